Context: an optimization exercise on an open-source flow, tuned for small area. The choices shown serve that exercise and are no tape-out recipe. At most, simulation tests tie the RTL to the original design; equivalence was not proved. Order is by start time. A run may have started before the one above it ended, and the first run may already hold edits. Some runs may be left out. An edit can pass the tests and still lose a function that they never use. No functional check of the RTL was part of runs 1 and 2.

### flow/config.mk
export PLATFORM = sky130hd
export DESIGN_NAME = z
export DESIGN_NICKNAME = z
export VERILOG_FILES = /design/flow/design.v
export SDC_FILE = /design/flow/constraint.sdc
export NUM_CORES = 4
export LEC_CHECK = 0
export CAP_MARGIN = 20
export CORE_MARGIN = 2
export CORE_UTILIZATION = 40
export SLEW_MARGIN = 20
### flow/constraint.sdc
create_clock -name core_clock -period 12.0 [get_ports {clk}]
set_input_delay 2.4000 -clock core_clock [delete_from_list [all_inputs] [get_ports {clk}]]
set_output_delay 2.4000 -clock core_clock [all_outputs]
set_load 0.01 [all_outputs]
### flow/design.v
module Fmultiplier #(parameter BIAS = 127)(
    input clk,
    input reset_n,
    input [31:0] A,
    input [31:0] B,
    output reg exception,
    output reg [31:0] result
);
reg A_sign, B_sign;
reg [7:0] A_exponent, B_exponent;
reg [22:0] A_fraction, B_fraction;
reg [23:0] ta_fraction, tb_fraction;
reg [7:0] temp_exponent;
reg [47:0] frac_prod, temp_fraction, normed_prod;
reg carry_exp, normed_carry, product_round, overflow, underflow;
reg result_sign;
reg [7:0] result_exp;
reg [22:0] result_frac;
always @ (posedge clk) begin
    if (!reset_n) begin
        result <= result;
    end else begin
        A_sign = A[31];
        B_sign = B[31];
        A_exponent = A[30:23];
        B_exponent = B[30:23];
        A_fraction = A[22:0];
        B_fraction = B[22:0];
        result_sign = A[31] ^ B[31];
        if (A[30:0] == 31'b0) begin  
            result <= {result_sign, 31'b0};
            exception <= 1'b0;
        end else if (B[30:0] == 31'b0) begin  
            result <= {result_sign, 31'b0};
            exception <= 1'b0;
        end else if ((A_exponent == 8'b1) & (A_fraction != 23'b0)) begin  
            result <= 32'b1;
            exception <= 1'b1;
        end else if ((B_exponent == 8'b1) & (B_fraction != 23'b0)) begin  
            result <= 32'b1;
            exception <= 1'b1;
        end else begin  
            ta_fraction = (|A_exponent) ? {1'b1, A_fraction} : {1'b0, A_fraction};
            tb_fraction = (|B_exponent) ? {1'b1, B_fraction} : {1'b0, B_fraction};
            frac_prod = ta_fraction * tb_fraction;
            normed_carry = frac_prod[47] ? 1'b1 : 1'b0;
            normed_prod = normed_carry ? frac_prod : frac_prod << 1;
            product_round = |normed_prod[22:0];  
	        result_frac = normed_prod[46:24]  + (normed_prod[23] & product_round);
            {carry_exp, result_exp} = A_exponent + B_exponent - BIAS + normed_carry;
            overflow = carry_exp;
            underflow = (!carry_exp & !result_exp[7]);
            result <= {result_sign, result_exp, result_frac};
	        exception <= 1'b0;
	    end 
    end
end
endmodule
module Fadder_Fsubtractor(
    input clk,
    input [31:0] A,
    input [31:0] B,
    input reset_n,
    input IsSub,
    output reg [31:0] result
);
reg result_sign;
reg B_sign;
reg big_sign, small_sign;
reg [7:0] big_exponent, small_exponent;
reg [22:0] big_fraction, small_fraction;
reg [7:0] exponent_diff;
reg input_diff;
reg [23:0] ts_fraction, temp_fraction;
reg [7:0] temp_exponent;
reg right_shift;
reg [4:0] left_shift;
reg operator;
always @ (posedge clk) begin
    if (!reset_n) begin
        temp_fraction = 0;
        temp_exponent = 0;
    end else begin
        B_sign = B[31];
        operator = (IsSub & B_sign) ? 1'b0 : IsSub;  
        B_sign = (IsSub & B_sign) ? 1'b0 : B_sign; 
        B_sign = (!operator) ? B_sign : 1'b1;
        input_diff = ({A[30:23], A[22:0]} >= {B[30:23], B[22:0]}) ? 1'b1 : 1'b0;
        big_sign = (input_diff) ? A[31] : B_sign;
        big_exponent = (input_diff) ? A[30:23] : B[30:23];
        big_fraction = (input_diff) ? A[22:0] : B[22:0];
        small_sign = (input_diff) ? B_sign : A[31];
        small_exponent = (input_diff) ? B[30:23] : A[30:23];
        small_fraction = (input_diff) ? B[22:0] : A[22:0];
        result_sign = big_sign;
        if (big_sign == small_sign) begin
            big_sign = 1'b0;
            small_sign = 1'b0;
        end
        exponent_diff = big_exponent - small_exponent;
        ts_fraction = {1'b1, small_fraction};
        ts_fraction = ts_fraction >> exponent_diff;
        {right_shift, temp_fraction} = (big_sign == small_sign) ? {1'b1, big_fraction} + ts_fraction : {1'b1, big_fraction} - ts_fraction;
        temp_exponent = big_exponent;
        if (right_shift) begin
            temp_fraction = temp_fraction >> 1'b1;
            temp_exponent = temp_exponent + 1'b1;
        end else begin
            left_shift = 0;
            casex (temp_fraction)
                24'b1xxx_xxxx_xxxx_xxxx_xxxx_xxxx :	    begin
                                                            temp_fraction = temp_fraction;
                                                            left_shift = 5'd0;
                                                        end
                24'b01xx_xxxx_xxxx_xxxx_xxxx_xxxx :     begin
                                                            temp_fraction = temp_fraction << 1;
                                                            left_shift = 5'd1;
                                                        end
                24'b001x_xxxx_xxxx_xxxx_xxxx_xxxx : 	begin
                                                            temp_fraction = temp_fraction << 2;
                                                            left_shift = 5'd2;
                                                        end
                24'b0001_xxxx_xxxx_xxxx_xxxx_xxxx : 	begin
                                                            temp_fraction = temp_fraction << 3;
                                                            left_shift = 5'd3;
                                                        end
                24'b0000_1xxx_xxxx_xxxx_xxxx_xxxx : 	begin
                                                            temp_fraction = temp_fraction << 4;
                                                            left_shift = 5'd4;
                                                        end
                24'b0000_01xx_xxxx_xxxx_xxxx_xxxx : 	begin
                                                            temp_fraction = temp_fraction << 5;
                                                            left_shift = 5'd5;
                                                        end
                24'b0000_001x_xxxx_xxxx_xxxx_xxxx : 	begin
                                                            temp_fraction = temp_fraction << 6;
                                                            left_shift = 5'd6;
                                                        end
                24'b0000_0001_xxxx_xxxx_xxxx_xxxx : 	begin
                                                            temp_fraction = temp_fraction << 7;
                                                            left_shift = 5'd7;
                                                        end
                24'b0000_0000_1xxx_xxxx_xxxx_xxxx : 	begin
                                                            temp_fraction = temp_fraction << 8;
                                                            left_shift = 5'd8;
                                                        end
                24'b0000_0000_01xx_xxxx_xxxx_xxxx : 	begin
                                                            temp_fraction = temp_fraction << 9;
                                                            left_shift = 5'd9;
                                                        end
                24'b0000_0000_001x_xxxx_xxxx_xxxx : 	begin
                                                            temp_fraction = temp_fraction << 10;
                                                            left_shift = 5'd10;
                                                        end
                24'b0000_0000_0001_xxxx_xxxx_xxxx : 	begin
                                                            temp_fraction = temp_fraction << 11;
                                                            left_shift = 5'd11;
                                                        end
                24'b0000_0000_0000_1xxx_xxxx_xxxx : 	begin
                                                            temp_fraction = temp_fraction << 12;
                                                            left_shift = 5'd12;
                                                        end
                24'b0000_0000_0000_01xx_xxxx_xxxx : 	begin
                                                            temp_fraction = temp_fraction << 13;
                                                            left_shift = 5'd13;
                                                        end
                24'b0000_0000_0000_001x_xxxx_xxxx : 	begin
                                                            temp_fraction = temp_fraction << 14;
                                                            left_shift = 5'd14;
                                                        end
                24'b0000_0000_0000_0001_xxxx_xxxx  : 	begin
                                                            temp_fraction = temp_fraction << 15;
                                                            left_shift = 5'd15;
                                                        end
                24'b0000_0000_0000_0000_1xxx_xxxx : 	begin
                                                            temp_fraction = temp_fraction << 16;
                                                            left_shift = 5'd16;
                                                        end
                24'b0000_0000_0000_0000_01xx_xxxx : 	begin
                                                            temp_fraction = temp_fraction << 17;
                                                            left_shift = 5'd17;
                                                        end
                24'b0000_0000_0000_0000_001x_xxxx : 	begin
                                                            temp_fraction = temp_fraction << 18;
                                                            left_shift = 5'd18;
                                                        end
                24'b0000_0000_0000_0000_0001_xxxx : 	begin
                                                            temp_fraction = temp_fraction << 19;
                                                            left_shift = 5'd19;
                                                        end
                24'b0000_0000_0000_0000_0000_1xxx :	begin
                                                            temp_fraction = temp_fraction << 20;
                                                            left_shift = 5'd20;
                                                        end
                24'b0000_0000_0000_0000_0000_01xx : 	begin
                                                            temp_fraction = temp_fraction << 21;
                                                            left_shift = 5'd21;
                                                        end
                24'b0000_0000_0000_0000_0000_001x : 	begin
                                                            temp_fraction = temp_fraction << 22;
                                                            left_shift = 5'd21;
                                                        end
                24'b0000_0000_0000_0000_0000_0001 : 	begin
                                                            temp_fraction = temp_fraction << 23;
                                                            left_shift = 5'd22;
                                                        end
                default : 	                            begin
                                                            temp_fraction = temp_fraction;
                                                            left_shift = 5'd0;
                                                        end
            endcase
	        temp_exponent = temp_exponent - left_shift;
        end
    end
    result <= (A == B) ? 32'b0 : {result_sign, temp_exponent, temp_fraction[22:0]};
end
endmodule
module sum(
    input clk,
    input [31:0] x1, x2, x3,
    input [31:0] w1, w2, w3,
    output[31:0] out
);
wire [31:0] wx1;
wire [31:0] wx2;
wire [31:0] wx3;
wire [31:0] sum_wx1, sum_wx2;
wire [31:0] final_result;
reg  [31:0] wx3_d;
always @(posedge clk) begin
    wx3_d <= wx3;
end
Fmultiplier mult1(.clk(clk), .reset_n(1'b1), .A(w1), .B(x1), .result(wx1));
Fmultiplier mult2(.clk(clk), .reset_n(1'b1), .A(w2), .B(x2), .result(wx2));
Fmultiplier mult3(.clk(clk), .reset_n(1'b1), .A(w3), .B(x3), .result(wx3));
Fadder_Fsubtractor add3(.clk(clk), .reset_n(1'b1), .IsSub(1'b0), .A(wx1), .B(wx2), .result(sum_wx1));
Fadder_Fsubtractor add4(.clk(clk), .reset_n(1'b1), .IsSub(1'b0), .A(sum_wx1), .B(wx3_d), .result(final_result));
assign out = final_result;
endmodule
module z(
    input [31:0] x1, x2, x3,
    input [31:0] w1, w2, w3,
    input clk,
    output[31:0] out
);
wire [31:0] sum;
reg [31:0] x11, x22, x33, w11, w22, w33;
assign out = sum;
sum sm(.clk(clk), .x1(x11), .x2(x22), .x3(x33), .w1(w11), .w2(w22), .w3(w33), .out(sum));
always @(posedge clk) begin
    x11 <= x1;
    x22 <= x2;
    x33 <= x3;
    w11 <= w1;
    w22 <= w2;
    w33 <= w3;
end
endmodule
### flow/run.sh
#!/bin/bash
# synth_recipe.tcl (not shown) runs the flow's synth.tcl, then flattens the netlist and writes it again
# the make line also repeats each setting of config.mk as NAME=value (left out here)
make -C /OpenROAD-flow-scripts/flow DESIGN_CONFIG=/design/flow/config.mk WORK_HOME=/design/flow/orfs CLKGATE_MAP_FILE= SYNTH_SCRIPT=/design/flow/synth_recipe.tcl finish
==> out/results.txt, run 1 <==
ANT nets after route = 0
Slew @ Worst Pin = 1.25 ns
Worst setup SP type = flop
Critical path capture point type = flop
First-pass GRT wire length = 441000 um
Asr flop ratio synth = 0
Top cell type by total area after synthesis = fa_1
Syn Inst Count = 10053
Worst rel slew slack = 0.164
P&R area growth vs syn = 9.85%
Cell family with most CP delay = adder cells
Synth top area share = 0.344
Root Buffer = clkbuf_16
Synth area leaders = fa_1 34%, ha_1 10%, dfxtp_1 9.1%
Max Clk Rate = 0.0893 GHz
Most common cell on crit path = fa_1
Grt ovf = 0
Maxcap violations = 0
Status = no timing/DRC/antenna violations
Clock Skews = 0.0487 ns
Num rows = 168
Final setup violation count = 0
Unrepaired setup endpoints after global routing = no
Bufs on Longest Clock Path = 3
Placed Cells = 12868
Largest net degree at the start of global routing = 72
Sequential cell area = 7700 um^2
Nets@finish = 12469
Commonest cells post-synth = 1642 x inv_1, 1561 x nand2_1, 1453 x fa_1
Mean area per synthesized cell = 8.42 um^2
Share of cells above drive strength 1 = 0.0622
Filler cells = 20569
Antenna violations before repair = 19
RD Place Congestion = 0.985
Most common flop cell mapped by yosys = dfxtp_1
Die height = 464 um
Die W = 464 um
Multi-input logic area = 68800 um^2
Register area share after synthesis = 0.0908
H-Tree Depth = 2
IO Pins = 225
CTS clock-pin slew for the worst setup and hold paths = 0.06 ns
Minimum clock period = 11.19 ns
Total buffers and inverters traversed by the critical path = 4
Post-route cell area = 93000 um^2
Cts hold-fix bufs = 0
Clock Sink Count = 384
Synth warnings = 4
Iteration count of the initial detailed-routing pass = 9
# DRC = 0
WP data arrival = 11.78 ns
Final hold violation count = 0
Clk latency of the worst-skew pair = 0.75 ns
GRT Overall Usage = 0.260
Critical path type = flop to flop
Cell with the most instances after synthesis = inv_1
Avg WL per Cell = 21.6 um
Initial DRC Count = 5913
Via Count = 72341
Mapped cell area = 84600 um^2
Routed Wire Length = 281000 um
Cell Area, Placed = 90800 um^2
Clock buffer count from CTS = 54
Slowest stage delay, CP = 0.63 ns
Core area = 210000 um^2
Final Cycle Share = 0.933
Distinct cells, synth = 118
Number of synthesized register bits = 384
Vias in the first global route = 75733
Post-synth EDFFs = 0
HPWL after DPL = 222000 um
Crit path max fanout = 23
Die area = 215000 um^2
Initial Utilization = 0.403
Slowest-stage cell, CP = or2_2
Port Buf Inserts = 224
Vias per cell = 5.57
Setup TNS = 0 ns
Hold Path Class = flop to flop
Pins Over Slew Limit = 0
Clock tree from TritonCTS = yes
CP Data Required Time = 12.59 ns
Final non-filler cell total = 12988
[flip-flops by register name (all words and copies together) (netlist names)]
name	count
w22	32
x11	32
w33	32
sm.wx3_d	32
x33	32
sm.add4.result	32
w11	32
sm.mult2.result	32
x22	32
sm.add3.result	32
sm.mult1.result	32
sm.mult3.result	32
[through the flow]
step | worst slack (ns) | util | hold WS [ns]
2_1_floorplan | 0.240 | - | 0.310
3_3_place_gp | 0.591 | 0.432 | 0.313
3_5_place_dp | 0.433 | 0.432 | 0.313
4_1_cts | 0.376 | 0.442 | 0.326
5_1_grt | 0.0236 | 0.443 | 0.329
6_report | 0.808 | 0.443 | 0.327
[placed cells by master, fill, tap and decap left out, types with 25 or more instances in the layout]
cell,count
a211oi_1,85
a21o_1,109
a21oi_1,351
a221oi_1,53
a22oi_1,63
a31oi_1,70
and2_1,601
and3_1,51
buf_4,336
clkbuf_16,55
clkdlybuf4s50_1,224
dfxtp_1,376
fa_1,1453
ha_1,694
inv_1,1641
mux2_2,25
mux2i_1,80
nand2_1,1559
nand2b_1,59
nand3_1,145
nand4_1,70
nor2_1,415
nor2b_1,48
nor3_1,170
nor4_1,71
o211ai_1,40
o21a_1,48
o21ai_0,303
o21bai_1,41
o221ai_1,30
o22ai_1,32
o31ai_1,36
or3_1,28
xnor2_1,192
xor2_1,116
[what timing repair did]
| item | 4_1_cts | 5_1_grt |
|---|---|---|
| setup endpoints to repair | 0 | 7 |
| buffers inserted | 0 | 5 |
| resized for setup | 0 | 17 |
[metal layers]
metal | vias to the layer above | part of all wire | global-route usage
met1 | 36463 | 0.43 | 0.350
met5 | - | 0.00054 | 0.00245
li1 | 32501 | - | -
met4 | 12 | 0.041 | 0.0956
met3 | 526 | 0.072 | 0.0364
met2 | 2839 | 0.46 | 0.425
[worst reg2reg max path: cells and delay by family (launching register included)]
kind | cells | cell delay (ns)
AND/OR/NAND/NOR | 11 | 2.88
adder cells (fa/ha/maj) | 10 | 4.42
XOR/XNOR | 1 | 0.20
buffers and inverters | 4 | 0.49
AO/OA/AOI/OAI | 11 | 2.40
multiplexers | 1 | 0.31
flip-flops | 1 | 0.32
[cells by family after synthesis]
group,synth area share
simple gates,0.187
buf+inv,0.0986
fa+ha+maj,0.447
compound gates,0.123
flops,0.0908
xor+xnor,0.0339
mux,0.0192
[layout make-up]
class                   count  area share
multi-input cells        7478       0.740
flip-flops and latches    384      0.0828
inverters                1645      0.0665
repair buffers            562      0.0516
well taps                2805      0.0378
clock buffers              68      0.0163
clock inverters            32     0.00477
diodes                     14    0.000377
[worst paths after layout]
kind,slack (ns),startpoint,end,cells past startpoint
setup / recovery,0.81,w22[27],sm.mult2.result[20],38
hold / removal,0.33,sm.mult3.result[18],sm.wx3_d[18],0
hold reg to reg,0.33,sm.mult3.result[18],sm.wx3_d[18],0
setup reg to reg,0.81,w22[27],sm.mult2.result[20],38
Power of run 1 is left out: the tool's default activity adds up to more than one toggle a clock period on the data nets, which glitch-free logic cannot reach.
--- run 2: outline of the changes from run 1 ---
flow/design.v: 258 -> 2342 lines; modules unchanged: 0
  mul24_pieces: new, 1868 lines, shown in part
  inc23: new, 70 lines
  Fmultiplier: edited, 58 -> 38 lines
  fa: new, 4 lines
  fadd_pieces: new, 268 lines
  Fadder_Fsubtractor: edited, 159 -> 62 lines
  z: edited, 19 -> 32 lines
  removed: sum
==> module mul24_pieces as of run 2, first 57 of 1868 lines <==
module mul24_pieces(
    input  [23:0] ta,
    input  [23:0] tb,
    output [25:0] P,           
    output        sticky_lo    
);
  wire m_1 = ~(ta[0] & tb[0]);
  wire m_2 = ~(ta[0] & tb[1]);
  wire m_3 = ~(ta[0] & tb[2]);
  wire m_4 = ~(ta[0] & tb[3]);
  wire m_5 = ~(ta[0] & tb[4]);
  wire m_6 = ~(ta[0] & tb[5]);
  wire m_7 = ~(ta[0] & tb[6]);
  wire m_8 = ~(ta[0] & tb[7]);
  wire m_9 = ~(ta[0] & tb[8]);
  wire m_10 = ~(ta[0] & tb[9]);
  wire m_11 = ~(ta[0] & tb[10]);
  wire m_12 = ~(ta[0] & tb[11]);
  wire m_13 = ~(ta[0] & tb[12]);
  wire m_14 = ~(ta[0] & tb[13]);
  wire m_15 = ~(ta[0] & tb[14]);
  wire m_16 = ~(ta[0] & tb[15]);
  wire m_17 = ~(ta[0] & tb[16]);
  wire m_18 = ~(ta[0] & tb[17]);
  wire m_19 = ~(ta[0] & tb[18]);
  wire m_20 = ~(ta[0] & tb[19]);
  wire m_21 = ~(ta[0] & tb[20]);
  wire m_22 = ~(ta[0] & tb[21]);
  wire m_23 = ~(ta[0] & tb[22]);
  wire m_24 = ~(ta[0] & tb[23]);
  wire m_25 = ~(ta[1] & tb[0]);
  wire m_26 = ~(ta[1] & tb[1]);
  wire m_27 = ~(ta[1] & tb[2]);
  wire m_28 = ~(ta[1] & tb[3]);
  wire m_29 = ~(ta[1] & tb[4]);
  wire m_30 = ~(ta[1] & tb[5]);
  wire m_31 = ~(ta[1] & tb[6]);
  wire m_32 = ~(ta[1] & tb[7]);
  wire m_33 = ~(ta[1] & tb[8]);
  wire m_34 = ~(ta[1] & tb[9]);
  wire m_35 = ~(ta[1] & tb[10]);
  wire m_36 = ~(ta[1] & tb[11]);
  wire m_37 = ~(ta[1] & tb[12]);
  wire m_38 = ~(ta[1] & tb[13]);
  wire m_39 = ~(ta[1] & tb[14]);
  wire m_40 = ~(ta[1] & tb[15]);
  wire m_41 = ~(ta[1] & tb[16]);
  wire m_42 = ~(ta[1] & tb[17]);
  wire m_43 = ~(ta[1] & tb[18]);
  wire m_44 = ~(ta[1] & tb[19]);
  wire m_45 = ~(ta[1] & tb[20]);
  wire m_46 = ~(ta[1] & tb[21]);
  wire m_47 = ~(ta[1] & tb[22]);
  wire m_48 = ~(ta[1] & tb[23]);
  wire m_49 = ~(ta[2] & tb[0]);
  wire m_50 = ~(ta[2] & tb[1]);
  wire m_51 = ~(ta[2] & tb[2]);
==> module inc23 as of run 2 <==
module inc23(input [22:0] f, input inc, output [22:0] r);
  wire i_1 = f[1] & f[0];
  wire i_2 = f[3] & f[2];
  wire i_3 = f[5] & f[4];
  wire i_4 = f[7] & f[6];
  wire i_5 = f[9] & f[8];
  wire i_6 = f[11] & f[10];
  wire i_7 = f[13] & f[12];
  wire i_8 = f[15] & f[14];
  wire i_9 = f[17] & f[16];
  wire i_10 = f[19] & f[18];
  wire i_11 = f[21] & f[20];
  wire i_12 = f[2] & i_1;
  wire i_13 = i_2 & i_1;
  wire i_14 = f[6] & i_3;
  wire i_15 = i_4 & i_3;
  wire i_16 = f[10] & i_5;
  wire i_17 = i_6 & i_5;
  wire i_18 = f[14] & i_7;
  wire i_19 = i_8 & i_7;
  wire i_20 = f[18] & i_9;
  wire i_21 = i_10 & i_9;
  wire i_22 = f[4] & i_13;
  wire i_23 = i_3 & i_13;
  wire i_24 = i_14 & i_13;
  wire i_25 = i_15 & i_13;
  wire i_26 = f[12] & i_17;
  wire i_27 = i_7 & i_17;
  wire i_28 = i_18 & i_17;
  wire i_29 = i_19 & i_17;
  wire i_30 = f[20] & i_21;
  wire i_31 = i_11 & i_21;
  wire i_32 = f[8] & i_25;
  wire i_33 = i_5 & i_25;
  wire i_34 = i_16 & i_25;
  wire i_35 = i_17 & i_25;
  wire i_36 = i_26 & i_25;
  wire i_37 = i_27 & i_25;
  wire i_38 = i_28 & i_25;
  wire i_39 = i_29 & i_25;
  wire i_40 = f[16] & i_39;
  wire i_41 = i_9 & i_39;
  wire i_42 = i_20 & i_39;
  wire i_43 = i_21 & i_39;
  wire i_44 = i_30 & i_39;
  wire i_45 = i_31 & i_39;
  assign r[0] = f[0] ^ inc;
  assign r[1] = f[1] ^ (inc & f[0]);
  assign r[2] = f[2] ^ (inc & i_1);
  assign r[3] = f[3] ^ (inc & i_12);
  assign r[4] = f[4] ^ (inc & i_13);
  assign r[5] = f[5] ^ (inc & i_22);
  assign r[6] = f[6] ^ (inc & i_23);
  assign r[7] = f[7] ^ (inc & i_24);
  assign r[8] = f[8] ^ (inc & i_25);
  assign r[9] = f[9] ^ (inc & i_32);
  assign r[10] = f[10] ^ (inc & i_33);
  assign r[11] = f[11] ^ (inc & i_34);
  assign r[12] = f[12] ^ (inc & i_35);
  assign r[13] = f[13] ^ (inc & i_36);
  assign r[14] = f[14] ^ (inc & i_37);
  assign r[15] = f[15] ^ (inc & i_38);
  assign r[16] = f[16] ^ (inc & i_39);
  assign r[17] = f[17] ^ (inc & i_40);
  assign r[18] = f[18] ^ (inc & i_41);
  assign r[19] = f[19] ^ (inc & i_42);
  assign r[20] = f[20] ^ (inc & i_43);
  assign r[21] = f[21] ^ (inc & i_44);
  assign r[22] = f[22] ^ (inc & i_45);
endmodule
==> module Fmultiplier as of run 2 <==
module Fmultiplier(
    input  [31:0] A,
    input  [31:0] B,
    output [31:0] result
);
    wire [7:0]  eA = A[30:23];
    wire [7:0]  eB = B[30:23];
    wire [23:0] ta = {|eA, A[22:0]};
    wire [23:0] tb = {|eB, B[22:0]};
    wire [25:0] P;
    wire        sticky_lo;
    mul24_pieces u_pp(.ta(ta), .tb(tb), .P(P), .sticky_lo(sticky_lo));
    wire        n     = P[25];                        
    wire [22:0] frac  = n ? P[24:2] : P[23:1];
    wire        guard = n ? P[1] : P[0];
    wire        st    = n ? (P[0] | sticky_lo) : sticky_lo;
    wire        inc   = guard & st;
    wire [22:0] rfrac;
    inc23 u_inc(.f(frac), .inc(inc), .r(rfrac));
    genvar i;
    wire [7:0] e0;
    wire [8:0] ec;
    assign ec[0] = 1'b1;
    generate for (i = 0; i < 8; i = i + 1) begin : g_exp
        assign e0[i]   = eA[i] ^ eB[i] ^ ec[i];
        assign ec[i+1] = (eA[i] & eB[i]) | (eA[i] & ec[i]) | (eB[i] & ec[i]);
    end endgenerate
    wire [7:0] ic;
    assign ic[0] = n;
    generate for (i = 1; i < 8; i = i + 1) begin : g_einc
        assign ic[i] = ic[i-1] & e0[i-1];
    end endgenerate
    wire [7:0] rexp = (e0 ^ ic) ^ 8'h80;
    wire sgn   = A[31] ^ B[31];
    wire zero  = ~(|A[30:0]) | ~(|B[30:0]);
    wire nan   = ((eA == 8'd1) & (|A[22:0])) | ((eB == 8'd1) & (|B[22:0]));
    assign result = zero ? {sgn, 31'b0} : nan ? 32'h00000001 : {sgn, rexp, rfrac};
endmodule
==> module fa as of run 2 <==
module fa(input a, input b, input c, output s, output co);
    assign s  = a ^ b ^ c;
    assign co = (a & b) | (a & c) | (b & c);
endmodule
==> module fadd_pieces as of run 2 <==
module fadd_pieces(
    input  [31:0] A,
    input  [31:0] B,
    input  [23:0] X,
    input  [23:0] Y,
    input         cin,
    output        ge,       
    output        eqm,      
    output [24:0] S         
);
  wire a_1 = A[0] & ~B[0];
  wire a_2 = ~(A[0] ^ B[0]);
  wire a_3 = A[1] & ~B[1];
  wire a_4 = ~(A[1] ^ B[1]);
  wire a_5 = A[2] & ~B[2];
  wire a_6 = ~(A[2] ^ B[2]);
  wire a_7 = A[3] & ~B[3];
  wire a_8 = ~(A[3] ^ B[3]);
  wire a_9 = A[4] & ~B[4];
  wire a_10 = ~(A[4] ^ B[4]);
  wire a_11 = A[5] & ~B[5];
  wire a_12 = ~(A[5] ^ B[5]);
  wire a_13 = A[6] & ~B[6];
  wire a_14 = ~(A[6] ^ B[6]);
  wire a_15 = A[7] & ~B[7];
  wire a_16 = ~(A[7] ^ B[7]);
  wire a_17 = A[8] & ~B[8];
  wire a_18 = ~(A[8] ^ B[8]);
  wire a_19 = A[9] & ~B[9];
  wire a_20 = ~(A[9] ^ B[9]);
  wire a_21 = A[10] & ~B[10];
  wire a_22 = ~(A[10] ^ B[10]);
  wire a_23 = A[11] & ~B[11];
  wire a_24 = ~(A[11] ^ B[11]);
  wire a_25 = A[12] & ~B[12];
  wire a_26 = ~(A[12] ^ B[12]);
  wire a_27 = A[13] & ~B[13];
  wire a_28 = ~(A[13] ^ B[13]);
  wire a_29 = A[14] & ~B[14];
  wire a_30 = ~(A[14] ^ B[14]);
  wire a_31 = A[15] & ~B[15];
  wire a_32 = ~(A[15] ^ B[15]);
  wire a_33 = A[16] & ~B[16];
  wire a_34 = ~(A[16] ^ B[16]);
  wire a_35 = A[17] & ~B[17];
  wire a_36 = ~(A[17] ^ B[17]);
  wire a_37 = A[18] & ~B[18];
  wire a_38 = ~(A[18] ^ B[18]);
  wire a_39 = A[19] & ~B[19];
  wire a_40 = ~(A[19] ^ B[19]);
  wire a_41 = A[20] & ~B[20];
  wire a_42 = ~(A[20] ^ B[20]);
  wire a_43 = A[21] & ~B[21];
  wire a_44 = ~(A[21] ^ B[21]);
  wire a_45 = A[22] & ~B[22];
  wire a_46 = ~(A[22] ^ B[22]);
  wire a_47 = A[23] & ~B[23];
  wire a_48 = ~(A[23] ^ B[23]);
  wire a_49 = A[24] & ~B[24];
  wire a_50 = ~(A[24] ^ B[24]);
  wire a_51 = A[25] & ~B[25];
  wire a_52 = ~(A[25] ^ B[25]);
  wire a_53 = A[26] & ~B[26];
  wire a_54 = ~(A[26] ^ B[26]);
  wire a_55 = A[27] & ~B[27];
  wire a_56 = ~(A[27] ^ B[27]);
  wire a_57 = A[28] & ~B[28];
  wire a_58 = ~(A[28] ^ B[28]);
  wire a_59 = A[29] & ~B[29];
  wire a_60 = ~(A[29] ^ B[29]);
  wire a_61 = A[30] & ~B[30];
  wire a_62 = ~(A[30] ^ B[30]);
  wire a_63 = a_3 | (a_4 & a_1);
  wire a_64 = a_4 & a_2;
  wire a_65 = a_7 | (a_8 & a_5);
  wire a_66 = a_8 & a_6;
  wire a_67 = a_11 | (a_12 & a_9);
  wire a_68 = a_12 & a_10;
  wire a_69 = a_15 | (a_16 & a_13);
  wire a_70 = a_16 & a_14;
  wire a_71 = a_19 | (a_20 & a_17);
  wire a_72 = a_20 & a_18;
  wire a_73 = a_23 | (a_24 & a_21);
  wire a_74 = a_24 & a_22;
  wire a_75 = a_27 | (a_28 & a_25);
  wire a_76 = a_28 & a_26;
  wire a_77 = a_31 | (a_32 & a_29);
  wire a_78 = a_32 & a_30;
  wire a_79 = a_35 | (a_36 & a_33);
  wire a_80 = a_36 & a_34;
  wire a_81 = a_39 | (a_40 & a_37);
  wire a_82 = a_40 & a_38;
  wire a_83 = a_43 | (a_44 & a_41);
  wire a_84 = a_44 & a_42;
  wire a_85 = a_47 | (a_48 & a_45);
  wire a_86 = a_48 & a_46;
  wire a_87 = a_51 | (a_52 & a_49);
  wire a_88 = a_52 & a_50;
  wire a_89 = a_55 | (a_56 & a_53);
  wire a_90 = a_56 & a_54;
  wire a_91 = a_59 | (a_60 & a_57);
  wire a_92 = a_60 & a_58;
  wire a_93 = a_65 | (a_66 & a_63);
  wire a_94 = a_66 & a_64;
  wire a_95 = a_69 | (a_70 & a_67);
  wire a_96 = a_70 & a_68;
  wire a_97 = a_73 | (a_74 & a_71);
  wire a_98 = a_74 & a_72;
  wire a_99 = a_77 | (a_78 & a_75);
  wire a_100 = a_78 & a_76;
  wire a_101 = a_81 | (a_82 & a_79);
  wire a_102 = a_82 & a_80;
  wire a_103 = a_85 | (a_86 & a_83);
  wire a_104 = a_86 & a_84;
  wire a_105 = a_89 | (a_90 & a_87);
  wire a_106 = a_90 & a_88;
  wire a_107 = a_61 | (a_62 & a_91);
  wire a_108 = a_62 & a_92;
  wire a_109 = a_95 | (a_96 & a_93);
  wire a_110 = a_96 & a_94;
  wire a_111 = a_99 | (a_100 & a_97);
  wire a_112 = a_100 & a_98;
  wire a_113 = a_103 | (a_104 & a_101);
  wire a_114 = a_104 & a_102;
  wire a_115 = a_107 | (a_108 & a_105);
  wire a_116 = a_108 & a_106;
  wire a_117 = a_111 | (a_112 & a_109);
  wire a_118 = a_112 & a_110;
  wire a_119 = a_115 | (a_116 & a_113);
  wire a_120 = a_116 & a_114;
  wire a_121 = a_119 | (a_120 & a_117);
  wire a_122 = a_120 & a_118;
  assign ge = a_121 | a_122;
  assign eqm = a_122;
  wire a_123 = X[0] & Y[0];
  wire a_124 = X[0] ^ Y[0];
  wire a_125 = X[1] & Y[1];
  wire a_126 = X[1] ^ Y[1];
  wire a_127 = X[2] & Y[2];
  wire a_128 = X[2] ^ Y[2];
  wire a_129 = X[3] & Y[3];
  wire a_130 = X[3] ^ Y[3];
  wire a_131 = X[4] & Y[4];
  wire a_132 = X[4] ^ Y[4];
  wire a_133 = X[5] & Y[5];
  wire a_134 = X[5] ^ Y[5];
  wire a_135 = X[6] & Y[6];
  wire a_136 = X[6] ^ Y[6];
  wire a_137 = X[7] & Y[7];
  wire a_138 = X[7] ^ Y[7];
  wire a_139 = X[8] & Y[8];
  wire a_140 = X[8] ^ Y[8];
  wire a_141 = X[9] & Y[9];
  wire a_142 = X[9] ^ Y[9];
  wire a_143 = X[10] & Y[10];
  wire a_144 = X[10] ^ Y[10];
  wire a_145 = X[11] & Y[11];
  wire a_146 = X[11] ^ Y[11];
  wire a_147 = X[12] & Y[12];
  wire a_148 = X[12] ^ Y[12];
  wire a_149 = X[13] & Y[13];
  wire a_150 = X[13] ^ Y[13];
  wire a_151 = X[14] & Y[14];
  wire a_152 = X[14] ^ Y[14];
  wire a_153 = X[15] & Y[15];
  wire a_154 = X[15] ^ Y[15];
  wire a_155 = X[16] & Y[16];
  wire a_156 = X[16] ^ Y[16];
  wire a_157 = X[17] & Y[17];
  wire a_158 = X[17] ^ Y[17];
  wire a_159 = X[18] & Y[18];
  wire a_160 = X[18] ^ Y[18];
  wire a_161 = X[19] & Y[19];
  wire a_162 = X[19] ^ Y[19];
  wire a_163 = X[20] & Y[20];
  wire a_164 = X[20] ^ Y[20];
  wire a_165 = X[21] & Y[21];
  wire a_166 = X[21] ^ Y[21];
  wire a_167 = X[22] & Y[22];
  wire a_168 = X[22] ^ Y[22];
  wire a_169 = X[23] & Y[23];
  wire a_170 = X[23] ^ Y[23];
  wire a_171 = a_123 | (a_124 & cin);
  wire a_172 = a_127 | (a_128 & a_125);
  wire a_173 = a_128 & a_126;
  wire a_174 = a_131 | (a_132 & a_129);
  wire a_175 = a_132 & a_130;
  wire a_176 = a_135 | (a_136 & a_133);
  wire a_177 = a_136 & a_134;
  wire a_178 = a_139 | (a_140 & a_137);
  wire a_179 = a_140 & a_138;
  wire a_180 = a_143 | (a_144 & a_141);
  wire a_181 = a_144 & a_142;
  wire a_182 = a_147 | (a_148 & a_145);
  wire a_183 = a_148 & a_146;
  wire a_184 = a_151 | (a_152 & a_149);
  wire a_185 = a_152 & a_150;
  wire a_186 = a_155 | (a_156 & a_153);
  wire a_187 = a_156 & a_154;
  wire a_188 = a_159 | (a_160 & a_157);
  wire a_189 = a_160 & a_158;
  wire a_190 = a_163 | (a_164 & a_161);
  wire a_191 = a_164 & a_162;
  wire a_192 = a_167 | (a_168 & a_165);
  wire a_193 = a_168 & a_166;
  wire a_194 = a_172 | (a_173 & a_171);
  wire a_195 = a_176 | (a_177 & a_174);
  wire a_196 = a_177 & a_175;
  wire a_197 = a_180 | (a_181 & a_178);
  wire a_198 = a_181 & a_179;
  wire a_199 = a_184 | (a_185 & a_182);
  wire a_200 = a_185 & a_183;
  wire a_201 = a_188 | (a_189 & a_186);
  wire a_202 = a_189 & a_187;
  wire a_203 = a_192 | (a_193 & a_190);
  wire a_204 = a_193 & a_191;
  wire a_205 = a_195 | (a_196 & a_194);
  wire a_206 = a_199 | (a_200 & a_197);
  wire a_207 = a_200 & a_198;
  wire a_208 = a_203 | (a_204 & a_201);
  wire a_209 = a_204 & a_202;
  wire a_210 = a_206 | (a_207 & a_205);
  wire a_211 = a_208 | (a_209 & a_210);
  wire a_212 = a_197 | (a_198 & a_205);
  wire a_213 = a_201 | (a_202 & a_210);
  wire a_214 = a_174 | (a_175 & a_194);
  wire a_215 = a_178 | (a_179 & a_205);
  wire a_216 = a_182 | (a_183 & a_212);
  wire a_217 = a_186 | (a_187 & a_210);
  wire a_218 = a_190 | (a_191 & a_213);
  wire a_219 = a_125 | (a_126 & a_171);
  wire a_220 = a_129 | (a_130 & a_194);
  wire a_221 = a_133 | (a_134 & a_214);
  wire a_222 = a_137 | (a_138 & a_205);
  wire a_223 = a_141 | (a_142 & a_215);
  wire a_224 = a_145 | (a_146 & a_212);
  wire a_225 = a_149 | (a_150 & a_216);
  wire a_226 = a_153 | (a_154 & a_210);
  wire a_227 = a_157 | (a_158 & a_217);
  wire a_228 = a_161 | (a_162 & a_213);
  wire a_229 = a_165 | (a_166 & a_218);
  wire a_230 = a_169 | (a_170 & a_211);
  assign S[0] = a_124 ^ cin;
  assign S[1] = a_126 ^ a_171;
  assign S[2] = a_128 ^ a_219;
  assign S[3] = a_130 ^ a_194;
  assign S[4] = a_132 ^ a_220;
  assign S[5] = a_134 ^ a_214;
  assign S[6] = a_136 ^ a_221;
  assign S[7] = a_138 ^ a_205;
  assign S[8] = a_140 ^ a_222;
  assign S[9] = a_142 ^ a_215;
  assign S[10] = a_144 ^ a_223;
  assign S[11] = a_146 ^ a_212;
  assign S[12] = a_148 ^ a_224;
  assign S[13] = a_150 ^ a_216;
  assign S[14] = a_152 ^ a_225;
  assign S[15] = a_154 ^ a_210;
  assign S[16] = a_156 ^ a_226;
  assign S[17] = a_158 ^ a_217;
  assign S[18] = a_160 ^ a_227;
  assign S[19] = a_162 ^ a_213;
  assign S[20] = a_164 ^ a_228;
  assign S[21] = a_166 ^ a_218;
  assign S[22] = a_168 ^ a_229;
  assign S[23] = a_170 ^ a_211;
  assign S[24] = a_230;
endmodule
==> module Fadder_Fsubtractor as of run 2 <==
module Fadder_Fsubtractor(
    input  [31:0] A,
    input  [31:0] B,
    output [31:0] result
);
    genvar i;
    wire ge, eqm;
    wire [24:0] S;
    wire [23:0] X, Y;
    wire sub = A[31] ^ B[31];
    fadd_pieces u_p(.A(A), .B(B), .X(X), .Y(Y), .cin(sub), .ge(ge), .eqm(eqm), .S(S));
    wire        rsign = ge ? A[31] : B[31];
    wire [7:0]  big_e = ge ? A[30:23] : B[30:23];
    wire [22:0] big_f = ge ? A[22:0] : B[22:0];
    wire [22:0] sml_f = ge ? B[22:0] : A[22:0];
    wire [7:0] dab, dba;
    wire [8:0] c1, c2;
    assign c1[0] = 1'b1;
    assign c2[0] = 1'b1;
    generate for (i = 0; i < 8; i = i + 1) begin : g_d
        assign dab[i]  = A[23+i] ^ ~B[23+i] ^ c1[i];
        assign c1[i+1] = (A[23+i] & ~B[23+i]) | (A[23+i] & c1[i]) | (~B[23+i] & c1[i]);
        assign dba[i]  = B[23+i] ^ ~A[23+i] ^ c2[i];
        assign c2[i+1] = (B[23+i] & ~A[23+i]) | (B[23+i] & c2[i]) | (~A[23+i] & c2[i]);
    end endgenerate
    wire [7:0] d = ge ? dab : dba;
    wire [23:0] s0 = {1'b1, sml_f};
    wire [23:0] s1 = d[0] ? {1'b0,  s0[23:1]}  : s0;
    wire [23:0] s2 = d[1] ? {2'b0,  s1[23:2]}  : s1;
    wire [23:0] s3 = d[2] ? {4'b0,  s2[23:4]}  : s2;
    wire [23:0] s4 = d[3] ? {8'b0,  s3[23:8]}  : s3;
    wire [23:0] s5 = d[4] ? {16'b0, s4[23:16]} : s4;
    wire        kill = |d[7:5] | (d[4] & d[3]);
    wire [23:0] ts = kill ? 24'b0 : s5;
    assign X = {1'b1, big_f};
    assign Y = sub ? ~ts : ts;
    wire rs = ~sub & S[24];
    wire [23:0] tf = S[23:0];
    wire z16 = ~(|tf[23:8]);
    wire [23:0] n1 = z16 ? {tf[7:0], 16'b0} : tf;
    wire z8  = ~(|n1[23:16]);
    wire [23:0] n2 = z8 ? {n1[15:0], 8'b0} : n1;
    wire z4  = ~(|n2[23:20]);
    wire [23:0] n3 = z4 ? {n2[19:0], 4'b0} : n2;
    wire z2  = ~(|n3[23:22]);
    wire [23:0] n4 = z2 ? {n3[21:0], 2'b0} : n3;
    wire z1  = ~n4[23];
    wire [22:0] nf = z1 ? n4[21:0] << 1 : n4[22:0];
    wire [4:0] lz = {z16, z8, z4, z2, z1};
    wire [4:0] ls = (lz == 5'd31) ? 5'd0 : (lz == 5'd22) ? 5'd21 : (lz == 5'd23) ? 5'd22 : lz;
    wire [22:0] rfrac = rs ? S[23:1] : nf;
    wire [7:0] xe = rs ? 8'd0 : ~{3'b0, ls};
    wire [7:0] rexp;
    wire [8:0] c3;
    assign c3[0] = 1'b1;
    generate for (i = 0; i < 8; i = i + 1) begin : g_e
        assign rexp[i]  = big_e[i] ^ xe[i] ^ c3[i];
        assign c3[i+1] = (big_e[i] & xe[i]) | (big_e[i] & c3[i]) | (xe[i] & c3[i]);
    end endgenerate
    wire eq = eqm & ~sub;
    assign result = eq ? 32'b0 : {rsign, rexp, rfrac};
endmodule
==> module z as of run 2 <==
module z(
    input [31:0] x1, x2, x3,
    input [31:0] w1, w2, w3,
    input clk,
    output[31:0] out
);
    wire [31:0] p1, p2, p3;
    Fmultiplier mul1(.A(w1), .B(x1), .result(p1));
    Fmultiplier mul2(.A(w2), .B(x2), .result(p2));
    Fmultiplier mul3(.A(w3), .B(x3), .result(p3));
    reg [31:0] p1_q, p2_q, p3_q;
    always @(posedge clk) begin
        p1_q <= p1;
        p2_q <= p2;
        p3_q <= p3;
    end
    wire [31:0] s12;
    Fadder_Fsubtractor add1(.A(p1_q), .B(p2_q), .result(s12));
    reg [31:0] s12_q, p3_qq;
    always @(posedge clk) begin
        s12_q <= s12;
        p3_qq <= p3_q;
    end
    wire [31:0] s;
    Fadder_Fsubtractor add2(.A(s12_q), .B(p3_qq), .result(s));
    reg [31:0] s_q, out_q;
    always @(posedge clk) begin
        s_q   <= s;
        out_q <= s_q;
    end
    assign out = out_q;
endmodule
--- a/flow/config.mk
+++ b/flow/config.mk
@@ -9,3 +9,4 @@
 export CORE_MARGIN = 2
 export CORE_UTILIZATION = 40
 export SLEW_MARGIN = 20
+export SYNTH_HIERARCHICAL = 1
==> out/results.txt, run 2 <==
Status = no timing/DRC/antenna violations
Critical path type = flop to flop
Worst rel slew slack = 0.254
Number of synthesized register bits = 224
Asr flop ratio synth = 0
Syn Inst Count = 6630
Antenna violations before repair = 9
Vias in the first global route = 56991
WP data arrival = 11.70 ns
Cell with the most instances after synthesis = nand2_1
ANT nets after route = 0
Met2 Resource Use GR = 0.427
Most common flop cell mapped by yosys = dfxtp_1
Hold EP = out_q[19]
Commonest cells post-synth = 1910 x nand2_1, 1664 x fa_1, 361 x clkbuf_1
GRT Overall Usage = 0.256
Post-synth EDFFs = 0
# DRC = 0
Final Cycle Share = 0.937
Reg2Reg Launch Point = p2_q[12]
Die W = 409 um
Final setup violation count = 0
Mux contribution to synthesized area = 0.0568
Core area = 163000 um^2
Reg2Reg Depth = 46
Avg WL per Cell = 23.6 um
Synth Area in Simple Gates = 0.169
Setup ws final = 0.756 ns
IO Pins = 225
Synth area leaders = fa_1 51%, nand2_1 11%, dfxtp_1 6.8%
Root Buffer = clkbuf_16
Mapped cell area = 65700 um^2
First-pass GRT wire length = 333000 um
Critical path capture point type = flop
Cts hold-fix bufs = 0
Slew @ Worst Pin = 1.12 ns
HPWL after DPL = 170000 um
Synth top area share = 0.507
Most common cell on crit path = fa_1
Slowest stage delay, CP = 0.60 ns
Reg2reg end = s12_q[30]
Hold Path Class = flop to flop
Clock Sink Count = 224
Clock buffer count from CTS = 25
Nets@finish = 8876
Crit path max fanout = 48
Most frequent cells in the layout = 1910 x nand2_1, 1664 x fa_1, 311 x inv_1
Initial DRC Count = 4138
Synth warnings = 7
Top cell type by total area after synthesis = fa_1
Die height = 409 um
Register area share after synthesis = 0.0683
Port Buf Inserts = 224
CTS clock-pin slew for the worst setup and hold paths = 0.07 ns
Clock tree from TritonCTS = yes
Minimum clock period = 11.24 ns
Setup WS pre-CTS = 0.580 ns
Max Clk Rate = 0.0889 GHz
Iteration count of the initial detailed-routing pass = 6
Unrepaired setup endpoints after global routing = no
Grt ovf = 0
Compound-Gate Fraction of Synth Area = 0.0626
Via Count = 51015
Clk latency of the worst-skew pair = 0.57 ns
Post-synthesis xor/xnor area fraction = 0.0303
Vias per cell = 5.70
Hold Path Origin = s_q[19]
H-Tree Depth = 1
Bufs on Longest Clock Path = 3
Slowest-stage cell, CP = or4_4
Num rows = 148
Most common cell after layout, fill and taps aside = nand2_1
Worst hold slack = 0.317 ns
Setup TNS = 0 ns
Share of cells above drive strength 1 = 0.0969
Adder-cell share of the synthesized area = 0.560
Clock Skews = 0.0183 ns
GRT busiest layer = met2
CP Data Required Time = 12.45 ns
Hold Crit Depth = 0
R2R Setup Slk = 0.76 ns
Pins Over Slew Limit = 0
Fraction of met1 tracks used by global routing = 0.333
Routed Wire Length = 211000 um
Largest family of logic cells by synthesized area = adder cells
Initial Utilization = 0.403
Maxcap violations = 0
Die area = 167000 um^2
Worst setup SP type = flop
RD Place Congestion = 0.937
Grt met3 use = 0.0501
Largest net degree at the start of global routing = 49
Mean area per synthesized cell = 9.91 um^2
P&R area growth vs syn = 9.35%
Distinct cells, synth = 93
Filler cells = 15571
Final hold violation count = 0
-- run 2: Yosys stat by module (local to each module, per instance) --
module,area (um^2),flops+latches
mul24_pieces,4660,0
fadd_pieces,1780,0
inc23,420,0
fa,20.0,0
Fmultiplier,1120,0
Fadder_Fsubtractor,4310,0
z,4480,224
-- run 2: cell families after synthesis --
logic type | count (synthesis)
other cells | 5
flops | 224
buf+inv | 806
simple gates | 2543
fa+ha+maj | 1941
xor+xnor | 227
compound gates | 585
mux | 299
-- run 2: final cells by class --
type                       instances  area (um^2)  share of cell area
antenna                            7         17.5            0.000244
clock buffer                      32          692             0.00964
clock inverter                    14          234             0.00326
inverter                         313         1170              0.0164
multi-input combinational       5666        58100               0.809
sequential                       224         4480              0.0624
tap                             2175         2720              0.0379
timing repair buffer             512         4410              0.0614
-- run 2: how the worst max path moves through the flow --
stage	from	end	slack [ns]	cells after the start
floorplan	p2_q[29]	s12_q[30]	1.43	45
global placement	p2_q[15]	s12_q[30]	0.74	45
detailed placement	p2_q[30]	s12_q[30]	0.58	43
CTS	p2_q[30]	s12_q[30]	0.55	43
global route	p3_qq[29]	s_q[30]	0.05	45
finish	p2_q[12]	s12_q[30]	0.76	46
-- run 2: worst max-delay path, delay by kind of cell (launching register included) --
kind                     cells  cell delay, ns
flip-flops                   1            0.44
XOR/XNOR                     3            0.41
multiplexers                 2            0.85
buffers and inverters        6            0.69
adder cells (fa/ha/maj)     10            3.29
AND/OR/NAND/NOR             11            2.80
AO/OA/AOI/OAI               14            2.58
-- run 2: per-layer routing --
| metal | up-vias | share of wire |
|---|---|---|
| met5 | - | 0.00079 |
| met4 | 10 | 0.038 |
| met3 | 542 | 0.088 |
| met2 | 2504 | 0.48 |
| met1 | 26464 | 0.40 |
| li1 | 21495 | - |
-- run 2: what timing repair did --
item / 4_1_cts / 5_1_grt
buffers inserted: 0 / 1
setup endpoints to repair: 0 / 1
gates resized for setup: 0 / 4
-- run 2: per-stage QoR --
step	cell area [um^2]	utilization	instances
final	71800	0.441	8943
after global routing	71800	0.441	8939
after CTS	71800	0.440	8935
after detailed placement	70800	0.435	8889
after global placement	70800	0.435	8889
after floorplan	65900	-	6696
Power of run 2 is left out for the same reason.
==> run 3: changes to the inputs <==
==> flow/design.v (replaced) <==
module mul24_pieces(
    input  [23:0] ta,
    input  [23:0] tb,
    output [25:0] P,           
    output        sticky_lo    
);
  wire m_1 = ta[0] ^ 1'b0;
  wire m_2 = (ta[1] & ~ta[0] & ~1'b0) | (~ta[1] & ta[0] & 1'b0);
  wire [24:0] m_y3;
  boothrow m_br3(.one(m_1), .two(m_2), .b(tb), .y(m_y3));
  wire m_4 = m_y3[0] ^ ta[1];
  wire m_5 = m_y3[1] ^ ta[1];
  wire m_6 = m_y3[2] ^ ta[1];
  wire m_7 = m_y3[3] ^ ta[1];
  wire m_8 = m_y3[4] ^ ta[1];
  wire m_9 = m_y3[5] ^ ta[1];
  wire m_10 = m_y3[6] ^ ta[1];
  wire m_11 = m_y3[7] ^ ta[1];
  wire m_12 = m_y3[8] ^ ta[1];
  wire m_13 = m_y3[9] ^ ta[1];
  wire m_14 = m_y3[10] ^ ta[1];
  wire m_15 = m_y3[11] ^ ta[1];
  wire m_16 = m_y3[12] ^ ta[1];
  wire m_17 = m_y3[13] ^ ta[1];
  wire m_18 = m_y3[14] ^ ta[1];
  wire m_19 = m_y3[15] ^ ta[1];
  wire m_20 = m_y3[16] ^ ta[1];
  wire m_21 = m_y3[17] ^ ta[1];
  wire m_22 = m_y3[18] ^ ta[1];
  wire m_23 = m_y3[19] ^ ta[1];
  wire m_24 = m_y3[20] ^ ta[1];
  wire m_25 = m_y3[21] ^ ta[1];
  wire m_26 = m_y3[22] ^ ta[1];
  wire m_27 = m_y3[23] ^ ta[1];
  wire m_28 = m_y3[24] ^ ta[1];
  wire m_29 = ~ta[1];
  wire m_30 = ta[2] ^ ta[1];
  wire m_31 = (ta[3] & ~ta[2] & ~ta[1]) | (~ta[3] & ta[2] & ta[1]);
  wire [24:0] m_y32;
  boothrow m_br32(.one(m_30), .two(m_31), .b(tb), .y(m_y32));
  wire m_33 = m_y32[0] ^ ta[3];
  wire m_34 = m_y32[1] ^ ta[3];
  wire m_35 = m_y32[2] ^ ta[3];
  wire m_36 = m_y32[3] ^ ta[3];
  wire m_37 = m_y32[4] ^ ta[3];
  wire m_38 = m_y32[5] ^ ta[3];
  wire m_39 = m_y32[6] ^ ta[3];
  wire m_40 = m_y32[7] ^ ta[3];
  wire m_41 = m_y32[8] ^ ta[3];
  wire m_42 = m_y32[9] ^ ta[3];
  wire m_43 = m_y32[10] ^ ta[3];
  wire m_44 = m_y32[11] ^ ta[3];
  wire m_45 = m_y32[12] ^ ta[3];
  wire m_46 = m_y32[13] ^ ta[3];
  wire m_47 = m_y32[14] ^ ta[3];
  wire m_48 = m_y32[15] ^ ta[3];
  wire m_49 = m_y32[16] ^ ta[3];
  wire m_50 = m_y32[17] ^ ta[3];
  wire m_51 = m_y32[18] ^ ta[3];
  wire m_52 = m_y32[19] ^ ta[3];
  wire m_53 = m_y32[20] ^ ta[3];
  wire m_54 = m_y32[21] ^ ta[3];
  wire m_55 = m_y32[22] ^ ta[3];
  wire m_56 = m_y32[23] ^ ta[3];
  wire m_57 = m_y32[24] ^ ta[3];
  wire m_58 = ~ta[3];
  wire m_59 = ta[4] ^ ta[3];
  wire m_60 = (ta[5] & ~ta[4] & ~ta[3]) | (~ta[5] & ta[4] & ta[3]);
  wire [24:0] m_y61;
  boothrow m_br61(.one(m_59), .two(m_60), .b(tb), .y(m_y61));
  wire m_62 = m_y61[0] ^ ta[5];
  wire m_63 = m_y61[1] ^ ta[5];
  wire m_64 = m_y61[2] ^ ta[5];
  wire m_65 = m_y61[3] ^ ta[5];
  wire m_66 = m_y61[4] ^ ta[5];
  wire m_67 = m_y61[5] ^ ta[5];
  wire m_68 = m_y61[6] ^ ta[5];
  wire m_69 = m_y61[7] ^ ta[5];
  wire m_70 = m_y61[8] ^ ta[5];
  wire m_71 = m_y61[9] ^ ta[5];
  wire m_72 = m_y61[10] ^ ta[5];
  wire m_73 = m_y61[11] ^ ta[5];
  wire m_74 = m_y61[12] ^ ta[5];
  wire m_75 = m_y61[13] ^ ta[5];
  wire m_76 = m_y61[14] ^ ta[5];
  wire m_77 = m_y61[15] ^ ta[5];
  wire m_78 = m_y61[16] ^ ta[5];
  wire m_79 = m_y61[17] ^ ta[5];
  wire m_80 = m_y61[18] ^ ta[5];
  wire m_81 = m_y61[19] ^ ta[5];
  wire m_82 = m_y61[20] ^ ta[5];
  wire m_83 = m_y61[21] ^ ta[5];
  wire m_84 = m_y61[22] ^ ta[5];
  wire m_85 = m_y61[23] ^ ta[5];
  wire m_86 = m_y61[24] ^ ta[5];
  wire m_87 = ~ta[5];
  wire m_88 = ta[6] ^ ta[5];
  wire m_89 = (ta[7] & ~ta[6] & ~ta[5]) | (~ta[7] & ta[6] & ta[5]);
  wire [24:0] m_y90;
  boothrow m_br90(.one(m_88), .two(m_89), .b(tb), .y(m_y90));
  wire m_91 = m_y90[0] ^ ta[7];
  wire m_92 = m_y90[1] ^ ta[7];
  wire m_93 = m_y90[2] ^ ta[7];
  wire m_94 = m_y90[3] ^ ta[7];
  wire m_95 = m_y90[4] ^ ta[7];
  wire m_96 = m_y90[5] ^ ta[7];
  wire m_97 = m_y90[6] ^ ta[7];
  wire m_98 = m_y90[7] ^ ta[7];
  wire m_99 = m_y90[8] ^ ta[7];
  wire m_100 = m_y90[9] ^ ta[7];
  wire m_101 = m_y90[10] ^ ta[7];
  wire m_102 = m_y90[11] ^ ta[7];
  wire m_103 = m_y90[12] ^ ta[7];
  wire m_104 = m_y90[13] ^ ta[7];
  wire m_105 = m_y90[14] ^ ta[7];
  wire m_106 = m_y90[15] ^ ta[7];
  wire m_107 = m_y90[16] ^ ta[7];
  wire m_108 = m_y90[17] ^ ta[7];
  wire m_109 = m_y90[18] ^ ta[7];
  wire m_110 = m_y90[19] ^ ta[7];
  wire m_111 = m_y90[20] ^ ta[7];
  wire m_112 = m_y90[21] ^ ta[7];
  wire m_113 = m_y90[22] ^ ta[7];
  wire m_114 = m_y90[23] ^ ta[7];
  wire m_115 = m_y90[24] ^ ta[7];
  wire m_116 = ~ta[7];
  wire m_117 = ta[8] ^ ta[7];
  wire m_118 = (ta[9] & ~ta[8] & ~ta[7]) | (~ta[9] & ta[8] & ta[7]);
  wire [24:0] m_y119;
  boothrow m_br119(.one(m_117), .two(m_118), .b(tb), .y(m_y119));
  wire m_120 = m_y119[0] ^ ta[9];
  wire m_121 = m_y119[1] ^ ta[9];
  wire m_122 = m_y119[2] ^ ta[9];
  wire m_123 = m_y119[3] ^ ta[9];
  wire m_124 = m_y119[4] ^ ta[9];
  wire m_125 = m_y119[5] ^ ta[9];
  wire m_126 = m_y119[6] ^ ta[9];
  wire m_127 = m_y119[7] ^ ta[9];
  wire m_128 = m_y119[8] ^ ta[9];
  wire m_129 = m_y119[9] ^ ta[9];
  wire m_130 = m_y119[10] ^ ta[9];
  wire m_131 = m_y119[11] ^ ta[9];
  wire m_132 = m_y119[12] ^ ta[9];
  wire m_133 = m_y119[13] ^ ta[9];
  wire m_134 = m_y119[14] ^ ta[9];
  wire m_135 = m_y119[15] ^ ta[9];
  wire m_136 = m_y119[16] ^ ta[9];
  wire m_137 = m_y119[17] ^ ta[9];
  wire m_138 = m_y119[18] ^ ta[9];
  wire m_139 = m_y119[19] ^ ta[9];
  wire m_140 = m_y119[20] ^ ta[9];
  wire m_141 = m_y119[21] ^ ta[9];
  wire m_142 = m_y119[22] ^ ta[9];
  wire m_143 = m_y119[23] ^ ta[9];
  wire m_144 = m_y119[24] ^ ta[9];
  wire m_145 = ~ta[9];
  wire m_146 = ta[10] ^ ta[9];
  wire m_147 = (ta[11] & ~ta[10] & ~ta[9]) | (~ta[11] & ta[10] & ta[9]);
  wire [24:0] m_y148;
  boothrow m_br148(.one(m_146), .two(m_147), .b(tb), .y(m_y148));
  wire m_149 = m_y148[0] ^ ta[11];
  wire m_150 = m_y148[1] ^ ta[11];
  wire m_151 = m_y148[2] ^ ta[11];
  wire m_152 = m_y148[3] ^ ta[11];
  wire m_153 = m_y148[4] ^ ta[11];
  wire m_154 = m_y148[5] ^ ta[11];
  wire m_155 = m_y148[6] ^ ta[11];
  wire m_156 = m_y148[7] ^ ta[11];
  wire m_157 = m_y148[8] ^ ta[11];
  wire m_158 = m_y148[9] ^ ta[11];
  wire m_159 = m_y148[10] ^ ta[11];
  wire m_160 = m_y148[11] ^ ta[11];
  wire m_161 = m_y148[12] ^ ta[11];
  wire m_162 = m_y148[13] ^ ta[11];
  wire m_163 = m_y148[14] ^ ta[11];
  wire m_164 = m_y148[15] ^ ta[11];
  wire m_165 = m_y148[16] ^ ta[11];
  wire m_166 = m_y148[17] ^ ta[11];
  wire m_167 = m_y148[18] ^ ta[11];
  wire m_168 = m_y148[19] ^ ta[11];
  wire m_169 = m_y148[20] ^ ta[11];
  wire m_170 = m_y148[21] ^ ta[11];
  wire m_171 = m_y148[22] ^ ta[11];
  wire m_172 = m_y148[23] ^ ta[11];
  wire m_173 = m_y148[24] ^ ta[11];
  wire m_174 = ~ta[11];
  wire m_175 = ta[12] ^ ta[11];
  wire m_176 = (ta[13] & ~ta[12] & ~ta[11]) | (~ta[13] & ta[12] & ta[11]);
  wire [24:0] m_y177;
  boothrow m_br177(.one(m_175), .two(m_176), .b(tb), .y(m_y177));
  wire m_178 = m_y177[0] ^ ta[13];
  wire m_179 = m_y177[1] ^ ta[13];
  wire m_180 = m_y177[2] ^ ta[13];
  wire m_181 = m_y177[3] ^ ta[13];
  wire m_182 = m_y177[4] ^ ta[13];
  wire m_183 = m_y177[5] ^ ta[13];
  wire m_184 = m_y177[6] ^ ta[13];
  wire m_185 = m_y177[7] ^ ta[13];
  wire m_186 = m_y177[8] ^ ta[13];
  wire m_187 = m_y177[9] ^ ta[13];
  wire m_188 = m_y177[10] ^ ta[13];
  wire m_189 = m_y177[11] ^ ta[13];
  wire m_190 = m_y177[12] ^ ta[13];
  wire m_191 = m_y177[13] ^ ta[13];
  wire m_192 = m_y177[14] ^ ta[13];
  wire m_193 = m_y177[15] ^ ta[13];
  wire m_194 = m_y177[16] ^ ta[13];
  wire m_195 = m_y177[17] ^ ta[13];
  wire m_196 = m_y177[18] ^ ta[13];
  wire m_197 = m_y177[19] ^ ta[13];
  wire m_198 = m_y177[20] ^ ta[13];
  wire m_199 = m_y177[21] ^ ta[13];
  wire m_200 = m_y177[22] ^ ta[13];
  wire m_201 = m_y177[23] ^ ta[13];
  wire m_202 = m_y177[24] ^ ta[13];
  wire m_203 = ~ta[13];
  wire m_204 = ta[14] ^ ta[13];
  wire m_205 = (ta[15] & ~ta[14] & ~ta[13]) | (~ta[15] & ta[14] & ta[13]);
  wire [24:0] m_y206;
  boothrow m_br206(.one(m_204), .two(m_205), .b(tb), .y(m_y206));
  wire m_207 = m_y206[0] ^ ta[15];
  wire m_208 = m_y206[1] ^ ta[15];
  wire m_209 = m_y206[2] ^ ta[15];
  wire m_210 = m_y206[3] ^ ta[15];
  wire m_211 = m_y206[4] ^ ta[15];
  wire m_212 = m_y206[5] ^ ta[15];
  wire m_213 = m_y206[6] ^ ta[15];
  wire m_214 = m_y206[7] ^ ta[15];
  wire m_215 = m_y206[8] ^ ta[15];
  wire m_216 = m_y206[9] ^ ta[15];
  wire m_217 = m_y206[10] ^ ta[15];
  wire m_218 = m_y206[11] ^ ta[15];
  wire m_219 = m_y206[12] ^ ta[15];
  wire m_220 = m_y206[13] ^ ta[15];
  wire m_221 = m_y206[14] ^ ta[15];
  wire m_222 = m_y206[15] ^ ta[15];
  wire m_223 = m_y206[16] ^ ta[15];
  wire m_224 = m_y206[17] ^ ta[15];
  wire m_225 = m_y206[18] ^ ta[15];
  wire m_226 = m_y206[19] ^ ta[15];
  wire m_227 = m_y206[20] ^ ta[15];
  wire m_228 = m_y206[21] ^ ta[15];
  wire m_229 = m_y206[22] ^ ta[15];
  wire m_230 = m_y206[23] ^ ta[15];
  wire m_231 = m_y206[24] ^ ta[15];
  wire m_232 = ~ta[15];
  wire m_233 = ta[16] ^ ta[15];
  wire m_234 = (ta[17] & ~ta[16] & ~ta[15]) | (~ta[17] & ta[16] & ta[15]);
  wire [24:0] m_y235;
  boothrow m_br235(.one(m_233), .two(m_234), .b(tb), .y(m_y235));
  wire m_236 = m_y235[0] ^ ta[17];
  wire m_237 = m_y235[1] ^ ta[17];
  wire m_238 = m_y235[2] ^ ta[17];
  wire m_239 = m_y235[3] ^ ta[17];
  wire m_240 = m_y235[4] ^ ta[17];
  wire m_241 = m_y235[5] ^ ta[17];
  wire m_242 = m_y235[6] ^ ta[17];
  wire m_243 = m_y235[7] ^ ta[17];
  wire m_244 = m_y235[8] ^ ta[17];
  wire m_245 = m_y235[9] ^ ta[17];
  wire m_246 = m_y235[10] ^ ta[17];
  wire m_247 = m_y235[11] ^ ta[17];
  wire m_248 = m_y235[12] ^ ta[17];
  wire m_249 = m_y235[13] ^ ta[17];
  wire m_250 = m_y235[14] ^ ta[17];
  wire m_251 = m_y235[15] ^ ta[17];
  wire m_252 = m_y235[16] ^ ta[17];
  wire m_253 = m_y235[17] ^ ta[17];
  wire m_254 = m_y235[18] ^ ta[17];
  wire m_255 = m_y235[19] ^ ta[17];
  wire m_256 = m_y235[20] ^ ta[17];
  wire m_257 = m_y235[21] ^ ta[17];
  wire m_258 = m_y235[22] ^ ta[17];
  wire m_259 = m_y235[23] ^ ta[17];
  wire m_260 = m_y235[24] ^ ta[17];
  wire m_261 = ~ta[17];
  wire m_262 = ta[18] ^ ta[17];
  wire m_263 = (ta[19] & ~ta[18] & ~ta[17]) | (~ta[19] & ta[18] & ta[17]);
  wire [24:0] m_y264;
  boothrow m_br264(.one(m_262), .two(m_263), .b(tb), .y(m_y264));
  wire m_265 = m_y264[0] ^ ta[19];
  wire m_266 = m_y264[1] ^ ta[19];
  wire m_267 = m_y264[2] ^ ta[19];
  wire m_268 = m_y264[3] ^ ta[19];
  wire m_269 = m_y264[4] ^ ta[19];
  wire m_270 = m_y264[5] ^ ta[19];
  wire m_271 = m_y264[6] ^ ta[19];
  wire m_272 = m_y264[7] ^ ta[19];
  wire m_273 = m_y264[8] ^ ta[19];
  wire m_274 = m_y264[9] ^ ta[19];
  wire m_275 = m_y264[10] ^ ta[19];
  wire m_276 = m_y264[11] ^ ta[19];
  wire m_277 = m_y264[12] ^ ta[19];
  wire m_278 = m_y264[13] ^ ta[19];
  wire m_279 = m_y264[14] ^ ta[19];
  wire m_280 = m_y264[15] ^ ta[19];
  wire m_281 = m_y264[16] ^ ta[19];
  wire m_282 = m_y264[17] ^ ta[19];
  wire m_283 = m_y264[18] ^ ta[19];
  wire m_284 = m_y264[19] ^ ta[19];
  wire m_285 = m_y264[20] ^ ta[19];
  wire m_286 = m_y264[21] ^ ta[19];
  wire m_287 = m_y264[22] ^ ta[19];
  wire m_288 = m_y264[23] ^ ta[19];
  wire m_289 = m_y264[24] ^ ta[19];
  wire m_290 = ~ta[19];
  wire m_291 = ta[20] ^ ta[19];
  wire m_292 = (ta[21] & ~ta[20] & ~ta[19]) | (~ta[21] & ta[20] & ta[19]);
  wire [24:0] m_y293;
  boothrow m_br293(.one(m_291), .two(m_292), .b(tb), .y(m_y293));
  wire m_294 = m_y293[0] ^ ta[21];
  wire m_295 = m_y293[1] ^ ta[21];
  wire m_296 = m_y293[2] ^ ta[21];
  wire m_297 = m_y293[3] ^ ta[21];
  wire m_298 = m_y293[4] ^ ta[21];
  wire m_299 = m_y293[5] ^ ta[21];
  wire m_300 = m_y293[6] ^ ta[21];
  wire m_301 = m_y293[7] ^ ta[21];
  wire m_302 = m_y293[8] ^ ta[21];
  wire m_303 = m_y293[9] ^ ta[21];
  wire m_304 = m_y293[10] ^ ta[21];
  wire m_305 = m_y293[11] ^ ta[21];
  wire m_306 = m_y293[12] ^ ta[21];
  wire m_307 = m_y293[13] ^ ta[21];
  wire m_308 = m_y293[14] ^ ta[21];
  wire m_309 = m_y293[15] ^ ta[21];
  wire m_310 = m_y293[16] ^ ta[21];
  wire m_311 = m_y293[17] ^ ta[21];
  wire m_312 = m_y293[18] ^ ta[21];
  wire m_313 = m_y293[19] ^ ta[21];
  wire m_314 = m_y293[20] ^ ta[21];
  wire m_315 = m_y293[21] ^ ta[21];
  wire m_316 = m_y293[22] ^ ta[21];
  wire m_317 = m_y293[23] ^ ta[21];
  wire m_318 = m_y293[24] ^ ta[21];
  wire m_319 = ~ta[21];
  wire m_320 = ta[22] ^ ta[21];
  wire m_321 = (ta[23] & ~ta[22] & ~ta[21]) | (~ta[23] & ta[22] & ta[21]);
  wire [24:0] m_y322;
  boothrow m_br322(.one(m_320), .two(m_321), .b(tb), .y(m_y322));
  wire m_323 = m_y322[0] ^ ta[23];
  wire m_324 = m_y322[1] ^ ta[23];
  wire m_325 = m_y322[2] ^ ta[23];
  wire m_326 = m_y322[3] ^ ta[23];
  wire m_327 = m_y322[4] ^ ta[23];
  wire m_328 = m_y322[5] ^ ta[23];
  wire m_329 = m_y322[6] ^ ta[23];
  wire m_330 = m_y322[7] ^ ta[23];
  wire m_331 = m_y322[8] ^ ta[23];
  wire m_332 = m_y322[9] ^ ta[23];
  wire m_333 = m_y322[10] ^ ta[23];
  wire m_334 = m_y322[11] ^ ta[23];
  wire m_335 = m_y322[12] ^ ta[23];
  wire m_336 = m_y322[13] ^ ta[23];
  wire m_337 = m_y322[14] ^ ta[23];
  wire m_338 = m_y322[15] ^ ta[23];
  wire m_339 = m_y322[16] ^ ta[23];
  wire m_340 = m_y322[17] ^ ta[23];
  wire m_341 = m_y322[18] ^ ta[23];
  wire m_342 = m_y322[19] ^ ta[23];
  wire m_343 = m_y322[20] ^ ta[23];
  wire m_344 = m_y322[21] ^ ta[23];
  wire m_345 = m_y322[22] ^ ta[23];
  wire m_346 = m_y322[23] ^ ta[23];
  wire m_347 = m_y322[24] ^ ta[23];
  wire m_348 = ~ta[23];
  wire m_349 = ~(ta[23] & tb[0]);
  wire m_350 = ~(ta[23] & tb[1]);
  wire m_351 = ~(ta[23] & tb[2]);
  wire m_352 = ~(ta[23] & tb[3]);
  wire m_353 = ~(ta[23] & tb[4]);
  wire m_354 = ~(ta[23] & tb[5]);
  wire m_355 = ~(ta[23] & tb[6]);
  wire m_356 = ~(ta[23] & tb[7]);
  wire m_357 = ~(ta[23] & tb[8]);
  wire m_358 = ~(ta[23] & tb[9]);
  wire m_359 = ~(ta[23] & tb[10]);
  wire m_360 = ~(ta[23] & tb[11]);
  wire m_361 = ~(ta[23] & tb[12]);
  wire m_362 = ~(ta[23] & tb[13]);
  wire m_363 = ~(ta[23] & tb[14]);
  wire m_364 = ~(ta[23] & tb[15]);
  wire m_365 = ~(ta[23] & tb[16]);
  wire m_366 = ~(ta[23] & tb[17]);
  wire m_367 = ~(ta[23] & tb[18]);
  wire m_368 = ~(ta[23] & tb[19]);
  wire m_369 = ~(ta[23] & tb[20]);
  wire m_370 = ~(ta[23] & tb[21]);
  wire m_371 = ~(ta[23] & tb[22]);
  wire m_372 = ~(ta[23] & tb[23]);
  wire m_373 = ~ta[1];
  wire m_374 = ~m_351;
  wire m_s375, m_c375;
  fa m_fa375(.a(m_261), .b(m_20), .c(1'b1), .s(m_s375), .co(m_c375));
  wire m_s376, m_c376;
  fa m_fa376(.a(m_21), .b(m_48), .c(1'b1), .s(m_s376), .co(m_c376));
  wire m_s377, m_c377;
  fa m_fa377(.a(m_290), .b(m_22), .c(m_49), .s(m_s377), .co(m_c377));
  wire m_s378, m_c378;
  fa m_fa378(.a(m_76), .b(m_103), .c(1'b1), .s(m_s378), .co(m_c378));
  wire m_s379, m_c379;
  fa m_fa379(.a(m_23), .b(m_50), .c(m_77), .s(m_s379), .co(m_c379));
  wire m_s380, m_c380;
  fa m_fa380(.a(m_104), .b(m_131), .c(1'b1), .s(m_s380), .co(m_c380));
  wire m_s381, m_c381;
  fa m_fa381(.a(m_319), .b(m_24), .c(m_51), .s(m_s381), .co(m_c381));
  wire m_s382, m_c382;
  fa m_fa382(.a(m_78), .b(m_105), .c(m_132), .s(m_s382), .co(m_c382));
  wire m_s383, m_c383;
  fa m_fa383(.a(m_159), .b(m_186), .c(1'b1), .s(m_s383), .co(m_c383));
  wire m_s384, m_c384;
  fa m_fa384(.a(m_25), .b(m_52), .c(m_79), .s(m_s384), .co(m_c384));
  wire m_s385, m_c385;
  fa m_fa385(.a(m_106), .b(m_133), .c(m_160), .s(m_s385), .co(m_c385));
  wire m_s386, m_c386;
  fa m_fa386(.a(m_187), .b(m_214), .c(1'b1), .s(m_s386), .co(m_c386));
  wire m_s387, m_c387;
  fa m_fa387(.a(m_348), .b(m_26), .c(m_53), .s(m_s387), .co(m_c387));
  wire m_s388, m_c388;
  fa m_fa388(.a(m_80), .b(m_107), .c(m_134), .s(m_s388), .co(m_c388));
  wire m_s389, m_c389;
  fa m_fa389(.a(m_161), .b(m_188), .c(m_215), .s(m_s389), .co(m_c389));
  wire m_s390, m_c390;
  fa m_fa390(.a(m_242), .b(m_269), .c(1'b1), .s(m_s390), .co(m_c390));
  wire m_s391, m_c391;
  fa m_fa391(.a(m_27), .b(m_54), .c(m_81), .s(m_s391), .co(m_c391));
  wire m_s392, m_c392;
  fa m_fa392(.a(m_108), .b(m_135), .c(m_162), .s(m_s392), .co(m_c392));
  wire m_s393, m_c393;
  fa m_fa393(.a(m_189), .b(m_216), .c(m_243), .s(m_s393), .co(m_c393));
  wire m_s394, m_c394;
  fa m_fa394(.a(m_270), .b(m_297), .c(1'b1), .s(m_s394), .co(m_c394));
  wire m_s395, m_c395;
  fa m_fa395(.a(m_349), .b(m_28), .c(m_55), .s(m_s395), .co(m_c395));
  wire m_s396, m_c396;
  fa m_fa396(.a(m_82), .b(m_109), .c(m_136), .s(m_s396), .co(m_c396));
  wire m_s397, m_c397;
  fa m_fa397(.a(m_163), .b(m_190), .c(m_217), .s(m_s397), .co(m_c397));
  wire m_s398, m_c398;
  fa m_fa398(.a(m_244), .b(m_271), .c(m_298), .s(m_s398), .co(m_c398));
  wire m_s399, m_c399;
  fa m_fa399(.a(m_350), .b(m_373), .c(m_56), .s(m_s399), .co(m_c399));
  wire m_s400, m_c400;
  fa m_fa400(.a(m_83), .b(m_110), .c(m_137), .s(m_s400), .co(m_c400));
  wire m_s401, m_c401;
  fa m_fa401(.a(m_164), .b(m_191), .c(m_218), .s(m_s401), .co(m_c401));
  wire m_s402, m_c402;
  fa m_fa402(.a(m_245), .b(m_272), .c(m_299), .s(m_s402), .co(m_c402));
  wire m_s403, m_c403;
  fa m_fa403(.a(ta[1]), .b(m_374), .c(m_57), .s(m_s403), .co(m_c403));
  wire m_s404, m_c404;
  fa m_fa404(.a(m_84), .b(m_111), .c(m_138), .s(m_s404), .co(m_c404));
  wire m_s405, m_c405;
  fa m_fa405(.a(m_165), .b(m_192), .c(m_219), .s(m_s405), .co(m_c405));
  wire m_s406, m_c406;
  fa m_fa406(.a(m_246), .b(m_273), .c(m_300), .s(m_s406), .co(m_c406));
  wire m_s407, m_c407;
  fa m_fa407(.a(ta[3]), .b(m_352), .c(m_351), .s(m_s407), .co(m_c407));
  wire m_s408, m_c408;
  fa m_fa408(.a(m_85), .b(m_112), .c(m_139), .s(m_s408), .co(m_c408));
  wire m_s409, m_c409;
  fa m_fa409(.a(m_166), .b(m_193), .c(m_220), .s(m_s409), .co(m_c409));
  wire m_s410, m_c410;
  fa m_fa410(.a(m_247), .b(m_274), .c(m_301), .s(m_s410), .co(m_c410));
  wire m_411 = m_353 ^ m_86;
  wire m_412 = m_353 & m_86;
  wire m_s413, m_c413;
  fa m_fa413(.a(m_113), .b(m_140), .c(m_167), .s(m_s413), .co(m_c413));
  wire m_s414, m_c414;
  fa m_fa414(.a(m_194), .b(m_221), .c(m_248), .s(m_s414), .co(m_c414));
  wire m_s415, m_c415;
  fa m_fa415(.a(m_275), .b(m_302), .c(1'b1), .s(m_s415), .co(m_c415));
  wire m_s416, m_c416;
  fa m_fa416(.a(ta[5]), .b(m_354), .c(m_114), .s(m_s416), .co(m_c416));
  wire m_s417, m_c417;
  fa m_fa417(.a(m_141), .b(m_168), .c(m_195), .s(m_s417), .co(m_c417));
  wire m_s418, m_c418;
  fa m_fa418(.a(m_222), .b(m_249), .c(m_276), .s(m_s418), .co(m_c418));
  wire m_419 = m_355 ^ m_115;
  wire m_420 = m_355 & m_115;
  wire m_s421, m_c421;
  fa m_fa421(.a(m_142), .b(m_169), .c(m_196), .s(m_s421), .co(m_c421));
  wire m_s422, m_c422;
  fa m_fa422(.a(m_223), .b(m_250), .c(1'b1), .s(m_s422), .co(m_c422));
  wire m_s423, m_c423;
  fa m_fa423(.a(ta[7]), .b(m_356), .c(m_143), .s(m_s423), .co(m_c423));
  wire m_s424, m_c424;
  fa m_fa424(.a(m_170), .b(m_197), .c(m_224), .s(m_s424), .co(m_c424));
  wire m_425 = m_357 ^ m_144;
  wire m_426 = m_357 & m_144;
  wire m_s427, m_c427;
  fa m_fa427(.a(m_171), .b(m_198), .c(1'b1), .s(m_s427), .co(m_c427));
  wire m_s428, m_c428;
  fa m_fa428(.a(ta[9]), .b(m_358), .c(m_172), .s(m_s428), .co(m_c428));
  wire m_429 = ~m_359;
  wire m_s430, m_c430;
  fa m_fa430(.a(m_174), .b(m_14), .c(1'b1), .s(m_s430), .co(m_c430));
  wire m_s431, m_c431;
  fa m_fa431(.a(m_15), .b(m_42), .c(1'b1), .s(m_s431), .co(m_c431));
  wire m_s432, m_c432;
  fa m_fa432(.a(m_203), .b(m_16), .c(m_43), .s(m_s432), .co(m_c432));
  wire m_s433, m_c433;
  fa m_fa433(.a(m_70), .b(m_97), .c(1'b1), .s(m_s433), .co(m_c433));
  wire m_s434, m_c434;
  fa m_fa434(.a(m_17), .b(m_44), .c(m_71), .s(m_s434), .co(m_c434));
  wire m_s435, m_c435;
  fa m_fa435(.a(m_98), .b(m_125), .c(1'b1), .s(m_s435), .co(m_c435));
  wire m_s436, m_c436;
  fa m_fa436(.a(m_232), .b(m_18), .c(m_45), .s(m_s436), .co(m_c436));
  wire m_s437, m_c437;
  fa m_fa437(.a(m_72), .b(m_99), .c(m_126), .s(m_s437), .co(m_c437));
  wire m_s438, m_c438;
  fa m_fa438(.a(m_153), .b(m_180), .c(1'b1), .s(m_s438), .co(m_c438));
  wire m_s439, m_c439;
  fa m_fa439(.a(m_19), .b(m_46), .c(m_73), .s(m_s439), .co(m_c439));
  wire m_s440, m_c440;
  fa m_fa440(.a(m_100), .b(m_127), .c(m_154), .s(m_s440), .co(m_c440));
  wire m_s441, m_c441;
  fa m_fa441(.a(m_181), .b(m_208), .c(1'b1), .s(m_s441), .co(m_c441));
  wire m_s442, m_c442;
  fa m_fa442(.a(m_47), .b(m_74), .c(m_101), .s(m_s442), .co(m_c442));
  wire m_s443, m_c443;
  fa m_fa443(.a(m_128), .b(m_155), .c(m_182), .s(m_s443), .co(m_c443));
  wire m_s444, m_c444;
  fa m_fa444(.a(m_209), .b(m_236), .c(m_s375), .s(m_s444), .co(m_c444));
  wire m_s445, m_c445;
  fa m_fa445(.a(m_75), .b(m_102), .c(m_129), .s(m_s445), .co(m_c445));
  wire m_s446, m_c446;
  fa m_fa446(.a(m_156), .b(m_183), .c(m_210), .s(m_s446), .co(m_c446));
  wire m_s447, m_c447;
  fa m_fa447(.a(m_237), .b(m_c375), .c(m_s376), .s(m_s447), .co(m_c447));
  wire m_s448, m_c448;
  fa m_fa448(.a(m_130), .b(m_157), .c(m_184), .s(m_s448), .co(m_c448));
  wire m_s449, m_c449;
  fa m_fa449(.a(m_211), .b(m_238), .c(m_265), .s(m_s449), .co(m_c449));
  wire m_s450, m_c450;
  fa m_fa450(.a(m_c376), .b(m_s378), .c(m_s377), .s(m_s450), .co(m_c450));
  wire m_s451, m_c451;
  fa m_fa451(.a(m_158), .b(m_185), .c(m_212), .s(m_s451), .co(m_c451));
  wire m_s452, m_c452;
  fa m_fa452(.a(m_239), .b(m_266), .c(m_c378), .s(m_s452), .co(m_c452));
  wire m_s453, m_c453;
  fa m_fa453(.a(m_s380), .b(m_c377), .c(m_s379), .s(m_s453), .co(m_c453));
  wire m_s454, m_c454;
  fa m_fa454(.a(m_213), .b(m_240), .c(m_267), .s(m_s454), .co(m_c454));
  wire m_s455, m_c455;
  fa m_fa455(.a(m_294), .b(m_c380), .c(m_s383), .s(m_s455), .co(m_c455));
  wire m_s456, m_c456;
  fa m_fa456(.a(m_c379), .b(m_s381), .c(m_s382), .s(m_s456), .co(m_c456));
  wire m_s457, m_c457;
  fa m_fa457(.a(m_241), .b(m_268), .c(m_295), .s(m_s457), .co(m_c457));
  wire m_s458, m_c458;
  fa m_fa458(.a(m_c383), .b(m_s386), .c(m_c381), .s(m_s458), .co(m_c458));
  wire m_s459, m_c459;
  fa m_fa459(.a(m_c382), .b(m_s384), .c(m_s385), .s(m_s459), .co(m_c459));
  wire m_s460, m_c460;
  fa m_fa460(.a(m_296), .b(m_323), .c(m_c386), .s(m_s460), .co(m_c460));
  wire m_s461, m_c461;
  fa m_fa461(.a(m_s390), .b(m_c384), .c(m_c385), .s(m_s461), .co(m_c461));
  wire m_s462, m_c462;
  fa m_fa462(.a(m_s387), .b(m_s388), .c(m_s389), .s(m_s462), .co(m_c462));
  wire m_s463, m_c463;
  fa m_fa463(.a(m_324), .b(m_c390), .c(m_s394), .s(m_s463), .co(m_c463));
  wire m_s464, m_c464;
  fa m_fa464(.a(m_c387), .b(m_c388), .c(m_c389), .s(m_s464), .co(m_c464));
  wire m_s465, m_c465;
  fa m_fa465(.a(m_s391), .b(m_s392), .c(m_s393), .s(m_s465), .co(m_c465));
  wire m_s466, m_c466;
  fa m_fa466(.a(m_325), .b(m_c394), .c(m_c391), .s(m_s466), .co(m_c466));
  wire m_s467, m_c467;
  fa m_fa467(.a(m_c392), .b(m_c393), .c(m_s395), .s(m_s467), .co(m_c467));
  wire m_s468, m_c468;
  fa m_fa468(.a(m_s396), .b(m_s397), .c(m_s398), .s(m_s468), .co(m_c468));
  wire m_s469, m_c469;
  fa m_fa469(.a(m_326), .b(m_c395), .c(m_c396), .s(m_s469), .co(m_c469));
  wire m_s470, m_c470;
  fa m_fa470(.a(m_c397), .b(m_c398), .c(m_s399), .s(m_s470), .co(m_c470));
  wire m_s471, m_c471;
  fa m_fa471(.a(m_s400), .b(m_s401), .c(m_s402), .s(m_s471), .co(m_c471));
  wire m_s472, m_c472;
  fa m_fa472(.a(m_327), .b(m_c399), .c(m_c400), .s(m_s472), .co(m_c472));
  wire m_s473, m_c473;
  fa m_fa473(.a(m_c401), .b(m_c402), .c(m_s403), .s(m_s473), .co(m_c473));
  wire m_s474, m_c474;
  fa m_fa474(.a(m_s404), .b(m_s405), .c(m_s406), .s(m_s474), .co(m_c474));
  wire m_s475, m_c475;
  fa m_fa475(.a(m_328), .b(m_c403), .c(m_c404), .s(m_s475), .co(m_c475));
  wire m_s476, m_c476;
  fa m_fa476(.a(m_c405), .b(m_c406), .c(m_s407), .s(m_s476), .co(m_c476));
  wire m_s477, m_c477;
  fa m_fa477(.a(m_s408), .b(m_s409), .c(m_s410), .s(m_s477), .co(m_c477));
  wire m_s478, m_c478;
  fa m_fa478(.a(m_329), .b(m_c407), .c(m_s415), .s(m_s478), .co(m_c478));
  wire m_s479, m_c479;
  fa m_fa479(.a(m_c408), .b(m_c409), .c(m_c410), .s(m_s479), .co(m_c479));
  wire m_s480, m_c480;
  fa m_fa480(.a(m_411), .b(m_s413), .c(m_s414), .s(m_s480), .co(m_c480));
  wire m_s481, m_c481;
  fa m_fa481(.a(m_303), .b(m_330), .c(m_c415), .s(m_s481), .co(m_c481));
  wire m_s482, m_c482;
  fa m_fa482(.a(m_412), .b(m_c413), .c(m_c414), .s(m_s482), .co(m_c482));
  wire m_s483, m_c483;
  fa m_fa483(.a(m_s416), .b(m_s417), .c(m_s418), .s(m_s483), .co(m_c483));
  wire m_s484, m_c484;
  fa m_fa484(.a(m_277), .b(m_304), .c(m_331), .s(m_s484), .co(m_c484));
  wire m_s485, m_c485;
  fa m_fa485(.a(m_s422), .b(m_c416), .c(m_c417), .s(m_s485), .co(m_c485));
  wire m_s486, m_c486;
  fa m_fa486(.a(m_c418), .b(m_419), .c(m_s421), .s(m_s486), .co(m_c486));
  wire m_s487, m_c487;
  fa m_fa487(.a(m_251), .b(m_278), .c(m_305), .s(m_s487), .co(m_c487));
  wire m_s488, m_c488;
  fa m_fa488(.a(m_332), .b(m_c422), .c(m_420), .s(m_s488), .co(m_c488));
  wire m_s489, m_c489;
  fa m_fa489(.a(m_c421), .b(m_s423), .c(m_s424), .s(m_s489), .co(m_c489));
  wire m_s490, m_c490;
  fa m_fa490(.a(m_225), .b(m_252), .c(m_279), .s(m_s490), .co(m_c490));
  wire m_s491, m_c491;
  fa m_fa491(.a(m_306), .b(m_333), .c(m_s427), .s(m_s491), .co(m_c491));
  wire m_s492, m_c492;
  fa m_fa492(.a(m_c423), .b(m_c424), .c(m_425), .s(m_s492), .co(m_c492));
  wire m_s493, m_c493;
  fa m_fa493(.a(m_199), .b(m_226), .c(m_253), .s(m_s493), .co(m_c493));
  wire m_s494, m_c494;
  fa m_fa494(.a(m_280), .b(m_307), .c(m_334), .s(m_s494), .co(m_c494));
  wire m_s495, m_c495;
  fa m_fa495(.a(m_c427), .b(m_426), .c(m_s428), .s(m_s495), .co(m_c495));
  wire m_s496, m_c496;
  fa m_fa496(.a(m_429), .b(m_173), .c(m_200), .s(m_s496), .co(m_c496));
  wire m_s497, m_c497;
  fa m_fa497(.a(m_227), .b(m_254), .c(m_281), .s(m_s497), .co(m_c497));
  wire m_s498, m_c498;
  fa m_fa498(.a(m_308), .b(m_335), .c(m_c428), .s(m_s498), .co(m_c498));
  wire m_s499, m_c499;
  fa m_fa499(.a(ta[11]), .b(m_360), .c(m_359), .s(m_s499), .co(m_c499));
  wire m_s500, m_c500;
  fa m_fa500(.a(m_201), .b(m_228), .c(m_255), .s(m_s500), .co(m_c500));
  wire m_s501, m_c501;
  fa m_fa501(.a(m_282), .b(m_309), .c(m_336), .s(m_s501), .co(m_c501));
  wire m_502 = m_361 ^ m_202;
  wire m_503 = m_361 & m_202;
  wire m_s504, m_c504;
  fa m_fa504(.a(m_229), .b(m_256), .c(m_283), .s(m_s504), .co(m_c504));
  wire m_s505, m_c505;
  fa m_fa505(.a(m_310), .b(m_337), .c(1'b1), .s(m_s505), .co(m_c505));
  wire m_s506, m_c506;
  fa m_fa506(.a(ta[13]), .b(m_362), .c(m_230), .s(m_s506), .co(m_c506));
  wire m_s507, m_c507;
  fa m_fa507(.a(m_257), .b(m_284), .c(m_311), .s(m_s507), .co(m_c507));
  wire m_508 = m_363 ^ m_231;
  wire m_509 = m_363 & m_231;
  wire m_s510, m_c510;
  fa m_fa510(.a(m_258), .b(m_285), .c(1'b1), .s(m_s510), .co(m_c510));
  wire m_s511, m_c511;
  fa m_fa511(.a(ta[15]), .b(m_364), .c(m_259), .s(m_s511), .co(m_c511));
  wire m_512 = ~m_365;
  wire m_s513, m_c513;
  fa m_fa513(.a(m_116), .b(m_10), .c(1'b1), .s(m_s513), .co(m_c513));
  wire m_s514, m_c514;
  fa m_fa514(.a(m_11), .b(m_38), .c(1'b1), .s(m_s514), .co(m_c514));
  wire m_s515, m_c515;
  fa m_fa515(.a(m_145), .b(m_12), .c(m_39), .s(m_s515), .co(m_c515));
  wire m_s516, m_c516;
  fa m_fa516(.a(m_66), .b(m_93), .c(1'b1), .s(m_s516), .co(m_c516));
  wire m_s517, m_c517;
  fa m_fa517(.a(m_13), .b(m_40), .c(m_67), .s(m_s517), .co(m_c517));
  wire m_s518, m_c518;
  fa m_fa518(.a(m_94), .b(m_121), .c(1'b1), .s(m_s518), .co(m_c518));
  wire m_s519, m_c519;
  fa m_fa519(.a(m_41), .b(m_68), .c(m_95), .s(m_s519), .co(m_c519));
  wire m_s520, m_c520;
  fa m_fa520(.a(m_122), .b(m_149), .c(m_s430), .s(m_s520), .co(m_c520));
  wire m_s521, m_c521;
  fa m_fa521(.a(m_69), .b(m_96), .c(m_123), .s(m_s521), .co(m_c521));
  wire m_s522, m_c522;
  fa m_fa522(.a(m_150), .b(m_c430), .c(m_s431), .s(m_s522), .co(m_c522));
  wire m_s523, m_c523;
  fa m_fa523(.a(m_124), .b(m_151), .c(m_178), .s(m_s523), .co(m_c523));
  wire m_s524, m_c524;
  fa m_fa524(.a(m_c431), .b(m_s433), .c(m_s432), .s(m_s524), .co(m_c524));
  wire m_s525, m_c525;
  fa m_fa525(.a(m_152), .b(m_179), .c(m_c433), .s(m_s525), .co(m_c525));
  wire m_s526, m_c526;
  fa m_fa526(.a(m_s435), .b(m_c432), .c(m_s434), .s(m_s526), .co(m_c526));
  wire m_s527, m_c527;
  fa m_fa527(.a(m_207), .b(m_c435), .c(m_s438), .s(m_s527), .co(m_c527));
  wire m_s528, m_c528;
  fa m_fa528(.a(m_c434), .b(m_s436), .c(m_s437), .s(m_s528), .co(m_c528));
  wire m_s529, m_c529;
  fa m_fa529(.a(m_c438), .b(m_s441), .c(m_c436), .s(m_s529), .co(m_c529));
  wire m_s530, m_c530;
  fa m_fa530(.a(m_c437), .b(m_s439), .c(m_s440), .s(m_s530), .co(m_c530));
  wire m_s531, m_c531;
  fa m_fa531(.a(m_c441), .b(m_c439), .c(m_c440), .s(m_s531), .co(m_c531));
  wire m_s532, m_c532;
  fa m_fa532(.a(m_s442), .b(m_s443), .c(m_s444), .s(m_s532), .co(m_c532));
  wire m_s533, m_c533;
  fa m_fa533(.a(m_c442), .b(m_c443), .c(m_s445), .s(m_s533), .co(m_c533));
  wire m_s534, m_c534;
  fa m_fa534(.a(m_s446), .b(m_c444), .c(m_s447), .s(m_s534), .co(m_c534));
  wire m_s535, m_c535;
  fa m_fa535(.a(m_c445), .b(m_c446), .c(m_s448), .s(m_s535), .co(m_c535));
  wire m_s536, m_c536;
  fa m_fa536(.a(m_s449), .b(m_c447), .c(m_s450), .s(m_s536), .co(m_c536));
  wire m_s537, m_c537;
  fa m_fa537(.a(m_c448), .b(m_c449), .c(m_s451), .s(m_s537), .co(m_c537));
  wire m_s538, m_c538;
  fa m_fa538(.a(m_s452), .b(m_c450), .c(m_s453), .s(m_s538), .co(m_c538));
  wire m_s539, m_c539;
  fa m_fa539(.a(m_c451), .b(m_s454), .c(m_c452), .s(m_s539), .co(m_c539));
  wire m_s540, m_c540;
  fa m_fa540(.a(m_s455), .b(m_c453), .c(m_s456), .s(m_s540), .co(m_c540));
  wire m_s541, m_c541;
  fa m_fa541(.a(m_c454), .b(m_s457), .c(m_c455), .s(m_s541), .co(m_c541));
  wire m_s542, m_c542;
  fa m_fa542(.a(m_c456), .b(m_s458), .c(m_s459), .s(m_s542), .co(m_c542));
  wire m_s543, m_c543;
  fa m_fa543(.a(m_c457), .b(m_s460), .c(m_c458), .s(m_s543), .co(m_c543));
  wire m_s544, m_c544;
  fa m_fa544(.a(m_c459), .b(m_s461), .c(m_s462), .s(m_s544), .co(m_c544));
  wire m_s545, m_c545;
  fa m_fa545(.a(m_c460), .b(m_c461), .c(m_s463), .s(m_s545), .co(m_c545));
  wire m_s546, m_c546;
  fa m_fa546(.a(m_c462), .b(m_s464), .c(m_s465), .s(m_s546), .co(m_c546));
  wire m_s547, m_c547;
  fa m_fa547(.a(m_c463), .b(m_c464), .c(m_c465), .s(m_s547), .co(m_c547));
  wire m_s548, m_c548;
  fa m_fa548(.a(m_s466), .b(m_s467), .c(m_s468), .s(m_s548), .co(m_c548));
  wire m_s549, m_c549;
  fa m_fa549(.a(m_c466), .b(m_c467), .c(m_c468), .s(m_s549), .co(m_c549));
  wire m_s550, m_c550;
  fa m_fa550(.a(m_s469), .b(m_s470), .c(m_s471), .s(m_s550), .co(m_c550));
  wire m_s551, m_c551;
  fa m_fa551(.a(m_c469), .b(m_c470), .c(m_c471), .s(m_s551), .co(m_c551));
  wire m_s552, m_c552;
  fa m_fa552(.a(m_s472), .b(m_s473), .c(m_s474), .s(m_s552), .co(m_c552));
  wire m_s553, m_c553;
  fa m_fa553(.a(m_c472), .b(m_c473), .c(m_c474), .s(m_s553), .co(m_c553));
  wire m_s554, m_c554;
  fa m_fa554(.a(m_s475), .b(m_s476), .c(m_s477), .s(m_s554), .co(m_c554));
  wire m_s555, m_c555;
  fa m_fa555(.a(m_c475), .b(m_c476), .c(m_s478), .s(m_s555), .co(m_c555));
  wire m_s556, m_c556;
  fa m_fa556(.a(m_c477), .b(m_s479), .c(m_s480), .s(m_s556), .co(m_c556));
  wire m_s557, m_c557;
  fa m_fa557(.a(m_c478), .b(m_s481), .c(m_c479), .s(m_s557), .co(m_c557));
  wire m_s558, m_c558;
  fa m_fa558(.a(m_c480), .b(m_s482), .c(m_s483), .s(m_s558), .co(m_c558));
  wire m_s559, m_c559;
  fa m_fa559(.a(m_s484), .b(m_c481), .c(m_c482), .s(m_s559), .co(m_c559));
  wire m_s560, m_c560;
  fa m_fa560(.a(m_c483), .b(m_s485), .c(m_s486), .s(m_s560), .co(m_c560));
  wire m_s561, m_c561;
  fa m_fa561(.a(m_c484), .b(m_s487), .c(m_c485), .s(m_s561), .co(m_c561));
  wire m_s562, m_c562;
  fa m_fa562(.a(m_c486), .b(m_s488), .c(m_s489), .s(m_s562), .co(m_c562));
  wire m_s563, m_c563;
  fa m_fa563(.a(m_c487), .b(m_s490), .c(m_c488), .s(m_s563), .co(m_c563));
  wire m_s564, m_c564;
  fa m_fa564(.a(m_s491), .b(m_c489), .c(m_s492), .s(m_s564), .co(m_c564));
  wire m_s565, m_c565;
  fa m_fa565(.a(m_c490), .b(m_s493), .c(m_s494), .s(m_s565), .co(m_c565));
  wire m_s566, m_c566;
  fa m_fa566(.a(m_c491), .b(m_c492), .c(m_s495), .s(m_s566), .co(m_c566));
  wire m_s567, m_c567;
  fa m_fa567(.a(m_c493), .b(m_c494), .c(m_s496), .s(m_s567), .co(m_c567));
  wire m_s568, m_c568;
  fa m_fa568(.a(m_s497), .b(m_c495), .c(m_s498), .s(m_s568), .co(m_c568));
  wire m_s569, m_c569;
  fa m_fa569(.a(m_c496), .b(m_c497), .c(m_s499), .s(m_s569), .co(m_c569));
  wire m_s570, m_c570;
  fa m_fa570(.a(m_s500), .b(m_s501), .c(m_c498), .s(m_s570), .co(m_c570));
  wire m_s571, m_c571;
  fa m_fa571(.a(m_c499), .b(m_s505), .c(m_c500), .s(m_s571), .co(m_c571));
  wire m_s572, m_c572;
  fa m_fa572(.a(m_c501), .b(m_502), .c(m_s504), .s(m_s572), .co(m_c572));
  wire m_s573, m_c573;
  fa m_fa573(.a(m_338), .b(m_c505), .c(m_503), .s(m_s573), .co(m_c573));
  wire m_s574, m_c574;
  fa m_fa574(.a(m_c504), .b(m_s506), .c(m_s507), .s(m_s574), .co(m_c574));
  wire m_s575, m_c575;
  fa m_fa575(.a(m_312), .b(m_339), .c(m_s510), .s(m_s575), .co(m_c575));
  wire m_s576, m_c576;
  fa m_fa576(.a(m_c506), .b(m_c507), .c(m_508), .s(m_s576), .co(m_c576));
  wire m_s577, m_c577;
  fa m_fa577(.a(m_286), .b(m_313), .c(m_340), .s(m_s577), .co(m_c577));
  wire m_s578, m_c578;
  fa m_fa578(.a(m_c510), .b(m_509), .c(m_s511), .s(m_s578), .co(m_c578));
  wire m_s579, m_c579;
  fa m_fa579(.a(m_512), .b(m_260), .c(m_287), .s(m_s579), .co(m_c579));
  wire m_s580, m_c580;
  fa m_fa580(.a(m_314), .b(m_341), .c(m_c511), .s(m_s580), .co(m_c580));
  wire m_s581, m_c581;
  fa m_fa581(.a(ta[17]), .b(m_366), .c(m_365), .s(m_s581), .co(m_c581));
  wire m_s582, m_c582;
  fa m_fa582(.a(m_288), .b(m_315), .c(m_342), .s(m_s582), .co(m_c582));
  wire m_583 = m_367 ^ m_289;
  wire m_584 = m_367 & m_289;
  wire m_s585, m_c585;
  fa m_fa585(.a(m_316), .b(m_343), .c(1'b1), .s(m_s585), .co(m_c585));
  wire m_s586, m_c586;
  fa m_fa586(.a(ta[19]), .b(m_368), .c(m_317), .s(m_s586), .co(m_c586));
  wire m_587 = ~m_369;
  wire m_s588, m_c588;
  fa m_fa588(.a(m_87), .b(m_8), .c(1'b1), .s(m_s588), .co(m_c588));
  wire m_s589, m_c589;
  fa m_fa589(.a(m_9), .b(m_36), .c(1'b1), .s(m_s589), .co(m_c589));
  wire m_s590, m_c590;
  fa m_fa590(.a(m_37), .b(m_64), .c(m_91), .s(m_s590), .co(m_c590));
  wire m_s591, m_c591;
  fa m_fa591(.a(m_65), .b(m_92), .c(m_c513), .s(m_s591), .co(m_c591));
  wire m_s592, m_c592;
  fa m_fa592(.a(m_120), .b(m_c514), .c(m_s516), .s(m_s592), .co(m_c592));
  wire m_s593, m_c593;
  fa m_fa593(.a(m_c516), .b(m_s518), .c(m_c515), .s(m_s593), .co(m_c593));
  wire m_s594, m_c594;
  fa m_fa594(.a(m_c518), .b(m_c517), .c(m_s519), .s(m_s594), .co(m_c594));
  wire m_s595, m_c595;
  fa m_fa595(.a(m_c519), .b(m_s521), .c(m_c520), .s(m_s595), .co(m_c595));
  wire m_s596, m_c596;
  fa m_fa596(.a(m_c521), .b(m_s523), .c(m_c522), .s(m_s596), .co(m_c596));
  wire m_s597, m_c597;
  fa m_fa597(.a(m_c523), .b(m_s525), .c(m_c524), .s(m_s597), .co(m_c597));
  wire m_s598, m_c598;
  fa m_fa598(.a(m_c525), .b(m_s527), .c(m_c526), .s(m_s598), .co(m_c598));
  wire m_s599, m_c599;
  fa m_fa599(.a(m_c527), .b(m_c528), .c(m_s529), .s(m_s599), .co(m_c599));
  wire m_s600, m_c600;
  fa m_fa600(.a(m_c529), .b(m_c530), .c(m_s531), .s(m_s600), .co(m_c600));
  wire m_s601, m_c601;
  fa m_fa601(.a(m_c531), .b(m_s533), .c(m_c532), .s(m_s601), .co(m_c601));
  wire m_s602, m_c602;
  fa m_fa602(.a(m_c533), .b(m_s535), .c(m_c534), .s(m_s602), .co(m_c602));
  wire m_s603, m_c603;
  fa m_fa603(.a(m_c535), .b(m_s537), .c(m_c536), .s(m_s603), .co(m_c603));
  wire m_s604, m_c604;
  fa m_fa604(.a(m_c537), .b(m_s539), .c(m_c538), .s(m_s604), .co(m_c604));
  wire m_s605, m_c605;
  fa m_fa605(.a(m_c539), .b(m_s541), .c(m_c540), .s(m_s605), .co(m_c605));
  wire m_s606, m_c606;
  fa m_fa606(.a(m_c541), .b(m_s543), .c(m_c542), .s(m_s606), .co(m_c606));
  wire m_s607, m_c607;
  fa m_fa607(.a(m_c543), .b(m_s545), .c(m_c544), .s(m_s607), .co(m_c607));
  wire m_s608, m_c608;
  fa m_fa608(.a(m_c545), .b(m_s547), .c(m_c546), .s(m_s608), .co(m_c608));
  wire m_s609, m_c609;
  fa m_fa609(.a(m_c547), .b(m_s549), .c(m_c548), .s(m_s609), .co(m_c609));
  wire m_s610, m_c610;
  fa m_fa610(.a(m_c549), .b(m_s551), .c(m_c550), .s(m_s610), .co(m_c610));
  wire m_s611, m_c611;
  fa m_fa611(.a(m_c551), .b(m_s553), .c(m_c552), .s(m_s611), .co(m_c611));
  wire m_s612, m_c612;
  fa m_fa612(.a(m_c553), .b(m_s555), .c(m_c554), .s(m_s612), .co(m_c612));
  wire m_s613, m_c613;
  fa m_fa613(.a(m_c555), .b(m_s557), .c(m_c556), .s(m_s613), .co(m_c613));
  wire m_s614, m_c614;
  fa m_fa614(.a(m_c557), .b(m_s559), .c(m_c558), .s(m_s614), .co(m_c614));
  wire m_s615, m_c615;
  fa m_fa615(.a(m_c559), .b(m_s561), .c(m_c560), .s(m_s615), .co(m_c615));
  wire m_s616, m_c616;
  fa m_fa616(.a(m_c561), .b(m_s563), .c(m_c562), .s(m_s616), .co(m_c616));
  wire m_s617, m_c617;
  fa m_fa617(.a(m_s565), .b(m_c563), .c(m_c564), .s(m_s617), .co(m_c617));
  wire m_s618, m_c618;
  fa m_fa618(.a(m_c565), .b(m_s567), .c(m_s568), .s(m_s618), .co(m_c618));
  wire m_s619, m_c619;
  fa m_fa619(.a(m_c567), .b(m_s569), .c(m_s570), .s(m_s619), .co(m_c619));
  wire m_s620, m_c620;
  fa m_fa620(.a(m_c569), .b(m_s571), .c(m_s572), .s(m_s620), .co(m_c620));
  wire m_s621, m_c621;
  fa m_fa621(.a(m_c571), .b(m_c572), .c(m_s573), .s(m_s621), .co(m_c621));
  wire m_s622, m_c622;
  fa m_fa622(.a(m_c573), .b(m_s575), .c(m_c574), .s(m_s622), .co(m_c622));
  wire m_s623, m_c623;
  fa m_fa623(.a(m_s577), .b(m_c575), .c(m_c576), .s(m_s623), .co(m_c623));
  wire m_s624, m_c624;
  fa m_fa624(.a(m_c577), .b(m_s579), .c(m_c578), .s(m_s624), .co(m_c624));
  wire m_s625, m_c625;
  fa m_fa625(.a(m_c579), .b(m_s581), .c(m_s582), .s(m_s625), .co(m_c625));
  wire m_s626, m_c626;
  fa m_fa626(.a(m_c581), .b(m_s585), .c(m_c582), .s(m_s626), .co(m_c626));
  wire m_s627, m_c627;
  fa m_fa627(.a(m_344), .b(m_c585), .c(m_584), .s(m_s627), .co(m_c627));
  wire m_s628, m_c628;
  fa m_fa628(.a(m_587), .b(m_318), .c(m_345), .s(m_s628), .co(m_c628));
  wire m_s629, m_c629;
  fa m_fa629(.a(ta[21]), .b(m_370), .c(m_369), .s(m_s629), .co(m_c629));
  wire m_630 = ~m_371;
  wire m_s631, m_c631;
  fa m_fa631(.a(m_58), .b(m_6), .c(1'b1), .s(m_s631), .co(m_c631));
  wire m_s632, m_c632;
  fa m_fa632(.a(m_7), .b(m_34), .c(1'b1), .s(m_s632), .co(m_c632));
  wire m_s633, m_c633;
  fa m_fa633(.a(m_35), .b(m_62), .c(m_s588), .s(m_s633), .co(m_c633));
  wire m_s634, m_c634;
  fa m_fa634(.a(m_63), .b(m_c588), .c(m_s589), .s(m_s634), .co(m_c634));
  wire m_s635, m_c635;
  fa m_fa635(.a(m_c589), .b(m_s513), .c(m_s590), .s(m_s635), .co(m_c635));
  wire m_s636, m_c636;
  fa m_fa636(.a(m_s514), .b(m_c590), .c(m_s591), .s(m_s636), .co(m_c636));
  wire m_s637, m_c637;
  fa m_fa637(.a(m_s515), .b(m_c591), .c(m_s592), .s(m_s637), .co(m_c637));
  wire m_s638, m_c638;
  fa m_fa638(.a(m_s517), .b(m_c592), .c(m_s593), .s(m_s638), .co(m_c638));
  wire m_s639, m_c639;
  fa m_fa639(.a(m_c593), .b(m_s520), .c(m_s594), .s(m_s639), .co(m_c639));
  wire m_s640, m_c640;
  fa m_fa640(.a(m_s522), .b(m_c594), .c(m_s595), .s(m_s640), .co(m_c640));
  wire m_s641, m_c641;
  fa m_fa641(.a(m_s524), .b(m_c595), .c(m_s596), .s(m_s641), .co(m_c641));
  wire m_s642, m_c642;
  fa m_fa642(.a(m_s526), .b(m_c596), .c(m_s597), .s(m_s642), .co(m_c642));
  wire m_s643, m_c643;
  fa m_fa643(.a(m_s528), .b(m_c597), .c(m_s598), .s(m_s643), .co(m_c643));
  wire m_s644, m_c644;
  fa m_fa644(.a(m_s530), .b(m_c598), .c(m_s599), .s(m_s644), .co(m_c644));
  wire m_s645, m_c645;
  fa m_fa645(.a(m_c599), .b(m_s532), .c(m_s600), .s(m_s645), .co(m_c645));
  wire m_s646, m_c646;
  fa m_fa646(.a(m_c600), .b(m_s534), .c(m_s601), .s(m_s646), .co(m_c646));
  wire m_s647, m_c647;
  fa m_fa647(.a(m_s536), .b(m_c601), .c(m_s602), .s(m_s647), .co(m_c647));
  wire m_s648, m_c648;
  fa m_fa648(.a(m_s538), .b(m_c602), .c(m_s603), .s(m_s648), .co(m_c648));
  wire m_s649, m_c649;
  fa m_fa649(.a(m_s540), .b(m_c603), .c(m_s604), .s(m_s649), .co(m_c649));
  wire m_s650, m_c650;
  fa m_fa650(.a(m_s542), .b(m_c604), .c(m_s605), .s(m_s650), .co(m_c650));
  wire m_s651, m_c651;
  fa m_fa651(.a(m_s544), .b(m_c605), .c(m_s606), .s(m_s651), .co(m_c651));
  wire m_s652, m_c652;
  fa m_fa652(.a(m_s546), .b(m_c606), .c(m_s607), .s(m_s652), .co(m_c652));
  wire m_s653, m_c653;
  fa m_fa653(.a(m_s548), .b(m_c607), .c(m_s608), .s(m_s653), .co(m_c653));
  wire m_s654, m_c654;
  fa m_fa654(.a(m_s550), .b(m_c608), .c(m_s609), .s(m_s654), .co(m_c654));
  wire m_s655, m_c655;
  fa m_fa655(.a(m_s552), .b(m_c609), .c(m_s610), .s(m_s655), .co(m_c655));
  wire m_s656, m_c656;
  fa m_fa656(.a(m_s554), .b(m_c610), .c(m_s611), .s(m_s656), .co(m_c656));
  wire m_s657, m_c657;
  fa m_fa657(.a(m_s556), .b(m_c611), .c(m_s612), .s(m_s657), .co(m_c657));
  wire m_s658, m_c658;
  fa m_fa658(.a(m_s558), .b(m_c612), .c(m_s613), .s(m_s658), .co(m_c658));
  wire m_s659, m_c659;
  fa m_fa659(.a(m_s560), .b(m_c613), .c(m_s614), .s(m_s659), .co(m_c659));
  wire m_s660, m_c660;
  fa m_fa660(.a(m_s562), .b(m_c614), .c(m_s615), .s(m_s660), .co(m_c660));
  wire m_s661, m_c661;
  fa m_fa661(.a(m_s564), .b(m_c615), .c(m_s616), .s(m_s661), .co(m_c661));
  wire m_s662, m_c662;
  fa m_fa662(.a(m_s566), .b(m_c616), .c(m_s617), .s(m_s662), .co(m_c662));
  wire m_s663, m_c663;
  fa m_fa663(.a(m_c566), .b(m_c617), .c(m_s618), .s(m_s663), .co(m_c663));
  wire m_s664, m_c664;
  fa m_fa664(.a(m_c568), .b(m_c618), .c(m_s619), .s(m_s664), .co(m_c664));
  wire m_s665, m_c665;
  fa m_fa665(.a(m_c570), .b(m_s620), .c(m_c619), .s(m_s665), .co(m_c665));
  wire m_s666, m_c666;
  fa m_fa666(.a(m_s574), .b(m_s621), .c(m_c620), .s(m_s666), .co(m_c666));
  wire m_s667, m_c667;
  fa m_fa667(.a(m_s576), .b(m_c621), .c(m_s622), .s(m_s667), .co(m_c667));
  wire m_s668, m_c668;
  fa m_fa668(.a(m_s578), .b(m_c622), .c(m_s623), .s(m_s668), .co(m_c668));
  wire m_s669, m_c669;
  fa m_fa669(.a(m_s580), .b(m_c623), .c(m_s624), .s(m_s669), .co(m_c669));
  wire m_s670, m_c670;
  fa m_fa670(.a(m_c580), .b(m_s625), .c(m_c624), .s(m_s670), .co(m_c670));
  wire m_s671, m_c671;
  fa m_fa671(.a(m_583), .b(m_c625), .c(m_s626), .s(m_s671), .co(m_c671));
  wire m_s672, m_c672;
  fa m_fa672(.a(m_s586), .b(m_c626), .c(m_s627), .s(m_s672), .co(m_c672));
  wire m_s673, m_c673;
  fa m_fa673(.a(m_c586), .b(m_s628), .c(m_c627), .s(m_s673), .co(m_c673));
  wire m_s674, m_c674;
  fa m_fa674(.a(m_346), .b(m_c628), .c(m_s629), .s(m_s674), .co(m_c674));
  wire m_s675, m_c675;
  fa m_fa675(.a(m_630), .b(m_347), .c(m_c629), .s(m_s675), .co(m_c675));
  wire m_s676, m_c676;
  fa m_fa676(.a(ta[23]), .b(m_372), .c(m_371), .s(m_s676), .co(m_c676));
  wire m_677 = m_29 ^ m_4;
  wire m_678 = m_29 & m_4;
  wire m_679 = ~m_5;
  wire m_680 = m_s631 ^ m_33;
  wire m_681 = m_s631 & m_33;
  wire m_682 = m_c631 ^ m_s632;
  wire m_683 = m_c631 & m_s632;
  wire m_684 = m_c632 ^ m_s633;
  wire m_685 = m_c632 & m_s633;
  wire m_686 = m_c633 ^ m_s634;
  wire m_687 = m_c633 & m_s634;
  wire m_688 = m_c634 ^ m_s635;
  wire m_689 = m_c634 & m_s635;
  wire m_690 = m_c635 ^ m_s636;
  wire m_691 = m_c635 & m_s636;
  wire m_692 = m_c636 ^ m_s637;
  wire m_693 = m_c636 & m_s637;
  wire m_694 = m_c637 ^ m_s638;
  wire m_695 = m_c637 & m_s638;
  wire m_696 = m_c638 ^ m_s639;
  wire m_697 = m_c638 & m_s639;
  wire m_698 = m_c639 ^ m_s640;
  wire m_699 = m_c639 & m_s640;
  wire m_700 = m_c640 ^ m_s641;
  wire m_701 = m_c640 & m_s641;
  wire m_702 = m_c641 ^ m_s642;
  wire m_703 = m_c641 & m_s642;
  wire m_704 = m_c642 ^ m_s643;
  wire m_705 = m_c642 & m_s643;
  wire m_706 = m_c643 ^ m_s644;
  wire m_707 = m_c643 & m_s644;
  wire m_708 = m_c644 ^ m_s645;
  wire m_709 = m_c644 & m_s645;
  wire m_710 = m_c645 ^ m_s646;
  wire m_711 = m_c645 & m_s646;
  wire m_712 = m_c646 ^ m_s647;
  wire m_713 = m_c646 & m_s647;
  wire m_714 = m_c647 ^ m_s648;
  wire m_715 = m_c647 & m_s648;
  wire m_716 = m_c648 ^ m_s649;
  wire m_717 = m_c648 & m_s649;
  wire m_718 = m_c649 ^ m_s650;
  wire m_719 = m_c649 & m_s650;
  wire m_720 = m_c650 ^ m_s651;
  wire m_721 = m_c650 & m_s651;
  wire m_722 = m_c651 ^ m_s652;
  wire m_723 = m_c651 & m_s652;
  wire m_724 = m_c652 ^ m_s653;
  wire m_725 = m_c652 & m_s653;
  wire m_726 = m_c653 ^ m_s654;
  wire m_727 = m_c653 & m_s654;
  wire m_728 = m_c654 ^ m_s655;
  wire m_729 = m_c654 & m_s655;
  wire m_730 = m_c655 ^ m_s656;
  wire m_731 = m_c655 & m_s656;
  wire m_732 = m_c656 ^ m_s657;
  wire m_733 = m_c656 & m_s657;
  wire m_734 = m_c657 ^ m_s658;
  wire m_735 = m_c657 & m_s658;
  wire m_736 = m_c658 ^ m_s659;
  wire m_737 = m_c658 & m_s659;
  wire m_738 = m_c659 ^ m_s660;
  wire m_739 = m_c659 & m_s660;
  wire m_740 = m_c660 ^ m_s661;
  wire m_741 = m_c660 & m_s661;
  wire m_742 = m_c661 ^ m_s662;
  wire m_743 = m_c661 & m_s662;
  wire m_744 = m_c662 ^ m_s663;
  wire m_745 = m_c662 & m_s663;
  wire m_746 = m_c663 ^ m_s664;
  wire m_747 = m_c663 & m_s664;
  wire m_748 = m_c664 ^ m_s665;
  wire m_749 = m_c664 & m_s665;
  wire m_750 = m_c665 ^ m_s666;
  wire m_751 = m_c665 & m_s666;
  wire m_752 = m_c666 ^ m_s667;
  wire m_753 = m_c666 & m_s667;
  wire m_754 = m_c667 ^ m_s668;
  wire m_755 = m_c667 & m_s668;
  wire m_756 = m_c668 ^ m_s669;
  wire m_757 = m_c668 & m_s669;
  wire m_758 = m_c669 ^ m_s670;
  wire m_759 = m_c669 & m_s670;
  wire m_760 = m_c670 ^ m_s671;
  wire m_761 = m_c670 & m_s671;
  wire m_762 = m_c671 ^ m_s672;
  wire m_763 = m_c671 & m_s672;
  wire m_764 = m_c672 ^ m_s673;
  wire m_765 = m_c672 & m_s673;
  wire m_766 = m_c673 ^ m_s674;
  wire m_767 = m_c673 & m_s674;
  wire m_768 = m_c674 ^ m_s675;
  wire m_769 = m_c674 & m_s675;
  wire m_770 = m_c675 ^ m_s676;
  wire m_771 = m_c675 & m_s676;
  wire m_772 = m_679 ^ m_678;
  wire m_773 = m_680 ^ m_5;
  wire m_774 = m_682 ^ m_681;
  wire m_775 = m_684 ^ m_683;
  wire m_776 = m_686 ^ m_685;
  wire m_777 = m_688 ^ m_687;
  wire m_778 = m_690 ^ m_689;
  wire m_779 = m_692 ^ m_691;
  wire m_780 = m_694 ^ m_693;
  wire m_781 = m_696 ^ m_695;
  wire m_782 = m_698 ^ m_697;
  wire m_783 = m_700 ^ m_699;
  wire m_784 = m_702 ^ m_701;
  wire m_785 = m_704 ^ m_703;
  wire m_786 = m_706 ^ m_705;
  wire m_787 = m_708 ^ m_707;
  wire m_788 = m_710 ^ m_709;
  wire m_789 = m_712 ^ m_711;
  wire m_790 = m_714 ^ m_713;
  wire m_791 = m_716 ^ m_715;
  wire m_792 = m_718 ^ m_717;
  wire m_793 = ~(~m_677 & m_772 & m_773 & m_774 & m_775 & m_776 & m_777 & m_778 & m_779 & m_780 & m_781 & m_782 & m_783 & m_784 & m_785 & m_786 & m_787 & m_788 & m_789 & m_790 & m_791 & m_792);
  wire m_794 = m_678 | (m_677 & 1'b1);
  wire m_795 = m_681 | (m_680 & m_5);
  wire m_796 = m_680 & m_679;
  wire m_797 = m_685 | (m_684 & m_683);
  wire m_798 = m_684 & m_682;
  wire m_799 = m_689 | (m_688 & m_687);
  wire m_800 = m_688 & m_686;
  wire m_801 = m_693 | (m_692 & m_691);
  wire m_802 = m_692 & m_690;
  wire m_803 = m_697 | (m_696 & m_695);
  wire m_804 = m_696 & m_694;
  wire m_805 = m_701 | (m_700 & m_699);
  wire m_806 = m_700 & m_698;
  wire m_807 = m_705 | (m_704 & m_703);
  wire m_808 = m_704 & m_702;
  wire m_809 = m_709 | (m_708 & m_707);
  wire m_810 = m_708 & m_706;
  wire m_811 = m_713 | (m_712 & m_711);
  wire m_812 = m_712 & m_710;
  wire m_813 = m_717 | (m_716 & m_715);
  wire m_814 = m_716 & m_714;
  wire m_815 = m_721 | (m_720 & m_719);
  wire m_816 = m_720 & m_718;
  wire m_817 = m_725 | (m_724 & m_723);
  wire m_818 = m_724 & m_722;
  wire m_819 = m_729 | (m_728 & m_727);
  wire m_820 = m_728 & m_726;
  wire m_821 = m_733 | (m_732 & m_731);
  wire m_822 = m_732 & m_730;
  wire m_823 = m_737 | (m_736 & m_735);
  wire m_824 = m_736 & m_734;
  wire m_825 = m_741 | (m_740 & m_739);
  wire m_826 = m_740 & m_738;
  wire m_827 = m_745 | (m_744 & m_743);
  wire m_828 = m_744 & m_742;
  wire m_829 = m_749 | (m_748 & m_747);
  wire m_830 = m_748 & m_746;
  wire m_831 = m_753 | (m_752 & m_751);
  wire m_832 = m_752 & m_750;
  wire m_833 = m_757 | (m_756 & m_755);
  wire m_834 = m_756 & m_754;
  wire m_835 = m_761 | (m_760 & m_759);
  wire m_836 = m_760 & m_758;
  wire m_837 = m_765 | (m_764 & m_763);
  wire m_838 = m_764 & m_762;
  wire m_839 = m_769 | (m_768 & m_767);
  wire m_840 = m_768 & m_766;
  wire m_841 = m_795 | (m_796 & m_794);
  wire m_842 = m_799 | (m_800 & m_797);
  wire m_843 = m_800 & m_798;
  wire m_844 = m_803 | (m_804 & m_801);
  wire m_845 = m_804 & m_802;
  wire m_846 = m_807 | (m_808 & m_805);
  wire m_847 = m_808 & m_806;
  wire m_848 = m_811 | (m_812 & m_809);
  wire m_849 = m_812 & m_810;
  wire m_850 = m_815 | (m_816 & m_813);
  wire m_851 = m_816 & m_814;
  wire m_852 = m_819 | (m_820 & m_817);
  wire m_853 = m_820 & m_818;
  wire m_854 = m_823 | (m_824 & m_821);
  wire m_855 = m_824 & m_822;
  wire m_856 = m_827 | (m_828 & m_825);
  wire m_857 = m_828 & m_826;
  wire m_858 = m_831 | (m_832 & m_829);
  wire m_859 = m_832 & m_830;
  wire m_860 = m_835 | (m_836 & m_833);
  wire m_861 = m_836 & m_834;
  wire m_862 = m_839 | (m_840 & m_837);
  wire m_863 = m_840 & m_838;
  wire m_864 = m_842 | (m_843 & m_841);
  wire m_865 = m_846 | (m_847 & m_844);
  wire m_866 = m_847 & m_845;
  wire m_867 = m_850 | (m_851 & m_848);
  wire m_868 = m_851 & m_849;
  wire m_869 = m_854 | (m_855 & m_852);
  wire m_870 = m_855 & m_853;
  wire m_871 = m_858 | (m_859 & m_856);
  wire m_872 = m_859 & m_857;
  wire m_873 = m_862 | (m_863 & m_860);
  wire m_874 = m_863 & m_861;
  wire m_875 = m_865 | (m_866 & m_864);
  wire m_876 = m_869 | (m_870 & m_867);
  wire m_877 = m_870 & m_868;
  wire m_878 = m_873 | (m_874 & m_871);
  wire m_879 = m_874 & m_872;
  wire m_880 = m_876 | (m_877 & m_875);
  wire m_881 = m_878 | (m_879 & m_880);
  wire m_882 = m_867 | (m_868 & m_875);
  wire m_883 = m_871 | (m_872 & m_880);
  wire m_884 = m_844 | (m_845 & m_864);
  wire m_885 = m_848 | (m_849 & m_875);
  wire m_886 = m_852 | (m_853 & m_882);
  wire m_887 = m_856 | (m_857 & m_880);
  wire m_888 = m_860 | (m_861 & m_883);
  wire m_889 = m_797 | (m_798 & m_841);
  wire m_890 = m_801 | (m_802 & m_864);
  wire m_891 = m_805 | (m_806 & m_884);
  wire m_892 = m_809 | (m_810 & m_875);
  wire m_893 = m_813 | (m_814 & m_885);
  wire m_894 = m_817 | (m_818 & m_882);
  wire m_895 = m_821 | (m_822 & m_886);
  wire m_896 = m_825 | (m_826 & m_880);
  wire m_897 = m_829 | (m_830 & m_887);
  wire m_898 = m_833 | (m_834 & m_883);
  wire m_899 = m_837 | (m_838 & m_888);
  wire m_900 = m_5 | (m_679 & m_794);
  wire m_901 = m_683 | (m_682 & m_841);
  wire m_902 = m_687 | (m_686 & m_889);
  wire m_903 = m_691 | (m_690 & m_864);
  wire m_904 = m_695 | (m_694 & m_890);
  wire m_905 = m_699 | (m_698 & m_884);
  wire m_906 = m_703 | (m_702 & m_891);
  wire m_907 = m_707 | (m_706 & m_875);
  wire m_908 = m_711 | (m_710 & m_892);
  wire m_909 = m_715 | (m_714 & m_885);
  wire m_910 = m_719 | (m_718 & m_893);
  wire m_911 = m_723 | (m_722 & m_882);
  wire m_912 = m_727 | (m_726 & m_894);
  wire m_913 = m_731 | (m_730 & m_886);
  wire m_914 = m_735 | (m_734 & m_895);
  wire m_915 = m_739 | (m_738 & m_880);
  wire m_916 = m_743 | (m_742 & m_896);
  wire m_917 = m_747 | (m_746 & m_887);
  wire m_918 = m_751 | (m_750 & m_897);
  wire m_919 = m_755 | (m_754 & m_883);
  wire m_920 = m_759 | (m_758 & m_898);
  wire m_921 = m_763 | (m_762 & m_888);
  wire m_922 = m_767 | (m_766 & m_899);
  wire m_923 = m_771 | (m_770 & m_881);
  wire m_924 = ~(m_720 ^ m_910);
  wire m_925 = ~(m_722 ^ m_882);
  wire m_926 = ~(m_724 ^ m_911);
  wire m_927 = ~(m_726 ^ m_894);
  wire m_928 = ~(m_728 ^ m_912);
  wire m_929 = ~(m_730 ^ m_886);
  wire m_930 = ~(m_732 ^ m_913);
  wire m_931 = ~(m_734 ^ m_895);
  wire m_932 = ~(m_736 ^ m_914);
  wire m_933 = ~(m_738 ^ m_880);
  wire m_934 = ~(m_740 ^ m_915);
  wire m_935 = ~(m_742 ^ m_896);
  wire m_936 = ~(m_744 ^ m_916);
  wire m_937 = ~(m_746 ^ m_887);
  wire m_938 = ~(m_748 ^ m_917);
  wire m_939 = ~(m_750 ^ m_897);
  wire m_940 = ~(m_752 ^ m_918);
  wire m_941 = ~(m_754 ^ m_883);
  wire m_942 = ~(m_756 ^ m_919);
  wire m_943 = ~(m_758 ^ m_898);
  wire m_944 = ~(m_760 ^ m_920);
  wire m_945 = ~(m_762 ^ m_888);
  wire m_946 = ~(m_764 ^ m_921);
  wire m_947 = ~(m_766 ^ m_899);
  wire m_948 = ~(m_768 ^ m_922);
  wire m_949 = ~(m_770 ^ m_881);
  assign P = {m_949, m_948, m_947, m_946, m_945, m_944, m_943, m_942, m_941, m_940, m_939, m_938, m_937, m_936, m_935, m_934, m_933, m_932, m_931, m_930, m_929, m_928, m_927, m_926, m_925, m_924};
  assign sticky_lo = m_793;
endmodule
module inc23(input [22:0] f, input inc, output [22:0] r);
  wire i_1 = f[1] & f[0];
  wire i_2 = f[3] & f[2];
  wire i_3 = f[5] & f[4];
  wire i_4 = f[7] & f[6];
  wire i_5 = f[9] & f[8];
  wire i_6 = f[11] & f[10];
  wire i_7 = f[13] & f[12];
  wire i_8 = f[15] & f[14];
  wire i_9 = f[17] & f[16];
  wire i_10 = f[19] & f[18];
  wire i_11 = f[21] & f[20];
  wire i_12 = f[2] & i_1;
  wire i_13 = i_2 & i_1;
  wire i_14 = f[6] & i_3;
  wire i_15 = i_4 & i_3;
  wire i_16 = f[10] & i_5;
  wire i_17 = i_6 & i_5;
  wire i_18 = f[14] & i_7;
  wire i_19 = i_8 & i_7;
  wire i_20 = f[18] & i_9;
  wire i_21 = i_10 & i_9;
  wire i_22 = f[4] & i_13;
  wire i_23 = i_3 & i_13;
  wire i_24 = i_14 & i_13;
  wire i_25 = i_15 & i_13;
  wire i_26 = f[12] & i_17;
  wire i_27 = i_7 & i_17;
  wire i_28 = i_18 & i_17;
  wire i_29 = i_19 & i_17;
  wire i_30 = f[20] & i_21;
  wire i_31 = i_11 & i_21;
  wire i_32 = f[8] & i_25;
  wire i_33 = i_5 & i_25;
  wire i_34 = i_16 & i_25;
  wire i_35 = i_17 & i_25;
  wire i_36 = i_26 & i_25;
  wire i_37 = i_27 & i_25;
  wire i_38 = i_28 & i_25;
  wire i_39 = i_29 & i_25;
  wire i_40 = f[16] & i_39;
  wire i_41 = i_9 & i_39;
  wire i_42 = i_20 & i_39;
  wire i_43 = i_21 & i_39;
  wire i_44 = i_30 & i_39;
  wire i_45 = i_31 & i_39;
  assign r[0] = f[0] ^ inc;
  assign r[1] = f[1] ^ (inc & f[0]);
  assign r[2] = f[2] ^ (inc & i_1);
  assign r[3] = f[3] ^ (inc & i_12);
  assign r[4] = f[4] ^ (inc & i_13);
  assign r[5] = f[5] ^ (inc & i_22);
  assign r[6] = f[6] ^ (inc & i_23);
  assign r[7] = f[7] ^ (inc & i_24);
  assign r[8] = f[8] ^ (inc & i_25);
  assign r[9] = f[9] ^ (inc & i_32);
  assign r[10] = f[10] ^ (inc & i_33);
  assign r[11] = f[11] ^ (inc & i_34);
  assign r[12] = f[12] ^ (inc & i_35);
  assign r[13] = f[13] ^ (inc & i_36);
  assign r[14] = f[14] ^ (inc & i_37);
  assign r[15] = f[15] ^ (inc & i_38);
  assign r[16] = f[16] ^ (inc & i_39);
  assign r[17] = f[17] ^ (inc & i_40);
  assign r[18] = f[18] ^ (inc & i_41);
  assign r[19] = f[19] ^ (inc & i_42);
  assign r[20] = f[20] ^ (inc & i_43);
  assign r[21] = f[21] ^ (inc & i_44);
  assign r[22] = f[22] ^ (inc & i_45);
endmodule
module Fmultiplier(
    input  [31:0] A,
    input  [31:0] B,
    output [31:0] result
);
    wire [7:0]  eA = A[30:23];
    wire [7:0]  eB = B[30:23];
    wire [23:0] ta = {|eA, A[22:0]};
    wire [23:0] tb = {|eB, B[22:0]};
    wire [25:0] P;
    wire        sticky_lo;
    mul24_pieces u_pp(.ta(ta), .tb(tb), .P(P), .sticky_lo(sticky_lo));
    wire        n     = P[25];                        
    wire [22:0] frac  = n ? P[24:2] : P[23:1];
    wire        guard = n ? P[1] : P[0];
    wire        st    = n ? (P[0] | sticky_lo) : sticky_lo;
    wire        inc   = guard & st;
    wire [22:0] rfrac;
    inc23 u_inc(.f(frac), .inc(inc), .r(rfrac));
    genvar i;
    wire [7:0] e0;
    wire [8:0] ec;
    assign ec[0] = 1'b1;
    generate for (i = 0; i < 8; i = i + 1) begin : g_exp
        assign e0[i]   = eA[i] ^ eB[i] ^ ec[i];
        assign ec[i+1] = (eA[i] & eB[i]) | (eA[i] & ec[i]) | (eB[i] & ec[i]);
    end endgenerate
    wire [7:0] ic;
    assign ic[0] = n;
    generate for (i = 1; i < 8; i = i + 1) begin : g_einc
        assign ic[i] = ic[i-1] & e0[i-1];
    end endgenerate
    wire [7:0] rexp = (e0 ^ ic) ^ 8'h80;
    wire sgn   = A[31] ^ B[31];
    wire zero  = ~(|A[30:0]) | ~(|B[30:0]);
    wire nan   = ((eA == 8'd1) & (|A[22:0])) | ((eB == 8'd1) & (|B[22:0]));
    assign result = zero ? {sgn, 31'b0} : nan ? 32'h00000001 : {sgn, rexp, rfrac};
endmodule
module fa(input a, input b, input c, output s, output co);
    assign s  = a ^ b ^ c;
    assign co = (a & b) | (a & c) | (b & c);
endmodule
module boothrow(input one, input two, input [23:0] b, output [24:0] y);
    assign y = ~(({25{one}} & {1'b0, b}) | ({25{two}} & {b, 1'b0}));
endmodule
module fadd_pieces(
    input  [31:0] A,
    input  [31:0] B,
    input  [23:0] X,
    input  [23:0] Y,
    input         cin,
    output        ge,       
    output        eqm,      
    output [24:0] S         
);
  wire a_1 = A[0] & ~B[0];
  wire a_2 = ~(A[0] ^ B[0]);
  wire a_3 = A[1] & ~B[1];
  wire a_4 = ~(A[1] ^ B[1]);
  wire a_5 = A[2] & ~B[2];
  wire a_6 = ~(A[2] ^ B[2]);
  wire a_7 = A[3] & ~B[3];
  wire a_8 = ~(A[3] ^ B[3]);
  wire a_9 = A[4] & ~B[4];
  wire a_10 = ~(A[4] ^ B[4]);
  wire a_11 = A[5] & ~B[5];
  wire a_12 = ~(A[5] ^ B[5]);
  wire a_13 = A[6] & ~B[6];
  wire a_14 = ~(A[6] ^ B[6]);
  wire a_15 = A[7] & ~B[7];
  wire a_16 = ~(A[7] ^ B[7]);
  wire a_17 = A[8] & ~B[8];
  wire a_18 = ~(A[8] ^ B[8]);
  wire a_19 = A[9] & ~B[9];
  wire a_20 = ~(A[9] ^ B[9]);
  wire a_21 = A[10] & ~B[10];
  wire a_22 = ~(A[10] ^ B[10]);
  wire a_23 = A[11] & ~B[11];
  wire a_24 = ~(A[11] ^ B[11]);
  wire a_25 = A[12] & ~B[12];
  wire a_26 = ~(A[12] ^ B[12]);
  wire a_27 = A[13] & ~B[13];
  wire a_28 = ~(A[13] ^ B[13]);
  wire a_29 = A[14] & ~B[14];
  wire a_30 = ~(A[14] ^ B[14]);
  wire a_31 = A[15] & ~B[15];
  wire a_32 = ~(A[15] ^ B[15]);
  wire a_33 = A[16] & ~B[16];
  wire a_34 = ~(A[16] ^ B[16]);
  wire a_35 = A[17] & ~B[17];
  wire a_36 = ~(A[17] ^ B[17]);
  wire a_37 = A[18] & ~B[18];
  wire a_38 = ~(A[18] ^ B[18]);
  wire a_39 = A[19] & ~B[19];
  wire a_40 = ~(A[19] ^ B[19]);
  wire a_41 = A[20] & ~B[20];
  wire a_42 = ~(A[20] ^ B[20]);
  wire a_43 = A[21] & ~B[21];
  wire a_44 = ~(A[21] ^ B[21]);
  wire a_45 = A[22] & ~B[22];
  wire a_46 = ~(A[22] ^ B[22]);
  wire a_47 = A[23] & ~B[23];
  wire a_48 = ~(A[23] ^ B[23]);
  wire a_49 = A[24] & ~B[24];
  wire a_50 = ~(A[24] ^ B[24]);
  wire a_51 = A[25] & ~B[25];
  wire a_52 = ~(A[25] ^ B[25]);
  wire a_53 = A[26] & ~B[26];
  wire a_54 = ~(A[26] ^ B[26]);
  wire a_55 = A[27] & ~B[27];
  wire a_56 = ~(A[27] ^ B[27]);
  wire a_57 = A[28] & ~B[28];
  wire a_58 = ~(A[28] ^ B[28]);
  wire a_59 = A[29] & ~B[29];
  wire a_60 = ~(A[29] ^ B[29]);
  wire a_61 = A[30] & ~B[30];
  wire a_62 = ~(A[30] ^ B[30]);
  wire a_63 = a_3 | (a_4 & a_1);
  wire a_64 = a_4 & a_2;
  wire a_65 = a_7 | (a_8 & a_5);
  wire a_66 = a_8 & a_6;
  wire a_67 = a_11 | (a_12 & a_9);
  wire a_68 = a_12 & a_10;
  wire a_69 = a_15 | (a_16 & a_13);
  wire a_70 = a_16 & a_14;
  wire a_71 = a_19 | (a_20 & a_17);
  wire a_72 = a_20 & a_18;
  wire a_73 = a_23 | (a_24 & a_21);
  wire a_74 = a_24 & a_22;
  wire a_75 = a_27 | (a_28 & a_25);
  wire a_76 = a_28 & a_26;
  wire a_77 = a_31 | (a_32 & a_29);
  wire a_78 = a_32 & a_30;
  wire a_79 = a_35 | (a_36 & a_33);
  wire a_80 = a_36 & a_34;
  wire a_81 = a_39 | (a_40 & a_37);
  wire a_82 = a_40 & a_38;
  wire a_83 = a_43 | (a_44 & a_41);
  wire a_84 = a_44 & a_42;
  wire a_85 = a_47 | (a_48 & a_45);
  wire a_86 = a_48 & a_46;
  wire a_87 = a_51 | (a_52 & a_49);
  wire a_88 = a_52 & a_50;
  wire a_89 = a_55 | (a_56 & a_53);
  wire a_90 = a_56 & a_54;
  wire a_91 = a_59 | (a_60 & a_57);
  wire a_92 = a_60 & a_58;
  wire a_93 = a_65 | (a_66 & a_63);
  wire a_94 = a_66 & a_64;
  wire a_95 = a_69 | (a_70 & a_67);
  wire a_96 = a_70 & a_68;
  wire a_97 = a_73 | (a_74 & a_71);
  wire a_98 = a_74 & a_72;
  wire a_99 = a_77 | (a_78 & a_75);
  wire a_100 = a_78 & a_76;
  wire a_101 = a_81 | (a_82 & a_79);
  wire a_102 = a_82 & a_80;
  wire a_103 = a_85 | (a_86 & a_83);
  wire a_104 = a_86 & a_84;
  wire a_105 = a_89 | (a_90 & a_87);
  wire a_106 = a_90 & a_88;
  wire a_107 = a_61 | (a_62 & a_91);
  wire a_108 = a_62 & a_92;
  wire a_109 = a_95 | (a_96 & a_93);
  wire a_110 = a_96 & a_94;
  wire a_111 = a_99 | (a_100 & a_97);
  wire a_112 = a_100 & a_98;
  wire a_113 = a_103 | (a_104 & a_101);
  wire a_114 = a_104 & a_102;
  wire a_115 = a_107 | (a_108 & a_105);
  wire a_116 = a_108 & a_106;
  wire a_117 = a_111 | (a_112 & a_109);
  wire a_118 = a_112 & a_110;
  wire a_119 = a_115 | (a_116 & a_113);
  wire a_120 = a_116 & a_114;
  wire a_121 = a_119 | (a_120 & a_117);
  wire a_122 = a_120 & a_118;
  assign ge = a_121 | a_122;
  assign eqm = a_122;
  wire a_123 = X[0] & Y[0];
  wire a_124 = X[0] ^ Y[0];
  wire a_125 = X[1] & Y[1];
  wire a_126 = X[1] ^ Y[1];
  wire a_127 = X[2] & Y[2];
  wire a_128 = X[2] ^ Y[2];
  wire a_129 = X[3] & Y[3];
  wire a_130 = X[3] ^ Y[3];
  wire a_131 = X[4] & Y[4];
  wire a_132 = X[4] ^ Y[4];
  wire a_133 = X[5] & Y[5];
  wire a_134 = X[5] ^ Y[5];
  wire a_135 = X[6] & Y[6];
  wire a_136 = X[6] ^ Y[6];
  wire a_137 = X[7] & Y[7];
  wire a_138 = X[7] ^ Y[7];
  wire a_139 = X[8] & Y[8];
  wire a_140 = X[8] ^ Y[8];
  wire a_141 = X[9] & Y[9];
  wire a_142 = X[9] ^ Y[9];
  wire a_143 = X[10] & Y[10];
  wire a_144 = X[10] ^ Y[10];
  wire a_145 = X[11] & Y[11];
  wire a_146 = X[11] ^ Y[11];
  wire a_147 = X[12] & Y[12];
  wire a_148 = X[12] ^ Y[12];
  wire a_149 = X[13] & Y[13];
  wire a_150 = X[13] ^ Y[13];
  wire a_151 = X[14] & Y[14];
  wire a_152 = X[14] ^ Y[14];
  wire a_153 = X[15] & Y[15];
  wire a_154 = X[15] ^ Y[15];
  wire a_155 = X[16] & Y[16];
  wire a_156 = X[16] ^ Y[16];
  wire a_157 = X[17] & Y[17];
  wire a_158 = X[17] ^ Y[17];
  wire a_159 = X[18] & Y[18];
  wire a_160 = X[18] ^ Y[18];
  wire a_161 = X[19] & Y[19];
  wire a_162 = X[19] ^ Y[19];
  wire a_163 = X[20] & Y[20];
  wire a_164 = X[20] ^ Y[20];
  wire a_165 = X[21] & Y[21];
  wire a_166 = X[21] ^ Y[21];
  wire a_167 = X[22] & Y[22];
  wire a_168 = X[22] ^ Y[22];
  wire a_169 = X[23] & Y[23];
  wire a_170 = X[23] ^ Y[23];
  wire a_171 = a_123 | (a_124 & cin);
  wire a_172 = a_127 | (a_128 & a_125);
  wire a_173 = a_128 & a_126;
  wire a_174 = a_131 | (a_132 & a_129);
  wire a_175 = a_132 & a_130;
  wire a_176 = a_135 | (a_136 & a_133);
  wire a_177 = a_136 & a_134;
  wire a_178 = a_139 | (a_140 & a_137);
  wire a_179 = a_140 & a_138;
  wire a_180 = a_143 | (a_144 & a_141);
  wire a_181 = a_144 & a_142;
  wire a_182 = a_147 | (a_148 & a_145);
  wire a_183 = a_148 & a_146;
  wire a_184 = a_151 | (a_152 & a_149);
  wire a_185 = a_152 & a_150;
  wire a_186 = a_155 | (a_156 & a_153);
  wire a_187 = a_156 & a_154;
  wire a_188 = a_159 | (a_160 & a_157);
  wire a_189 = a_160 & a_158;
  wire a_190 = a_163 | (a_164 & a_161);
  wire a_191 = a_164 & a_162;
  wire a_192 = a_167 | (a_168 & a_165);
  wire a_193 = a_168 & a_166;
  wire a_194 = a_172 | (a_173 & a_171);
  wire a_195 = a_176 | (a_177 & a_174);
  wire a_196 = a_177 & a_175;
  wire a_197 = a_180 | (a_181 & a_178);
  wire a_198 = a_181 & a_179;
  wire a_199 = a_184 | (a_185 & a_182);
  wire a_200 = a_185 & a_183;
  wire a_201 = a_188 | (a_189 & a_186);
  wire a_202 = a_189 & a_187;
  wire a_203 = a_192 | (a_193 & a_190);
  wire a_204 = a_193 & a_191;
  wire a_205 = a_195 | (a_196 & a_194);
  wire a_206 = a_199 | (a_200 & a_197);
  wire a_207 = a_200 & a_198;
  wire a_208 = a_203 | (a_204 & a_201);
  wire a_209 = a_204 & a_202;
  wire a_210 = a_206 | (a_207 & a_205);
  wire a_211 = a_208 | (a_209 & a_210);
  wire a_212 = a_197 | (a_198 & a_205);
  wire a_213 = a_201 | (a_202 & a_210);
  wire a_214 = a_174 | (a_175 & a_194);
  wire a_215 = a_178 | (a_179 & a_205);
  wire a_216 = a_182 | (a_183 & a_212);
  wire a_217 = a_186 | (a_187 & a_210);
  wire a_218 = a_190 | (a_191 & a_213);
  wire a_219 = a_125 | (a_126 & a_171);
  wire a_220 = a_129 | (a_130 & a_194);
  wire a_221 = a_133 | (a_134 & a_214);
  wire a_222 = a_137 | (a_138 & a_205);
  wire a_223 = a_141 | (a_142 & a_215);
  wire a_224 = a_145 | (a_146 & a_212);
  wire a_225 = a_149 | (a_150 & a_216);
  wire a_226 = a_153 | (a_154 & a_210);
  wire a_227 = a_157 | (a_158 & a_217);
  wire a_228 = a_161 | (a_162 & a_213);
  wire a_229 = a_165 | (a_166 & a_218);
  wire a_230 = a_169 | (a_170 & a_211);
  assign S[0] = a_124 ^ cin;
  assign S[1] = a_126 ^ a_171;
  assign S[2] = a_128 ^ a_219;
  assign S[3] = a_130 ^ a_194;
  assign S[4] = a_132 ^ a_220;
  assign S[5] = a_134 ^ a_214;
  assign S[6] = a_136 ^ a_221;
  assign S[7] = a_138 ^ a_205;
  assign S[8] = a_140 ^ a_222;
  assign S[9] = a_142 ^ a_215;
  assign S[10] = a_144 ^ a_223;
  assign S[11] = a_146 ^ a_212;
  assign S[12] = a_148 ^ a_224;
  assign S[13] = a_150 ^ a_216;
  assign S[14] = a_152 ^ a_225;
  assign S[15] = a_154 ^ a_210;
  assign S[16] = a_156 ^ a_226;
  assign S[17] = a_158 ^ a_217;
  assign S[18] = a_160 ^ a_227;
  assign S[19] = a_162 ^ a_213;
  assign S[20] = a_164 ^ a_228;
  assign S[21] = a_166 ^ a_218;
  assign S[22] = a_168 ^ a_229;
  assign S[23] = a_170 ^ a_211;
  assign S[24] = a_230;
endmodule
module Fadder_Fsubtractor(
    input  [31:0] A,
    input  [31:0] B,
    output [31:0] result
);
    genvar i;
    wire ge, eqm;
    wire [24:0] S;
    wire [23:0] X, Y;
    wire sub = A[31] ^ B[31];
    fadd_pieces u_p(.A(A), .B(B), .X(X), .Y(Y), .cin(sub), .ge(ge), .eqm(eqm), .S(S));
    wire        rsign = ge ? A[31] : B[31];
    wire [7:0]  big_e = ge ? A[30:23] : B[30:23];
    wire [22:0] big_f = ge ? A[22:0] : B[22:0];
    wire [22:0] sml_f = ge ? B[22:0] : A[22:0];
    wire [7:0] dab, dba;
    wire [8:0] c1, c2;
    assign c1[0] = 1'b1;
    assign c2[0] = 1'b1;
    generate for (i = 0; i < 8; i = i + 1) begin : g_d
        assign dab[i]  = A[23+i] ^ ~B[23+i] ^ c1[i];
        assign c1[i+1] = (A[23+i] & ~B[23+i]) | (A[23+i] & c1[i]) | (~B[23+i] & c1[i]);
        assign dba[i]  = B[23+i] ^ ~A[23+i] ^ c2[i];
        assign c2[i+1] = (B[23+i] & ~A[23+i]) | (B[23+i] & c2[i]) | (~A[23+i] & c2[i]);
    end endgenerate
    wire [7:0] d = ge ? dab : dba;
    wire [23:0] s0 = {1'b1, sml_f};
    wire [23:0] s1 = d[0] ? {1'b0,  s0[23:1]}  : s0;
    wire [23:0] s2 = d[1] ? {2'b0,  s1[23:2]}  : s1;
    wire [23:0] s3 = d[2] ? {4'b0,  s2[23:4]}  : s2;
    wire [23:0] s4 = d[3] ? {8'b0,  s3[23:8]}  : s3;
    wire [23:0] s5 = d[4] ? {16'b0, s4[23:16]} : s4;
    wire        kill = |d[7:5] | (d[4] & d[3]);
    wire [23:0] ts = kill ? 24'b0 : s5;
    assign X = {1'b1, big_f};
    assign Y = sub ? ~ts : ts;
    wire rs = ~sub & S[24];
    wire [23:0] tf = S[23:0];
    wire z16 = ~(|tf[23:8]);
    wire [23:0] n1 = z16 ? {tf[7:0], 16'b0} : tf;
    wire z8  = ~(|n1[23:16]);
    wire [23:0] n2 = z8 ? {n1[15:0], 8'b0} : n1;
    wire z4  = ~(|n2[23:20]);
    wire [23:0] n3 = z4 ? {n2[19:0], 4'b0} : n2;
    wire z2  = ~(|n3[23:22]);
    wire [23:0] n4 = z2 ? {n3[21:0], 2'b0} : n3;
    wire z1  = ~n4[23];
    wire [22:0] nf = z1 ? n4[21:0] << 1 : n4[22:0];
    wire [4:0] lz = {z16, z8, z4, z2, z1};
    wire [4:0] ls = (lz == 5'd31) ? 5'd0 : (lz == 5'd22) ? 5'd21 : (lz == 5'd23) ? 5'd22 : lz;
    wire [22:0] rfrac = rs ? S[23:1] : nf;
    wire [7:0] xe = rs ? 8'd0 : ~{3'b0, ls};
    wire [7:0] rexp;
    wire [8:0] c3;
    assign c3[0] = 1'b1;
    generate for (i = 0; i < 8; i = i + 1) begin : g_e
        assign rexp[i]  = big_e[i] ^ xe[i] ^ c3[i];
        assign c3[i+1] = (big_e[i] & xe[i]) | (big_e[i] & c3[i]) | (xe[i] & c3[i]);
    end endgenerate
    wire eq = eqm & ~sub;
    assign result = eq ? 32'b0 : {rsign, rexp, rfrac};
endmodule
module z(
    input [31:0] x1, x2, x3,
    input [31:0] w1, w2, w3,
    input clk,
    output[31:0] out
);
    wire [31:0] p1, p2, p3;
    Fmultiplier mul1(.A(w1), .B(x1), .result(p1));
    Fmultiplier mul2(.A(w2), .B(x2), .result(p2));
    Fmultiplier mul3(.A(w3), .B(x3), .result(p3));
    reg [31:0] p1_q, p2_q, p3_q;
    always @(posedge clk) begin
        p1_q <= p1;
        p2_q <= p2;
        p3_q <= p3;
    end
    wire [31:0] s12;
    Fadder_Fsubtractor add1(.A(p1_q), .B(p2_q), .result(s12));
    reg [31:0] s12_q, p3_qq;
    always @(posedge clk) begin
        s12_q <= s12;
        p3_qq <= p3_q;
    end
    wire [31:0] s;
    Fadder_Fsubtractor add2(.A(s12_q), .B(p3_qq), .result(s));
    reg [31:0] s_q, out_q;
    always @(posedge clk) begin
        s_q   <= s;
        out_q <= s_q;
    end
    assign out = out_q;
endmodule
--- a/flow/config.mk
+++ b/flow/config.mk
@@ -7,6 +7,6 @@
 export LEC_CHECK = 0
 export CAP_MARGIN = 20
 export CORE_MARGIN = 2
-export CORE_UTILIZATION = 40
+export CORE_UTILIZATION = 60
 export SLEW_MARGIN = 20
 export SYNTH_HIERARCHICAL = 1
==> out/results.txt, run 3 <==
Status = no timing/DRC/antenna violations
H-Tree Depth = 1
Die height = 327 um
Final non-filler cell total = 7813
Number of synthesized register bits = 224
Clk latency of the worst-skew pair = 0.55 ns
Die area = 107000 um^2
Final setup violation count = 0
Reg2Reg Depth = 45
Most frequent cells in the layout = 1004 x fa_1, 947 x xor2_1, 836 x a22oi_1
Syn Inst Count = 6284
Final hold violation count = 0
Top cell type by total area after synthesis = fa_1
Maxcap violations = 0
Synth warnings = 7
Sequential cell area = 4480 um^2
Antenna violations before repair = 4
Vias per cell = 6.52
Cts hold-fix bufs = 0
Most common flop cell mapped by yosys = dfxtp_1
Hold Crit Depth = 0
Mapped cell area = 62400 um^2
Max Clk Rate = 0.0888 GHz
Num rows = 118
Port Buf Inserts = 224
Clock buffer count from CTS = 25
Most common cell on crit path = fa_1
# DRC = 0
Initial Utilization = 0.604
Grt ovf = 0
Register area share after synthesis = 0.0718
Commonest cells post-synth = 1004 x fa_1, 972 x xor2_1, 836 x a22oi_1
Synth area leaders = fa_1 32%, xor2_1 14%, a22oi_1 10%
Unrepaired setup endpoints after global routing = yes
Pins Over Slew Limit = 0
Core area = 103000 um^2
Setup WS pre-CTS = 0.633 ns
Crit path max fanout = 60
Slowest-stage cell, CP = mux4_2
GRT Overall Usage = 0.382
CP Data Required Time = 12.41 ns
Critical path capture point type = flop
Iteration count of the initial detailed-routing pass = 7
Slew @ Worst Pin = 1.12 ns
Setup ws final = 0.739 ns
Fraction of met1 tracks used by global routing = 0.498
Final Cycle Share = 0.938
Post-synth EDFFs = 0
Avg WL per Cell = 25.9 um
CTS clock-pin slew for the worst setup and hold paths = 0.06 ns
Share of cells above drive strength 1 = 0.105
End-of-flow core utilization = 0.646
First-pass GRT wire length = 318000 um
P&R area growth vs syn = 6.92%
Synth top area share = 0.322
Post-CTS sizing = 0
Filler cells = 8793
Bufs on Longest Clock Path = 3
IO Pins = 225
Met2 Resource Use GR = 0.618
WP data arrival = 11.67 ns
RD Place Congestion = 0.961
Worst rel slew slack = 0.251
HPWL after DPL = 157000 um
Post-CTS Setup Inserts = 0
Root Buffer = clkbuf_16
Placed Cells = 7769
Most common cell after layout, fill and taps aside = fa_1
Critical path type = flop to flop
Hold Path Class = flop to flop
Mean area per synthesized cell = 9.93 um^2
Routed Wire Length = 202000 um
Clock Sink Count = 224
ANT nets after route = 0
Nets@finish = 7914
Worst setup SP type = flop
Initial DRC Count = 5544
Via Count = 50924
Largest net degree at the start of global routing = 67
Slowest stage delay, CP = 0.61 ns
Grt met3 use = 0.0726
Asr flop ratio synth = 0
Multi-input logic area = 54200 um^2
Vias in the first global route = 53777
GRT busiest layer = met2
Die W = 327 um
Cell with the most instances after synthesis = fa_1
Clock tree from TritonCTS = yes
Clock Skews = 0.0228 ns
Minimum clock period = 11.26 ns
Distinct cells, synth = 91
==> run 3: through the flow <==
step | setup TNS, ns | instance area, um^2 | hold slack [ns]
global placement | 0 | 65900 | 0.310
floorplan | 0 | 62700 | 0.310
finish | 0 | 66700 | 0.322
CTS | 0 | 66700 | 0.325
global route | -0.0534 | 66700 | 0.329
detailed placement | 0 | 65900 | 0.312
==> run 3: final timing paths <==
| path | start | to | slack [ns] |
|---|---|---|---|
| worst max-delay path | p3_qq[15] | s_q[30] | 0.74 |
| worst min-delay path | s_q[0] | out_q[0] | 0.32 |
| worst max register to register | p3_qq[15] | s_q[30] | 0.74 |
| worst min register to register | s_q[0] | out_q[0] | 0.32 |
==> run 3: cells by family (layout without fill, tap and decap cells) <==
family / count (synthesis) / after routing / synth area share
compound gates: 1430 / 1430 / 0.165
other cells: 5 / 87 / 0.000301
fa+ha+maj: 1305 / 1305 / 0.382
simple gates: 1000 / 1000 / 0.0850
flops: 224 / 224 / 0.0718
buf+inv: 846 / 913 / 0.0707
xor+xnor: 1169 / 1169 / 0.164
mux: 305 / 305 / 0.0612
==> run 3: worst max-delay path, delay by kind of cell, from the launching register on <==
family,cells,cell delay [ns]
AO/OA/AOI/OAI,15,3.48
XOR/XNOR,3,0.46
adder cells (fa/ha/maj),10,3.33
buffers and inverters,6,0.76
flip-flops,1,0.36
multiplexers,1,0.61
AND/OR/NAND/NOR,10,2.13
==> run 3: cell type report <==
| class | count | area share |
|---|---|---|
| antenna | 1 | 0.0000375 |
| clock buffer | 30 | 0.0103 |
| clock inverter | 13 | 0.00199 |
| inverter | 378 | 0.0213 |
| multi-input combinational | 5295 | 0.812 |
| sequential | 224 | 0.0672 |
| tap | 1380 | 0.0259 |
| timing repair buffer | 492 | 0.0618 |
==> run 3: layer usage <==
layer / vias up / wire length, um
met4: 6 / 10600
met2: 2848 / 94500
met3: 662 / 19000
met1: 25312 / 78300
met5: - / 37
li1: 22096 / -
==> run 3: Yosys stat by module, one instance, submodules excluded <==
| module | cells | area (um^2) | times used | flip-flops and latches |
|---|---|---|---|---|
| z | 224 | 4480 | 1 | 224 |
| inc23 | 52 | 420 | 3 | 0 |
| fadd_pieces | 223 | 1780 | 2 | 0 |
| Fmultiplier | 142 | 1120 | 3 | 0 |
| Fadder_Fsubtractor | 548 | 4240 | 2 | 0 |
| boothrow | 29 | 218 | 36 | 0 |
| mul24_pieces | 678 | 5420 | 3 | 0 |
| fa | 1 | 20.0 | 858 | 0 |
Power of run 3 is left out for the same reason.
==> run 4: changes to the inputs <==
==> flow/flow/run.sh (new file) <==
#!/bin/bash
# The standard layout, with the smallest buffer on the input and output ports.
set -euo pipefail
export BUFFER_PORTS_ARGS="-buffer_cell sky130_fd_sc_hd__buf_1"
bash standard.sh > standard_flow.log 2>&1
==> flow/standard.sh (new file) <==
#!/bin/bash
# synth_recipe.tcl (not shown) runs the flow's synth.tcl, then flattens the netlist and writes it again
# the make line also repeats each setting of config.mk as NAME=value (left out here)
make -C /OpenROAD-flow-scripts/flow DESIGN_CONFIG=/design/flow/config.mk WORK_HOME=/design/flow/orfs CLKGATE_MAP_FILE= SYNTH_SCRIPT=/design/flow/synth_recipe.tcl "${@:-finish}"
removed: flow/run.sh
==> out/results.txt, run 4 <==
Final non-filler cell total = 7823
Cts hold-fix bufs = 0
Iteration count of the initial detailed-routing pass = 8
Worst rel slew slack = 0.193
Mapped cell area = 62400 um^2
Crit path depth = 41
Cell family with most CP delay = adder cells
Initial DRC Count = 5522
Filler cells = 8862
Largest net degree at the start of global routing = 52
Avg WL per Cell = 25.9 um
Commonest cells post-synth = 1004 x fa_1, 972 x xor2_1, 836 x a22oi_1
RD Place Congestion = 0.985
Post-synth EDFFs = 0
Worst setup SP type = flop
Most common cell after layout, fill and taps aside = fa_1
CP endpoint = s12_q[30]
CP Data Required Time = 12.44 ns
Adder-cell share of the synthesized area = 0.382
Compound-Gate Fraction of Synth Area = 0.165
Unrepaired setup endpoints after global routing = no
Die height = 327 um
Slowest stage delay, CP = 0.57 ns
Largest family of logic cells by synthesized area = adder cells
Pins Over Slew Limit = 0
Slew @ Worst Pin = 1.21 ns
Most common flop cell mapped by yosys = dfxtp_1
First-pass GRT wire length = 316000 um
Synth warnings = 7
Distinct cells, synth = 91
Crit path max fanout = 20
Share of cells above drive strength 1 = 0.108
CP startpoint = p2_q[26]
Max Clk Rate = 0.0886 GHz
Bufs on Longest Clock Path = 3
Setup TNS = 0 ns
Critical path capture point type = flop
Port Buf Inserts = 224
Num rows = 118
Die W = 327 um
Root Buffer = clkbuf_16
Reg2reg end = s12_q[30]
Clock Skews = 0.0327 ns
Status = no timing/DRC/antenna violations
Minimum clock period = 11.29 ns
Sequential cell area = 4480 um^2
Syn Inst Count = 6284
P&R area growth vs syn = 5.19%
Synth Area in Simple Gates = 0.0850
Synth top area share = 0.322
Synth area leaders = fa_1 32%, xor2_1 14%, a22oi_1 10%
Slowest-stage cell, CP = mux4_2
ANT nets after route = 0
Asr flop ratio synth = 0
# DRC = 0
Most frequent cells in the layout = 1004 x fa_1, 945 x xor2_1, 836 x a22oi_1
Via Count = 51164
Post-CTS Setup Inserts = 0
GRT Overall Usage = 0.380
Number of synthesized register bits = 224
Multi-input logic area = 54200 um^2
CTS clock-pin slew for the worst setup and hold paths = 0.06 ns
Cell with the most instances after synthesis = fa_1
Final hold violation count = 0
Final Cycle Share = 0.941
Mux contribution to synthesized area = 0.0612
Register area share after synthesis = 0.0718
Clock tree from TritonCTS = yes
Top cell type by total area after synthesis = fa_1
Clock buffer count from CTS = 25
WP data arrival = 11.72 ns
Final setup violation count = 0
Critical path type = flop to flop
Reg2Reg Launch Point = p2_q[26]
Routed Wire Length = 203000 um
Clk latency of the worst-skew pair = 0.57 ns
Die area = 107000 um^2
Clock Sink Count = 224
Vias per cell = 6.54
Reg2Reg Depth = 41
IO Pins = 225
Vias in the first global route = 53426
Most common cell on crit path = fa_1
Maxcap violations = 0
Mean area per synthesized cell = 9.93 um^2
R2R Setup Slk = 0.71 ns
Hold Path Class = flop to flop
Nets@finish = 7922
Antenna violations before repair = 4
Placed Cells = 7777
HPWL after DPL = 157000 um
Total buffers and inverters traversed by the critical path = 7
Grt ovf = 0
Initial Utilization = 0.604
H-Tree Depth = 1
Core area = 103000 um^2
Post-CTS sizing = 0
Post-synthesis xor/xnor area fraction = 0.164
[run 4: cell types whose count changed in the layout (fill, tap and decap cells not counted), sizes merged]
cell | previous run | this run
buf | 301 | 462
bufinv | 1 | 4
clkbuf | 30 | 67
clkdlybuf4s50 | 191 | 0
clkinv | 3 | 6
diode | 1 | 2
inv | 384 | 380
[run 4: final cells by class]
class,count,area share
tap,1380,0.0263
inverter,378,0.0216
clock inverter,15,0.00305
clock buffer,29,0.00991
sequential,224,0.0683
multi-input combinational,5295,0.826
timing repair buffer,500,0.0451
antenna,2,0.0000762
[run 4: logic make-up (layout without fill, tap and decap cells)]
| group | after synthesis | in the layout |
|---|---|---|
| other | 5 | 88 |
| DFF | 224 | 224 |
| adders and majority gates | 1305 | 1305 |
| buffers and inverters | 846 | 922 |
| muxes | 305 | 305 |
| and+or+nand+nor | 1000 | 1000 |
| AOI/OAI and AO/OA | 1430 | 1430 |
| xor gates and xnor gates | 1169 | 1169 |
[run 4: metal layers]
layer	share of wire	track usage
met5	0.00011	0
met4	0.050	0.163
met3	0.098	0.0788
met2	0.47	0.615
met1	0.39	0.495
[run 4: per-module statistics from Yosys, one instance, submodules excluded]
module	cells	times used
Fadder_Fsubtractor	548	2
mul24_pieces	678	3
fa	1	858
boothrow	29	36
inc23	52	3
fadd_pieces	223	2
z	224	1
Fmultiplier	142	3
[run 4: worst register-to-register path: cells and delay by family (launching register included)]
| kind | cells | cell delay (ns) |
|---|---|---|
| simple gates | 8 | 2.09 |
| compound gates | 11 | 2.91 |
| mux | 3 | 1.05 |
| xor+xnor | 3 | 0.44 |
| flops | 1 | 0.42 |
| fa+ha+maj | 9 | 3.17 |
| buf+inv | 7 | 1.10 |
[run 4: per-stage QoR]
stage / util / worst slack, ns / hold slack [ns] / instance area (um^2)
final: 0.635 / 0.711 / 0.324 / 65700
after global routing: 0.635 / 0.00269 / 0.329 / 65700
after CTS: 0.635 / 0.509 / 0.325 / 65600
after detailed placement: 0.627 / 0.532 / 0.312 / 64800
after global placement: 0.627 / 0.629 / 0.309 / 64800
after floorplan: - / 1.41 / 0.310 / 62700
[run 4: worst min path at each step]
stage | start | to | slack (ns) | cells past startpoint
final | s_q[2] | out_q[2] | 0.32 | 0
after floorplan | s_q[0] | out_q[0] | 0.31 | 0
after CTS | s_q[29] | out_q[29] | 0.32 | 0
after global placement | p3_q[31] | p3_qq[31] | 0.31 | 0
after global routing | p3_q[10] | p3_qq[10] | 0.33 | 0
after detailed placement | s_q[21] | out_q[21] | 0.31 | 0
Power of run 4 is left out for the same reason.
==> run 5: changes to the inputs <==
--- a/flow/design.v
+++ b/flow/design.v
@@ -1254,7 +1254,8 @@
   assign P = {m_949, m_948, m_947, m_946, m_945, m_944, m_943, m_942, m_941, m_940, m_939, m_938, m_937, m_936, m_935, m_934, m_933, m_932, m_931, m_930, m_929, m_928, m_927, m_926, m_925, m_924};
   assign sticky_lo = m_793;
 endmodule
-module inc23(input [22:0] f, input inc, output [22:0] r);
+module inc23(input [22:0] f, input inc, input z, input nan, output [22:0] r);
+  wire en = ~z & ~nan;
   wire i_1 = f[1] & f[0];
   wire i_2 = f[3] & f[2];
   wire i_3 = f[5] & f[4];
@@ -1300,29 +1301,29 @@
   wire i_43 = i_21 & i_39;
   wire i_44 = i_30 & i_39;
   wire i_45 = i_31 & i_39;
-  assign r[0] = f[0] ^ inc;
-  assign r[1] = f[1] ^ (inc & f[0]);
-  assign r[2] = f[2] ^ (inc & i_1);
-  assign r[3] = f[3] ^ (inc & i_12);
-  assign r[4] = f[4] ^ (inc & i_13);
-  assign r[5] = f[5] ^ (inc & i_22);
-  assign r[6] = f[6] ^ (inc & i_23);
-  assign r[7] = f[7] ^ (inc & i_24);
-  assign r[8] = f[8] ^ (inc & i_25);
-  assign r[9] = f[9] ^ (inc & i_32);
-  assign r[10] = f[10] ^ (inc & i_33);
-  assign r[11] = f[11] ^ (inc & i_34);
-  assign r[12] = f[12] ^ (inc & i_35);
-  assign r[13] = f[13] ^ (inc & i_36);
-  assign r[14] = f[14] ^ (inc & i_37);
-  assign r[15] = f[15] ^ (inc & i_38);
-  assign r[16] = f[16] ^ (inc & i_39);
-  assign r[17] = f[17] ^ (inc & i_40);
-  assign r[18] = f[18] ^ (inc & i_41);
-  assign r[19] = f[19] ^ (inc & i_42);
-  assign r[20] = f[20] ^ (inc & i_43);
-  assign r[21] = f[21] ^ (inc & i_44);
-  assign r[22] = f[22] ^ (inc & i_45);
+  assign r[0] = ~z & (nan | (f[0] ^ inc));
+  assign r[1] = en & (f[1] ^ (inc & f[0]));
+  assign r[2] = en & (f[2] ^ (inc & i_1));
+  assign r[3] = en & (f[3] ^ (inc & i_12));
+  assign r[4] = en & (f[4] ^ (inc & i_13));
+  assign r[5] = en & (f[5] ^ (inc & i_22));
+  assign r[6] = en & (f[6] ^ (inc & i_23));
+  assign r[7] = en & (f[7] ^ (inc & i_24));
+  assign r[8] = en & (f[8] ^ (inc & i_25));
+  assign r[9] = en & (f[9] ^ (inc & i_32));
+  assign r[10] = en & (f[10] ^ (inc & i_33));
+  assign r[11] = en & (f[11] ^ (inc & i_34));
+  assign r[12] = en & (f[12] ^ (inc & i_35));
+  assign r[13] = en & (f[13] ^ (inc & i_36));
+  assign r[14] = en & (f[14] ^ (inc & i_37));
+  assign r[15] = en & (f[15] ^ (inc & i_38));
+  assign r[16] = en & (f[16] ^ (inc & i_39));
+  assign r[17] = en & (f[17] ^ (inc & i_40));
+  assign r[18] = en & (f[18] ^ (inc & i_41));
+  assign r[19] = en & (f[19] ^ (inc & i_42));
+  assign r[20] = en & (f[20] ^ (inc & i_43));
+  assign r[21] = en & (f[21] ^ (inc & i_44));
+  assign r[22] = en & (f[22] ^ (inc & i_45));
 endmodule
 module Fmultiplier(
     input  [31:0] A,
@@ -1333,6 +1334,8 @@
     wire [7:0]  eB = B[30:23];
     wire [23:0] ta = {|eA, A[22:0]};
     wire [23:0] tb = {|eB, B[22:0]};
+    wire zero  = ~(|A[30:0]) | ~(|B[30:0]);
+    wire nan   = ((eA == 8'd1) & (|A[22:0])) | ((eB == 8'd1) & (|B[22:0]));
     wire [25:0] P;
     wire        sticky_lo;
     mul24_pieces u_pp(.ta(ta), .tb(tb), .P(P), .sticky_lo(sticky_lo));
@@ -1342,7 +1345,7 @@
     wire        st    = n ? (P[0] | sticky_lo) : sticky_lo;
     wire        inc   = guard & st;
     wire [22:0] rfrac;
-    inc23 u_inc(.f(frac), .inc(inc), .r(rfrac));
+    inc23 u_inc(.f(frac), .inc(inc), .z(zero), .nan(nan), .r(rfrac));
     genvar i;
     wire [7:0] e0;
     wire [8:0] ec;
@@ -1358,9 +1361,7 @@
     end endgenerate
     wire [7:0] rexp = (e0 ^ ic) ^ 8'h80;
     wire sgn   = A[31] ^ B[31];
-    wire zero  = ~(|A[30:0]) | ~(|B[30:0]);
-    wire nan   = ((eA == 8'd1) & (|A[22:0])) | ((eB == 8'd1) & (|B[22:0]));
-    assign result = zero ? {sgn, 31'b0} : nan ? 32'h00000001 : {sgn, rexp, rfrac};
+    assign result = {sgn & ~(nan & ~zero), (zero | nan) ? 8'b0 : rexp, rfrac};
 endmodule
 module fa(input a, input b, input c, output s, output co);
     assign s  = a ^ b ^ c;
--- a/flow/config.mk
+++ b/flow/config.mk
@@ -8,5 +8,8 @@
 export CAP_MARGIN = 20
 export CORE_MARGIN = 2
 export CORE_UTILIZATION = 60
+export CTS_BUF_LIST = sky130_fd_sc_hd__clkbuf_8
+export CTS_CLUSTER_DIAMETER = 60
+export CTS_CLUSTER_SIZE = 16
 export SLEW_MARGIN = 20
 export SYNTH_HIERARCHICAL = 1
==> out/results.txt, run 5 <==
Status = no timing/DRC/antenna violations
Antenna violations before repair = 3
CP Data Required Time = 12.49 ns
Distinct cells, synth = 90
Die area = 106000 um^2
Mapped cell area = 62200 um^2
Setup WS pre-CTS = 0.667 ns
Final Cycle Share = 0.948
Final setup violation count = 0
Nets@finish = 7968
RD Place Congestion = 0.980
GRT Overall Usage = 0.382
Synth area leaders = fa_1 32%, xor2_1 14%, a22oi_1 10%
Avg WL per Cell = 25.7 um
Reg2Reg Depth = 45
Worst rel slew slack = 0.204
Minimum clock period = 11.38 ns
Most common cell on crit path = fa_1
Largest family of logic cells by synthesized area = adder cells
Number of synthesized register bits = 224
Final hold violation count = 0
Syn Inst Count = 6323
Reg2reg end = s_q[30]
Mean area per synthesized cell = 9.83 um^2
Largest net degree at the start of global routing = 67
Slowest-stage cell, CP = mux2i_1
ANT nets after route = 0
Most common flop cell mapped by yosys = dfxtp_1
Initial DRC Count = 5292
Routed Wire Length = 202000 um
Clock buffer count from CTS = 24
Total buffers and inverters traversed by the critical path = 6
Clk latency of the worst-skew pair = 0.62 ns
Root Buffer = clkbuf_8
WL met1 = 80400 um
Met2 routed WL = 92400 um
Synth warnings = 7
IO Pins = 225
Synth top area share = 0.323
Commonest cells post-synth = 1004 x fa_1, 975 x xor2_1, 836 x a22oi_1
Cell with the most instances after synthesis = fa_1
# DRC = 0
Clock tree from TritonCTS = yes
Slowest stage delay, CP = 0.71 ns
Clock Skews = 0.0263 ns
P&R area growth vs syn = 4.81%
Setup TNS = 0 ns
Critical path type = flop to flop
Post-synth EDFFs = 0
WP data arrival = 11.87 ns
Unrepaired setup endpoints after global routing = no
First-pass GRT wire length = 318000 um
Mux contribution to synthesized area = 0.0628
Reg2Reg Launch Point = p3_qq[15]
Num rows = 118
Die W = 326 um
Core area = 103000 um^2
Adder-cell share of the synthesized area = 0.384
Iteration count of the initial detailed-routing pass = 8
Setup ws final = 0.625 ns
Most common cell after layout, fill and taps aside = fa_1
Critical path capture point type = flop
Crit path max fanout = 66
Most frequent cells in the layout = 1004 x fa_1, 949 x xor2_1, 836 x a22oi_1
CP startpoint = p3_qq[15]
Vias in the first global route = 53709
Slew @ Worst Pin = 1.19 ns
Top routing layer in use = met4
End-of-flow core utilization = 0.631
Worst setup SP type = flop
Port Buf Inserts = 224
Bufs on Longest Clock Path = 3
CP endpoint = s_q[30]
Crit path depth = 45
H-Tree Depth = 1
Initial Utilization = 0.602
Grt ovf = 0
Vias per cell = 6.53
Hold Path Class = flop to flop
Via Count = 51374
HPWL after DPL = 158000 um
Synth Area in Simple Gates = 0.0842
Asr flop ratio synth = 0
Maxcap violations = 0
Cts hold-fix bufs = 0
Hold Path Origin = s_q[0]
Register area share after synthesis = 0.0721
Post-synthesis xor/xnor area fraction = 0.160
CTS clock-pin slew for the worst setup and hold paths = 0.09 ns
Die height = 326 um
Pins Over Slew Limit = 0
Max Clk Rate = 0.0879 GHz
Clock Sink Count = 224
R2R Setup Slk = 0.62 ns
Compound-Gate Fraction of Synth Area = 0.167
Share of cells above drive strength 1 = 0.107
Metal3 WL = 20500 um
Top cell type by total area after synthesis = fa_1
Cell family with most CP delay = adder cells
run 5: changes by cell type after synthesis, moves of 15 or more:
cell	delta
a21oi_1	+15
and2_1	+24
nand2_1	+18
nor2_1	+54
nor3b_1	-87
xnor2_1	-36
run 5: Yosys stat by module, one instance, submodules excluded:
module,area [um^2],flops+latches,times used
boothrow,218,0,36
Fadder_Fsubtractor,4240,0,2
fadd_pieces,1780,0,2
Fmultiplier,861,0,3
z,4480,224,1
mul24_pieces,5420,0,3
fa,20.0,0,858
inc23,601,0,3
run 5: worst min-delay path by stage:
stage	to	slack, ns	depth (start not counted)
2_1_floorplan	out_q[0]	0.31	0
3_3_place_gp	p3_qq[29]	0.31	0
3_5_place_dp	out_q[17]	0.31	0
4_1_cts	out_q[0]	0.33	0
5_1_grt	out_q[31]	0.33	0
6_report	out_q[0]	0.33	0
run 5: area by class of cell:
cell class | count | area (um^2)
Antenna cell | 2 | 5.00
Sequential cell | 224 | 4480
Clock buffer | 25 | 344
Fill cell | 8877 | 38000
Tap cell | 1380 | 1730
Multi-Input combinational cell | 5337 | 54000
Timing Repair Buffer | 502 | 3020
Inverter | 381 | 1430
Clock inverter | 17 | 184
run 5: what timing repair did:
action                                  4_1_cts  5_1_grt
setup buffers                                 0        3
endpoints found under the setup margin        0        2
endpoints found under the hold margin         0        0
gates resized for setup                       0        2
run 5: kinds of logic after synthesis:
group	after synthesis
AO/OA/AOI/OAI	1448
XOR/XNOR	1136
adder cells (fa/ha/maj)	1305
buffers and inverters	843
flip-flops	224
multiplexers	314
other	5
AND/OR/NAND/NOR	1048
run 5: per-stage QoR:
stage | hold slack, ns | instance area, um^2 | cells
final | 0.330 | 65200 | 7868
after CTS | 0.332 | 65100 | 7863
after global routing | 0.329 | 65200 | 7867
after floorplan | 0.310 | 62500 | 6404
after global placement | 0.310 | 64600 | 7821
after detailed placement | 0.312 | 64600 | 7821
run 5: routing by layer:
metal,GRT usage,vias up
li1,-,22262
met1,0.512,25589
met5,0,-
met2,0.607,2940
met3,0.0860,583
met4,0.143,0
Power of run 5 is left out for the same reason.
==> run 6: changes to the inputs <==
--- a/flow/config.mk
+++ b/flow/config.mk
@@ -8,8 +8,8 @@
 export CAP_MARGIN = 20
 export CORE_MARGIN = 2
 export CORE_UTILIZATION = 60
-export CTS_BUF_LIST = sky130_fd_sc_hd__clkbuf_8
-export CTS_CLUSTER_DIAMETER = 60
-export CTS_CLUSTER_SIZE = 16
+export CTS_BUF_LIST = sky130_fd_sc_hd__clkbuf_4
+export CTS_CLUSTER_DIAMETER = 40
+export CTS_CLUSTER_SIZE = 8
 export SLEW_MARGIN = 20
 export SYNTH_HIERARCHICAL = 1
==> out/results.txt, run 6 <==
Synth area leaders = fa_1 32%, xor2_1 14%, a22oi_1 10%
GRT Overall Usage = 0.383
Worst rel slew slack = 0.166
Grt ovf = 0
Critical path capture point type = flop
Slowest stage delay, CP = 0.71 ns
Mean area per synthesized cell = 9.83 um^2
Avg WL per Cell = 25.7 um
CP Data Required Time = 12.58 ns
Clock buffer count from CTS = 37
Maxcap violations = 0
Iteration count of the initial detailed-routing pass = 6
Worst setup SP type = flop
Cell with the most instances after synthesis = fa_1
Share of cells above drive strength 1 = 0.108
Most common cell on crit path = fa_1
R2R Setup Slk = 0.76 ns
Final hold violation count = 0
Clock Skews = 0.0540 ns
CTS clock-pin slew for the worst setup and hold paths = 0.08 ns
Syn Inst Count = 6323
Most common cell after layout, fill and taps aside = fa_1
Final setup violation count = 0
Crit path max fanout = 66
Most frequent cells in the layout = 1004 x fa_1, 949 x xor2_1, 836 x a22oi_1
ANT nets after route = 0
H-Tree Depth = 2
Clock Sink Count = 224
Nets@finish = 7981
P&R area growth vs syn = 4.62%
Synth warnings = 7
Critical path type = flop to flop
First-pass GRT wire length = 318000 um
Via Count = 51475
Final Cycle Share = 0.937
HPWL after DPL = 158000 um
Placed Cells = 7821
Die height = 326 um
Slowest-stage cell, CP = xor2_1
Routed Wire Length = 202000 um
Hold Path Class = flop to flop
Pins Over Slew Limit = 0
# DRC = 0
Mapped cell area = 62200 um^2
Post-synth EDFFs = 0
Die area = 106000 um^2
Commonest cells post-synth = 1004 x fa_1, 975 x xor2_1, 836 x a22oi_1
Vias per cell = 6.53
Status = no timing/DRC/antenna violations
Setup TNS = 0 ns
Bufs on Longest Clock Path = 3
Die W = 326 um
Distinct cells, synth = 90
Most common flop cell mapped by yosys = dfxtp_1
Register area share after synthesis = 0.0721
RD Place Congestion = 0.980
Minimum clock period = 11.24 ns
Core area = 103000 um^2
Top cell type by total area after synthesis = fa_1
Initial DRC Count = 5306
Synth top area share = 0.323
Largest net degree at the start of global routing = 67
Vias in the first global route = 53899
Final non-filler cell total = 7878
Number of synthesized register bits = 224
Slew @ Worst Pin = 1.25 ns
Cts hold-fix bufs = 0
Antenna violations before repair = 5
Num rows = 118
Clk latency of the worst-skew pair = 0.74 ns
Initial Utilization = 0.602
Port Buf Inserts = 224
Clock tree from TritonCTS = yes
Asr flop ratio synth = 0
Unrepaired setup endpoints after global routing = no
IO Pins = 225
WP data arrival = 11.82 ns
Root Buffer = clkbuf_4
Max Clk Rate = 0.0890 GHz
==> run 6: cells by family (layout without fill, tap and decap cells) <==
| group | Yosys count | count (layout) | synth area share |
|---|---|---|---|
| mux | 314 | 314 | 0.0628 |
| fa+ha+maj | 1305 | 1305 | 0.384 |
| simple gates | 1048 | 1048 | 0.0842 |
| buf+inv | 843 | 933 | 0.0702 |
| xor+xnor | 1136 | 1136 | 0.160 |
| compound gates | 1448 | 1448 | 0.167 |
| other cells | 5 | 90 | 0.000302 |
| flops | 224 | 224 | 0.0721 |
==> run 6: modules after synthesis (local to each module, per instance) <==
module	flip-flops and latches	cell area [um^2]	copies in the design	cells inside
inc23	0	601	3	103
mul24_pieces	0	5420	3	678
fa	0	20.0	858	1
Fadder_Fsubtractor	0	4240	2	548
Fmultiplier	0	861	3	104
z	224	4480	1	224
boothrow	0	218	36	29
fadd_pieces	0	1780	2	223
==> run 6: worst paths after layout <==
kind	startpoint	to	cells after the start
worst max register to register	p3_qq[15]	s_q[30]	44
worst min-delay path	p3_q[9]	p3_qq[9]	0
worst max-delay path	p3_qq[15]	s_q[30]	44
worst min register to register	p3_q[9]	p3_qq[9]	0
==> run 6: stage by stage <==
step                hold WS [ns]   util  cell area, um^2  setup WS [ns]
global placement           0.310  0.626            64600          0.676
finish                     0.295  0.630            65100          0.760
global route               0.284  0.630            65100         0.0453
CTS                        0.283  0.630            65000          0.694
detailed placement         0.312  0.626            64600          0.667
floorplan                  0.310      -            62500           1.46
==> run 6: cell type report <==
type                            count  area, um^2
Antenna cell                        4        10.0
Timing Repair Buffer              502        3020
Fill cell                        8897       38100
Tap cell                         1380        1730
Clock inverter                     12         119
Inverter                          381        1430
Sequential cell                   224        4480
Clock buffer                       38         285
Multi-Input combinational cell   5337       54000
==> run 6: timing repair <==
item / CTS / global route
buffers inserted: 0 / 3
gates resized for setup: 0 / 3
endpoints found under the hold margin: 0 / 0
endpoints found under the setup margin: 0 / 3
==> run 6: critical path, delay by kind of cell, from the launching register on <==
kind | cells | cell delay [ns]
AOI/OAI and AO/OA | 15 | 3.37
xor gates and xnor gates | 4 | 1.17
adders and majority gates | 10 | 3.03
buffers and inverters | 4 | 0.59
DFF | 1 | 0.38
muxes | 2 | 0.85
and+or+nand+nor | 9 | 1.66
==> run 6: layer usage <==
layer / up-vias / part of all wire / track usage
met5: - / 0 / 0
met4: 0 / 0.044 / 0.150
met3: 569 / 0.10 / 0.0870
met2: 2938 / 0.46 / 0.605
met1: 25680 / 0.40 / 0.512
li1: 22288 / - / -
Power of run 6 is left out for the same reason.
==> run 7: changes to the inputs <==
--- a/flow/config.mk
+++ b/flow/config.mk
@@ -5,11 +5,11 @@
 export SDC_FILE = /design/flow/constraint.sdc
 export NUM_CORES = 4
 export LEC_CHECK = 0
-export CAP_MARGIN = 20
+export CAP_MARGIN = 0
 export CORE_MARGIN = 2
 export CORE_UTILIZATION = 60
 export CTS_BUF_LIST = sky130_fd_sc_hd__clkbuf_4
 export CTS_CLUSTER_DIAMETER = 40
 export CTS_CLUSTER_SIZE = 8
-export SLEW_MARGIN = 20
+export SLEW_MARGIN = 0
 export SYNTH_HIERARCHICAL = 1
==> out/results.txt, run 7 <==
Reg2Reg Launch Point = p3_qq[15]
Sequential cell area = 4480 um^2
Clock Sink Count = 224
Multi-input logic area = 54000 um^2
Vias in the first global route = 53899
Max Clk Rate = 0.0889 GHz
Filler cells = 8893
Minimum clock period = 11.24 ns
Critical path type = flop to flop
Root Buffer = clkbuf_4
HPWL after DPL = 158000 um
Hold Path Class = flop to flop
Maxcap violations = 0
Final hold violation count = 0
Reg2Reg Depth = 43
Iteration count of the initial detailed-routing pass = 7
GRT Overall Usage = 0.383
Setup ws final = 0.756 ns
Port Buf Inserts = 224
CP Data Required Time = 12.58 ns
# DRC = 0
R2R Setup Slk = 0.76 ns
Grt ovf = 0
Nets@finish = 7981
Bufs on Longest Clock Path = 3
Routed Wire Length = 202000 um
Share of cells above drive strength 1 = 0.107
Worst rel slew slack = 0.154
Register area share after synthesis = 0.0721
Avg WL per Cell = 25.7 um
Via Count = 51417
ANT nets after route = 0
CTS clock-pin slew for the worst setup and hold paths = 0.08 ns
Core area = 103000 um^2
Pins Over Slew Limit = 0
Synth warnings = 7
Vias per cell = 6.53
Clock Skews = 0.0516 ns
Setup TNS = 0 ns
Die W = 326 um
Largest net degree at the start of global routing = 67
Number of synthesized register bits = 224
Slowest-stage cell, CP = xor2_1
Most common cell after layout, fill and taps aside = fa_1
Synth area leaders = fa_1 32%, xor2_1 14%, a22oi_1 10%
RD Place Congestion = 0.980
Total buffers and inverters traversed by the critical path = 4
WP data arrival = 11.82 ns
Clock buffer count from CTS = 37
Clock tree from TritonCTS = yes
Final Cycle Share = 0.937
P&R area growth vs syn = 4.62%
Post-synth EDFFs = 0
Die area = 106000 um^2
Cell family with most CP delay = compound AO/OA/AOI/OAI gates
Unrepaired setup endpoints after global routing = no
Most frequent cells in the layout = 1004 x fa_1, 949 x xor2_1, 836 x a22oi_1
Slowest stage delay, CP = 0.71 ns
Worst setup SP type = flop
Antenna violations before repair = 5
Most common cell on crit path = fa_1
Worst hold slack = 0.296 ns
H-Tree Depth = 2
Commonest cells post-synth = 1004 x fa_1, 975 x xor2_1, 836 x a22oi_1
Hold EP = p3_qq[9]
Hold Path Origin = p3_q[9]
Hold Crit Depth = 0
Reg2reg end = s_q[30]
Crit path max fanout = 66
Syn Inst Count = 6323
Slew @ Worst Pin = 1.27 ns
Top cell type by total area after synthesis = fa_1
First-pass GRT wire length = 318000 um
Critical path capture point type = flop
Initial Utilization = 0.602
Mapped cell area = 62200 um^2
IO Pins = 225
Asr flop ratio synth = 0
Most common flop cell mapped by yosys = dfxtp_1
Cell with the most instances after synthesis = fa_1
Synth top area share = 0.323
Setup WS pre-CTS = 0.667 ns
Distinct cells, synth = 90
Initial DRC Count = 5169
Mean area per synthesized cell = 9.83 um^2
Final setup violation count = 0
Clk latency of the worst-skew pair = 0.73 ns
Die height = 326 um
Num rows = 118
Status = no timing/DRC/antenna violations
-- run 7: cell count changes in the layout (fill, tap and decap cells not counted), sizes merged --
cell / previous run / this run
buf: 457 / 459
clkbuf: 83 / 81
-- run 7: final cells by class --
class	instances	share of cell area
Antenna cell	4	0.000154
Sequential cell	224	0.0689
Multi-Input combinational cell	5337	0.830
Inverter	381	0.0220
Clock buffer	38	0.00439
Timing Repair Buffer	502	0.0464
Clock inverter	12	0.00183
Tap cell	1380	0.0265
-- run 7: routing by layer --
metal	global-route usage	vias up	wire, um
li1	-	22295	-
met1	0.512	25640	80400
met2	0.605	2889	92200
met3	0.0870	593	20200
met4	0.150	0	9440
met5	0	-	0
-- run 7: cell families (layout without fill, tap and decap cells) --
logic type,Yosys count,after routing,share of synthesized area
other,5,90,0.000302
adders and majority gates,1305,1305,0.384
DFF,224,224,0.0721
xor gates and xnor gates,1136,1136,0.160
muxes,314,314,0.0628
AOI/OAI and AO/OA,1448,1448,0.167
and+or+nand+nor,1048,1048,0.0842
buffers and inverters,843,933,0.0702
-- run 7: metrics by stage --
step                      utilization  instances  instance area (um^2)
final                           0.630       7878                 65100
after global routing            0.630       7878                 65100
after CTS                       0.630       7871                 65000
after detailed placement        0.626       7821                 64600
after global placement          0.626       7821                 64600
after floorplan                     -       6404                 62500
-- run 7: worst register-to-register path, delay by kind of cell, from the launching register on --
family / cells / cell delay (ns)
AO/OA/AOI/OAI: 13 / 3.07
adder cells (fa/ha/maj): 10 / 3.04
AND/OR/NAND/NOR: 11 / 2.17
XOR/XNOR: 4 / 1.26
buffers and inverters: 4 / 0.59
multiplexers: 1 / 0.58
flip-flops: 1 / 0.38
-- run 7: per-module statistics from Yosys, one instance, submodules excluded --
| module | flops+latches | area [um^2] |
|---|---|---|
| mul24_pieces | 0 | 5420 |
| z | 224 | 4480 |
| Fadder_Fsubtractor | 0 | 4240 |
| fadd_pieces | 0 | 1780 |
| Fmultiplier | 0 | 861 |
| inc23 | 0 | 601 |
| boothrow | 0 | 218 |
| fa | 0 | 20.0 |
-- run 7: worst max path at each step --
stage,startpoint,endpoint,slack (ns),cells after the start
finish,p3_qq[15],s_q[30],0.76,43
global route,p2_q[25],s12_q[30],0.05,46
CTS,p3_qq[15],s_q[30],0.69,45
detailed placement,w1[26],p1_q[15],0.67,27
global placement,w1[26],p1_q[15],0.68,27
floorplan,w1[1],p1_q[17],1.46,31
-- run 7: repair_timing --
item,4_1_cts,5_1_grt
hold buffers,0,0
setup buffers,0,3
resized for setup,0,3
setup endpoints to repair,0,3
Power of run 7 is left out for the same reason.
==> run 8: changes to the inputs <==
==> flow/flow/run.sh (replaced) <==
#!/bin/bash
# The standard layout, with the smallest buffer on the input and output ports and
# non-critical gates downsized after global routing (repair_timing -recover_power).
set -euo pipefail
export BUFFER_PORTS_ARGS="-buffer_cell sky130_fd_sc_hd__buf_1"
export RECOVER_POWER=100
bash standard.sh > standard_flow.log 2>&1
--- a/flow/config.mk
+++ b/flow/config.mk
@@ -5,11 +5,11 @@
 export SDC_FILE = /design/flow/constraint.sdc
 export NUM_CORES = 4
 export LEC_CHECK = 0
-export CAP_MARGIN = 0
+export CAP_MARGIN = 20
 export CORE_MARGIN = 2
 export CORE_UTILIZATION = 60
 export CTS_BUF_LIST = sky130_fd_sc_hd__clkbuf_4
 export CTS_CLUSTER_DIAMETER = 40
 export CTS_CLUSTER_SIZE = 8
-export SLEW_MARGIN = 0
+export SLEW_MARGIN = 20
 export SYNTH_HIERARCHICAL = 1
==> out/results.txt, run 8 <==
Crit path max fanout = 25
Clk latency of the worst-skew pair = 0.74 ns
Syn Inst Count = 6323
Core area = 103000 um^2
Antenna violations before repair = 5
Slowest stage delay, CP = 1.14 ns
Num rows = 118
Final Cycle Share = 0.959
Post-synth EDFFs = 0
Met2 Resource Use GR = 0.605
GRT Overall Usage = 0.383
Max Clk Rate = 0.0869 GHz
Clock Skews = 0.0542 ns
Initial DRC Count = 5143
Routed Wire Length = 202000 um
Die W = 326 um
Initial Utilization = 0.602
ANT nets after route = 0
Worst rel slew slack = -0.307
Reg2reg end = s_q[30]
Most common flop cell mapped by yosys = dfxtp_1
CP Data Required Time = 12.62 ns
Most common cell after layout, fill and taps aside = fa_1
Cell with the most instances after synthesis = fa_1
Reg2Reg Launch Point = p3_qq[15]
Slew @ Worst Pin = 1.94 ns
Die height = 326 um
Share of cells above drive strength 1 = 0.104
Slowest-stage cell, CP = clkbuf_1
HPWL after DPL = 158000 um
Die area = 106000 um^2
Multi-input logic area = 53900 um^2
Status = failed layout checks
Mapped cell area = 62200 um^2
Via Count = 51347
Mean area per synthesized cell = 9.83 um^2
Worst setup SP type = input pin
Root Buffer = clkbuf_4
P&R area growth vs syn = 4.48%
Setup TNS = 0 ns
IO Pins = 225
Asr flop ratio synth = 0
Iteration count of the initial detailed-routing pass = 7
Grt met3 use = 0.0870
Hold EP = p3_qq[9]
Hold Path Origin = p3_q[9]
Commonest cells post-synth = 1004 x fa_1, 975 x xor2_1, 836 x a22oi_1
Minimum clock period = 11.51 ns
Most common cell on crit path = fa_1
Maxcap violations = 7
Total buffers and inverters traversed by the critical path = 4
Pins Over Slew Limit = 108
Avg WL per Cell = 25.7 um
Critical path type = input pin to flop
Distinct cells, synth = 90
First-pass GRT wire length = 318000 um
Clock Sink Count = 224
Synth top area share = 0.323
Final setup violation count = 0
Top cell type by total area after synthesis = fa_1
Critical path capture point type = flop
GRT busiest layer = met2
Unrepaired setup endpoints after global routing = no
Final hold violation count = 0
Cell family with most CP delay = adder cells
# DRC = 0
Hold Path Class = flop to flop
Fraction of met1 tracks used by global routing = 0.512
R2R Setup Slk = 0.78 ns
Register area share after synthesis = 0.0721
Bufs on Longest Clock Path = 3
Largest net degree at the start of global routing = 67
Filler cells = 8919
WP data arrival = 12.13 ns
H-Tree Depth = 2
Synth area leaders = fa_1 32%, xor2_1 14%, a22oi_1 10%
RD Place Congestion = 0.980
Vias per cell = 6.52
Clock tree from TritonCTS = yes
Port Buf Inserts = 224
Reg2Reg Depth = 44
Clock buffer count from CTS = 37
Sequential cell area = 4480 um^2
Grt ovf = 0
Layout Check Fails = capacitance limit, slew limit
Synth warnings = 7
Hold Crit Depth = 0
Nets@finish = 7981
CTS clock-pin slew for the worst setup and hold paths = 0.08 ns
Vias in the first global route = 53899
Most frequent cells in the layout = 1004 x fa_1, 949 x xor2_1, 836 x a22oi_1
Number of synthesized register bits = 224
## run 8: cell types whose count changed in the layout (fill, tap and decap cells not counted), sizes merged
cell,before,now
clkbuf,81,88
buf,459,452
## run 8: final cells by class
cell class              count  share of cell area
multi-input cells        5337               0.830
repair buffers            502              0.0462
clock inverters            12             0.00183
inverters                 381              0.0220
diodes                      4            0.000154
well taps                1380              0.0266
clock buffers              38             0.00439
flip-flops and latches    224              0.0690
## run 8: metrics by stage
stage / hold WS (ns) / instances / setup WS (ns) / cell area [um^2] / util
6_report: 0.294 / 7878 / 0.491 / 65000 / 0.629
5_1_grt: 0.284 / 7878 / 0.0360 / 65000 / 0.629
4_1_cts: 0.283 / 7871 / 0.694 / 65000 / 0.630
3_5_place_dp: 0.312 / 7821 / 0.667 / 64600 / 0.626
3_3_place_gp: 0.310 / 7821 / 0.676 / 64600 / 0.626
2_1_floorplan: 0.310 / 6404 / 1.46 / 62500 / -
## run 8: modules after synthesis, one instance, submodules excluded
| module | copies in the design | flip-flops and latches |
|---|---|---|
| fa | 858 | 0 |
| boothrow | 36 | 0 |
| Fadder_Fsubtractor | 2 | 0 |
| mul24_pieces | 3 | 0 |
| z | 1 | 224 |
| fadd_pieces | 2 | 0 |
| inc23 | 3 | 0 |
| Fmultiplier | 3 | 0 |
## run 8: timing repair
item,4_1_cts,5_1_grt
setup endpoints to repair,0,3
resized for setup,0,3
setup buffers,0,3
hold buffers,0,0
## run 8: per-layer routing
layer / vias up / part of all wire / wire (um)
met5: - / 0 / 0
met4: 0 / 0.047 / 9590
met3: 601 / 0.098 / 19800
met2: 2823 / 0.45 / 92000
met1: 25632 / 0.40 / 80900
li1: 22291 / - / -
## run 8: worst max-delay path by stage
stage,slack [ns],end,depth (start not counted),startpoint
after CTS,0.69,s_q[30],45,p3_qq[15]
after floorplan,1.46,p1_q[17],31,w1[1]
final,0.49,p1_q[15],28,w1[17]
after global routing,0.04,p1_q[19],28,w1[17]
after global placement,0.68,p1_q[15],27,w1[26]
after detailed placement,0.67,p1_q[15],27,w1[26]
## run 8: cell families after synthesis
family / synth area share
AO/OA/AOI/OAI: 0.167
adder cells (fa/ha/maj): 0.384
XOR/XNOR: 0.160
AND/OR/NAND/NOR: 0.0842
buffers and inverters: 0.0702
multiplexers: 0.0628
flip-flops: 0.0721
other: 0.000302
Power of run 8 is left out for the same reason.
==> run 9: changes to the inputs <==
==> flow/design.v (replaced) <==
module mul24_pieces(
    input  [23:0] ta,
    input  [23:0] tb,
    output [25:0] P,           
    output        sticky_lo    
);
  wire m_1 = ta[1] & ta[0];
  wire m_2 = ta[1] & ~ta[0];
  wire m_3 = ta[3] & ta[2];
  wire m_4 = ta[3] & ~ta[2];
  wire m_5 = ta[5] & ta[4];
  wire m_6 = ta[5] & ~ta[4];
  wire m_7 = ta[7] & ta[6];
  wire m_8 = ta[7] & ~ta[6];
  wire m_9 = ta[9] & ta[8];
  wire m_10 = ta[9] & ~ta[8];
  wire m_11 = ta[11] & ta[10];
  wire m_12 = ta[11] & ~ta[10];
  wire m_13 = ta[13] & ta[12];
  wire m_14 = ta[13] & ~ta[12];
  wire m_15 = ta[15] & ta[14];
  wire m_16 = ta[15] & ~ta[14];
  wire m_17 = ta[17] & ta[16];
  wire m_18 = ta[17] & ~ta[16];
  wire m_19 = ta[19] & ta[18];
  wire m_20 = ta[19] & ~ta[18];
  wire m_21 = ta[21] & ta[20];
  wire m_22 = ta[21] & ~ta[20];
  wire m_23 = ta[23] & ta[22];
  wire m_24 = ta[23] & ~ta[22];
  wire m_25 = m_1 | (m_2 & 1'b0);
  wire m_26 = m_5 | (m_6 & m_3);
  wire m_27 = m_6 & m_4;
  wire m_28 = m_9 | (m_10 & m_7);
  wire m_29 = m_10 & m_8;
  wire m_30 = m_13 | (m_14 & m_11);
  wire m_31 = m_14 & m_12;
  wire m_32 = m_17 | (m_18 & m_15);
  wire m_33 = m_18 & m_16;
  wire m_34 = m_21 | (m_22 & m_19);
  wire m_35 = m_22 & m_20;
  wire m_36 = m_3 | (m_4 & m_25);
  wire m_37 = m_26 | (m_27 & m_25);
  wire m_38 = m_11 | (m_12 & m_28);
  wire m_39 = m_12 & m_29;
  wire m_40 = m_30 | (m_31 & m_28);
  wire m_41 = m_31 & m_29;
  wire m_42 = m_19 | (m_20 & m_32);
  wire m_43 = m_20 & m_33;
  wire m_44 = m_34 | (m_35 & m_32);
  wire m_45 = m_35 & m_33;
  wire m_46 = m_7 | (m_8 & m_37);
  wire m_47 = m_28 | (m_29 & m_37);
  wire m_48 = m_38 | (m_39 & m_37);
  wire m_49 = m_40 | (m_41 & m_37);
  wire m_50 = m_23 | (m_24 & m_44);
  wire m_51 = m_24 & m_45;
  wire m_52 = m_15 | (m_16 & m_49);
  wire m_53 = m_32 | (m_33 & m_49);
  wire m_54 = m_42 | (m_43 & m_49);
  wire m_55 = m_44 | (m_45 & m_49);
  wire m_56 = m_50 | (m_51 & m_49);
  wire m_57 = ta[0] ^ 1'b0;
  wire m_58 = ~ta[1] & m_57;
  wire m_59 = ta[1] & m_57;
  wire m_60 = (ta[1] & ~ta[0] & ~1'b0) | (~ta[1] & ta[0] & 1'b0);
  wire [24:0] m_y61;
  wire [24:0] m_cc61 = {m_59, {24{m_59}} & ~tb};
  boothrow3 m_br61(.p1(m_58), .two(m_60), .c(m_cc61), .b(tb), .y(m_y61));
  wire m_62 = ~m_59;
  wire m_63 = ta[2] ^ m_25;
  wire m_64 = ~ta[3] & m_63;
  wire m_65 = ta[3] & m_63;
  wire m_66 = (ta[3] & ~ta[2] & ~m_25) | (~ta[3] & ta[2] & m_25);
  wire [24:0] m_y67;
  wire [24:0] m_cc67 = {m_65, {24{m_65}} & ~tb};
  boothrow3 m_br67(.p1(m_64), .two(m_66), .c(m_cc67), .b(tb), .y(m_y67));
  wire m_68 = ~m_65;
  wire m_69 = ta[4] ^ m_36;
  wire m_70 = ~ta[5] & m_69;
  wire m_71 = ta[5] & m_69;
  wire m_72 = (ta[5] & ~ta[4] & ~m_36) | (~ta[5] & ta[4] & m_36);
  wire [24:0] m_y73;
  wire [24:0] m_cc73 = {m_71, {24{m_71}} & ~tb};
  boothrow3 m_br73(.p1(m_70), .two(m_72), .c(m_cc73), .b(tb), .y(m_y73));
  wire m_74 = ~m_71;
  wire m_75 = ta[6] ^ m_37;
  wire m_76 = ~ta[7] & m_75;
  wire m_77 = ta[7] & m_75;
  wire m_78 = (ta[7] & ~ta[6] & ~m_37) | (~ta[7] & ta[6] & m_37);
  wire [24:0] m_y79;
  wire [24:0] m_cc79 = {m_77, {24{m_77}} & ~tb};
  boothrow3 m_br79(.p1(m_76), .two(m_78), .c(m_cc79), .b(tb), .y(m_y79));
  wire m_80 = ~m_77;
  wire m_81 = ta[8] ^ m_46;
  wire m_82 = ~ta[9] & m_81;
  wire m_83 = ta[9] & m_81;
  wire m_84 = (ta[9] & ~ta[8] & ~m_46) | (~ta[9] & ta[8] & m_46);
  wire [24:0] m_y85;
  wire [24:0] m_cc85 = {m_83, {24{m_83}} & ~tb};
  boothrow3 m_br85(.p1(m_82), .two(m_84), .c(m_cc85), .b(tb), .y(m_y85));
  wire m_86 = ~m_83;
  wire m_87 = ta[10] ^ m_47;
  wire m_88 = ~ta[11] & m_87;
  wire m_89 = ta[11] & m_87;
  wire m_90 = (ta[11] & ~ta[10] & ~m_47) | (~ta[11] & ta[10] & m_47);
  wire [24:0] m_y91;
  wire [24:0] m_cc91 = {m_89, {24{m_89}} & ~tb};
  boothrow3 m_br91(.p1(m_88), .two(m_90), .c(m_cc91), .b(tb), .y(m_y91));
  wire m_92 = ~m_89;
  wire m_93 = ta[12] ^ m_48;
  wire m_94 = ~ta[13] & m_93;
  wire m_95 = ta[13] & m_93;
  wire m_96 = (ta[13] & ~ta[12] & ~m_48) | (~ta[13] & ta[12] & m_48);
  wire [24:0] m_y97;
  wire [24:0] m_cc97 = {m_95, {24{m_95}} & ~tb};
  boothrow3 m_br97(.p1(m_94), .two(m_96), .c(m_cc97), .b(tb), .y(m_y97));
  wire m_98 = ~m_95;
  wire m_99 = ta[14] ^ m_49;
  wire m_100 = ~ta[15] & m_99;
  wire m_101 = ta[15] & m_99;
  wire m_102 = (ta[15] & ~ta[14] & ~m_49) | (~ta[15] & ta[14] & m_49);
  wire [24:0] m_y103;
  wire [24:0] m_cc103 = {m_101, {24{m_101}} & ~tb};
  boothrow3 m_br103(.p1(m_100), .two(m_102), .c(m_cc103), .b(tb), .y(m_y103));
  wire m_104 = ~m_101;
  wire m_105 = ta[16] ^ m_52;
  wire m_106 = ~ta[17] & m_105;
  wire m_107 = ta[17] & m_105;
  wire m_108 = (ta[17] & ~ta[16] & ~m_52) | (~ta[17] & ta[16] & m_52);
  wire [24:0] m_y109;
  wire [24:0] m_cc109 = {m_107, {24{m_107}} & ~tb};
  boothrow3 m_br109(.p1(m_106), .two(m_108), .c(m_cc109), .b(tb), .y(m_y109));
  wire m_110 = ~m_107;
  wire m_111 = ta[18] ^ m_53;
  wire m_112 = ~ta[19] & m_111;
  wire m_113 = ta[19] & m_111;
  wire m_114 = (ta[19] & ~ta[18] & ~m_53) | (~ta[19] & ta[18] & m_53);
  wire [24:0] m_y115;
  wire [24:0] m_cc115 = {m_113, {24{m_113}} & ~tb};
  boothrow3 m_br115(.p1(m_112), .two(m_114), .c(m_cc115), .b(tb), .y(m_y115));
  wire m_116 = ~m_113;
  wire m_117 = ta[20] ^ m_54;
  wire m_118 = ~ta[21] & m_117;
  wire m_119 = ta[21] & m_117;
  wire m_120 = (ta[21] & ~ta[20] & ~m_54) | (~ta[21] & ta[20] & m_54);
  wire [24:0] m_y121;
  wire [24:0] m_cc121 = {m_119, {24{m_119}} & ~tb};
  boothrow3 m_br121(.p1(m_118), .two(m_120), .c(m_cc121), .b(tb), .y(m_y121));
  wire m_122 = ~m_119;
  wire m_123 = ta[22] ^ m_55;
  wire m_124 = ~ta[23] & m_123;
  wire m_125 = ta[23] & m_123;
  wire m_126 = (ta[23] & ~ta[22] & ~m_55) | (~ta[23] & ta[22] & m_55);
  wire [24:0] m_y127;
  wire [24:0] m_cc127 = {m_125, {24{m_125}} & ~tb};
  boothrow3 m_br127(.p1(m_124), .two(m_126), .c(m_cc127), .b(tb), .y(m_y127));
  wire m_128 = ~m_125;
  wire m_129 = ~(m_56 & tb[0]);
  wire m_130 = ~(m_56 & tb[1]);
  wire m_131 = ~(m_56 & tb[2]);
  wire m_132 = ~(m_56 & tb[3]);
  wire m_133 = ~(m_56 & tb[4]);
  wire m_134 = ~(m_56 & tb[5]);
  wire m_135 = ~(m_56 & tb[6]);
  wire m_136 = ~(m_56 & tb[7]);
  wire m_137 = ~(m_56 & tb[8]);
  wire m_138 = ~(m_56 & tb[9]);
  wire m_139 = ~(m_56 & tb[10]);
  wire m_140 = ~(m_56 & tb[11]);
  wire m_141 = ~(m_56 & tb[12]);
  wire m_142 = ~(m_56 & tb[13]);
  wire m_143 = ~(m_56 & tb[14]);
  wire m_144 = ~(m_56 & tb[15]);
  wire m_145 = ~(m_56 & tb[16]);
  wire m_146 = ~(m_56 & tb[17]);
  wire m_147 = ~(m_56 & tb[18]);
  wire m_148 = ~(m_56 & tb[19]);
  wire m_149 = ~(m_56 & tb[20]);
  wire m_150 = ~(m_56 & tb[21]);
  wire m_151 = ~(m_56 & tb[22]);
  wire m_152 = ~(m_56 & tb[23]);
  wire m_153 = ~m_59;
  wire m_154 = ~m_131;
  wire m_s155, m_c155;
  fa m_fa155(.a(m_110), .b(m_y61[16]), .c(1'b1), .s(m_s155), .co(m_c155));
  wire m_s156, m_c156;
  fa m_fa156(.a(m_y61[17]), .b(m_y67[15]), .c(1'b1), .s(m_s156), .co(m_c156));
  wire m_s157, m_c157;
  fa m_fa157(.a(m_116), .b(m_y61[18]), .c(m_y67[16]), .s(m_s157), .co(m_c157));
  wire m_s158, m_c158;
  fa m_fa158(.a(m_y73[14]), .b(m_y79[12]), .c(1'b1), .s(m_s158), .co(m_c158));
  wire m_s159, m_c159;
  fa m_fa159(.a(m_y61[19]), .b(m_y67[17]), .c(m_y73[15]), .s(m_s159), .co(m_c159));
  wire m_s160, m_c160;
  fa m_fa160(.a(m_y79[13]), .b(m_y85[11]), .c(1'b1), .s(m_s160), .co(m_c160));
  wire m_s161, m_c161;
  fa m_fa161(.a(m_122), .b(m_y61[20]), .c(m_y67[18]), .s(m_s161), .co(m_c161));
  wire m_s162, m_c162;
  fa m_fa162(.a(m_y73[16]), .b(m_y79[14]), .c(m_y85[12]), .s(m_s162), .co(m_c162));
  wire m_s163, m_c163;
  fa m_fa163(.a(m_y91[10]), .b(m_y97[8]), .c(1'b1), .s(m_s163), .co(m_c163));
  wire m_s164, m_c164;
  fa m_fa164(.a(m_y61[21]), .b(m_y67[19]), .c(m_y73[17]), .s(m_s164), .co(m_c164));
  wire m_s165, m_c165;
  fa m_fa165(.a(m_y79[15]), .b(m_y85[13]), .c(m_y91[11]), .s(m_s165), .co(m_c165));
  wire m_s166, m_c166;
  fa m_fa166(.a(m_y97[9]), .b(m_y103[7]), .c(1'b1), .s(m_s166), .co(m_c166));
  wire m_s167, m_c167;
  fa m_fa167(.a(m_128), .b(m_y61[22]), .c(m_y67[20]), .s(m_s167), .co(m_c167));
  wire m_s168, m_c168;
  fa m_fa168(.a(m_y73[18]), .b(m_y79[16]), .c(m_y85[14]), .s(m_s168), .co(m_c168));
  wire m_s169, m_c169;
  fa m_fa169(.a(m_y91[12]), .b(m_y97[10]), .c(m_y103[8]), .s(m_s169), .co(m_c169));
  wire m_s170, m_c170;
  fa m_fa170(.a(m_y109[6]), .b(m_y115[4]), .c(1'b1), .s(m_s170), .co(m_c170));
  wire m_s171, m_c171;
  fa m_fa171(.a(m_y61[23]), .b(m_y67[21]), .c(m_y73[19]), .s(m_s171), .co(m_c171));
  wire m_s172, m_c172;
  fa m_fa172(.a(m_y79[17]), .b(m_y85[15]), .c(m_y91[13]), .s(m_s172), .co(m_c172));
  wire m_s173, m_c173;
  fa m_fa173(.a(m_y97[11]), .b(m_y103[9]), .c(m_y109[7]), .s(m_s173), .co(m_c173));
  wire m_s174, m_c174;
  fa m_fa174(.a(m_y115[5]), .b(m_y121[3]), .c(1'b1), .s(m_s174), .co(m_c174));
  wire m_s175, m_c175;
  fa m_fa175(.a(m_129), .b(m_y61[24]), .c(m_y67[22]), .s(m_s175), .co(m_c175));
  wire m_s176, m_c176;
  fa m_fa176(.a(m_y73[20]), .b(m_y79[18]), .c(m_y85[16]), .s(m_s176), .co(m_c176));
  wire m_s177, m_c177;
  fa m_fa177(.a(m_y91[14]), .b(m_y97[12]), .c(m_y103[10]), .s(m_s177), .co(m_c177));
  wire m_s178, m_c178;
  fa m_fa178(.a(m_y109[8]), .b(m_y115[6]), .c(m_y121[4]), .s(m_s178), .co(m_c178));
  wire m_s179, m_c179;
  fa m_fa179(.a(m_130), .b(m_y67[23]), .c(m_y73[21]), .s(m_s179), .co(m_c179));
  wire m_s180, m_c180;
  fa m_fa180(.a(m_y79[19]), .b(m_y85[17]), .c(m_y91[15]), .s(m_s180), .co(m_c180));
  wire m_s181, m_c181;
  fa m_fa181(.a(m_y97[13]), .b(m_y103[11]), .c(m_y109[9]), .s(m_s181), .co(m_c181));
  wire m_s182, m_c182;
  fa m_fa182(.a(m_y115[7]), .b(m_y121[5]), .c(m_y127[3]), .s(m_s182), .co(m_c182));
  wire m_s183, m_c183;
  fa m_fa183(.a(m_y67[24]), .b(m_y73[22]), .c(m_y79[20]), .s(m_s183), .co(m_c183));
  wire m_s184, m_c184;
  fa m_fa184(.a(m_y85[18]), .b(m_y91[16]), .c(m_y97[14]), .s(m_s184), .co(m_c184));
  wire m_s185, m_c185;
  fa m_fa185(.a(m_y103[12]), .b(m_y109[10]), .c(m_y115[8]), .s(m_s185), .co(m_c185));
  wire m_s186, m_c186;
  fa m_fa186(.a(m_y121[6]), .b(m_y127[4]), .c(m_59), .s(m_s186), .co(m_c186));
  wire m_s187, m_c187;
  fa m_fa187(.a(m_65), .b(m_132), .c(m_y73[23]), .s(m_s187), .co(m_c187));
  wire m_s188, m_c188;
  fa m_fa188(.a(m_y79[21]), .b(m_y85[19]), .c(m_y91[17]), .s(m_s188), .co(m_c188));
  wire m_s189, m_c189;
  fa m_fa189(.a(m_y97[15]), .b(m_y103[13]), .c(m_y109[11]), .s(m_s189), .co(m_c189));
  wire m_s190, m_c190;
  fa m_fa190(.a(m_y115[9]), .b(m_y121[7]), .c(m_y127[5]), .s(m_s190), .co(m_c190));
  wire m_191 = m_133 ^ m_y73[24];
  wire m_192 = m_133 & m_y73[24];
  wire m_s193, m_c193;
  fa m_fa193(.a(m_y79[22]), .b(m_y85[20]), .c(m_y91[18]), .s(m_s193), .co(m_c193));
  wire m_s194, m_c194;
  fa m_fa194(.a(m_y97[16]), .b(m_y103[14]), .c(m_y109[12]), .s(m_s194), .co(m_c194));
  wire m_s195, m_c195;
  fa m_fa195(.a(m_y115[10]), .b(m_y121[8]), .c(1'b1), .s(m_s195), .co(m_c195));
  wire m_s196, m_c196;
  fa m_fa196(.a(m_71), .b(m_134), .c(m_y79[23]), .s(m_s196), .co(m_c196));
  wire m_s197, m_c197;
  fa m_fa197(.a(m_y85[21]), .b(m_y91[19]), .c(m_y97[17]), .s(m_s197), .co(m_c197));
  wire m_s198, m_c198;
  fa m_fa198(.a(m_y103[15]), .b(m_y109[13]), .c(m_y115[11]), .s(m_s198), .co(m_c198));
  wire m_199 = m_135 ^ m_y79[24];
  wire m_200 = m_135 & m_y79[24];
  wire m_s201, m_c201;
  fa m_fa201(.a(m_y85[22]), .b(m_y91[20]), .c(m_y97[18]), .s(m_s201), .co(m_c201));
  wire m_s202, m_c202;
  fa m_fa202(.a(m_y103[16]), .b(m_y109[14]), .c(1'b1), .s(m_s202), .co(m_c202));
  wire m_s203, m_c203;
  fa m_fa203(.a(m_77), .b(m_136), .c(m_y85[23]), .s(m_s203), .co(m_c203));
  wire m_s204, m_c204;
  fa m_fa204(.a(m_y91[21]), .b(m_y97[19]), .c(m_y103[17]), .s(m_s204), .co(m_c204));
  wire m_205 = m_137 ^ m_y85[24];
  wire m_206 = m_137 & m_y85[24];
  wire m_s207, m_c207;
  fa m_fa207(.a(m_y91[22]), .b(m_y97[20]), .c(1'b1), .s(m_s207), .co(m_c207));
  wire m_s208, m_c208;
  fa m_fa208(.a(m_83), .b(m_138), .c(m_y91[23]), .s(m_s208), .co(m_c208));
  wire m_209 = ~m_139;
  wire m_s210, m_c210;
  fa m_fa210(.a(m_92), .b(m_y61[10]), .c(1'b1), .s(m_s210), .co(m_c210));
  wire m_s211, m_c211;
  fa m_fa211(.a(m_y61[11]), .b(m_y67[9]), .c(1'b1), .s(m_s211), .co(m_c211));
  wire m_s212, m_c212;
  fa m_fa212(.a(m_98), .b(m_y61[12]), .c(m_y67[10]), .s(m_s212), .co(m_c212));
  wire m_s213, m_c213;
  fa m_fa213(.a(m_y73[8]), .b(m_y79[6]), .c(1'b1), .s(m_s213), .co(m_c213));
  wire m_s214, m_c214;
  fa m_fa214(.a(m_y61[13]), .b(m_y67[11]), .c(m_y73[9]), .s(m_s214), .co(m_c214));
  wire m_s215, m_c215;
  fa m_fa215(.a(m_y79[7]), .b(m_y85[5]), .c(1'b1), .s(m_s215), .co(m_c215));
  wire m_s216, m_c216;
  fa m_fa216(.a(m_104), .b(m_y61[14]), .c(m_y67[12]), .s(m_s216), .co(m_c216));
  wire m_s217, m_c217;
  fa m_fa217(.a(m_y73[10]), .b(m_y79[8]), .c(m_y85[6]), .s(m_s217), .co(m_c217));
  wire m_s218, m_c218;
  fa m_fa218(.a(m_y91[4]), .b(m_y97[2]), .c(1'b1), .s(m_s218), .co(m_c218));
  wire m_s219, m_c219;
  fa m_fa219(.a(m_y61[15]), .b(m_y67[13]), .c(m_y73[11]), .s(m_s219), .co(m_c219));
  wire m_s220, m_c220;
  fa m_fa220(.a(m_y79[9]), .b(m_y85[7]), .c(m_y91[5]), .s(m_s220), .co(m_c220));
  wire m_s221, m_c221;
  fa m_fa221(.a(m_y97[3]), .b(m_y103[1]), .c(1'b1), .s(m_s221), .co(m_c221));
  wire m_s222, m_c222;
  fa m_fa222(.a(m_y67[14]), .b(m_y73[12]), .c(m_y79[10]), .s(m_s222), .co(m_c222));
  wire m_s223, m_c223;
  fa m_fa223(.a(m_y85[8]), .b(m_y91[6]), .c(m_y97[4]), .s(m_s223), .co(m_c223));
  wire m_s224, m_c224;
  fa m_fa224(.a(m_y103[2]), .b(m_y109[0]), .c(m_s155), .s(m_s224), .co(m_c224));
  wire m_s225, m_c225;
  fa m_fa225(.a(m_y73[13]), .b(m_y79[11]), .c(m_y85[9]), .s(m_s225), .co(m_c225));
  wire m_s226, m_c226;
  fa m_fa226(.a(m_y91[7]), .b(m_y97[5]), .c(m_y103[3]), .s(m_s226), .co(m_c226));
  wire m_s227, m_c227;
  fa m_fa227(.a(m_y109[1]), .b(m_c155), .c(m_s156), .s(m_s227), .co(m_c227));
  wire m_s228, m_c228;
  fa m_fa228(.a(m_y85[10]), .b(m_y91[8]), .c(m_y97[6]), .s(m_s228), .co(m_c228));
  wire m_s229, m_c229;
  fa m_fa229(.a(m_y103[4]), .b(m_y109[2]), .c(m_y115[0]), .s(m_s229), .co(m_c229));
  wire m_s230, m_c230;
  fa m_fa230(.a(m_c156), .b(m_s158), .c(m_s157), .s(m_s230), .co(m_c230));
  wire m_s231, m_c231;
  fa m_fa231(.a(m_y91[9]), .b(m_y97[7]), .c(m_y103[5]), .s(m_s231), .co(m_c231));
  wire m_s232, m_c232;
  fa m_fa232(.a(m_y109[3]), .b(m_y115[1]), .c(m_c158), .s(m_s232), .co(m_c232));
  wire m_s233, m_c233;
  fa m_fa233(.a(m_s160), .b(m_c157), .c(m_s159), .s(m_s233), .co(m_c233));
  wire m_s234, m_c234;
  fa m_fa234(.a(m_y103[6]), .b(m_y109[4]), .c(m_y115[2]), .s(m_s234), .co(m_c234));
  wire m_s235, m_c235;
  fa m_fa235(.a(m_y121[0]), .b(m_c160), .c(m_s163), .s(m_s235), .co(m_c235));
  wire m_s236, m_c236;
  fa m_fa236(.a(m_c159), .b(m_s161), .c(m_s162), .s(m_s236), .co(m_c236));
  wire m_s237, m_c237;
  fa m_fa237(.a(m_y109[5]), .b(m_y115[3]), .c(m_y121[1]), .s(m_s237), .co(m_c237));
  wire m_s238, m_c238;
  fa m_fa238(.a(m_c163), .b(m_s166), .c(m_c161), .s(m_s238), .co(m_c238));
  wire m_s239, m_c239;
  fa m_fa239(.a(m_c162), .b(m_s164), .c(m_s165), .s(m_s239), .co(m_c239));
  wire m_s240, m_c240;
  fa m_fa240(.a(m_y121[2]), .b(m_y127[0]), .c(m_c166), .s(m_s240), .co(m_c240));
  wire m_s241, m_c241;
  fa m_fa241(.a(m_s170), .b(m_c164), .c(m_c165), .s(m_s241), .co(m_c241));
  wire m_s242, m_c242;
  fa m_fa242(.a(m_s167), .b(m_s168), .c(m_s169), .s(m_s242), .co(m_c242));
  wire m_s243, m_c243;
  fa m_fa243(.a(m_y127[1]), .b(m_c170), .c(m_s174), .s(m_s243), .co(m_c243));
  wire m_s244, m_c244;
  fa m_fa244(.a(m_c167), .b(m_c168), .c(m_c169), .s(m_s244), .co(m_c244));
  wire m_s245, m_c245;
  fa m_fa245(.a(m_s171), .b(m_s172), .c(m_s173), .s(m_s245), .co(m_c245));
  wire m_s246, m_c246;
  fa m_fa246(.a(m_y127[2]), .b(m_c174), .c(m_c171), .s(m_s246), .co(m_c246));
  wire m_s247, m_c247;
  fa m_fa247(.a(m_c172), .b(m_c173), .c(m_s175), .s(m_s247), .co(m_c247));
  wire m_s248, m_c248;
  fa m_fa248(.a(m_s176), .b(m_s177), .c(m_s178), .s(m_s248), .co(m_c248));
  wire m_s249, m_c249;
  fa m_fa249(.a(m_153), .b(m_c175), .c(m_c176), .s(m_s249), .co(m_c249));
  wire m_s250, m_c250;
  fa m_fa250(.a(m_c177), .b(m_c178), .c(m_s179), .s(m_s250), .co(m_c250));
  wire m_s251, m_c251;
  fa m_fa251(.a(m_s180), .b(m_s181), .c(m_s182), .s(m_s251), .co(m_c251));
  wire m_s252, m_c252;
  fa m_fa252(.a(m_154), .b(m_c179), .c(m_c180), .s(m_s252), .co(m_c252));
  wire m_s253, m_c253;
  fa m_fa253(.a(m_c181), .b(m_c182), .c(m_s183), .s(m_s253), .co(m_c253));
  wire m_s254, m_c254;
  fa m_fa254(.a(m_s184), .b(m_s185), .c(m_s186), .s(m_s254), .co(m_c254));
  wire m_s255, m_c255;
  fa m_fa255(.a(m_131), .b(m_c183), .c(m_c184), .s(m_s255), .co(m_c255));
  wire m_s256, m_c256;
  fa m_fa256(.a(m_c185), .b(m_c186), .c(m_s187), .s(m_s256), .co(m_c256));
  wire m_s257, m_c257;
  fa m_fa257(.a(m_s188), .b(m_s189), .c(m_s190), .s(m_s257), .co(m_c257));
  wire m_s258, m_c258;
  fa m_fa258(.a(m_y127[6]), .b(m_s195), .c(m_c187), .s(m_s258), .co(m_c258));
  wire m_s259, m_c259;
  fa m_fa259(.a(m_c188), .b(m_c189), .c(m_c190), .s(m_s259), .co(m_c259));
  wire m_s260, m_c260;
  fa m_fa260(.a(m_191), .b(m_s193), .c(m_s194), .s(m_s260), .co(m_c260));
  wire m_s261, m_c261;
  fa m_fa261(.a(m_y121[9]), .b(m_y127[7]), .c(m_c195), .s(m_s261), .co(m_c261));
  wire m_s262, m_c262;
  fa m_fa262(.a(m_192), .b(m_c193), .c(m_c194), .s(m_s262), .co(m_c262));
  wire m_s263, m_c263;
  fa m_fa263(.a(m_s196), .b(m_s197), .c(m_s198), .s(m_s263), .co(m_c263));
  wire m_s264, m_c264;
  fa m_fa264(.a(m_y115[12]), .b(m_y121[10]), .c(m_y127[8]), .s(m_s264), .co(m_c264));
  wire m_s265, m_c265;
  fa m_fa265(.a(m_s202), .b(m_c196), .c(m_c197), .s(m_s265), .co(m_c265));
  wire m_s266, m_c266;
  fa m_fa266(.a(m_c198), .b(m_199), .c(m_s201), .s(m_s266), .co(m_c266));
  wire m_s267, m_c267;
  fa m_fa267(.a(m_y109[15]), .b(m_y115[13]), .c(m_y121[11]), .s(m_s267), .co(m_c267));
  wire m_s268, m_c268;
  fa m_fa268(.a(m_y127[9]), .b(m_c202), .c(m_200), .s(m_s268), .co(m_c268));
  wire m_s269, m_c269;
  fa m_fa269(.a(m_c201), .b(m_s203), .c(m_s204), .s(m_s269), .co(m_c269));
  wire m_s270, m_c270;
  fa m_fa270(.a(m_y103[18]), .b(m_y109[16]), .c(m_y115[14]), .s(m_s270), .co(m_c270));
  wire m_s271, m_c271;
  fa m_fa271(.a(m_y121[12]), .b(m_y127[10]), .c(m_s207), .s(m_s271), .co(m_c271));
  wire m_s272, m_c272;
  fa m_fa272(.a(m_c203), .b(m_c204), .c(m_205), .s(m_s272), .co(m_c272));
  wire m_s273, m_c273;
  fa m_fa273(.a(m_y97[21]), .b(m_y103[19]), .c(m_y109[17]), .s(m_s273), .co(m_c273));
  wire m_s274, m_c274;
  fa m_fa274(.a(m_y115[15]), .b(m_y121[13]), .c(m_y127[11]), .s(m_s274), .co(m_c274));
  wire m_s275, m_c275;
  fa m_fa275(.a(m_c207), .b(m_206), .c(m_s208), .s(m_s275), .co(m_c275));
  wire m_s276, m_c276;
  fa m_fa276(.a(m_y91[24]), .b(m_y97[22]), .c(m_y103[20]), .s(m_s276), .co(m_c276));
  wire m_s277, m_c277;
  fa m_fa277(.a(m_y109[18]), .b(m_y115[16]), .c(m_y121[14]), .s(m_s277), .co(m_c277));
  wire m_s278, m_c278;
  fa m_fa278(.a(m_y127[12]), .b(m_209), .c(m_c208), .s(m_s278), .co(m_c278));
  wire m_s279, m_c279;
  fa m_fa279(.a(m_89), .b(m_140), .c(m_y97[23]), .s(m_s279), .co(m_c279));
  wire m_s280, m_c280;
  fa m_fa280(.a(m_y103[21]), .b(m_y109[19]), .c(m_y115[17]), .s(m_s280), .co(m_c280));
  wire m_s281, m_c281;
  fa m_fa281(.a(m_y121[15]), .b(m_y127[13]), .c(m_139), .s(m_s281), .co(m_c281));
  wire m_282 = m_141 ^ m_y97[24];
  wire m_283 = m_141 & m_y97[24];
  wire m_s284, m_c284;
  fa m_fa284(.a(m_y103[22]), .b(m_y109[20]), .c(m_y115[18]), .s(m_s284), .co(m_c284));
  wire m_s285, m_c285;
  fa m_fa285(.a(m_y121[16]), .b(m_y127[14]), .c(1'b1), .s(m_s285), .co(m_c285));
  wire m_s286, m_c286;
  fa m_fa286(.a(m_95), .b(m_142), .c(m_y103[23]), .s(m_s286), .co(m_c286));
  wire m_s287, m_c287;
  fa m_fa287(.a(m_y109[21]), .b(m_y115[19]), .c(m_y121[17]), .s(m_s287), .co(m_c287));
  wire m_288 = m_143 ^ m_y103[24];
  wire m_289 = m_143 & m_y103[24];
  wire m_s290, m_c290;
  fa m_fa290(.a(m_y109[22]), .b(m_y115[20]), .c(1'b1), .s(m_s290), .co(m_c290));
  wire m_s291, m_c291;
  fa m_fa291(.a(m_101), .b(m_144), .c(m_y109[23]), .s(m_s291), .co(m_c291));
  wire m_292 = ~m_145;
  wire m_s293, m_c293;
  fa m_fa293(.a(m_80), .b(m_y61[6]), .c(1'b1), .s(m_s293), .co(m_c293));
  wire m_s294, m_c294;
  fa m_fa294(.a(m_y61[7]), .b(m_y67[5]), .c(1'b1), .s(m_s294), .co(m_c294));
  wire m_s295, m_c295;
  fa m_fa295(.a(m_86), .b(m_y61[8]), .c(m_y67[6]), .s(m_s295), .co(m_c295));
  wire m_s296, m_c296;
  fa m_fa296(.a(m_y73[4]), .b(m_y79[2]), .c(1'b1), .s(m_s296), .co(m_c296));
  wire m_s297, m_c297;
  fa m_fa297(.a(m_y61[9]), .b(m_y67[7]), .c(m_y73[5]), .s(m_s297), .co(m_c297));
  wire m_s298, m_c298;
  fa m_fa298(.a(m_y79[3]), .b(m_y85[1]), .c(1'b1), .s(m_s298), .co(m_c298));
  wire m_s299, m_c299;
  fa m_fa299(.a(m_y67[8]), .b(m_y73[6]), .c(m_y79[4]), .s(m_s299), .co(m_c299));
  wire m_s300, m_c300;
  fa m_fa300(.a(m_y85[2]), .b(m_y91[0]), .c(m_s210), .s(m_s300), .co(m_c300));
  wire m_s301, m_c301;
  fa m_fa301(.a(m_y73[7]), .b(m_y79[5]), .c(m_y85[3]), .s(m_s301), .co(m_c301));
  wire m_s302, m_c302;
  fa m_fa302(.a(m_y91[1]), .b(m_c210), .c(m_s211), .s(m_s302), .co(m_c302));
  wire m_s303, m_c303;
  fa m_fa303(.a(m_y85[4]), .b(m_y91[2]), .c(m_y97[0]), .s(m_s303), .co(m_c303));
  wire m_s304, m_c304;
  fa m_fa304(.a(m_c211), .b(m_s213), .c(m_s212), .s(m_s304), .co(m_c304));
  wire m_s305, m_c305;
  fa m_fa305(.a(m_y91[3]), .b(m_y97[1]), .c(m_c213), .s(m_s305), .co(m_c305));
  wire m_s306, m_c306;
  fa m_fa306(.a(m_s215), .b(m_c212), .c(m_s214), .s(m_s306), .co(m_c306));
  wire m_s307, m_c307;
  fa m_fa307(.a(m_y103[0]), .b(m_c215), .c(m_s218), .s(m_s307), .co(m_c307));
  wire m_s308, m_c308;
  fa m_fa308(.a(m_c214), .b(m_s216), .c(m_s217), .s(m_s308), .co(m_c308));
  wire m_s309, m_c309;
  fa m_fa309(.a(m_c218), .b(m_s221), .c(m_c216), .s(m_s309), .co(m_c309));
  wire m_s310, m_c310;
  fa m_fa310(.a(m_c217), .b(m_s219), .c(m_s220), .s(m_s310), .co(m_c310));
  wire m_s311, m_c311;
  fa m_fa311(.a(m_c221), .b(m_c219), .c(m_c220), .s(m_s311), .co(m_c311));
  wire m_s312, m_c312;
  fa m_fa312(.a(m_s222), .b(m_s223), .c(m_s224), .s(m_s312), .co(m_c312));
  wire m_s313, m_c313;
  fa m_fa313(.a(m_c222), .b(m_c223), .c(m_s225), .s(m_s313), .co(m_c313));
  wire m_s314, m_c314;
  fa m_fa314(.a(m_s226), .b(m_c224), .c(m_s227), .s(m_s314), .co(m_c314));
  wire m_s315, m_c315;
  fa m_fa315(.a(m_c225), .b(m_c226), .c(m_s228), .s(m_s315), .co(m_c315));
  wire m_s316, m_c316;
  fa m_fa316(.a(m_s229), .b(m_c227), .c(m_s230), .s(m_s316), .co(m_c316));
  wire m_s317, m_c317;
  fa m_fa317(.a(m_c228), .b(m_c229), .c(m_s231), .s(m_s317), .co(m_c317));
  wire m_s318, m_c318;
  fa m_fa318(.a(m_s232), .b(m_c230), .c(m_s233), .s(m_s318), .co(m_c318));
  wire m_s319, m_c319;
  fa m_fa319(.a(m_c231), .b(m_s234), .c(m_c232), .s(m_s319), .co(m_c319));
  wire m_s320, m_c320;
  fa m_fa320(.a(m_s235), .b(m_c233), .c(m_s236), .s(m_s320), .co(m_c320));
  wire m_s321, m_c321;
  fa m_fa321(.a(m_c234), .b(m_s237), .c(m_c235), .s(m_s321), .co(m_c321));
  wire m_s322, m_c322;
  fa m_fa322(.a(m_c236), .b(m_s238), .c(m_s239), .s(m_s322), .co(m_c322));
  wire m_s323, m_c323;
  fa m_fa323(.a(m_c237), .b(m_s240), .c(m_c238), .s(m_s323), .co(m_c323));
  wire m_s324, m_c324;
  fa m_fa324(.a(m_c239), .b(m_s241), .c(m_s242), .s(m_s324), .co(m_c324));
  wire m_s325, m_c325;
  fa m_fa325(.a(m_c240), .b(m_c241), .c(m_s243), .s(m_s325), .co(m_c325));
  wire m_s326, m_c326;
  fa m_fa326(.a(m_c242), .b(m_s244), .c(m_s245), .s(m_s326), .co(m_c326));
  wire m_s327, m_c327;
  fa m_fa327(.a(m_c243), .b(m_c244), .c(m_c245), .s(m_s327), .co(m_c327));
  wire m_s328, m_c328;
  fa m_fa328(.a(m_s246), .b(m_s247), .c(m_s248), .s(m_s328), .co(m_c328));
  wire m_s329, m_c329;
  fa m_fa329(.a(m_c246), .b(m_c247), .c(m_c248), .s(m_s329), .co(m_c329));
  wire m_s330, m_c330;
  fa m_fa330(.a(m_s249), .b(m_s250), .c(m_s251), .s(m_s330), .co(m_c330));
  wire m_s331, m_c331;
  fa m_fa331(.a(m_c249), .b(m_c250), .c(m_c251), .s(m_s331), .co(m_c331));
  wire m_s332, m_c332;
  fa m_fa332(.a(m_s252), .b(m_s253), .c(m_s254), .s(m_s332), .co(m_c332));
  wire m_s333, m_c333;
  fa m_fa333(.a(m_c252), .b(m_c253), .c(m_c254), .s(m_s333), .co(m_c333));
  wire m_s334, m_c334;
  fa m_fa334(.a(m_s255), .b(m_s256), .c(m_s257), .s(m_s334), .co(m_c334));
  wire m_s335, m_c335;
  fa m_fa335(.a(m_c255), .b(m_c256), .c(m_c257), .s(m_s335), .co(m_c335));
  wire m_s336, m_c336;
  fa m_fa336(.a(m_s258), .b(m_s259), .c(m_s260), .s(m_s336), .co(m_c336));
  wire m_s337, m_c337;
  fa m_fa337(.a(m_s261), .b(m_c258), .c(m_c259), .s(m_s337), .co(m_c337));
  wire m_s338, m_c338;
  fa m_fa338(.a(m_c260), .b(m_s262), .c(m_s263), .s(m_s338), .co(m_c338));
  wire m_s339, m_c339;
  fa m_fa339(.a(m_s264), .b(m_c261), .c(m_c262), .s(m_s339), .co(m_c339));
  wire m_s340, m_c340;
  fa m_fa340(.a(m_c263), .b(m_s265), .c(m_s266), .s(m_s340), .co(m_c340));
  wire m_s341, m_c341;
  fa m_fa341(.a(m_c264), .b(m_s267), .c(m_c265), .s(m_s341), .co(m_c341));
  wire m_s342, m_c342;
  fa m_fa342(.a(m_c266), .b(m_s268), .c(m_s269), .s(m_s342), .co(m_c342));
  wire m_s343, m_c343;
  fa m_fa343(.a(m_c267), .b(m_s270), .c(m_c268), .s(m_s343), .co(m_c343));
  wire m_s344, m_c344;
  fa m_fa344(.a(m_s271), .b(m_c269), .c(m_s272), .s(m_s344), .co(m_c344));
  wire m_s345, m_c345;
  fa m_fa345(.a(m_c270), .b(m_s273), .c(m_s274), .s(m_s345), .co(m_c345));
  wire m_s346, m_c346;
  fa m_fa346(.a(m_c271), .b(m_c272), .c(m_s275), .s(m_s346), .co(m_c346));
  wire m_s347, m_c347;
  fa m_fa347(.a(m_c273), .b(m_c274), .c(m_s276), .s(m_s347), .co(m_c347));
  wire m_s348, m_c348;
  fa m_fa348(.a(m_s277), .b(m_c275), .c(m_s278), .s(m_s348), .co(m_c348));
  wire m_s349, m_c349;
  fa m_fa349(.a(m_c276), .b(m_c277), .c(m_s279), .s(m_s349), .co(m_c349));
  wire m_s350, m_c350;
  fa m_fa350(.a(m_s280), .b(m_s281), .c(m_c278), .s(m_s350), .co(m_c350));
  wire m_s351, m_c351;
  fa m_fa351(.a(m_s285), .b(m_c279), .c(m_c280), .s(m_s351), .co(m_c351));
  wire m_s352, m_c352;
  fa m_fa352(.a(m_c281), .b(m_282), .c(m_s284), .s(m_s352), .co(m_c352));
  wire m_s353, m_c353;
  fa m_fa353(.a(m_y127[15]), .b(m_c285), .c(m_283), .s(m_s353), .co(m_c353));
  wire m_s354, m_c354;
  fa m_fa354(.a(m_c284), .b(m_s286), .c(m_s287), .s(m_s354), .co(m_c354));
  wire m_s355, m_c355;
  fa m_fa355(.a(m_y121[18]), .b(m_y127[16]), .c(m_s290), .s(m_s355), .co(m_c355));
  wire m_s356, m_c356;
  fa m_fa356(.a(m_c286), .b(m_c287), .c(m_288), .s(m_s356), .co(m_c356));
  wire m_s357, m_c357;
  fa m_fa357(.a(m_y115[21]), .b(m_y121[19]), .c(m_y127[17]), .s(m_s357), .co(m_c357));
  wire m_s358, m_c358;
  fa m_fa358(.a(m_c290), .b(m_289), .c(m_s291), .s(m_s358), .co(m_c358));
  wire m_s359, m_c359;
  fa m_fa359(.a(m_y109[24]), .b(m_y115[22]), .c(m_y121[20]), .s(m_s359), .co(m_c359));
  wire m_s360, m_c360;
  fa m_fa360(.a(m_y127[18]), .b(m_292), .c(m_c291), .s(m_s360), .co(m_c360));
  wire m_s361, m_c361;
  fa m_fa361(.a(m_107), .b(m_146), .c(m_y115[23]), .s(m_s361), .co(m_c361));
  wire m_s362, m_c362;
  fa m_fa362(.a(m_y121[21]), .b(m_y127[19]), .c(m_145), .s(m_s362), .co(m_c362));
  wire m_363 = m_147 ^ m_y115[24];
  wire m_364 = m_147 & m_y115[24];
  wire m_s365, m_c365;
  fa m_fa365(.a(m_y121[22]), .b(m_y127[20]), .c(1'b1), .s(m_s365), .co(m_c365));
  wire m_s366, m_c366;
  fa m_fa366(.a(m_113), .b(m_148), .c(m_y121[23]), .s(m_s366), .co(m_c366));
  wire m_367 = ~m_149;
  wire m_s368, m_c368;
  fa m_fa368(.a(m_74), .b(m_y61[4]), .c(1'b1), .s(m_s368), .co(m_c368));
  wire m_s369, m_c369;
  fa m_fa369(.a(m_y61[5]), .b(m_y67[3]), .c(1'b1), .s(m_s369), .co(m_c369));
  wire m_s370, m_c370;
  fa m_fa370(.a(m_y67[4]), .b(m_y73[2]), .c(m_y79[0]), .s(m_s370), .co(m_c370));
  wire m_s371, m_c371;
  fa m_fa371(.a(m_y73[3]), .b(m_y79[1]), .c(m_c293), .s(m_s371), .co(m_c371));
  wire m_s372, m_c372;
  fa m_fa372(.a(m_y85[0]), .b(m_c294), .c(m_s296), .s(m_s372), .co(m_c372));
  wire m_s373, m_c373;
  fa m_fa373(.a(m_c296), .b(m_s298), .c(m_c295), .s(m_s373), .co(m_c373));
  wire m_s374, m_c374;
  fa m_fa374(.a(m_c298), .b(m_c297), .c(m_s299), .s(m_s374), .co(m_c374));
  wire m_s375, m_c375;
  fa m_fa375(.a(m_c299), .b(m_s301), .c(m_c300), .s(m_s375), .co(m_c375));
  wire m_s376, m_c376;
  fa m_fa376(.a(m_c301), .b(m_s303), .c(m_c302), .s(m_s376), .co(m_c376));
  wire m_s377, m_c377;
  fa m_fa377(.a(m_c303), .b(m_s305), .c(m_c304), .s(m_s377), .co(m_c377));
  wire m_s378, m_c378;
  fa m_fa378(.a(m_c305), .b(m_s307), .c(m_c306), .s(m_s378), .co(m_c378));
  wire m_s379, m_c379;
  fa m_fa379(.a(m_c307), .b(m_c308), .c(m_s309), .s(m_s379), .co(m_c379));
  wire m_s380, m_c380;
  fa m_fa380(.a(m_c309), .b(m_c310), .c(m_s311), .s(m_s380), .co(m_c380));
  wire m_s381, m_c381;
  fa m_fa381(.a(m_c311), .b(m_s313), .c(m_c312), .s(m_s381), .co(m_c381));
  wire m_s382, m_c382;
  fa m_fa382(.a(m_c313), .b(m_s315), .c(m_c314), .s(m_s382), .co(m_c382));
  wire m_s383, m_c383;
  fa m_fa383(.a(m_c315), .b(m_s317), .c(m_c316), .s(m_s383), .co(m_c383));
  wire m_s384, m_c384;
  fa m_fa384(.a(m_c317), .b(m_s319), .c(m_c318), .s(m_s384), .co(m_c384));
  wire m_s385, m_c385;
  fa m_fa385(.a(m_c319), .b(m_s321), .c(m_c320), .s(m_s385), .co(m_c385));
  wire m_s386, m_c386;
  fa m_fa386(.a(m_c321), .b(m_s323), .c(m_c322), .s(m_s386), .co(m_c386));
  wire m_s387, m_c387;
  fa m_fa387(.a(m_c323), .b(m_s325), .c(m_c324), .s(m_s387), .co(m_c387));
  wire m_s388, m_c388;
  fa m_fa388(.a(m_c325), .b(m_s327), .c(m_c326), .s(m_s388), .co(m_c388));
  wire m_s389, m_c389;
  fa m_fa389(.a(m_c327), .b(m_s329), .c(m_c328), .s(m_s389), .co(m_c389));
  wire m_s390, m_c390;
  fa m_fa390(.a(m_c329), .b(m_s331), .c(m_c330), .s(m_s390), .co(m_c390));
  wire m_s391, m_c391;
  fa m_fa391(.a(m_c331), .b(m_s333), .c(m_c332), .s(m_s391), .co(m_c391));
  wire m_s392, m_c392;
  fa m_fa392(.a(m_c333), .b(m_s335), .c(m_c334), .s(m_s392), .co(m_c392));
  wire m_s393, m_c393;
  fa m_fa393(.a(m_s337), .b(m_c335), .c(m_c336), .s(m_s393), .co(m_c393));
  wire m_s394, m_c394;
  fa m_fa394(.a(m_c337), .b(m_s339), .c(m_c338), .s(m_s394), .co(m_c394));
  wire m_s395, m_c395;
  fa m_fa395(.a(m_c339), .b(m_s341), .c(m_c340), .s(m_s395), .co(m_c395));
  wire m_s396, m_c396;
  fa m_fa396(.a(m_c341), .b(m_s343), .c(m_c342), .s(m_s396), .co(m_c396));
  wire m_s397, m_c397;
  fa m_fa397(.a(m_s345), .b(m_c343), .c(m_c344), .s(m_s397), .co(m_c397));
  wire m_s398, m_c398;
  fa m_fa398(.a(m_c345), .b(m_s347), .c(m_s348), .s(m_s398), .co(m_c398));
  wire m_s399, m_c399;
  fa m_fa399(.a(m_c347), .b(m_s349), .c(m_s350), .s(m_s399), .co(m_c399));
  wire m_s400, m_c400;
  fa m_fa400(.a(m_c349), .b(m_s351), .c(m_s352), .s(m_s400), .co(m_c400));
  wire m_s401, m_c401;
  fa m_fa401(.a(m_c351), .b(m_c352), .c(m_s353), .s(m_s401), .co(m_c401));
  wire m_s402, m_c402;
  fa m_fa402(.a(m_c353), .b(m_s355), .c(m_c354), .s(m_s402), .co(m_c402));
  wire m_s403, m_c403;
  fa m_fa403(.a(m_s357), .b(m_c355), .c(m_c356), .s(m_s403), .co(m_c403));
  wire m_s404, m_c404;
  fa m_fa404(.a(m_c357), .b(m_s359), .c(m_c358), .s(m_s404), .co(m_c404));
  wire m_s405, m_c405;
  fa m_fa405(.a(m_c359), .b(m_s361), .c(m_s362), .s(m_s405), .co(m_c405));
  wire m_s406, m_c406;
  fa m_fa406(.a(m_s365), .b(m_c361), .c(m_c362), .s(m_s406), .co(m_c406));
  wire m_s407, m_c407;
  fa m_fa407(.a(m_y127[21]), .b(m_c365), .c(m_364), .s(m_s407), .co(m_c407));
  wire m_s408, m_c408;
  fa m_fa408(.a(m_y121[24]), .b(m_y127[22]), .c(m_367), .s(m_s408), .co(m_c408));
  wire m_s409, m_c409;
  fa m_fa409(.a(m_119), .b(m_150), .c(m_y127[23]), .s(m_s409), .co(m_c409));
  wire m_410 = ~m_151;
  wire m_s411, m_c411;
  fa m_fa411(.a(m_68), .b(m_y61[2]), .c(1'b1), .s(m_s411), .co(m_c411));
  wire m_s412, m_c412;
  fa m_fa412(.a(m_y61[3]), .b(m_y67[1]), .c(1'b1), .s(m_s412), .co(m_c412));
  wire m_s413, m_c413;
  fa m_fa413(.a(m_y67[2]), .b(m_y73[0]), .c(m_s368), .s(m_s413), .co(m_c413));
  wire m_s414, m_c414;
  fa m_fa414(.a(m_y73[1]), .b(m_c368), .c(m_s369), .s(m_s414), .co(m_c414));
  wire m_s415, m_c415;
  fa m_fa415(.a(m_c369), .b(m_s293), .c(m_s370), .s(m_s415), .co(m_c415));
  wire m_s416, m_c416;
  fa m_fa416(.a(m_s294), .b(m_c370), .c(m_s371), .s(m_s416), .co(m_c416));
  wire m_s417, m_c417;
  fa m_fa417(.a(m_s295), .b(m_c371), .c(m_s372), .s(m_s417), .co(m_c417));
  wire m_s418, m_c418;
  fa m_fa418(.a(m_s297), .b(m_c372), .c(m_s373), .s(m_s418), .co(m_c418));
  wire m_s419, m_c419;
  fa m_fa419(.a(m_c373), .b(m_s300), .c(m_s374), .s(m_s419), .co(m_c419));
  wire m_s420, m_c420;
  fa m_fa420(.a(m_s302), .b(m_c374), .c(m_s375), .s(m_s420), .co(m_c420));
  wire m_s421, m_c421;
  fa m_fa421(.a(m_s304), .b(m_c375), .c(m_s376), .s(m_s421), .co(m_c421));
  wire m_s422, m_c422;
  fa m_fa422(.a(m_s306), .b(m_c376), .c(m_s377), .s(m_s422), .co(m_c422));
  wire m_s423, m_c423;
  fa m_fa423(.a(m_s308), .b(m_c377), .c(m_s378), .s(m_s423), .co(m_c423));
  wire m_s424, m_c424;
  fa m_fa424(.a(m_s310), .b(m_c378), .c(m_s379), .s(m_s424), .co(m_c424));
  wire m_s425, m_c425;
  fa m_fa425(.a(m_c379), .b(m_s312), .c(m_s380), .s(m_s425), .co(m_c425));
  wire m_s426, m_c426;
  fa m_fa426(.a(m_c380), .b(m_s314), .c(m_s381), .s(m_s426), .co(m_c426));
  wire m_s427, m_c427;
  fa m_fa427(.a(m_s316), .b(m_c381), .c(m_s382), .s(m_s427), .co(m_c427));
  wire m_s428, m_c428;
  fa m_fa428(.a(m_s318), .b(m_c382), .c(m_s383), .s(m_s428), .co(m_c428));
  wire m_s429, m_c429;
  fa m_fa429(.a(m_s320), .b(m_c383), .c(m_s384), .s(m_s429), .co(m_c429));
  wire m_s430, m_c430;
  fa m_fa430(.a(m_s322), .b(m_c384), .c(m_s385), .s(m_s430), .co(m_c430));
  wire m_s431, m_c431;
  fa m_fa431(.a(m_s324), .b(m_c385), .c(m_s386), .s(m_s431), .co(m_c431));
  wire m_s432, m_c432;
  fa m_fa432(.a(m_s326), .b(m_c386), .c(m_s387), .s(m_s432), .co(m_c432));
  wire m_s433, m_c433;
  fa m_fa433(.a(m_s328), .b(m_c387), .c(m_s388), .s(m_s433), .co(m_c433));
  wire m_s434, m_c434;
  fa m_fa434(.a(m_s330), .b(m_c388), .c(m_s389), .s(m_s434), .co(m_c434));
  wire m_s435, m_c435;
  fa m_fa435(.a(m_s332), .b(m_c389), .c(m_s390), .s(m_s435), .co(m_c435));
  wire m_s436, m_c436;
  fa m_fa436(.a(m_s334), .b(m_c390), .c(m_s391), .s(m_s436), .co(m_c436));
  wire m_s437, m_c437;
  fa m_fa437(.a(m_s336), .b(m_c391), .c(m_s392), .s(m_s437), .co(m_c437));
  wire m_s438, m_c438;
  fa m_fa438(.a(m_s338), .b(m_c392), .c(m_s393), .s(m_s438), .co(m_c438));
  wire m_s439, m_c439;
  fa m_fa439(.a(m_s340), .b(m_c393), .c(m_s394), .s(m_s439), .co(m_c439));
  wire m_s440, m_c440;
  fa m_fa440(.a(m_s342), .b(m_c394), .c(m_s395), .s(m_s440), .co(m_c440));
  wire m_s441, m_c441;
  fa m_fa441(.a(m_s344), .b(m_c395), .c(m_s396), .s(m_s441), .co(m_c441));
  wire m_s442, m_c442;
  fa m_fa442(.a(m_s346), .b(m_c396), .c(m_s397), .s(m_s442), .co(m_c442));
  wire m_s443, m_c443;
  fa m_fa443(.a(m_c346), .b(m_c397), .c(m_s398), .s(m_s443), .co(m_c443));
  wire m_s444, m_c444;
  fa m_fa444(.a(m_c348), .b(m_c398), .c(m_s399), .s(m_s444), .co(m_c444));
  wire m_s445, m_c445;
  fa m_fa445(.a(m_c350), .b(m_s400), .c(m_c399), .s(m_s445), .co(m_c445));
  wire m_s446, m_c446;
  fa m_fa446(.a(m_s354), .b(m_s401), .c(m_c400), .s(m_s446), .co(m_c446));
  wire m_s447, m_c447;
  fa m_fa447(.a(m_s356), .b(m_c401), .c(m_s402), .s(m_s447), .co(m_c447));
  wire m_s448, m_c448;
  fa m_fa448(.a(m_s358), .b(m_c402), .c(m_s403), .s(m_s448), .co(m_c448));
  wire m_s449, m_c449;
  fa m_fa449(.a(m_s360), .b(m_c403), .c(m_s404), .s(m_s449), .co(m_c449));
  wire m_s450, m_c450;
  fa m_fa450(.a(m_c360), .b(m_s405), .c(m_c404), .s(m_s450), .co(m_c450));
  wire m_s451, m_c451;
  fa m_fa451(.a(m_363), .b(m_s406), .c(m_c405), .s(m_s451), .co(m_c451));
  wire m_s452, m_c452;
  fa m_fa452(.a(m_s366), .b(m_c406), .c(m_s407), .s(m_s452), .co(m_c452));
  wire m_s453, m_c453;
  fa m_fa453(.a(m_c366), .b(m_s408), .c(m_c407), .s(m_s453), .co(m_c453));
  wire m_s454, m_c454;
  fa m_fa454(.a(m_149), .b(m_s409), .c(m_c408), .s(m_s454), .co(m_c454));
  wire m_s455, m_c455;
  fa m_fa455(.a(m_y127[24]), .b(m_410), .c(m_c409), .s(m_s455), .co(m_c455));
  wire m_s456, m_c456;
  fa m_fa456(.a(m_125), .b(m_152), .c(m_151), .s(m_s456), .co(m_c456));
  wire m_457 = m_62 ^ m_y61[0];
  wire m_458 = m_62 & m_y61[0];
  wire m_459 = ~m_y61[1];
  wire m_460 = m_s411 ^ m_y67[0];
  wire m_461 = m_s411 & m_y67[0];
  wire m_462 = m_c411 ^ m_s412;
  wire m_463 = m_c411 & m_s412;
  wire m_464 = m_c412 ^ m_s413;
  wire m_465 = m_c412 & m_s413;
  wire m_466 = m_c413 ^ m_s414;
  wire m_467 = m_c413 & m_s414;
  wire m_468 = m_c414 ^ m_s415;
  wire m_469 = m_c414 & m_s415;
  wire m_470 = m_c415 ^ m_s416;
  wire m_471 = m_c415 & m_s416;
  wire m_472 = m_c416 ^ m_s417;
  wire m_473 = m_c416 & m_s417;
  wire m_474 = m_c417 ^ m_s418;
  wire m_475 = m_c417 & m_s418;
  wire m_476 = m_c418 ^ m_s419;
  wire m_477 = m_c418 & m_s419;
  wire m_478 = m_c419 ^ m_s420;
  wire m_479 = m_c419 & m_s420;
  wire m_480 = m_c420 ^ m_s421;
  wire m_481 = m_c420 & m_s421;
  wire m_482 = m_c421 ^ m_s422;
  wire m_483 = m_c421 & m_s422;
  wire m_484 = m_c422 ^ m_s423;
  wire m_485 = m_c422 & m_s423;
  wire m_486 = m_c423 ^ m_s424;
  wire m_487 = m_c423 & m_s424;
  wire m_488 = m_c424 ^ m_s425;
  wire m_489 = m_c424 & m_s425;
  wire m_490 = m_c425 ^ m_s426;
  wire m_491 = m_c425 & m_s426;
  wire m_492 = m_c426 ^ m_s427;
  wire m_493 = m_c426 & m_s427;
  wire m_494 = m_c427 ^ m_s428;
  wire m_495 = m_c427 & m_s428;
  wire m_496 = m_c428 ^ m_s429;
  wire m_497 = m_c428 & m_s429;
  wire m_498 = m_c429 ^ m_s430;
  wire m_499 = m_c429 & m_s430;
  wire m_500 = m_c430 ^ m_s431;
  wire m_501 = m_c430 & m_s431;
  wire m_502 = m_c431 ^ m_s432;
  wire m_503 = m_c431 & m_s432;
  wire m_504 = m_c432 ^ m_s433;
  wire m_505 = m_c432 & m_s433;
  wire m_506 = m_c433 ^ m_s434;
  wire m_507 = m_c433 & m_s434;
  wire m_508 = m_c434 ^ m_s435;
  wire m_509 = m_c434 & m_s435;
  wire m_510 = m_c435 ^ m_s436;
  wire m_511 = m_c435 & m_s436;
  wire m_512 = m_c436 ^ m_s437;
  wire m_513 = m_c436 & m_s437;
  wire m_514 = m_c437 ^ m_s438;
  wire m_515 = m_c437 & m_s438;
  wire m_516 = m_c438 ^ m_s439;
  wire m_517 = m_c438 & m_s439;
  wire m_518 = m_c439 ^ m_s440;
  wire m_519 = m_c439 & m_s440;
  wire m_520 = m_c440 ^ m_s441;
  wire m_521 = m_c440 & m_s441;
  wire m_522 = m_c441 ^ m_s442;
  wire m_523 = m_c441 & m_s442;
  wire m_524 = m_c442 ^ m_s443;
  wire m_525 = m_c442 & m_s443;
  wire m_526 = m_c443 ^ m_s444;
  wire m_527 = m_c443 & m_s444;
  wire m_528 = m_c444 ^ m_s445;
  wire m_529 = m_c444 & m_s445;
  wire m_530 = m_c445 ^ m_s446;
  wire m_531 = m_c445 & m_s446;
  wire m_532 = m_c446 ^ m_s447;
  wire m_533 = m_c446 & m_s447;
  wire m_534 = m_c447 ^ m_s448;
  wire m_535 = m_c447 & m_s448;
  wire m_536 = m_c448 ^ m_s449;
  wire m_537 = m_c448 & m_s449;
  wire m_538 = m_c449 ^ m_s450;
  wire m_539 = m_c449 & m_s450;
  wire m_540 = m_c450 ^ m_s451;
  wire m_541 = m_c450 & m_s451;
  wire m_542 = m_c451 ^ m_s452;
  wire m_543 = m_c451 & m_s452;
  wire m_544 = m_c452 ^ m_s453;
  wire m_545 = m_c452 & m_s453;
  wire m_546 = m_c453 ^ m_s454;
  wire m_547 = m_c453 & m_s454;
  wire m_548 = m_c454 ^ m_s455;
  wire m_549 = m_c454 & m_s455;
  wire m_550 = m_c455 ^ m_s456;
  wire m_551 = m_c455 & m_s456;
  wire m_552 = m_459 ^ m_458;
  wire m_553 = m_460 ^ m_y61[1];
  wire m_554 = m_462 ^ m_461;
  wire m_555 = m_464 ^ m_463;
  wire m_556 = m_466 ^ m_465;
  wire m_557 = m_468 ^ m_467;
  wire m_558 = m_470 ^ m_469;
  wire m_559 = m_472 ^ m_471;
  wire m_560 = m_474 ^ m_473;
  wire m_561 = m_476 ^ m_475;
  wire m_562 = m_478 ^ m_477;
  wire m_563 = m_480 ^ m_479;
  wire m_564 = m_482 ^ m_481;
  wire m_565 = m_484 ^ m_483;
  wire m_566 = m_486 ^ m_485;
  wire m_567 = m_488 ^ m_487;
  wire m_568 = m_490 ^ m_489;
  wire m_569 = m_492 ^ m_491;
  wire m_570 = m_494 ^ m_493;
  wire m_571 = m_496 ^ m_495;
  wire m_572 = m_498 ^ m_497;
  wire m_573 = ~(~m_457 & m_552 & m_553 & m_554 & m_555 & m_556 & m_557 & m_558 & m_559 & m_560 & m_561 & m_562 & m_563 & m_564 & m_565 & m_566 & m_567 & m_568 & m_569 & m_570 & m_571 & m_572);
  wire m_574 = m_458 | (m_457 & 1'b1);
  wire m_575 = m_461 | (m_460 & m_y61[1]);
  wire m_576 = m_460 & m_459;
  wire m_577 = m_465 | (m_464 & m_463);
  wire m_578 = m_464 & m_462;
  wire m_579 = m_469 | (m_468 & m_467);
  wire m_580 = m_468 & m_466;
  wire m_581 = m_473 | (m_472 & m_471);
  wire m_582 = m_472 & m_470;
  wire m_583 = m_477 | (m_476 & m_475);
  wire m_584 = m_476 & m_474;
  wire m_585 = m_481 | (m_480 & m_479);
  wire m_586 = m_480 & m_478;
  wire m_587 = m_485 | (m_484 & m_483);
  wire m_588 = m_484 & m_482;
  wire m_589 = m_489 | (m_488 & m_487);
  wire m_590 = m_488 & m_486;
  wire m_591 = m_493 | (m_492 & m_491);
  wire m_592 = m_492 & m_490;
  wire m_593 = m_497 | (m_496 & m_495);
  wire m_594 = m_496 & m_494;
  wire m_595 = m_501 | (m_500 & m_499);
  wire m_596 = m_500 & m_498;
  wire m_597 = m_505 | (m_504 & m_503);
  wire m_598 = m_504 & m_502;
  wire m_599 = m_509 | (m_508 & m_507);
  wire m_600 = m_508 & m_506;
  wire m_601 = m_513 | (m_512 & m_511);
  wire m_602 = m_512 & m_510;
  wire m_603 = m_517 | (m_516 & m_515);
  wire m_604 = m_516 & m_514;
  wire m_605 = m_521 | (m_520 & m_519);
  wire m_606 = m_520 & m_518;
  wire m_607 = m_525 | (m_524 & m_523);
  wire m_608 = m_524 & m_522;
  wire m_609 = m_529 | (m_528 & m_527);
  wire m_610 = m_528 & m_526;
  wire m_611 = m_533 | (m_532 & m_531);
  wire m_612 = m_532 & m_530;
  wire m_613 = m_537 | (m_536 & m_535);
  wire m_614 = m_536 & m_534;
  wire m_615 = m_541 | (m_540 & m_539);
  wire m_616 = m_540 & m_538;
  wire m_617 = m_545 | (m_544 & m_543);
  wire m_618 = m_544 & m_542;
  wire m_619 = m_549 | (m_548 & m_547);
  wire m_620 = m_548 & m_546;
  wire m_621 = m_575 | (m_576 & m_574);
  wire m_622 = m_579 | (m_580 & m_577);
  wire m_623 = m_580 & m_578;
  wire m_624 = m_583 | (m_584 & m_581);
  wire m_625 = m_584 & m_582;
  wire m_626 = m_587 | (m_588 & m_585);
  wire m_627 = m_588 & m_586;
  wire m_628 = m_591 | (m_592 & m_589);
  wire m_629 = m_592 & m_590;
  wire m_630 = m_595 | (m_596 & m_593);
  wire m_631 = m_596 & m_594;
  wire m_632 = m_599 | (m_600 & m_597);
  wire m_633 = m_600 & m_598;
  wire m_634 = m_603 | (m_604 & m_601);
  wire m_635 = m_604 & m_602;
  wire m_636 = m_607 | (m_608 & m_605);
  wire m_637 = m_608 & m_606;
  wire m_638 = m_611 | (m_612 & m_609);
  wire m_639 = m_612 & m_610;
  wire m_640 = m_615 | (m_616 & m_613);
  wire m_641 = m_616 & m_614;
  wire m_642 = m_619 | (m_620 & m_617);
  wire m_643 = m_620 & m_618;
  wire m_644 = m_622 | (m_623 & m_621);
  wire m_645 = m_626 | (m_627 & m_624);
  wire m_646 = m_627 & m_625;
  wire m_647 = m_630 | (m_631 & m_628);
  wire m_648 = m_631 & m_629;
  wire m_649 = m_634 | (m_635 & m_632);
  wire m_650 = m_635 & m_633;
  wire m_651 = m_638 | (m_639 & m_636);
  wire m_652 = m_639 & m_637;
  wire m_653 = m_642 | (m_643 & m_640);
  wire m_654 = m_643 & m_641;
  wire m_655 = m_645 | (m_646 & m_644);
  wire m_656 = m_649 | (m_650 & m_647);
  wire m_657 = m_650 & m_648;
  wire m_658 = m_653 | (m_654 & m_651);
  wire m_659 = m_654 & m_652;
  wire m_660 = m_656 | (m_657 & m_655);
  wire m_661 = m_658 | (m_659 & m_660);
  wire m_662 = m_647 | (m_648 & m_655);
  wire m_663 = m_651 | (m_652 & m_660);
  wire m_664 = m_624 | (m_625 & m_644);
  wire m_665 = m_628 | (m_629 & m_655);
  wire m_666 = m_632 | (m_633 & m_662);
  wire m_667 = m_636 | (m_637 & m_660);
  wire m_668 = m_640 | (m_641 & m_663);
  wire m_669 = m_577 | (m_578 & m_621);
  wire m_670 = m_581 | (m_582 & m_644);
  wire m_671 = m_585 | (m_586 & m_664);
  wire m_672 = m_589 | (m_590 & m_655);
  wire m_673 = m_593 | (m_594 & m_665);
  wire m_674 = m_597 | (m_598 & m_662);
  wire m_675 = m_601 | (m_602 & m_666);
  wire m_676 = m_605 | (m_606 & m_660);
  wire m_677 = m_609 | (m_610 & m_667);
  wire m_678 = m_613 | (m_614 & m_663);
  wire m_679 = m_617 | (m_618 & m_668);
  wire m_680 = m_y61[1] | (m_459 & m_574);
  wire m_681 = m_463 | (m_462 & m_621);
  wire m_682 = m_467 | (m_466 & m_669);
  wire m_683 = m_471 | (m_470 & m_644);
  wire m_684 = m_475 | (m_474 & m_670);
  wire m_685 = m_479 | (m_478 & m_664);
  wire m_686 = m_483 | (m_482 & m_671);
  wire m_687 = m_487 | (m_486 & m_655);
  wire m_688 = m_491 | (m_490 & m_672);
  wire m_689 = m_495 | (m_494 & m_665);
  wire m_690 = m_499 | (m_498 & m_673);
  wire m_691 = m_503 | (m_502 & m_662);
  wire m_692 = m_507 | (m_506 & m_674);
  wire m_693 = m_511 | (m_510 & m_666);
  wire m_694 = m_515 | (m_514 & m_675);
  wire m_695 = m_519 | (m_518 & m_660);
  wire m_696 = m_523 | (m_522 & m_676);
  wire m_697 = m_527 | (m_526 & m_667);
  wire m_698 = m_531 | (m_530 & m_677);
  wire m_699 = m_535 | (m_534 & m_663);
  wire m_700 = m_539 | (m_538 & m_678);
  wire m_701 = m_543 | (m_542 & m_668);
  wire m_702 = m_547 | (m_546 & m_679);
  wire m_703 = m_551 | (m_550 & m_661);
  wire m_704 = ~(m_500 ^ m_690);
  wire m_705 = ~(m_502 ^ m_662);
  wire m_706 = ~(m_504 ^ m_691);
  wire m_707 = ~(m_506 ^ m_674);
  wire m_708 = ~(m_508 ^ m_692);
  wire m_709 = ~(m_510 ^ m_666);
  wire m_710 = ~(m_512 ^ m_693);
  wire m_711 = ~(m_514 ^ m_675);
  wire m_712 = ~(m_516 ^ m_694);
  wire m_713 = ~(m_518 ^ m_660);
  wire m_714 = ~(m_520 ^ m_695);
  wire m_715 = ~(m_522 ^ m_676);
  wire m_716 = ~(m_524 ^ m_696);
  wire m_717 = ~(m_526 ^ m_667);
  wire m_718 = ~(m_528 ^ m_697);
  wire m_719 = ~(m_530 ^ m_677);
  wire m_720 = ~(m_532 ^ m_698);
  wire m_721 = ~(m_534 ^ m_663);
  wire m_722 = ~(m_536 ^ m_699);
  wire m_723 = ~(m_538 ^ m_678);
  wire m_724 = ~(m_540 ^ m_700);
  wire m_725 = ~(m_542 ^ m_668);
  wire m_726 = ~(m_544 ^ m_701);
  wire m_727 = ~(m_546 ^ m_679);
  wire m_728 = ~(m_548 ^ m_702);
  wire m_729 = ~(m_550 ^ m_661);
  assign P = {m_729, m_728, m_727, m_726, m_725, m_724, m_723, m_722, m_721, m_720, m_719, m_718, m_717, m_716, m_715, m_714, m_713, m_712, m_711, m_710, m_709, m_708, m_707, m_706, m_705, m_704};
  assign sticky_lo = m_573;
endmodule
module inc23(input [22:0] f, input inc, input z, input nan, output [22:0] r);
  wire en = ~z & ~nan;
  wire i_1 = f[1] & f[0];
  wire i_2 = f[3] & f[2];
  wire i_3 = f[5] & f[4];
  wire i_4 = f[7] & f[6];
  wire i_5 = f[9] & f[8];
  wire i_6 = f[11] & f[10];
  wire i_7 = f[13] & f[12];
  wire i_8 = f[15] & f[14];
  wire i_9 = f[17] & f[16];
  wire i_10 = f[19] & f[18];
  wire i_11 = f[21] & f[20];
  wire i_12 = f[2] & i_1;
  wire i_13 = i_2 & i_1;
  wire i_14 = f[6] & i_3;
  wire i_15 = i_4 & i_3;
  wire i_16 = f[10] & i_5;
  wire i_17 = i_6 & i_5;
  wire i_18 = f[14] & i_7;
  wire i_19 = i_8 & i_7;
  wire i_20 = f[18] & i_9;
  wire i_21 = i_10 & i_9;
  wire i_22 = f[4] & i_13;
  wire i_23 = i_3 & i_13;
  wire i_24 = i_14 & i_13;
  wire i_25 = i_15 & i_13;
  wire i_26 = f[12] & i_17;
  wire i_27 = i_7 & i_17;
  wire i_28 = i_18 & i_17;
  wire i_29 = i_19 & i_17;
  wire i_30 = f[20] & i_21;
  wire i_31 = i_11 & i_21;
  wire i_32 = f[8] & i_25;
  wire i_33 = i_5 & i_25;
  wire i_34 = i_16 & i_25;
  wire i_35 = i_17 & i_25;
  wire i_36 = i_26 & i_25;
  wire i_37 = i_27 & i_25;
  wire i_38 = i_28 & i_25;
  wire i_39 = i_29 & i_25;
  wire i_40 = f[16] & i_39;
  wire i_41 = i_9 & i_39;
  wire i_42 = i_20 & i_39;
  wire i_43 = i_21 & i_39;
  wire i_44 = i_30 & i_39;
  wire i_45 = i_31 & i_39;
  assign r[0] = ~z & (nan | (f[0] ^ inc));
  assign r[1] = en & (f[1] ^ (inc & f[0]));
  assign r[2] = en & (f[2] ^ (inc & i_1));
  assign r[3] = en & (f[3] ^ (inc & i_12));
  assign r[4] = en & (f[4] ^ (inc & i_13));
  assign r[5] = en & (f[5] ^ (inc & i_22));
  assign r[6] = en & (f[6] ^ (inc & i_23));
  assign r[7] = en & (f[7] ^ (inc & i_24));
  assign r[8] = en & (f[8] ^ (inc & i_25));
  assign r[9] = en & (f[9] ^ (inc & i_32));
  assign r[10] = en & (f[10] ^ (inc & i_33));
  assign r[11] = en & (f[11] ^ (inc & i_34));
  assign r[12] = en & (f[12] ^ (inc & i_35));
  assign r[13] = en & (f[13] ^ (inc & i_36));
  assign r[14] = en & (f[14] ^ (inc & i_37));
  assign r[15] = en & (f[15] ^ (inc & i_38));
  assign r[16] = en & (f[16] ^ (inc & i_39));
  assign r[17] = en & (f[17] ^ (inc & i_40));
  assign r[18] = en & (f[18] ^ (inc & i_41));
  assign r[19] = en & (f[19] ^ (inc & i_42));
  assign r[20] = en & (f[20] ^ (inc & i_43));
  assign r[21] = en & (f[21] ^ (inc & i_44));
  assign r[22] = en & (f[22] ^ (inc & i_45));
endmodule
module Fmultiplier(
    input  [31:0] A,
    input  [31:0] B,
    output [31:0] result
);
    wire [7:0]  eA = A[30:23];
    wire [7:0]  eB = B[30:23];
    wire [23:0] ta = {|eA, A[22:0]};
    wire [23:0] tb = {|eB, B[22:0]};
    wire zero  = ~(|A[30:0]) | ~(|B[30:0]);
    wire nan   = ((eA == 8'd1) & (|A[22:0])) | ((eB == 8'd1) & (|B[22:0]));
    wire [25:0] P;
    wire        sticky_lo;
    mul24_pieces u_pp(.ta(ta), .tb(tb), .P(P), .sticky_lo(sticky_lo));
    wire        n     = P[25];                        
    wire [22:0] frac  = n ? P[24:2] : P[23:1];
    wire        guard = n ? P[1] : P[0];
    wire        st    = n ? (P[0] | sticky_lo) : sticky_lo;
    wire        inc   = guard & st;
    wire [22:0] rfrac;
    inc23 u_inc(.f(frac), .inc(inc), .z(zero), .nan(nan), .r(rfrac));
    genvar i;
    wire [7:0] e0;
    wire [8:0] ec;
    assign ec[0] = 1'b1;
    generate for (i = 0; i < 8; i = i + 1) begin : g_exp
        assign e0[i]   = eA[i] ^ eB[i] ^ ec[i];
        assign ec[i+1] = (eA[i] & eB[i]) | (eA[i] & ec[i]) | (eB[i] & ec[i]);
    end endgenerate
    wire [7:0] ic;
    assign ic[0] = n;
    generate for (i = 1; i < 8; i = i + 1) begin : g_einc
        assign ic[i] = ic[i-1] & e0[i-1];
    end endgenerate
    wire [7:0] rexp = (e0 ^ ic) ^ 8'h80;
    wire sgn   = A[31] ^ B[31];
    assign result = {sgn & ~(nan & ~zero), (zero | nan) ? 8'b0 : rexp, rfrac};
endmodule
module fa(input a, input b, input c, output s, output co);
    assign s  = a ^ b ^ c;
    assign co = (a & b) | (a & c) | (b & c);
endmodule
module boothrow(input one, input two, input [23:0] b, output [24:0] y);
    assign y = ~(({25{one}} & {1'b0, b}) | ({25{two}} & {b, 1'b0}));
endmodule
module boothrow3(input p1, input two, input [24:0] c, input [23:0] b, output [24:0] y);
    assign y = ~(({25{p1}} & {1'b0, b}) | ({25{two}} & {b, 1'b0}) | c);
endmodule
module fadd_pieces(
    input  [31:0] A,
    input  [31:0] B,
    input  [23:0] X,
    input  [23:0] Y,
    input         cin,
    output        ge,       
    output        eqm,      
    output [24:0] S         
);
  wire a_1 = A[0] & ~B[0];
  wire a_2 = ~(A[0] ^ B[0]);
  wire a_3 = A[1] & ~B[1];
  wire a_4 = ~(A[1] ^ B[1]);
  wire a_5 = A[2] & ~B[2];
  wire a_6 = ~(A[2] ^ B[2]);
  wire a_7 = A[3] & ~B[3];
  wire a_8 = ~(A[3] ^ B[3]);
  wire a_9 = A[4] & ~B[4];
  wire a_10 = ~(A[4] ^ B[4]);
  wire a_11 = A[5] & ~B[5];
  wire a_12 = ~(A[5] ^ B[5]);
  wire a_13 = A[6] & ~B[6];
  wire a_14 = ~(A[6] ^ B[6]);
  wire a_15 = A[7] & ~B[7];
  wire a_16 = ~(A[7] ^ B[7]);
  wire a_17 = A[8] & ~B[8];
  wire a_18 = ~(A[8] ^ B[8]);
  wire a_19 = A[9] & ~B[9];
  wire a_20 = ~(A[9] ^ B[9]);
  wire a_21 = A[10] & ~B[10];
  wire a_22 = ~(A[10] ^ B[10]);
  wire a_23 = A[11] & ~B[11];
  wire a_24 = ~(A[11] ^ B[11]);
  wire a_25 = A[12] & ~B[12];
  wire a_26 = ~(A[12] ^ B[12]);
  wire a_27 = A[13] & ~B[13];
  wire a_28 = ~(A[13] ^ B[13]);
  wire a_29 = A[14] & ~B[14];
  wire a_30 = ~(A[14] ^ B[14]);
  wire a_31 = A[15] & ~B[15];
  wire a_32 = ~(A[15] ^ B[15]);
  wire a_33 = A[16] & ~B[16];
  wire a_34 = ~(A[16] ^ B[16]);
  wire a_35 = A[17] & ~B[17];
  wire a_36 = ~(A[17] ^ B[17]);
  wire a_37 = A[18] & ~B[18];
  wire a_38 = ~(A[18] ^ B[18]);
  wire a_39 = A[19] & ~B[19];
  wire a_40 = ~(A[19] ^ B[19]);
  wire a_41 = A[20] & ~B[20];
  wire a_42 = ~(A[20] ^ B[20]);
  wire a_43 = A[21] & ~B[21];
  wire a_44 = ~(A[21] ^ B[21]);
  wire a_45 = A[22] & ~B[22];
  wire a_46 = ~(A[22] ^ B[22]);
  wire a_47 = A[23] & ~B[23];
  wire a_48 = ~(A[23] ^ B[23]);
  wire a_49 = A[24] & ~B[24];
  wire a_50 = ~(A[24] ^ B[24]);
  wire a_51 = A[25] & ~B[25];
  wire a_52 = ~(A[25] ^ B[25]);
  wire a_53 = A[26] & ~B[26];
  wire a_54 = ~(A[26] ^ B[26]);
  wire a_55 = A[27] & ~B[27];
  wire a_56 = ~(A[27] ^ B[27]);
  wire a_57 = A[28] & ~B[28];
  wire a_58 = ~(A[28] ^ B[28]);
  wire a_59 = A[29] & ~B[29];
  wire a_60 = ~(A[29] ^ B[29]);
  wire a_61 = A[30] & ~B[30];
  wire a_62 = ~(A[30] ^ B[30]);
  wire a_63 = a_3 | (a_4 & a_1);
  wire a_64 = a_4 & a_2;
  wire a_65 = a_7 | (a_8 & a_5);
  wire a_66 = a_8 & a_6;
  wire a_67 = a_11 | (a_12 & a_9);
  wire a_68 = a_12 & a_10;
  wire a_69 = a_15 | (a_16 & a_13);
  wire a_70 = a_16 & a_14;
  wire a_71 = a_19 | (a_20 & a_17);
  wire a_72 = a_20 & a_18;
  wire a_73 = a_23 | (a_24 & a_21);
  wire a_74 = a_24 & a_22;
  wire a_75 = a_27 | (a_28 & a_25);
  wire a_76 = a_28 & a_26;
  wire a_77 = a_31 | (a_32 & a_29);
  wire a_78 = a_32 & a_30;
  wire a_79 = a_35 | (a_36 & a_33);
  wire a_80 = a_36 & a_34;
  wire a_81 = a_39 | (a_40 & a_37);
  wire a_82 = a_40 & a_38;
  wire a_83 = a_43 | (a_44 & a_41);
  wire a_84 = a_44 & a_42;
  wire a_85 = a_47 | (a_48 & a_45);
  wire a_86 = a_48 & a_46;
  wire a_87 = a_51 | (a_52 & a_49);
  wire a_88 = a_52 & a_50;
  wire a_89 = a_55 | (a_56 & a_53);
  wire a_90 = a_56 & a_54;
  wire a_91 = a_59 | (a_60 & a_57);
  wire a_92 = a_60 & a_58;
  wire a_93 = a_65 | (a_66 & a_63);
  wire a_94 = a_66 & a_64;
  wire a_95 = a_69 | (a_70 & a_67);
  wire a_96 = a_70 & a_68;
  wire a_97 = a_73 | (a_74 & a_71);
  wire a_98 = a_74 & a_72;
  wire a_99 = a_77 | (a_78 & a_75);
  wire a_100 = a_78 & a_76;
  wire a_101 = a_81 | (a_82 & a_79);
  wire a_102 = a_82 & a_80;
  wire a_103 = a_85 | (a_86 & a_83);
  wire a_104 = a_86 & a_84;
  wire a_105 = a_89 | (a_90 & a_87);
  wire a_106 = a_90 & a_88;
  wire a_107 = a_61 | (a_62 & a_91);
  wire a_108 = a_62 & a_92;
  wire a_109 = a_95 | (a_96 & a_93);
  wire a_110 = a_96 & a_94;
  wire a_111 = a_99 | (a_100 & a_97);
  wire a_112 = a_100 & a_98;
  wire a_113 = a_103 | (a_104 & a_101);
  wire a_114 = a_104 & a_102;
  wire a_115 = a_107 | (a_108 & a_105);
  wire a_116 = a_108 & a_106;
  wire a_117 = a_111 | (a_112 & a_109);
  wire a_118 = a_112 & a_110;
  wire a_119 = a_115 | (a_116 & a_113);
  wire a_120 = a_116 & a_114;
  wire a_121 = a_119 | (a_120 & a_117);
  wire a_122 = a_120 & a_118;
  assign ge = a_121 | a_122;
  assign eqm = a_122;
  wire a_123 = X[0] & Y[0];
  wire a_124 = X[0] ^ Y[0];
  wire a_125 = X[1] & Y[1];
  wire a_126 = X[1] ^ Y[1];
  wire a_127 = X[2] & Y[2];
  wire a_128 = X[2] ^ Y[2];
  wire a_129 = X[3] & Y[3];
  wire a_130 = X[3] ^ Y[3];
  wire a_131 = X[4] & Y[4];
  wire a_132 = X[4] ^ Y[4];
  wire a_133 = X[5] & Y[5];
  wire a_134 = X[5] ^ Y[5];
  wire a_135 = X[6] & Y[6];
  wire a_136 = X[6] ^ Y[6];
  wire a_137 = X[7] & Y[7];
  wire a_138 = X[7] ^ Y[7];
  wire a_139 = X[8] & Y[8];
  wire a_140 = X[8] ^ Y[8];
  wire a_141 = X[9] & Y[9];
  wire a_142 = X[9] ^ Y[9];
  wire a_143 = X[10] & Y[10];
  wire a_144 = X[10] ^ Y[10];
  wire a_145 = X[11] & Y[11];
  wire a_146 = X[11] ^ Y[11];
  wire a_147 = X[12] & Y[12];
  wire a_148 = X[12] ^ Y[12];
  wire a_149 = X[13] & Y[13];
  wire a_150 = X[13] ^ Y[13];
  wire a_151 = X[14] & Y[14];
  wire a_152 = X[14] ^ Y[14];
  wire a_153 = X[15] & Y[15];
  wire a_154 = X[15] ^ Y[15];
  wire a_155 = X[16] & Y[16];
  wire a_156 = X[16] ^ Y[16];
  wire a_157 = X[17] & Y[17];
  wire a_158 = X[17] ^ Y[17];
  wire a_159 = X[18] & Y[18];
  wire a_160 = X[18] ^ Y[18];
  wire a_161 = X[19] & Y[19];
  wire a_162 = X[19] ^ Y[19];
  wire a_163 = X[20] & Y[20];
  wire a_164 = X[20] ^ Y[20];
  wire a_165 = X[21] & Y[21];
  wire a_166 = X[21] ^ Y[21];
  wire a_167 = X[22] & Y[22];
  wire a_168 = X[22] ^ Y[22];
  wire a_169 = X[23] & Y[23];
  wire a_170 = X[23] ^ Y[23];
  wire a_171 = a_123 | (a_124 & cin);
  wire a_172 = a_127 | (a_128 & a_125);
  wire a_173 = a_128 & a_126;
  wire a_174 = a_131 | (a_132 & a_129);
  wire a_175 = a_132 & a_130;
  wire a_176 = a_135 | (a_136 & a_133);
  wire a_177 = a_136 & a_134;
  wire a_178 = a_139 | (a_140 & a_137);
  wire a_179 = a_140 & a_138;
  wire a_180 = a_143 | (a_144 & a_141);
  wire a_181 = a_144 & a_142;
  wire a_182 = a_147 | (a_148 & a_145);
  wire a_183 = a_148 & a_146;
  wire a_184 = a_151 | (a_152 & a_149);
  wire a_185 = a_152 & a_150;
  wire a_186 = a_155 | (a_156 & a_153);
  wire a_187 = a_156 & a_154;
  wire a_188 = a_159 | (a_160 & a_157);
  wire a_189 = a_160 & a_158;
  wire a_190 = a_163 | (a_164 & a_161);
  wire a_191 = a_164 & a_162;
  wire a_192 = a_167 | (a_168 & a_165);
  wire a_193 = a_168 & a_166;
  wire a_194 = a_172 | (a_173 & a_171);
  wire a_195 = a_176 | (a_177 & a_174);
  wire a_196 = a_177 & a_175;
  wire a_197 = a_180 | (a_181 & a_178);
  wire a_198 = a_181 & a_179;
  wire a_199 = a_184 | (a_185 & a_182);
  wire a_200 = a_185 & a_183;
  wire a_201 = a_188 | (a_189 & a_186);
  wire a_202 = a_189 & a_187;
  wire a_203 = a_192 | (a_193 & a_190);
  wire a_204 = a_193 & a_191;
  wire a_205 = a_195 | (a_196 & a_194);
  wire a_206 = a_199 | (a_200 & a_197);
  wire a_207 = a_200 & a_198;
  wire a_208 = a_203 | (a_204 & a_201);
  wire a_209 = a_204 & a_202;
  wire a_210 = a_206 | (a_207 & a_205);
  wire a_211 = a_208 | (a_209 & a_210);
  wire a_212 = a_197 | (a_198 & a_205);
  wire a_213 = a_201 | (a_202 & a_210);
  wire a_214 = a_174 | (a_175 & a_194);
  wire a_215 = a_178 | (a_179 & a_205);
  wire a_216 = a_182 | (a_183 & a_212);
  wire a_217 = a_186 | (a_187 & a_210);
  wire a_218 = a_190 | (a_191 & a_213);
  wire a_219 = a_125 | (a_126 & a_171);
  wire a_220 = a_129 | (a_130 & a_194);
  wire a_221 = a_133 | (a_134 & a_214);
  wire a_222 = a_137 | (a_138 & a_205);
  wire a_223 = a_141 | (a_142 & a_215);
  wire a_224 = a_145 | (a_146 & a_212);
  wire a_225 = a_149 | (a_150 & a_216);
  wire a_226 = a_153 | (a_154 & a_210);
  wire a_227 = a_157 | (a_158 & a_217);
  wire a_228 = a_161 | (a_162 & a_213);
  wire a_229 = a_165 | (a_166 & a_218);
  wire a_230 = a_169 | (a_170 & a_211);
  assign S[0] = a_124 ^ cin;
  assign S[1] = a_126 ^ a_171;
  assign S[2] = a_128 ^ a_219;
  assign S[3] = a_130 ^ a_194;
  assign S[4] = a_132 ^ a_220;
  assign S[5] = a_134 ^ a_214;
  assign S[6] = a_136 ^ a_221;
  assign S[7] = a_138 ^ a_205;
  assign S[8] = a_140 ^ a_222;
  assign S[9] = a_142 ^ a_215;
  assign S[10] = a_144 ^ a_223;
  assign S[11] = a_146 ^ a_212;
  assign S[12] = a_148 ^ a_224;
  assign S[13] = a_150 ^ a_216;
  assign S[14] = a_152 ^ a_225;
  assign S[15] = a_154 ^ a_210;
  assign S[16] = a_156 ^ a_226;
  assign S[17] = a_158 ^ a_217;
  assign S[18] = a_160 ^ a_227;
  assign S[19] = a_162 ^ a_213;
  assign S[20] = a_164 ^ a_228;
  assign S[21] = a_166 ^ a_218;
  assign S[22] = a_168 ^ a_229;
  assign S[23] = a_170 ^ a_211;
  assign S[24] = a_230;
endmodule
module Fadder_Fsubtractor(
    input  [31:0] A,
    input  [31:0] B,
    output [31:0] result
);
    genvar i;
    wire ge, eqm;
    wire [24:0] S;
    wire [23:0] X, Y;
    wire sub = A[31] ^ B[31];
    fadd_pieces u_p(.A(A), .B(B), .X(X), .Y(Y), .cin(sub), .ge(ge), .eqm(eqm), .S(S));
    wire        rsign = ge ? A[31] : B[31];
    wire [7:0]  big_e = ge ? A[30:23] : B[30:23];
    wire [22:0] big_f = ge ? A[22:0] : B[22:0];
    wire [22:0] sml_f = ge ? B[22:0] : A[22:0];
    wire [7:0] dab, dba;
    wire [8:0] c1, c2;
    assign c1[0] = 1'b1;
    assign c2[0] = 1'b1;
    generate for (i = 0; i < 8; i = i + 1) begin : g_d
        assign dab[i]  = A[23+i] ^ ~B[23+i] ^ c1[i];
        assign c1[i+1] = (A[23+i] & ~B[23+i]) | (A[23+i] & c1[i]) | (~B[23+i] & c1[i]);
        assign dba[i]  = B[23+i] ^ ~A[23+i] ^ c2[i];
        assign c2[i+1] = (B[23+i] & ~A[23+i]) | (B[23+i] & c2[i]) | (~A[23+i] & c2[i]);
    end endgenerate
    wire [7:0] d = ge ? dab : dba;
    wire [23:0] s0 = {1'b1, sml_f};
    wire [23:0] s1 = d[0] ? {1'b0,  s0[23:1]}  : s0;
    wire [23:0] s2 = d[1] ? {2'b0,  s1[23:2]}  : s1;
    wire [23:0] s3 = d[2] ? {4'b0,  s2[23:4]}  : s2;
    wire [23:0] s4 = d[3] ? {8'b0,  s3[23:8]}  : s3;
    wire [23:0] s5 = d[4] ? {16'b0, s4[23:16]} : s4;
    wire        kill = |d[7:5] | (d[4] & d[3]);
    wire [23:0] ts = kill ? 24'b0 : s5;
    assign X = {1'b1, big_f};
    assign Y = sub ? ~ts : ts;
    wire rs = ~sub & S[24];
    wire [23:0] tf = S[23:0];
    wire z16 = ~(|tf[23:8]);
    wire [23:0] n1 = z16 ? {tf[7:0], 16'b0} : tf;
    wire z8  = ~(|n1[23:16]);
    wire [23:0] n2 = z8 ? {n1[15:0], 8'b0} : n1;
    wire z4  = ~(|n2[23:20]);
    wire [23:0] n3 = z4 ? {n2[19:0], 4'b0} : n2;
    wire z2  = ~(|n3[23:22]);
    wire [23:0] n4 = z2 ? {n3[21:0], 2'b0} : n3;
    wire z1  = ~n4[23];
    wire [22:0] nf = z1 ? n4[21:0] << 1 : n4[22:0];
    wire [4:0] lz = {z16, z8, z4, z2, z1};
    wire [4:0] ls = (lz == 5'd31) ? 5'd0 : (lz == 5'd22) ? 5'd21 : (lz == 5'd23) ? 5'd22 : lz;
    wire [22:0] rfrac = rs ? S[23:1] : nf;
    wire [7:0] xe = rs ? 8'd0 : ~{3'b0, ls};
    wire [7:0] rexp;
    wire [8:0] c3;
    assign c3[0] = 1'b1;
    generate for (i = 0; i < 8; i = i + 1) begin : g_e
        assign rexp[i]  = big_e[i] ^ xe[i] ^ c3[i];
        assign c3[i+1] = (big_e[i] & xe[i]) | (big_e[i] & c3[i]) | (xe[i] & c3[i]);
    end endgenerate
    wire eq = eqm & ~sub;
    assign result = eq ? 32'b0 : {rsign, rexp, rfrac};
endmodule
module z(
    input [31:0] x1, x2, x3,
    input [31:0] w1, w2, w3,
    input clk,
    output[31:0] out
);
    wire [31:0] p1, p2, p3;
    Fmultiplier mul1(.A(w1), .B(x1), .result(p1));
    Fmultiplier mul2(.A(w2), .B(x2), .result(p2));
    Fmultiplier mul3(.A(w3), .B(x3), .result(p3));
    reg [31:0] p1_q, p2_q, p3_q;
    always @(posedge clk) begin
        p1_q <= p1;
        p2_q <= p2;
        p3_q <= p3;
    end
    wire [31:0] s12;
    Fadder_Fsubtractor add1(.A(p1_q), .B(p2_q), .result(s12));
    reg [31:0] s12_q, p3_qq;
    always @(posedge clk) begin
        s12_q <= s12;
        p3_qq <= p3_q;
    end
    wire [31:0] s;
    Fadder_Fsubtractor add2(.A(s12_q), .B(p3_qq), .result(s));
    reg [31:0] s_q, out_q;
    always @(posedge clk) begin
        s_q   <= s;
        out_q <= s_q;
    end
    assign out = out_q;
endmodule
==> flow/flow/run.sh (replaced) <==
#!/bin/bash
# The standard layout, with the smallest buffer on the input and output ports.
set -euo pipefail
export BUFFER_PORTS_ARGS="-buffer_cell sky130_fd_sc_hd__buf_1"
bash standard.sh > standard_flow.log 2>&1
==> out/results.txt, run 9 <==
Hold EP = p3_qq[9]
Post-synth EDFFs = 0
Core area = 100000 um^2
Most frequent cells in the layout = 1076 x nor2_1, 1004 x fa_1, 828 x a221oi_1
ANT nets after route = 0
P&R area growth vs syn = 3.26%
Hold Path Class = flop to flop
Top cell type by total area after synthesis = fa_1
Most common cell after layout, fill and taps aside = nor2_1
Share of cells above drive strength 1 = 0.103
Reg2reg end = s_q[30]
CP Data Required Time = 12.60 ns
Synth top area share = 0.333
Maxcap violations = 0
Iteration count of the initial detailed-routing pass = 7
Vias in the first global route = 54634
Bufs on Longest Clock Path = 3
Nets@finish = 8078
Synth warnings = 7
Mapped cell area = 60400 um^2
Clock Sink Count = 224
Num rows = 116
Post-route cell area = 62400 um^2
Worst rel slew slack = 0.208
Minimum clock period = 11.31 ns
Grt ovf = 0
R2R Setup Slk = 0.69 ns
Root Buffer = clkbuf_4
Setup TNS = 0 ns
Hold Crit Depth = 0
Hold Path Origin = p3_q[9]
Filler cells = 8823
Slowest stage delay, CP = 0.58 ns
Die area = 103000 um^2
RD Place Congestion = 0.955
Post-CTS Setup Inserts = 0
Reg2Reg Depth = 45
Mean area per synthesized cell = 9.29 um^2
Slew @ Worst Pin = 1.19 ns
H-Tree Depth = 2
Asr flop ratio synth = 0
First-pass GRT wire length = 317000 um
Clock buffer count from CTS = 42
Routed Wire Length = 204000 um
Die height = 321 um
Clock tree from TritonCTS = yes
Avg WL per Cell = 25.9 um
Synth area leaders = fa_1 33%, a221oi_1 12%, dfxtp_1 7.4%
WP data arrival = 11.91 ns
Most common cell on crit path = fa_1
Syn Inst Count = 6503
Final setup violation count = 0
Port Buf Inserts = 224
Critical path type = flop to flop
Critical path capture point type = flop
Distinct cells, synth = 89
Worst setup SP type = flop
End-of-flow core utilization = 0.624
Antenna violations before repair = 5
Pins Over Slew Limit = 0
Clk latency of the worst-skew pair = 0.81 ns
Commonest cells post-synth = 1076 x nor2_1, 1004 x fa_1, 828 x a221oi_1
Final hold violation count = 0
Max Clk Rate = 0.0884 GHz
Initial Utilization = 0.604
Cts hold-fix bufs = 0
Post-CTS sizing = 0
Via Count = 54668
Final Cycle Share = 0.942
GRT Overall Usage = 0.393
Worst hold slack = 0.262 ns
Cell Area, Placed = 61800 um^2
Number of synthesized register bits = 224
Largest net degree at the start of global routing = 67
Status = no timing/DRC/antenna violations
Initial DRC Count = 6857
# DRC = 0
Die W = 321 um
Register area share after synthesis = 0.0742
Vias per cell = 6.92
IO Pins = 225
Most common flop cell mapped by yosys = dfxtp_1
HPWL after DPL = 153000 um
Cell with the most instances after synthesis = nor2_1
Slowest-stage cell, CP = mux4_2
Crit path max fanout = 66
Reg2Reg Launch Point = p3_qq[12]
Clock Skews = 0.138 ns
CTS clock-pin slew for the worst setup and hold paths = 0.09 ns
[run 9: cell count changes after synthesis, moves of 78 or more]
| cell | previous run | this run |
|---|---|---|
| xor2_1 | 975 | 48 |
| a22oi_1 | 836 | 8 |
| a221oi_1 | 0 | 828 |
| clkbuf_1 | 118 | 196 |
| buf_6 | 80 | 167 |
| nor2_1 | 182 | 1076 |
[run 9: cells by family (layout without fill, tap and decap cells)]
logic type,count (synthesis),count (layout),share of synthesized area
and+or+nand+nor,1954,1954,0.145
muxes,323,323,0.0668
other,5,87,0.000311
buffers and inverters,876,893,0.0817
xor gates and xnor gates,230,230,0.0333
AOI/OAI and AO/OA,1586,1586,0.204
adders and majority gates,1305,1305,0.395
DFF,224,224,0.0742
[run 9: cell type report]
type	instances	area [um^2]	area share
antenna	1	2.50	0.0000401
clock buffer	45	338	0.00541
clock inverter	20	219	0.00351
inverter	360	1350	0.0217
multi-input combinational	5484	51600	0.826
sequential	224	4480	0.0719
tap	1298	1620	0.0260
timing repair buffer	468	2820	0.0452
[run 9: worst max path at each step]
stage              start  slack [ns]   endpoint  depth (start not counted)
4_1_cts         p2_q[15]        0.47  s12_q[30]                         44
3_3_place_gp    p2_q[15]        0.53  s12_q[30]                         44
3_5_place_dp       w1[2]        0.53   p1_q[30]                         31
6_report       p3_qq[12]        0.69    s_q[30]                         45
2_1_floorplan   p2_q[15]        1.66  s12_q[30]                         48
5_1_grt         p2_q[15]       -0.01  s12_q[30]                         46
[run 9: worst max-delay path, delay by kind of cell, from the launching register on]
family                     cells  cell delay (ns)
muxes                          3             1.01
adders and majority gates     10             3.31
xor gates and xnor gates       3             0.46
and+or+nand+nor               10             2.38
DFF                            1             0.40
buffers and inverters          6             0.84
AOI/OAI and AO/OA             13             2.66
[run 9: metal layers]
metal  vias up  wire [um]  track usage
met5         -         35            0
met4         6      10000        0.167
met3       718      23100       0.0989
met2      3631      93100        0.629
met1     26592      78200        0.508
li1      23721          -            -
[run 9: per-module statistics from Yosys, one instance, submodules excluded, a selection]
module              cells inside  area [um^2]  times used
fa                             1         20.0         858
z                            224         4480           1
Fadder_Fsubtractor           548         4240           2
Fmultiplier                  104          861           3
boothrow3                     29          256          36
mul24_pieces                 738         4370           3
[run 9: per-stage QoR]
stage | setup WS (ns) | cells
3_3_place_gp | 0.526 | 7834
5_1_grt | -0.0131 | 7900
2_1_floorplan | 1.66 | 6584
6_report | 0.692 | 7900
3_5_place_dp | 0.533 | 7834
4_1_cts | 0.469 | 7899
Power of run 9 is left out for the same reason.
==> run 10: changes to the inputs <==
--- a/flow/design.v
+++ b/flow/design.v
@@ -183,29 +183,35 @@
   wire m_153 = ~m_59;
   wire m_154 = ~m_131;
   wire m_s155, m_c155;
-  fa m_fa155(.a(m_110), .b(m_y61[16]), .c(1'b1), .s(m_s155), .co(m_c155));
+  xnor2m m_xn155(.a(m_110), .b(m_y61[16]), .y(m_s155));
+  or2m m_or155(.a(m_110), .b(m_y61[16]), .y(m_c155));
   wire m_s156, m_c156;
-  fa m_fa156(.a(m_y61[17]), .b(m_y67[15]), .c(1'b1), .s(m_s156), .co(m_c156));
+  xnor2m m_xn156(.a(m_y61[17]), .b(m_y67[15]), .y(m_s156));
+  or2m m_or156(.a(m_y61[17]), .b(m_y67[15]), .y(m_c156));
   wire m_s157, m_c157;
   fa m_fa157(.a(m_116), .b(m_y61[18]), .c(m_y67[16]), .s(m_s157), .co(m_c157));
   wire m_s158, m_c158;
-  fa m_fa158(.a(m_y73[14]), .b(m_y79[12]), .c(1'b1), .s(m_s158), .co(m_c158));
+  xnor2m m_xn158(.a(m_y73[14]), .b(m_y79[12]), .y(m_s158));
+  or2m m_or158(.a(m_y73[14]), .b(m_y79[12]), .y(m_c158));
   wire m_s159, m_c159;
   fa m_fa159(.a(m_y61[19]), .b(m_y67[17]), .c(m_y73[15]), .s(m_s159), .co(m_c159));
   wire m_s160, m_c160;
-  fa m_fa160(.a(m_y79[13]), .b(m_y85[11]), .c(1'b1), .s(m_s160), .co(m_c160));
+  xnor2m m_xn160(.a(m_y79[13]), .b(m_y85[11]), .y(m_s160));
+  or2m m_or160(.a(m_y79[13]), .b(m_y85[11]), .y(m_c160));
   wire m_s161, m_c161;
   fa m_fa161(.a(m_122), .b(m_y61[20]), .c(m_y67[18]), .s(m_s161), .co(m_c161));
   wire m_s162, m_c162;
   fa m_fa162(.a(m_y73[16]), .b(m_y79[14]), .c(m_y85[12]), .s(m_s162), .co(m_c162));
   wire m_s163, m_c163;
-  fa m_fa163(.a(m_y91[10]), .b(m_y97[8]), .c(1'b1), .s(m_s163), .co(m_c163));
+  xnor2m m_xn163(.a(m_y91[10]), .b(m_y97[8]), .y(m_s163));
+  or2m m_or163(.a(m_y91[10]), .b(m_y97[8]), .y(m_c163));
   wire m_s164, m_c164;
   fa m_fa164(.a(m_y61[21]), .b(m_y67[19]), .c(m_y73[17]), .s(m_s164), .co(m_c164));
   wire m_s165, m_c165;
   fa m_fa165(.a(m_y79[15]), .b(m_y85[13]), .c(m_y91[11]), .s(m_s165), .co(m_c165));
   wire m_s166, m_c166;
-  fa m_fa166(.a(m_y97[9]), .b(m_y103[7]), .c(1'b1), .s(m_s166), .co(m_c166));
+  xnor2m m_xn166(.a(m_y97[9]), .b(m_y103[7]), .y(m_s166));
+  or2m m_or166(.a(m_y97[9]), .b(m_y103[7]), .y(m_c166));
   wire m_s167, m_c167;
   fa m_fa167(.a(m_128), .b(m_y61[22]), .c(m_y67[20]), .s(m_s167), .co(m_c167));
   wire m_s168, m_c168;
@@ -213,7 +219,8 @@
   wire m_s169, m_c169;
   fa m_fa169(.a(m_y91[12]), .b(m_y97[10]), .c(m_y103[8]), .s(m_s169), .co(m_c169));
   wire m_s170, m_c170;
-  fa m_fa170(.a(m_y109[6]), .b(m_y115[4]), .c(1'b1), .s(m_s170), .co(m_c170));
+  xnor2m m_xn170(.a(m_y109[6]), .b(m_y115[4]), .y(m_s170));
+  or2m m_or170(.a(m_y109[6]), .b(m_y115[4]), .y(m_c170));
   wire m_s171, m_c171;
   fa m_fa171(.a(m_y61[23]), .b(m_y67[21]), .c(m_y73[19]), .s(m_s171), .co(m_c171));
   wire m_s172, m_c172;
@@ -221,7 +228,8 @@
   wire m_s173, m_c173;
   fa m_fa173(.a(m_y97[11]), .b(m_y103[9]), .c(m_y109[7]), .s(m_s173), .co(m_c173));
   wire m_s174, m_c174;
-  fa m_fa174(.a(m_y115[5]), .b(m_y121[3]), .c(1'b1), .s(m_s174), .co(m_c174));
+  xnor2m m_xn174(.a(m_y115[5]), .b(m_y121[3]), .y(m_s174));
+  or2m m_or174(.a(m_y115[5]), .b(m_y121[3]), .y(m_c174));
   wire m_s175, m_c175;
   fa m_fa175(.a(m_129), .b(m_y61[24]), .c(m_y67[22]), .s(m_s175), .co(m_c175));
   wire m_s176, m_c176;
@@ -261,7 +269,8 @@
   wire m_s194, m_c194;
   fa m_fa194(.a(m_y97[16]), .b(m_y103[14]), .c(m_y109[12]), .s(m_s194), .co(m_c194));
   wire m_s195, m_c195;
-  fa m_fa195(.a(m_y115[10]), .b(m_y121[8]), .c(1'b1), .s(m_s195), .co(m_c195));
+  xnor2m m_xn195(.a(m_y115[10]), .b(m_y121[8]), .y(m_s195));
+  or2m m_or195(.a(m_y115[10]), .b(m_y121[8]), .y(m_c195));
   wire m_s196, m_c196;
   fa m_fa196(.a(m_71), .b(m_134), .c(m_y79[23]), .s(m_s196), .co(m_c196));
   wire m_s197, m_c197;
@@ -273,7 +282,8 @@
   wire m_s201, m_c201;
   fa m_fa201(.a(m_y85[22]), .b(m_y91[20]), .c(m_y97[18]), .s(m_s201), .co(m_c201));
   wire m_s202, m_c202;
-  fa m_fa202(.a(m_y103[16]), .b(m_y109[14]), .c(1'b1), .s(m_s202), .co(m_c202));
+  xnor2m m_xn202(.a(m_y103[16]), .b(m_y109[14]), .y(m_s202));
+  or2m m_or202(.a(m_y103[16]), .b(m_y109[14]), .y(m_c202));
   wire m_s203, m_c203;
   fa m_fa203(.a(m_77), .b(m_136), .c(m_y85[23]), .s(m_s203), .co(m_c203));
   wire m_s204, m_c204;
@@ -281,34 +291,41 @@
   wire m_205 = m_137 ^ m_y85[24];
   wire m_206 = m_137 & m_y85[24];
   wire m_s207, m_c207;
-  fa m_fa207(.a(m_y91[22]), .b(m_y97[20]), .c(1'b1), .s(m_s207), .co(m_c207));
+  xnor2m m_xn207(.a(m_y91[22]), .b(m_y97[20]), .y(m_s207));
+  or2m m_or207(.a(m_y91[22]), .b(m_y97[20]), .y(m_c207));
   wire m_s208, m_c208;
   fa m_fa208(.a(m_83), .b(m_138), .c(m_y91[23]), .s(m_s208), .co(m_c208));
   wire m_209 = ~m_139;
   wire m_s210, m_c210;
-  fa m_fa210(.a(m_92), .b(m_y61[10]), .c(1'b1), .s(m_s210), .co(m_c210));
+  xnor2m m_xn210(.a(m_92), .b(m_y61[10]), .y(m_s210));
+  or2m m_or210(.a(m_92), .b(m_y61[10]), .y(m_c210));
   wire m_s211, m_c211;
-  fa m_fa211(.a(m_y61[11]), .b(m_y67[9]), .c(1'b1), .s(m_s211), .co(m_c211));
+  xnor2m m_xn211(.a(m_y61[11]), .b(m_y67[9]), .y(m_s211));
+  or2m m_or211(.a(m_y61[11]), .b(m_y67[9]), .y(m_c211));
   wire m_s212, m_c212;
   fa m_fa212(.a(m_98), .b(m_y61[12]), .c(m_y67[10]), .s(m_s212), .co(m_c212));
   wire m_s213, m_c213;
-  fa m_fa213(.a(m_y73[8]), .b(m_y79[6]), .c(1'b1), .s(m_s213), .co(m_c213));
+  xnor2m m_xn213(.a(m_y73[8]), .b(m_y79[6]), .y(m_s213));
+  or2m m_or213(.a(m_y73[8]), .b(m_y79[6]), .y(m_c213));
   wire m_s214, m_c214;
   fa m_fa214(.a(m_y61[13]), .b(m_y67[11]), .c(m_y73[9]), .s(m_s214), .co(m_c214));
   wire m_s215, m_c215;
-  fa m_fa215(.a(m_y79[7]), .b(m_y85[5]), .c(1'b1), .s(m_s215), .co(m_c215));
+  xnor2m m_xn215(.a(m_y79[7]), .b(m_y85[5]), .y(m_s215));
+  or2m m_or215(.a(m_y79[7]), .b(m_y85[5]), .y(m_c215));
   wire m_s216, m_c216;
   fa m_fa216(.a(m_104), .b(m_y61[14]), .c(m_y67[12]), .s(m_s216), .co(m_c216));
   wire m_s217, m_c217;
   fa m_fa217(.a(m_y73[10]), .b(m_y79[8]), .c(m_y85[6]), .s(m_s217), .co(m_c217));
   wire m_s218, m_c218;
-  fa m_fa218(.a(m_y91[4]), .b(m_y97[2]), .c(1'b1), .s(m_s218), .co(m_c218));
+  xnor2m m_xn218(.a(m_y91[4]), .b(m_y97[2]), .y(m_s218));
+  or2m m_or218(.a(m_y91[4]), .b(m_y97[2]), .y(m_c218));
   wire m_s219, m_c219;
   fa m_fa219(.a(m_y61[15]), .b(m_y67[13]), .c(m_y73[11]), .s(m_s219), .co(m_c219));
   wire m_s220, m_c220;
   fa m_fa220(.a(m_y79[9]), .b(m_y85[7]), .c(m_y91[5]), .s(m_s220), .co(m_c220));
   wire m_s221, m_c221;
-  fa m_fa221(.a(m_y97[3]), .b(m_y103[1]), .c(1'b1), .s(m_s221), .co(m_c221));
+  xnor2m m_xn221(.a(m_y97[3]), .b(m_y103[1]), .y(m_s221));
+  or2m m_or221(.a(m_y97[3]), .b(m_y103[1]), .y(m_c221));
   wire m_s222, m_c222;
   fa m_fa222(.a(m_y67[14]), .b(m_y73[12]), .c(m_y79[10]), .s(m_s222), .co(m_c222));
   wire m_s223, m_c223;
@@ -434,7 +451,8 @@
   wire m_s284, m_c284;
   fa m_fa284(.a(m_y103[22]), .b(m_y109[20]), .c(m_y115[18]), .s(m_s284), .co(m_c284));
   wire m_s285, m_c285;
-  fa m_fa285(.a(m_y121[16]), .b(m_y127[14]), .c(1'b1), .s(m_s285), .co(m_c285));
+  xnor2m m_xn285(.a(m_y121[16]), .b(m_y127[14]), .y(m_s285));
+  or2m m_or285(.a(m_y121[16]), .b(m_y127[14]), .y(m_c285));
   wire m_s286, m_c286;
   fa m_fa286(.a(m_95), .b(m_142), .c(m_y103[23]), .s(m_s286), .co(m_c286));
   wire m_s287, m_c287;
@@ -442,22 +460,27 @@
   wire m_288 = m_143 ^ m_y103[24];
   wire m_289 = m_143 & m_y103[24];
   wire m_s290, m_c290;
-  fa m_fa290(.a(m_y109[22]), .b(m_y115[20]), .c(1'b1), .s(m_s290), .co(m_c290));
+  xnor2m m_xn290(.a(m_y109[22]), .b(m_y115[20]), .y(m_s290));
+  or2m m_or290(.a(m_y109[22]), .b(m_y115[20]), .y(m_c290));
   wire m_s291, m_c291;
   fa m_fa291(.a(m_101), .b(m_144), .c(m_y109[23]), .s(m_s291), .co(m_c291));
   wire m_292 = ~m_145;
   wire m_s293, m_c293;
-  fa m_fa293(.a(m_80), .b(m_y61[6]), .c(1'b1), .s(m_s293), .co(m_c293));
+  xnor2m m_xn293(.a(m_80), .b(m_y61[6]), .y(m_s293));
+  or2m m_or293(.a(m_80), .b(m_y61[6]), .y(m_c293));
   wire m_s294, m_c294;
-  fa m_fa294(.a(m_y61[7]), .b(m_y67[5]), .c(1'b1), .s(m_s294), .co(m_c294));
+  xnor2m m_xn294(.a(m_y61[7]), .b(m_y67[5]), .y(m_s294));
+  or2m m_or294(.a(m_y61[7]), .b(m_y67[5]), .y(m_c294));
   wire m_s295, m_c295;
   fa m_fa295(.a(m_86), .b(m_y61[8]), .c(m_y67[6]), .s(m_s295), .co(m_c295));
   wire m_s296, m_c296;
-  fa m_fa296(.a(m_y73[4]), .b(m_y79[2]), .c(1'b1), .s(m_s296), .co(m_c296));
+  xnor2m m_xn296(.a(m_y73[4]), .b(m_y79[2]), .y(m_s296));
+  or2m m_or296(.a(m_y73[4]), .b(m_y79[2]), .y(m_c296));
   wire m_s297, m_c297;
   fa m_fa297(.a(m_y61[9]), .b(m_y67[7]), .c(m_y73[5]), .s(m_s297), .co(m_c297));
   wire m_s298, m_c298;
-  fa m_fa298(.a(m_y79[3]), .b(m_y85[1]), .c(1'b1), .s(m_s298), .co(m_c298));
+  xnor2m m_xn298(.a(m_y79[3]), .b(m_y85[1]), .y(m_s298));
+  or2m m_or298(.a(m_y79[3]), .b(m_y85[1]), .y(m_c298));
   wire m_s299, m_c299;
   fa m_fa299(.a(m_y67[8]), .b(m_y73[6]), .c(m_y79[4]), .s(m_s299), .co(m_c299));
   wire m_s300, m_c300;
@@ -589,14 +612,17 @@
   wire m_363 = m_147 ^ m_y115[24];
   wire m_364 = m_147 & m_y115[24];
   wire m_s365, m_c365;
-  fa m_fa365(.a(m_y121[22]), .b(m_y127[20]), .c(1'b1), .s(m_s365), .co(m_c365));
+  xnor2m m_xn365(.a(m_y121[22]), .b(m_y127[20]), .y(m_s365));
+  or2m m_or365(.a(m_y121[22]), .b(m_y127[20]), .y(m_c365));
   wire m_s366, m_c366;
   fa m_fa366(.a(m_113), .b(m_148), .c(m_y121[23]), .s(m_s366), .co(m_c366));
   wire m_367 = ~m_149;
   wire m_s368, m_c368;
-  fa m_fa368(.a(m_74), .b(m_y61[4]), .c(1'b1), .s(m_s368), .co(m_c368));
+  xnor2m m_xn368(.a(m_74), .b(m_y61[4]), .y(m_s368));
+  or2m m_or368(.a(m_74), .b(m_y61[4]), .y(m_c368));
   wire m_s369, m_c369;
-  fa m_fa369(.a(m_y61[5]), .b(m_y67[3]), .c(1'b1), .s(m_s369), .co(m_c369));
+  xnor2m m_xn369(.a(m_y61[5]), .b(m_y67[3]), .y(m_s369));
+  or2m m_or369(.a(m_y61[5]), .b(m_y67[3]), .y(m_c369));
   wire m_s370, m_c370;
   fa m_fa370(.a(m_y67[4]), .b(m_y73[2]), .c(m_y79[0]), .s(m_s370), .co(m_c370));
   wire m_s371, m_c371;
@@ -679,9 +705,11 @@
   fa m_fa409(.a(m_119), .b(m_150), .c(m_y127[23]), .s(m_s409), .co(m_c409));
   wire m_410 = ~m_151;
   wire m_s411, m_c411;
-  fa m_fa411(.a(m_68), .b(m_y61[2]), .c(1'b1), .s(m_s411), .co(m_c411));
+  xnor2m m_xn411(.a(m_68), .b(m_y61[2]), .y(m_s411));
+  or2m m_or411(.a(m_68), .b(m_y61[2]), .y(m_c411));
   wire m_s412, m_c412;
-  fa m_fa412(.a(m_y61[3]), .b(m_y67[1]), .c(1'b1), .s(m_s412), .co(m_c412));
+  xnor2m m_xn412(.a(m_y61[3]), .b(m_y67[1]), .y(m_s412));
+  or2m m_or412(.a(m_y61[3]), .b(m_y67[1]), .y(m_c412));
   wire m_s413, m_c413;
   fa m_fa413(.a(m_y67[2]), .b(m_y73[0]), .c(m_s368), .s(m_s413), .co(m_c413));
   wire m_s414, m_c414;
@@ -1159,6 +1187,12 @@
     assign s  = a ^ b ^ c;
     assign co = (a & b) | (a & c) | (b & c);
 endmodule
+module xnor2m(input a, input b, output y);
+    assign y = ~(a ^ b);
+endmodule
+module or2m(input a, input b, output y);
+    assign y = a | b;
+endmodule
 module boothrow(input one, input two, input [23:0] b, output [24:0] y);
     assign y = ~(({25{one}} & {1'b0, b}) | ({25{two}} & {b, 1'b0}));
 endmodule
==> out/results.txt, run 10 <==
Worst setup SP type = flop
Critical path capture point type = flop
Die W = 320 um
Largest net degree at the start of global routing = 51
H-Tree Depth = 2
Most frequent cells in the layout = 1076 x nor2_1, 920 x fa_1, 828 x a221oi_1
Grt ovf = 0
Register area share after synthesis = 0.0748
RD Place Congestion = 0.952
Die height = 320 um
Pins Over Slew Limit = 0
Vias in the first global route = 54695
Syn Inst Count = 6578
Metal3 WL = 22400 um
Maxcap violations = 0
IO Pins = 225
Cell family with most CP delay = compound AO/OA/AOI/OAI gates
Filler cells = 8784
Share of cells above drive strength 1 = 0.0999
Minimum clock period = 11.30 ns
Max Clk Rate = 0.0885 GHz
CP Data Required Time = 12.63 ns
Total buffers and inverters traversed by the critical path = 5
ANT nets after route = 0
R2R Setup Slk = 0.70 ns
P&R area growth vs syn = 2.41%
Core area = 98700 um^2
WL met1 = 78500 um
Most common cell after layout, fill and taps aside = nor2_1
First-pass GRT wire length = 314000 um
Synth area leaders = fa_1 31%, a221oi_1 12%, dfxtp_1 7.5%
Status = no timing/DRC/antenna violations
# DRC = 0
Setup TNS = 0 ns
Most common flop cell mapped by yosys = dfxtp_1
Initial DRC Count = 6942
Unrepaired setup endpoints after global routing = no
Cell with the most instances after synthesis = nor2_1
Antenna violations before repair = 10
Commonest cells post-synth = 1076 x nor2_1, 920 x fa_1, 828 x a221oi_1
Mean area per synthesized cell = 9.12 um^2
Iteration count of the initial detailed-routing pass = 10
Met2 routed WL = 88900 um
Nets@finish = 7972
Final setup violation count = 0
Synth top area share = 0.307
Bufs on Longest Clock Path = 3
Final Cycle Share = 0.942
Hold Crit Depth = 0
Vias per cell = 6.93
GRT Overall Usage = 0.388
Via Count = 54552
Slowest stage delay, CP = 0.81 ns
Clock buffer count from CTS = 41
End-of-flow core utilization = 0.622
Top routing layer in use = met5
Initial Utilization = 0.607
Clock Skews = 0.0652 ns
Asr flop ratio synth = 0
Die area = 102000 um^2
Reg2reg end = s_q[30]
CTS clock-pin slew for the worst setup and hold paths = 0.09 ns
Hold Path Class = flop to flop
Distinct cells, synth = 90
Slew @ Worst Pin = 1.18 ns
Clock tree from TritonCTS = yes
Slowest-stage cell, CP = xor2_1
Number of synthesized register bits = 224
Most common cell on crit path = fa_1
Worst rel slew slack = 0.214
Root Buffer = clkbuf_4
Top cell type by total area after synthesis = fa_1
Num rows = 115
Routed Wire Length = 200000 um
Hold Path Origin = s_q[14]
Post-synth EDFFs = 0
Reg2Reg Depth = 45
Clock Sink Count = 224
Final hold violation count = 0
Port Buf Inserts = 224
Avg WL per Cell = 25.4 um
Clk latency of the worst-skew pair = 0.75 ns
Synth warnings = 7
WP data arrival = 11.93 ns
HPWL after DPL = 148000 um
Hold EP = out_q[14]
Critical path type = flop to flop
Crit path max fanout = 48
Mapped cell area = 60000 um^2
Reg2Reg Launch Point = p3_qq[12]
-- run 10: cell types whose count changed after synthesis, sizes merged, moves of 9 or more --
cell,previous run,this run
xnor2,182,269
fa,1004,920
or2,15,99
nand2b,52,43
-- run 10: cells by family (layout without fill, tap and decap cells) --
logic type      after synthesis  in the layout  synth area share
fa+ha+maj                  1221           1221             0.370
flops                       224            224            0.0748
other cells                   2              9          0.000125
compound gates             1580           1580             0.205
buf+inv                     873            869            0.0815
mux                         323            323            0.0674
simple gates               2041           2041             0.156
xor+xnor                    314            314            0.0459
-- run 10: area by class of cell --
cell class                      count  area, um^2  share of cell area
Sequential cell                   224        4480              0.0730
Inverter                          357        1340              0.0218
Clock inverter                     16         150             0.00245
Clock buffer                       43         323             0.00526
Tap cell                         1287        1610              0.0262
Timing Repair Buffer              453        2630              0.0429
Multi-Input combinational cell   5481       50800               0.828
Antenna cell                        7        17.5            0.000285
-- run 10: how the worst max path moves through the flow --
stage	from	to	slack, ns	depth (start not counted)
2_1_floorplan	p2_q[15]	s12_q[30]	1.66	48
3_5_place_dp	p3_qq[15]	s_q[30]	0.46	45
5_1_grt	p3_qq[15]	s_q[30]	0.03	44
3_3_place_gp	p3_qq[15]	s_q[30]	0.49	45
4_1_cts	p3_qq[15]	s_q[30]	0.50	45
6_report	p3_qq[12]	s_q[30]	0.70	45
-- run 10: Yosys stat by module, one instance, submodules excluded --
module	cells inside	flip-flops and latches	times used	cell area, um^2
fa	1	0	774	20.0
inc23	103	0	3	601
mul24_pieces	735	0	3	4350
z	224	224	1	4480
Fmultiplier	104	0	3	861
Fadder_Fsubtractor	548	0	2	4240
fadd_pieces	223	0	2	1780
or2m	1	0	84	6.26
xnor2m	1	0	84	8.76
boothrow3	29	0	36	256
-- run 10: routing by layer --
layer	up-vias	track usage
met5	-	0.00142
met2	3566	0.605
met3	766	0.0931
met1	26399	0.514
met4	6	0.175
li1	23815	-
-- run 10: metrics by stage --
stage | hold slack [ns] | std cells | setup WS, ns | area, um^2
after floorplan | 0.310 | 6578 | 1.66 | 60000
after global routing | 0.309 | 7868 | 0.0267 | 61400
final | 0.324 | 7868 | 0.700 | 61400
after detailed placement | 0.312 | 7802 | 0.461 | 60900
after global placement | 0.310 | 7802 | 0.487 | 60900
after CTS | 0.319 | 7861 | 0.504 | 61400
-- run 10: repair_timing --
action,in CTS,in global routing
hold buffers,0,0
resized for setup,0,3
endpoints found under the setup margin,0,2
setup buffers,0,0
Power of run 10 is left out for the same reason.
==> run 11: changes to the inputs <==
--- a/flow/config.mk
+++ b/flow/config.mk
@@ -7,7 +7,7 @@
 export LEC_CHECK = 0
 export CAP_MARGIN = 20
 export CORE_MARGIN = 2
-export CORE_UTILIZATION = 60
+export CORE_UTILIZATION = 55
 export CTS_BUF_LIST = sky130_fd_sc_hd__clkbuf_4
 export CTS_CLUSTER_DIAMETER = 40
 export CTS_CLUSTER_SIZE = 8
==> out/results.txt, run 11 <==
Routed Wire Length = 208000 um
Most frequent cells in the layout = 1074 x nor2_1, 920 x fa_1, 828 x a221oi_1
Iteration count of the initial detailed-routing pass = 6
Core area = 109000 um^2
First-pass GRT wire length = 321000 um
Asr flop ratio synth = 0
Worst setup SP type = flop
Commonest cells post-synth = 1076 x nor2_1, 920 x fa_1, 828 x a221oi_1
Post-synth EDFFs = 0
Most common cell after layout, fill and taps aside = nor2_1
Die height = 334 um
Met2 Resource Use GR = 0.576
Hold Crit Depth = 0
Top cell type by total area after synthesis = fa_1
Initial Utilization = 0.552
Most common cell on crit path = fa_1
Filler cells = 9883
Grt ovf = 0
Worst rel slew slack = 0.238
Avg WL per Cell = 25.9 um
RD Place Congestion = 0.983
Clock Sink Count = 224
Antenna violations before repair = 5
Maxcap violations = 0
Clock tree from TritonCTS = yes
H-Tree Depth = 2
Final setup violation count = 0
Most common flop cell mapped by yosys = dfxtp_1
Vias in the first global route = 53773
Nets@finish = 7984
Root Buffer = clkbuf_4
Critical path type = flop to flop
Synth top area share = 0.307
Final hold violation count = 0
Share of cells above drive strength 1 = 0.104
Crit path max fanout = 28
Cts hold-fix bufs = 0
Register area share after synthesis = 0.0748
Synth warnings = 7
Mean area per synthesized cell = 9.12 um^2
Status = no timing/DRC/antenna violations
Die W = 334 um
# DRC = 0
Pins Over Slew Limit = 0
Unrepaired setup endpoints after global routing = yes
Minimum clock period = 11.24 ns
Synth area leaders = fa_1 31%, a221oi_1 12%, dfxtp_1 7.5%
Final Cycle Share = 0.936
CTS clock-pin slew for the worst setup and hold paths = 0.09 ns
WP data arrival = 11.80 ns
Reg2Reg Depth = 45
Clock Skews = 0.105 ns
Via Count = 53943
Slowest stage delay, CP = 0.70 ns
Worst hold slack = 0.232 ns
Die area = 112000 um^2
Slew @ Worst Pin = 1.14 ns
Grt met3 use = 0.0871
Bufs on Longest Clock Path = 3
Number of synthesized register bits = 224
Slowest-stage cell, CP = mux2_2
Mapped cell area = 60000 um^2
Clock buffer count from CTS = 41
Vias per cell = 6.74
Total buffers and inverters traversed by the critical path = 3
GRT busiest layer = met2
Clk latency of the worst-skew pair = 0.79 ns
Cell with the most instances after synthesis = nor2_1
IO Pins = 225
Distinct cells, synth = 90
HPWL after DPL = 154000 um
Max Clk Rate = 0.0890 GHz
Critical path capture point type = flop
GRT Overall Usage = 0.369
Crit path depth = 45
P&R area growth vs syn = 2.97%
Fraction of met1 tracks used by global routing = 0.489
Initial DRC Count = 5908
End-of-flow core utilization = 0.569
Largest net degree at the start of global routing = 40
Port Buf Inserts = 224
CP Data Required Time = 12.56 ns
Syn Inst Count = 6578
Num rows = 121
ANT nets after route = 0
Cell family with most CP delay = compound AO/OA/AOI/OAI gates
Hold Path Class = flop to flop
## run 11: cell counts after synthesis
No cell type changed its count.
## run 11: layout make-up
cell class | count | area [um^2] | area share
Clock inverter | 17 | 186 | 0.00302
Multi-Input combinational cell | 5481 | 50900 | 0.824
Timing Repair Buffer | 465 | 2740 | 0.0443
Clock buffer | 45 | 338 | 0.00547
Antenna cell | 2 | 5.00 | 0.0000811
Sequential cell | 224 | 4480 | 0.0726
Inverter | 357 | 1340 | 0.0217
Tap cell | 1414 | 1770 | 0.0287
## run 11: what timing repair did
action                                  CTS  global route
hold endpoints to repair                  0             0
resized for setup                         0             7
buffers inserted                          0             4
endpoints found under the setup margin    0             4
## run 11: cell families (layout without fill, tap and decap cells)
group | after synthesis | after routing | synth area share
buffers and inverters | 873 | 884 | 0.0815
DFF | 224 | 224 | 0.0748
adders and majority gates | 1221 | 1221 | 0.370
muxes | 323 | 323 | 0.0674
and+or+nand+nor | 2041 | 2041 | 0.156
xor gates and xnor gates | 314 | 314 | 0.0459
AOI/OAI and AO/OA | 1580 | 1580 | 0.205
other | 2 | 4 | 0.000125
## run 11: per-module statistics from Yosys, one instance, submodules excluded, a selection
| module | copies in the design | cells inside | flip-flops and latches |
|---|---|---|---|
| z | 1 | 224 | 224 |
| fadd_pieces | 2 | 223 | 0 |
| Fmultiplier | 3 | 104 | 0 |
| inc23 | 3 | 103 | 0 |
| boothrow3 | 36 | 29 | 0 |
| xnor2m | 84 | 1 | 0 |
| or2m | 84 | 1 | 0 |
## run 11: metal layers
layer / share of wire / wire length (um)
met1: 0.40 / 82200
met2: 0.44 / 92300
met3: 0.11 / 22700
met4: 0.050 / 10400
met5: 0.00013 / 26
## run 11: worst paths after layout
check / startpoint / end / slack, ns
worst max-delay path: p2_q[25] / s12_q[30] / 0.76
worst min register to register: p3_q[28] / p3_qq[28] / 0.23
worst min-delay path: p3_q[28] / p3_qq[28] / 0.23
worst max register to register: p2_q[25] / s12_q[30] / 0.76
## run 11: worst register-to-register path: cells and delay by family (launching register included)
| kind | cells | cell delay [ns] |
|---|---|---|
| xor+xnor | 4 | 1.23 |
| flops | 1 | 0.45 |
| mux | 2 | 1.01 |
| buf+inv | 3 | 0.19 |
| simple gates | 9 | 1.04 |
| compound gates | 17 | 3.99 |
| fa+ha+maj | 10 | 3.09 |
## run 11: metrics by stage
step	TNS (ns)	setup WS, ns	instance area [um^2]	instances
6_report	0	0.764	61700	8005
5_1_grt	-0.0540	-0.0540	61700	8005
4_1_cts	0	0.391	61700	7999
3_5_place_dp	0	0.452	61100	7937
3_3_place_gp	0	0.393	61100	7937
2_1_floorplan	0	1.66	60000	6578
Power of run 11 is left out for the same reason.

## what the ideal ports hide
How much do the figures lean on ideal ports? The routed layouts below were timed once more, with nothing changed but the port constraints. Step 1 sets driving cells, clkbuf_16 on the clock port and buf_2 on the other inputs (assumed; they add their load-dependent delay and slew). Step 2 also shifts input and output timing later by t, the mid clock arrival at the registers, as if the neighbouring blocks saw the same clock. Three values: no drivers, after step 1, after step 2; two values: the first two.
run | shift t [ns] | setup WS [ns] | clock arrival spread, ns | slew at the worst register clock pin (ns) | cell pins on the clock port's net
run 1 | 0.816 | 0.808 / 0.808 / 0.808 | 0.049 / 0.048 | 0.08 / 0.08 | 1
run 2 | 0.615 | 0.756 / 0.756 / 0.585 | 0.019 / 0.019 | 0.07 / 0.07 | 1
run 3 | 0.599 | 0.739 / 0.739 / 0.732 | 0.023 / 0.023 | 0.07 / 0.07 | 1
run 4 | 0.609 | 0.711 / 0.711 / 0.671 | 0.033 / 0.033 | 0.07 / 0.07 | 1
run 5 | 0.654 | 0.625 / 0.625 / 0.518 | 0.030 / 0.030 | 0.09 / 0.09 | 1
run 6 | 0.753 | 0.760 / 0.760 / 0.481 | 0.060 / 0.060 | 0.09 / 0.09 | 1
run 7 | 0.768 | 0.756 / 0.756 / 0.496 | 0.057 / 0.057 | 0.09 / 0.09 | 1
run 8 | 0.752 | 0.491 / 0.502 / -0.250 | 0.059 / 0.059 | 0.09 / 0.09 | 1
run 9 | 0.794 | 0.692 / 0.692 / 0.303 | 0.137 / 0.138 | 0.09 / 0.09 | 1
run 10 | 0.774 | 0.700 / 0.700 / 0.508 | 0.066 / 0.065 | 0.09 / 0.09 | 1
run 11 | 0.798 | 0.764 / 0.764 / 0.523 | 0.107 / 0.107 | 0.09 / 0.09 | 1
For run 8, which loses most, drivers alone change the setup slack by +0.011 ns; drivers and shift together by -0.741 ns.
